Background: an optimization exercise with open tools, aiming at small area and a short achievable clock period. Do not read the settings as production practice. At most, simulation tests tie the RTL to the original design; equivalence was not proved. Runs are listed by start time; runs that overlapped did not see each other's results, and the first one shown may already differ from the original design. The series may have gaps, and a smaller design here may also do less where the tests do not look. Function not checked in runs 5 to 8, 10 to 12, 16 to 22, 25, 26 and 35 to 37: the RTL went through the layout flow alone. Power figures rest on the tool's default switching activity, not on a simulated workload.

**flow/run.sh**
```bash
#!/bin/bash
# synth_recipe.tcl (not shown) runs the flow's synth.tcl, then flattens the netlist and writes it again
# the make line also repeats each setting of config.mk as NAME=value (left out here)
make -C /OpenROAD-flow-scripts/flow DESIGN_CONFIG=/design/flow/config.mk WORK_HOME=/design/flow/orfs CLKGATE_MAP_FILE= SYNTH_SCRIPT=/design/flow/synth_recipe.tcl finish
```
**flow/config.mk**
```make
export PLATFORM = sky130hd
export DESIGN_NAME = cpu_top_level
export DESIGN_NICKNAME = cpu_top_level
export VERILOG_FILES = /design/flow/design.v
export SDC_FILE = /design/flow/constraint.sdc
export NUM_CORES = 4
export LEC_CHECK = 0
export CAP_MARGIN = 20
export CORE_MARGIN = 2
export CORE_UTILIZATION = 40
export PLACE_DENSITY = 0.6
export SLEW_MARGIN = 20
```
**flow/constraint.sdc**
```tcl
create_clock -name core_clock -period 7.0 [get_ports {clk}]
set_input_delay 1.4000 -clock core_clock [delete_from_list [all_inputs] [get_ports {clk}]]
set_output_delay 1.4000 -clock core_clock [all_outputs]
set_load 0.01 [all_outputs]
```
**flow/design.v**
```verilog
module adder (A, B, out);
  input [15:0] A, B;
  output [15:0] out;
  assign out = A + B;
endmodule  
module sign_extend (IR_in,extended_out);
  input [15:0] IR_in;
  output [15:0] extended_out;
  wire [3:0] opcode;
  assign opcode = IR_in[15:12];
  reg [15:0] extend;
  assign extended_out = extend;
  always @(*) begin
       if((opcode == 4'b0000) || (opcode == 4'b0100) || (opcode == 4'b0101) || (opcode == 4'b1000) || (opcode == 4'b1001) || (opcode == 4'b1010))
            extend <= (IR_in[5] == 1) ? {10'b1111111111, IR_in[5:0]} : {10'b0000000000, IR_in[5:0]};
       else if((opcode == 4'b1100) || (opcode == 4'b1111))
            extend <= (IR_in[8] == 1) ? {7'b1111111, IR_in[8:0]} : {7'b0000000, IR_in[8:0]};
		 else
				extend <= 0;
  end
endmodule  
module alu(A,B,alu_out,carryin,alu_ctrl,carryout,zeroout);
    input [15:0] A,B;
    input carryin;
    input [2:0] alu_ctrl;
    output [15:0] alu_out;
    output zeroout,carryout;
    reg [16:0] result;
    always @(*) begin
        case(alu_ctrl)
            3'b000: result <= A + B;
            3'b001: result <= A + ~B;
            3'b010: result <= A + B + carryin;
            3'b011: result <= A + ~B + carryin;
            3'b100: result <= ~(A & B);
            3'b101: result <= ~(A & ~B);          
            3'b110: result <= A - B;
            default: result <= 17'b0;  
        endcase
    end
    assign alu_out = result[15:0];
    assign carryout = result[16];
    assign zeroout =  ~(alu_out[0] | alu_out[1] | alu_out[2] | alu_out[3] | alu_out[4] | alu_out[5] | alu_out[6] | alu_out[7] | 
                   alu_out[8] | alu_out[9] | alu_out[10] | alu_out[11] | alu_out[12] | alu_out[13] | alu_out[14] | alu_out[15]);
endmodule    
module flag_register(
    input clk,rst,
    input carry_in,
    input zero_in,
    input carry_wr,
    input zero_wr,
    output carry_flag_status,
    output zero_flag_status
);
    reg carry;
    reg zero;
    assign carry_flag_status = carry;
    assign zero_flag_status = zero;
    always @(posedge clk) begin
        if(rst) begin
            carry <= 0;
            zero <= 0;
        end
        else begin
            if(carry_wr) begin
                carry <= carry_in;
            end
            if(zero_wr) begin
                zero <= zero_in;
            end
        end
    end
endmodule
module reg_file(
    input clk, rst,wr_en, pc_write,
    input [2:0] A1, A2, A3,
    input [15:0] Data_in, pc_in,
    output [15:0] D1, D2, pc_out,
	 output [15:0] r0,r1,r2,r3,r4,r5,r6,r7
);
    reg [15:0] regfile [7:0];  
    assign D1 = regfile[A1];   
    assign D2 = regfile[A2];   
    assign pc_out = regfile[0];   
	 assign r0 = regfile[0];
	 assign r1 = regfile[1];
	 assign r2 = regfile[2];
	 assign r3 = regfile[3];
	 assign r4 = regfile[4];
	 assign r5 = regfile[5];
	 assign r6 = regfile[6];
	 assign r7 = regfile[7];
    always @(posedge clk) begin
		if (rst) begin
        regfile[0] <= 16'b0000000000000000;
        regfile[1] <= 16'b0000000000000000;
        regfile[2] <= 16'b0000000000000000;
        regfile[3] <= 16'b0000000000000000;
        regfile[4] <= 16'b0000000000000000;
        regfile[5] <= 16'b0000000000000000;
        regfile[6] <= 16'b0000000000000000;
        regfile[7] <= 16'b0000000000000000;
		end 
		else begin
			if (wr_en) begin
				regfile[A3] <= Data_in;
			end 
			if (pc_write) begin
				regfile[0] <= pc_in;
			end
		end 	
end
endmodule
module IF_stage(clk,rst,br_taken,pc_update_mux_signal,pc_plus_imm,regb
                ,rega_plus_imm,pc_in,IR,pc_2,pc_updated,pc_write,freeze,imem_addr,imem_data);
    input clk,rst;
    input br_taken,freeze;
    input [1:0] pc_update_mux_signal;
    input [15:0] pc_in,pc_plus_imm,regb,rega_plus_imm;
    output reg [15:0] pc_updated;
	output [15:0] IR,pc_2;	 
    output pc_write;
    output [15:0] imem_addr;
    input [15:0] imem_data;
    assign imem_addr = pc_in;
    assign IR = imem_data;
    adder add_2(.A(pc_in), .B(16'b0000000000000010), .out(pc_2));
    assign pc_write = (freeze) ? 1'b0 : 1'b1;
    always @(*) begin
        case(pc_update_mux_signal)
            2'b00: pc_updated <= pc_2;
            2'b01: pc_updated <= pc_plus_imm;
            2'b10: pc_updated <= regb;
            2'b11: pc_updated <= rega_plus_imm;
        endcase
    end
endmodule    
module IF_ID (clk, rst, br_taken, pc_in, pc2_in, IR_in, pc_out,pc2_out,IR_out,freeze);
  input clk, rst, br_taken;
  input [15:0] pc_in, pc2_in, IR_in;
  input freeze;
  output reg [15:0] pc_out, pc2_out, IR_out;
  always @ (posedge clk) begin    
        if(rst) begin         
          {pc_out,IR_out,pc2_out,IR_out} <= 0;
        end
		else begin
			if(freeze==0) begin
			  if (br_taken) begin
				 IR_out <= 0;
				 pc2_out <= pc2_in;
				 pc_out <= pc_in;           
			  end
			  else begin
				 IR_out <= IR_in;
				 pc2_out <= pc2_in;
				 pc_out <= pc_in; 
			  end
			end
			else begin
				IR_out <= IR_out;
				pc2_out <= pc2_out;
				pc_out <= pc_out; 
			end
		  end  
  end
endmodule  
module ID_stage(clk,pc_in,pc2_in,IR_in,alu_ctrl,reg_wr_en,mem_wr_en);
    input clk;
    input [15:0] pc_in,pc2_in,IR_in;
    output reg [2:0] alu_ctrl ;
    output reg reg_wr_en,mem_wr_en;
    wire [3:0] opcode;   
    assign opcode = IR_in[15:12]; 
    always @(*) begin
        alu_ctrl <= 3'b000;
        reg_wr_en <= 1'b0;
        mem_wr_en <= 1'b0;
        if(IR_in != 16'b0000000000000000) begin
            if(opcode == 4'b0000) begin
                alu_ctrl <= 3'b000;
                reg_wr_en <= 1'b1;
                mem_wr_en <=  1'b0;
            end
            else if(opcode == 4'b0001) begin
                reg_wr_en <= 1'b1;
                mem_wr_en <= 1'b0;
                if((IR_in[2:0] == 3'b000) || (IR_in[2:0] == 3'b010) || (IR_in[2:0] == 3'b001)) 
                    alu_ctrl <= 3'b000;
                else if((IR_in[2:0] == 3'b011))
                    alu_ctrl <= 3'b010;
                else if((IR_in[2:0] == 3'b100) || (IR_in[2:0] == 3'b110) || (IR_in[2:0] == 3'b101)) 
                    alu_ctrl <= 3'b001;
                else if((IR_in[2:0] == 3'b111))
                    alu_ctrl <= 3'b011;        
            end
            else if(opcode == 4'b0100) begin
                alu_ctrl <= 3'b000;
                reg_wr_en <= 1'b1;
                mem_wr_en <=  1'b0;
            end
            else if(opcode == 4'b0011) begin  
                alu_ctrl <= 3'b000;
                reg_wr_en <= 1'b1;
                mem_wr_en <=  1'b0;
            end
            else if(opcode == 4'b0101) begin
                alu_ctrl <= 3'b000;
                reg_wr_en <= 1'b0;
                mem_wr_en <=  1'b1;
            end
            else if((opcode == 4'b1000) || (opcode == 4'b1001) || (opcode == 4'b1010) ) begin
                alu_ctrl <= 3'b110;
                reg_wr_en <= 1'b0;
                mem_wr_en <=  1'b0;
            end
            else if((opcode == 4'b1100) || (opcode == 4'b1101)) begin
                alu_ctrl <= 3'b000;  
                reg_wr_en <= 1'b1;
                mem_wr_en <=  1'b0;
            end
            else if(opcode == 4'b1111) begin
                alu_ctrl <= 3'b000;  
                reg_wr_en <= 1'b0;
                mem_wr_en <=  1'b0;
            end
            else if(opcode == 4'b0010) begin
                reg_wr_en <= 1'b1;
                mem_wr_en <= 1'b0;
                if((IR_in[2:0] == 3'b000) || (IR_in[2:0] == 3'b010) || (IR_in[2:0] == 3'b001)) 
                    alu_ctrl <= 3'b000;
                else if((IR_in[2:0] == 3'b100) || (IR_in[2:0] == 3'b110) || (IR_in[2:0] == 3'b101)) 
                    alu_ctrl <= 3'b101;
            else begin
                alu_ctrl <= 3'b000;  
                reg_wr_en <= 1'b0;
                mem_wr_en <=  1'b0;
            end        
            end
        end    
        else begin
            alu_ctrl <= 3'b000;  
            reg_wr_en <= 1'b0;
            mem_wr_en <=  1'b0;
        end
    end
endmodule
module ID_RR (clk, rst, br_taken, pc_in, pc2_in, IR_in, pc_out,
              pc2_out,IR_out,alu_ctrl_in,reg_wr_en_in,mem_wr_en_in,
              alu_ctrl_out,reg_wr_en_out,mem_wr_en_out,freeze);
  input clk, rst, br_taken,mem_wr_en_in,reg_wr_en_in;
  input [15:0] pc_in, pc2_in, IR_in;
  input [2:0] alu_ctrl_in;
  input freeze;
  output reg [2:0] alu_ctrl_out;
  output reg mem_wr_en_out,reg_wr_en_out;
  output reg [15:0] pc_out, pc2_out, IR_out;
  always @ (posedge clk) begin 
        if(rst) begin
          IR_out <= 0; 
          pc2_out <= 0;
          pc_out <= 0; 
          alu_ctrl_out <= 0;
          mem_wr_en_out <= 0; 
          reg_wr_en_out <= 0;  
        end
        else begin
          if(freeze==0) begin  
            if (br_taken) begin
              mem_wr_en_out <= 1'b0;  
              reg_wr_en_out <= 1'b0;     
            end
            else begin
              mem_wr_en_out <= mem_wr_en_in; 
              reg_wr_en_out <= reg_wr_en_in;          
            end
              IR_out <= IR_in; 
              pc2_out <= pc2_in;
              pc_out <= pc_in; 
              alu_ctrl_out <= alu_ctrl_in;
          end
          else begin
            IR_out <= IR_out; 
            pc2_out <= pc2_out;
            pc_out <= pc_out; 
            alu_ctrl_out <= alu_ctrl_out;
            mem_wr_en_out <= mem_wr_en_out; 
            reg_wr_en_out <= reg_wr_en_out; 
          end
        end
  end
endmodule  
module RR_stage(clk,rst,IR_in,dest_add,data_in,write_signal,
D1_out,D2_out,pc,pc_update,pc_write,r0,r1,r2,r3,r4,r5,r6,r7);
    input clk, rst,write_signal, pc_write;
    input [2:0] dest_add;
    input [15:0] IR_in,data_in,pc_update;
    output [15:0] D1_out,D2_out,pc;
	output [15:0] r0,r1,r2,r3,r4,r5,r6,r7;
    wire [2:0] Ra,Rb;
    assign Ra = IR_in[11:9];
    assign Rb = IR_in[8:6];
    reg_file regfile(.clk(clk),.rst(rst),.A1(Ra),.A2(Rb),.A3(dest_add),.D1(D1_out)
                    ,.D2(D2_out),.Data_in(data_in),.wr_en(write_signal),.pc_out(pc),.pc_in(pc_update),.pc_write(pc_write),
						  .r0(r0),.r1(r1),.r2(r2),.r3(r3),.r4(r4),.r5(r5),.r6(r6),.r7(r7));
endmodule
module RR_EX (clk, rst, br_taken, pc_in, pc2_in, IR_in, pc_out,pc2_out,
              IR_out,alu_ctrl_in,reg_wr_en_in,mem_wr_en_in,alu_ctrl_out,
              reg_wr_en_out,mem_wr_en_out,D1_in,D2_in,D1_out,D2_out,D1_forward,
              D1_forward_en,D2_forward,D2_forward_en,freeze);
  input clk, rst, br_taken,mem_wr_en_in,reg_wr_en_in;
  input [15:0] pc_in, pc2_in, IR_in,D1_in,D2_in;
  input [2:0] alu_ctrl_in;
  input [15:0] D1_forward,D2_forward;
  input D1_forward_en,D2_forward_en;
  input freeze;
  output reg [2:0] alu_ctrl_out;
  output reg mem_wr_en_out,reg_wr_en_out;
  output reg [15:0] pc_out, pc2_out, IR_out,D1_out,D2_out;
  always @ (posedge clk) begin 
        if (rst) begin
          IR_out <= 0; 
          pc2_out <= 0;
          pc_out <= 0; 
          alu_ctrl_out <= 0;
          D1_out <= 0;
          D2_out <= 0;
          mem_wr_en_out <= 1'b0; 
          reg_wr_en_out <= 1'b0;
        end
        else begin
          if(freeze==0) begin 
            if (br_taken) begin
              mem_wr_en_out <= 1'b0;  
              reg_wr_en_out <= 1'b0;     
            end
            else begin
              mem_wr_en_out <= mem_wr_en_in; 
              reg_wr_en_out <= reg_wr_en_in;          
            end          
            IR_out <= IR_in; 
            pc2_out <= pc2_in;
            pc_out <= pc_in; 
            alu_ctrl_out <= alu_ctrl_in;
            if(D1_forward_en)
                D1_out <= D1_forward;
            else 
                D1_out <= D1_in;
            if(D2_forward_en) 
                D2_out <= D2_forward;   
            else       
                D2_out <= D2_in;
          end
          else begin
                IR_out <= 0; 
                pc2_out <= 0;
                pc_out <= 0; 
                alu_ctrl_out <= 0;
                D1_out <= 0;
                D2_out <= 0;
                mem_wr_en_out <= 0; 
                reg_wr_en_out <= 0;
          end
        end
  end
endmodule  
module EX_stage(clk,IR_in,D1_in,D2_in,alu_ctrl_in,
                carryin,alu_out,carryout,zeroout);
    input clk,carryin;
    input [2:0] alu_ctrl_in;
    input [15:0] IR_in,D1_in,D2_in;
    output [15:0] alu_out;
    output carryout,zeroout;
    reg [15:0] Ain,Bin;
    wire [3:0] opcode;
    assign opcode = IR_in[15:12];
    wire [15:0] extended_out;
    alu alu(.A(Ain),.B(Bin),.alu_out(alu_out),.carryin(carryin),.alu_ctrl(alu_ctrl_in),
                .carryout(carryout),.zeroout(zeroout));
    sign_extend sign_extend (.IR_in(IR_in),.extended_out(extended_out));     
    always @(*) begin
        if((opcode == 4'b0001) || (opcode == 4'b0010) || (opcode == 4'b1000) || (opcode == 4'b1001) || (opcode == 4'b1010)) begin
            Ain <= D1_in;
            Bin <= D2_in;
        end
        else if(opcode == 4'b0000)begin
            Ain <= D1_in;
            Bin <= extended_out;
        end
        else if((opcode == 4'b0100) || (opcode == 4'b0101))begin
            Ain <= extended_out;
            Bin <= D2_in;
        end
        else if(opcode == 4'b1111)begin
            Ain <= D1_in;
            Bin <= extended_out<<1;
        end
        else begin
            Ain <= D1_in;
            Bin <= D2_in;
        end
    end      
endmodule
module EX_MEM (clk, rst, pc_in, pc2_in, IR_in, pc_out,pc2_out,IR_out,reg_wr_en_in,mem_wr_en_in,reg_wr_en_out,mem_wr_en_out,D1_in,D1_out,alu_out_in,alu_out_out,carryin,carryout,zeroin,zeroout);
  input clk, rst, mem_wr_en_in,reg_wr_en_in,carryin,zeroin;
  input [15:0] pc_in, pc2_in, IR_in,D1_in,alu_out_in;  
  output reg carryout,zeroout;
  output reg mem_wr_en_out,reg_wr_en_out;
  output reg [15:0] pc_out, pc2_out, IR_out,D1_out,alu_out_out;
  always @ (posedge clk) begin    
        if(rst) begin
          mem_wr_en_out <= 0; 
          reg_wr_en_out <= 0;         
          IR_out <= 0; 
          pc2_out <= 0;
          pc_out <= 0;        
          D1_out <= 0;
          carryout <= 0;
          zeroout <= 0;
          alu_out_out <= 0;
        end
        else begin
          mem_wr_en_out <= mem_wr_en_in; 
          reg_wr_en_out <= reg_wr_en_in;         
          IR_out <= IR_in; 
          pc2_out <= pc2_in;
          pc_out <= pc_in;        
          D1_out <= D1_in;
          carryout <= carryin;
          zeroout <= zeroin;
          alu_out_out <= alu_out_in;
        end    
  end
endmodule  
module MEM_stage(clk,rst,data_in,mem_wr_en_in,alu_out_in,mem_read_val,
                 dmem_addr,dmem_wdata,dmem_we,dmem_rdata);
    input clk,mem_wr_en_in,rst;
    input [15:0] data_in,alu_out_in;
    output [15:0] mem_read_val;
    output [15:0] dmem_addr,dmem_wdata;
    output dmem_we;
    input [15:0] dmem_rdata;
    assign dmem_addr = alu_out_in;
    assign dmem_wdata = data_in;
    assign dmem_we = mem_wr_en_in;
    assign mem_read_val = dmem_rdata;         
endmodule
module MEM_WB (clk, rst, pc_in, pc2_in, IR_in, pc_out,pc2_out,IR_out,reg_wr_en_in,reg_wr_en_out,alu_out_in,alu_out_out,carryin,carryout,zeroin,zeroout,mem_read_val_in,mem_read_val_out);
  input clk, rst, reg_wr_en_in, carryin, zeroin;
  input [15:0] pc_in, pc2_in, IR_in, alu_out_in, mem_read_val_in;  
  output reg carryout, zeroout;
  output reg reg_wr_en_out;
  output reg [15:0] pc_out, pc2_out, IR_out, alu_out_out, mem_read_val_out;
  always @ (posedge clk) begin    
        if(rst) begin
            reg_wr_en_out <= 0;         
            IR_out <= 0; 
            pc2_out <= 0;
            pc_out <= 0;        
            mem_read_val_out <= 0;
            alu_out_out <= 0;
            carryout <= 0;
            zeroout <= 0;
        end
        else begin
          reg_wr_en_out <= reg_wr_en_in;         
          IR_out <= IR_in; 
          pc2_out <= pc2_in;
          pc_out <= pc_in;        
          mem_read_val_out <= mem_read_val_in;
          alu_out_out <= alu_out_in;
          carryout <= carryin;
          zeroout <= zeroin;
        end
  end
endmodule  
module WB_stage(clk,IR_in,alu_out,mem_read_val, pc_in,pc2_in, carryin,zeroin,carryout,zeroout,data_to_reg,dest_add,carry_wr,zero_wr,reg_wr_en_in,reg_wr_en_out,carry_flag_status,zero_flag_status);
    input clk,carryin,zeroin,carry_flag_status,zero_flag_status,reg_wr_en_in;
    input [15:0] IR_in,alu_out,mem_read_val,pc_in,pc2_in;
    output reg [15:0] data_to_reg;
    output reg reg_wr_en_out;
    output reg [2:0] dest_add;
    output reg carryout,zeroout;
    output reg carry_wr,zero_wr;
    wire [3:0] opcode;
    wire [2:0] last_3bits;
    assign opcode = IR_in[15:12];
    assign last_3bits = IR_in[2:0];
    wire [15:0] extended_out;
    sign_extend signExtend (.IR_in(IR_in),.extended_out(extended_out));         
    always @(*) begin
        if((opcode == 4'b0001) || (opcode == 4'b0010)) begin
            data_to_reg <= alu_out;
            dest_add <= IR_in[5:3];
        end
        else if(opcode == 4'b0000)begin
            data_to_reg <= alu_out;
            dest_add <= IR_in[8:6];
        end
        else if((opcode == 4'b0100) )begin
            data_to_reg <= mem_read_val;
            dest_add <= IR_in[11:9];
        end
        else if((opcode == 4'b0011) )begin
            data_to_reg <= {7'b0000000,IR_in[8:0]};
            dest_add <= IR_in[11:9];
        end
        else if((opcode == 4'b1100) || (opcode == 4'b1101) )begin
            data_to_reg <= pc2_in;
            dest_add <= IR_in[11:9];
        end
        else begin  
            data_to_reg <= 0;
            dest_add <= 0;
        end
	 end
    always @(*) begin
        if((opcode == 4'b0001)) begin
            carry_wr <= 1'b1;
            zero_wr <= 1'b1;
            carryout <= carryin;
            zeroout <= zeroin;
        end
        else if(opcode == 4'b0000)begin
            carry_wr <= 1'b1;
            zero_wr <= 1'b1;
            carryout <= carryin;
            zeroout <= zeroin;
        end
        else if(opcode == 4'b0010)begin
            carry_wr <= 1'b0;
            zero_wr <= 1'b1;
            carryout <= carryin;
            zeroout <= zeroin;
        end
        else if((opcode == 4'b0100) )begin
            carry_wr <= 1'b0;
            zero_wr <= 1'b1;
            carryout <= carryin;
            zeroout <=  ~(mem_read_val[0] | mem_read_val[1] | mem_read_val[2] | mem_read_val[3] | mem_read_val[4] | mem_read_val[5] | mem_read_val[6] | mem_read_val[7] | 
                   mem_read_val[8] | mem_read_val[9] | mem_read_val[10] | mem_read_val[11] | mem_read_val[12] | mem_read_val[13] | mem_read_val[14] | mem_read_val[15]);
        end
        else begin
            carry_wr <= 1'b0;
            zero_wr <= 1'b0;
            carryout <= carryin;
            zeroout <= zeroin;
        end
    end      
    always @(*) begin
        reg_wr_en_out <= reg_wr_en_in;  
        if((opcode == 4'b0001) ) begin
            if((last_3bits == 3'b000) || (last_3bits == 3'b011) || (last_3bits == 3'b100) || (last_3bits == 3'b111))
                reg_wr_en_out <= reg_wr_en_in;
            else if((last_3bits == 3'b010) || (last_3bits == 3'b110))
                reg_wr_en_out <= (carry_flag_status) ? reg_wr_en_in : 1'b0 ;
            else if((last_3bits == 3'b001) || (last_3bits == 3'b101))
                reg_wr_en_out <= (zero_flag_status) ? reg_wr_en_in : 1'b0 ;
        end
        else if ((opcode == 4'b0010)) begin
            if((last_3bits == 3'b000) ||  (last_3bits == 3'b100))
                reg_wr_en_out <= reg_wr_en_in;
            else if((last_3bits == 3'b010) || (last_3bits == 3'b110))
                reg_wr_en_out <= (carry_flag_status) ? reg_wr_en_in : 1'b0 ;
            else if((last_3bits == 3'b001) || (last_3bits == 3'b101))
                reg_wr_en_out <= (zero_flag_status) ? reg_wr_en_in : 1'b0 ;
        end 
        else begin  
            reg_wr_en_out <= reg_wr_en_in;
        end
    end  
endmodule
module branch_handler(IR_in_from_EX_stage,pc_update_mux_signal,flush);
    input [15:0] IR_in_from_EX_stage;    
    output reg flush;
    output reg [1:0] pc_update_mux_signal;
    wire [3:0] opcode;
    assign opcode = IR_in_from_EX_stage[15:12];
    always @(*) begin
        if((opcode == 4'b1000) || (opcode == 4'b1001) || (opcode == 4'b1010)) begin
            flush <= 1'b1;
            pc_update_mux_signal <= 2'b01;
        end
        else if(opcode == 4'b1100) begin
            flush <= 1'b1;
            pc_update_mux_signal <= 2'b01;
        end
        else if(opcode == 4'b1101) begin
            flush <= 1'b1;
            pc_update_mux_signal <= 2'b10;
        end
        else if(opcode == 4'b1111) begin
            flush <= 1'b1;
            pc_update_mux_signal <= 2'b11;
        end
        else begin
            flush <= 1'b0;
            pc_update_mux_signal <= 2'b00;
        end
    end
endmodule
module forwarding_unit(IR_RR,IR_EX,IR_MEM,IR_WB,alu_out_EX,alu_out_MEM,alu_out_WB,pc2_EX,
                        pc2_MEM,pc2_WB,mem_read_val_MEM,mem_read_val_WB,D1_forward,D1_forward_en,
                        D2_forward,D2_forward_en,
                        freeze,
                        reg_wr_en_EX,reg_wr_en_MEM,reg_wr_en_WB);
    input [15:0] IR_RR,IR_EX,IR_MEM,IR_WB,alu_out_EX,alu_out_MEM,alu_out_WB,pc2_EX,pc2_MEM,pc2_WB;
    input [15:0] mem_read_val_MEM,mem_read_val_WB;
    input reg_wr_en_EX,reg_wr_en_MEM,reg_wr_en_WB;
    output reg [15:0] D1_forward,D2_forward;
    output reg D1_forward_en,D2_forward_en;
    output freeze;
    wire [3:0] opcode_RR = IR_RR[15:12];
    wire [3:0] opcode_EX = IR_EX[15:12];
    wire [3:0] opcode_MEM = IR_MEM[15:12];
    wire [3:0] opcode_WB = IR_WB[15:12];
    reg freeze1,freeze2;
    assign freeze = freeze1 || freeze2;
    always @(*) begin
        if(((opcode_EX == 4'b0001) || (opcode_EX == 4'b0010)) && (IR_EX[5:3] == IR_RR[11:9]) && (reg_wr_en_EX == 1'b1)) begin             
                D1_forward <= alu_out_EX;
                D1_forward_en <= 1'b1; 
                freeze1 <= 1'b0;
        end
        else if((opcode_EX == 4'b0000) && (IR_EX[8:6] == IR_RR[11:9]) && (reg_wr_en_EX == 1'b1)) begin
                D1_forward <= alu_out_EX;
                D1_forward_en <= 1'b1; 
                freeze1 <= 1'b0;
        end
        else if(((opcode_EX == 4'b1100) || (opcode_EX == 4'b1101)) && (IR_EX[11:9] == IR_RR[11:9])  && (reg_wr_en_EX == 1'b1)) begin
                D1_forward <= pc2_EX;
                D1_forward_en <= 1'b1;
                freeze1 <= 1'b0;       
        end
        else if((opcode_EX == 4'b0100) && (IR_EX[11:9] == IR_RR[11:9]) && (reg_wr_en_EX == 1'b1) ) begin
                D1_forward <= 0;
                D1_forward_en <= 1'b0; 
                freeze1 <= 1'b1;
        end
        else if(((opcode_MEM == 4'b0001) || (opcode_MEM == 4'b0010)) && (IR_MEM[5:3] == IR_RR[11:9]) && (reg_wr_en_MEM == 1'b1)) begin    
                D1_forward <= alu_out_MEM;
                D1_forward_en <= 1'b1; 
                freeze1 <= 1'b0; 
        end
        else if((opcode_MEM == 4'b0000) && (IR_MEM[8:6] == IR_RR[11:9])&& (reg_wr_en_MEM == 1'b1)) begin
                D1_forward <= alu_out_MEM;
                D1_forward_en <= 1'b1; 
                freeze1 <= 1'b0; 
        end
        else if(((opcode_MEM == 4'b1100) || (opcode_MEM == 4'b1101)) && (IR_MEM[11:9] == IR_RR[11:9]) && (reg_wr_en_MEM == 1'b1)) begin
                D1_forward <= pc2_MEM;
                D1_forward_en <= 1'b1; 
                freeze1 <= 1'b0; 
        end
        else if((opcode_MEM == 4'b0100) && (IR_MEM[11:9] == IR_RR[11:9]) && (reg_wr_en_MEM == 1'b1) ) begin
                D1_forward <= mem_read_val_MEM;
                D1_forward_en <= 1'b1;
                freeze1 <= 1'b0; 
        end
        else if(((opcode_WB == 4'b0001) || (opcode_WB == 4'b0010)) && (IR_WB[5:3] == IR_RR[11:9]) && (reg_wr_en_WB == 1'b1)) begin    
                D1_forward <= alu_out_WB;
                D1_forward_en <= 1'b1;
                freeze1 <= 1'b0; 
        end
        else if((opcode_WB == 4'b0000) && (IR_WB[8:6] == IR_RR[11:9]) && (reg_wr_en_WB == 1'b1)) begin
                D1_forward <= alu_out_WB;
                D1_forward_en <= 1'b1; 
                freeze1 <= 1'b0;
        end
        else if((opcode_WB == 4'b0100) && (IR_WB[11:9] == IR_RR[11:9])&& (reg_wr_en_WB == 1'b1)) begin
                D1_forward <= mem_read_val_WB;
                D1_forward_en <= 1'b1; 
                freeze1 <= 1'b0;
        end
        else if(((opcode_WB == 4'b1100) || (opcode_WB == 4'b1101)) && (IR_WB[11:9] == IR_RR[11:9]) && (reg_wr_en_WB == 1'b1)) begin
                D1_forward <= pc2_WB;
                D1_forward_en <= 1'b1; 
                freeze1 <= 1'b0;
        end
        else begin
               D1_forward <= 0;
               D1_forward_en <= 1'b0; 
               freeze1 <= 1'b0;
        end
    end
    always @(*) begin  
        if(((opcode_EX == 4'b0001) || (opcode_EX == 4'b0010)) && (IR_EX[5:3] == IR_RR[8:6])&& (reg_wr_en_EX == 1'b1)) begin    
                D2_forward <= alu_out_EX;
                D2_forward_en <= 1'b1; 
                freeze2 <= 1'b0;
        end
        else if((opcode_EX == 4'b0000) && (IR_EX[8:6] == IR_RR[8:6]) && (reg_wr_en_EX == 1'b1)) begin
                D2_forward <= alu_out_EX;
                D2_forward_en <= 1'b1; 
                freeze2 <= 1'b0;
        end
        else if((opcode_EX == 4'b0100) && (IR_EX[11:9] == IR_RR[8:6]) && (reg_wr_en_EX == 1'b1) ) begin
                D2_forward <= 0;
                D2_forward_en <= 0; 
                freeze2 <= 1'b1;
        end
        else if(((opcode_EX == 4'b1100) || (opcode_EX == 4'b1101)) && (IR_EX[11:9] == IR_RR[8:6]) && (reg_wr_en_EX == 1'b1)) begin
                D2_forward <= pc2_EX;
                D2_forward_en <= 1'b1; 
                freeze2 <= 1'b0;
        end
        else if(((opcode_MEM == 4'b0001) || (opcode_MEM == 4'b0010)) && (IR_MEM[5:3] == IR_RR[8:6]) && (reg_wr_en_MEM == 1'b1)) begin    
                D2_forward <= alu_out_MEM;
                D2_forward_en <= 1'b1; 
                freeze2 <= 1'b0; 
        end
        else if((opcode_MEM == 4'b0000) && (IR_MEM[8:6] == IR_RR[8:6]) && (reg_wr_en_MEM == 1'b1)) begin
                D2_forward <= alu_out_MEM;
                D2_forward_en <= 1'b1; 
                freeze2 <= 1'b0; 
        end
        else if((opcode_MEM == 4'b0100) && (IR_MEM[11:9] == IR_RR[8:6]) && (reg_wr_en_MEM == 1'b1)) begin
                D2_forward <= mem_read_val_MEM;
                D2_forward_en <= 1'b1;
                freeze2 <= 1'b0; 
        end
        else if(((opcode_MEM == 4'b1100) || (opcode_MEM == 4'b1101)) && (IR_MEM[11:9] == IR_RR[8:6]) && (reg_wr_en_MEM == 1'b1)) begin
                D2_forward <= pc2_MEM;
                D2_forward_en <= 1'b1; 
                freeze2 <= 1'b0;
        end
        else if(((opcode_WB == 4'b0001) || (opcode_WB == 4'b0010)) && (IR_WB[5:3] == IR_RR[8:6]) && (reg_wr_en_WB == 1'b1) ) begin    
                D2_forward <= alu_out_WB;
                D2_forward_en <= 1'b1; 
                freeze2 <= 1'b0;
        end
        else if((opcode_WB == 4'b0000) && (IR_WB[8:6] == IR_RR[8:6]) && (reg_wr_en_WB == 1'b1)  ) begin
                D2_forward <= alu_out_WB;
                D2_forward_en <= 1'b1; 
                freeze2 <= 1'b0;
        end
        else if((opcode_WB == 4'b0100) && (IR_WB[11:9] == IR_RR[8:6]) && (reg_wr_en_WB == 1'b1) ) begin
                D2_forward <= mem_read_val_WB;
                D2_forward_en <= 1'b1; 
                freeze2 <= 1'b0;
        end
        else if(((opcode_WB == 4'b1100) || (opcode_WB == 4'b1101)) && (IR_WB[11:9] == IR_RR[8:6]) && (reg_wr_en_WB == 1'b1) ) begin
                D2_forward <= pc2_WB;
                D2_forward_en <= 1'b1; 
                freeze2 <= 1'b0;
        end
        else begin
                D2_forward <= 0;
                D2_forward_en <= 1'b0;
                freeze2 <= 1'b0;
        end
   end
endmodule
module cpu_top_level(clk,rst,r0,r1,r2,r3,r4,r5,r6,r7,
                     imem_addr,imem_data,dmem_addr,dmem_wdata,dmem_we,dmem_rdata);
    input clk,rst;
	output [15:0] r0,r1,r2,r3,r4,r5,r6,r7;
    output [15:0] imem_addr;
    input [15:0] imem_data;
    output [15:0] dmem_addr,dmem_wdata;
    output dmem_we;
    input [15:0] dmem_rdata;
    wire [15:0] pc_IF,pc_ID,pc_RR,pc_EX,pc_MEM,pc_WB;
    wire [15:0] pc2_IF,pc2_ID,pc2_RR,pc2_EX,pc2_MEM,pc2_WB;
    wire [15:0] IR_IF,IR_ID,IR_RR,IR_EX,IR_MEM,IR_WB;
    wire [15:0] pc_updated;
    wire [1:0] pc_mux_signal;
    wire [15:0] pc_plus_imm;
    wire reg_wr_en_ID,mem_wr_en_ID,reg_wr_en_RR,mem_wr_en_RR,reg_wr_en_EX,mem_wr_en_EX;
    wire reg_wr_en_MEM,mem_wr_en_MEM,reg_wr_en_WB;
    wire [2:0] alu_ctrl_ID,alu_ctrl_RR,alu_ctrl_EX;
    wire pc_write;
    wire write_signal_to_reg;
    wire [15:0] data_in_to_reg;
    wire [15:0] D1_val,D2_val,D1_EX,D2_EX,D1_MEM;
    wire [15:0] alu_out_EX,alu_out_MEM,alu_out_WB;
    wire [15:0] mem_read_val_MEM,mem_read_val_WB;
    wire carry_EX,zero_EX,carry_MEM,zero_MEM,carry_WB,zero_WB;
    wire carry_wr,zero_wr;
    reg carry_flag_status,zero_flag_status;
    wire [2:0] dest_add_to_reg;
    wire flush;
	wire carryout_WB,zeroout_WB;
    wire [15:0] Imm_16 ;
	wire [15:0] Imm_16_left_shifted;
    wire [15:0] D1_forward,D2_forward ;
    wire D1_forward_en,D2_forward_en;
    wire freeze;
    IF_stage IF_stage(.clk(clk),.rst(rst),.br_taken(flush),
                        .pc_update_mux_signal(pc_mux_signal),
                        .pc_plus_imm(pc_plus_imm),
                        .regb(D2_EX),
                        .rega_plus_imm(alu_out_EX),
                        .pc_in(pc_IF),
                        .IR(IR_IF),
                        .pc_2(pc2_IF),
                        .pc_updated(pc_updated),
                        .pc_write(pc_write),
                        .freeze(freeze),
                        .imem_addr(imem_addr),
                        .imem_data(imem_data));
    IF_ID IF_ID(.clk(clk), .rst(rst), .br_taken(flush), .pc_in(pc_IF),
                     .pc2_in(pc2_IF), .IR_in(IR_IF), .pc_out(pc_ID)
                     ,.pc2_out(pc2_ID),.IR_out(IR_ID),.freeze(freeze));
    ID_stage ID_stage(.clk(clk),.pc_in(pc_ID),.pc2_in(pc2_ID),.IR_in(IR_ID),
                        .alu_ctrl(alu_ctrl_ID),.reg_wr_en(reg_wr_en_ID),.mem_wr_en(mem_wr_en_ID));
    ID_RR ID_RR(.clk(clk), .rst(rst), .br_taken(flush), .pc_in(pc_ID), .pc2_in(pc2_ID),
                     .IR_in(IR_ID), .pc_out(pc_RR),.pc2_out(pc2_RR),.IR_out(IR_RR),
                     .alu_ctrl_in(alu_ctrl_ID),
                     .reg_wr_en_in(reg_wr_en_ID),.mem_wr_en_in(mem_wr_en_ID),.alu_ctrl_out(alu_ctrl_RR),
                     .reg_wr_en_out(reg_wr_en_RR),.mem_wr_en_out(mem_wr_en_RR),.freeze(freeze));
    RR_stage  RR_stage(.clk(clk),.rst(rst),.IR_in(IR_RR),.dest_add(dest_add_to_reg),.data_in(data_in_to_reg),
                        .write_signal(write_signal_to_reg),
                        .D1_out(D1_val),
                        .D2_out(D2_val),
                        .pc(pc_IF),
                        .pc_update(pc_updated),
                        .pc_write(pc_write),
								.r0(r0),.r1(r1),.r2(r2),.r3(r3),.r4(r4),.r5(r5),.r6(r6),.r7(r7)
								);
    RR_EX RR_EX(.clk(clk), .rst(rst), .br_taken(flush),
                     .pc_in(pc_RR), .pc2_in(pc2_RR), 
                    .IR_in(IR_RR), .pc_out(pc_EX),.pc2_out(pc2_EX),.IR_out(IR_EX),
                    .alu_ctrl_in(alu_ctrl_RR),
                    .reg_wr_en_in(reg_wr_en_RR),
                    .mem_wr_en_in(mem_wr_en_RR),
                    .alu_ctrl_out(alu_ctrl_EX),
                    .reg_wr_en_out(reg_wr_en_EX),
                    .mem_wr_en_out(mem_wr_en_EX),
                    .D1_in(D1_val),
                    .D2_in(D2_val),
                    .D1_out(D1_EX),
                    .D2_out(D2_EX),
                    .D1_forward(D1_forward),
                    .D1_forward_en(D1_forward_en),
                    .D2_forward(D2_forward),
                    .D2_forward_en(D2_forward_en),
                    .freeze(freeze));
    EX_stage EX_stage(.clk(clk),.IR_in(IR_EX),.D1_in(D1_EX),.D2_in(D2_EX),
                      .alu_ctrl_in(alu_ctrl_EX),
                      .carryin(carry_MEM),.alu_out(alu_out_EX),.carryout(carry_EX),.zeroout(zero_EX));
    EX_MEM EX_MEM(.clk(clk), .rst(rst), .pc_in(pc_EX), .pc2_in(pc2_EX), .IR_in(IR_EX),
                         .pc_out(pc_MEM),.pc2_out(pc2_MEM),
                         .IR_out(IR_MEM),
                         .reg_wr_en_in(reg_wr_en_EX),
                         . mem_wr_en_in(mem_wr_en_EX),
                         .reg_wr_en_out(reg_wr_en_MEM),.mem_wr_en_out(mem_wr_en_MEM),
                        .D1_in(D1_EX),.D1_out(D1_MEM),.alu_out_in(alu_out_EX),
                        .alu_out_out(alu_out_MEM),.carryin(carry_EX)
                        ,.carryout(carry_MEM),
                        .zeroin(zero_EX),
                        .zeroout(zero_MEM));
    MEM_stage MEM_stage(.clk(clk),.rst(rst),.data_in(D1_MEM),.mem_wr_en_in(mem_wr_en_MEM),
                        .alu_out_in(alu_out_MEM),.mem_read_val(mem_read_val_MEM),
                        .dmem_addr(dmem_addr),.dmem_wdata(dmem_wdata),
                        .dmem_we(dmem_we),.dmem_rdata(dmem_rdata)
                           );
    MEM_WB MEM_WB(.clk(clk), .rst(rst), .pc_in(pc_MEM), .pc2_in(pc2_MEM),
                       .IR_in(IR_MEM),  
                       .pc_out(pc_WB),.pc2_out(pc2_WB),.IR_out(IR_WB),
                       .reg_wr_en_in(reg_wr_en_MEM),
                       .reg_wr_en_out(reg_wr_en_WB),
                       .alu_out_in(alu_out_MEM),
                       .alu_out_out(alu_out_WB),
                       .carryin(carry_MEM),
                       .carryout(carry_WB),
                       .zeroin(zero_MEM),
                       .zeroout(zero_WB),
                       .mem_read_val_in(mem_read_val_MEM),
                       .mem_read_val_out(mem_read_val_WB));
    WB_stage WB_stage(.clk(clk),.IR_in(IR_WB),
                      .alu_out(alu_out_WB),
                      .mem_read_val(mem_read_val_WB),
                      .pc_in(pc_WB),
                      .pc2_in(pc2_WB),
                      .carryin(carry_WB),
                      .zeroin(zero_WB),
                      .carryout(carryout_WB),
                      .zeroout(zeroout_WB),
                      .data_to_reg(data_in_to_reg),
                      .dest_add(dest_add_to_reg),
                      .carry_wr(carry_wr),
                      .zero_wr(zero_wr),
                      .reg_wr_en_in(reg_wr_en_WB),
                      .reg_wr_en_out(write_signal_to_reg),
                      .carry_flag_status(carry_flag_status),
                      .zero_flag_status(zero_flag_status));    
    flag_register flag_reg(
                             .clk(clk),.rst(rst),
                             .carry_in(carryout_WB),
                             .zero_in(zeroout_WB),
                             .carry_wr(carry_wr),
                             .zero_wr(zero_wr),
                             .carry_flag_status(carry_flag_status),
                             .zero_flag_status(zero_flag_status));
    branch_handler branch_handler(.IR_in_from_EX_stage(IR_EX),
                                  .pc_update_mux_signal(pc_mux_signal),
                                  .flush(flush));    
    adder pc_branching(.A(pc_EX), .B(Imm_16_left_shifted), .out(pc_plus_imm));
	forwarding_unit forwarding_unit(.IR_RR(IR_RR),.IR_EX(IR_EX),.IR_MEM(IR_MEM),.IR_WB(IR_WB),
									.alu_out_EX(alu_out_EX),.alu_out_MEM(alu_out_MEM),
                                    .alu_out_WB(alu_out_WB),
									.pc2_EX(pc2_EX),
									.pc2_MEM(pc2_MEM),
									.pc2_WB(pc2_WB),
                                    .mem_read_val_MEM(mem_read_val_MEM),
                                    .mem_read_val_WB(mem_read_val_WB),
									.D1_forward(D1_forward),
									.D1_forward_en(D1_forward_en),
									.D2_forward(D2_forward),
									.D2_forward_en(D2_forward_en),
                           .freeze(freeze),
                           .reg_wr_en_EX(reg_wr_en_EX),.reg_wr_en_MEM(reg_wr_en_MEM)
                           ,.reg_wr_en_WB(reg_wr_en_WB)
                                    );
	 assign Imm_16_left_shifted = Imm_16<<1;
    sign_extend nine_to_sixteen(.IR_in(IR_EX),.extended_out(Imm_16));  
endmodule
```
==> results of run 1 <==
## per-stage QoR
stage | area, um^2 | instances | power (W)
detailed placement | 27500 | 3509 | 0.00429
global placement | 27500 | 3509 | 0.00429
global route | 29200 | 3604 | 0.00713
floorplan | 24800 | 2655 | 0.00373
CTS | 29200 | 3603 | 0.00691
finish | 29200 | 3604 | 0.00693
## worst max path at each step
stage	to	start	cells past startpoint
6_report	RR_stage.regfile.regfile[0][15]	RR_EX.IR_out[13]	17
5_1_grt	RR_EX.D2_out[14]	RR_EX.IR_out[13]	17
4_1_cts	RR_stage.regfile.regfile[0][15]	RR_EX.IR_out[13]	17
3_5_place_dp	RR_stage.regfile.regfile[0][15]	RR_EX.IR_out[13]	17
3_3_place_gp	RR_stage.regfile.regfile[0][15]	RR_EX.IR_out[13]	17
2_1_floorplan	RR_stage.regfile.regfile[0][15]	RR_EX.IR_out[13]	17
## worst reg2reg max path: stages, from the launching register on
cell and delay, ps:
dfxtp_1 620, and3b_1 260, o21ai_0 210, and3_1 310, nand2_1 130, nor2_1 850, a21o_1 180, ha_1 450
nor4_1 910, and3_1 310, a21boi_0 380, o31ai_1 160, a21oi_1 250, o2111ai_2 190, o31a_1 350, nor3_2 370
nor2_1 90, o22a_1 230
## state kept, by name, summed over array words and instances (netlist names), 15 cells and up, named ones only
register	cells
RR_EX.D1_out	16
RR_EX.pc2_out	16
EX_MEM.pc2_out	16
MEM_WB.IR_out	16
ID_RR.IR_out	16
MEM_WB.pc2_out	16
IF_ID.pc_out	15
IF_ID.pc2_out	16
EX_MEM.D1_out	16
RR_EX.pc_out	15
EX_MEM.alu_out_out	16
MEM_WB.mem_read_val_out	16
MEM_WB.alu_out_out	16
RR_EX.IR_out	16
RR_stage.regfile.regfile	128
ID_RR.pc2_out	16
EX_MEM.IR_out	16
IF_ID.IR_out	16
ID_RR.pc_out	15
RR_EX.D2_out	16
## synthesized netlist by cell type (38+ instances only)
master	instances
a211oi_1	65
mux4_2	64
a221oi_1	42
nand2_1	242
o21ai_0	68
clkbuf_1	156
dfxtp_1	326
and2_1	66
xnor2_1	77
inv_1	42
mux2i_1	47
edfxtp_1	128
a21oi_1	194
xor2_1	38
ha_1	50
nor2_1	292
nor2b_1	138
## metal layers
| layer | GRT usage [%] | up-vias |
|---|---|---|
| li1 | - | 9956 |
| met1 | 43.3 | 11235 |
| met2 | 48.1 | 1331 |
| met3 | 6.60 | 221 |
| met4 | 11.9 | 0 |
| met5 | 0 | - |
## cell families after synthesis
group / after synthesis / share of synthesized area [%]
compound gates: 689 / 19.5
buf+inv: 252 / 4.17
simple gates: 953 / 18.7
xor+xnor: 115 / 4.06
flops: 454 / 41.8
fa+ha+maj: 53 / 2.77
mux: 139 / 8.98
## power by group
part | internal, W | total [W] | switching, W
registers | 0.00281 | 0.00295 | 0.000139
logic | 0.000500 | 0.00133 | 0.000835
clock network | 0.00147 | 0.00264 | 0.00117
## final cells by class
cell class,count,share of cell area (%)
Clock buffer,69,4.86
Clock inverter,25,0.721
Inverter,45,0.579
Multi-Input combinational cell,1949,46.1
Sequential cell,454,35.6
Tap cell,790,3.39
Timing Repair Buffer,272,8.80
==> flow_metrics.env, run 1 <==
export IMPL_finalHoldViolations=0
export IMPL_syn_area_per_cell_um2=9.34
export IMPL_syn_area_um2=24800
export IMPL_tns_ps=0
export IMPL_finalClockSkew_ps=50.4
export IMPL_layout_common_cells="dfxtp_1 (324), nor2_1 (286), nand2_1 (242)"
export IMPL_placementRows=91
export IMPL_hpwl_mm=75.3
export IMPL_seq_area_um2=10400
export IMPL_wire_per_inst_um=28.4
export IMPL_vdd_ir_drop_max_uv=184
export IMPL_ys_flop_type="dfxtp_1"
export IMPL_timing_rr_end="RR_stage.regfile.regfile[0][15]"
export IMPL_top_layer="met4"
export IMPL_wl_met2_mm=45.0
export IMPL_die_h_um=253
export IMPL_num_vias=22743
export IMPL_grt_max_degree=73
export IMPL_timing_final_crit_share_pct=92.2
export IMPL_cts_resized=0
export IMPL_end_kind="flop"
export IMPL_place_ws_ps=729
export IMPL_start_util_pct=40.3
export IMPL_remaining_drc_errors=0
export IMPL_die_x_um=253
export IMPL_finish_utilization_pct=47.4
export IMPL_clkLatencyLatePin_ps=630
export IMPL_htreeDepth=2
export IMPL_first_iter_violations=2992
export IMPL_max_freq_mhz=155
export IMPL_cp_slowest_cell="nor4_1"
export IMPL_min_from="IF_ID.pc2_out[6]"
export IMPL_nets=2859
export IMPL_num_fill_cells=5845
export IMPL_grt_antenna_before_repair=3
export IMPL_clockBufferDepth=3
export IMPL_grt_ovfl_total=0
export IMPL_critPathTopFamily="simple AND/OR/NAND/NOR gates"
export IMPL_cts_tree="built"
export IMPL_r2r_slack_ps=540
export IMPL_drv_cap=0
export IMPL_hp_class="flop to flop"
export IMPL_p_per_area_nw_per_um2=237
export IMPL_globalplace_congestion=1.01
export IMPL_io_buffers=210
export IMPL_post_cts_buffers=0
export IMPL_cts_made_buffers=50
export IMPL_antenna_cells=0
export IMPL_grt_pass1_vias=21610
export IMPL_critPathKind="flop to flop"
export IMPL_cp_required_ps=7390
export IMPL_synth_edff_count=128
export IMPL_yosysTopAreaCellShare_pct=26.3
export IMPL_dr_pass1_iters=7
export IMPL_start_kind="flop"
export IMPL_grtUsageTotal_pct=31.3
export IMPL_tightest_slew_ps=1210
export IMPL_p_leak_nw=10.7
export IMPL_drive_gt1_share_pct=10.2
export IMPL_timing_slew_headroom_pct=19.0
export IMPL_yosys_area_top_type="dfxtp_1"
export IMPL_slew_violations=0
export IMPL_worstPathCellList="and3b_1 -> o21ai_0 -> and3_1 -> nand2_1 -> nor2_1 -> a21o_1 -> ha_1 -> nor4_1 -> and3_1 -> a21boi_0 -> o31ai_1 -> a21oi_1 -> o2111ai_2 -> o31a_1 -> nor3_2 -> nor2_1 -> o22a_1"
export IMPL_synth_area_leaders="dfxtp_1 (26%), edfxtp_1 (16%), mux4_2 (5.8%)"
export IMPL_area_delta_synth_final_pct=17.6
export IMPL_cts_sinks=454
export IMPL_status="complete, no violations"
export IMPL_worst_path_max_fanout=18
export IMPL_clk_pin_slew_worst_paths_ps=60
export IMPL_cts_root_buf="clkbuf_16"
export IMPL_met1Wirelength_mm=42.9
export IMPL_synthesis_nets=2742
export IMPL_ys_ff_latch=454
export IMPL_via_per_inst=6.31
export IMPL_setup_viol=0
export IMPL_rsz0062_at_grt="false"
export IMPL_core_area_um2=61500
export IMPL_mostFrequentLayoutCell="dfxtp_1"
export IMPL_r2r_cells=17
export IMPL_die_area_um2=64000
export IMPL_rr_startpoint="RR_EX.IR_out[13]"
export IMPL_ys_async_sr_fraction_pct=0
export IMPL_ios=211
export IMPL_ctsHoldBuffers=0
export IMPL_route_final_wire_length_mm=102
export IMPL_ys_types=92
export IMPL_period_needed_ps=6460
export IMPL_antenna_left=0
export IMPL_slowest_delay_ps=900
export IMPL_setup_ws_ps=543
export IMPL_hold_end="ID_RR.pc2_out[6]"
export IMPL_wl_met3_mm=9.92
export IMPL_yosysWarningCount=15
export IMPL_worstPathArrival_ps=6840
export IMPL_ys_seq_area_share_pct=41.8
export IMPL_grt_pass1_wl_mm=148
export IMPL_path_buf_inv=0
export IMPL_holdWs_ps=444
export IMPL_synthCells=2655
export IMPL_multi_input_area_um2=13400
export IMPL_hold_depth=2
==> run 2: changes to the inputs <==
==> flow/design.v (replaced) <==
module cpu_top_level(clk,rst,r0,r1,r2,r3,r4,r5,r6,r7,
                     imem_addr,imem_data,dmem_addr,dmem_wdata,dmem_we,dmem_rdata);
    input clk,rst;
    output [15:0] r0,r1,r2,r3,r4,r5,r6,r7;
    output [15:0] imem_addr;
    input [15:0] imem_data;
    output [15:0] dmem_addr,dmem_wdata;
    output dmem_we;
    input [15:0] dmem_rdata;
    reg [15:0] pc;                        
    reg [15:0] rf1,rf2,rf3,rf4,rf5,rf6,rf7;
    reg        cflag, zflag;
    reg [15:0] ir_id, pc2_id;
    reg [15:0] ir_rr, pc2_rr;
    reg        cancel_rr;
    reg [3:0]  op_ex;
    reg [2:0]  dest_ex;
    reg [8:0]  imm_ex;
    reg [15:0] pc2_ex, a_ex, b_ex;
    reg        wr_ex, we_ex, memop_ex, invb_ex, usec_ex, cin1_ex, nand_ex;
    reg [15:0] res_mem, sd_mem;
    reg        carry_mem;
    reg [2:0]  dest_mem;
    reg        wr_mem, fwd_mem, we_mem, lw_mem, cwr_mem, zwr_mem, cc_mem, zc_mem;
    reg [15:0] res_wb;
    reg        carry_wb;
    reg [2:0]  dest_wb;
    reg        wr_wb, fwd_wb, cwr_wb, zwr_wb, cc_wb, zc_wb;
    assign r0 = pc; assign r1 = rf1; assign r2 = rf2; assign r3 = rf3;
    assign r4 = rf4; assign r5 = rf5; assign r6 = rf6; assign r7 = rf7;
    assign imem_addr = pc;
    wire ex_br   = (op_ex == 4'b1000) | (op_ex == 4'b1001) | (op_ex == 4'b1010);
    wire ex_jal  = (op_ex == 4'b1100);
    wire ex_jlr  = (op_ex == 4'b1101);
    wire ex_jri  = (op_ex == 4'b1111);
    wire ex_lli  = (op_ex == 4'b0011);
    wire ex_lw   = (op_ex == 4'b0100);
    wire flush   = ex_br | ex_jal | ex_jlr | ex_jri;
    wire [15:0] ain = memop_ex ? {{10{imm_ex[5]}}, imm_ex[5:0]} : a_ex;
    wire [15:0] bx  = b_ex ^ {16{invb_ex}};
    wire        cin = usec_ex ? carry_mem : cin1_ex;
    wire [16:0] sum = {1'b0, ain} + {1'b0, bx} + {16'b0, cin};
    wire [15:0] alu = nand_ex ? ~(ain & ~b_ex) : sum[15:0];
    wire        carry_ex = nand_ex | (sum[16] ^ invb_ex);
    wire [15:0] res_ex = (ex_jal | ex_jlr) ? pc2_ex :
                         ex_lli ? {7'b0, imm_ex} : alu;
    wire [14:0] off = ex_jal ? {{6{imm_ex[8]}}, imm_ex} : {{9{imm_ex[5]}}, imm_ex[5:0]};
    wire [14:0] tgt_hi = pc2_ex[15:1] + off - 15'd1;
    wire [15:0] target = (ex_br | ex_jal) ? {tgt_hi, pc2_ex[0]} :
                         ex_jlr ? b_ex : alu;
    wire [3:0] op_rr = ir_rr[15:12];
    wire [2:0] fn_rr = ir_rr[2:0];
    wire [2:0] ra = ir_rr[11:9];
    wire [2:0] rb = ir_rr[8:6];
    wire rr_nz   = |ir_rr;
    wire rr_add  = (op_rr == 4'b0001);
    wire rr_nand = (op_rr == 4'b0010);
    wire rr_br   = (op_rr == 4'b1000) | (op_rr == 4'b1001) | (op_rr == 4'b1010);
    wire rr_dwr  = ((op_rr == 4'b0000) & rr_nz) | rr_add | (op_rr == 4'b0100) |
                   (op_rr == 4'b0011) | (op_rr == 4'b1100) | (op_rr == 4'b1101) |
                   (rr_nand & (fn_rr[1:0] != 2'b11));
    wire rr_dwe  = (op_rr == 4'b0101);
    wire [2:0] dest_rr = (rr_add | rr_nand) ? ir_rr[5:3] :
                         (op_rr == 4'b0000) ? ir_rr[8:6] : ir_rr[11:9];
    wire ex_fwd  = wr_ex & ~ex_lli;
    wire freeze  = wr_ex & ex_lw & ((dest_ex == ra) | (dest_ex == rb));
    wire [15:0] mem_val = lw_mem ? dmem_rdata : res_mem;
    reg [15:0] rf_a, rf_b;
    always @(*) begin
        case (ra)
            3'd0: rf_a = pc;  3'd1: rf_a = rf1; 3'd2: rf_a = rf2; 3'd3: rf_a = rf3;
            3'd4: rf_a = rf4; 3'd5: rf_a = rf5; 3'd6: rf_a = rf6; default: rf_a = rf7;
        endcase
        case (rb)
            3'd0: rf_b = pc;  3'd1: rf_b = rf1; 3'd2: rf_b = rf2; 3'd3: rf_b = rf3;
            3'd4: rf_b = rf4; 3'd5: rf_b = rf5; 3'd6: rf_b = rf6; default: rf_b = rf7;
        endcase
    end
    wire [15:0] a_old = (fwd_mem & (dest_mem == ra)) ? mem_val :
                        (fwd_wb  & (dest_wb  == ra)) ? res_wb : rf_a;
    wire [15:0] b_old = (fwd_mem & (dest_mem == rb)) ? mem_val :
                        (fwd_wb  & (dest_wb  == rb)) ? res_wb : rf_b;
    wire hit_a = ex_fwd & (dest_ex == ra);
    wire hit_b = ex_fwd & (dest_ex == rb);
    wire b_imm6 = (op_rr == 4'b0000);
    wire b_imm9 = (op_rr == 4'b1111);
    wire [15:0] a_next = hit_a ? res_ex : a_old;
    wire [15:0] b_next = b_imm6 ? {{10{ir_rr[5]}}, ir_rr[5:0]} :
                         b_imm9 ? {{6{ir_rr[8]}}, ir_rr[8:0], 1'b0} :
                         hit_b ? res_ex : b_old;
    wire wb_wr = wr_wb & (~cc_wb | cflag) & (~zc_wb | zflag);
    wire [15:0] pc2_if = {pc[15:1] + 15'd1, pc[0]};
    wire clr_ex = rst | freeze;
    always @(posedge clk) begin
        if (rst) pc <= 16'd0;
        else if (!freeze) pc <= flush ? target : pc2_if;
        else if (wb_wr && dest_wb == 3'd0) pc <= res_wb;
        if (rst) rf1 <= 16'd0; else if (wb_wr && dest_wb == 3'd1) rf1 <= res_wb;
        if (rst) rf2 <= 16'd0; else if (wb_wr && dest_wb == 3'd2) rf2 <= res_wb;
        if (rst) rf3 <= 16'd0; else if (wb_wr && dest_wb == 3'd3) rf3 <= res_wb;
        if (rst) rf4 <= 16'd0; else if (wb_wr && dest_wb == 3'd4) rf4 <= res_wb;
        if (rst) rf5 <= 16'd0; else if (wb_wr && dest_wb == 3'd5) rf5 <= res_wb;
        if (rst) rf6 <= 16'd0; else if (wb_wr && dest_wb == 3'd6) rf6 <= res_wb;
        if (rst) rf7 <= 16'd0; else if (wb_wr && dest_wb == 3'd7) rf7 <= res_wb;
        if (cwr_wb) cflag <= carry_wb;
        if (zwr_wb) zflag <= ~|res_wb;
        if (rst) ir_id <= 16'd0;
        else if (!freeze) ir_id <= flush ? 16'd0 : imem_data;
        if (!freeze) pc2_id <= pc2_if;
        if (rst) ir_rr <= 16'd0;
        else if (!freeze) ir_rr <= ir_id;
        if (!freeze) begin
            pc2_rr <= pc2_id;
            cancel_rr <= flush;
        end
        if (clr_ex) begin
            op_ex <= 4'd0; wr_ex <= 1'b0; we_ex <= 1'b0; memop_ex <= 1'b0;
            invb_ex <= 1'b0; usec_ex <= 1'b0; cin1_ex <= 1'b0; nand_ex <= 1'b0;
            a_ex <= 16'd0; b_ex <= 16'd0;
        end else begin
            op_ex <= op_rr;
            wr_ex <= rr_dwr & ~cancel_rr & ~flush;
            we_ex <= rr_dwe & ~cancel_rr & ~flush;
            memop_ex <= (op_rr == 4'b0100) | (op_rr == 4'b0101);
            invb_ex <= (rr_add & fn_rr[2]) | rr_br;
            usec_ex <= rr_add & (fn_rr[1:0] == 2'b11);
            cin1_ex <= rr_br;
            nand_ex <= rr_nand & fn_rr[2] & (fn_rr[1:0] != 2'b11);
            a_ex <= a_next;
            b_ex <= b_next;
        end
        dest_ex <= dest_rr;
        imm_ex <= ir_rr[8:0];
        pc2_ex <= pc2_rr;
        res_mem <= res_ex;
        sd_mem <= a_ex;
        carry_mem <= carry_ex;
        dest_mem <= dest_ex;
        lw_mem <= ex_lw;
        cwr_mem <= (op_ex == 4'b0000) | (op_ex == 4'b0001);
        zwr_mem <= (op_ex == 4'b0000) | (op_ex == 4'b0001) | (op_ex == 4'b0010) | ex_lw;
        cc_mem <= ((op_ex == 4'b0001) | (op_ex == 4'b0010)) & (imm_ex[1:0] == 2'b10);
        zc_mem <= ((op_ex == 4'b0001) | (op_ex == 4'b0010)) & (imm_ex[1:0] == 2'b01);
        if (rst) begin
            wr_mem <= 1'b0; fwd_mem <= 1'b0; we_mem <= 1'b0;
        end else begin
            wr_mem <= wr_ex; fwd_mem <= ex_fwd; we_mem <= we_ex;
        end
        res_wb <= mem_val;
        carry_wb <= carry_mem;
        dest_wb <= dest_mem;
        cwr_wb <= cwr_mem; zwr_wb <= zwr_mem; cc_wb <= cc_mem; zc_wb <= zc_mem;
        if (rst) begin
            wr_wb <= 1'b0; fwd_wb <= 1'b0;
        end else begin
            wr_wb <= wr_mem; fwd_wb <= fwd_mem;
        end
    end
    assign dmem_addr = res_mem;
    assign dmem_wdata = sd_mem;
    assign dmem_we = we_mem;
endmodule
==> run 2 against run 1 <==
  * Synthesized area fell by 29%
  * Sequential power down 21%
  * Power down 25%
  * Still clean
  * Critical endpoint is now pc[13]
  * Clock skew shrank 24 ps
  * Largest power group unchanged
==> flow_metrics.env, run 2 <==
export IMPL_cts_root_buf="clkbuf_16"
export IMPL_synth_most_common_cell="dfxtp_1"
export IMPL_cp_required_ps=7460
export IMPL_start_kind="flop"
export IMPL_wire_per_inst_um=26.6
export IMPL_synth_area_leaders="dfxtp_1 (34%), mux2i_1 (9.4%), edfxtp_1 (6.0%)"
export IMPL_tns_ps=0
export IMPL_layout_common_cells="dfxtp_1 (297), clkdlybuf4s50_1 (209), nor2_1 (197)"
export IMPL_rsz0062_at_grt="false"
export IMPL_antenna_left=0
export IMPL_start_util_pct=40.6
export IMPL_clkLatencyLatePin_ps=570
export IMPL_setup_viol=0
export IMPL_holdWs_ps=309
export IMPL_place_ws_ps=3010
export IMPL_mostFrequentLayoutCell="dfxtp_1"
export IMPL_ys_seq_area_share_pct=40.4
export IMPL_io_buffers=210
export IMPL_ios=211
export IMPL_first_iter_violations=1752
export IMPL_final_design_area_no_fill_um2=20900
export IMPL_cts_tree="built"
export IMPL_finalClockSkew_ps=26.3
export IMPL_area_delta_synth_final_pct=19.4
export IMPL_clk_pin_slew_worst_paths_ps=70
export IMPL_cts_resized=0
export IMPL_grt_antenna_before_repair=4
export IMPL_yosys_area_top_type="dfxtp_1"
export IMPL_grt_pass1_wl_mm=102
export IMPL_period_needed_ps=4080
export IMPL_hp_class="flop to flop"
export IMPL_synthesis_nets=2005
export IMPL_ys_async_sr_fraction_pct=0
export IMPL_p_leak_nw=7.96
export IMPL_use_met1_pct=43.4
export IMPL_timing_final_crit_share_pct=58.3
export IMPL_via_per_inst=5.98
export IMPL_remaining_drc_errors=0
export IMPL_ys_flop_type="dfxtp_1"
export IMPL_max_freq_mhz=245
export IMPL_nets=2105
export IMPL_die_h_um=213
export IMPL_cp_slowest_cell="a311oi_1"
export IMPL_hpwl_mm=50.9
export IMPL_dpl_cell_area_um2=19800
export IMPL_globalplace_congestion=0.924
export IMPL_die_x_um=213
export IMPL_timing_slew_headroom_pct=24.4
export IMPL_ys_ff_latch=336
export IMPL_die_area_um2=45500
export IMPL_met2_usage_pct=45.7
export IMPL_post_cts_buffers=0
export IMPL_synthCells=1925
export IMPL_busiest_layer="met2"
export IMPL_num_vias=15764
export IMPL_grt_ovfl_total=0
export IMPL_finalHoldViolations=0
export IMPL_critPathKind="flop to flop"
export IMPL_end_kind="flop"
export IMPL_status="complete, no violations"
export IMPL_yosysWarningCount=1
export IMPL_dpl_cell_count=2571
export IMPL_slew_violations=0
export IMPL_ctsHoldBuffers=0
export IMPL_htreeDepth=2
export IMPL_clockBufferDepth=3
export IMPL_grt_max_degree=112
export IMPL_p_per_area_nw_per_um2=248
export IMPL_syn_area_um2=17500
export IMPL_tightest_slew_ps=1130
export IMPL_yosysTopAreaCellShare_pct=34.4
export IMPL_core_area_um2=43200
export IMPL_setup_ws_ps=2920
export IMPL_dr_pass1_iters=6
export IMPL_syn_area_per_cell_um2=9.10
export IMPL_cts_sinks=336
export IMPL_worst_path_max_fanout=17
export IMPL_worstPathCellList="nand2_1 -> o21ai_0 -> ha_1 -> o211ai_1 -> nand2b_1 -> a31oi_2 -> nor4_1 -> a311oi_1 -> a221oi_1 -> a211oi_1"
export IMPL_synth_common_cells="dfxtp_1 (301), nor2_1 (200), mux2i_1 (164)"
export IMPL_worstPathArrival_ps=4540
export IMPL_fin_cells=2637
export IMPL_ys_types=85
export IMPL_grtUsageTotal_pct=30.6
export IMPL_synth_edff_count=35
export IMPL_vdd_ir_drop_max_uv=163
export IMPL_drv_cap=0
export IMPL_grt_pass1_vias=14804
export IMPL_cts_made_buffers=37
export IMPL_met3_usage_pct=5.71
export IMPL_drive_gt1_share_pct=8.00
export IMPL_slowest_delay_ps=920
export IMPL_route_final_wire_length_mm=70.2
export IMPL_placementRows=76
## run 2: cell types whose count changed in the layout (fill, tap and decap cells not counted), moves of 26 or more
cell	before	now
nor2_1	286	197
inv_1	42	82
nor2b_1	138	17
xnor2_1	77	39
and2_1	66	8
buf_4	61	23
a211oi_1	65	32
mux2i_1	47	164
nand2_1	242	141
o21ai_0	68	94
edfxtp_1	128	35
a21oi_1	193	137
dfxtp_1	324	297
mux4_2	64	29
## run 2: final timing paths
| path | cells past startpoint | from | endpoint | slack (ps) |
|---|---|---|---|---|
| hold / removal | 0 | zc_mem | zc_wb | 310 |
| hold reg to reg | 0 | zc_mem | zc_wb | 310 |
| setup reg to reg | 10 | memop_ex | pc[13] | 2920 |
| setup / recovery | 10 | memop_ex | pc[13] | 2920 |
## run 2: through the flow
stage	utilization, %	total power [W]
global route	48.4	0.00536
floorplan	-	0.00285
global placement	45.7	0.00328
finish	48.4	0.00518
CTS	48.4	0.00518
detailed placement	45.8	0.00328
## run 2: power breakdown
part	switching [W]	total, W	internal [W]	leakage (nW)
Clock	0.000824	0.00191	0.00108	0.559
Combinational	0.000553	0.000952	0.000398	4.53
Sequential	0.000239	0.00232	0.00208	2.87
## run 2: per-layer routing
metal | part of all wire (%) | vias up | routed length (um)
met5 | 0.037 | - | 26
met4 | 4.0 | 4 | 2800
met3 | 9.2 | 142 | 6430
met2 | 44 | 850 | 30700
met1 | 43 | 7665 | 30300
li1 | - | 7103 | -
## run 2: area by class of cell
cell class | count | area, um^2
Timing Repair Buffer | 234 | 2290
Clock inverter | 11 | 136
Multi-Input combinational cell | 1333 | 9350
Tap cell | 585 | 732
Inverter | 83 | 312
Fill cell | 4160 | 22300
Sequential cell | 336 | 7080
Clock buffer | 54 | 1010
Antenna cell | 1 | 2.50
## run 2: cell families (layout without fill, tap and decap cells)
group	after synthesis	after routing	share of synthesized area [%]
flops	336	336	40.4
simple gates	536	536	14.2
compound gates	456	456	16.8
other cells	0	1	0
xor+xnor	65	65	3.29
fa+ha+maj	47	47	3.47
mux	229	229	15.4
buf+inv	256	382	6.41
## run 2: critical path: cells and delay by family, from the launching register on
kind                       cells  cell delay (ps)
AOI/OAI and AO/OA              6             2320
adders and majority gates      1              340
DFF                            1              730
and+or+nand+nor                3              580
==> run 3: changes to the inputs <==
==> flow/flow/run.sh (new file) <==
#!/bin/bash
# Standard ORFS layout, with the smallest buffer cell on the ports.
set -euo pipefail
bash standard.sh "BUFFER_PORTS_ARGS=-buffer_cell sky130_fd_sc_hd__buf_1" finish > standard.log 2>&1
==> flow/standard.sh (new file) <==
#!/bin/bash
# synth_recipe.tcl (not shown) runs the flow's synth.tcl, then flattens the netlist and writes it again
# the make line also repeats each setting of config.mk as NAME=value (left out here)
make -C /OpenROAD-flow-scripts/flow DESIGN_CONFIG=/design/flow/config.mk WORK_HOME=/design/flow/orfs CLKGATE_MAP_FILE= SYNTH_SCRIPT=/design/flow/synth_recipe.tcl "${@:-finish}"
removed: flow/run.sh
==> run 3 against run 2 <==
  * Core utilization fell by 2.7 points
  * First-iteration DRC count rose by 2.4%
  * Critical path depth increased by 1
  * Sequential cell count stayed put
  * Clock skew down 8.7 ps
  * Worst hold slack better by 17 ps
  * Maximum frequency is 3.3% higher
  * Non-clock buffer count fell by 1
  * Wire length shrank 2.2%
  * Global-route usage fell by 0.74 points
  * Count of clock-buffer cells in the layout is 2 higher
  * Clock power grew 9%
==> flow_metrics.env, run 3 <==
export IMPL_status="complete, no violations"
export IMPL_seq_area_um2=7080
export IMPL_max_freq_mhz=253
export IMPL_antenna_left=0
export IMPL_wl_met3_mm=6.35
export IMPL_synthesis_nets=2005
export IMPL_fin_cells=2643
export IMPL_critPathKind="flop to flop"
export IMPL_cp_required_ps=7450
export IMPL_cts_made_buffers=39
export IMPL_wl_met2_mm=30.3
export IMPL_p_total_w=0.00530
export IMPL_grt_pass1_wl_mm=99.4
export IMPL_grt_ovfl_total=0
export IMPL_top_layer="met5"
export IMPL_grt_pass1_vias=14765
export IMPL_globalplace_congestion=0.965
export IMPL_clkLatencyLatePin_ps=560
export IMPL_dr_pass1_iters=8
export IMPL_ios=211
export IMPL_ys_seq_area_share_pct=40.4
export IMPL_htreeDepth=2
export IMPL_multi_input_area_um2=9360
export IMPL_worstPathCellList="mux2_2 -> fa_1 -> inv_1 -> fa_1 -> nor2b_1 -> o31ai_1 -> a21boi_1 -> nor2_1 -> xnor2_1 -> o21ai_0 -> a221oi_1"
export IMPL_critPathTopFamily="compound AO/OA/AOI/OAI gates"
export IMPL_core_area_um2=43200
export IMPL_clockBufferDepth=3
export IMPL_synth_common_cells="dfxtp_1 (301), nor2_1 (200), mux2i_1 (164)"
export IMPL_area_delta_synth_final_pct=12.8
export IMPL_rr_startpoint="memop_ex"
export IMPL_mostFrequentLayoutCell="dfxtp_1"
export IMPL_p_leak_nw=7.55
export IMPL_grtUsageTotal_pct=29.8
export IMPL_finalClockSkew_ps=17.7
export IMPL_grt_max_degree=90
export IMPL_yosys_area_top_type="dfxtp_1"
export IMPL_vdd_ir_drop_max_uv=142
export IMPL_layout_common_cells="dfxtp_1 (297), buf_1 (209), nor2_1 (198)"
export IMPL_ys_async_sr_fraction_pct=0
export IMPL_end_kind="flop"
export IMPL_clk_pin_slew_worst_paths_ps=70
export IMPL_hp_class="flop to flop"
export IMPL_cts_resized=0
export IMPL_hpwl_mm=49.5
export IMPL_cts_root_buf="clkbuf_16"
export IMPL_ctsHoldBuffers=0
export IMPL_num_vias=15829
export IMPL_dpl_cell_count=2570
export IMPL_start_util_pct=40.6
export IMPL_drive_gt1_share_pct=8.56
export IMPL_route_final_wire_length_mm=68.7
export IMPL_tns_ps=0
export IMPL_path_buf_inv=1
export IMPL_slew_violations=0
export IMPL_timing_rr_end="pc[10]"
export IMPL_synth_area_leaders="dfxtp_1 (34%), mux2i_1 (9.4%), edfxtp_1 (6.0%)"
export IMPL_yosysTopAreaCellShare_pct=34.4
export IMPL_ys_ff_latch=336
export IMPL_cts_sinks=336
export IMPL_placementRows=76
export IMPL_synth_edff_count=35
export IMPL_p_per_area_nw_per_um2=268
export IMPL_min_from="cc_mem"
export IMPL_ys_types=85
export IMPL_slowest_delay_ps=770
export IMPL_nets=2106
export IMPL_syn_area_per_cell_um2=9.10
export IMPL_die_x_um=213
export IMPL_tightest_slew_ps=1100
export IMPL_met1Wirelength_mm=29.1
export IMPL_synth_most_common_cell="dfxtp_1"
export IMPL_cts_tree="built"
export IMPL_timing_final_crit_share_pct=56.5
export IMPL_hold_depth=0
export IMPL_timing_slew_headroom_pct=26.0
export IMPL_first_iter_violations=1794
export IMPL_die_area_um2=45500
export IMPL_die_h_um=213
export IMPL_via_per_inst=5.99
export IMPL_drv_cap=0
export IMPL_post_cts_buffers=0
export IMPL_yosysWarningCount=1
export IMPL_rsz0062_at_grt="false"
export IMPL_remaining_drc_errors=0
export IMPL_hold_end="cc_wb"
export IMPL_num_fill_cells=4340
export IMPL_synthCells=1925
export IMPL_start_kind="flop"
export IMPL_holdWs_ps=326
export IMPL_grt_antenna_before_repair=4
export IMPL_cp_slowest_cell="dfxtp_1"
export IMPL_io_buffers=210
export IMPL_wire_per_inst_um=26.0
export IMPL_ys_flop_type="dfxtp_1"
export IMPL_cpMostUsedCell="fa_1"
export IMPL_period_needed_ps=3950
export IMPL_finish_utilization_pct=45.8
export IMPL_finalHoldViolations=0
export IMPL_r2r_slack_ps=3050
export IMPL_setup_viol=0
export IMPL_syn_area_um2=17500
export IMPL_worst_path_max_fanout=17
export IMPL_worstPathArrival_ps=4410
export IMPL_path_depth=11
export IMPL_r2r_cells=11
run 3: cell count changes in the layout (fill, tap and decap cells not counted), sizes merged:
cell,delta
clkinv,+2
buf,+207
inv,-1
clkbuf,+3
diode,+2
clkinvlp,+2
clkdlybuf4s50,-209
run 3: metrics by stage:
step / instance area [um^2] / setup slack [ps]
4_1_cts: 19700 / 2910
5_1_grt: 19800 / 2870
2_1_floorplan: 17500 / 3670
3_3_place_gp: 18400 / 2950
3_5_place_dp: 18400 / 2970
6_report: 19800 / 3050
run 3: worst reg2reg max path, delay by kind of cell (launching register included):
| family | cells | cell delay, ps |
|---|---|---|
| AO/OA/AOI/OAI | 4 | 1120 |
| AND/OR/NAND/NOR | 2 | 310 |
| flip-flops | 1 | 770 |
| buffers and inverters | 1 | 80 |
| multiplexers | 1 | 320 |
| XOR/XNOR | 1 | 530 |
| adder cells (fa/ha/maj) | 2 | 710 |
run 3: area by class of cell:
cell class              count  area share, %
clock buffers              56           5.94
flip-flops and latches    336           35.8
multi-input cells        1333           47.3
inverters                  83           1.58
well taps                 585           3.70
repair buffers            233           4.88
diodes                      3         0.0380
clock inverters            14          0.677
run 3: worst max-delay path by stage:
stage	from	endpoint	slack, ps
floorplan	invb_ex	b_ex[14]	3670
global placement	memop_ex	pc[13]	2950
detailed placement	memop_ex	pc[13]	2970
CTS	memop_ex	pc[13]	2910
global route	op_ex[3]	pc[14]	2870
finish	memop_ex	pc[10]	3050
run 3: kinds of logic after synthesis:
kind of cell               synth area share [%]
xor gates and xnor gates                   3.29
adders and majority gates                  3.47
buffers and inverters                      6.41
and+or+nand+nor                            14.2
AOI/OAI and AO/OA                          16.8
DFF                                        40.4
muxes                                      15.4
run 3: report_power, final:
group / internal [W] / leakage [nW] / total, W / switching [W]
combinational: 0.000332 / 4.04 / 0.000899 / 0.000567
sequential: 0.00208 / 2.87 / 0.00231 / 0.000232
clock: 0.00124 / 0.644 / 0.00209 / 0.000848
total: 0.00366 / 7.55 / 0.00530 / 0.00165
run 3: layer usage:
layer  track usage [%]  vias to the layer above
met5                 0                        -
met4              12.5                        2
met3              6.02                      146
met2              45.0                      868
met1              41.4                     7709
li1                  -                     7104
==> run 4: changes to the inputs <==
--- a/flow/config.mk
+++ b/flow/config.mk
@@ -10,3 +10,4 @@
 export CORE_UTILIZATION = 40
 export PLACE_DENSITY = 0.6
+export SETUP_SLACK_MARGIN = 4
 export SLEW_MARGIN = 20
==> run 4 against run 3 <==
  * Synthesized cell count unchanged
  * Worst hold slack improved by 2.8 ps
  * Via count increased by 2.2%
  * Critical endpoint is now b_ex[14]
==> flow_metrics.env, run 4 <==
export IMPL_status="complete, no violations"
export IMPL_timing_final_crit_share_pct=43.7
export IMPL_synthesis_nets=2005
export IMPL_setup_viol=0
export IMPL_rr_startpoint="op_ex[1]"
export IMPL_grt_max_degree=72
export IMPL_synth_most_common_cell="dfxtp_1"
export IMPL_grt_antenna_before_repair=2
export IMPL_r2r_slack_ps=3940
export IMPL_start_util_pct=40.6
export IMPL_p_per_area_nw_per_um2=257
export IMPL_first_iter_violations=1951
export IMPL_worstPathArrival_ps=3480
export IMPL_timing_slew_headroom_pct=28.0
export IMPL_yosysWarningCount=1
export IMPL_synth_common_cells="dfxtp_1 (301), nor2_1 (200), mux2i_1 (164)"
export IMPL_dr_pass1_iters=6
export IMPL_globalplace_congestion=0.966
export IMPL_holdWs_ps=329
export IMPL_die_area_um2=45500
export IMPL_grtUsageTotal_pct=29.8
export IMPL_placementRows=76
export IMPL_cts_tree="built"
export IMPL_grt_ovfl_total=0
export IMPL_tns_ps=0
export IMPL_synth_area_leaders="dfxtp_1 (34%), mux2i_1 (9.4%), edfxtp_1 (6.0%)"
export IMPL_min_from="zc_mem"
export IMPL_hpwl_mm=49.0
export IMPL_start_kind="flop"
export IMPL_clkLatencyLatePin_ps=560
export IMPL_hold_end="zc_wb"
export IMPL_ys_async_sr_fraction_pct=0
export IMPL_max_freq_mhz=327
export IMPL_yosys_area_top_type="dfxtp_1"
export IMPL_mostFrequentLayoutCell="dfxtp_1"
export IMPL_ys_types=85
export IMPL_cts_root_buf="clkbuf_16"
export IMPL_clockBufferDepth=3
export IMPL_ys_flop_type="dfxtp_1"
export IMPL_worst_path_max_fanout=26
export IMPL_layout_common_cells="dfxtp_1 (287), buf_1 (209), nor2_1 (197)"
export IMPL_r2r_cells=8
export IMPL_syn_area_per_cell_um2=9.10
export IMPL_period_needed_ps=3060
export IMPL_cts_sinks=336
export IMPL_area_delta_synth_final_pct=18.5
export IMPL_finalClockSkew_ps=18.3
export IMPL_remaining_drc_errors=0
export IMPL_ios=211
export IMPL_io_buffers=210
export IMPL_slew_violations=0
export IMPL_synthCells=1925
export IMPL_ys_ff_latch=336
export IMPL_antenna_left=0
export IMPL_die_h_um=213
export IMPL_critPathKind="flop to flop"
export IMPL_rsz0062_at_grt="true"
export IMPL_syn_area_um2=17500
export IMPL_drv_cap=0
export IMPL_vdd_ir_drop_max_uv=152
export IMPL_grt_pass1_wl_mm=100
export IMPL_p_total_w=0.00534
export IMPL_nets=2152
export IMPL_drive_gt1_share_pct=14.6
export IMPL_route_final_wire_length_mm=69.7
export IMPL_cp_required_ps=7420
export IMPL_ys_seq_area_share_pct=40.4
export IMPL_htreeDepth=2
export IMPL_synth_edff_count=35
export IMPL_tightest_slew_ps=1080
export IMPL_yosysTopAreaCellShare_pct=34.4
export IMPL_timing_rr_end="b_ex[14]"
export IMPL_clk_pin_slew_worst_paths_ps=60
export IMPL_end_kind="flop"
export IMPL_wire_per_inst_um=26.0
export IMPL_cts_made_buffers=38
export IMPL_finish_utilization_pct=48.1
export IMPL_num_vias=16184
export IMPL_finalHoldViolations=0
export IMPL_antenna_cells=0
export IMPL_die_x_um=213
export IMPL_grt_pass1_vias=15235
export IMPL_hp_class="flop to flop"
export IMPL_p_leak_nw=7.84
export IMPL_hold_depth=0
export IMPL_core_area_um2=43200
export IMPL_via_per_inst=6.03
## run 4: worst max path at each step
stage	slack, ps	depth (start not counted)	endpoint	from
global placement	2990	9	pc[13]	invb_ex
finish	3940	8	b_ex[14]	op_ex[1]
CTS	3850	12	b_ex[14]	memop_ex
global route	3860	12	b_ex[13]	memop_ex
floorplan	4000	12	b_ex[14]	memop_ex
detailed placement	2860	9	pc[13]	invb_ex
## run 4: per-layer routing
metal	wire length, um	vias up	global-route usage (%)
met2	30200	930	44.5
met1	29200	7886	40.6
li1	-	7192	-
met5	12	-	0
met4	3390	2	13.5
met3	6890	174	7.22
## run 4: cells by family after synthesis
group	Yosys count	share of synthesized area [%]
AOI/OAI and AO/OA	456	16.8
muxes	229	15.4
buffers and inverters	256	6.41
adders and majority gates	47	3.47
xor gates and xnor gates	65	3.29
DFF	336	40.4
and+or+nand+nor	536	14.2
## run 4: power breakdown
group	internal, W	switching, W	leakage [nW]	total, W
registers	0.00208	0.000242	2.88	0.00232
clock network	0.00116	0.000832	0.607	0.00199
logic	0.000416	0.000610	4.36	0.00103
total	0.00366	0.00168	7.84	0.00534
## run 4: metrics by stage
stage                     instances  setup slack [ps]  instance area, um^2
final                          2684              3940                20800
after global routing           2684              3860                20800
after CTS                      2666              3850                20200
after detailed placement       2570              2860                18500
after global placement         2570              2990                18500
after floorplan                1925              4000                17500
## run 4: cell type report
cell class,instances,area [um^2]
clock buffers,59,1180
clock inverters,8,52.6
fillers,4140,22400
inverters,83,312
multi-input cells,1336,9960
flip-flops and latches,336,7110
well taps,585,732
repair buffers,277,1400
## run 4: what timing repair did
| action | in CTS | in global routing |
|---|---|---|
| pin swaps | 24 | 33 |
| setup endpoints to repair | 84 | 97 |
| gates resized for setup | 73 | 81 |
| hold endpoints to repair | 0 | 0 |
| hold buffers | 0 | 0 |
| gates cloned | 2 | 1 |
| setup buffers | 27 | 17 |
## run 4: critical path: stages, from the launching register on
cell,delay (ps)
dfxtp_4,350
buf_4,200
nor4b_4,580
o211a_4,410
inv_2,100
nand2b_4,290
or3_1,340
nor3_1,90
or4_1,530
==> run 5: changes to the inputs <==
--- a/flow/design.v
+++ b/flow/design.v
@@ -18,5 +18,5 @@
     reg [8:0]  imm_ex;
     reg [15:0] pc2_ex, a_ex, b_ex;
-    reg        wr_ex, we_ex, memop_ex, invb_ex, usec_ex, cin1_ex, nand_ex;
+    reg        wr_ex, we_ex, memop_ex, invb_ex, usec_ex, cin1_ex, nand_ex, kill_ex;
     reg [15:0] res_mem, sd_mem;
     reg        carry_mem;
@@ -42,6 +42,6 @@
     wire [16:0] sum = {1'b0, ain} + {1'b0, bx} + {16'b0, cin};
     wire [15:0] alu = nand_ex ? ~(ain & ~b_ex) : sum[15:0];
-    wire        carry_ex = nand_ex | (sum[16] ^ invb_ex);
-    wire [15:0] res_ex = (ex_jal | ex_jlr) ? pc2_ex :
+    wire        carry_ex = ~kill_ex & (nand_ex | (sum[16] ^ invb_ex));
+    wire [15:0] res_ex = kill_ex ? 16'd0 : (ex_jal | ex_jlr) ? pc2_ex :
                          ex_lli ? {7'b0, imm_ex} : alu;
     wire [14:0] off = ex_jal ? {{6{imm_ex[8]}}, imm_ex} : {{9{imm_ex[5]}}, imm_ex[5:0]};
@@ -90,4 +90,6 @@
                          hit_b ? res_ex : b_old;
     wire wb_wr = wr_wb & (~cc_wb | cflag) & (~zc_wb | zflag);
+    wire [15:0] rf_wd = res_wb & {16{~rst}};
+    wire [7:0]  rf_we = {8{rst}} | ({8{wb_wr}} & (8'd1 << dest_wb));
     wire [15:0] pc2_if = {pc[15:1] + 15'd1, pc[0]};
     wire clr_ex = rst | freeze;
@@ -96,11 +98,11 @@
         else if (!freeze) pc <= flush ? target : pc2_if;
         else if (wb_wr && dest_wb == 3'd0) pc <= res_wb;
-        if (rst) rf1 <= 16'd0; else if (wb_wr && dest_wb == 3'd1) rf1 <= res_wb;
-        if (rst) rf2 <= 16'd0; else if (wb_wr && dest_wb == 3'd2) rf2 <= res_wb;
-        if (rst) rf3 <= 16'd0; else if (wb_wr && dest_wb == 3'd3) rf3 <= res_wb;
-        if (rst) rf4 <= 16'd0; else if (wb_wr && dest_wb == 3'd4) rf4 <= res_wb;
-        if (rst) rf5 <= 16'd0; else if (wb_wr && dest_wb == 3'd5) rf5 <= res_wb;
-        if (rst) rf6 <= 16'd0; else if (wb_wr && dest_wb == 3'd6) rf6 <= res_wb;
-        if (rst) rf7 <= 16'd0; else if (wb_wr && dest_wb == 3'd7) rf7 <= res_wb;
+        if (rf_we[1]) rf1 <= rf_wd;
+        if (rf_we[2]) rf2 <= rf_wd;
+        if (rf_we[3]) rf3 <= rf_wd;
+        if (rf_we[4]) rf4 <= rf_wd;
+        if (rf_we[5]) rf5 <= rf_wd;
+        if (rf_we[6]) rf6 <= rf_wd;
+        if (rf_we[7]) rf7 <= rf_wd;
         if (cwr_wb) cflag <= carry_wb;
         if (zwr_wb) zflag <= ~|res_wb;
@@ -114,12 +116,13 @@
             cancel_rr <= flush;
         end
+        kill_ex <= clr_ex;
         if (clr_ex) begin
-            op_ex <= 4'd0; wr_ex <= 1'b0; we_ex <= 1'b0; memop_ex <= 1'b0;
-            invb_ex <= 1'b0; usec_ex <= 1'b0; cin1_ex <= 1'b0; nand_ex <= 1'b0;
-            a_ex <= 16'd0; b_ex <= 16'd0;
+            op_ex <= 4'd0; wr_ex <= 1'b0; we_ex <= 1'b0;
         end else begin
             op_ex <= op_rr;
             wr_ex <= rr_dwr & ~cancel_rr & ~flush;
             we_ex <= rr_dwe & ~cancel_rr & ~flush;
+        end
+        begin
             memop_ex <= (op_rr == 4'b0100) | (op_rr == 4'b0101);
             invb_ex <= (rr_add & fn_rr[2]) | rr_br;
==> run 5 against run 4 <==
  * Core utilization decreased by 0.57 points
  * Clock power decreased by 5%
  * Die area decreased by 1.7%
  * Critical endpoint is now pc[12]
  * Largest power group unchanged
  * Combinational power increased by 82%
  * Worst hold slack got worse by 2.1 ps
==> flow_metrics.env, run 5 <==
export IMPL_status="complete, no violations"
export IMPL_hold_depth=0
export IMPL_ys_ff_latch=337
export IMPL_start_util_pct=40.8
export IMPL_synth_common_cells="dfxtp_1 (190), edfxtp_1 (147), nand2_1 (141)"
export IMPL_hold_end="cwr_wb"
export IMPL_grt_ovfl_total=0
export IMPL_drv_cap=0
export IMPL_p_per_area_nw_per_um2=325
export IMPL_ios=211
export IMPL_ys_async_sr_fraction_pct=0
export IMPL_timing_slew_headroom_pct=32.6
export IMPL_tightest_slew_ps=1000
export IMPL_route_final_wire_length_mm=65.8
export IMPL_nets=1960
export IMPL_htreeDepth=2
export IMPL_first_iter_violations=1611
export IMPL_syn_area_per_cell_um2=9.99
export IMPL_setup_viol=0
export IMPL_clk_pin_slew_worst_paths_ps=70
export IMPL_yosysTopAreaCellShare_pct=25.6
export IMPL_timing_final_crit_share_pct=43.6
export IMPL_remaining_drc_errors=0
export IMPL_period_needed_ps=3050
export IMPL_worstPathArrival_ps=3490
export IMPL_syn_area_um2=17200
export IMPL_synth_area_leaders="edfxtp_1 (26%), dfxtp_1 (22%), a21oi_1 (3.6%)"
export IMPL_ys_seq_area_share_pct=47.7
export IMPL_hp_class="flop to flop"
export IMPL_cts_sinks=337
export IMPL_finish_utilization_pct=47.5
export IMPL_p_leak_nw=7.39
export IMPL_drive_gt1_share_pct=13.5
export IMPL_mostFrequentLayoutCell="buf_1"
export IMPL_synthCells=1723
export IMPL_r2r_slack_ps=3950
export IMPL_min_from="cwr_mem"
export IMPL_area_delta_synth_final_pct=16.5
export IMPL_finalClockSkew_ps=18.6
export IMPL_timing_rr_end="pc[12]"
export IMPL_io_buffers=210
export IMPL_wire_per_inst_um=26.9
export IMPL_ys_flop_type="dfxtp_1"
export IMPL_cp_required_ps=7440
export IMPL_tns_ps=0
export IMPL_rr_startpoint="op_ex[1]"
export IMPL_ctsHoldBuffers=0
export IMPL_antenna_left=0
export IMPL_max_freq_mhz=328
export IMPL_cts_tree="built"
export IMPL_layout_common_cells="buf_1 (209), dfxtp_1 (171), edfxtp_1 (147)"
export IMPL_num_vias=15063
export IMPL_clockBufferDepth=3
export IMPL_dr_pass1_iters=6
export IMPL_r2r_cells=13
export IMPL_synthesis_nets=1803
export IMPL_finalHoldViolations=0
export IMPL_globalplace_congestion=0.950
export IMPL_clkLatencyLatePin_ps=550
export IMPL_ys_types=95
export IMPL_cts_made_buffers=37
export IMPL_grtUsageTotal_pct=28.8
export IMPL_yosys_area_top_type="edfxtp_1"
export IMPL_end_kind="flop"
export IMPL_via_per_inst=6.16
export IMPL_rsz0062_at_grt="true"
export IMPL_synth_edff_count=147
export IMPL_die_x_um=211
export IMPL_core_area_um2=42200
export IMPL_hpwl_mm=48.0
export IMPL_grt_pass1_wl_mm=95.3
export IMPL_placementRows=75
export IMPL_num_fill_cells=4017
export IMPL_cts_root_buf="clkbuf_16"
export IMPL_grt_antenna_before_repair=3
export IMPL_start_kind="flop"
export IMPL_grt_max_degree=78
export IMPL_die_area_um2=44700
export IMPL_grt_pass1_vias=14200
export IMPL_die_h_um=211
export IMPL_critPathKind="flop to flop"
export IMPL_synth_most_common_cell="dfxtp_1"
export IMPL_slew_violations=0
export IMPL_yosysWarningCount=1
export IMPL_vdd_ir_drop_max_uv=215
export IMPL_worst_path_max_fanout=5
==> run 5: changes by cell type after synthesis, sizes merged, moves of 14 or more <==
| cell | previous run | this run |
|---|---|---|
| dfxtp | 301 | 190 |
| clkbuf | 101 | 46 |
| buf | 72 | 86 |
| mux2i | 164 | 48 |
| nor2b | 18 | 35 |
| mux4 | 29 | 13 |
| nor2 | 200 | 115 |
| edfxtp | 35 | 147 |
==> run 5: area by class of cell <==
cell class / instances / area (um^2) / area share [%]
clock buffer: 49 / 1020 / 5.10
clock inverter: 15 / 130 / 0.649
sequential: 337 / 8260 / 41.2
antenna: 2 / 5.00 / 0.0250
inverter: 93 / 350 / 1.75
timing repair buffer: 250 / 1200 / 5.97
multi-input combinational: 1161 / 8420 / 42.0
tap: 539 / 674 / 3.36
==> run 5: worst max path at each step <==
stage	from	end	slack, ps	cells after the start
floorplan	op_ex[1]	pc[12]	4020	13
global placement	invb_ex	a_ex[8]	2870	11
detailed placement	invb_ex	a_ex[8]	2860	11
CTS	memop_ex	b_ex[15]	4000	11
global route	op_ex[1]	pc[12]	3850	13
finish	op_ex[1]	pc[12]	3950	13
==> run 5: worst max-delay path, cell delays in order (launching register included) <==
cell,delay (ps)
dfxtp_4,360
nor2_4,160
buf_12,130
a41oi_4,170
ha_1,320
inv_1,40
ha_1,230
or4_1,560
o21ai_2,100
a31oi_4,70
a22o_1,250
a211oi_1,200
o21ai_1,110
o31a_1,240
==> run 5: cell families (layout without fill, tap and decap cells) <==
group / after synthesis / in the layout / synth area share [%]
compound gates: 497 / 497 / 19.6
simple gates: 453 / 453 / 12.9
flops: 337 / 337 / 47.7
buf+inv: 225 / 407 / 6.01
mux: 94 / 94 / 6.70
xor+xnor: 70 / 70 / 3.56
fa+ha+maj: 47 / 47 / 3.54
other cells: 0 / 2 / 0
==> run 5: what timing repair did <==
action                     in CTS  in global routing
resized for setup              66                 65
setup endpoints to repair     125                 48
pin swaps                      11                 31
buffers inserted               16                  4
==> run 5: through the flow <==
| stage | setup WS (ps) | instance area (um^2) | power [W] | hold slack, ps | cells |
|---|---|---|---|---|---|
| CTS | 4000 | 19700 | 0.00639 | 329 | 2440 |
| global route | 3850 | 20100 | 0.00676 | 338 | 2444 |
| detailed placement | 2860 | 18200 | 0.00444 | 314 | 2360 |
| global placement | 2870 | 18200 | 0.00444 | 312 | 2358 |
| finish | 3950 | 20100 | 0.00653 | 327 | 2446 |
| floorplan | 4020 | 17200 | 0.00372 | 310 | 1723 |
==> run 5: report_power, final <==
group          internal (W)  total [W]  switching (W)
Clock               0.00110    0.00190       0.000802
Combinational      0.000701    0.00187        0.00117
Sequential          0.00239    0.00275       0.000361
==> run 5: layer usage <==
metal	part of all wire, %	global-route usage [%]	wire length, um	vias up
met2	45	44.6	29600	906
met5	0.049	0	32	-
met1	42	40.0	27300	7347
met4	3.6	10.3	2350	4
li1	-	-	-	6649
met3	9.8	5.59	6420	157
==> run 6: changes to the inputs <==
--- a/flow/design.v
+++ b/flow/design.v
@@ -19,4 +19,5 @@
     reg [15:0] pc2_ex, a_ex, b_ex;
     reg        wr_ex, we_ex, memop_ex, invb_ex, usec_ex, cin1_ex, nand_ex, kill_ex;
+    reg        lwr_ex, fwd_ex, flush_ex, link_ex;
     reg [15:0] res_mem, sd_mem;
     reg        carry_mem;
@@ -36,10 +37,11 @@
     wire ex_lli  = (op_ex == 4'b0011);
     wire ex_lw   = (op_ex == 4'b0100);
-    wire flush   = ex_br | ex_jal | ex_jlr | ex_jri;
+    wire flush   = flush_ex;
     wire [15:0] ain = memop_ex ? {{10{imm_ex[5]}}, imm_ex[5:0]} : a_ex;
     wire [15:0] bx  = b_ex ^ {16{invb_ex}};
     wire        cin = usec_ex ? carry_mem : cin1_ex;
     wire [16:0] sum = {1'b0, ain} + {1'b0, bx} + {16'b0, cin};
-    wire [15:0] alu = nand_ex ? ~(ain & ~b_ex) : sum[15:0];
+    wire [15:0] nres = ~(ain & ~b_ex);
+    wire [15:0] alu = nand_ex ? nres : sum[15:0];
     wire        carry_ex = ~kill_ex & (nand_ex | (sum[16] ^ invb_ex));
     wire [15:0] res_ex = kill_ex ? 16'd0 : (ex_jal | ex_jlr) ? pc2_ex :
@@ -63,6 +65,6 @@
     wire [2:0] dest_rr = (rr_add | rr_nand) ? ir_rr[5:3] :
                          (op_rr == 4'b0000) ? ir_rr[8:6] : ir_rr[11:9];
-    wire ex_fwd  = wr_ex & ~ex_lli;
-    wire freeze  = wr_ex & ex_lw & ((dest_ex == ra) | (dest_ex == rb));
+    wire ex_fwd  = fwd_ex;
+    wire freeze  = lwr_ex & ((dest_ex == ra) | (dest_ex == rb));
     wire [15:0] mem_val = lw_mem ? dmem_rdata : res_mem;
     reg [15:0] rf_a, rf_b;
@@ -85,8 +87,12 @@
     wire b_imm6 = (op_rr == 4'b0000);
     wire b_imm9 = (op_rr == 4'b1111);
-    wire [15:0] a_next = hit_a ? res_ex : a_old;
-    wire [15:0] b_next = b_imm6 ? {{10{ir_rr[5]}}, ir_rr[5:0]} :
-                         b_imm9 ? {{6{ir_rr[8]}}, ir_rr[8:0], 1'b0} :
-                         hit_b ? res_ex : b_old;
+    wire take_sum_a = hit_a & ~nand_ex & ~link_ex;
+    wire take_sum_b = hit_b & ~nand_ex & ~link_ex & ~b_imm6 & ~b_imm9;
+    wire [15:0] a_other = hit_a ? (link_ex ? pc2_ex : nres) : a_old;
+    wire [15:0] b_other = b_imm6 ? {{10{ir_rr[5]}}, ir_rr[5:0]} :
+                          b_imm9 ? {{6{ir_rr[8]}}, ir_rr[8:0], 1'b0} :
+                          hit_b ? (link_ex ? pc2_ex : nres) : b_old;
+    wire [15:0] a_next = take_sum_a ? sum[15:0] : a_other;
+    wire [15:0] b_next = take_sum_b ? sum[15:0] : b_other;
     wire wb_wr = wr_wb & (~cc_wb | cflag) & (~zc_wb | zflag);
     wire [15:0] rf_wd = res_wb & {16{~rst}};
@@ -96,5 +102,6 @@
     always @(posedge clk) begin
         if (rst) pc <= 16'd0;
-        else if (!freeze) pc <= flush ? target : pc2_if;
+        else if (flush) pc <= target;
+        else if (!freeze) pc <= pc2_if;
         else if (wb_wr && dest_wb == 3'd0) pc <= res_wb;
         if (rf_we[1]) rf1 <= rf_wd;
@@ -119,5 +126,10 @@
         if (clr_ex) begin
             op_ex <= 4'd0; wr_ex <= 1'b0; we_ex <= 1'b0;
+            lwr_ex <= 1'b0; fwd_ex <= 1'b0; flush_ex <= 1'b0; link_ex <= 1'b0;
         end else begin
+            lwr_ex <= (op_rr == 4'b0100) & ~cancel_rr & ~flush;
+            fwd_ex <= rr_dwr & (op_rr != 4'b0011) & ~cancel_rr & ~flush;
+            flush_ex <= op_rr[3] & (op_rr != 4'b1011) & (op_rr != 4'b1110);
+            link_ex <= (op_rr == 4'b1100) | (op_rr == 4'b1101);
             op_ex <= op_rr;
             wr_ex <= rr_dwr & ~cancel_rr & ~flush;
@@ -148,5 +160,5 @@
             wr_mem <= 1'b0; fwd_mem <= 1'b0; we_mem <= 1'b0;
         end else begin
-            wr_mem <= wr_ex; fwd_mem <= ex_fwd; we_mem <= we_ex;
+            wr_mem <= wr_ex; fwd_mem <= fwd_ex; we_mem <= we_ex;
         end
         res_wb <= mem_val;
==> run 6 against run 5 <==
  * Register-to-register slack better by 20 ps
  * Final cell count up 2.4%
  * Synthesized area up 2.0%
  * Wire length down 7.3%
  * Non-clock buffer count down 3
  * Critical path depth down 2
  * Design area up 1.6%
  * Global-route usage down 2.4 points
  * First-iteration DRC count down 6.3%
  * Via count down 1.2%
  * Synthesized cell count up 0.41%
  * Sequential share of layout area down 0.35 points
  * Critical endpoint is now pc[11]
==> flow_metrics.env, run 6 <==
export IMPL_combPwrFrac_pct=29.3
export IMPL_clk_pin_slew_worst_paths_ps=60
export IMPL_num_fill_cells=4147
export IMPL_ios=211
export IMPL_hp_class="flop to flop"
export IMPL_die_x_um=213
export IMPL_worstPathCellList="buf_8 -> o21a_1 -> inv_1 -> ha_2 -> and3_1 -> nand3_2 -> a211oi_2 -> nor2_1 -> xnor2_2 -> o221ai_1 -> a31oi_1"
export IMPL_grt_pass1_wl_mm=89.6
export IMPL_die_h_um=213
export IMPL_synth_common_cells="dfxtp_1 (194), edfxtp_1 (147), nand2_1 (143)"
export IMPL_cts_tree="built"
export IMPL_grtUsageTotal_pct=26.4
export IMPL_ys_ff_latch=341
export IMPL_yosys_area_top_type="edfxtp_1"
export IMPL_yosysTopAreaCellShare_pct=25.2
export IMPL_mostFrequentLayoutCell="buf_1"
export IMPL_timing_final_crit_share_pct=43.3
export IMPL_p_sw_w=0.00240
export IMPL_layout_common_cells="buf_1 (209), dfxtp_1 (180), edfxtp_1 (147)"
export IMPL_grt_ovfl_total=0
export IMPL_vdd_ir_drop_max_uv=171
export IMPL_top_layer="met5"
export IMPL_max_freq_mhz=330
export IMPL_route_final_wire_length_mm=61.0
export IMPL_multi_input_area_um2=8710
export IMPL_cp_slowest_cell="dfxtp_4"
export IMPL_p_clk_share_pct=29.7
export IMPL_grt_antenna_before_repair=2
export IMPL_ys_flop_type="dfxtp_1"
export IMPL_die_area_um2=45600
export IMPL_p_leak_nw=7.49
export IMPL_cts_root_buf="clkbuf_16"
export IMPL_htreeDepth=2
export IMPL_via_per_inst=5.94
export IMPL_io_buffers=210
export IMPL_cts_sinks=341
export IMPL_setup_viol=0
export IMPL_seq_power_share_pct=41.0
export IMPL_sw_frac_of_total_pct=35.5
export IMPL_antenna_left=0
export IMPL_synthesis_nets=1804
export IMPL_grt_pass1_vias=13820
export IMPL_timing_slew_headroom_pct=22.0
export IMPL_start_util_pct=40.7
export IMPL_hpwl_mm=42.5
export IMPL_setup_ws_ps=3970
export IMPL_slowest_delay_ps=410
export IMPL_synth_area_leaders="edfxtp_1 (25%), dfxtp_1 (22%), mux4_2 (4.6%)"
export IMPL_antenna_cells=0
export IMPL_core_area_um2=43200
export IMPL_period_needed_ps=3030
export IMPL_ys_types=88
export IMPL_yosysWarningCount=1
export IMPL_finalHoldViolations=0
export IMPL_seq_area_um2=8320
export IMPL_start_kind="flop"
export IMPL_worstPathArrival_ps=3530
export IMPL_finish_utilization_pct=47.2
export IMPL_critPathKind="flop to flop"
export IMPL_clkLatencyLatePin_ps=570
export IMPL_nets=1963
export IMPL_syn_area_um2=17600
export IMPL_met1Wirelength_mm=26.7
export IMPL_p_int_w=0.00435
export IMPL_num_vias=14878
export IMPL_p_per_area_nw_per_um2=331
export IMPL_first_iter_violations=1510
export IMPL_ys_seq_area_share_pct=47.3
export IMPL_rsz0062_at_grt="true"
export IMPL_place_ws_ps=2860
export IMPL_wire_per_inst_um=24.3
export IMPL_synthCells=1730
export IMPL_remaining_drc_errors=0
export IMPL_worst_path_max_fanout=11
export IMPL_drv_cap=0
export IMPL_finalClockSkew_ps=28.4
export IMPL_wl_met2_mm=26.0
export IMPL_synth_edff_count=147
export IMPL_status="complete, no violations"
export IMPL_wl_met3_mm=6.36
export IMPL_end_kind="flop"
export IMPL_clockBufferDepth=3
export IMPL_slew_violations=0
export IMPL_placementRows=76
export IMPL_cp_required_ps=7500
export IMPL_syn_area_per_cell_um2=10.1
export IMPL_synth_most_common_cell="dfxtp_1"
export IMPL_tightest_slew_ps=1170
export IMPL_ys_async_sr_fraction_pct=0
export IMPL_tns_ps=0
export IMPL_area_delta_synth_final_pct=16.1
export IMPL_drive_gt1_share_pct=13.8
export IMPL_cts_made_buffers=41
export IMPL_globalplace_congestion=0.944
export IMPL_ctsHoldBuffers=0
export IMPL_grt_max_degree=70
export IMPL_dr_pass1_iters=5
-- run 6: metrics by stage --
stage	hold slack (ps)	total power (W)	area [um^2]	instances
detailed placement	312	0.00460	18600	2412
global route	335	0.00704	20400	2505
global placement	313	0.00459	18600	2412
finish	329	0.00675	20400	2505
floorplan	310	0.00392	17600	1730
CTS	326	0.00666	20100	2502
-- run 6: area by class of cell --
class | count | area share [%]
clock inverter | 17 | 0.602
inverter | 68 | 1.30
clock buffer | 57 | 5.43
timing repair buffer | 247 | 5.53
multi-input combinational | 1190 | 42.7
tap | 585 | 3.59
sequential | 341 | 40.8
-- run 6: logic make-up (layout without fill, tap and decap cells) --
family	after synthesis	after routing	share of synthesized area, %
AOI/OAI and AO/OA	447	449	16.8
muxes	111	111	9.13
DFF	341	341	47.3
adders and majority gates	40	40	2.98
and+or+nand+nor	512	512	14.5
xor gates and xnor gates	78	78	3.98
buffers and inverters	201	389	5.33
-- run 6: final timing paths --
check | cells after the start | start | to | slack [ps]
worst min-delay path | 0 | cc_mem | cc_wb | 330
worst max-delay path | 11 | memop_ex | pc[11] | 3970
worst min register to register | 0 | cc_mem | cc_wb | 330
worst max register to register | 11 | memop_ex | pc[11] | 3970
-- run 6: power by group through the flow --
| stage | combinational, W | clock, W | sequential (W) |
|---|---|---|---|
| 5_1_grt | 0.00213 | 0.00211 | 0.00280 |
| 6_report | 0.00198 | 0.00201 | 0.00277 |
| 2_1_floorplan | 0.00119 | 0 | 0.00273 |
| 3_5_place_dp | 0.00180 | 0 | 0.00279 |
| 3_3_place_gp | 0.00179 | 0 | 0.00279 |
| 4_1_cts | 0.00187 | 0.00203 | 0.00275 |
-- run 6: layer usage --
layer,GRT usage [%],up-vias
met5,0,-
met4,8.86,2
met1,38.5,7260
met3,6.02,126
li1,-,6652
met2,38.4,838
-- run 6: worst max-delay path: cells and delay by family (launching register included) --
| kind | cells | cell delay (ps) |
|---|---|---|
| buf+inv | 2 | 270 |
| flops | 1 | 410 |
| simple gates | 3 | 620 |
| compound gates | 4 | 960 |
| fa+ha+maj | 1 | 390 |
| xor+xnor | 1 | 300 |
-- run 6: timing repair --
| action | 4_1_cts | 5_1_grt |
|---|---|---|
| hold endpoints to repair | 0 | 0 |
| gates resized for setup | 34 | 56 |
| gates cloned | 2 | 0 |
| setup buffers | 14 | 3 |
| setup endpoints to repair | 196 | 40 |
| pin swaps | 7 | 15 |
==> run 7: changes to the inputs <==
==> flow/design.v: back to that of run 5 <==
--- a/flow/config.mk
+++ b/flow/config.mk
@@ -10,4 +10,4 @@
 export CORE_UTILIZATION = 40
 export PLACE_DENSITY = 0.6
-export SETUP_SLACK_MARGIN = 4
+export SETUP_SLACK_MARGIN = 4.3
 export SLEW_MARGIN = 20
==> run 7 against run 6 <==
  * Power grew 6.3%
  * Sequential share of layout area shrank 2.4 points
  * Worst hold slack lost 2.4 ps
  * Final cell count fell by 0.12%
==> flow_metrics.env, run 7 <==
export IMPL_multi_input_area_um2=9200
export IMPL_end_kind="flop"
export IMPL_cp_slowest_cell="or4_4"
export IMPL_io_buffers=210
export IMPL_synth_edff_count=147
export IMPL_nets=2012
export IMPL_synth_area_leaders="edfxtp_1 (26%), dfxtp_1 (22%), a21oi_1 (3.6%)"
export IMPL_worstPathCellList="nor2_4 -> a31oi_4 -> a41oi_4 -> ha_4 -> inv_2 -> ha_4 -> or4_4 -> o21ai_4 -> a31oi_4 -> buf_6 -> buf_6 -> xor2_2 -> a221oi_2 -> a221oi_1"
export IMPL_grt_ovfl_total=0
export IMPL_period_needed_ps=3100
export IMPL_p_leak_nw=7.94
export IMPL_ios=211
export IMPL_antenna_left=0
export IMPL_mostFrequentLayoutCell="buf_1"
export IMPL_tns_ps=0
export IMPL_p_total_w=0.00718
export IMPL_grtUsageTotal_pct=29.2
export IMPL_num_fill_cells=3761
export IMPL_finish_utilization_pct=51.2
export IMPL_finalHoldViolations=0
export IMPL_vdd_ir_drop_max_uv=193
export IMPL_status="complete, no violations"
export IMPL_synthCells=1723
export IMPL_fin_cells=2502
export IMPL_ctsHoldBuffers=0
export IMPL_globalplace_congestion=1.00
export IMPL_syn_area_um2=17200
export IMPL_layout_common_cells="buf_1 (209), dfxtp_1 (158), edfxtp_1 (147)"
export IMPL_cp_required_ps=7410
export IMPL_p_per_area_nw_per_um2=332
export IMPL_area_delta_synth_final_pct=25.6
export IMPL_die_area_um2=44700
export IMPL_critPathLaunch="op_ex[0]"
export IMPL_ys_async_sr_fraction_pct=0
export IMPL_slew_violations=0
export IMPL_yosysTopAreaCellShare_pct=25.6
export IMPL_hold_depth=0
export IMPL_htreeDepth=2
export IMPL_worstPathArrival_ps=3510
export IMPL_first_iter_violations=1761
export IMPL_via_per_inst=6.22
export IMPL_grt_pass1_vias=14742
export IMPL_seq_area_um2=8300
export IMPL_synth_most_common_cell="dfxtp_1"
export IMPL_die_x_um=211
export IMPL_synthSimpleGateAreaFrac_pct=12.9
export IMPL_clk_pin_slew_worst_paths_ps=60
export IMPL_synthAdderAreaFrac_pct=3.54
export IMPL_synth_top_family_by_area="compound AO/OA/AOI/OAI gates"
export IMPL_synth_xor_xnor_area_share_pct=3.56
export IMPL_ys_flop_type="dfxtp_1"
export IMPL_ys_types=95
export IMPL_finalClockSkew_ps=41.9
export IMPL_synthesis_nets=1803
export IMPL_setup_viol=0
export IMPL_cts_root_buf="clkbuf_16"
export IMPL_drv_cap=0
export IMPL_dpl_cell_count=2360
export IMPL_core_area_um2=42200
export IMPL_cts_sinks=337
export IMPL_clkLatencyLatePin_ps=580
export IMPL_ys_ff_latch=337
export IMPL_max_freq_mhz=323
export IMPL_dr_pass1_iters=5
export IMPL_r2r_cells=14
export IMPL_placementRows=75
export IMPL_slowest_delay_ps=490
export IMPL_min_from="cc_mem"
export IMPL_clockBufferDepth=3
export IMPL_grt_max_degree=67
export IMPL_rsz0062_at_grt="true"
export IMPL_synthMuxAreaShare_pct=6.70
export IMPL_rr_startpoint="op_ex[0]"
export IMPL_yosys_area_top_type="edfxtp_1"
export IMPL_ys_seq_area_share_pct=47.7
export IMPL_wire_per_inst_um=26.8
export IMPL_syn_area_per_cell_um2=9.99
export IMPL_synth_compound_area_share_pct=19.6
export IMPL_num_vias=15569
export IMPL_cts_made_buffers=39
export IMPL_die_h_um=211
export IMPL_grt_pass1_wl_mm=97.8
export IMPL_hpwl_mm=47.7
export IMPL_remaining_drc_errors=0
export IMPL_start_kind="flop"
export IMPL_critPathKind="flop to flop"
export IMPL_start_util_pct=40.8
export IMPL_tightest_slew_ps=1020
export IMPL_hp_class="flop to flop"
export IMPL_drive_gt1_share_pct=21.6
export IMPL_cts_tree="built"
export IMPL_synth_common_cells="dfxtp_1 (190), edfxtp_1 (147), nand2_1 (141)"
export IMPL_route_final_wire_length_mm=67.2
export IMPL_timing_slew_headroom_pct=32.1
export IMPL_yosysWarningCount=1
export IMPL_worst_path_max_fanout=3
export IMPL_timing_final_crit_share_pct=44.3
export IMPL_grt_antenna_before_repair=1
run 7: cell count changes after synthesis, moves of 10 or more:
cell      previous run  this run
a221oi_1             8        27
a22oi_1              4        17
o221ai_1             8        19
o211ai_1            34        24
a21oi_1            135       123
clkbuf_1            58        46
nand3b_1            23         5
nand2b_1            28        12
inv_1               66        91
xor2_1              37        27
nor2_1             125       111
mux4_2              36        13
nor3_1              41        23
o21ai_0             89       101
run 7: timing repair:
item	4_1_cts	5_1_grt
pin swaps	47	80
setup buffers	32	37
resized for setup	139	155
gates cloned	0	1
setup endpoints to repair	216	86
run 7: path summary, 6_finish.rpt:
check	slack, ps	endpoint
setup / recovery	3900	pc[10]
hold / removal	330	cc_wb
setup reg to reg	3900	pc[10]
hold reg to reg	330	cc_wb
run 7: power by group:
part	internal [W]	leakage (nW)	total (W)	switching, W
Sequential	0.00239	3.15	0.00275	0.000355
Combinational	0.000943	4.08	0.00225	0.00130
Clock	0.00131	0.698	0.00218	0.000870
run 7: logic make-up (layout without fill, tap and decap cells):
| group | Yosys count | in the layout |
|---|---|---|
| other cells | 0 | 1 |
| flops | 337 | 337 |
| fa+ha+maj | 47 | 47 |
| xor+xnor | 70 | 70 |
| buf+inv | 225 | 463 |
| mux | 94 | 94 |
| simple gates | 453 | 454 |
| compound gates | 497 | 497 |
run 7: critical path: cells and delay by family (launching register included):
kind                       cells  cell delay [ps]
and+or+nand+nor                2              660
buffers and inverters          3              330
xor gates and xnor gates       1              150
DFF                            1              360
adders and majority gates      2              440
AOI/OAI and AO/OA              6             1030
run 7: layout make-up:
class	count	share of cell area (%)
Multi-Input combinational cell	1162	42.6
Sequential cell	337	38.4
Timing Repair Buffer	299	7.74
Clock buffer	59	5.93
Tap cell	539	3.12
Inverter	93	1.65
Clock inverter	12	0.591
Antenna cell	1	0.0116
run 7: metrics by stage:
| stage | worst slack [ps] | instance area (um^2) | hold WS [ps] |
|---|---|---|---|
| after floorplan | 4110 | 17300 | 310 |
| after global placement | 3270 | 18300 | 312 |
| after detailed placement | 3220 | 18300 | 313 |
| after CTS | 3890 | 20500 | 328 |
| after global routing | 3840 | 21600 | 337 |
| final | 3900 | 21600 | 327 |
run 7: per-layer routing:
layer	GRT usage (%)	vias to the layer above	share of wire, %
met3	6.14	172	10
met4	11.0	0	4.0
met2	44.8	985	44
met5	0	-	0
li1	-	6745	-
met1	40.6	7667	41
==> run 8: changes to the inputs <==
--- a/flow/config.mk
+++ b/flow/config.mk
@@ -10,4 +10,4 @@
 export CORE_UTILIZATION = 40
 export PLACE_DENSITY = 0.6
-export SETUP_SLACK_MARGIN = 4.3
+export SETUP_SLACK_MARGIN = 4.6
 export SLEW_MARGIN = 20
==> run 8 against run 7 <==
  * Synthesized area stayed put
  * Worst hold slack hardly changed
  * Maximum frequency is 2.9% higher
  * Count of clock-buffer cells in the layout is 6 lower
  * Still clean on timing, DRC and antenna
  * Clock power is 9.2% lower
  * First-iteration DRC count is 0.68% lower
==> flow_metrics.env, run 8 <==
export IMPL_slowest_delay_ps=450
export IMPL_grt_pass1_vias=15403
export IMPL_slew_violations=0
export IMPL_hpwl_mm=46.8
export IMPL_tns_ps=0
export IMPL_timing_final_crit_share_pct=43.0
export IMPL_max_freq_mhz=332
export IMPL_p_int_w=0.00473
export IMPL_finalHoldViolations=0
export IMPL_num_fill_cells=3644
export IMPL_combPwrFrac_pct=35.7
export IMPL_area_delta_synth_final_pct=34.3
export IMPL_end_kind="flop"
export IMPL_ys_seq_area_share_pct=47.7
export IMPL_critPathLaunch="memop_ex"
export IMPL_first_iter_violations=1749
export IMPL_clockBufferDepth=3
export IMPL_yosysWarningCount=1
export IMPL_core_area_um2=42200
export IMPL_setup_viol=0
export IMPL_layout_common_cells="buf_4 (217), edfxtp_1 (147), dfxtp_1 (138)"
export IMPL_p_sw_w=0.00256
export IMPL_seq_power_share_pct=37.2
export IMPL_grtUsageTotal_pct=29.6
export IMPL_ys_types=95
export IMPL_clkLatencyLatePin_ps=570
export IMPL_status="complete, no violations"
export IMPL_drv_cap=0
export IMPL_hold_depth=0
export IMPL_p_per_area_nw_per_um2=315
export IMPL_htreeDepth=2
export IMPL_grt_pass1_wl_mm=99.0
export IMPL_ys_ff_latch=337
export IMPL_grt_ovfl_total=0
export IMPL_die_x_um=211
export IMPL_antenna_left=0
export IMPL_synthesis_nets=1803
export IMPL_hp_class="flop to flop"
export IMPL_r2r_slack_ps=3990
export IMPL_p_leak_nw=9.22
export IMPL_ys_async_sr_fraction_pct=0
export IMPL_cp_slowest_cell="dfxtp_4"
export IMPL_r2r_cells=11
export IMPL_syn_area_per_cell_um2=9.99
export IMPL_met3_usage_pct=5.95
export IMPL_start_util_pct=40.8
export IMPL_globalplace_congestion=0.929
export IMPL_clk_pin_slew_worst_paths_ps=70
export IMPL_vdd_ir_drop_max_uv=219
export IMPL_syn_area_um2=17200
export IMPL_busiest_layer="met2"
export IMPL_timing_slew_headroom_pct=27.3
export IMPL_yosysTopAreaCellShare_pct=25.6
export IMPL_cts_made_buffers=37
export IMPL_p_clk_share_pct=27.1
export IMPL_cts_sinks=337
export IMPL_synth_area_leaders="edfxtp_1 (26%), dfxtp_1 (22%), a21oi_1 (3.6%)"
export IMPL_die_area_um2=44700
export IMPL_io_buffers=210
export IMPL_route_final_wire_length_mm=69.2
export IMPL_worstPathArrival_ps=3500
export IMPL_via_per_inst=6.10
export IMPL_synth_common_cells="dfxtp_1 (190), edfxtp_1 (147), nand2_1 (141)"
export IMPL_yosys_area_top_type="edfxtp_1"
export IMPL_timing_rr_end="b_ex[15]"
export IMPL_nets=2164
export IMPL_p_total_w=0.00729
export IMPL_ios=211
export IMPL_met2_usage_pct=46.1
export IMPL_synthCells=1723
export IMPL_placementRows=75
export IMPL_die_h_um=211
export IMPL_use_met1_pct=39.9
export IMPL_critPathKind="flop to flop"
export IMPL_worst_path_max_fanout=7
export IMPL_drive_gt1_share_pct=35.2
export IMPL_mostFrequentLayoutCell="buf_4"
export IMPL_synth_most_common_cell="dfxtp_1"
export IMPL_synth_edff_count=147
export IMPL_cts_root_buf="clkbuf_16"
export IMPL_finalClockSkew_ps=35.0
export IMPL_period_needed_ps=3010
export IMPL_ys_flop_type="dfxtp_1"
export IMPL_sw_frac_of_total_pct=35.2
export IMPL_start_kind="flop"
export IMPL_num_vias=16162
export IMPL_worstPathCellList="buf_4 -> mux2_2 -> ha_4 -> o21ai_2 -> o21ai_2 -> a41oi_2 -> buf_4 -> mux2_4 -> o41ai_4 -> nor2_1 -> o21ai_1"
export IMPL_cts_tree="built"
export IMPL_finish_utilization_pct=54.7
export IMPL_min_from="cwr_mem"
export IMPL_dr_pass1_iters=5
export IMPL_wire_per_inst_um=26.1
export IMPL_tightest_slew_ps=1090
export IMPL_rr_startpoint="memop_ex"
export IMPL_cp_required_ps=7490
export IMPL_grt_max_degree=66
export IMPL_hold_end="cwr_wb"
export IMPL_rsz0062_at_grt="true"
export IMPL_grt_antenna_before_repair=2
export IMPL_remaining_drc_errors=0
-- run 8: cell counts after synthesis --
Identical to the previous run, type by type.
-- run 8: worst max path at each step --
| stage | endpoint | depth (start not counted) |
|---|---|---|
| after floorplan | pc[12] | 14 |
| after global placement | pc[14] | 11 |
| after detailed placement | b_ex[8] | 11 |
| after CTS | b_ex[12] | 11 |
| after global routing | b_ex[8] | 12 |
| final | b_ex[15] | 11 |
-- run 8: layout make-up --
type	count	area [um^2]	area share (%)
timing repair buffer	454	3460	15.0
sequential	337	8360	36.2
clock buffer	53	1130	4.89
inverter	93	357	1.54
antenna	1	2.50	0.0108
tap	539	674	2.92
multi-input combinational	1161	9050	39.2
clock inverter	13	80.1	0.346
-- run 8: routing by layer --
layer	share of wire (%)	up-vias
met5	0	-
met2	45	1032
met4	4.8	0
li1	-	7072
met3	10	210
met1	40	7848
-- run 8: timing repair --
item	CTS	global route
buffers inserted	165	56
hold buffers	0	0
pin swaps	52	42
gates cloned	0	3
endpoints found under the setup margin	458	346
gates resized for setup	350	167
hold endpoints to repair	0	0
-- run 8: per-stage QoR --
stage	hold slack (ps)	area, um^2	setup slack (ps)	std cells
finish	327	23100	3990	2651
global route	337	23100	3900	2650
CTS	326	22100	4040	2589
detailed placement	312	18300	3140	2358
global placement	310	18300	3210	2357
floorplan	310	17500	4120	1723
-- run 8: cells by family after synthesis --
| group | count (synthesis) | synth area share [%] |
|---|---|---|
| AND/OR/NAND/NOR | 453 | 12.9 |
| adder cells (fa/ha/maj) | 47 | 3.54 |
| multiplexers | 94 | 6.70 |
| buffers and inverters | 225 | 6.01 |
| flip-flops | 337 | 47.7 |
| XOR/XNOR | 70 | 3.56 |
| AO/OA/AOI/OAI | 497 | 19.6 |
-- run 8: worst max-delay path: cells and delay by family, from the launching register on --
kind	cells	cell delay (ps)
AOI/OAI and AO/OA	5	1110
muxes	2	690
adders and majority gates	1	270
buffers and inverters	2	340
and+or+nand+nor	1	80
DFF	1	450
-- run 8: power by group through the flow --
| stage | clock (W) | sequential, W | combinational (W) |
|---|---|---|---|
| floorplan | 0 | 0.00266 | 0.00110 |
| global placement | 0 | 0.00276 | 0.00166 |
| detailed placement | 0 | 0.00276 | 0.00168 |
| CTS | 0.00198 | 0.00270 | 0.00227 |
| global route | 0.00206 | 0.00273 | 0.00274 |
| finish | 0.00198 | 0.00272 | 0.00260 |
==> run 9: changes to the inputs <==
--- a/flow/design.v
+++ b/flow/design.v
@@ -17,5 +17,5 @@
     reg [2:0]  dest_ex;
     reg [8:0]  imm_ex;
-    reg [15:0] pc2_ex, a_ex, b_ex;
+    reg [15:0] pc2_ex, a_ex, b_ex, tgt_ex;
     reg        wr_ex, we_ex, memop_ex, invb_ex, usec_ex, cin1_ex, nand_ex, kill_ex;
     reg [15:0] res_mem, sd_mem;
@@ -45,7 +45,5 @@
     wire [15:0] res_ex = kill_ex ? 16'd0 : (ex_jal | ex_jlr) ? pc2_ex :
                          ex_lli ? {7'b0, imm_ex} : alu;
-    wire [14:0] off = ex_jal ? {{6{imm_ex[8]}}, imm_ex} : {{9{imm_ex[5]}}, imm_ex[5:0]};
-    wire [14:0] tgt_hi = pc2_ex[15:1] + off - 15'd1;
-    wire [15:0] target = (ex_br | ex_jal) ? {tgt_hi, pc2_ex[0]} :
+    wire [15:0] target = (ex_br | ex_jal) ? tgt_ex :
                          ex_jlr ? b_ex : alu;
     wire [3:0] op_rr = ir_rr[15:12];
@@ -83,4 +81,6 @@
     wire hit_a = ex_fwd & (dest_ex == ra);
     wire hit_b = ex_fwd & (dest_ex == rb);
+    wire [14:0] off_rr = (op_rr == 4'b1100) ? {{6{ir_rr[8]}}, ir_rr[8:0]} : {{9{ir_rr[5]}}, ir_rr[5:0]};
+    wire [14:0] tgt_hi = pc2_rr[15:1] + off_rr - 15'd1;
     wire b_imm6 = (op_rr == 4'b0000);
     wire b_imm9 = (op_rr == 4'b1111);
@@ -136,4 +136,5 @@
         imm_ex <= ir_rr[8:0];
         pc2_ex <= pc2_rr;
+        tgt_ex <= {tgt_hi, pc2_rr[0]};
         res_mem <= res_ex;
         sd_mem <= a_ex;
--- a/flow/config.mk
+++ b/flow/config.mk
@@ -10,4 +10,4 @@
 export CORE_UTILIZATION = 40
 export PLACE_DENSITY = 0.6
-export SETUP_SLACK_MARGIN = 4.6
+export SETUP_SLACK_MARGIN = 4
 export SLEW_MARGIN = 20
==> run 9 against run 8 <==
  * Clock skew fell by 9.5 ps
  * Sequential cell count is 15 higher
  * Clock power grew 5%
  * Register-to-register slack improved by 60 ps
  * Via count down 9.5%
  * Sequential share of layout area grew 6.7 points
  * Still clean on timing, DRC and antenna
  * Combinational power is 45% lower
  * Non-clock buffer count decreased by 207
  * Design area shrank 14%
  * Core utilization is 7.2 points lower
==> flow_metrics.env, run 9 <==
export IMPL_grt_pass1_vias=13669
export IMPL_end_kind="primary output"
export IMPL_ys_flop_type="dfxtp_1"
export IMPL_timing_final_crit_share_pct=43.0
export IMPL_ys_types=79
export IMPL_hold_depth=0
export IMPL_cts_root_buf="clkbuf_16"
export IMPL_slowest_delay_ps=820
export IMPL_drive_gt1_share_pct=13.1
export IMPL_remaining_drc_errors=0
export IMPL_path_buf_inv=1
export IMPL_yosysTopAreaCellShare_pct=25.9
export IMPL_worst_path_max_fanout=9
export IMPL_critPathKind="flop to primary output"
export IMPL_clockBufferDepth=3
export IMPL_cp_required_ps=5600
export IMPL_start_kind="flop"
export IMPL_die_area_um2=44200
export IMPL_cts_tree="built"
export IMPL_grt_antenna_before_repair=0
export IMPL_htreeDepth=2
export IMPL_cts_sinks=352
export IMPL_die_x_um=210
export IMPL_antenna_left=0
export IMPL_die_h_um=210
export IMPL_dr_pass1_iters=6
export IMPL_hpwl_mm=47.0
export IMPL_synth_edff_count=147
export IMPL_rr_startpoint="usec_ex"
export IMPL_place_ws_ps=3170
export IMPL_hp_class="flop to flop"
export IMPL_period_needed_ps=3010
export IMPL_busiest_layer="met2"
export IMPL_rsz0062_at_grt="true"
export IMPL_ys_seq_area_share_pct=50.0
export IMPL_use_met1_pct=39.5
export IMPL_max_freq_mhz=332
export IMPL_globalplace_congestion=0.988
export IMPL_grt_pass1_wl_mm=92.1
export IMPL_timing_slew_headroom_pct=22.3
export IMPL_met2_usage_pct=42.5
export IMPL_synthCells=1691
export IMPL_critPathTopFamily="flip-flops"
export IMPL_ios=211
export IMPL_mostFrequentLayoutCell="buf_1"
export IMPL_clk_pin_slew_worst_paths_ps=60
export IMPL_route_final_wire_length_mm=64.0
export IMPL_tns_ps=0
export IMPL_vdd_ir_drop_max_uv=224
export IMPL_synthesis_nets=1771
export IMPL_finalClockSkew_ps=25.5
export IMPL_timing_rr_end="b_ex[14]"
export IMPL_slew_violations=0
export IMPL_first_iter_violations=1874
export IMPL_syn_area_um2=17000
export IMPL_synth_area_leaders="edfxtp_1 (26%), dfxtp_1 (24%), a21oi_1 (4.0%)"
export IMPL_tightest_slew_ps=1160
export IMPL_worstPathCellList="buf_1"
export IMPL_syn_area_per_cell_um2=10.1
export IMPL_r2r_slack_ps=4050
export IMPL_grtUsageTotal_pct=28.3
export IMPL_hold_end="cwr_wb"
export IMPL_min_from="cwr_mem"
export IMPL_core_area_um2=41900
export IMPL_r2r_cells=11
export IMPL_status="complete, no violations"
export IMPL_worstPathArrival_ps=1610
export IMPL_finalHoldViolations=0
export IMPL_start_util_pct=40.6
export IMPL_met3_usage_pct=5.75
export IMPL_placementRows=75
export IMPL_io_buffers=210
export IMPL_p_per_area_nw_per_um2=316
export IMPL_yosysWarningCount=1
export IMPL_layout_common_cells="buf_1 (209), dfxtp_1 (188), nand2_1 (153)"
export IMPL_clkLatencyLatePin_ps=570
export IMPL_p_leak_nw=7.52
export IMPL_ys_async_sr_fraction_pct=0
export IMPL_setup_viol=0
export IMPL_grt_ovfl_total=0
export IMPL_area_delta_synth_final_pct=17.1
export IMPL_synth_common_cells="dfxtp_1 (205), nand2_1 (155), edfxtp_1 (147)"
export IMPL_synth_most_common_cell="dfxtp_1"
export IMPL_cp_slowest_cell="dfxtp_1"
export IMPL_setup_ws_ps=3990
export IMPL_cts_made_buffers=39
export IMPL_yosys_area_top_type="edfxtp_1"
export IMPL_via_per_inst=6.04
export IMPL_drv_cap=0
export IMPL_nets=1933
export IMPL_grt_max_degree=71
export IMPL_ys_ff_latch=352
export IMPL_num_vias=14632
export IMPL_wire_per_inst_um=26.4
-- run 9: changes by cell type after synthesis, moves of 13 or more --
| cell | delta |
|---|---|
| o21ai_0 | -30 |
| dfxtp_1 | +15 |
| a21oi_1 | +13 |
| buf_2 | -19 |
| clkbuf_1 | +20 |
| nand2_1 | +14 |
| nor2_1 | -17 |
-- run 9: stage by stage --
step                area, um^2  hold slack (ps)  total power [W]  util, %  std cells
finish                   19900              326          0.00630     47.5       2424
CTS                      19600              323          0.00623     46.8       2419
global route             19900              333          0.00655     47.5       2423
global placement         18100              312          0.00414     43.2       2332
detailed placement       18200              312          0.00414     43.3       2334
floorplan                17000              310          0.00356        -       1691
-- run 9: cell type report --
| cell class | count | area (um^2) |
|---|---|---|
| clock inverters | 18 | 164 |
| well taps | 539 | 674 |
| clock buffers | 54 | 1120 |
| flip-flops and latches | 352 | 8550 |
| multi-input cells | 1113 | 7930 |
| inverters | 100 | 375 |
| fillers | 3954 | 22000 |
| repair buffers | 247 | 1130 |
| diodes | 1 | 2.50 |
-- run 9: cell families after synthesis --
group,after synthesis,synth area share (%)
fa+ha+maj,46,3.51
buf+inv,227,5.63
compound gates,481,18.7
flops,352,50.0
simple gates,425,12.0
mux,90,6.54
xor+xnor,70,3.60
-- run 9: timing repair --
action | CTS | global route
buffers inserted | 13 | 3
hold buffers | 0 | 0
gates cloned | 0 | 1
pin swaps | 4 | 9
endpoints found under the setup margin | 120 | 40
gates resized for setup | 33 | 67
-- run 9: per-layer routing --
metal / vias to the layer above / share of wire, %
met5: - / 0
met1: 7044 / 41
met2: 919 / 44
li1: 6510 / -
met3: 159 / 10
met4: 0 / 4.8
-- run 9: worst max-delay path by stage --
| stage | start | end | slack (ps) | cells after the start |
|---|---|---|---|---|
| 6_report | pc[2] | r0[2] | 3990 | 1 |
| 4_1_cts | memop_ex | b_ex[14] | 3990 | 11 |
| 3_5_place_dp | invb_ex | b_ex[4] | 3170 | 11 |
| 5_1_grt | memop_ex | a_ex[15] | 3890 | 12 |
| 3_3_place_gp | invb_ex | b_ex[4] | 3190 | 11 |
| 2_1_floorplan | memop_ex | b_ex[14] | 3970 | 12 |
-- run 9: power by group --
| group | leakage, nW | internal, W | switching, W |
|---|---|---|---|
| clock network | 0.645 | 0.00120 | 0.000865 |
| registers | 3.27 | 0.00248 | 0.000342 |
| logic | 3.61 | 0.000541 | 0.000875 |
==> run 10: changes to the inputs <==
--- a/flow/design.v
+++ b/flow/design.v
@@ -17,5 +17,5 @@
     reg [2:0]  dest_ex;
     reg [8:0]  imm_ex;
-    reg [15:0] pc2_ex, a_ex, b_ex, tgt_ex;
+    reg [15:0] pc2_ex, a_ex, b_ex;
     reg        wr_ex, we_ex, memop_ex, invb_ex, usec_ex, cin1_ex, nand_ex, kill_ex;
     reg [15:0] res_mem, sd_mem;
@@ -45,5 +45,7 @@
     wire [15:0] res_ex = kill_ex ? 16'd0 : (ex_jal | ex_jlr) ? pc2_ex :
                          ex_lli ? {7'b0, imm_ex} : alu;
-    wire [15:0] target = (ex_br | ex_jal) ? tgt_ex :
+    wire [14:0] off = ex_jal ? {{6{imm_ex[8]}}, imm_ex} : {{9{imm_ex[5]}}, imm_ex[5:0]};
+    wire [14:0] tgt_hi = pc2_ex[15:1] + off - 15'd1;
+    wire [15:0] target = (ex_br | ex_jal) ? {tgt_hi, pc2_ex[0]} :
                          ex_jlr ? b_ex : alu;
     wire [3:0] op_rr = ir_rr[15:12];
@@ -81,6 +83,4 @@
     wire hit_a = ex_fwd & (dest_ex == ra);
     wire hit_b = ex_fwd & (dest_ex == rb);
-    wire [14:0] off_rr = (op_rr == 4'b1100) ? {{6{ir_rr[8]}}, ir_rr[8:0]} : {{9{ir_rr[5]}}, ir_rr[5:0]};
-    wire [14:0] tgt_hi = pc2_rr[15:1] + off_rr - 15'd1;
     wire b_imm6 = (op_rr == 4'b0000);
     wire b_imm9 = (op_rr == 4'b1111);
@@ -136,5 +136,4 @@
         imm_ex <= ir_rr[8:0];
         pc2_ex <= pc2_rr;
-        tgt_ex <= {tgt_hi, pc2_rr[0]};
         res_mem <= res_ex;
         sd_mem <= a_ex;
--- a/flow/config.mk
+++ b/flow/config.mk
@@ -9,4 +9,5 @@
 export CORE_MARGIN = 2
 export CORE_UTILIZATION = 40
+export CTS_BUF_LIST = sky130_fd_sc_hd__clkbuf_8
 export PLACE_DENSITY = 0.6
 export SETUP_SLACK_MARGIN = 4
==> run 10 against run 9 <==
  * Still clean
  * Synthesized cell count grew 1.9%
  * Worst hold slack better by 0.98 ps
  * Non-clock buffer count up 7
  * Register-to-register slack lost 60 ps
==> flow_metrics.env, run 10 <==
export IMPL_status="complete, no violations"
export IMPL_num_vias=15186
export IMPL_ctsHoldBuffers=0
export IMPL_rsz0062_at_grt="true"
export IMPL_setup_ws_ps=3990
export IMPL_syn_area_per_cell_um2=9.99
export IMPL_synthCells=1723
export IMPL_synthAdderAreaFrac_pct=3.54
export IMPL_route_final_wire_length_mm=65.8
export IMPL_ys_seq_area_share_pct=47.7
export IMPL_clkLatencyLatePin_ps=640
export IMPL_cp_slowest_cell="or4_1"
export IMPL_grt_pass1_vias=14402
export IMPL_yosysWarningCount=1
export IMPL_period_needed_ps=3010
export IMPL_wire_per_inst_um=26.5
export IMPL_ys_async_sr_fraction_pct=0
export IMPL_drv_cap=0
export IMPL_antenna_left=0
export IMPL_yosys_area_top_type="edfxtp_1"
export IMPL_die_h_um=211
export IMPL_start_kind="flop"
export IMPL_synth_edff_count=147
export IMPL_first_iter_violations=1762
export IMPL_p_per_area_nw_per_um2=318
export IMPL_layout_common_cells="buf_1 (209), dfxtp_1 (167), edfxtp_1 (147)"
export IMPL_via_per_inst=6.11
export IMPL_finish_utilization_pct=47.3
export IMPL_critPathTopFamily="compound AO/OA/AOI/OAI gates"
export IMPL_holdWs_ps=327
export IMPL_worstPathCellList="nor2_4 -> buf_4 -> a41oi_4 -> ha_1 -> inv_1 -> ha_2 -> or4_1 -> o21ai_2 -> a31oi_4 -> a22o_1 -> a211oi_1 -> o21ai_1 -> o31a_1"
export IMPL_synth_top_family_by_area="compound AO/OA/AOI/OAI gates"
export IMPL_grt_ovfl_total=0
export IMPL_grtUsageTotal_pct=28.9
export IMPL_drive_gt1_share_pct=14.9
export IMPL_critPathKind="flop to flop"
export IMPL_area_delta_synth_final_pct=16.1
export IMPL_path_buf_inv=2
export IMPL_tns_ps=0
export IMPL_worst_path_max_fanout=5
export IMPL_cp_required_ps=7510
export IMPL_p_total_w=0.00636
export IMPL_grt_antenna_before_repair=1
export IMPL_synth_compound_area_share_pct=19.6
export IMPL_die_area_um2=44700
export IMPL_grt_pass1_wl_mm=95.9
export IMPL_cts_sinks=337
export IMPL_worstPathArrival_ps=3530
export IMPL_p_leak_nw=7.46
export IMPL_syn_area_um2=17200
export IMPL_ys_types=95
export IMPL_timing_final_crit_share_pct=43.1
export IMPL_end_kind="flop"
export IMPL_synth_common_cells="dfxtp_1 (190), edfxtp_1 (147), nand2_1 (141)"
export IMPL_slew_violations=0
export IMPL_core_area_um2=42200
export IMPL_yosysTopAreaCellShare_pct=25.6
export IMPL_dr_pass1_iters=5
export IMPL_globalplace_congestion=0.950
export IMPL_setup_viol=0
export IMPL_ys_flop_type="dfxtp_1"
export IMPL_io_buffers=210
export IMPL_ys_ff_latch=337
export IMPL_nets=1982
export IMPL_synthesis_nets=1803
export IMPL_tightest_slew_ps=986
export IMPL_hpwl_mm=48.0
export IMPL_placementRows=75
export IMPL_slowest_delay_ps=550
export IMPL_cts_tree="built"
export IMPL_clk_pin_slew_worst_paths_ps=70
export IMPL_clockBufferDepth=3
export IMPL_mostFrequentLayoutCell="buf_1"
export IMPL_synthSimpleGateAreaFrac_pct=12.9
export IMPL_die_x_um=211
export IMPL_vdd_ir_drop_max_uv=182
export IMPL_grt_max_degree=78
export IMPL_htreeDepth=2
export IMPL_remaining_drc_errors=0
export IMPL_synth_most_common_cell="dfxtp_1"
export IMPL_cts_made_buffers=55
export IMPL_finalClockSkew_ps=35.9
export IMPL_cts_root_buf="clkbuf_8"
export IMPL_finalHoldViolations=0
export IMPL_synth_area_leaders="edfxtp_1 (26%), dfxtp_1 (22%), a21oi_1 (3.6%)"
export IMPL_hp_class="flop to flop"
export IMPL_start_util_pct=40.8
export IMPL_synth_xor_xnor_area_share_pct=3.56
export IMPL_max_freq_mhz=332
export IMPL_synthMuxAreaShare_pct=6.70
export IMPL_place_ws_ps=2860
export IMPL_ios=211
export IMPL_timing_slew_headroom_pct=34.2
run 10: stage by stage:
stage | instances | cell area, um^2
2_1_floorplan | 1723 | 17200
3_3_place_gp | 2358 | 18200
3_5_place_dp | 2360 | 18200
4_1_cts | 2478 | 19700
5_1_grt | 2485 | 20000
6_report | 2486 | 20000
run 10: area by class of cell:
type | count | area (um^2)
Multi-Input combinational cell | 1161 | 8380
Fill cell | 4090 | 22200
Inverter | 93 | 353
Clock buffer | 67 | 922
Timing Repair Buffer | 254 | 1190
Clock inverter | 34 | 198
Sequential cell | 337 | 8260
Antenna cell | 1 | 2.50
Tap cell | 539 | 674
run 10: final timing paths:
path	startpoint	to	slack, ps	cells after the start
setup / recovery	op_ex[1]	pc[12]	3990	13
hold / removal	cwr_mem	cwr_wb	330	0
setup reg to reg	op_ex[1]	pc[12]	3990	13
hold reg to reg	cwr_mem	cwr_wb	330	0
run 10: repair_timing:
item,in CTS,in global routing
endpoints found under the setup margin,92,52
gates resized for setup,66,58
pin swaps,16,21
setup buffers,17,7
run 10: worst reg2reg max path: cells and delay by family, from the launching register on:
family	cells	cell delay, ps
AO/OA/AOI/OAI	7	1140
adder cells (fa/ha/maj)	2	510
buffers and inverters	2	200
flip-flops	1	370
AND/OR/NAND/NOR	2	670
run 10: where the power goes:
part,switching (W),internal (W)
clock network,0.000813,0.000937
registers,0.000361,0.00239
logic,0.00116,0.000697
run 10: cells by family after synthesis:
group	Yosys count
AO/OA/AOI/OAI	497
XOR/XNOR	70
adder cells (fa/ha/maj)	47
buffers and inverters	225
flip-flops	337
multiplexers	94
AND/OR/NAND/NOR	453
run 10: per-layer routing:
| metal | vias up | track usage [%] | wire [um] |
|---|---|---|---|
| met1 | 7418 | 39.7 | 27300 |
| met2 | 911 | 44.7 | 29500 |
| met5 | - | 0 | 12 |
| met3 | 152 | 6.10 | 6510 |
| li1 | 6703 | - | - |
| met4 | 2 | 11.1 | 2450 |
==> run 11: changes to the inputs <==
--- a/flow/design.v
+++ b/flow/design.v
@@ -17,6 +17,7 @@
     reg [2:0]  dest_ex;
     reg [8:0]  imm_ex;
-    reg [15:0] pc2_ex, a_ex, b_ex;
+    reg [15:0] pc2_ex, a_ex, b_ex, tgt_ex;
     reg        wr_ex, we_ex, memop_ex, invb_ex, usec_ex, cin1_ex, nand_ex, kill_ex;
+    reg        fa_ex, fb_ex;              
     reg [15:0] res_mem, sd_mem;
     reg        carry_mem;
@@ -37,16 +38,16 @@
     wire ex_lw   = (op_ex == 4'b0100);
     wire flush   = ex_br | ex_jal | ex_jlr | ex_jri;
-    wire [15:0] ain = memop_ex ? {{10{imm_ex[5]}}, imm_ex[5:0]} : a_ex;
-    wire [15:0] bx  = b_ex ^ {16{invb_ex}};
+    wire [15:0] a_eff = fa_ex ? res_mem : a_ex;
+    wire [15:0] b_eff = fb_ex ? res_mem : b_ex;
+    wire [15:0] ain = memop_ex ? {{10{imm_ex[5]}}, imm_ex[5:0]} : a_eff;
+    wire [15:0] bx  = b_eff ^ {16{invb_ex}};
     wire        cin = usec_ex ? carry_mem : cin1_ex;
     wire [16:0] sum = {1'b0, ain} + {1'b0, bx} + {16'b0, cin};
-    wire [15:0] alu = nand_ex ? ~(ain & ~b_ex) : sum[15:0];
+    wire [15:0] alu = nand_ex ? ~(ain & ~b_eff) : sum[15:0];
     wire        carry_ex = ~kill_ex & (nand_ex | (sum[16] ^ invb_ex));
     wire [15:0] res_ex = kill_ex ? 16'd0 : (ex_jal | ex_jlr) ? pc2_ex :
                          ex_lli ? {7'b0, imm_ex} : alu;
-    wire [14:0] off = ex_jal ? {{6{imm_ex[8]}}, imm_ex} : {{9{imm_ex[5]}}, imm_ex[5:0]};
-    wire [14:0] tgt_hi = pc2_ex[15:1] + off - 15'd1;
-    wire [15:0] target = (ex_br | ex_jal) ? {tgt_hi, pc2_ex[0]} :
-                         ex_jlr ? b_ex : alu;
+    wire [15:0] target = (ex_br | ex_jal) ? tgt_ex :
+                         ex_jlr ? b_eff : alu;
     wire [3:0] op_rr = ir_rr[15:12];
     wire [2:0] fn_rr = ir_rr[2:0];
@@ -83,10 +84,11 @@
     wire hit_a = ex_fwd & (dest_ex == ra);
     wire hit_b = ex_fwd & (dest_ex == rb);
+    wire [14:0] off_rr = (op_rr == 4'b1100) ? {{6{ir_rr[8]}}, ir_rr[8:0]} : {{9{ir_rr[5]}}, ir_rr[5:0]};
+    wire [14:0] tgt_hi = pc2_rr[15:1] + off_rr - 15'd1;
     wire b_imm6 = (op_rr == 4'b0000);
     wire b_imm9 = (op_rr == 4'b1111);
-    wire [15:0] a_next = hit_a ? res_ex : a_old;
+    wire [15:0] a_next = a_old;
     wire [15:0] b_next = b_imm6 ? {{10{ir_rr[5]}}, ir_rr[5:0]} :
-                         b_imm9 ? {{6{ir_rr[8]}}, ir_rr[8:0], 1'b0} :
-                         hit_b ? res_ex : b_old;
+                         b_imm9 ? {{6{ir_rr[8]}}, ir_rr[8:0], 1'b0} : b_old;
     wire wb_wr = wr_wb & (~cc_wb | cflag) & (~zc_wb | zflag);
     wire [15:0] rf_wd = res_wb & {16{~rst}};
@@ -132,10 +134,13 @@
             a_ex <= a_next;
             b_ex <= b_next;
+            fa_ex <= hit_a;
+            fb_ex <= hit_b & ~b_imm6 & ~b_imm9;
         end
         dest_ex <= dest_rr;
         imm_ex <= ir_rr[8:0];
         pc2_ex <= pc2_rr;
+        tgt_ex <= {tgt_hi, pc2_rr[0]};
         res_mem <= res_ex;
-        sd_mem <= a_ex;
+        sd_mem <= a_eff;
         carry_mem <= carry_ex;
         dest_mem <= dest_ex;
==> flow/flow/run.sh (replaced) <==
#!/bin/bash
# Standard ORFS layout, with the smallest buffer cell on the ports and a clock tree
# of fewer, larger leaf clusters.
set -euo pipefail
bash standard.sh "BUFFER_PORTS_ARGS=-buffer_cell sky130_fd_sc_hd__buf_1" \
  "CTS_ARGS=-sink_clustering_enable -repair_clock_nets -buf_list sky130_fd_sc_hd__clkbuf_16 -sink_clustering_size 30 -sink_clustering_max_diameter 100 -dont_use_dummy_load" \
  finish > standard.log 2>&1
--- a/flow/config.mk
+++ b/flow/config.mk
@@ -9,5 +9,4 @@
 export CORE_MARGIN = 2
 export CORE_UTILIZATION = 40
-export CTS_BUF_LIST = sky130_fd_sc_hd__clkbuf_8
 export PLACE_DENSITY = 0.6
 export SETUP_SLACK_MARGIN = 4
==> run 11 against run 10 <==
  * Wire length decreased by 3.7%
  * Synthesized area rose by 0.17%
  * First-iteration DRC count is 20% lower
  * Count of clock-buffer cells in the layout fell by 51
  * Final cell count is 3.1% lower
  * Synthesized cell count fell by 0.46%
  * Critical path depth unchanged
  * Die area rose by 0.17%
  * Power down 12%
  * Critical path type unchanged
  * Critical endpoint is now pc[10]
  * Largest cell class is now flip-flops and latches
==> flow_metrics.env, run 11 <==
export IMPL_rsz0062_at_grt="true"
export IMPL_timing_rr_end="pc[10]"
export IMPL_cts_root_buf="clkbuf_16"
export IMPL_place_ws_ps=2960
export IMPL_nets=1945
export IMPL_timing_slew_headroom_pct=33.0
export IMPL_met3_usage_pct=3.53
export IMPL_grt_ovfl_total=0
export IMPL_ctsHoldBuffers=0
export IMPL_synth_edff_count=147
export IMPL_grt_pass1_wl_mm=91.4
export IMPL_r2r_slack_ps=3790
export IMPL_hold_end="zc_wb"
export IMPL_ys_async_sr_fraction_pct=0
export IMPL_die_x_um=212
export IMPL_period_needed_ps=3210
export IMPL_setup_ws_ps=3790
export IMPL_yosysWarningCount=1
export IMPL_clk_pin_slew_worst_paths_ps=120
export IMPL_htreeDepth=1
export IMPL_met2_usage_pct=44.3
export IMPL_grt_pass1_vias=13661
export IMPL_grt_max_degree=66
export IMPL_p_per_area_nw_per_um2=287
export IMPL_drive_gt1_share_pct=12.8
export IMPL_min_from="zc_mem"
export IMPL_cts_tree="built"
export IMPL_p_leak_nw=7.25
export IMPL_start_util_pct=40.3
export IMPL_antenna_cells=0
export IMPL_io_buffers=210
export IMPL_synth_xor_xnor_area_share_pct=3.56
export IMPL_synthSimpleGateAreaFrac_pct=12.8
export IMPL_dr_pass1_iters=7
export IMPL_synth_common_cells="dfxtp_1 (207), nand2_1 (165), edfxtp_1 (147)"
export IMPL_clkLatencyLatePin_ps=530
export IMPL_synth_most_common_cell="dfxtp_1"
export IMPL_die_h_um=212
export IMPL_num_fill_cells=4154
export IMPL_start_kind="flop"
export IMPL_slew_violations=0
export IMPL_globalplace_congestion=0.994
export IMPL_rr_startpoint="fb_ex"
export IMPL_busiest_layer="met2"
export IMPL_synth_area_leaders="edfxtp_1 (26%), dfxtp_1 (24%), a21oi_1 (3.7%)"
export IMPL_area_delta_synth_final_pct=12.7
export IMPL_setup_viol=0
export IMPL_ios=211
export IMPL_p_total_w=0.00557
export IMPL_vdd_ir_drop_max_uv=169
export IMPL_first_iter_violations=1412
export IMPL_ys_seq_area_share_pct=49.6
export IMPL_ys_ff_latch=354
export IMPL_cts_sinks=354
export IMPL_num_vias=14379
export IMPL_placementRows=76
export IMPL_route_final_wire_length_mm=63.4
export IMPL_antenna_left=0
export IMPL_max_freq_mhz=312
export IMPL_synthCells=1715
export IMPL_yosysTopAreaCellShare_pct=25.6
export IMPL_core_area_um2=42800
export IMPL_tightest_slew_ps=994
export IMPL_mostFrequentLayoutCell="buf_1"
export IMPL_finish_utilization_pct=45.4
export IMPL_grtUsageTotal_pct=27.5
export IMPL_synthAdderAreaFrac_pct=3.53
export IMPL_layout_common_cells="buf_1 (209), dfxtp_1 (190), nand2_1 (164)"
export IMPL_synthMuxAreaShare_pct=8.75
export IMPL_die_area_um2=44800
export IMPL_via_per_inst=5.97
export IMPL_finalClockSkew_ps=35.3
export IMPL_grt_antenna_before_repair=0
export IMPL_hpwl_mm=46.1
export IMPL_synthesis_nets=1795
export IMPL_timing_final_crit_share_pct=45.8
export IMPL_hold_depth=0
export IMPL_r2r_cells=13
export IMPL_ys_types=80
export IMPL_tns_ps=0
export IMPL_yosys_area_top_type="edfxtp_1"
export IMPL_synth_compound_area_share_pct=16.1
export IMPL_end_kind="flop"
export IMPL_synth_top_family_by_area="compound AO/OA/AOI/OAI gates"
export IMPL_cts_made_buffers=16
export IMPL_fin_cells=2409
export IMPL_status="complete, no violations"
export IMPL_cp_required_ps=7420
export IMPL_remaining_drc_errors=0
export IMPL_use_met1_pct=39.0
export IMPL_hp_class="flop to flop"
export IMPL_drv_cap=0
export IMPL_dpl_cell_count=2362
export IMPL_worstPathArrival_ps=3620
export IMPL_worst_path_max_fanout=5
export IMPL_finalHoldViolations=0
export IMPL_ys_flop_type="dfxtp_1"
export IMPL_wire_per_inst_um=26.3
export IMPL_critPathKind="flop to flop"
export IMPL_clockBufferDepth=3
export IMPL_syn_area_per_cell_um2=10.1
export IMPL_syn_area_um2=17200
-- run 11: worst max-delay path, stage by stage (launching register included) --
cell and delay (ps):
dfxtp_2 360, buf_12 120, mux2i_4 260, xnor2_2 150
fa_2 260, inv_2 50, fa_2 360, nand2b_4 170
a21oi_4 230, o2111ai_4 170, mux2_4 350, a2111oi_4 260
o21ai_2 110, a221oi_2 240
-- run 11: logic make-up (layout without fill, tap and decap cells) --
kind of cell,after synthesis,count (layout)
XOR/XNOR,70,70
AO/OA/AOI/OAI,423,423
multiplexers,125,125
adder cells (fa/ha/maj),47,47
AND/OR/NAND/NOR,483,483
flip-flops,354,354
buffers and inverters,213,361
-- run 11: final cells by class --
cell class / count / area, um^2 / area share [%]
Multi-Input combinational cell: 1148 / 8150 / 42.0
Clock buffer: 16 / 400 / 2.06
Inverter: 78 / 298 / 1.53
Tap cell: 546 / 683 / 3.52
Sequential cell: 354 / 8590 / 44.2
Timing Repair Buffer: 267 / 1300 / 6.70
-- run 11: power breakdown --
group          switching [W]  internal (W)  total, W
sequential          0.000366       0.00251   0.00287
combinational       0.000963      0.000666   0.00163
clock               0.000655      0.000416   0.00107
-- run 11: metal layers --
layer / wire (um) / vias to the layer above / part of all wire (%)
met5: 0 / - / 0
met4: 1990 / 0 / 3.1
met3: 4760 / 100 / 7.5
met2: 29000 / 672 / 46
met1: 27600 / 7153 / 44
li1: - / 6454 / -
-- run 11: timing repair --
action / in CTS / in global routing
endpoints found under the setup margin: 80 / 38
pin swaps: 13 / 22
resized for setup: 53 / 60
setup buffers: 19 / 12
-- run 11: worst max-delay path by stage --
stage / from / end / slack, ps / cells past startpoint
global route: fb_ex / pc[10] / 3680 / 13
floorplan: fb_ex / pc[10] / 3990 / 14
detailed placement: fa_ex / pc[12] / 2960 / 12
finish: fb_ex / pc[10] / 3790 / 13
CTS: fb_ex / pc[10] / 3780 / 13
global placement: fa_ex / pc[12] / 3040 / 12
-- run 11: per-stage QoR --
stage               hold slack, ps  instance area, um^2
detailed placement             315                18300
global placement               313                18300
floorplan                      310                17300
global route                   343                19400
CTS                            341                19100
finish                         339                19400
==> run 12: changes to the inputs <==
==> flow/flow/run.sh (replaced) <==
#!/bin/bash
# Standard ORFS layout, with the smallest buffer cell on the ports and a clock tree
# of fewer, larger leaf clusters.
set -euo pipefail
bash standard.sh "BUFFER_PORTS_ARGS=-buffer_cell sky130_fd_sc_hd__buf_1" \
  "CTS_ARGS=-sink_clustering_enable -repair_clock_nets -buf_list sky130_fd_sc_hd__clkbuf_8 -sink_clustering_size 14 -sink_clustering_max_diameter 100 -dont_use_dummy_load" \
  finish > standard.log 2>&1
==> run 12 against run 11 <==
  * Clock skew rose by 33 ps
  * Still clean on timing, DRC and antenna
  * Core utilization up 0.16 points
  * Synthesized cell count stayed put
  * Worst setup slack improved by 27 ps
  * Count of clock-buffer cells in the layout increased by 13
  * Largest power group unchanged
==> flow_metrics.env, run 12 <==
export IMPL_grt_pass1_vias=13696
export IMPL_critPathKind="flop to flop"
export IMPL_setup_viol=0
export IMPL_clockBufferDepth=3
export IMPL_timing_final_crit_share_pct=45.4
export IMPL_die_x_um=212
export IMPL_start_util_pct=40.3
export IMPL_synth_most_common_cell="dfxtp_1"
export IMPL_wl_met3_mm=4.64
export IMPL_num_fill_cells=4146
export IMPL_worst_path_max_fanout=5
export IMPL_critPathTopFamily="compound AO/OA/AOI/OAI gates"
export IMPL_globalplace_congestion=0.994
export IMPL_die_h_um=212
export IMPL_p_total_w=0.00556
export IMPL_ys_types=80
export IMPL_io_buffers=210
export IMPL_tns_ps=0
export IMPL_ys_flop_type="dfxtp_1"
export IMPL_max_freq_mhz=315
export IMPL_start_kind="flop"
export IMPL_finalClockSkew_ps=68.8
export IMPL_area_delta_synth_final_pct=13.1
export IMPL_num_vias=14437
export IMPL_wl_met2_mm=29.3
export IMPL_setup_ws_ps=3820
export IMPL_grtUsageTotal_pct=27.7
export IMPL_synthesis_nets=1795
export IMPL_antenna_left=0
export IMPL_p_leak_nw=7.29
export IMPL_cp_required_ps=7530
export IMPL_antenna_cells=0
export IMPL_period_needed_ps=3180
export IMPL_grt_pass1_wl_mm=91.9
export IMPL_hold_end="zc_wb"
export IMPL_hold_depth=0
export IMPL_p_sw_w=0.00201
export IMPL_mostFrequentLayoutCell="buf_1"
export IMPL_synth_area_leaders="edfxtp_1 (26%), dfxtp_1 (24%), a21oi_1 (3.7%)"
export IMPL_p_clk_share_pct=18.9
export IMPL_placementRows=76
export IMPL_yosys_area_top_type="edfxtp_1"
export IMPL_path_buf_inv=2
export IMPL_slew_violations=0
export IMPL_grt_max_degree=66
export IMPL_cts_made_buffers=29
export IMPL_place_ws_ps=2960
export IMPL_seq_power_share_pct=51.7
export IMPL_remaining_drc_errors=0
export IMPL_synthCells=1715
export IMPL_synth_common_cells="dfxtp_1 (207), nand2_1 (165), edfxtp_1 (147)"
export IMPL_grt_antenna_before_repair=1
export IMPL_wire_per_inst_um=26.1
export IMPL_met1Wirelength_mm=27.6
export IMPL_vdd_ir_drop_max_uv=146
export IMPL_p_int_w=0.00355
export IMPL_p_per_area_nw_per_um2=285
export IMPL_fin_cells=2428
export IMPL_hp_class="flop to flop"
export IMPL_cts_root_buf="clkbuf_8"
export IMPL_end_kind="flop"
export IMPL_r2r_slack_ps=3820
export IMPL_status="complete, no violations"
export IMPL_worstPathCellList="buf_12 -> mux2i_4 -> xnor2_2 -> fa_2 -> inv_2 -> fa_2 -> nand2b_4 -> a21oi_4 -> o2111ai_4 -> mux2_4 -> a2111oi_4 -> o21ai_2 -> a221oi_2"
export IMPL_syn_area_um2=17200
export IMPL_cp_slowest_cell="dfxtp_2"
export IMPL_ys_seq_area_share_pct=49.6
export IMPL_clkLatencyLatePin_ps=650
export IMPL_top_layer="met4"
export IMPL_syn_area_per_cell_um2=10.1
export IMPL_layout_common_cells="buf_1 (209), dfxtp_1 (184), nand2_1 (163)"
export IMPL_min_from="zc_mem"
export IMPL_clk_pin_slew_worst_paths_ps=120
export IMPL_yosysTopAreaCellShare_pct=25.6
export IMPL_die_area_um2=44800
export IMPL_grt_ovfl_total=0
export IMPL_ys_ff_latch=354
export IMPL_synth_edff_count=147
export IMPL_ys_async_sr_fraction_pct=0
export IMPL_slowest_delay_ps=360
export IMPL_via_per_inst=5.95
export IMPL_timing_rr_end="pc[10]"
export IMPL_cts_sinks=354
export IMPL_rr_startpoint="fb_ex"
export IMPL_r2r_cells=13
export IMPL_ios=211
export IMPL_cts_tree="built"
export IMPL_sw_frac_of_total_pct=36.1
export IMPL_combPwrFrac_pct=29.4
export IMPL_tightest_slew_ps=973
export IMPL_yosysWarningCount=1
export IMPL_dpl_cell_count=2362
export IMPL_nets=1964
export IMPL_route_final_wire_length_mm=63.5
export IMPL_finalHoldViolations=0
export IMPL_worstPathArrival_ps=3710
export IMPL_cpMostUsedCell="fa_2"
export IMPL_core_area_um2=42800
export IMPL_first_iter_violations=1382
export IMPL_hpwl_mm=46.1
export IMPL_drive_gt1_share_pct=14.1
export IMPL_dr_pass1_iters=5
export IMPL_htreeDepth=1
export IMPL_ctsHoldBuffers=0
export IMPL_rsz0062_at_grt="true"
export IMPL_timing_slew_headroom_pct=34.7
export IMPL_drv_cap=0
==> run 12: worst max-delay path by stage <==
| stage | endpoint | slack (ps) | cells after the start | start |
|---|---|---|---|---|
| floorplan | pc[10] | 3990 | 14 | fb_ex |
| global placement | pc[12] | 3040 | 12 | fa_ex |
| detailed placement | pc[12] | 2960 | 12 | fa_ex |
| CTS | pc[10] | 3790 | 13 | fb_ex |
| global route | pc[12] | 3720 | 14 | fa_ex |
| finish | pc[10] | 3820 | 13 | fb_ex |
==> run 12: repair_timing <==
action                                  4_1_cts  5_1_grt
gates resized for setup                      53       70
endpoints found under the setup margin       90       37
pin swaps                                     7       21
hold endpoints to repair                      0        0
cloned                                        0        0
setup buffers                                17       20
==> run 12: logic make-up (layout without fill, tap and decap cells) <==
family	count (synthesis)	count (layout)	synth area share (%)
fa+ha+maj	47	47	3.53
compound gates	423	423	16.1
flops	354	354	49.6
mux	125	125	8.75
buf+inv	213	380	5.61
xor+xnor	70	70	3.56
simple gates	483	483	12.8
==> run 12: power groups by stage <==
stage	clock network (W)	logic, W	registers [W]
finish	0.00105	0.00163	0.00287
global placement	0	0.00142	0.00291
global route	0.00113	0.00177	0.00290
CTS	0.00107	0.00149	0.00286
floorplan	0	0.000948	0.00278
detailed placement	0	0.00143	0.00291
==> run 12: final cells by class <==
type,count,area [um^2],area share [%]
flip-flops and latches,354,8600,44.1
multi-input cells,1148,8160,41.9
inverters,78,298,1.53
repair buffers,273,1350,6.92
clock buffers,29,399,2.05
well taps,546,683,3.50
==> run 12: through the flow <==
step	util, %	hold WS (ps)	cell area, um^2
floorplan	-	310	17300
global placement	42.8	313	18300
detailed placement	42.8	315	18300
CTS	44.5	335	19100
global route	45.6	338	19500
finish	45.6	334	19500
==> run 12: layer usage <==
metal,vias up,GRT usage [%]
met5,-,0
met4,0,7.58
met3,109,3.81
met2,701,44.6
met1,7134,39.2
li1,6493,-
==> run 13: changes to the inputs <==
--- a/flow/design.v
+++ b/flow/design.v
@@ -19,5 +19,4 @@
     reg [15:0] pc2_ex, a_ex, b_ex, tgt_ex;
     reg        wr_ex, we_ex, memop_ex, invb_ex, usec_ex, cin1_ex, nand_ex, kill_ex;
-    reg        fa_ex, fb_ex;              
     reg [15:0] res_mem, sd_mem;
     reg        carry_mem;
@@ -38,16 +37,14 @@
     wire ex_lw   = (op_ex == 4'b0100);
     wire flush   = ex_br | ex_jal | ex_jlr | ex_jri;
-    wire [15:0] a_eff = fa_ex ? res_mem : a_ex;
-    wire [15:0] b_eff = fb_ex ? res_mem : b_ex;
-    wire [15:0] ain = memop_ex ? {{10{imm_ex[5]}}, imm_ex[5:0]} : a_eff;
-    wire [15:0] bx  = b_eff ^ {16{invb_ex}};
+    wire [15:0] ain = memop_ex ? {{10{imm_ex[5]}}, imm_ex[5:0]} : a_ex;
+    wire [15:0] bx  = b_ex ^ {16{invb_ex}};
     wire        cin = usec_ex ? carry_mem : cin1_ex;
     wire [16:0] sum = {1'b0, ain} + {1'b0, bx} + {16'b0, cin};
-    wire [15:0] alu = nand_ex ? ~(ain & ~b_eff) : sum[15:0];
+    wire [15:0] alu = nand_ex ? ~(ain & ~b_ex) : sum[15:0];
     wire        carry_ex = ~kill_ex & (nand_ex | (sum[16] ^ invb_ex));
     wire [15:0] res_ex = kill_ex ? 16'd0 : (ex_jal | ex_jlr) ? pc2_ex :
                          ex_lli ? {7'b0, imm_ex} : alu;
     wire [15:0] target = (ex_br | ex_jal) ? tgt_ex :
-                         ex_jlr ? b_eff : alu;
+                         ex_jlr ? b_ex : alu;
     wire [3:0] op_rr = ir_rr[15:12];
     wire [2:0] fn_rr = ir_rr[2:0];
@@ -88,7 +85,8 @@
     wire b_imm6 = (op_rr == 4'b0000);
     wire b_imm9 = (op_rr == 4'b1111);
-    wire [15:0] a_next = a_old;
+    wire [15:0] a_next = hit_a ? res_ex : a_old;
     wire [15:0] b_next = b_imm6 ? {{10{ir_rr[5]}}, ir_rr[5:0]} :
-                         b_imm9 ? {{6{ir_rr[8]}}, ir_rr[8:0], 1'b0} : b_old;
+                         b_imm9 ? {{6{ir_rr[8]}}, ir_rr[8:0], 1'b0} :
+                         hit_b ? res_ex : b_old;
     wire wb_wr = wr_wb & (~cc_wb | cflag) & (~zc_wb | zflag);
     wire [15:0] rf_wd = res_wb & {16{~rst}};
@@ -134,6 +132,4 @@
             a_ex <= a_next;
             b_ex <= b_next;
-            fa_ex <= hit_a;
-            fb_ex <= hit_b & ~b_imm6 & ~b_imm9;
         end
         dest_ex <= dest_rr;
@@ -142,5 +138,5 @@
         tgt_ex <= {tgt_hi, pc2_rr[0]};
         res_mem <= res_ex;
-        sd_mem <= a_eff;
+        sd_mem <= a_ex;
         carry_mem <= carry_ex;
         dest_mem <= dest_ex;
==> flow/flow/run.sh (replaced) <==
#!/bin/bash
# Standard ORFS layout, with the smallest buffer cell on the ports and a clock tree
# of fewer, larger leaf clusters.
set -euo pipefail
bash standard.sh "BUFFER_PORTS_ARGS=-buffer_cell sky130_fd_sc_hd__buf_1" \
  "CTS_ARGS=-sink_clustering_enable -repair_clock_nets -buf_list sky130_fd_sc_hd__clkbuf_16 -sink_clustering_size 30 -sink_clustering_max_diameter 100 -dont_use_dummy_load" \
  finish > standard.log 2>&1
==> run 13 against run 12 <==
  * Still clean on timing, DRC and antenna
  * Sequential share of layout area increased by 0.80 points
  * Synthesized cell count decreased by 1.4%
  * Register-to-register slack improved by 200 ps
  * Clock skew increased by 2.8 ps
  * Combinational power decreased by 13%
  * Die area decreased by 1.2%
  * Sequential cell count decreased by 2
  * Non-clock buffer count decreased by 25
  * Critical endpoint is now pc[15]
  * Highest routed layer unchanged
==> flow_metrics.env, run 13 <==
export IMPL_placementRows=75
export IMPL_htreeDepth=1
export IMPL_first_iter_violations=1909
export IMPL_ctsHoldBuffers=0
export IMPL_synth_common_cells="dfxtp_1 (205), nand2_1 (155), edfxtp_1 (147)"
export IMPL_timing_slew_headroom_pct=21.0
export IMPL_num_vias=14564
export IMPL_cp_required_ps=7400
export IMPL_drv_cap=0
export IMPL_antenna_left=0
export IMPL_die_x_um=210
export IMPL_worstPathCellList="buf_4 -> buf_4 -> xor2_1 -> ha_1 -> a21oi_1 -> o21ai_0 -> a221oi_1 -> o31ai_2 -> xor2_1 -> o221ai_1 -> o311ai_1"
export IMPL_synth_edff_count=147
export IMPL_synth_most_common_cell="dfxtp_1"
export IMPL_grt_antenna_before_repair=1
export IMPL_yosys_area_top_type="edfxtp_1"
export IMPL_critPathKind="flop to flop"
export IMPL_setup_viol=0
export IMPL_yosysWarningCount=1
export IMPL_dr_pass1_iters=5
export IMPL_p_per_area_nw_per_um2=279
export IMPL_tightest_slew_ps=1180
export IMPL_cts_made_buffers=17
export IMPL_die_area_um2=44200
export IMPL_yosysTopAreaCellShare_pct=25.9
export IMPL_finalClockSkew_ps=71.6
export IMPL_grt_pass1_wl_mm=91.3
export IMPL_io_buffers=210
export IMPL_finalHoldViolations=0
export IMPL_cts_tree="built"
export IMPL_area_delta_synth_final_pct=11.9
export IMPL_start_util_pct=40.6
export IMPL_clockBufferDepth=3
export IMPL_remaining_drc_errors=0
export IMPL_core_area_um2=41900
export IMPL_drive_gt1_share_pct=10.9
export IMPL_end_kind="flop"
export IMPL_start_kind="flop"
export IMPL_cts_sinks=352
export IMPL_grt_max_degree=71
export IMPL_p_total_w=0.00531
export IMPL_slowest_delay_ps=390
export IMPL_layout_common_cells="buf_1 (209), dfxtp_1 (183), nand2_1 (153)"
export IMPL_r2r_slack_ps=4020
export IMPL_cp_slowest_cell="ha_1"
export IMPL_critPathTopFamily="compound AO/OA/AOI/OAI gates"
export IMPL_cts_root_buf="clkbuf_16"
export IMPL_rsz0062_at_grt="true"
export IMPL_mostFrequentLayoutCell="buf_1"
export IMPL_synth_area_leaders="edfxtp_1 (26%), dfxtp_1 (24%), a21oi_1 (4.0%)"
export IMPL_ys_async_sr_fraction_pct=0
export IMPL_synthesis_nets=1771
export IMPL_clkLatencyLatePin_ps=550
export IMPL_tns_ps=0
export IMPL_die_h_um=210
export IMPL_ys_types=79
export IMPL_vdd_ir_drop_max_uv=171
export IMPL_hp_class="flop to flop"
export IMPL_grt_ovfl_total=0
export IMPL_max_freq_mhz=336
export IMPL_ys_ff_latch=352
export IMPL_wire_per_inst_um=26.8
export IMPL_period_needed_ps=2980
export IMPL_grtUsageTotal_pct=27.8
export IMPL_slew_violations=0
export IMPL_globalplace_congestion=0.988
export IMPL_p_leak_nw=7.07
export IMPL_worst_path_max_fanout=10
export IMPL_path_buf_inv=2
export IMPL_num_fill_cells=4037
export IMPL_route_final_wire_length_mm=63.7
export IMPL_hpwl_mm=47.0
export IMPL_place_ws_ps=3170
export IMPL_clk_pin_slew_worst_paths_ps=120
export IMPL_syn_area_um2=17000
export IMPL_ys_seq_area_share_pct=50.0
export IMPL_status="complete, no violations"
export IMPL_timing_final_crit_share_pct=42.6
export IMPL_grt_pass1_vias=13499
export IMPL_ys_flop_type="dfxtp_1"
export IMPL_nets=1912
export IMPL_syn_area_per_cell_um2=10.1
export IMPL_setup_ws_ps=4020
export IMPL_synthCells=1691
export IMPL_via_per_inst=6.14
export IMPL_ios=211
export IMPL_worstPathArrival_ps=3380
==> run 13: report_power, final <==
part	leakage, nW	internal (W)	switching [W]
sequential	3.27	0.00247	0.000341
combinational	3.59	0.000536	0.000877
clock	0.209	0.000439	0.000641
==> run 13: worst paths after layout <==
check,from,endpoint,cells after the start
hold reg to reg,cwr_mem,cwr_wb,0
setup reg to reg,invb_ex,pc[15],11
hold / removal,cwr_mem,cwr_wb,0
setup / recovery,invb_ex,pc[15],11
==> run 13: timing repair <==
item,4_1_cts,5_1_grt
pin swaps,5,10
setup buffers,13,4
cloned,0,1
resized for setup,38,60
endpoints found under the setup margin,121,43
==> run 13: kinds of logic (layout without fill, tap and decap cells) <==
kind of cell             count (synthesis)  in the layout  share of synthesized area (%)
flip-flops                             352            352                           50.0
multiplexers                            90             90                           6.54
adder cells (fa/ha/maj)                 46             46                           3.51
buffers and inverters                  227            365                           5.63
other                                    0              2                              0
XOR/XNOR                                70             70                           3.60
AND/OR/NAND/NOR                        425            425                           12.0
AO/OA/AOI/OAI                          481            482                           18.7
==> run 13: worst reg2reg max path, cell delays in order (launching register included) <==
cell and delay [ps]:
dfxtp_4 370, buf_4 190, buf_4 170, xor2_1 160, ha_1 390, a21oi_1 260, o21ai_0 170, a221oi_1 370
o31ai_2 130, xor2_1 350, o221ai_1 230, o311ai_1 110
==> run 13: routing by layer <==
metal  GRT usage, %  part of all wire [%]  wire, um  vias up
met5              0                     0         0        -
li1               -                     -         -     6439
met3           4.65                   9.8      6210      142
met1           39.2                    42     26500     7079
met2           42.4                    44     27900      904
met4           11.5                   4.8      3020        0
==> run 13: final cells by class <==
class	instances	area, um^2	share of cell area [%]
flip-flops and latches	352	8560	44.9
multi-input cells	1113	7880	41.4
repair buffers	248	1130	5.94
well taps	539	674	3.54
clock buffers	17	425	2.23
inverters	100	375	1.97
diodes	2	5.00	0.0263
==> run 13: metrics by stage <==
step	hold slack, ps	utilization (%)	cell area [um^2]	cells
after floorplan	310	-	17000	1691
after detailed placement	312	43.3	18200	2334
after global routing	347	45.4	19000	2369
after global placement	312	43.2	18100	2332
final	337	45.4	19100	2371
after CTS	337	44.8	18800	2364
==> run 14: changes to the inputs <==
--- a/flow/config.mk
+++ b/flow/config.mk
@@ -10,4 +10,4 @@
 export CORE_UTILIZATION = 40
 export PLACE_DENSITY = 0.6
-export SETUP_SLACK_MARGIN = 4
+export SETUP_SLACK_MARGIN = 4.3
 export SLEW_MARGIN = 20
==> run 14 against run 13 <==
  * Synthesized area did not move
  * Sequential share of layout area fell by 1.9 points
  * Core utilization rose by 2.3 points
  * Worst setup slack lost 84 ps
  * Wire length grew 3.1%
  * Sequential cell count unchanged
  * Clock power about the same
  * Non-clock buffer count is 37 higher
  * Critical endpoint is now b_ex[14]
  * Largest power group unchanged
==> flow_metrics.env, run 14 <==
export IMPL_grt_ovfl_total=0
export IMPL_setup_ws_ps=3940
export IMPL_die_x_um=210
export IMPL_ys_ff_latch=352
export IMPL_yosysWarningCount=1
export IMPL_met2_usage_pct=43.7
export IMPL_ys_seq_area_share_pct=50.0
export IMPL_sw_frac_of_total_pct=35.5
export IMPL_hp_class="flop to flop"
export IMPL_worst_path_max_fanout=6
export IMPL_final_design_area_no_fill_um2=20000
export IMPL_multi_input_area_um2=8420
export IMPL_worstPathArrival_ps=3440
export IMPL_synthesis_nets=1771
export IMPL_io_buffers=210
export IMPL_clk_pin_slew_worst_paths_ps=120
export IMPL_syn_area_per_cell_um2=10.1
export IMPL_ios=211
export IMPL_seq_area_um2=8620
export IMPL_grt_antenna_before_repair=0
export IMPL_hold_depth=0
export IMPL_finalClockSkew_ps=46.6
export IMPL_timing_final_crit_share_pct=43.8
export IMPL_die_h_um=210
export IMPL_finalHoldViolations=0
export IMPL_cp_required_ps=7380
export IMPL_use_met1_pct=39.6
export IMPL_core_area_um2=41900
export IMPL_tightest_slew_ps=1190
export IMPL_p_leak_nw=7.36
export IMPL_p_per_area_nw_per_um2=275
export IMPL_vdd_ir_drop_max_uv=131
export IMPL_grt_max_degree=72
export IMPL_synthCells=1691
export IMPL_grt_pass1_vias=13752
export IMPL_route_final_wire_length_mm=65.6
export IMPL_critPathLaunch="memop_ex"
export IMPL_die_area_um2=44200
export IMPL_p_sw_w=0.00195
export IMPL_drive_gt1_share_pct=17.4
export IMPL_ys_flop_type="dfxtp_1"
export IMPL_cts_root_buf="clkbuf_16"
export IMPL_cts_made_buffers=16
export IMPL_p_clk_share_pct=19.0
export IMPL_start_util_pct=40.6
export IMPL_start_kind="flop"
export IMPL_p_int_w=0.00355
export IMPL_dr_pass1_iters=8
export IMPL_layout_common_cells="buf_1 (209), dfxtp_1 (166), nand2_1 (149)"
export IMPL_wire_per_inst_um=27.3
export IMPL_place_ws_ps=3230
export IMPL_grtUsageTotal_pct=28.5
export IMPL_num_vias=14916
export IMPL_remaining_drc_errors=0
export IMPL_num_fill_cells=3892
export IMPL_min_from="cwr_mem"
export IMPL_syn_area_um2=17000
export IMPL_htreeDepth=1
export IMPL_rr_startpoint="memop_ex"
export IMPL_yosys_area_top_type="edfxtp_1"
export IMPL_drv_cap=0
export IMPL_synth_common_cells="dfxtp_1 (205), nand2_1 (155), edfxtp_1 (147)"
export IMPL_slew_violations=0
export IMPL_setup_viol=0
export IMPL_dpl_cell_area_um2=18200
export IMPL_grt_pass1_wl_mm=93.4
export IMPL_first_iter_violations=1965
export IMPL_synth_area_leaders="edfxtp_1 (26%), dfxtp_1 (24%), a21oi_1 (4.0%)"
export IMPL_ys_async_sr_fraction_pct=0
export IMPL_timing_slew_headroom_pct=20.8
export IMPL_status="complete, no violations"
export IMPL_antenna_cells=0
export IMPL_mostFrequentLayoutCell="buf_1"
export IMPL_clockBufferDepth=3
export IMPL_busiest_layer="met2"
export IMPL_critPathKind="flop to flop"
export IMPL_globalplace_congestion=0.997
export IMPL_nets=1947
export IMPL_combPwrFrac_pct=29.6
export IMPL_period_needed_ps=3060
export IMPL_holdWs_ps=338
export IMPL_rsz0062_at_grt="true"
export IMPL_via_per_inst=6.20
export IMPL_cts_tree="built"
export IMPL_area_delta_synth_final_pct=17.6
export IMPL_synth_edff_count=147
export IMPL_cts_sinks=352
export IMPL_end_kind="flop"
export IMPL_synth_most_common_cell="dfxtp_1"
export IMPL_tns_ps=0
export IMPL_hpwl_mm=47.3
export IMPL_r2r_cells=11
export IMPL_ys_types=79
export IMPL_antenna_left=0
export IMPL_clkLatencyLatePin_ps=540
export IMPL_met3_usage_pct=5.14
export IMPL_yosysTopAreaCellShare_pct=25.9
export IMPL_max_freq_mhz=326
export IMPL_p_total_w=0.00550
export IMPL_seq_power_share_pct=51.4
export IMPL_placementRows=75
## run 14: final timing paths
check	end	slack, ps
setup / recovery	b_ex[14]	3940
hold / removal	cwr_wb	340
setup reg to reg	b_ex[14]	3940
hold reg to reg	cwr_wb	340
## run 14: kinds of logic (layout without fill, tap and decap cells)
kind of cell | Yosys count | after routing | share of synthesized area, %
multiplexers | 90 | 90 | 6.54
adder cells (fa/ha/maj) | 46 | 46 | 3.51
buffers and inverters | 227 | 401 | 5.63
AO/OA/AOI/OAI | 481 | 481 | 18.7
AND/OR/NAND/NOR | 425 | 425 | 12.0
flip-flops | 352 | 352 | 50.0
XOR/XNOR | 70 | 70 | 3.60
## run 14: area by class of cell
| class | instances | share of cell area, % |
|---|---|---|
| Sequential cell | 352 | 43.0 |
| Timing Repair Buffer | 285 | 7.62 |
| Inverter | 100 | 1.94 |
| Multi-Input combinational cell | 1112 | 42.0 |
| Tap cell | 539 | 3.37 |
| Clock buffer | 16 | 2.00 |
## run 14: repair_timing
item	4_1_cts	5_1_grt
hold buffers	0	0
gates resized for setup	100	141
pin swaps	24	57
setup endpoints to repair	260	184
cloned	2	0
setup buffers	25	30
## run 14: power groups by stage
stage / combinational, W / clock (W) / sequential, W
after detailed placement: 0.00129 / 0 / 0.00286
after global routing: 0.00175 / 0.00113 / 0.00284
after CTS: 0.00139 / 0.00106 / 0.00282
after floorplan: 0.000842 / 0 / 0.00273
final: 0.00163 / 0.00105 / 0.00283
after global placement: 0.00129 / 0 / 0.00286
## run 14: stage by stage
step / cells / utilization [%]
floorplan: 1691 / -
global placement: 2331 / 43.3
detailed placement: 2331 / 43.3
CTS: 2374 / 45.7
global route: 2404 / 47.7
finish: 2404 / 47.7
## run 14: routing by layer
layer | vias up | wire length [um]
met5 | - | 0
met4 | 0 | 3570
met3 | 172 | 6920
met2 | 990 | 28700
met1 | 7247 | 26500
li1 | 6507 | -
## run 14: worst max-delay path, cell delays in order, from the launching register on
cell and delay [ps]:
dfxtp_4 430, mux2_4 330, fa_2 360, inv_2 70, fa_2 220, nor2b_2 60, o21ai_2 160, a31o_4 210
a221oi_4 80, or4b_1 480, and3_4 200, a221o_1 310
==> run 15: changes to the inputs <==
--- a/flow/config.mk
+++ b/flow/config.mk
@@ -10,4 +10,4 @@
 export CORE_UTILIZATION = 40
 export PLACE_DENSITY = 0.6
-export SETUP_SLACK_MARGIN = 4.3
+export SETUP_SLACK_MARGIN = 3.6
 export SLEW_MARGIN = 20
==> run 15 against run 14 <==
  * Worst setup slack got worse by 320 ps
  * Global-route usage fell by 0.69 points
  * Core utilization fell by 3.1 points
  * Wire length fell by 4.1%
  * Combinational power fell by 17%
  * Power fell by 5.3%
  * First-iteration DRC count fell by 16%
  * Final cell count fell by 1.7%
  * Sequential share of layout area rose by 2.5 points
  * Largest power group unchanged
==> flow_metrics.env, run 15 <==
export IMPL_timing_rr_end="b_ex[5]"
export IMPL_slew_violations=0
export IMPL_syn_area_um2=17000
export IMPL_syn_area_per_cell_um2=10.1
export IMPL_grt_pass1_wl_mm=91.2
export IMPL_setup_ws_ps=3610
export IMPL_cts_made_buffers=16
export IMPL_r2r_cells=6
export IMPL_globalplace_congestion=0.953
export IMPL_antenna_left=0
export IMPL_fin_cells=2362
export IMPL_max_freq_mhz=295
export IMPL_synth_common_cells="dfxtp_1 (205), nand2_1 (155), edfxtp_1 (147)"
export IMPL_ys_async_sr_fraction_pct=0
export IMPL_clockBufferDepth=3
export IMPL_ys_seq_area_share_pct=50.0
export IMPL_wire_per_inst_um=26.6
export IMPL_grtUsageTotal_pct=27.8
export IMPL_via_per_inst=6.14
export IMPL_rsz0062_at_grt="true"
export IMPL_synthCells=1691
export IMPL_p_clk_share_pct=20.2
export IMPL_drive_gt1_share_pct=7.68
export IMPL_worst_path_max_fanout=19
export IMPL_grt_pass1_vias=13167
export IMPL_timing_final_crit_share_pct=48.4
export IMPL_period_needed_ps=3390
export IMPL_grt_max_degree=67
export IMPL_ys_ff_latch=352
export IMPL_grt_ovfl_total=0
export IMPL_ys_types=79
export IMPL_end_kind="flop"
export IMPL_vdd_ir_drop_max_uv=159
export IMPL_dpl_cell_count=2336
export IMPL_synthesis_nets=1771
export IMPL_die_x_um=210
export IMPL_cp_required_ps=7450
export IMPL_start_util_pct=40.6
export IMPL_ctsHoldBuffers=0
export IMPL_placementRows=75
export IMPL_wl_met2_mm=27.9
export IMPL_critPathLaunch="op_ex[1]"
export IMPL_p_sw_w=0.00182
export IMPL_ys_flop_type="dfxtp_1"
export IMPL_first_iter_violations=1660
export IMPL_p_leak_nw=6.97
export IMPL_antenna_cells=0
export IMPL_combPwrFrac_pct=25.9
export IMPL_status="complete, no violations"
export IMPL_mostFrequentLayoutCell="buf_1"
export IMPL_worstPathArrival_ps=3840
export IMPL_num_vias=14504
export IMPL_synth_most_common_cell="dfxtp_1"
export IMPL_p_per_area_nw_per_um2=278
export IMPL_die_area_um2=44200
export IMPL_rr_startpoint="op_ex[1]"
export IMPL_tns_ps=0
export IMPL_setup_viol=0
export IMPL_finalClockSkew_ps=45.5
export IMPL_remaining_drc_errors=0
export IMPL_layout_common_cells="buf_1 (209), dfxtp_1 (198), nand2_1 (155)"
export IMPL_sw_frac_of_total_pct=34.8
export IMPL_die_h_um=210
export IMPL_seq_power_share_pct=53.8
export IMPL_clk_pin_slew_worst_paths_ps=120
export IMPL_critPathKind="flop to flop"
export IMPL_core_area_um2=41900
export IMPL_yosysWarningCount=1
export IMPL_dr_pass1_iters=5
export IMPL_num_fill_cells=4005
export IMPL_nets=1905
export IMPL_place_ws_ps=3240
export IMPL_start_kind="flop"
export IMPL_finalHoldViolations=0
export IMPL_io_buffers=210
export IMPL_p_int_w=0.00340
export IMPL_synth_edff_count=147
export IMPL_top_layer="met4"
export IMPL_yosys_area_top_type="edfxtp_1"
export IMPL_synth_area_leaders="edfxtp_1 (26%), dfxtp_1 (24%), a21oi_1 (4.0%)"
export IMPL_r2r_slack_ps=3610
export IMPL_area_delta_synth_final_pct=9.94
export IMPL_ios=211
export IMPL_p_total_w=0.00521
export IMPL_hpwl_mm=46.7
export IMPL_drv_cap=0
export IMPL_htreeDepth=1
export IMPL_route_final_wire_length_mm=62.9
export IMPL_timing_slew_headroom_pct=24.2
export IMPL_cts_tree="built"
export IMPL_clkLatencyLatePin_ps=540
export IMPL_cts_sinks=352
export IMPL_met1Wirelength_mm=26.1
export IMPL_wl_met3_mm=6.40
export IMPL_tightest_slew_ps=1140
export IMPL_endpoint="b_ex[5]"
export IMPL_hp_class="flop to flop"
export IMPL_yosysTopAreaCellShare_pct=25.9
export IMPL_grt_antenna_before_repair=1
export IMPL_cts_root_buf="clkbuf_16"
## run 15: changes by cell type in the layout (fill, tap and decap cells not counted), sizes merged
cell	delta
buf	-39
bufbuf	-2
clkinvlp	-2
inv	+2
clkbuf	-1
## run 15: area by class of cell
class,instances,area [um^2],area share [%]
inverter,100,375,2.00
tap,539,674,3.60
clock buffer,16,400,2.14
multi-input combinational,1112,7680,41.0
sequential,352,8530,45.6
timing repair buffer,243,1060,5.66
## run 15: metal layers
metal	up-vias	GRT usage, %
met5	-	0
met1	7025	40.0
li1	6433	-
met3	114	3.74
met4	0	9.81
met2	932	42.9
## run 15: power groups by stage
stage	sequential (W)	combinational, W	clock, W
2_1_floorplan	0.00273	0.000833	0
3_3_place_gp	0.00284	0.00130	0
3_5_place_dp	0.00284	0.00130	0
4_1_cts	0.00280	0.00131	0.00107
5_1_grt	0.00283	0.00146	0.00113
6_report	0.00280	0.00135	0.00105
## run 15: logic make-up after synthesis
logic type                 share of synthesized area [%]
DFF                                                 50.0
buffers and inverters                               5.63
adders and majority gates                           3.51
AOI/OAI and AO/OA                                   18.7
muxes                                               6.54
xor gates and xnor gates                            3.60
and+or+nand+nor                                     12.0
## run 15: what timing repair did
action	CTS	global route
buffers inserted	0	7
resized for setup	8	6
setup endpoints to repair	38	27
pin swaps	0	1
## run 15: worst min-delay path by stage
stage	depth (start not counted)	endpoint	startpoint
2_1_floorplan	0	cc_wb	cc_mem
3_3_place_gp	0	cc_wb	cc_mem
3_5_place_dp	0	cwr_wb	cwr_mem
4_1_cts	0	cc_wb	cc_mem
5_1_grt	0	cc_wb	cc_mem
6_report	0	cc_wb	cc_mem
## run 15: stage by stage
| stage | util (%) | instance area [um^2] | hold WS [ps] |
|---|---|---|---|
| after CTS | 44.3 | 18600 | 346 |
| final | 44.6 | 18700 | 342 |
| after floorplan | - | 17000 | 310 |
| after global routing | 44.6 | 18700 | 347 |
| after detailed placement | 43.3 | 18200 | 313 |
| after global placement | 43.3 | 18200 | 312 |
## run 15: worst max-delay path: stages (launching register included)
cell and delay, ps:
dfxtp_1 970, nand4bb_1 610, nand3_1 560, inv_1 190, nor2_1 560, o211ai_1 260, o211ai_1 160
==> run 16: changes to the inputs <==
--- a/flow/design.v
+++ b/flow/design.v
@@ -19,4 +19,5 @@
     reg [15:0] pc2_ex, a_ex, b_ex, tgt_ex;
     reg        wr_ex, we_ex, memop_ex, invb_ex, usec_ex, cin1_ex, nand_ex, kill_ex;
+    reg        fa_ex, fa_alu_ex, fb_ex;   
     reg [15:0] res_mem, sd_mem;
     reg        carry_mem;
@@ -37,14 +38,16 @@
     wire ex_lw   = (op_ex == 4'b0100);
     wire flush   = ex_br | ex_jal | ex_jlr | ex_jri;
-    wire [15:0] ain = memop_ex ? {{10{imm_ex[5]}}, imm_ex[5:0]} : a_ex;
-    wire [15:0] bx  = b_ex ^ {16{invb_ex}};
+    wire [15:0] a_eff = fa_ex ? res_mem : a_ex;
+    wire [15:0] ain = memop_ex ? {{10{imm_ex[5]}}, imm_ex[5:0]} :
+                      fa_alu_ex ? res_mem : a_ex;
+    wire [15:0] bx  = fb_ex ? (res_mem ^ {16{invb_ex}}) : b_ex;
     wire        cin = usec_ex ? carry_mem : cin1_ex;
     wire [16:0] sum = {1'b0, ain} + {1'b0, bx} + {16'b0, cin};
-    wire [15:0] alu = nand_ex ? ~(ain & ~b_ex) : sum[15:0];
+    wire [15:0] alu = nand_ex ? ~(ain & ~bx) : sum[15:0];
     wire        carry_ex = ~kill_ex & (nand_ex | (sum[16] ^ invb_ex));
     wire [15:0] res_ex = kill_ex ? 16'd0 : (ex_jal | ex_jlr) ? pc2_ex :
                          ex_lli ? {7'b0, imm_ex} : alu;
     wire [15:0] target = (ex_br | ex_jal) ? tgt_ex :
-                         ex_jlr ? b_ex : alu;
+                         ex_jlr ? bx : alu;
     wire [3:0] op_rr = ir_rr[15:12];
     wire [2:0] fn_rr = ir_rr[2:0];
@@ -85,8 +88,10 @@
     wire b_imm6 = (op_rr == 4'b0000);
     wire b_imm9 = (op_rr == 4'b1111);
-    wire [15:0] a_next = hit_a ? res_ex : a_old;
+    wire rr_memop = (op_rr == 4'b0100) | (op_rr == 4'b0101);
+    wire rr_invb  = (rr_add & fn_rr[2]) | rr_br;
+    wire [15:0] a_next = a_old;
     wire [15:0] b_next = b_imm6 ? {{10{ir_rr[5]}}, ir_rr[5:0]} :
                          b_imm9 ? {{6{ir_rr[8]}}, ir_rr[8:0], 1'b0} :
-                         hit_b ? res_ex : b_old;
+                         b_old ^ {16{rr_invb}};
     wire wb_wr = wr_wb & (~cc_wb | cflag) & (~zc_wb | zflag);
     wire [15:0] rf_wd = res_wb & {16{~rst}};
@@ -125,6 +130,6 @@
         end
         begin
-            memop_ex <= (op_rr == 4'b0100) | (op_rr == 4'b0101);
-            invb_ex <= (rr_add & fn_rr[2]) | rr_br;
+            memop_ex <= rr_memop;
+            invb_ex <= rr_invb;
             usec_ex <= rr_add & (fn_rr[1:0] == 2'b11);
             cin1_ex <= rr_br;
@@ -132,4 +137,7 @@
             a_ex <= a_next;
             b_ex <= b_next;
+            fa_ex <= hit_a;
+            fa_alu_ex <= hit_a & ~rr_memop;
+            fb_ex <= hit_b & ~b_imm6 & ~b_imm9;
         end
         dest_ex <= dest_rr;
@@ -138,5 +146,5 @@
         tgt_ex <= {tgt_hi, pc2_rr[0]};
         res_mem <= res_ex;
-        sd_mem <= a_ex;
+        sd_mem <= a_eff;
         carry_mem <= carry_ex;
         dest_mem <= dest_ex;
--- a/flow/config.mk
+++ b/flow/config.mk
@@ -10,4 +10,4 @@
 export CORE_UTILIZATION = 40
 export PLACE_DENSITY = 0.6
-export SETUP_SLACK_MARGIN = 3.6
+export SETUP_SLACK_MARGIN = 4
 export SLEW_MARGIN = 20
==> run 16 against run 15 <==
  * Clock skew up 25 ps
  * Combinational power up 19%
  * Worst hold slack worse by 4.6 ps
  * Critical path depth up 10
  * Highest routed layer unchanged
  * Critical path type unchanged
  * Sequential cell count up 3
  * Final cell count up 6.7%
  * Count of clock-buffer cells in the layout up 1
  * Global-route usage about the same
  * Clock power up 5%
  * Register-to-register slack better by 340 ps
==> flow_metrics.env, run 16 <==
export IMPL_ios=211
export IMPL_wire_per_inst_um=26.1
export IMPL_hold_depth=0
export IMPL_die_x_um=214
export IMPL_rsz0062_at_grt="true"
export IMPL_synthCells=1754
export IMPL_grtUsageTotal_pct=27.8
export IMPL_yosys_area_top_type="edfxtp_1"
export IMPL_synthesis_nets=1848
export IMPL_synth_common_cells="dfxtp_1 (208), nand2_1 (191), edfxtp_1 (147)"
export IMPL_rr_startpoint="fa_alu_ex"
export IMPL_fin_cells=2520
export IMPL_top_layer="met4"
export IMPL_drive_gt1_share_pct=16.0
export IMPL_ys_flop_type="dfxtp_1"
export IMPL_seq_power_share_pct=51.4
export IMPL_status="complete, no violations"
export IMPL_yosysWarningCount=1
export IMPL_die_h_um=214
export IMPL_met1Wirelength_mm=27.9
export IMPL_nets=2029
export IMPL_grt_antenna_before_repair=2
export IMPL_clk_pin_slew_worst_paths_ps=120
export IMPL_remaining_drc_errors=0
export IMPL_critPathKind="flop to flop"
export IMPL_hold_end="cwr_wb"
export IMPL_clockBufferDepth=3
export IMPL_dpl_cell_count=2445
export IMPL_cts_sinks=355
export IMPL_worstPathArrival_ps=3500
export IMPL_synth_area_leaders="edfxtp_1 (25%), dfxtp_1 (24%), ha_1 (4.1%)"
export IMPL_hp_class="flop to flop"
export IMPL_wl_met3_mm=5.73
export IMPL_worst_path_max_fanout=5
export IMPL_drv_cap=0
export IMPL_finalClockSkew_ps=70.0
export IMPL_via_per_inst=5.83
export IMPL_r2r_cells=16
export IMPL_grt_ovfl_total=0
export IMPL_mostFrequentLayoutCell="buf_1"
export IMPL_syn_area_um2=17600
export IMPL_cts_tree="built"
export IMPL_route_final_wire_length_mm=65.9
export IMPL_dr_pass1_iters=6
export IMPL_num_vias=14680
export IMPL_die_area_um2=45800
export IMPL_finalHoldViolations=0
export IMPL_globalplace_congestion=0.972
export IMPL_start_kind="flop"
export IMPL_p_per_area_nw_per_um2=272
export IMPL_tightest_slew_ps=1090
export IMPL_cts_made_buffers=17
export IMPL_synth_edff_count=147
export IMPL_max_freq_mhz=328
export IMPL_antenna_left=0
export IMPL_setup_viol=0
export IMPL_io_buffers=210
export IMPL_grt_pass1_wl_mm=95.8
export IMPL_layout_common_cells="buf_1 (209), nand2_1 (189), dfxtp_1 (177)"
export IMPL_first_iter_violations=1530
export IMPL_p_clk_share_pct=19.7
export IMPL_syn_area_per_cell_um2=10.1
export IMPL_sw_frac_of_total_pct=35.1
export IMPL_p_int_w=0.00360
export IMPL_start_util_pct=40.8
export IMPL_ys_seq_area_share_pct=48.6
export IMPL_cp_required_ps=7450
export IMPL_ys_async_sr_fraction_pct=0
export IMPL_timing_rr_end="pc[13]"
export IMPL_yosysTopAreaCellShare_pct=25.0
export IMPL_hpwl_mm=47.1
export IMPL_timing_final_crit_share_pct=43.5
export IMPL_ys_ff_latch=355
export IMPL_tns_ps=0
export IMPL_clkLatencyLatePin_ps=560
export IMPL_min_from="cwr_mem"
export IMPL_p_sw_w=0.00195
export IMPL_core_area_um2=43300
export IMPL_grt_pass1_vias=13861
export IMPL_area_delta_synth_final_pct=15.5
export IMPL_ys_types=82
export IMPL_slew_violations=0
export IMPL_period_needed_ps=3050
export IMPL_synth_most_common_cell="dfxtp_1"
export IMPL_cts_root_buf="clkbuf_16"
export IMPL_placementRows=76
export IMPL_vdd_ir_drop_max_uv=171
export IMPL_combPwrFrac_pct=28.9
export IMPL_r2r_slack_ps=3950
export IMPL_timing_slew_headroom_pct=27.4
export IMPL_htreeDepth=1
export IMPL_end_kind="flop"
export IMPL_wl_met2_mm=29.1
export IMPL_grt_max_degree=61
export IMPL_p_leak_nw=7.66
==> run 16: stage by stage <==
| step | total power, W | hold WS, ps | util [%] | setup WS [ps] | cell area (um^2) |
|---|---|---|---|---|---|
| finish | 0.00555 | 337 | 47.1 | 3950 | 20400 |
| global route | 0.00579 | 353 | 47.1 | 3830 | 20400 |
| CTS | 0.00541 | 341 | 45.8 | 3930 | 19800 |
| detailed placement | 0.00424 | 314 | 43.6 | 2920 | 18900 |
| global placement | 0.00423 | 311 | 43.6 | 3100 | 18900 |
| floorplan | 0.00364 | 310 | - | 3930 | 17700 |
==> run 16: routing by layer <==
metal	GRT usage, %	vias up
li1	-	6634
met1	38.8	7177
met2	42.5	718
met3	5.47	151
met4	11.0	0
met5	0	-
==> run 16: power by group through the flow <==
stage | Combinational [W] | Sequential (W) | Clock (W)
after floorplan | 0.000904 | 0.00274 | 0
after detailed placement | 0.00135 | 0.00289 | 0
after global placement | 0.00134 | 0.00289 | 0
final | 0.00160 | 0.00285 | 0.00110
after global routing | 0.00174 | 0.00287 | 0.00118
after CTS | 0.00145 | 0.00284 | 0.00112
==> run 16: worst max-delay path, stage by stage, from the launching register on <==
cell and delay [ps]:
dfxtp_4 370, buf_6 130, buf_6 110, mux2i_2 140, o21ai_2 200, ha_4 260, nor2b_4 140, buf_4 130
o21bai_4 70, a31oi_4 190, o32ai_4 130, buf_6 150, o211ai_4 200, nand2_2 100, xnor2_2 200, o2111ai_2 160
a221oi_2 260
==> run 16: cell type report <==
class                   count  area (um^2)
fillers                  4104        22900
multi-input cells        1175         8730
flip-flops and latches    355         8640
repair buffers            292         1480
well taps                 585          732
clock buffers              17          425
inverters                  94          357
diodes                      2         5.00
==> run 16: cell families (layout without fill, tap and decap cells) <==
logic type               after synthesis  in the layout  share of synthesized area, %
AO/OA/AOI/OAI                        419            419                          15.6
multiplexers                         128            128                          9.17
XOR/XNOR                              82             82                          4.11
adder cells (fa/ha/maj)               61             61                          4.40
other                                  0              2                             0
flip-flops                           355            355                          48.6
AND/OR/NAND/NOR                      485            485                          12.7
buffers and inverters                224            403                          5.41
==> run 16: how the worst max path moves through the flow <==
stage / startpoint / endpoint / slack [ps] / depth (start not counted)
finish: fa_alu_ex / pc[13] / 3950 / 16
floorplan: ir_rr[13] / tgt_ex[15] / 3930 / 14
detailed placement: memop_ex / pc[15] / 2920 / 12
global placement: invb_ex / pc[9] / 3100 / 13
CTS: ir_rr[13] / tgt_ex[15] / 3930 / 14
global route: ir_rr[13] / tgt_ex[15] / 3830 / 14
==> run 16: repair_timing <==
action	in CTS	in global routing
pin swaps	26	41
hold buffers	0	0
buffers inserted	36	20
gates resized for setup	87	78
endpoints found under the setup margin	65	32
==> run 17: changes to the inputs <==
==> flow/flow/run.sh (replaced) <==
#!/bin/bash
# Standard ORFS layout, with the smallest buffer cell on the ports and a clock tree
# of fewer, larger leaf clusters.
set -euo pipefail
bash standard.sh "BUFFER_PORTS_ARGS=-buffer_cell sky130_fd_sc_hd__buf_1" \
  "CTS_ARGS=-sink_clustering_enable -repair_clock_nets -buf_list sky130_fd_sc_hd__clkbuf_16 -sink_clustering_size 24 -sink_clustering_max_diameter 100 -dont_use_dummy_load" \
  finish > standard.log 2>&1
==> run 17 against run 16 <==
  * Core utilization about the same
  * Synthesized area unchanged
  * Clock power up 5%
  * Global-route usage down 0.076 points
  * Non-clock buffer count down 10
  * Maximum frequency up 1.4%
==> flow_metrics.env, run 17 <==
export IMPL_status="complete, no violations"
export IMPL_synthesis_nets=1848
export IMPL_route_final_wire_length_mm=65.9
export IMPL_p_total_w=0.00558
export IMPL_grt_pass1_vias=13874
export IMPL_core_area_um2=43300
export IMPL_drive_gt1_share_pct=16.3
export IMPL_end_kind="flop"
export IMPL_ios=211
export IMPL_worst_path_max_fanout=7
export IMPL_placementRows=76
export IMPL_cp_slowest_cell="or4_1"
export IMPL_die_h_um=214
export IMPL_grt_antenna_before_repair=2
export IMPL_drv_cap=0
export IMPL_remaining_drc_errors=0
export IMPL_die_x_um=214
export IMPL_grt_pass1_wl_mm=95.5
export IMPL_vdd_ir_drop_max_uv=175
export IMPL_wire_per_inst_um=26.2
export IMPL_ys_seq_area_share_pct=48.6
export IMPL_synth_common_cells="dfxtp_1 (208), nand2_1 (191), edfxtp_1 (147)"
export IMPL_cts_made_buffers=19
export IMPL_cts_tree="built"
export IMPL_critPathKind="flop to flop"
export IMPL_yosysTopAreaCellShare_pct=25.0
export IMPL_period_needed_ps=3000
export IMPL_globalplace_congestion=0.972
export IMPL_finalClockSkew_ps=40.1
export IMPL_num_vias=14648
export IMPL_antenna_left=0
export IMPL_ctsHoldBuffers=0
export IMPL_first_iter_violations=1379
export IMPL_cp_required_ps=7480
export IMPL_max_freq_mhz=333
export IMPL_slew_violations=0
export IMPL_grtUsageTotal_pct=27.7
export IMPL_nets=2021
export IMPL_finalHoldViolations=0
export IMPL_via_per_inst=5.83
export IMPL_dr_pass1_iters=5
export IMPL_ys_ff_latch=355
export IMPL_start_util_pct=40.8
export IMPL_clkLatencyLatePin_ps=550
export IMPL_tns_ps=0
export IMPL_layout_common_cells="buf_1 (209), nand2_1 (189), dfxtp_1 (177)"
export IMPL_tightest_slew_ps=1060
export IMPL_htreeDepth=1
export IMPL_ys_flop_type="dfxtp_1"
export IMPL_r2r_slack_ps=4000
export IMPL_p_clk_share_pct=20.8
export IMPL_area_delta_synth_final_pct=15.4
export IMPL_synth_most_common_cell="dfxtp_1"
export IMPL_syn_area_um2=17600
export IMPL_setup_viol=0
export IMPL_clockBufferDepth=3
export IMPL_syn_area_per_cell_um2=10.1
export IMPL_yosysWarningCount=1
export IMPL_rsz0062_at_grt="true"
export IMPL_slowest_delay_ps=440
export IMPL_grt_max_degree=61
export IMPL_start_kind="flop"
export IMPL_grt_ovfl_total=0
export IMPL_timing_slew_headroom_pct=29.2
export IMPL_p_int_w=0.00363
export IMPL_die_area_um2=45800
export IMPL_fin_cells=2513
export IMPL_io_buffers=210
export IMPL_dpl_cell_count=2445
export IMPL_clk_pin_slew_worst_paths_ps=100
export IMPL_p_sw_w=0.00196
export IMPL_synthCells=1754
export IMPL_seq_power_share_pct=51.1
export IMPL_yosys_area_top_type="edfxtp_1"
export IMPL_sw_frac_of_total_pct=35.1
export IMPL_p_leak_nw=7.65
export IMPL_finish_utilization_pct=47.1
export IMPL_critPathTopFamily="simple AND/OR/NAND/NOR gates"
export IMPL_timing_final_crit_share_pct=42.9
export IMPL_synth_area_leaders="edfxtp_1 (25%), dfxtp_1 (24%), ha_1 (4.1%)"
export IMPL_worstPathArrival_ps=3480
export IMPL_synth_edff_count=147
export IMPL_hp_class="flop to flop"
export IMPL_ys_async_sr_fraction_pct=0
export IMPL_worstPathCellList="nand2b_4 -> nor3b_4 -> buf_6 -> mux2i_4 -> ha_4 -> inv_2 -> ha_4 -> and2_4 -> o21ai_2 -> o31ai_2 -> or4_1 -> a41o_1 -> a21oi_2 -> xnor2_1"
export IMPL_mostFrequentLayoutCell="buf_1"
export IMPL_path_buf_inv=2
export IMPL_hpwl_mm=47.1
export IMPL_combPwrFrac_pct=28.1
export IMPL_p_per_area_nw_per_um2=274
export IMPL_cts_root_buf="clkbuf_16"
export IMPL_cpMostUsedCell="ha_4"
export IMPL_ys_types=82
export IMPL_cts_sinks=355
run 17: kinds of logic (layout without fill, tap and decap cells):
group	count (synthesis)	in the layout	share of synthesized area [%]
other	0	3	0
buffers and inverters	224	395	5.41
AO/OA/AOI/OAI	419	419	15.6
multiplexers	128	128	9.17
XOR/XNOR	82	82	4.11
adder cells (fa/ha/maj)	61	61	4.40
flip-flops	355	355	48.6
AND/OR/NAND/NOR	485	485	12.7
run 17: metrics by stage:
| step | worst slack (ps) | instance area [um^2] | hold WS (ps) |
|---|---|---|---|
| final | 4000 | 20400 | 340 |
| after floorplan | 3930 | 17700 | 310 |
| after CTS | 3940 | 19800 | 336 |
| after global placement | 3100 | 18900 | 311 |
| after global routing | 3850 | 20400 | 350 |
| after detailed placement | 2920 | 18900 | 314 |
run 17: power by group through the flow:
stage          combinational (W)  clock [W]  sequential (W)
6_report                 0.00157    0.00116         0.00285
4_1_cts                  0.00144    0.00117         0.00284
3_3_place_gp             0.00134          0         0.00289
2_1_floorplan           0.000904          0         0.00274
3_5_place_dp             0.00135          0         0.00289
5_1_grt                  0.00170    0.00124         0.00288
run 17: what timing repair did:
action | 4_1_cts | 5_1_grt
resized for setup | 82 | 90
endpoints found under the setup margin | 61 | 38
pin swaps | 13 | 42
buffers inserted | 26 | 20
run 17: worst paths after layout:
kind,startpoint,end,depth (start not counted)
max,ir_rr[13],tgt_ex[15],14
min,cwr_mem,cwr_wb,0
max reg2reg,ir_rr[13],tgt_ex[15],14
min reg2reg,cwr_mem,cwr_wb,0
run 17: layout make-up:
class | instances | area (um^2)
antenna | 3 | 7.51
clock buffer | 19 | 475
fill | 4137 | 22900
inverter | 94 | 357
multi-input combinational | 1175 | 8750
sequential | 355 | 8640
tap | 585 | 732
timing repair buffer | 282 | 1400
run 17: metal layers:
metal / global-route usage [%] / wire, um / vias to the layer above
met5: 0 / 0 / -
met4: 11.6 / 3240 / 0
met3: 5.47 / 5900 / 143
met2: 42.3 / 29300 / 673
met1: 38.5 / 27400 / 7210
li1: - / - / 6622
run 17: worst reg2reg max path, cell delays in order (launching register included):
cell	delay [ps]
dfxtp_4	380
nand2b_4	160
nor3b_4	180
buf_6	150
mux2i_4	320
ha_4	250
inv_2	50
ha_4	200
and2_4	130
o21ai_2	110
o31ai_2	90
or4_1	440
a41o_1	220
a21oi_2	140
xnor2_1	120
==> run 18: changes to the inputs <==
--- a/flow/config.mk
+++ b/flow/config.mk
@@ -10,4 +10,4 @@
 export CORE_UTILIZATION = 40
 export PLACE_DENSITY = 0.6
-export SETUP_SLACK_MARGIN = 4
+export SETUP_SLACK_MARGIN = 4.8
 export SLEW_MARGIN = 20
==> run 18 against run 17 <==
  * First-iteration DRC count is 33% higher
  * Clock skew is 13 ps higher
  * Clock power hardly changed
  * Critical endpoint unchanged
  * Via count is 10% higher
  * Non-clock buffer count is 242 higher
  * Wire length is 11% higher
  * Highest routed layer unchanged
  * Global-route usage is 2.8 points higher
  * Final cell count is 9.6% higher
  * Maximum frequency is 1.5% higher
  * Synthesized area stayed put
  * Sequential cell count stayed put
  * Die area stayed put
==> flow_metrics.env, run 18 <==
export IMPL_status="complete, no violations"
export IMPL_sw_frac_of_total_pct=34.6
export IMPL_cpMostUsedCell="buf_6"
export IMPL_ys_types=82
export IMPL_yosysWarningCount=1
export IMPL_path_buf_inv=3
export IMPL_use_met1_pct=40.4
export IMPL_first_iter_violations=1834
export IMPL_dr_pass1_iters=5
export IMPL_syn_area_um2=17600
export IMPL_htreeDepth=1
export IMPL_nets=2264
export IMPL_clkLatencyLatePin_ps=560
export IMPL_cp_slowest_cell="or4_4"
export IMPL_ys_seq_area_share_pct=48.6
export IMPL_combPwrFrac_pct=35.5
export IMPL_antenna_left=0
export IMPL_synth_edff_count=147
export IMPL_p_clk_share_pct=19.0
export IMPL_cts_tree="built"
export IMPL_p_int_w=0.00406
export IMPL_path_depth=14
export IMPL_clockBufferDepth=3
export IMPL_vdd_ir_drop_max_uv=233
export IMPL_globalplace_congestion=0.943
export IMPL_hp_class="flop to flop"
export IMPL_busiest_layer="met2"
export IMPL_synthesis_nets=1848
export IMPL_max_freq_mhz=338
export IMPL_synth_area_leaders="edfxtp_1 (25%), dfxtp_1 (24%), ha_1 (4.1%)"
export IMPL_cts_root_buf="clkbuf_16"
export IMPL_holdWs_ps=332
export IMPL_drive_gt1_share_pct=39.0
export IMPL_timing_slew_headroom_pct=22.4
export IMPL_synthCells=1754
export IMPL_ys_async_sr_fraction_pct=0
export IMPL_layout_common_cells="buf_4 (237), nand2_1 (186), dfxtp_1 (149)"
export IMPL_endpoint="tgt_ex[15]"
export IMPL_rr_startpoint="ir_rr[13]"
export IMPL_ios=211
export IMPL_cp_required_ps=7460
export IMPL_worstPathCellList="nand2b_4 -> nor3b_4 -> buf_6 -> mux2i_4 -> buf_6 -> ha_1 -> inv_1 -> ha_4 -> nand3_1 -> o31ai_2 -> or4_4 -> a41o_1 -> a21oi_2 -> xnor2_1"
export IMPL_die_x_um=214
export IMPL_timing_rr_end="tgt_ex[15]"
export IMPL_r2r_slack_ps=4040
export IMPL_tns_ps=0
export IMPL_drv_cap=0
export IMPL_placementRows=76
export IMPL_critPathKind="flop to flop"
export IMPL_route_final_wire_length_mm=72.9
export IMPL_yosys_area_top_type="edfxtp_1"
export IMPL_timing_final_crit_share_pct=42.3
export IMPL_finalHoldViolations=0
export IMPL_die_area_um2=45800
export IMPL_yosysTopAreaCellShare_pct=25.0
export IMPL_synth_most_common_cell="dfxtp_1"
export IMPL_period_needed_ps=2960
export IMPL_cts_made_buffers=19
export IMPL_antenna_cells=0
export IMPL_synth_common_cells="dfxtp_1 (208), nand2_1 (191), edfxtp_1 (147)"
export IMPL_met3_usage_pct=6.79
export IMPL_hpwl_mm=46.1
export IMPL_worstPathArrival_ps=3420
export IMPL_rsz0062_at_grt="true"
export IMPL_finalClockSkew_ps=53.5
export IMPL_p_leak_nw=9.92
export IMPL_end_kind="flop"
export IMPL_met2_usage_pct=48.1
export IMPL_io_buffers=210
export IMPL_tightest_slew_ps=1150
export IMPL_grt_pass1_wl_mm=105
export IMPL_grt_pass1_vias=15577
export IMPL_critPathTopFamily="simple AND/OR/NAND/NOR gates"
export IMPL_die_h_um=214
export IMPL_wire_per_inst_um=26.5
export IMPL_critPathLaunch="ir_rr[13]"
export IMPL_cts_sinks=355
export IMPL_area_delta_synth_final_pct=38.3
export IMPL_p_sw_w=0.00214
export IMPL_ys_flop_type="dfxtp_1"
export IMPL_core_area_um2=43300
export IMPL_slew_violations=0
export IMPL_worst_path_max_fanout=5
export IMPL_remaining_drc_errors=0
export IMPL_ys_ff_latch=355
export IMPL_setup_viol=0
export IMPL_start_util_pct=40.8
export IMPL_grt_ovfl_total=0
export IMPL_seq_power_share_pct=45.5
export IMPL_syn_area_per_cell_um2=10.1
export IMPL_start_kind="flop"
export IMPL_grtUsageTotal_pct=30.5
export IMPL_mostFrequentLayoutCell="buf_4"
export IMPL_clk_pin_slew_worst_paths_ps=100
export IMPL_p_per_area_nw_per_um2=254
export IMPL_r2r_cells=14
export IMPL_via_per_inst=5.88
export IMPL_grt_max_degree=61
export IMPL_slowest_delay_ps=430
export IMPL_grt_antenna_before_repair=2
export IMPL_num_vias=16186
[run 18: changes by cell type in the layout (fill, tap and decap cells not counted), sizes merged]
cell / before / now
buf: 281 / 452
bufbuf: 0 / 7
clkbuf: 20 / 84
clkinv: 1 / 2
clkinvlp: 0 / 1
diode: 3 / 0
inv: 93 / 92
[run 18: through the flow]
step	cell area [um^2]	instances	power, W	setup slack (ps)	util, %
after floorplan	18000	1754	0.00370	3970	-
after global placement	19100	2446	0.00426	3160	44.1
after detailed placement	19100	2447	0.00427	3190	44.2
after CTS	23100	2688	0.00592	4060	53.5
after global routing	24400	2753	0.00643	3910	56.4
final	24400	2753	0.00621	4040	56.4
[run 18: worst min-delay path by stage]
stage                     startpoint  slack, ps  cells past startpoint  endpoint
final                         cc_mem        330                      0     cc_wb
after global routing          cc_mem        330                      0     cc_wb
after CTS                     cc_mem        330                      0     cc_wb
after detailed placement     zwr_mem        310                      0    zwr_wb
after global placement        zc_mem        310                      0     zc_wb
after floorplan               cc_mem        310                      0     cc_wb
[run 18: worst register-to-register path: cells and delay by family (launching register included)]
kind	cells	cell delay, ps
AOI/OAI and AO/OA	3	420
xor gates and xnor gates	1	120
adders and majority gates	2	430
buffers and inverters	3	380
DFF	1	350
muxes	1	310
and+or+nand+nor	4	860
[run 18: layout make-up]
class / count / area [um^2]
multi-input cells: 1175 / 9460
flip-flops and latches: 355 / 8750
clock buffers: 19 / 475
repair buffers: 524 / 4590
fillers: 3687 / 18900
well taps: 585 / 732
repair inverters: 1 / 8.76
inverters: 94 / 378
[run 18: cells by family (layout without fill, tap and decap cells)]
kind of cell | count (synthesis) | count (layout) | synth area share, %
AO/OA/AOI/OAI | 419 | 419 | 15.6
XOR/XNOR | 82 | 82 | 4.11
adder cells (fa/ha/maj) | 61 | 61 | 4.40
buffers and inverters | 224 | 638 | 5.41
flip-flops | 355 | 355 | 48.6
multiplexers | 128 | 128 | 9.17
AND/OR/NAND/NOR | 485 | 485 | 12.7
[run 18: power groups by stage]
stage | Sequential, W | Clock [W] | Combinational, W
3_5_place_dp | 0.00287 | 0 | 0.00140
2_1_floorplan | 0.00274 | 0 | 0.000956
5_1_grt | 0.00284 | 0.00125 | 0.00234
6_report | 0.00282 | 0.00118 | 0.00221
4_1_cts | 0.00280 | 0.00118 | 0.00194
3_3_place_gp | 0.00287 | 0 | 0.00139
[run 18: repair_timing]
action	CTS	global route
hold buffers	0	0
hold endpoints to repair	0	0
setup endpoints to repair	524	291
setup buffers	209	62
resized for setup	450	211
pin swaps	80	70
cloned	13	3
[run 18: layer usage]
metal / vias up / share of wire [%]
met5: - / 0
met1: 7863 / 39
met4: 0 / 5.7
met2: 984 / 45
met3: 222 / 10
li1: 7117 / -
==> run 19: changes to the inputs <==
--- a/flow/config.mk
+++ b/flow/config.mk
@@ -10,4 +10,4 @@
 export CORE_UTILIZATION = 40
 export PLACE_DENSITY = 0.6
-export SETUP_SLACK_MARGIN = 4.8
+export SETUP_SLACK_MARGIN = 4.4
 export SLEW_MARGIN = 20
==> run 19 against run 18 <==
  * Sequential share of layout area is 4.2 points higher
  * Global-route usage is 1.9 points lower
  * Still clean
  * Synthesized cell count did not move
  * Count of clock-buffer cells in the layout unchanged
  * Power is 5.6% lower
  * Synthesized area unchanged
  * Wire length fell by 5.9%
  * Die area unchanged
  * Critical path type unchanged
  * Core utilization fell by 6.0 points
==> flow_metrics.env, run 19 <==
export IMPL_tns_ps=0
export IMPL_route_final_wire_length_mm=68.5
export IMPL_die_h_um=214
export IMPL_clockBufferDepth=3
export IMPL_finalClockSkew_ps=75.5
export IMPL_via_per_inst=5.85
export IMPL_num_fill_cells=4005
export IMPL_ios=211
export IMPL_timing_slew_headroom_pct=36.3
export IMPL_antenna_left=0
export IMPL_start_kind="flop"
export IMPL_cts_sinks=355
export IMPL_core_area_um2=43300
export IMPL_drive_gt1_share_pct=25.3
export IMPL_setup_viol=0
export IMPL_synth_most_common_cell="dfxtp_1"
export IMPL_max_freq_mhz=326
export IMPL_clkLatencyLatePin_ps=570
export IMPL_area_delta_synth_final_pct=23.6
export IMPL_syn_area_um2=17600
export IMPL_worst_path_max_fanout=3
export IMPL_hp_class="flop to flop"
export IMPL_finish_utilization_pct=50.4
export IMPL_holdWs_ps=331
export IMPL_drv_cap=0
export IMPL_grt_pass1_wl_mm=98.6
export IMPL_io_buffers=210
export IMPL_synth_common_cells="dfxtp_1 (208), nand2_1 (191), edfxtp_1 (147)"
export IMPL_synth_compound_area_share_pct=15.6
export IMPL_finalHoldViolations=0
export IMPL_dpl_cell_count=2446
export IMPL_clk_pin_slew_worst_paths_ps=100
export IMPL_p_per_area_nw_per_um2=269
export IMPL_synth_area_leaders="edfxtp_1 (25%), dfxtp_1 (24%), ha_1 (4.1%)"
export IMPL_rsz0062_at_grt="true"
export IMPL_htreeDepth=1
export IMPL_num_vias=15205
export IMPL_synthSimpleGateAreaFrac_pct=12.7
export IMPL_p_leak_nw=8.33
export IMPL_remaining_drc_errors=0
export IMPL_yosysTopAreaCellShare_pct=25.0
export IMPL_yosys_area_top_type="edfxtp_1"
export IMPL_synth_xor_xnor_area_share_pct=4.11
export IMPL_cts_tree="built"
export IMPL_cts_made_buffers=19
export IMPL_vdd_ir_drop_max_uv=173
export IMPL_syn_area_per_cell_um2=10.1
export IMPL_end_kind="flop"
export IMPL_period_needed_ps=3060
export IMPL_wire_per_inst_um=26.4
export IMPL_synth_edff_count=147
export IMPL_start_util_pct=40.8
export IMPL_dr_pass1_iters=6
export IMPL_grt_pass1_vias=14595
export IMPL_hpwl_mm=46.5
export IMPL_worstPathArrival_ps=3500
export IMPL_grtUsageTotal_pct=28.7
export IMPL_layout_common_cells="nand2_1 (187), buf_1 (171), dfxtp_1 (157)"
export IMPL_nets=2110
export IMPL_critPathKind="flop to flop"
export IMPL_status="complete, no violations"
export IMPL_ys_seq_area_share_pct=48.6
export IMPL_fin_cells=2601
export IMPL_synthCells=1754
export IMPL_grt_max_degree=61
export IMPL_grt_ovfl_total=0
export IMPL_ys_async_sr_fraction_pct=0
export IMPL_first_iter_violations=1530
export IMPL_ctsHoldBuffers=0
export IMPL_cts_root_buf="clkbuf_16"
export IMPL_placementRows=76
export IMPL_cp_required_ps=7430
export IMPL_synthMuxAreaShare_pct=9.17
export IMPL_yosysWarningCount=1
export IMPL_ys_ff_latch=355
export IMPL_slew_violations=0
export IMPL_grt_antenna_before_repair=4
export IMPL_dpl_cell_area_um2=19000
export IMPL_timing_final_crit_share_pct=43.8
export IMPL_tightest_slew_ps=945
export IMPL_synthAdderAreaFrac_pct=4.40
export IMPL_mostFrequentLayoutCell="nand2_1"
export IMPL_globalplace_congestion=0.931
export IMPL_ys_types=82
export IMPL_final_design_area_no_fill_um2=21800
export IMPL_ys_flop_type="dfxtp_1"
export IMPL_synth_top_family_by_area="compound AO/OA/AOI/OAI gates"
export IMPL_synthesis_nets=1848
export IMPL_die_area_um2=45800
export IMPL_die_x_um=214
==> run 19: cell counts after synthesis <==
No cell type changed its count.
==> run 19: critical path: stages, from the launching register on <==
cell and delay, ps:
dfxtp_4 350, nand2b_4 150, nor3b_4 310, mux2i_4 360, ha_4 240, inv_2 60
ha_4 190, and2_4 130, o21ai_2 110, o31ai_2 90, or4_4 430, a41o_1 210
a21oi_2 150, xnor2_1 120
==> run 19: per-layer routing <==
metal	GRT usage, %	up-vias	part of all wire (%)
met5	2.29	-	0.019
met4	11.1	2	4.2
li1	-	6791	-
met3	5.62	146	9.7
met2	44.7	838	45
met1	39.1	7428	41
==> run 19: repair_timing <==
action | CTS | global route
endpoints found under the setup margin | 143 | 218
setup buffers | 86 | 44
pin swaps | 51 | 65
gates resized for setup | 223 | 122
cloned | 3 | 1
endpoints found under the hold margin | 0 | 0
==> run 19: where the power goes <==
group / switching [W] / internal, W
Sequential: 0.000353 / 0.00249
Clock: 0.000689 / 0.000488
Combinational: 0.00102 / 0.000824
==> run 19: cell families after synthesis <==
| group | count (synthesis) |
|---|---|
| DFF | 355 |
| and+or+nand+nor | 485 |
| buffers and inverters | 224 |
| AOI/OAI and AO/OA | 419 |
| muxes | 128 |
| xor gates and xnor gates | 82 |
| adders and majority gates | 61 |
==> run 19: area by class of cell <==
cell class / count / area [um^2] / area share [%]
inverter: 94 / 369 / 1.69
clock buffer: 19 / 475 / 2.18
tap: 585 / 732 / 3.36
timing repair buffer: 371 / 2350 / 10.8
antenna: 2 / 5.00 / 0.0230
multi-input combinational: 1175 / 9130 / 41.9
sequential: 355 / 8730 / 40.1
==> run 19: worst paths after layout <==
check,start,endpoint,slack [ps],cells after the start
worst max-delay path,ir_rr[13],tgt_ex[15],3940,13
worst max register to register,ir_rr[13],tgt_ex[15],3940,13
worst min-delay path,pc2_rr[12],pc2_ex[12],330,0
worst min register to register,pc2_rr[12],pc2_ex[12],330,0
==> run 19: stage by stage <==
| stage | setup WS (ps) | total power, W |
|---|---|---|
| 2_1_floorplan | 3970 | 0.00367 |
| 5_1_grt | 3810 | 0.00609 |
| 3_5_place_dp | 3340 | 0.00425 |
| 3_3_place_gp | 3380 | 0.00424 |
| 6_report | 3940 | 0.00586 |
| 4_1_cts | 3940 | 0.00566 |
==> run 20: changes to the inputs <==
--- a/flow/design.v
+++ b/flow/design.v
@@ -11,6 +11,6 @@
     reg [15:0] rf1,rf2,rf3,rf4,rf5,rf6,rf7;
     reg        cflag, zflag;
-    reg [15:0] ir_id, pc2_id;
-    reg [15:0] ir_rr, pc2_rr;
+    reg [15:0] ir_id, pc_id;
+    reg [15:0] ir_rr, pc_rr;
     reg        cancel_rr;
     reg [3:0]  op_ex;
@@ -19,5 +19,6 @@
     reg [15:0] pc2_ex, a_ex, b_ex, tgt_ex;
     reg        wr_ex, we_ex, memop_ex, invb_ex, usec_ex, cin1_ex, nand_ex, kill_ex;
-    reg        fa_ex, fa_alu_ex, fb_ex;   
+    reg        fa_ex, fa_alu_ex;          
+    reg        fbp_ex, fbn_ex, nfb_ex;    
     reg [15:0] res_mem, sd_mem;
     reg        carry_mem;
@@ -41,5 +42,5 @@
     wire [15:0] ain = memop_ex ? {{10{imm_ex[5]}}, imm_ex[5:0]} :
                       fa_alu_ex ? res_mem : a_ex;
-    wire [15:0] bx  = fb_ex ? (res_mem ^ {16{invb_ex}}) : b_ex;
+    wire [15:0] bx  = ({16{fbp_ex}} & res_mem) | ({16{fbn_ex}} & ~res_mem) | ({16{nfb_ex}} & b_ex);
     wire        cin = usec_ex ? carry_mem : cin1_ex;
     wire [16:0] sum = {1'b0, ain} + {1'b0, bx} + {16'b0, cin};
@@ -85,5 +86,6 @@
     wire hit_b = ex_fwd & (dest_ex == rb);
     wire [14:0] off_rr = (op_rr == 4'b1100) ? {{6{ir_rr[8]}}, ir_rr[8:0]} : {{9{ir_rr[5]}}, ir_rr[5:0]};
-    wire [14:0] tgt_hi = pc2_rr[15:1] + off_rr - 15'd1;
+    wire [14:0] tgt_hi = pc_rr[15:1] + off_rr;
+    wire [14:0] pc2_hi = pc_rr[15:1] + 15'd1;
     wire b_imm6 = (op_rr == 4'b0000);
     wire b_imm9 = (op_rr == 4'b1111);
@@ -114,9 +116,9 @@
         if (rst) ir_id <= 16'd0;
         else if (!freeze) ir_id <= flush ? 16'd0 : imem_data;
-        if (!freeze) pc2_id <= pc2_if;
+        if (!freeze) pc_id <= pc;
         if (rst) ir_rr <= 16'd0;
         else if (!freeze) ir_rr <= ir_id;
         if (!freeze) begin
-            pc2_rr <= pc2_id;
+            pc_rr <= pc_id;
             cancel_rr <= flush;
         end
@@ -139,10 +141,12 @@
             fa_ex <= hit_a;
             fa_alu_ex <= hit_a & ~rr_memop;
-            fb_ex <= hit_b & ~b_imm6 & ~b_imm9;
+            fbp_ex <= hit_b & ~b_imm6 & ~b_imm9 & ~rr_invb;
+            fbn_ex <= hit_b & ~b_imm6 & ~b_imm9 & rr_invb;
+            nfb_ex <= ~(hit_b & ~b_imm6 & ~b_imm9);
         end
         dest_ex <= dest_rr;
         imm_ex <= ir_rr[8:0];
-        pc2_ex <= pc2_rr;
-        tgt_ex <= {tgt_hi, pc2_rr[0]};
+        pc2_ex <= {pc2_hi, pc_rr[0]};
+        tgt_ex <= {tgt_hi, pc_rr[0]};
         res_mem <= res_ex;
         sd_mem <= a_eff;
--- a/flow/config.mk
+++ b/flow/config.mk
@@ -10,4 +10,4 @@
 export CORE_UTILIZATION = 40
 export PLACE_DENSITY = 0.6
-export SETUP_SLACK_MARGIN = 4.4
+export SETUP_SLACK_MARGIN = 4
 export SLEW_MARGIN = 20
==> run 20 against run 19 <==
  * Via count decreased by 4.9%
  * Core utilization decreased by 4.5 points
  * Sequential power decreased by 4%
  * Synthesized cell count decreased by 2.5%
  * Wire length decreased by 6.3%
  * Non-clock buffer count decreased by 108
  * Clock skew decreased by 14 ps
  * Maximum frequency increased by 2.2%
  * Design area decreased by 9.3%
  * Register-to-register slack improved by 70 ps
  * Critical path type unchanged
  * Largest power group unchanged
==> flow_metrics.env, run 20 <==
export IMPL_status="complete, no violations"
export IMPL_synthCells=1710
export IMPL_synth_edff_count=147
export IMPL_finalClockSkew_ps=61.6
export IMPL_setup_viol=0
export IMPL_finalHoldViolations=0
export IMPL_cp_required_ps=7410
export IMPL_cts_made_buffers=19
export IMPL_htreeDepth=1
export IMPL_ys_async_sr_fraction_pct=0
export IMPL_die_area_um2=45300
export IMPL_drive_gt1_share_pct=14.0
export IMPL_num_vias=14465
export IMPL_core_area_um2=43100
export IMPL_endpoint="carry_mem"
export IMPL_holdWs_ps=335
export IMPL_wire_per_inst_um=26.3
export IMPL_tightest_slew_ps=1090
export IMPL_ys_flop_type="dfxtp_1"
export IMPL_cts_tree="built"
export IMPL_r2r_cells=13
export IMPL_antenna_left=0
export IMPL_area_delta_synth_final_pct=13.3
export IMPL_yosysWarningCount=1
export IMPL_grtUsageTotal_pct=28.0
export IMPL_max_freq_mhz=333
export IMPL_worstPathArrival_ps=3410
export IMPL_globalplace_congestion=0.947
export IMPL_grt_ovfl_total=0
export IMPL_hp_class="flop to flop"
export IMPL_ys_types=72
export IMPL_synth_common_cells="dfxtp_1 (210), nand2_1 (158), edfxtp_1 (147)"
export IMPL_num_fill_cells=4084
export IMPL_grt_antenna_before_repair=2
export IMPL_yosysTopAreaCellShare_pct=25.3
export IMPL_io_buffers=210
export IMPL_critPathKind="flop to flop"
export IMPL_cpMostUsedCell="nor2b_1"
export IMPL_mostFrequentLayoutCell="buf_1"
export IMPL_worst_path_max_fanout=9
export IMPL_ios=211
export IMPL_placementRows=76
export IMPL_slowest_delay_ps=390
export IMPL_worstPathCellList="nor2b_1 -> a221o_2 -> inv_1 -> ha_4 -> nor2b_1 -> o21ai_0 -> o211ai_1 -> nor2b_4 -> or3_4 -> o41ai_4 -> o311a_1 -> xor2_1 -> a21oi_1"
export IMPL_critPathLaunch="fbn_ex"
export IMPL_end_kind="flop"
export IMPL_timing_slew_headroom_pct=27.1
export IMPL_die_x_um=213
export IMPL_start_util_pct=40.5
export IMPL_start_kind="flop"
export IMPL_first_iter_violations=1558
export IMPL_ys_seq_area_share_pct=49.4
export IMPL_remaining_drc_errors=0
export IMPL_tns_ps=0
export IMPL_p_per_area_nw_per_um2=257
export IMPL_yosys_area_top_type="edfxtp_1"
export IMPL_cp_slowest_cell="dfxtp_4"
export IMPL_clockBufferDepth=3
export IMPL_grt_pass1_vias=13857
export IMPL_hpwl_mm=46.0
export IMPL_grt_max_degree=79
export IMPL_syn_area_um2=17400
export IMPL_seq_area_um2=8670
export IMPL_synth_most_common_cell="dfxtp_1"
export IMPL_drv_cap=0
export IMPL_timing_rr_end="carry_mem"
export IMPL_nets=1942
export IMPL_cts_sinks=357
export IMPL_multi_input_area_um2=8460
export IMPL_syn_area_per_cell_um2=10.2
export IMPL_min_from="cwr_mem"
export IMPL_slew_violations=0
export IMPL_clk_pin_slew_worst_paths_ps=110
export IMPL_ys_ff_latch=357
export IMPL_period_needed_ps=3000
export IMPL_vdd_ir_drop_max_uv=168
export IMPL_p_leak_nw=7.26
export IMPL_die_h_um=213
export IMPL_rsz0062_at_grt="true"
export IMPL_grt_pass1_wl_mm=92.9
export IMPL_synthesis_nets=1791
export IMPL_timing_final_crit_share_pct=42.8
export IMPL_dr_pass1_iters=6
export IMPL_rr_startpoint="fbn_ex"
export IMPL_synth_area_leaders="edfxtp_1 (25%), dfxtp_1 (24%), mux2i_1 (3.5%)"
export IMPL_r2r_slack_ps=4000
export IMPL_route_final_wire_length_mm=64.2
export IMPL_clkLatencyLatePin_ps=560
export IMPL_layout_common_cells="buf_1 (209), dfxtp_1 (180), nand2_1 (158)"
export IMPL_cts_root_buf="clkbuf_16"
export IMPL_via_per_inst=5.91
run 20: cell types whose count changed in the layout (fill, tap and decap cells not counted), sizes merged, moves of 14 or more:
cell / change
nand2: -33
xnor2: -14
inv: -45
buf: -86
clkbuf: -21
o21ai: -19
run 20: power breakdown:
group          total (W)  internal [W]  switching (W)
registers        0.00274       0.00243       0.000311
clock network    0.00116      0.000488       0.000673
logic            0.00117      0.000482       0.000691
total            0.00507       0.00340        0.00168
run 20: what timing repair did:
item | in CTS | in global routing
buffers inserted | 17 | 13
setup endpoints to repair | 53 | 35
hold buffers | 0 | 0
pin swaps | 12 | 34
resized for setup | 71 | 70
run 20: cell families (layout without fill, tap and decap cells):
| kind of cell | count (synthesis) | in the layout | synth area share (%) |
|---|---|---|---|
| and+or+nand+nor | 487 | 487 | 13.4 |
| AOI/OAI and AO/OA | 428 | 428 | 16.3 |
| DFF | 357 | 357 | 49.4 |
| buffers and inverters | 182 | 331 | 4.38 |
| muxes | 132 | 132 | 9.14 |
| xor gates and xnor gates | 76 | 76 | 3.89 |
| adders and majority gates | 48 | 48 | 3.51 |
| other | 0 | 2 | 0 |
run 20: routing by layer:
metal	vias up	part of all wire, %	global-route usage, %	wire [um]
met5	-	0	0	0
met4	0	4.0	10.3	2550
met3	117	8.7	6.37	5580
met2	675	45	44.2	29200
met1	7143	42	37.5	26900
li1	6530	-	-	-
run 20: worst min-delay path by stage:
| stage | to | slack (ps) | cells past startpoint |
|---|---|---|---|
| 3_5_place_dp | cwr_wb | 310 | 0 |
| 5_1_grt | cwr_wb | 340 | 0 |
| 3_3_place_gp | zc_wb | 310 | 0 |
| 6_report | cwr_wb | 340 | 0 |
| 2_1_floorplan | cc_wb | 310 | 0 |
| 4_1_cts | cwr_wb | 330 | 0 |
run 20: through the flow:
step | utilization [%] | worst slack, ps | instances | cell area (um^2) | power [W]
floorplan | - | 4000 | 1710 | 17400 | 0.00332
global route | 45.9 | 3850 | 2444 | 19800 | 0.00527
detailed placement | 43.1 | 3020 | 2394 | 18600 | 0.00381
CTS | 45.1 | 3980 | 2430 | 19400 | 0.00500
global placement | 43.1 | 3080 | 2394 | 18600 | 0.00380
finish | 45.9 | 4000 | 2446 | 19800 | 0.00507
run 20: area by class of cell:
class	instances	share of cell area [%]
diodes	2	0.0253
repair buffers	263	6.23
flip-flops and latches	357	43.9
clock buffers	19	2.41
well taps	585	3.70
multi-input cells	1171	42.8
inverters	49	0.962
run 20: critical path, delay by kind of cell, from the launching register on:
family | cells | cell delay (ps)
buf+inv | 1 | 120
xor+xnor | 1 | 150
flops | 1 | 390
compound gates | 6 | 1250
fa+ha+maj | 1 | 190
simple gates | 4 | 770
==> run 21: changes to the inputs <==
--- a/flow/config.mk
+++ b/flow/config.mk
@@ -10,4 +10,4 @@
 export CORE_UTILIZATION = 40
 export PLACE_DENSITY = 0.6
-export SETUP_SLACK_MARGIN = 4
+export SETUP_SLACK_MARGIN = 4.4
 export SLEW_MARGIN = 20
==> run 21 against run 20 <==
  * Highest routed layer unchanged
  * Still clean on timing, DRC and antenna
  * Largest power group unchanged
  * Synthesized area unchanged
  * Wire length increased by 2.7%
  * Synthesized cell count unchanged
  * Critical path type unchanged
  * Critical endpoint is now pc[7]
  * Worst setup slack improved by 14 ps
  * Sequential share of layout area decreased by 2.7 points
==> flow_metrics.env, run 21 <==
export IMPL_status="complete, no violations"
export IMPL_htreeDepth=1
export IMPL_ys_ff_latch=357
export IMPL_cts_tree="built"
export IMPL_min_from="cwr_mem"
export IMPL_synth_area_leaders="edfxtp_1 (25%), dfxtp_1 (24%), mux2i_1 (3.5%)"
export IMPL_grt_pass1_vias=13879
export IMPL_route_final_wire_length_mm=66.0
export IMPL_p_per_area_nw_per_um2=249
export IMPL_io_buffers=210
export IMPL_nets=2030
export IMPL_finalClockSkew_ps=49.1
export IMPL_synthesis_nets=1791
export IMPL_hold_end="cwr_wb"
export IMPL_num_fill_cells=4014
export IMPL_num_vias=14920
export IMPL_ios=211
export IMPL_rr_startpoint="fbn_ex"
export IMPL_timing_rr_end="pc[7]"
export IMPL_critPathKind="flop to flop"
export IMPL_grt_ovfl_total=0
export IMPL_tightest_slew_ps=963
export IMPL_end_kind="flop"
export IMPL_cp_required_ps=7440
export IMPL_grt_antenna_before_repair=2
export IMPL_worstPathArrival_ps=3420
export IMPL_yosys_area_top_type="edfxtp_1"
export IMPL_syn_area_um2=17400
export IMPL_yosysTopAreaCellShare_pct=25.3
export IMPL_synth_edff_count=147
export IMPL_first_iter_violations=1496
export IMPL_ys_flop_type="dfxtp_1"
export IMPL_wire_per_inst_um=26.0
export IMPL_rsz0062_at_grt="true"
export IMPL_synth_most_common_cell="dfxtp_1"
export IMPL_start_util_pct=40.5
export IMPL_hpwl_mm=46.4
export IMPL_area_delta_synth_final_pct=21.9
export IMPL_vdd_ir_drop_max_uv=196
export IMPL_r2r_cells=13
export IMPL_placementRows=76
export IMPL_clk_pin_slew_worst_paths_ps=100
export IMPL_layout_common_cells="buf_1 (185), dfxtp_1 (160), nand2_1 (155)"
export IMPL_dr_pass1_iters=5
export IMPL_ys_async_sr_fraction_pct=0
export IMPL_max_freq_mhz=335
export IMPL_cts_made_buffers=19
export IMPL_drv_cap=0
export IMPL_clkLatencyLatePin_ps=560
export IMPL_antenna_left=0
export IMPL_r2r_slack_ps=4020
export IMPL_globalplace_congestion=0.946
export IMPL_start_kind="flop"
export IMPL_hold_depth=0
export IMPL_slew_violations=0
export IMPL_mostFrequentLayoutCell="buf_1"
export IMPL_core_area_um2=43100
export IMPL_grt_max_degree=61
export IMPL_drive_gt1_share_pct=23.8
export IMPL_remaining_drc_errors=0
export IMPL_clockBufferDepth=3
export IMPL_synthCells=1710
export IMPL_ctsHoldBuffers=0
export IMPL_setup_viol=0
export IMPL_synth_common_cells="dfxtp_1 (210), nand2_1 (158), edfxtp_1 (147)"
export IMPL_grtUsageTotal_pct=28.3
export IMPL_period_needed_ps=2980
export IMPL_worst_path_max_fanout=8
export IMPL_timing_slew_headroom_pct=35.7
export IMPL_syn_area_per_cell_um2=10.2
export IMPL_ys_types=72
export IMPL_p_leak_nw=7.91
export IMPL_sw_frac_of_total_pct=33.4
export IMPL_p_int_w=0.00353
export IMPL_hp_class="flop to flop"
export IMPL_yosysWarningCount=1
export IMPL_die_h_um=213
export IMPL_timing_final_crit_share_pct=42.6
export IMPL_p_sw_w=0.00177
export IMPL_combPwrFrac_pct=26.3
export IMPL_via_per_inst=5.89
export IMPL_p_total_w=0.00530
export IMPL_cts_sinks=357
export IMPL_die_x_um=213
export IMPL_grt_pass1_wl_mm=94.1
export IMPL_die_area_um2=45300
export IMPL_finalHoldViolations=0
export IMPL_tns_ps=0
export IMPL_seq_power_share_pct=51.8
export IMPL_ys_seq_area_share_pct=49.4
export IMPL_cts_root_buf="clkbuf_16"
export IMPL_p_clk_share_pct=21.9
-- run 21: cell counts after synthesis --
Identical to the previous run, type by type.
-- run 21: what timing repair did --
action                                  4_1_cts  5_1_grt
endpoints found under the hold margin         0        0
pin swaps                                    57       43
buffers inserted                             81       36
endpoints found under the setup margin      255      165
gates resized for setup                     226       97
gates cloned                                  0        2
-- run 21: layout make-up --
cell class                      count  area (um^2)  share of cell area, %
Antenna cell                        1         2.50                 0.0118
Clock buffer                       19          475                   2.24
Timing Repair Buffer              351         2080                   9.77
Sequential cell                   357         8770                   41.2
Multi-Input combinational cell   1171         9020                   42.4
Inverter                           49          190                  0.894
Tap cell                          585          732                   3.44
-- run 21: per-stage QoR --
step	cell area (um^2)	setup slack, ps	util [%]	std cells	hold slack [ps]
2_1_floorplan	17700	4170	-	1710	310
3_3_place_gp	18700	3450	43.4	2393	315
3_5_place_dp	18700	3430	43.4	2394	315
4_1_cts	20500	4010	47.7	2494	339
5_1_grt	21300	3920	49.4	2532	351
6_report	21300	4020	49.4	2533	340
-- run 21: power groups by stage --
stage | clock network (W) | logic, W | registers, W
5_1_grt | 0.00124 | 0.00149 | 0.00276
6_report | 0.00116 | 0.00139 | 0.00274
4_1_cts | 0.00117 | 0.00127 | 0.00273
3_3_place_gp | 0 | 0.00106 | 0.00278
3_5_place_dp | 0 | 0.00106 | 0.00278
2_1_floorplan | 0 | 0.000682 | 0.00266
-- run 21: kinds of logic (layout without fill, tap and decap cells) --
group / Yosys count / after routing / share of synthesized area (%)
buf+inv: 182 / 419 / 4.38
compound gates: 428 / 428 / 16.3
flops: 357 / 357 / 49.4
fa+ha+maj: 48 / 48 / 3.51
mux: 132 / 132 / 9.14
xor+xnor: 76 / 76 / 3.89
other cells: 0 / 1 / 0
simple gates: 487 / 487 / 13.4
-- run 21: critical path, cell delays in order, from the launching register on --
cell and delay [ps]:
dfxtp_4 410, buf_6 140, nor2b_4 150, a221oi_2 40, buf_4 170, ha_4 320
nor3_4 50, a311o_2 370, a21oi_2 180, o211ai_1 120, and3_1 190, or3_4 390
a311oi_2 270, a211oi_1 70
-- run 21: how the worst max path moves through the flow --
stage | startpoint | to | slack [ps] | cells past startpoint
3_5_place_dp | memop_ex | carry_mem | 3430 | 12
5_1_grt | fbn_ex | res_mem[10] | 3920 | 15
4_1_cts | fa_alu_ex | carry_mem | 4010 | 13
3_3_place_gp | nfb_ex | carry_mem | 3450 | 14
2_1_floorplan | fbn_ex | carry_mem | 4170 | 15
6_report | fbn_ex | pc[7] | 4020 | 13
-- run 21: per-layer routing --
metal | track usage (%) | vias to the layer above | share of wire, %
met4 | 11.3 | 0 | 4.6
met2 | 44.2 | 756 | 45
met1 | 38.8 | 7316 | 42
met5 | 0 | - | 0
met3 | 5.12 | 141 | 8.4
li1 | - | 6707 | -
==> run 22: changes to the inputs <==
--- a/flow/design.v
+++ b/flow/design.v
@@ -20,4 +20,5 @@
     reg        wr_ex, we_ex, memop_ex, invb_ex, usec_ex, cin1_ex, nand_ex, kill_ex;
     reg        fa_ex, fa_alu_ex;          
+    reg        sum_ex;                    
     reg        fbp_ex, fbn_ex, nfb_ex;    
     reg [15:0] res_mem, sd_mem;
@@ -47,8 +48,7 @@
     wire [15:0] alu = nand_ex ? ~(ain & ~bx) : sum[15:0];
     wire        carry_ex = ~kill_ex & (nand_ex | (sum[16] ^ invb_ex));
-    wire [15:0] res_ex = kill_ex ? 16'd0 : (ex_jal | ex_jlr) ? pc2_ex :
-                         ex_lli ? {7'b0, imm_ex} : alu;
-    wire [15:0] target = (ex_br | ex_jal) ? tgt_ex :
-                         ex_jlr ? bx : alu;
+    wire [15:0] res_other = kill_ex ? 16'd0 : (ex_jal | ex_jlr) ? pc2_ex :
+                            ex_lli ? {7'b0, imm_ex} : ~(ain & ~bx);
+    wire [15:0] res_ex = sum_ex ? sum[15:0] : res_other;
     wire [3:0] op_rr = ir_rr[15:12];
     wire [2:0] fn_rr = ir_rr[2:0];
@@ -102,6 +102,8 @@
     wire clr_ex = rst | freeze;
     always @(posedge clk) begin
-        if (rst) pc <= 16'd0;
-        else if (!freeze) pc <= flush ? target : pc2_if;
+        if (ex_jri && !rst) pc <= sum[15:0];
+        else if (rst) pc <= 16'd0;
+        else if (flush) pc <= (ex_br | ex_jal) ? tgt_ex : bx;
+        else if (!freeze) pc <= pc2_if;
         else if (wb_wr && dest_wb == 3'd0) pc <= res_wb;
         if (rf_we[1]) rf1 <= rf_wd;
@@ -124,4 +126,6 @@
         end
         kill_ex <= clr_ex;
+        sum_ex <= ~clr_ex & ~(op_rr == 4'b1100) & ~(op_rr == 4'b1101) & ~(op_rr == 4'b0011) &
+                  ~(rr_nand & fn_rr[2] & (fn_rr[1:0] != 2'b11));
         if (clr_ex) begin
             op_ex <= 4'd0; wr_ex <= 1'b0; we_ex <= 1'b0;
--- a/flow/config.mk
+++ b/flow/config.mk
@@ -10,4 +10,4 @@
 export CORE_UTILIZATION = 40
 export PLACE_DENSITY = 0.6
-export SETUP_SLACK_MARGIN = 4.4
+export SETUP_SLACK_MARGIN = 4
 export SLEW_MARGIN = 20
==> run 22 against run 21 <==
  * Largest power group unchanged
  * Still clean on timing, DRC and antenna
  * Wire length up 3.3%
  * Worst hold slack got worse by 4.6 ps
  * Sequential cell count grew 1
  * Maximum frequency shrank 0.55%
==> flow_metrics.env, run 22 <==
export IMPL_start_util_pct=40.4
export IMPL_io_buffers=210
export IMPL_die_h_um=215
export IMPL_grt_ovfl_total=0
export IMPL_finalHoldViolations=0
export IMPL_num_fill_cells=4268
export IMPL_start_kind="flop"
export IMPL_rr_startpoint="fa_alu_ex"
export IMPL_ys_async_sr_fraction_pct=0
export IMPL_slowest_delay_ps=430
export IMPL_synth_top_family_by_area="compound AO/OA/AOI/OAI gates"
export IMPL_ys_flop_type="dfxtp_1"
export IMPL_grt_antenna_before_repair=3
export IMPL_die_area_um2=46300
export IMPL_layout_common_cells="buf_1 (209), dfxtp_1 (177), edfxtp_1 (163)"
export IMPL_rsz0062_at_grt="true"
export IMPL_placementRows=77
export IMPL_grtUsageTotal_pct=28.6
export IMPL_antenna_left=0
export IMPL_cp_required_ps=7300
export IMPL_end_kind="flop"
export IMPL_slew_violations=0
export IMPL_ys_ff_latch=358
export IMPL_p_total_w=0.00550
export IMPL_setup_ws_ps=4000
export IMPL_wire_per_inst_um=27.5
export IMPL_synth_compound_area_share_pct=17.5
export IMPL_hpwl_mm=49.2
export IMPL_remaining_drc_errors=0
export IMPL_critPathKind="flop to flop"
export IMPL_status="complete, no violations"
export IMPL_num_vias=14941
export IMPL_r2r_cells=12
export IMPL_place_ws_ps=3290
export IMPL_p_leak_nw=7.46
export IMPL_critPathTopFamily="compound AO/OA/AOI/OAI gates"
export IMPL_yosysTopAreaCellShare_pct=27.4
export IMPL_wl_met2_mm=30.0
export IMPL_yosys_area_top_type="edfxtp_1"
export IMPL_cts_sinks=358
export IMPL_synth_edff_count=163
export IMPL_dr_pass1_iters=5
export IMPL_nets=1972
export IMPL_clk_pin_slew_worst_paths_ps=110
export IMPL_yosysWarningCount=1
export IMPL_hp_class="flop to flop"
export IMPL_die_x_um=215
export IMPL_timing_rr_end="pc[15]"
export IMPL_worstPathCellList="buf_4 -> buf_12 -> nor2b_1 -> a211oi_1 -> nor2_1 -> ha_1 -> nor2b_1 -> o21a_1 -> or2_2 -> o311ai_1 -> nand3_1 -> a31o_1"
export IMPL_cp_slowest_cell="dfxtp_4"
export IMPL_synth_area_leaders="edfxtp_1 (27%), dfxtp_1 (22%), mux2i_1 (3.3%)"
export IMPL_ys_seq_area_share_pct=49.3
export IMPL_worst_path_max_fanout=6
export IMPL_cts_root_buf="clkbuf_16"
export IMPL_path_buf_inv=2
export IMPL_synthSimpleGateAreaFrac_pct=12.5
export IMPL_synthAdderAreaFrac_pct=3.69
export IMPL_via_per_inst=6.03
export IMPL_synthCells=1710
export IMPL_tightest_slew_ps=987
export IMPL_core_area_um2=44100
export IMPL_hold_end="cwr_wb"
export IMPL_min_from="cwr_mem"
export IMPL_clockBufferDepth=3
export IMPL_wl_met3_mm=5.90
export IMPL_hold_depth=0
export IMPL_grt_pass1_vias=14204
export IMPL_top_layer="met4"
export IMPL_ys_types=87
export IMPL_cts_made_buffers=19
export IMPL_area_delta_synth_final_pct=13.5
export IMPL_timing_slew_headroom_pct=34.1
export IMPL_period_needed_ps=3000
export IMPL_syn_area_um2=17800
export IMPL_p_per_area_nw_per_um2=271
export IMPL_route_final_wire_length_mm=68.1
export IMPL_clkLatencyLatePin_ps=560
export IMPL_htreeDepth=1
export IMPL_synthMuxAreaShare_pct=7.79
export IMPL_globalplace_congestion=0.949
export IMPL_finalClockSkew_ps=43.1
export IMPL_synthesis_nets=1794
export IMPL_max_freq_mhz=333
export IMPL_worstPathArrival_ps=3300
export IMPL_mostFrequentLayoutCell="buf_1"
export IMPL_met1Wirelength_mm=29.5
export IMPL_grt_pass1_wl_mm=98.1
export IMPL_r2r_slack_ps=4000
export IMPL_grt_max_degree=66
export IMPL_antenna_cells=0
export IMPL_synth_xor_xnor_area_share_pct=3.90
export IMPL_tns_ps=0
export IMPL_timing_final_crit_share_pct=42.9
export IMPL_syn_area_per_cell_um2=10.4
export IMPL_synth_common_cells="dfxtp_1 (195), edfxtp_1 (163), nand2_1 (126)"
export IMPL_vdd_ir_drop_max_uv=212
export IMPL_first_iter_violations=1845
export IMPL_setup_viol=0
export IMPL_drv_cap=0
export IMPL_drive_gt1_share_pct=13.6
export IMPL_cts_tree="built"
export IMPL_ios=211
export IMPL_cpMostUsedCell="nor2b_1"
export IMPL_synth_most_common_cell="dfxtp_1"
-- run 22: worst reg2reg max path, cell delays in order (launching register included) --
cell and delay, ps:
dfxtp_4 430, buf_4 140, buf_12 100, nor2b_1 40, a211oi_1 230, nor2_1 140
ha_1 230, nor2b_1 130, o21a_1 200, or2_2 330, o311ai_1 390, nand3_1 150
a31o_1 230
-- run 22: cells by family after synthesis --
family	Yosys count
simple gates	451
buf+inv	189
flops	358
fa+ha+maj	51
xor+xnor	77
compound gates	462
mux	122
-- run 22: area by class of cell --
type	instances	area [um^2]	area share, %
Inverter	61	236	1.17
Sequential cell	358	8840	43.6
Multi-Input combinational cell	1163	8500	42.0
Tap cell	592	741	3.66
Timing Repair inverter	1	5.00	0.0247
Timing Repair Buffer	284	1460	7.23
Clock buffer	19	475	2.35
-- run 22: power breakdown --
group          internal, W  switching, W  leakage, nW
registers          0.00252      0.000423         3.38
clock network     0.000488      0.000682        0.234
logic             0.000549      0.000837         3.85
total              0.00355       0.00194         7.46
-- run 22: how the worst max path moves through the flow --
stage | startpoint | cells past startpoint | to | slack, ps
6_report | fa_alu_ex | 12 | pc[15] | 4000
3_5_place_dp | rst | 7 | pc[6] | 3290
4_1_cts | fa_alu_ex | 11 | pc[14] | 3890
3_3_place_gp | rst | 7 | pc[6] | 3300
5_1_grt | fa_alu_ex | 12 | pc[14] | 3860
2_1_floorplan | fbp_ex | 12 | pc[14] | 4040
-- run 22: routing by layer --
layer / GRT usage, % / vias up
met5: 0 / -
met4: 9.40 / 0
met3: 4.26 / 145
met2: 44.2 / 833
met1: 41.1 / 7320
li1: - / 6643
-- run 22: what timing repair did --
item,4_1_cts,5_1_grt
pin swaps,5,18
resized for setup,32,64
gates cloned,0,1
buffers inserted,24,29
setup endpoints to repair,61,70
hold buffers,0,0
-- run 22: per-stage QoR --
step	hold WS [ps]	util, %	instance area (um^2)	std cells
after global placement	314	42.8	18900	2403
after global routing	348	45.9	20300	2478
final	336	45.9	20300	2478
after detailed placement	316	42.9	18900	2405
after floorplan	310	-	17900	1710
after CTS	338	44.7	19700	2448
==> run 23: changes to the inputs <==
==> flow/design.v: back to that of run 9 <==
--- a/flow/config.mk
+++ b/flow/config.mk
@@ -9,5 +9,7 @@
 export CORE_MARGIN = 2
 export CORE_UTILIZATION = 40
+export GPL_TIMING_DRIVEN = 0
 export PLACE_DENSITY = 0.6
 export SETUP_SLACK_MARGIN = 4
 export SLEW_MARGIN = 20
+export TNS_END_PERCENT = 20
==> run 23 against run 22 <==
  * Clock skew rose by 16 ps
  * Register-to-register slack worse by 130 ps
  * Sequential cell count is 6 lower
  * Power increased by 1.7%
  * Critical path type is now flop to primary output
  * Critical endpoint is now r0[5]
  * Still clean
==> flow_metrics.env, run 23 <==
export IMPL_fin_cells=2502
export IMPL_p_int_w=0.00361
export IMPL_holdWs_ps=336
export IMPL_grt_max_degree=31
export IMPL_dr_pass1_iters=6
export IMPL_die_h_um=210
export IMPL_syn_area_per_cell_um2=10.1
export IMPL_remaining_drc_errors=0
export IMPL_timing_final_crit_share_pct=44.8
export IMPL_slowest_delay_ps=830
export IMPL_cts_root_buf="clkbuf_16"
export IMPL_grtUsageTotal_pct=31.3
export IMPL_antenna_left=0
export IMPL_p_sw_w=0.00198
export IMPL_nets=2044
export IMPL_seq_power_share_pct=50.3
export IMPL_num_vias=15407
export IMPL_ys_seq_area_share_pct=50.0
export IMPL_dpl_cell_area_um2=18700
export IMPL_via_per_inst=6.16
export IMPL_clockBufferDepth=3
export IMPL_start_kind="flop"
export IMPL_htreeDepth=1
export IMPL_setup_ws_ps=3860
export IMPL_synth_xor_xnor_area_share_pct=3.60
export IMPL_ctsHoldBuffers=0
export IMPL_hp_class="flop to flop"
export IMPL_timing_rr_end="b_ex[14]"
export IMPL_r2r_cells=12
export IMPL_synthesis_nets=1771
export IMPL_period_needed_ps=3140
export IMPL_synthSimpleGateAreaFrac_pct=12.0
export IMPL_yosysTopAreaCellShare_pct=25.9
export IMPL_area_delta_synth_final_pct=18.3
export IMPL_synth_compound_area_share_pct=18.7
export IMPL_globalplace_congestion=1.02
export IMPL_cp_slowest_cell="dfxtp_1"
export IMPL_tns_ps=0
export IMPL_num_fill_cells=3992
export IMPL_setup_viol=0
export IMPL_drv_cap=0
export IMPL_synth_most_common_cell="dfxtp_1"
export IMPL_yosys_area_top_type="edfxtp_1"
export IMPL_rsz0062_at_grt="true"
export IMPL_min_from="cc_mem"
export IMPL_ys_ff_latch=352
export IMPL_sw_frac_of_total_pct=35.5
export IMPL_max_freq_mhz=319
export IMPL_first_iter_violations=2223
export IMPL_hpwl_mm=54.6
export IMPL_worstPathArrival_ps=1740
export IMPL_critPathLaunch="pc[5]"
export IMPL_multi_input_area_um2=8190
export IMPL_ys_async_sr_fraction_pct=0
export IMPL_slew_violations=0
export IMPL_start_util_pct=40.6
export IMPL_ys_flop_type="dfxtp_1"
export IMPL_cp_required_ps=5600
export IMPL_final_design_area_no_fill_um2=20100
export IMPL_clk_pin_slew_worst_paths_ps=110
export IMPL_finalHoldViolations=0
export IMPL_endpoint="r0[5]"
export IMPL_mostFrequentLayoutCell="buf_1"
export IMPL_p_per_area_nw_per_um2=277
export IMPL_cts_sinks=352
export IMPL_ys_types=79
export IMPL_clkLatencyLatePin_ps=570
export IMPL_grt_pass1_vias=14438
export IMPL_grt_ovfl_total=0
export IMPL_end_kind="primary output"
export IMPL_synthAdderAreaFrac_pct=3.51
export IMPL_synth_top_family_by_area="compound AO/OA/AOI/OAI gates"
export IMPL_synthMuxAreaShare_pct=6.54
export IMPL_core_area_um2=41900
export IMPL_p_clk_share_pct=20.5
export IMPL_synth_common_cells="dfxtp_1 (205), nand2_1 (155), edfxtp_1 (147)"
export IMPL_yosysWarningCount=1
export IMPL_r2r_slack_ps=3870
export IMPL_synth_edff_count=147
export IMPL_vdd_ir_drop_max_uv=182
export IMPL_tightest_slew_ps=1190
export IMPL_synth_area_leaders="edfxtp_1 (26%), dfxtp_1 (24%), a21oi_1 (4.0%)"
export IMPL_ios=211
export IMPL_grt_antenna_before_repair=2
export IMPL_layout_common_cells="buf_1 (216), dfxtp_1 (197), nand2_1 (153)"
export IMPL_combPwrFrac_pct=29.1
export IMPL_cts_made_buffers=19
export IMPL_p_leak_nw=7.60
export IMPL_dpl_cell_count=2449
export IMPL_wire_per_inst_um=28.5
export IMPL_die_area_um2=44200
export IMPL_placementRows=75
export IMPL_syn_area_um2=17000
export IMPL_grt_pass1_wl_mm=100
export IMPL_timing_slew_headroom_pct=20.3
export IMPL_drive_gt1_share_pct=14.3
export IMPL_critPathKind="flop to primary output"
export IMPL_die_x_um=210
export IMPL_worst_path_max_fanout=7
export IMPL_cts_tree="built"
export IMPL_place_ws_ps=2930
export IMPL_rr_startpoint="memop_ex"
export IMPL_route_final_wire_length_mm=71.3
export IMPL_finalClockSkew_ps=59.4
export IMPL_seq_area_um2=8540
export IMPL_synthCells=1691
export IMPL_io_buffers=209
export IMPL_status="complete, no violations"
export IMPL_worstPathCellList="buf_4 -> buf_1"
## run 23: changes by cell type after synthesis, sizes merged, moves of 18 or more
cell	before	now
nand2	126	155
mux2i	59	37
nor2b	57	33
o211ai	11	32
o22ai	43	25
nor2	120	94
a22oi	7	26
a21oi	113	136
inv	59	100
xnor2	54	31
## run 23: layout make-up
class | count | share of cell area, %
clock buffers | 19 | 2.36
plain buffers | 127 | 3.52
diodes | 1 | 0.0124
flip-flops and latches | 352 | 42.4
well taps | 539 | 3.35
repair buffers | 252 | 5.89
multi-input cells | 1112 | 40.6
inverters | 100 | 1.86
## run 23: worst min-delay path by stage
stage	endpoint	slack (ps)	cells after the start
after floorplan	cc_wb	310	0
after global placement	cc_wb	310	0
after detailed placement	cc_wb	310	0
after CTS	cc_wb	340	0
after global routing	zwr_wb	340	0
final	cc_wb	340	0
## run 23: power groups by stage
stage	clock network (W)	logic, W	registers [W]
after global placement	0	0.00134	0.00284
after floorplan	0	0.000834	0.00273
after global routing	0.00121	0.00174	0.00283
after detailed placement	0	0.00136	0.00284
final	0.00115	0.00163	0.00281
after CTS	0.00116	0.00147	0.00280
## run 23: critical path, delay by kind of cell, from the launching register on
kind	cells	cell delay [ps]
flops	1	830
buf+inv	2	370
## run 23: per-layer routing
layer | vias to the layer above | wire length, um | track usage (%)
met2 | 1084 | 31000 | 48.4
met5 | - | 33 | 0
li1 | 6702 | - | -
met1 | 7403 | 29000 | 42.9
met4 | 4 | 3840 | 13.3
met3 | 214 | 7400 | 6.00
## run 23: logic make-up (layout without fill, tap and decap cells)
| kind of cell | count (synthesis) | after routing |
|---|---|---|
| AOI/OAI and AO/OA | 481 | 481 |
| adders and majority gates | 46 | 46 |
| and+or+nand+nor | 425 | 425 |
| other | 0 | 1 |
| muxes | 90 | 90 |
| buffers and inverters | 227 | 498 |
| DFF | 352 | 352 |
| xor gates and xnor gates | 70 | 70 |
## run 23: metrics by stage
step / utilization [%] / total power (W)
final: 48.0 / 0.00559
after global routing: 48.0 / 0.00578
after global placement: 44.1 / 0.00418
after detailed placement: 44.6 / 0.00420
after floorplan: - / 0.00356
after CTS: 46.8 / 0.00542
## run 23: timing repair
item / in CTS / in global routing
gates resized for setup: 80 / 100
hold endpoints to repair: 0 / 0
pin swaps: 15 / 27
setup buffers: 14 / 19
setup endpoints to repair: 157 / 166
==> run 24: changes to the inputs <==
--- a/flow/config.mk
+++ b/flow/config.mk
@@ -9,5 +9,4 @@
 export CORE_MARGIN = 2
 export CORE_UTILIZATION = 40
-export GPL_TIMING_DRIVEN = 0
 export PLACE_DENSITY = 0.6
 export SETUP_SLACK_MARGIN = 4
==> run 24 against run 23 <==
  * Still clean
  * Clock skew increased by 8.5 ps
  * Sequential cell count is the same
  * Register-to-register slack gained 70 ps
  * Clock power is essentially flat
  * Synthesized area did not move
  * Power down 4.1%
  * Core utilization shrank 2.7 points
  * Non-clock buffer count down 136
  * Synthesized cell count unchanged
  * Final cell count down 5.4%
  * Worst hold slack worse by 3.1 ps
  * Highest routed layer is now met4
==> flow_metrics.env, run 24 <==
export IMPL_wl_met2_mm=27.5
export IMPL_cts_sinks=352
export IMPL_drv_cap=0
export IMPL_grt_max_degree=71
export IMPL_grtUsageTotal_pct=27.8
export IMPL_placementRows=75
export IMPL_mostFrequentLayoutCell="buf_1"
export IMPL_clockBufferDepth=3
export IMPL_drive_gt1_share_pct=9.91
export IMPL_place_ws_ps=3170
export IMPL_cp_required_ps=7410
export IMPL_grt_antenna_before_repair=0
export IMPL_clkLatencyLatePin_ps=550
export IMPL_p_leak_nw=7.06
export IMPL_max_freq_mhz=327
export IMPL_tightest_slew_ps=1210
export IMPL_num_vias=14455
export IMPL_htreeDepth=1
export IMPL_worstPathArrival_ps=3470
export IMPL_syn_area_um2=17000
export IMPL_cp_slowest_cell="or4b_1"
export IMPL_num_fill_cells=4035
export IMPL_path_buf_inv=2
export IMPL_slowest_delay_ps=480
export IMPL_cts_made_buffers=19
export IMPL_start_util_pct=40.6
export IMPL_wire_per_inst_um=26.8
export IMPL_synth_most_common_cell="dfxtp_1"
export IMPL_layout_common_cells="buf_1 (209), dfxtp_1 (191), nand2_1 (153)"
export IMPL_io_buffers=210
export IMPL_via_per_inst=6.10
export IMPL_synth_area_leaders="edfxtp_1 (26%), dfxtp_1 (24%), a21oi_1 (4.0%)"
export IMPL_critPathTopFamily="compound AO/OA/AOI/OAI gates"
export IMPL_yosys_area_top_type="edfxtp_1"
export IMPL_ys_seq_area_share_pct=50.0
export IMPL_globalplace_congestion=0.988
export IMPL_ios=211
export IMPL_timing_slew_headroom_pct=18.9
export IMPL_tns_ps=0
export IMPL_worst_path_max_fanout=11
export IMPL_ys_flop_type="dfxtp_1"
export IMPL_worstPathCellList="buf_4 -> buf_4 -> o21ai_1 -> ha_1 -> a21oi_1 -> a31o_4 -> a221oi_2 -> or4b_1 -> and3_4 -> a221o_1"
export IMPL_start_kind="flop"
export IMPL_yosysTopAreaCellShare_pct=25.9
export IMPL_slew_violations=0
export IMPL_synthesis_nets=1771
export IMPL_p_per_area_nw_per_um2=282
export IMPL_wl_met3_mm=5.82
export IMPL_status="complete, no violations"
export IMPL_ys_types=79
export IMPL_critPathKind="flop to flop"
export IMPL_cts_root_buf="clkbuf_16"
export IMPL_cpMostUsedCell="buf_4"
export IMPL_end_kind="flop"
export IMPL_setup_viol=0
export IMPL_antenna_left=0
export IMPL_cts_tree="built"
export IMPL_grt_ovfl_total=0
export IMPL_timing_final_crit_share_pct=43.7
export IMPL_met1Wirelength_mm=26.8
export IMPL_remaining_drc_errors=0
export IMPL_ys_async_sr_fraction_pct=0
export IMPL_route_final_wire_length_mm=63.4
export IMPL_setup_ws_ps=3940
export IMPL_die_x_um=210
export IMPL_die_area_um2=44200
export IMPL_area_delta_synth_final_pct=11.7
export IMPL_synth_common_cells="dfxtp_1 (205), nand2_1 (155), edfxtp_1 (147)"
export IMPL_ys_ff_latch=352
export IMPL_grt_pass1_vias=13487
export IMPL_hp_class="flop to flop"
export IMPL_syn_area_per_cell_um2=10.1
export IMPL_dpl_cell_count=2334
export IMPL_fin_cells=2368
export IMPL_grt_pass1_wl_mm=91.2
export IMPL_synthCells=1691
export IMPL_die_h_um=210
export IMPL_core_area_um2=41900
export IMPL_first_iter_violations=2003
export IMPL_yosysWarningCount=1
export IMPL_finalHoldViolations=0
export IMPL_period_needed_ps=3060
export IMPL_rsz0062_at_grt="true"
export IMPL_clk_pin_slew_worst_paths_ps=110
export IMPL_top_layer="met4"
export IMPL_vdd_ir_drop_max_uv=169
export IMPL_dr_pass1_iters=6
export IMPL_nets=1909
export IMPL_synth_edff_count=147
export IMPL_finalClockSkew_ps=67.9
export IMPL_hpwl_mm=47.0
==> run 24: final timing paths <==
kind | from | end | slack (ps) | cells past startpoint
worst min-delay path | cwr_mem | cwr_wb | 330 | 0
worst min register to register | cwr_mem | cwr_wb | 330 | 0
worst max-delay path | memop_ex | b_ex[14] | 3940 | 10
worst max register to register | memop_ex | b_ex[14] | 3940 | 10
==> run 24: routing by layer <==
layer | up-vias | GRT usage, %
met3 | 150 | 4.62
met4 | 0 | 12.0
met1 | 7029 | 39.2
met2 | 853 | 42.2
li1 | 6423 | -
met5 | - | 0
==> run 24: stage by stage <==
step | total power, W | hold WS [ps] | instance area [um^2] | util (%)
2_1_floorplan | 0.00356 | 310 | 17000 | -
3_3_place_gp | 0.00414 | 312 | 18100 | 43.2
3_5_place_dp | 0.00414 | 312 | 18200 | 43.3
4_1_cts | 0.00530 | 333 | 18800 | 44.9
5_1_grt | 0.00557 | 342 | 19000 | 45.3
6_report | 0.00536 | 333 | 19000 | 45.3
==> run 24: where the power goes <==
group / internal [W] / switching, W
sequential: 0.00247 / 0.000341
clock: 0.000487 / 0.000659
combinational: 0.000528 / 0.000873
==> run 24: cell families after synthesis <==
family,Yosys count,synth area share (%)
AOI/OAI and AO/OA,481,18.7
and+or+nand+nor,425,12.0
DFF,352,50.0
buffers and inverters,227,5.63
muxes,90,6.54
xor gates and xnor gates,70,3.60
adders and majority gates,46,3.51
==> run 24: cell type report <==
cell class | count | area [um^2] | share of cell area, %
Inverter | 100 | 375 | 1.97
Antenna cell | 2 | 5.00 | 0.0263
Timing Repair Buffer | 243 | 1100 | 5.78
Multi-Input combinational cell | 1113 | 7850 | 41.3
Tap cell | 539 | 674 | 3.55
Sequential cell | 352 | 8540 | 44.9
Clock buffer | 19 | 475 | 2.50
==> run 24: repair_timing <==
action                                  CTS  global route
gates cloned                              0             1
hold buffers                              0             0
pin swaps                                 4             5
resized for setup                        32            46
endpoints found under the setup margin  120            44
setup buffers                            12             0
==> run 24: worst reg2reg max path, delay by kind of cell, from the launching register on <==
| family | cells | cell delay (ps) |
|---|---|---|
| AOI/OAI and AO/OA | 5 | 1220 |
| and+or+nand+nor | 2 | 700 |
| DFF | 1 | 370 |
| adders and majority gates | 1 | 340 |
| buffers and inverters | 2 | 310 |
==> run 25: changes to the inputs <==
--- a/flow/design.v
+++ b/flow/design.v
@@ -17,6 +17,6 @@
     reg [2:0]  dest_ex;
     reg [8:0]  imm_ex;
-    reg [15:0] pc2_ex, a_ex, b_ex, tgt_ex;
-    reg        wr_ex, we_ex, memop_ex, invb_ex, usec_ex, cin1_ex, nand_ex, kill_ex;
+    reg [15:0] pc2_ex, a_ex, b_ex, tgt_ex, sd_ex;
+    reg        wr_ex, we_ex, invb_ex, usec_ex, cin1_ex, nand_ex, kill_ex;
     reg [15:0] res_mem, sd_mem;
     reg        carry_mem;
@@ -37,9 +37,9 @@
     wire ex_lw   = (op_ex == 4'b0100);
     wire flush   = ex_br | ex_jal | ex_jlr | ex_jri;
-    wire [15:0] ain = memop_ex ? {{10{imm_ex[5]}}, imm_ex[5:0]} : a_ex;
-    wire [15:0] bx  = b_ex ^ {16{invb_ex}};
+    wire [15:0] ain = a_ex;
+    wire [15:0] bx  = b_ex;
     wire        cin = usec_ex ? carry_mem : cin1_ex;
     wire [16:0] sum = {1'b0, ain} + {1'b0, bx} + {16'b0, cin};
-    wire [15:0] alu = nand_ex ? ~(ain & ~b_ex) : sum[15:0];
+    wire [15:0] alu = nand_ex ? ~(ain & ~bx) : sum[15:0];
     wire        carry_ex = ~kill_ex & (nand_ex | (sum[16] ^ invb_ex));
     wire [15:0] res_ex = kill_ex ? 16'd0 : (ex_jal | ex_jlr) ? pc2_ex :
@@ -85,8 +85,11 @@
     wire b_imm6 = (op_rr == 4'b0000);
     wire b_imm9 = (op_rr == 4'b1111);
-    wire [15:0] a_next = hit_a ? res_ex : a_old;
-    wire [15:0] b_next = b_imm6 ? {{10{ir_rr[5]}}, ir_rr[5:0]} :
-                         b_imm9 ? {{6{ir_rr[8]}}, ir_rr[8:0], 1'b0} :
-                         hit_b ? res_ex : b_old;
+    wire rr_memop = (op_rr == 4'b0100) | (op_rr == 4'b0101);
+    wire rr_invb  = (rr_add & fn_rr[2]) | rr_br;
+    wire [15:0] a_val  = hit_a ? res_ex : a_old;
+    wire [15:0] a_next = rr_memop ? {{10{ir_rr[5]}}, ir_rr[5:0]} : a_val;
+    wire [15:0] b_next = (b_imm6 ? {{10{ir_rr[5]}}, ir_rr[5:0]} :
+                          b_imm9 ? {{6{ir_rr[8]}}, ir_rr[8:0], 1'b0} :
+                          hit_b ? res_ex : b_old) ^ {16{rr_invb}};
     wire wb_wr = wr_wb & (~cc_wb | cflag) & (~zc_wb | zflag);
     wire [15:0] rf_wd = res_wb & {16{~rst}};
@@ -125,6 +128,5 @@
         end
         begin
-            memop_ex <= (op_rr == 4'b0100) | (op_rr == 4'b0101);
-            invb_ex <= (rr_add & fn_rr[2]) | rr_br;
+            invb_ex <= rr_invb;
             usec_ex <= rr_add & (fn_rr[1:0] == 2'b11);
             cin1_ex <= rr_br;
@@ -132,4 +134,5 @@
             a_ex <= a_next;
             b_ex <= b_next;
+            sd_ex <= a_val;
         end
         dest_ex <= dest_rr;
@@ -138,5 +141,5 @@
         tgt_ex <= {tgt_hi, pc2_rr[0]};
         res_mem <= res_ex;
-        sd_mem <= a_ex;
+        sd_mem <= sd_ex;
         carry_mem <= carry_ex;
         dest_mem <= dest_ex;
--- a/flow/config.mk
+++ b/flow/config.mk
@@ -12,3 +12,2 @@
 export SETUP_SLACK_MARGIN = 4
 export SLEW_MARGIN = 20
-export TNS_END_PERCENT = 20
==> run 25 against run 24 <==
  * Design area grew 5.1%
  * Die area grew 3.7%
  * Count of clock-buffer cells in the layout is the same
  * Wire length shrank 1.2%
  * Via count grew 0.37%
==> flow_metrics.env, run 25 <==
export IMPL_via_per_inst=5.96
export IMPL_setup_ws_ps=3910
export IMPL_slowest_delay_ps=580
export IMPL_area_delta_synth_final_pct=13.1
export IMPL_grt_ovfl_total=0
export IMPL_r2r_cells=11
export IMPL_drive_gt1_share_pct=13.0
export IMPL_cp_slowest_cell="o221ai_1"
export IMPL_end_kind="flop"
export IMPL_synth_area_leaders="edfxtp_1 (25%), dfxtp_1 (25%), ha_1 (4.2%)"
export IMPL_worstPathCellList="inv_1 -> ha_1 -> or2_1 -> a211oi_4 -> buf_4 -> mux2i_1 -> a21oi_1 -> o221ai_1 -> o211ai_1 -> o221ai_1 -> xnor2_1"
export IMPL_slew_violations=0
export IMPL_holdWs_ps=330
export IMPL_die_h_um=214
export IMPL_critPathKind="flop to flop"
export IMPL_finalClockSkew_ps=59.5
export IMPL_start_kind="flop"
export IMPL_period_needed_ps=3090
export IMPL_drv_cap=0
export IMPL_rr_startpoint="b_ex[4]"
export IMPL_place_ws_ps=3380
export IMPL_ys_async_sr_fraction_pct=0
export IMPL_yosys_area_top_type="edfxtp_1"
export IMPL_remaining_drc_errors=0
export IMPL_dr_pass1_iters=6
export IMPL_finish_utilization_pct=45.5
export IMPL_synthesis_nets=1787
export IMPL_timing_rr_end="b_ex[5]"
export IMPL_setup_viol=0
export IMPL_rsz0062_at_grt="true"
export IMPL_start_util_pct=40.2
export IMPL_ys_flop_type="dfxtp_1"
export IMPL_hpwl_mm=46.0
export IMPL_grt_max_degree=74
export IMPL_die_x_um=214
export IMPL_globalplace_congestion=0.966
export IMPL_grt_pass1_wl_mm=89.9
export IMPL_timing_final_crit_share_pct=44.2
export IMPL_wire_per_inst_um=25.7
export IMPL_min_from="sd_ex[0]"
export IMPL_ys_ff_latch=367
export IMPL_cpMostUsedCell="o221ai_1"
export IMPL_cts_made_buffers=19
export IMPL_cts_root_buf="clkbuf_16"
export IMPL_grt_antenna_before_repair=0
export IMPL_hp_class="flop to flop"
export IMPL_finalHoldViolations=0
export IMPL_grtUsageTotal_pct=26.2
export IMPL_layout_common_cells="buf_1 (209), dfxtp_1 (203), edfxtp_1 (147)"
export IMPL_synth_edff_count=147
export IMPL_ctsHoldBuffers=0
export IMPL_max_freq_mhz=323
export IMPL_syn_area_um2=17700
export IMPL_num_fill_cells=4248
export IMPL_hold_depth=0
export IMPL_ys_seq_area_share_pct=49.9
export IMPL_vdd_ir_drop_max_uv=171
export IMPL_yosysWarningCount=1
export IMPL_synthCells=1691
export IMPL_syn_area_per_cell_um2=10.4
export IMPL_yosysTopAreaCellShare_pct=25.0
export IMPL_mostFrequentLayoutCell="buf_1"
export IMPL_status="complete, no violations"
export IMPL_num_vias=14509
export IMPL_tns_ps=0
export IMPL_cts_tree="built"
export IMPL_hold_end="sd_mem[0]"
export IMPL_tightest_slew_ps=1140
export IMPL_placementRows=77
export IMPL_r2r_slack_ps=3910
export IMPL_grt_pass1_vias=13462
export IMPL_p_leak_nw=7.44
export IMPL_nets=1939
export IMPL_synth_common_cells="dfxtp_1 (220), edfxtp_1 (147), nand2_1 (136)"
export IMPL_io_buffers=210
export IMPL_cts_sinks=367
export IMPL_route_final_wire_length_mm=62.6
export IMPL_cp_required_ps=7400
export IMPL_antenna_left=0
export IMPL_ios=211
export IMPL_worstPathArrival_ps=3500
export IMPL_p_per_area_nw_per_um2=290
export IMPL_clkLatencyLatePin_ps=560
export IMPL_timing_slew_headroom_pct=23.7
export IMPL_first_iter_violations=1594
export IMPL_htreeDepth=1
export IMPL_clk_pin_slew_worst_paths_ps=110
export IMPL_core_area_um2=43900
export IMPL_clockBufferDepth=3
export IMPL_die_area_um2=45900
export IMPL_worst_path_max_fanout=4
export IMPL_ys_types=88
export IMPL_synth_most_common_cell="dfxtp_1"
export IMPL_antenna_cells=0
[run 25: cell count changes after synthesis, sizes merged, moves of 14 or more]
cell	before	now
dfxtp	205	220
ha	43	59
mux2i	37	64
mux4	13	28
nand2	155	136
o211ai	32	17
xnor2	31	45
xor2	39	11
[run 25: worst max-delay path: cells and delay by family (launching register included)]
family	cells	cell delay [ps]
compound gates	5	1270
xor+xnor	1	200
fa+ha+maj	1	330
buf+inv	2	240
flops	1	350
mux	1	230
simple gates	1	340
[run 25: kinds of logic (layout without fill, tap and decap cells)]
| family | after synthesis | in the layout | synth area share (%) |
|---|---|---|---|
| DFF | 367 | 367 | 49.9 |
| muxes | 133 | 133 | 9.85 |
| AOI/OAI and AO/OA | 398 | 398 | 14.9 |
| and+or+nand+nor | 450 | 451 | 12.7 |
| xor gates and xnor gates | 56 | 56 | 2.78 |
| buffers and inverters | 224 | 373 | 5.38 |
| adders and majority gates | 63 | 63 | 4.57 |
[run 25: repair_timing]
action	in CTS	in global routing
cloned	1	0
resized for setup	53	55
setup endpoints to repair	75	51
buffers inserted	9	13
pin swaps	17	19
[run 25: worst max-delay path by stage]
stage / startpoint / to / depth (start not counted)
after floorplan: ir_rr[13] / tgt_ex[14] / 14
after global placement: rst / rf6[1] / 4
after detailed placement: rst / rf6[1] / 4
after CTS: carry_mem / b_ex[12] / 12
after global routing: carry_mem / b_ex[12] / 12
final: b_ex[4] / b_ex[5] / 11
[run 25: where the power goes]
group          switching (W)  internal [W]
logic               0.000996      0.000669
registers           0.000359       0.00261
clock network       0.000676      0.000488
total                0.00203       0.00376
[run 25: metrics by stage]
step,instances,total power [W],instance area [um^2]
global route,2433,0.00602,20000
global placement,2388,0.00447,18900
finish,2433,0.00580,20000
floorplan,1691,0.00384,17700
CTS,2418,0.00569,19600
detailed placement,2389,0.00449,18900
[run 25: final cells by class]
| type | count | area, um^2 | share of cell area, % |
|---|---|---|---|
| clock buffer | 19 | 475 | 2.38 |
| inverter | 99 | 377 | 1.89 |
| multi-input combinational | 1101 | 8300 | 41.6 |
| sequential | 367 | 8860 | 44.3 |
| tap | 592 | 741 | 3.71 |
| timing repair buffer | 255 | 1220 | 6.13 |
[run 25: routing by layer]
layer,vias to the layer above,share of wire (%),track usage (%)
li1,6421,-,-
met1,7055,42,37.3
met2,885,43,38.9
met3,148,9.8,4.81
met4,0,5.3,11.5
met5,-,0,0
==> run 26: changes to the inputs <==
--- a/flow/config.mk
+++ b/flow/config.mk
@@ -10,4 +10,4 @@
 export CORE_UTILIZATION = 40
 export PLACE_DENSITY = 0.6
-export SETUP_SLACK_MARGIN = 4
+export SETUP_SLACK_MARGIN = 4.4
 export SLEW_MARGIN = 20
==> run 26 against run 25 <==
  * First-iteration DRC count rose by 11%
  * Via count rose by 5.2%
  * Design area rose by 9.8%
  * Critical endpoint is now a_ex[10]
==> flow_metrics.env, run 26 <==
export IMPL_vdd_ir_drop_max_uv=168
export IMPL_timing_slew_headroom_pct=22.4
export IMPL_cts_sinks=367
export IMPL_finish_utilization_pct=49.9
export IMPL_synth_edff_count=147
export IMPL_period_needed_ps=3190
export IMPL_hp_class="flop to flop"
export IMPL_ys_seq_area_share_pct=49.9
export IMPL_worstPathArrival_ps=3610
export IMPL_synth_area_leaders="edfxtp_1 (25%), dfxtp_1 (25%), ha_1 (4.2%)"
export IMPL_grt_pass1_vias=14213
export IMPL_cts_tree="built"
export IMPL_timing_final_crit_share_pct=45.6
export IMPL_rr_startpoint="usec_ex"
export IMPL_clk_pin_slew_worst_paths_ps=100
export IMPL_core_area_um2=43900
export IMPL_yosysTopAreaCellShare_pct=25.0
export IMPL_mostFrequentLayoutCell="buf_1"
export IMPL_num_fill_cells=4008
export IMPL_ctsHoldBuffers=0
export IMPL_synth_most_common_cell="dfxtp_1"
export IMPL_wire_per_inst_um=26.4
export IMPL_dr_pass1_iters=5
export IMPL_r2r_cells=12
export IMPL_clkLatencyLatePin_ps=560
export IMPL_finalHoldViolations=0
export IMPL_antenna_cells=0
export IMPL_ys_flop_type="dfxtp_1"
export IMPL_syn_area_per_cell_um2=10.4
export IMPL_die_h_um=214
export IMPL_worst_path_max_fanout=4
export IMPL_synthesis_nets=1787
export IMPL_route_final_wire_length_mm=67.1
export IMPL_area_delta_synth_final_pct=24.1
export IMPL_ys_types=88
export IMPL_critPathKind="flop to flop"
export IMPL_ys_ff_latch=367
export IMPL_antenna_left=0
export IMPL_layout_common_cells="buf_1 (198), dfxtp_1 (180), edfxtp_1 (147)"
export IMPL_grtUsageTotal_pct=27.9
export IMPL_ys_async_sr_fraction_pct=0
export IMPL_placementRows=77
export IMPL_finalClockSkew_ps=44.1
export IMPL_start_kind="flop"
export IMPL_via_per_inst=6.00
export IMPL_yosys_area_top_type="edfxtp_1"
export IMPL_r2r_slack_ps=3810
export IMPL_nets=2052
export IMPL_setup_viol=0
export IMPL_die_area_um2=45900
export IMPL_die_x_um=214
export IMPL_drv_cap=0
export IMPL_fin_cells=2546
export IMPL_max_freq_mhz=313
export IMPL_syn_area_um2=17700
export IMPL_cts_root_buf="clkbuf_16"
export IMPL_cts_made_buffers=19
export IMPL_end_kind="flop"
export IMPL_timing_rr_end="a_ex[10]"
export IMPL_grt_max_degree=71
export IMPL_grt_ovfl_total=0
export IMPL_slew_violations=0
export IMPL_first_iter_violations=1765
export IMPL_remaining_drc_errors=0
export IMPL_clockBufferDepth=3
export IMPL_synth_common_cells="dfxtp_1 (220), edfxtp_1 (147), nand2_1 (136)"
export IMPL_synthCells=1691
export IMPL_critPathLaunch="usec_ex"
export IMPL_grt_antenna_before_repair=3
export IMPL_dpl_cell_count=2391
export IMPL_globalplace_congestion=0.964
export IMPL_cp_required_ps=7420
export IMPL_num_vias=15268
export IMPL_tightest_slew_ps=1160
export IMPL_htreeDepth=1
export IMPL_p_leak_nw=8.29
export IMPL_tns_ps=0
export IMPL_hpwl_mm=47.6
export IMPL_status="complete, no violations"
export IMPL_drive_gt1_share_pct=25.6
export IMPL_io_buffers=210
export IMPL_rsz0062_at_grt="true"
export IMPL_grt_pass1_wl_mm=96.2
export IMPL_holdWs_ps=328
export IMPL_endpoint="a_ex[10]"
export IMPL_start_util_pct=40.2
export IMPL_yosysWarningCount=1
export IMPL_ios=211
export IMPL_p_per_area_nw_per_um2=287
==> run 26: critical path: stages, from the launching register on <==
cell       delay (ps)
dfxtp_2           340
mux2_4            310
fa_2              380
inv_2              80
fa_2              220
o21ba_4           170
o2111ai_4         160
nor3b_2           200
o2111ai_1         200
mux2i_1           170
a22o_2            320
mux2_4            300
a21bo_2           190
==> run 26: routing by layer <==
| metal | GRT usage (%) | wire length (um) | part of all wire, % |
|---|---|---|---|
| met1 | 39.8 | 27300 | 41 |
| met2 | 41.6 | 28800 | 43 |
| met3 | 5.33 | 7650 | 11 |
| met4 | 11.3 | 3350 | 5.0 |
| met5 | 0 | 54 | 0.080 |
==> run 26: where the power goes <==
group	switching [W]	leakage, nW	internal (W)	total (W)
combinational	0.00120	4.64	0.000964	0.00217
sequential	0.000367	3.41	0.00261	0.00297
clock	0.000671	0.234	0.000488	0.00116
==> run 26: area by class of cell <==
class                   count  area, um^2  share of cell area (%)
multi-input cells        1103        9160                    41.7
flip-flops and latches    367        8940                    40.7
repair buffers            366        2240                    10.2
inverters                  99         385                    1.76
well taps                 592         741                    3.38
clock buffers              19         475                    2.17
==> run 26: how the worst min path moves through the flow <==
stage	start	end	cells past startpoint
after floorplan	cc_mem	cc_wb	0
after global placement	sd_ex[5]	sd_mem[5]	0
after detailed placement	sd_ex[2]	sd_mem[2]	0
after CTS	sd_ex[2]	sd_mem[2]	0
after global routing	sd_ex[2]	sd_mem[2]	0
final	sd_ex[12]	sd_mem[12]	0
==> run 26: through the flow <==
step,total power [W],setup WS [ps],area (um^2)
final,0.00630,3810,21900
after detailed placement,0.00456,3340,19000
after CTS,0.00605,3850,21100
after floorplan,0.00387,4120,17800
after global placement,0.00454,3380,19000
after global routing,0.00653,3740,21900
==> run 26: cells by family (layout without fill, tap and decap cells) <==
| logic type | after synthesis | count (layout) | synth area share [%] |
|---|---|---|---|
| simple gates | 450 | 453 | 12.7 |
| buf+inv | 224 | 484 | 5.38 |
| fa+ha+maj | 63 | 63 | 4.57 |
| compound gates | 398 | 398 | 14.9 |
| flops | 367 | 367 | 49.9 |
| mux | 133 | 133 | 9.85 |
| xor+xnor | 56 | 56 | 2.78 |
==> run 26: what timing repair did <==
item                       4_1_cts  5_1_grt
cloned                           3        2
pin swaps                       68       56
setup endpoints to repair      325      195
gates resized for setup        237      103
buffers inserted                86       44
==> run 27: changes to the inputs <==
==> flow/design.v: back to that of run 9 <==
--- a/flow/config.mk
+++ b/flow/config.mk
@@ -10,4 +10,4 @@
 export CORE_UTILIZATION = 40
 export PLACE_DENSITY = 0.6
-export SETUP_SLACK_MARGIN = 4.4
+export SETUP_SLACK_MARGIN = 4.15
 export SLEW_MARGIN = 20
==> run 27 against run 26 <==
  * Critical path depth is 1 lower
  * Synthesized area is 3.6% lower
  * Register-to-register slack better by 150 ps
  * Power is 13% lower
  * Design area is 11% lower
  * Clock power hardly changed
  * Wire length is 2.8% lower
  * Combinational power is 31% lower
  * Still clean on timing, DRC and antenna
  * Largest power group unchanged
  * Die area is 3.5% lower
  * Global-route usage is 0.50 points higher
  * Maximum frequency is 4.9% higher
  * First-iteration DRC count is 8.4% higher
==> flow_metrics.env, run 27 <==
export IMPL_max_freq_mhz=329
export IMPL_rsz0062_at_grt="true"
export IMPL_seq_power_share_pct=51.4
export IMPL_ys_types=79
export IMPL_remaining_drc_errors=0
export IMPL_globalplace_congestion=0.952
export IMPL_synth_area_leaders="edfxtp_1 (26%), dfxtp_1 (24%), a21oi_1 (4.0%)"
export IMPL_mostFrequentLayoutCell="buf_1"
export IMPL_critPathKind="flop to flop"
export IMPL_grt_max_degree=67
export IMPL_hold_depth=0
export IMPL_area_delta_synth_final_pct=15.2
export IMPL_start_util_pct=40.6
export IMPL_sw_frac_of_total_pct=35.0
export IMPL_ys_flop_type="dfxtp_1"
export IMPL_via_per_inst=6.13
export IMPL_min_from="zc_mem"
export IMPL_grt_pass1_wl_mm=92.9
export IMPL_tns_ps=0
export IMPL_nets=1934
export IMPL_finalHoldViolations=0
export IMPL_p_total_w=0.00548
export IMPL_p_sw_w=0.00191
export IMPL_grt_ovfl_total=0
export IMPL_period_needed_ps=3040
export IMPL_ios=211
export IMPL_cpMostUsedCell="fa_2"
export IMPL_finalClockSkew_ps=67.4
export IMPL_wire_per_inst_um=27.3
export IMPL_hold_end="zc_wb"
export IMPL_p_leak_nw=7.25
export IMPL_status="complete, no violations"
export IMPL_htreeDepth=1
export IMPL_die_h_um=210
export IMPL_combPwrFrac_pct=27.4
export IMPL_synth_most_common_cell="dfxtp_1"
export IMPL_io_buffers=210
export IMPL_synth_common_cells="dfxtp_1 (205), nand2_1 (155), edfxtp_1 (147)"
export IMPL_synth_edff_count=147
export IMPL_antenna_left=0
export IMPL_start_kind="flop"
export IMPL_vdd_ir_drop_max_uv=221
export IMPL_ys_async_sr_fraction_pct=0
export IMPL_slew_violations=0
export IMPL_hp_class="flop to flop"
export IMPL_layout_common_cells="buf_1 (209), dfxtp_1 (170), nand2_1 (152)"
export IMPL_cp_required_ps=7420
export IMPL_p_per_area_nw_per_um2=279
export IMPL_num_fill_cells=3944
export IMPL_die_x_um=210
export IMPL_r2r_slack_ps=3960
export IMPL_route_final_wire_length_mm=65.2
export IMPL_cts_root_buf="clkbuf_16"
export IMPL_dpl_cell_count=2336
export IMPL_clockBufferDepth=3
export IMPL_num_vias=14671
export IMPL_ys_seq_area_share_pct=50.0
export IMPL_p_clk_share_pct=21.1
export IMPL_drv_cap=0
export IMPL_cts_tree="built"
export IMPL_clkLatencyLatePin_ps=570
export IMPL_hpwl_mm=47.3
export IMPL_grt_antenna_before_repair=0
export IMPL_setup_viol=0
export IMPL_yosysWarningCount=1
export IMPL_worstPathArrival_ps=3470
export IMPL_timing_slew_headroom_pct=22.3
export IMPL_rr_startpoint="memop_ex"
export IMPL_cts_made_buffers=19
export IMPL_synthCells=1691
export IMPL_clk_pin_slew_worst_paths_ps=110
export IMPL_syn_area_per_cell_um2=10.1
export IMPL_end_kind="flop"
export IMPL_slowest_delay_ps=480
export IMPL_dr_pass1_iters=6
export IMPL_die_area_um2=44200
export IMPL_grt_pass1_vias=13612
export IMPL_first_iter_violations=1914
export IMPL_cts_sinks=352
export IMPL_yosys_area_top_type="edfxtp_1"
export IMPL_synthesis_nets=1771
export IMPL_worstPathCellList="mux2_4 -> fa_2 -> inv_2 -> fa_2 -> nor2b_2 -> o21ai_4 -> a31o_4 -> a221oi_4 -> or4b_1 -> and3_4 -> a221o_1"
export IMPL_fin_cells=2392
export IMPL_timing_final_crit_share_pct=43.5
export IMPL_placementRows=75
export IMPL_p_int_w=0.00356
export IMPL_ys_ff_latch=352
export IMPL_r2r_cells=11
export IMPL_ctsHoldBuffers=0
export IMPL_drive_gt1_share_pct=14.5
export IMPL_cp_slowest_cell="or4b_1"
export IMPL_worst_path_max_fanout=6
export IMPL_grtUsageTotal_pct=28.4
export IMPL_syn_area_um2=17000
export IMPL_timing_rr_end="b_ex[14]"
export IMPL_tightest_slew_ps=1160
export IMPL_finish_utilization_pct=46.8
export IMPL_yosysTopAreaCellShare_pct=25.9
export IMPL_core_area_um2=41900
==> run 27: layer usage <==
layer | share of wire, % | wire [um] | track usage, %
met5 | 0 | 0 | 0
met4 | 4.6 | 3010 | 10.5
met3 | 10 | 6670 | 5.01
met2 | 44 | 29000 | 44.5
met1 | 41 | 26500 | 39.4
==> run 27: timing repair <==
item | 4_1_cts | 5_1_grt
resized for setup | 79 | 83
endpoints found under the setup margin | 154 | 47
pin swaps | 10 | 34
buffers inserted | 17 | 19
==> run 27: worst max-delay path by stage <==
stage             start        to  slack (ps)  cells after the start
2_1_floorplan  memop_ex  b_ex[14]        4040                     12
3_3_place_gp    invb_ex  b_ex[14]        3280                     11
3_5_place_dp    invb_ex  b_ex[14]        3220                     11
4_1_cts        memop_ex  b_ex[14]        3990                     11
5_1_grt        memop_ex  b_ex[14]        3900                     11
6_report       memop_ex  b_ex[14]        3960                     11
==> run 27: cell type report <==
type                       count  area (um^2)  share of cell area (%)
sequential                   352         8580                    43.8
tap                          539          674                    3.44
antenna                        1         2.50                  0.0128
clock buffer                  19          475                    2.42
inverter                     100          375                    1.91
timing repair buffer         269         1350                    6.87
multi-input combinational   1112         8150                    41.6
==> run 27: cell families after synthesis <==
family                     synth area share [%]
xor gates and xnor gates                   3.60
AOI/OAI and AO/OA                          18.7
buffers and inverters                      5.63
DFF                                        50.0
and+or+nand+nor                            12.0
muxes                                      6.54
adders and majority gates                  3.51
==> run 27: worst max-delay path: cells and delay by family, from the launching register on <==
kind | cells | cell delay (ps)
muxes | 1 | 330
buffers and inverters | 1 | 70
adders and majority gates | 2 | 580
DFF | 1 | 420
and+or+nand+nor | 3 | 760
AOI/OAI and AO/OA | 4 | 770
==> run 27: power groups by stage <==
stage | Sequential (W) | Clock (W) | Combinational [W]
floorplan | 0.00273 | 0 | 0.000837
global placement | 0.00285 | 0 | 0.00128
detailed placement | 0.00285 | 0 | 0.00128
global route | 0.00283 | 0.00123 | 0.00162
CTS | 0.00280 | 0.00117 | 0.00135
finish | 0.00282 | 0.00116 | 0.00150
==> run 27: metrics by stage <==
step                cell area (um^2)  hold WS, ps  worst slack (ps)
detailed placement             18200          318              3220
global placement               18200          311              3280
finish                         19600          335              3960
global route                   19600          339              3900
floorplan                      17100          310              4040
CTS                            19100          336              3990
==> run 28: changes to the inputs <==
--- a/flow/flow/run.sh
+++ b/flow/flow/run.sh
@@ -5,3 +5,3 @@
 bash standard.sh "BUFFER_PORTS_ARGS=-buffer_cell sky130_fd_sc_hd__buf_1" \
   "CTS_ARGS=-sink_clustering_enable -repair_clock_nets -buf_list sky130_fd_sc_hd__clkbuf_16 -sink_clustering_size 24 -sink_clustering_max_diameter 100 -dont_use_dummy_load" \
-  finish > standard.log 2>&1
+  "RECOVER_POWER=100" finish > standard.log 2>&1
--- a/flow/config.mk
+++ b/flow/config.mk
@@ -10,4 +10,4 @@
 export CORE_UTILIZATION = 40
 export PLACE_DENSITY = 0.6
-export SETUP_SLACK_MARGIN = 4.15
+export SETUP_SLACK_MARGIN = 4
 export SLEW_MARGIN = 20
==> run 28 against run 27 <==
  * Now fails the layout checks on capacitance limit, slew limit
  * Sequential power is essentially flat
  * Sequential share of layout area grew 1.5 points
  * Synthesized cell count is the same
  * First-iteration DRC count shrank 8.9%
  * Synthesized area is the same
  * Clock power is essentially flat
  * Critical path depth shrank 3
  * Register-to-register slack lost 1600 ps
  * Sequential cell count is the same
  * Non-clock buffer count shrank 18
  * Clock skew grew 4.3 ps
  * Count of clock-buffer cells in the layout is the same
  * Largest cell class unchanged
  * Largest power group unchanged
==> flow_metrics.env, run 28 <==
export IMPL_start_kind="flop"
export IMPL_synth_edff_count=147
export IMPL_status="complete, but fails checks"
export IMPL_cts_tree="built"
export IMPL_yosys_area_top_type="edfxtp_1"
export IMPL_start_util_pct=40.6
export IMPL_drv_cap=8
export IMPL_finalClockSkew_ps=71.6
export IMPL_ctsHoldBuffers=0
export IMPL_synth_common_cells="dfxtp_1 (205), nand2_1 (155), edfxtp_1 (147)"
export IMPL_die_x_um=210
export IMPL_io_buffers=210
export IMPL_htreeDepth=1
export IMPL_die_area_um2=44200
export IMPL_ys_ff_latch=352
export IMPL_placementRows=75
export IMPL_antenna_cells=0
export IMPL_synth_area_leaders="edfxtp_1 (26%), dfxtp_1 (24%), a21oi_1 (4.0%)"
export IMPL_critPathKind="flop to flop"
export IMPL_synth_most_common_cell="dfxtp_1"
export IMPL_hpwl_mm=47.0
export IMPL_antenna_left=0
export IMPL_cts_sinks=352
export IMPL_setup_viol=0
export IMPL_ios=211
export IMPL_yosysWarningCount=1
export IMPL_timing_slew_headroom_pct=-126
export IMPL_ys_flop_type="dfxtp_1"
export IMPL_grtUsageTotal_pct=27.8
export IMPL_period_needed_ps=4680
export IMPL_synthesis_nets=1771
export IMPL_syn_area_per_cell_um2=10.1
export IMPL_syn_area_um2=17000
export IMPL_rr_startpoint="ir_rr[8]"
export IMPL_layout_common_cells="buf_1 (209), dfxtp_1 (198), nand2_1 (154)"
export IMPL_cp_slowest_cell="clkbuf_1"
export IMPL_grt_max_degree=71
export IMPL_timing_final_crit_share_pct=66.9
export IMPL_p_leak_nw=7.03
export IMPL_cp_required_ps=7430
export IMPL_clk_pin_slew_worst_paths_ps=100
export IMPL_setup_ws_ps=2320
export IMPL_cts_made_buffers=19
export IMPL_place_ws_ps=3170
export IMPL_worst_path_max_fanout=38
export IMPL_nets=1917
export IMPL_vdd_ir_drop_max_uv=170
export IMPL_hp_class="flop to flop"
export IMPL_critPathLaunch="ir_rr[8]"
export IMPL_grt_antenna_before_repair=0
export IMPL_grt_pass1_vias=13487
export IMPL_synthCells=1691
export IMPL_worstPathArrival_ps=5110
export IMPL_clockBufferDepth=3
export IMPL_num_fill_cells=4061
export IMPL_ys_seq_area_share_pct=50.0
export IMPL_min_from="cwr_mem"
export IMPL_num_vias=14536
export IMPL_failed_checks="capacitance limit, slew limit"
export IMPL_route_final_wire_length_mm=63.8
export IMPL_slowest_delay_ps=1620
export IMPL_rsz0062_at_grt="true"
export IMPL_tns_ps=0
export IMPL_multi_input_area_um2=7710
export IMPL_holdWs_ps=333
export IMPL_drive_gt1_share_pct=7.57
export IMPL_tightest_slew_ps=3350
export IMPL_finalHoldViolations=0
export IMPL_remaining_drc_errors=0
export IMPL_first_iter_violations=1744
export IMPL_seq_area_um2=8530
export IMPL_finish_utilization_pct=45.0
export IMPL_die_h_um=210
export IMPL_mostFrequentLayoutCell="buf_1"
export IMPL_p_per_area_nw_per_um2=284
export IMPL_worstPathCellList="clkbuf_1 -> nor2b_1 -> a221o_1 -> a221oi_1 -> o21ai_0 -> o211a_1 -> a211oi_1 -> o22ai_1"
export IMPL_wire_per_inst_um=26.9
export IMPL_area_delta_synth_final_pct=10.8
export IMPL_grt_pass1_wl_mm=91.2
export IMPL_ys_async_sr_fraction_pct=0
export IMPL_grt_ovfl_total=0
export IMPL_end_kind="flop"
export IMPL_globalplace_congestion=0.988
export IMPL_slew_violations=160
export IMPL_cts_root_buf="clkbuf_16"
export IMPL_core_area_um2=41900
export IMPL_max_freq_mhz=214
export IMPL_ys_types=79
export IMPL_clkLatencyLatePin_ps=560
export IMPL_dr_pass1_iters=5
export IMPL_yosysTopAreaCellShare_pct=25.9
export IMPL_via_per_inst=6.12
## run 28: cell counts after synthesis
No cell type changed its count.
## run 28: cells by family (layout without fill, tap and decap cells)
| kind of cell | count (synthesis) | count (layout) | share of synthesized area (%) |
|---|---|---|---|
| compound gates | 481 | 482 | 18.7 |
| xor+xnor | 70 | 70 | 3.60 |
| fa+ha+maj | 46 | 46 | 3.51 |
| buf+inv | 227 | 370 | 5.63 |
| flops | 352 | 352 | 50.0 |
| mux | 90 | 90 | 6.54 |
| simple gates | 425 | 425 | 12.0 |
## run 28: final timing paths
check	end	slack, ps	depth (start not counted)
worst max-delay path	b_ex[1]	2320	8
worst min-delay path	cwr_wb	330	0
worst max register to register	b_ex[1]	2320	8
worst min register to register	cwr_wb	330	0
## run 28: final cells by class
cell class | instances | area share [%]
flip-flops and latches | 352 | 45.2
multi-input cells | 1113 | 40.9
repair buffers | 251 | 5.82
well taps | 539 | 3.57
clock buffers | 19 | 2.52
inverters | 100 | 1.99
## run 28: power breakdown
group          switching [W]  internal, W
logic               0.000866     0.000522
clock network       0.000663     0.000487
registers           0.000336      0.00248
total                0.00187      0.00349
## run 28: what timing repair did
item	in CTS	in global routing
resized for setup	33	78
endpoints found under the setup margin	120	44
pin swaps	4	12
setup buffers	12	8
cloned	0	1
## run 28: critical path, delay by kind of cell (launching register included)
family                 cells  cell delay [ps]
AO/OA/AOI/OAI              6             1660
buffers and inverters      1             1620
flip-flops                 1             1060
AND/OR/NAND/NOR            1              210
## run 28: routing by layer
layer / GRT usage [%] / wire, um / part of all wire, %
met1: 39.2 / 26700 / 42
met2: 42.2 / 27800 / 44
met3: 4.62 / 6110 / 9.6
met4: 12.0 / 3180 / 5.0
met5: 0 / 0 / 0
## run 28: through the flow
step                      instance area (um^2)  std cells  total power [W]
after detailed placement                 18200       2334          0.00414
after CTS                                18800       2365          0.00530
after floorplan                          17000       1691          0.00356
final                                    18900       2374          0.00535
after global placement                   18100       2332          0.00414
after global routing                     18900       2374          0.00555
==> run 29: changes to the inputs <==
--- a/flow/flow/run.sh
+++ b/flow/flow/run.sh
@@ -5,3 +5,3 @@
 bash standard.sh "BUFFER_PORTS_ARGS=-buffer_cell sky130_fd_sc_hd__buf_1" \
   "CTS_ARGS=-sink_clustering_enable -repair_clock_nets -buf_list sky130_fd_sc_hd__clkbuf_16 -sink_clustering_size 24 -sink_clustering_max_diameter 100 -dont_use_dummy_load" \
-  "RECOVER_POWER=100" finish > standard.log 2>&1
+  finish > standard.log 2>&1
==> run 29 against run 28 <==
  * The run now finishes clean
  * Wire length is 0.41% lower
  * Worst hold slack better by 0.82 ps
  * Design area is 1.7% higher
  * Clock power hardly changed
  * Synthesized cell count stayed put
  * Non-clock buffer count stayed put
  * Maximum frequency is 55% higher
  * Global-route usage stayed put
  * Final cell count hardly changed
  * Register-to-register slack better by 1700 ps
  * Power is 1.0% higher
  * Synthesized area stayed put
  * Largest cell class unchanged
==> flow_metrics.env, run 29 <==
export IMPL_status="complete, no violations"
export IMPL_clkLatencyLatePin_ps=560
export IMPL_dpl_cell_count=2334
export IMPL_drv_cap=0
export IMPL_tns_ps=0
export IMPL_core_area_um2=41900
export IMPL_worstPathArrival_ps=1630
export IMPL_timing_slew_headroom_pct=21.1
export IMPL_grt_antenna_before_repair=0
export IMPL_yosys_area_top_type="edfxtp_1"
export IMPL_grtUsageTotal_pct=27.8
export IMPL_grt_pass1_vias=13487
export IMPL_dr_pass1_iters=6
export IMPL_cp_slowest_cell="dfxtp_1"
export IMPL_synth_common_cells="dfxtp_1 (205), nand2_1 (155), edfxtp_1 (147)"
export IMPL_cts_made_buffers=19
export IMPL_ys_seq_area_share_pct=50.0
export IMPL_yosysTopAreaCellShare_pct=25.9
export IMPL_die_area_um2=44200
export IMPL_syn_area_per_cell_um2=10.1
export IMPL_start_kind="flop"
export IMPL_num_vias=14460
export IMPL_cts_tree="built"
export IMPL_antenna_left=0
export IMPL_start_util_pct=40.6
export IMPL_max_freq_mhz=330
export IMPL_ys_ff_latch=352
export IMPL_p_leak_nw=7.13
export IMPL_remaining_drc_errors=0
export IMPL_ys_types=79
export IMPL_syn_area_um2=17000
export IMPL_htreeDepth=1
export IMPL_worst_path_max_fanout=9
export IMPL_path_buf_inv=1
export IMPL_p_per_area_nw_per_um2=282
export IMPL_period_needed_ps=3030
export IMPL_die_x_um=210
export IMPL_ys_async_sr_fraction_pct=0
export IMPL_hpwl_mm=47.0
export IMPL_ios=211
export IMPL_critPathTopFamily="flip-flops"
export IMPL_synth_area_leaders="edfxtp_1 (26%), dfxtp_1 (24%), a21oi_1 (4.0%)"
export IMPL_io_buffers=210
export IMPL_area_delta_synth_final_pct=12.6
export IMPL_yosysWarningCount=1
export IMPL_cp_required_ps=5600
export IMPL_cts_root_buf="clkbuf_16"
export IMPL_slowest_delay_ps=850
export IMPL_clockBufferDepth=3
export IMPL_synth_most_common_cell="dfxtp_1"
export IMPL_placementRows=75
export IMPL_ctsHoldBuffers=0
export IMPL_seq_area_um2=8550
export IMPL_grt_max_degree=71
export IMPL_first_iter_violations=1930
export IMPL_wire_per_inst_um=26.7
export IMPL_layout_common_cells="buf_1 (209), dfxtp_1 (187), nand2_1 (153)"
export IMPL_globalplace_congestion=0.988
export IMPL_setup_viol=0
export IMPL_fin_cells=2375
export IMPL_rsz0062_at_grt="true"
export IMPL_cts_sinks=352
export IMPL_drive_gt1_share_pct=11.5
export IMPL_clk_pin_slew_worst_paths_ps=100
export IMPL_end_kind="primary output"
export IMPL_ys_flop_type="dfxtp_1"
export IMPL_multi_input_area_um2=7940
export IMPL_grt_pass1_wl_mm=91.2
export IMPL_worstPathCellList="buf_1"
export IMPL_route_final_wire_length_mm=63.5
export IMPL_finalHoldViolations=0
export IMPL_grt_ovfl_total=0
export IMPL_hp_class="flop to flop"
export IMPL_mostFrequentLayoutCell="buf_1"
export IMPL_nets=1917
export IMPL_die_h_um=210
export IMPL_vdd_ir_drop_max_uv=169
export IMPL_synth_edff_count=147
export IMPL_num_fill_cells=4017
export IMPL_tightest_slew_ps=1180
export IMPL_r2r_slack_ps=4010
export IMPL_via_per_inst=6.09
export IMPL_finalClockSkew_ps=71.0
export IMPL_timing_final_crit_share_pct=43.2
export IMPL_slew_violations=0
export IMPL_synthCells=1691
export IMPL_synthesis_nets=1771
export IMPL_critPathKind="flop to primary output"
==> run 29: cells by family after synthesis <==
group / synth area share, %
multiplexers: 6.54
buffers and inverters: 5.63
AO/OA/AOI/OAI: 18.7
XOR/XNOR: 3.60
adder cells (fa/ha/maj): 3.51
AND/OR/NAND/NOR: 12.0
flip-flops: 50.0
==> run 29: area by class of cell <==
class	instances	share of cell area, %
Timing Repair Buffer	251	6.07
Inverter	100	1.96
Antenna cell	1	0.0130
Sequential cell	352	44.6
Multi-Input combinational cell	1113	41.4
Tap cell	539	3.52
Clock buffer	19	2.48
==> run 29: what timing repair did <==
| action | in CTS | in global routing |
|---|---|---|
| cloned | 0 | 1 |
| buffers inserted | 12 | 8 |
| pin swaps | 4 | 12 |
| resized for setup | 33 | 78 |
| endpoints found under the setup margin | 120 | 44 |
==> run 29: power by group <==
group | switching, W | leakage (nW) | total (W) | internal [W]
Combinational | 0.000885 | 3.63 | 0.00144 | 0.000550
Clock | 0.000666 | 0.234 | 0.00115 | 0.000487
Sequential | 0.000342 | 3.27 | 0.00282 | 0.00247
Total | 0.00189 | 7.13 | 0.00541 | 0.00351
==> run 29: stage by stage <==
step	power, W	cell area [um^2]	utilization [%]	worst slack [ps]	hold slack [ps]
finish	0.00541	19200	45.7	3970	334
global route	0.00560	19200	45.7	3920	342
CTS	0.00530	18800	44.9	3940	333
detailed placement	0.00414	18200	43.3	3170	312
global placement	0.00414	18100	43.2	3190	312
floorplan	0.00356	17000	-	3970	310
==> run 29: final timing paths <==
kind | from | endpoint | cells past startpoint
max | pc[2] | r0[2] | 1
min | cwr_mem | cwr_wb | 0
max reg2reg | memop_ex | b_ex[14] | 11
min reg2reg | cwr_mem | cwr_wb | 0
==> run 29: layer usage <==
| layer | GRT usage [%] | vias up | part of all wire, % |
|---|---|---|---|
| met4 | 12.0 | 0 | 5.0 |
| met5 | 0 | - | 0 |
| met1 | 39.2 | 7006 | 42 |
| li1 | - | 6448 | - |
| met2 | 42.2 | 871 | 44 |
| met3 | 4.62 | 135 | 9.7 |
==> run 30: changes to the inputs <==
--- a/flow/config.mk
+++ b/flow/config.mk
@@ -8,6 +8,6 @@
 export CAP_MARGIN = 20
 export CORE_MARGIN = 2
-export CORE_UTILIZATION = 40
-export PLACE_DENSITY = 0.6
+export CORE_UTILIZATION = 55
+export PLACE_DENSITY = 0.7
 export SETUP_SLACK_MARGIN = 4
 export SLEW_MARGIN = 20
==> run 30 against run 29 <==
  * Clock power shrank 4%
  * First-iteration DRC count shrank 11%
  * Critical endpoint is now b_ex[14]
  * Via count grew 0.55%
  * Sequential cell count is the same
==> flow_metrics.env, run 30 <==
export IMPL_layout_common_cells="buf_1 (209), dfxtp_1 (187), nand2_1 (151)"
export IMPL_grt_pass1_vias=13645
export IMPL_die_x_um=180
export IMPL_worst_path_max_fanout=4
export IMPL_hpwl_mm=42.8
export IMPL_synth_common_cells="dfxtp_1 (205), nand2_1 (155), edfxtp_1 (147)"
export IMPL_dpl_cell_count=2192
export IMPL_critPathKind="flop to flop"
export IMPL_status="complete, no violations"
export IMPL_vdd_ir_drop_max_uv=220
export IMPL_endpoint="b_ex[14]"
export IMPL_yosysTopAreaCellShare_pct=25.9
export IMPL_globalplace_congestion=1.00
export IMPL_io_buffers=210
export IMPL_p_int_w=0.00347
export IMPL_num_fill_cells=2553
export IMPL_multi_input_area_um2=7800
export IMPL_rr_startpoint="a_ex[0]"
export IMPL_finalHoldViolations=0
export IMPL_clkLatencyLatePin_ps=540
export IMPL_grt_antenna_before_repair=1
export IMPL_ys_seq_area_share_pct=50.0
export IMPL_finalClockSkew_ps=31.6
export IMPL_period_needed_ps=3040
export IMPL_cts_root_buf="clkbuf_16"
export IMPL_htreeDepth=1
export IMPL_placementRows=64
export IMPL_fin_cells=2229
export IMPL_rsz0062_at_grt="true"
export IMPL_tns_ps=0
export IMPL_wire_per_inst_um=26.3
export IMPL_seq_area_um2=8560
export IMPL_cts_tree="built"
export IMPL_timing_rr_end="b_ex[14]"
export IMPL_drive_gt1_share_pct=10.5
export IMPL_clockBufferDepth=3
export IMPL_critPathLaunch="a_ex[0]"
export IMPL_area_delta_synth_final_pct=10.4
export IMPL_clk_pin_slew_worst_paths_ps=100
export IMPL_antenna_cells=0
export IMPL_p_clk_share_pct=20.9
export IMPL_grtUsageTotal_pct=35.2
export IMPL_tightest_slew_ps=972
export IMPL_ios=211
export IMPL_seq_power_share_pct=53.0
export IMPL_ctsHoldBuffers=0
export IMPL_p_leak_nw=7.08
export IMPL_ys_ff_latch=352
export IMPL_p_sw_w=0.00181
export IMPL_yosysWarningCount=1
export IMPL_yosys_area_top_type="edfxtp_1"
export IMPL_grt_max_degree=70
export IMPL_mostFrequentLayoutCell="buf_1"
export IMPL_synthCells=1691
export IMPL_core_area_um2=30500
export IMPL_hp_class="flop to flop"
export IMPL_combPwrFrac_pct=26.1
export IMPL_die_h_um=180
export IMPL_drv_cap=0
export IMPL_via_per_inst=6.52
export IMPL_start_kind="flop"
export IMPL_synth_most_common_cell="dfxtp_1"
export IMPL_setup_viol=0
export IMPL_r2r_slack_ps=3960
export IMPL_remaining_drc_errors=0
export IMPL_synthesis_nets=1771
export IMPL_die_area_um2=32400
export IMPL_grt_pass1_wl_mm=87.6
export IMPL_met3_usage_pct=5.88
export IMPL_r2r_cells=11
export IMPL_num_vias=14540
export IMPL_synth_edff_count=147
export IMPL_ys_types=79
export IMPL_ys_flop_type="dfxtp_1"
export IMPL_worstPathArrival_ps=3450
export IMPL_slew_violations=0
export IMPL_first_iter_violations=1721
export IMPL_cp_required_ps=7410
export IMPL_sw_frac_of_total_pct=34.3
export IMPL_timing_final_crit_share_pct=43.4
export IMPL_end_kind="flop"
export IMPL_cts_made_buffers=18
export IMPL_route_final_wire_length_mm=58.6
export IMPL_ys_async_sr_fraction_pct=0
export IMPL_max_freq_mhz=329
export IMPL_busiest_layer="met2"
export IMPL_syn_area_um2=17000
export IMPL_met2_usage_pct=55.9
export IMPL_syn_area_per_cell_um2=10.1
export IMPL_dr_pass1_iters=6
export IMPL_p_per_area_nw_per_um2=280
export IMPL_synth_area_leaders="edfxtp_1 (26%), dfxtp_1 (24%), a21oi_1 (4.0%)"
export IMPL_nets=1915
export IMPL_timing_slew_headroom_pct=35.1
export IMPL_grt_ovfl_total=0
export IMPL_antenna_left=0
export IMPL_use_met1_pct=48.5
export IMPL_start_util_pct=55.8
export IMPL_cts_sinks=352
run 30: what timing repair did:
action | CTS | global route
buffers inserted | 10 | 8
gates cloned | 0 | 0
pin swaps | 4 | 12
gates resized for setup | 24 | 61
setup endpoints to repair | 65 | 45
run 30: critical path: stages (launching register included):
cell and delay, ps:
dfxtp_1 370, mux2_4 310, fa_2 400, inv_2 70, fa_2 200, nor2b_2 50
o21ai_2 190, a31o_4 230, a221oi_4 90, or4b_1 500, and3_4 220, a221o_1 280
run 30: area by class of cell:
| cell class | instances | area share (%) |
|---|---|---|
| Clock buffer | 18 | 2.39 |
| Tap cell | 396 | 2.63 |
| Inverter | 100 | 2.01 |
| Multi-Input combinational cell | 1112 | 41.5 |
| Timing Repair Buffer | 251 | 6.01 |
| Sequential cell | 352 | 45.5 |
run 30: cell families (layout without fill, tap and decap cells):
group / count (synthesis) / count (layout) / share of synthesized area, %
fa+ha+maj: 46 / 46 / 3.51
compound gates: 481 / 481 / 18.7
simple gates: 425 / 425 / 12.0
buf+inv: 227 / 369 / 5.63
flops: 352 / 352 / 50.0
mux: 90 / 90 / 6.54
xor+xnor: 70 / 70 / 3.60
run 30: through the flow:
| stage | worst slack, ps | util [%] | total power (W) | instance area, um^2 | hold WS, ps |
|---|---|---|---|---|---|
| after floorplan | 3970 | - | 0.00356 | 17000 | 310 |
| after global placement | 3370 | 58.8 | 0.00408 | 17900 | 313 |
| after detailed placement | 3360 | 58.8 | 0.00409 | 18000 | 312 |
| after CTS | 3850 | 60.8 | 0.00518 | 18500 | 331 |
| after global routing | 3850 | 61.7 | 0.00548 | 18800 | 340 |
| final | 3960 | 61.7 | 0.00527 | 18800 | 329 |
run 30: power by group through the flow:
stage               Clock (W)  Combinational (W)  Sequential [W]
floorplan                   0           0.000834         0.00273
global placement            0            0.00126         0.00282
detailed placement          0            0.00127         0.00282
CTS                   0.00111            0.00129         0.00278
global route          0.00117            0.00148         0.00282
finish                0.00110            0.00137         0.00279
run 30: worst min-delay path by stage:
stage / slack, ps / end / startpoint / cells past startpoint
2_1_floorplan: 310 / cc_wb / cc_mem / 0
6_report: 330 / cwr_wb / cwr_mem / 0
3_3_place_gp: 310 / cc_wb / cc_mem / 0
4_1_cts: 330 / cwr_wb / cwr_mem / 0
3_5_place_dp: 310 / cwr_wb / cwr_mem / 0
5_1_grt: 340 / zwr_wb / zwr_mem / 0
run 30: layer usage:
metal	share of wire, %	up-vias
met5	0.027	-
met4	4.4	2
met3	11	146
met2	45	986
met1	40	6955
li1	-	6451
==> run 31: changes to the inputs <==
--- a/flow/flow/run.sh
+++ b/flow/flow/run.sh
@@ -5,3 +5,3 @@
 bash standard.sh "BUFFER_PORTS_ARGS=-buffer_cell sky130_fd_sc_hd__buf_1" \
   "CTS_ARGS=-sink_clustering_enable -repair_clock_nets -buf_list sky130_fd_sc_hd__clkbuf_16 -sink_clustering_size 24 -sink_clustering_max_diameter 100 -dont_use_dummy_load" \
-  finish > standard.log 2>&1
+  "MATCH_CELL_FOOTPRINT=0" finish > standard.log 2>&1
--- a/flow/config.mk
+++ b/flow/config.mk
@@ -8,6 +8,6 @@
 export CAP_MARGIN = 20
 export CORE_MARGIN = 2
-export CORE_UTILIZATION = 55
-export PLACE_DENSITY = 0.7
+export CORE_UTILIZATION = 40
+export PLACE_DENSITY = 0.6
 export SETUP_SLACK_MARGIN = 4
 export SLEW_MARGIN = 20
==> run 31 against run 30 <==
  * Wire length grew 9.6%
  * First-iteration DRC count increased by 11%
  * Count of clock-buffer cells in the layout up 1
  * Final cell count is 6.5% higher
  * Worst setup slack got worse by 5.0 ps
  * Core utilization down 16 points
  * Sequential power about the same
  * Synthesized area did not move
  * Sequential share of layout area shrank 0.84 points
  * Synthesized cell count unchanged
  * Largest power group unchanged
==> flow_metrics.env, run 31 <==
export IMPL_tightest_slew_ps=1130
export IMPL_p_per_area_nw_per_um2=280
export IMPL_finalClockSkew_ps=37.6
export IMPL_seq_area_um2=8560
export IMPL_synthSimpleGateAreaFrac_pct=12.0
export IMPL_antenna_cells=0
export IMPL_yosysTopAreaCellShare_pct=25.9
export IMPL_synth_edff_count=147
export IMPL_start_kind="flop"
export IMPL_cts_made_buffers=19
export IMPL_status="complete, no violations"
export IMPL_synth_xor_xnor_area_share_pct=3.60
export IMPL_antenna_left=0
export IMPL_num_vias=14525
export IMPL_grt_antenna_before_repair=2
export IMPL_die_x_um=210
export IMPL_slew_violations=0
export IMPL_r2r_cells=8
export IMPL_hpwl_mm=47.7
export IMPL_period_needed_ps=3040
export IMPL_ios=211
export IMPL_p_leak_nw=7.11
export IMPL_ys_types=79
export IMPL_synthAdderAreaFrac_pct=3.51
export IMPL_ctsHoldBuffers=0
export IMPL_finalHoldViolations=0
export IMPL_tns_ps=0
export IMPL_synth_common_cells="dfxtp_1 (205), nand2_1 (155), edfxtp_1 (147)"
export IMPL_grt_pass1_vias=13577
export IMPL_endpoint="b_ex[0]"
export IMPL_synth_area_leaders="edfxtp_1 (26%), dfxtp_1 (24%), a21oi_1 (4.0%)"
export IMPL_rr_startpoint="memop_ex"
export IMPL_core_area_um2=41900
export IMPL_syn_area_um2=17000
export IMPL_first_iter_violations=1903
export IMPL_grtUsageTotal_pct=28.3
export IMPL_end_kind="flop"
export IMPL_vdd_ir_drop_max_uv=139
export IMPL_start_util_pct=40.6
export IMPL_ys_flop_type="dfxtp_1"
export IMPL_ys_seq_area_share_pct=50.0
export IMPL_timing_rr_end="b_ex[0]"
export IMPL_placementRows=75
export IMPL_worst_path_max_fanout=4
export IMPL_syn_area_per_cell_um2=10.1
export IMPL_synthMuxAreaShare_pct=6.54
export IMPL_io_buffers=210
export IMPL_grt_ovfl_total=0
export IMPL_multi_input_area_um2=7910
export IMPL_nets=1917
export IMPL_final_design_area_no_fill_um2=19200
export IMPL_synthCells=1691
export IMPL_layout_common_cells="buf_1 (209), dfxtp_1 (184), nand2_1 (153)"
export IMPL_mostFrequentLayoutCell="buf_1"
export IMPL_via_per_inst=6.12
export IMPL_finish_utilization_pct=45.7
export IMPL_ys_async_sr_fraction_pct=0
export IMPL_htreeDepth=1
export IMPL_max_freq_mhz=329
export IMPL_num_fill_cells=3995
export IMPL_yosysWarningCount=1
export IMPL_worstPathArrival_ps=3500
export IMPL_synthesis_nets=1771
export IMPL_r2r_slack_ps=3960
export IMPL_clk_pin_slew_worst_paths_ps=90
export IMPL_synth_compound_area_share_pct=18.7
export IMPL_grt_max_degree=60
export IMPL_cts_root_buf="clkbuf_16"
export IMPL_clkLatencyLatePin_ps=550
export IMPL_drive_gt1_share_pct=11.0
export IMPL_ys_ff_latch=352
export IMPL_clockBufferDepth=3
export IMPL_remaining_drc_errors=0
export IMPL_hp_class="flop to flop"
export IMPL_timing_final_crit_share_pct=43.5
export IMPL_cts_sinks=352
export IMPL_setup_viol=0
export IMPL_globalplace_congestion=0.958
export IMPL_dpl_cell_area_um2=18200
export IMPL_cts_tree="built"
export IMPL_die_area_um2=44200
export IMPL_wire_per_inst_um=27.1
export IMPL_rsz0062_at_grt="true"
export IMPL_grt_pass1_wl_mm=92.9
export IMPL_area_delta_synth_final_pct=12.6
export IMPL_critPathKind="flop to flop"
export IMPL_route_final_wire_length_mm=64.3
export IMPL_die_h_um=210
export IMPL_dr_pass1_iters=6
export IMPL_drv_cap=0
export IMPL_yosys_area_top_type="edfxtp_1"
export IMPL_synth_top_family_by_area="compound AO/OA/AOI/OAI gates"
export IMPL_cp_required_ps=7460
export IMPL_critPathLaunch="memop_ex"
export IMPL_timing_slew_headroom_pct=25.0
export IMPL_synth_most_common_cell="dfxtp_1"
-- run 31: cell type report --
cell class / count / area share (%)
flip-flops and latches: 352 / 44.6
multi-input cells: 1113 / 41.2
well taps: 539 / 3.52
inverters: 100 / 1.96
repair buffers: 251 / 6.18
clock buffers: 19 / 2.48
-- run 31: worst min-delay path by stage --
stage | start | to | slack (ps) | cells past startpoint
after floorplan | cc_mem | cc_wb | 310 | 0
after global placement | cwr_mem | cwr_wb | 310 | 0
after detailed placement | zwr_mem | zwr_wb | 310 | 0
after CTS | cc_mem | cc_wb | 340 | 0
after global routing | cwr_mem | cwr_wb | 350 | 0
final | cc_mem | cc_wb | 330 | 0
-- run 31: power by group --
group	internal (W)	switching (W)
Sequential	0.00247	0.000346
Clock	0.000487	0.000668
Combinational	0.000537	0.000861
-- run 31: what timing repair did --
item	in CTS	in global routing
cloned	0	1
gates resized for setup	35	60
pin swaps	4	13
setup buffers	12	4
setup endpoints to repair	124	39
-- run 31: cell families after synthesis --
kind of cell / after synthesis
simple gates: 425
xor+xnor: 70
fa+ha+maj: 46
mux: 90
compound gates: 481
buf+inv: 227
flops: 352
-- run 31: metal layers --
| metal | up-vias | share of wire (%) | global-route usage (%) |
|---|---|---|---|
| met4 | 4 | 5.3 | 12.3 |
| met5 | - | 0.036 | 0 |
| li1 | 6441 | - | - |
| met3 | 158 | 10 | 5.15 |
| met1 | 7041 | 41 | 39.6 |
| met2 | 881 | 43 | 43.1 |
-- run 31: critical path, cell delays in order (launching register included) --
cell	delay, ps
dfxtp_4	400
mux2_4	320
fa_2	520
nor2_1	40
a31oi_1	340
nand2_1	110
a311oi_1	890
a22oi_1	150
nand2_1	190
-- run 31: stage by stage --
step	total power (W)	hold slack, ps	std cells	setup slack (ps)
after floorplan	0.00356	310	1691	4000
after global placement	0.00414	310	2335	3340
after detailed placement	0.00414	314	2337	3290
after CTS	0.00530	336	2368	3930
after global routing	0.00559	348	2374	3920
final	0.00537	334	2374	3960
==> run 32: changes to the inputs <==
--- a/flow/config.mk
+++ b/flow/config.mk
@@ -10,4 +10,4 @@
 export CORE_UTILIZATION = 40
 export PLACE_DENSITY = 0.6
-export SETUP_SLACK_MARGIN = 4
+export SETUP_SLACK_MARGIN = 4.4
 export SLEW_MARGIN = 20
==> run 32 against run 31 <==
  * Sequential share of layout area down 3.0 points
  * Combinational power up 25%
  * Synthesized area unchanged
  * Register-to-register slack better by 20 ps
  * Critical path type unchanged
  * Critical endpoint is now b_ex[14]
  * Largest cell class unchanged
  * Largest power group unchanged
  * Highest routed layer unchanged
==> flow_metrics.env, run 32 <==
export IMPL_nets=2007
export IMPL_syn_area_per_cell_um2=10.1
export IMPL_ios=211
export IMPL_grt_ovfl_total=0
export IMPL_synthesis_nets=1771
export IMPL_slowest_delay_ps=480
export IMPL_cp_slowest_cell="or4b_1"
export IMPL_path_buf_inv=1
export IMPL_grt_antenna_before_repair=1
export IMPL_ys_async_sr_fraction_pct=0
export IMPL_seq_power_share_pct=49.1
export IMPL_finalHoldViolations=0
export IMPL_p_leak_nw=7.80
export IMPL_status="complete, no violations"
export IMPL_drive_gt1_share_pct=21.8
export IMPL_remaining_drc_errors=0
export IMPL_worstPathCellList="mux2_4 -> fa_2 -> inv_2 -> fa_2 -> nor2b_4 -> o21ai_4 -> a31o_4 -> a221oi_4 -> or4b_1 -> and3_4 -> a221o_1"
export IMPL_ys_seq_area_share_pct=50.0
export IMPL_multi_input_area_um2=8590
export IMPL_finish_utilization_pct=49.4
export IMPL_max_freq_mhz=330
export IMPL_placementRows=75
export IMPL_critPathTopFamily="simple AND/OR/NAND/NOR gates"
export IMPL_slew_violations=0
export IMPL_syn_area_um2=17000
export IMPL_antenna_cells=0
export IMPL_met1Wirelength_mm=27.0
export IMPL_hp_class="flop to flop"
export IMPL_worstPathArrival_ps=3450
export IMPL_tns_ps=0
export IMPL_period_needed_ps=3030
export IMPL_io_buffers=210
export IMPL_combPwrFrac_pct=30.7
export IMPL_first_iter_violations=2168
export IMPL_mostFrequentLayoutCell="buf_1"
export IMPL_synth_edff_count=147
export IMPL_yosysTopAreaCellShare_pct=25.9
export IMPL_start_kind="flop"
export IMPL_tightest_slew_ps=1290
export IMPL_p_per_area_nw_per_um2=275
export IMPL_cts_made_buffers=19
export IMPL_setup_viol=0
export IMPL_num_vias=15193
export IMPL_holdWs_ps=337
export IMPL_via_per_inst=6.17
export IMPL_rsz0062_at_grt="true"
export IMPL_grtUsageTotal_pct=28.8
export IMPL_dr_pass1_iters=6
export IMPL_start_util_pct=40.6
export IMPL_cp_required_ps=7420
export IMPL_finalClockSkew_ps=55.0
export IMPL_clockBufferDepth=3
export IMPL_htreeDepth=1
export IMPL_synth_common_cells="dfxtp_1 (205), nand2_1 (155), edfxtp_1 (147)"
export IMPL_hpwl_mm=46.9
export IMPL_ys_flop_type="dfxtp_1"
export IMPL_globalplace_congestion=0.977
export IMPL_synthCells=1691
export IMPL_num_fill_cells=3857
export IMPL_yosys_area_top_type="edfxtp_1"
export IMPL_ys_types=79
export IMPL_grt_pass1_vias=13968
export IMPL_vdd_ir_drop_max_uv=187
export IMPL_end_kind="flop"
export IMPL_worst_path_max_fanout=5
export IMPL_p_clk_share_pct=20.1
export IMPL_layout_common_cells="buf_1 (194), dfxtp_1 (166), nand2_1 (148)"
export IMPL_die_area_um2=44200
export IMPL_synth_most_common_cell="dfxtp_1"
export IMPL_cts_sinks=352
export IMPL_wire_per_inst_um=27.0
export IMPL_area_delta_synth_final_pct=21.8
export IMPL_core_area_um2=41900
export IMPL_wl_met2_mm=29.2
export IMPL_ys_ff_latch=352
export IMPL_seq_area_um2=8640
export IMPL_route_final_wire_length_mm=66.6
export IMPL_die_x_um=210
export IMPL_timing_slew_headroom_pct=13.3
export IMPL_yosysWarningCount=1
export IMPL_p_sw_w=0.00200
export IMPL_synth_area_leaders="edfxtp_1 (26%), dfxtp_1 (24%), a21oi_1 (4.0%)"
export IMPL_wl_met3_mm=6.67
export IMPL_grt_pass1_wl_mm=94.2
export IMPL_clkLatencyLatePin_ps=560
export IMPL_ctsHoldBuffers=0
export IMPL_grt_max_degree=62
export IMPL_antenna_left=0
export IMPL_cts_tree="built"
export IMPL_top_layer="met5"
export IMPL_die_h_um=210
export IMPL_sw_frac_of_total_pct=35.0
export IMPL_cts_root_buf="clkbuf_16"
export IMPL_cpMostUsedCell="fa_2"
export IMPL_critPathKind="flop to flop"
export IMPL_p_total_w=0.00570
export IMPL_drv_cap=0
export IMPL_timing_final_crit_share_pct=43.3
export IMPL_p_int_w=0.00370
export IMPL_clk_pin_slew_worst_paths_ps=100
## run 32: layout make-up
class                   count  area share, %
clock buffers              19           2.29
inverters                 100           1.84
multi-input cells        1112           41.4
flip-flops and latches    352           41.7
well taps                 539           3.25
repair buffers            342           9.55
## run 32: worst register-to-register path: stages (launching register included)
cell,delay (ps)
dfxtp_4,410
mux2_4,330
fa_2,410
inv_2,70
fa_2,230
nor2b_4,60
o21ai_4,160
a31o_4,220
a221oi_4,80
or4b_1,480
and3_4,200
a221o_1,280
## run 32: cells by family after synthesis
family          Yosys count  share of synthesized area, %
buf+inv                 227                          5.63
fa+ha+maj                46                          3.51
flops                   352                          50.0
xor+xnor                 70                          3.60
compound gates          481                          18.7
simple gates            425                          12.0
mux                      90                          6.54
## run 32: worst paths after layout
path | start | endpoint | slack [ps] | cells past startpoint
worst max-delay path | memop_ex | b_ex[14] | 3970 | 11
worst min-delay path | cc_mem | cc_wb | 340 | 0
worst max register to register | memop_ex | b_ex[14] | 3970 | 11
worst min register to register | cc_mem | cc_wb | 340 | 0
## run 32: timing repair
item / 4_1_cts / 5_1_grt
resized for setup: 152 / 130
buffers inserted: 57 / 55
pin swaps: 50 / 87
endpoints found under the setup margin: 291 / 131
cloned: 1 / 1
## run 32: metrics by stage
stage | cells | setup slack (ps) | instance area, um^2
2_1_floorplan | 1691 | 4060 | 17200
3_3_place_gp | 2329 | 3380 | 18200
3_5_place_dp | 2329 | 3330 | 18200
4_1_cts | 2406 | 3990 | 19700
5_1_grt | 2464 | 3920 | 20700
6_report | 2464 | 3970 | 20700
## run 32: power groups by stage
stage          combinational [W]  clock [W]  sequential (W)
2_1_floorplan           0.000857          0         0.00273
3_3_place_gp             0.00129          0         0.00286
3_5_place_dp             0.00129          0         0.00285
4_1_cts                  0.00149    0.00115         0.00279
5_1_grt                  0.00187    0.00123         0.00282
6_report                 0.00175    0.00115         0.00280
## run 32: layer usage
layer  GRT usage [%]  vias to the layer above
met2            43.8                      978
li1                -                     6637
met5               0                        -
met3            5.96                      183
met1            39.5                     7393
met4            13.2                        2
==> run 33: changes to the inputs <==
--- a/flow/design.v
+++ b/flow/design.v
@@ -19,4 +19,5 @@
     reg [15:0] pc2_ex, a_ex, b_ex, tgt_ex;
     reg        wr_ex, we_ex, memop_ex, invb_ex, usec_ex, cin1_ex, nand_ex, kill_ex;
+    reg        link_ex, sum_ex;           
     reg [15:0] res_mem, sd_mem;
     reg        carry_mem;
@@ -41,10 +42,10 @@
     wire        cin = usec_ex ? carry_mem : cin1_ex;
     wire [16:0] sum = {1'b0, ain} + {1'b0, bx} + {16'b0, cin};
-    wire [15:0] alu = nand_ex ? ~(ain & ~b_ex) : sum[15:0];
+    wire [15:0] nres = ~(ain & ~b_ex);
+    wire [15:0] alu = nand_ex ? nres : sum[15:0];
     wire        carry_ex = ~kill_ex & (nand_ex | (sum[16] ^ invb_ex));
-    wire [15:0] res_ex = kill_ex ? 16'd0 : (ex_jal | ex_jlr) ? pc2_ex :
-                         ex_lli ? {7'b0, imm_ex} : alu;
-    wire [15:0] target = (ex_br | ex_jal) ? tgt_ex :
-                         ex_jlr ? b_ex : alu;
+    wire [15:0] res_other = kill_ex ? 16'd0 : link_ex ? pc2_ex :
+                            ex_lli ? {7'b0, imm_ex} : nres;
+    wire [15:0] res_ex = sum_ex ? sum[15:0] : res_other;
     wire [3:0] op_rr = ir_rr[15:12];
     wire [2:0] fn_rr = ir_rr[2:0];
@@ -85,8 +86,12 @@
     wire b_imm6 = (op_rr == 4'b0000);
     wire b_imm9 = (op_rr == 4'b1111);
-    wire [15:0] a_next = hit_a ? res_ex : a_old;
-    wire [15:0] b_next = b_imm6 ? {{10{ir_rr[5]}}, ir_rr[5:0]} :
-                         b_imm9 ? {{6{ir_rr[8]}}, ir_rr[8:0], 1'b0} :
-                         hit_b ? res_ex : b_old;
+    wire take_a = hit_a & sum_ex;
+    wire take_b = hit_b & sum_ex & ~b_imm6 & ~b_imm9;
+    wire [15:0] a_other = hit_a ? (link_ex ? pc2_ex : nres) : a_old;
+    wire [15:0] b_other = b_imm6 ? {{10{ir_rr[5]}}, ir_rr[5:0]} :
+                          b_imm9 ? {{6{ir_rr[8]}}, ir_rr[8:0], 1'b0} :
+                          hit_b ? (link_ex ? pc2_ex : nres) : b_old;
+    wire [15:0] a_next = take_a ? sum[15:0] : a_other;
+    wire [15:0] b_next = take_b ? sum[15:0] : b_other;
     wire wb_wr = wr_wb & (~cc_wb | cflag) & (~zc_wb | zflag);
     wire [15:0] rf_wd = res_wb & {16{~rst}};
@@ -95,6 +100,8 @@
     wire clr_ex = rst | freeze;
     always @(posedge clk) begin
-        if (rst) pc <= 16'd0;
-        else if (!freeze) pc <= flush ? target : pc2_if;
+        if (ex_jri && !rst) pc <= sum[15:0];
+        else if (rst) pc <= 16'd0;
+        else if (flush) pc <= (ex_br | ex_jal) ? tgt_ex : b_ex;
+        else if (!freeze) pc <= pc2_if;
         else if (wb_wr && dest_wb == 3'd0) pc <= res_wb;
         if (rf_we[1]) rf1 <= rf_wd;
@@ -117,4 +124,7 @@
         end
         kill_ex <= clr_ex;
+        link_ex <= ~clr_ex & ((op_rr == 4'b1100) | (op_rr == 4'b1101));
+        sum_ex <= ~clr_ex & (op_rr != 4'b1100) & (op_rr != 4'b1101) & (op_rr != 4'b0011) &
+                  ~(rr_nand & fn_rr[2] & (fn_rr[1:0] != 2'b11));
         if (clr_ex) begin
             op_ex <= 4'd0; wr_ex <= 1'b0; we_ex <= 1'b0;
--- a/flow/flow/run.sh
+++ b/flow/flow/run.sh
@@ -5,3 +5,3 @@
 bash standard.sh "BUFFER_PORTS_ARGS=-buffer_cell sky130_fd_sc_hd__buf_1" \
   "CTS_ARGS=-sink_clustering_enable -repair_clock_nets -buf_list sky130_fd_sc_hd__clkbuf_16 -sink_clustering_size 24 -sink_clustering_max_diameter 100 -dont_use_dummy_load" \
-  "MATCH_CELL_FOOTPRINT=0" finish > standard.log 2>&1
+  finish > standard.log 2>&1
--- a/flow/config.mk
+++ b/flow/config.mk
@@ -10,4 +10,4 @@
 export CORE_UTILIZATION = 40
 export PLACE_DENSITY = 0.6
-export SETUP_SLACK_MARGIN = 4.4
+export SETUP_SLACK_MARGIN = 4.3
 export SLEW_MARGIN = 20
==> run 33 against run 32 <==
  * Critical path depth stayed put
  * Final cell count is 2.5% higher
  * Combinational power is 21% higher
  * Power is 8.7% higher
  * Core utilization is 0.96 points lower
  * Global-route usage is 0.53 points lower
  * Largest power group unchanged
  * Synthesized area is 2.0% higher
==> flow_metrics.env, run 33 <==
export IMPL_globalplace_congestion=0.960
export IMPL_via_per_inst=6.03
export IMPL_antenna_left=0
export IMPL_synth_xor_xnor_area_share_pct=3.73
export IMPL_rsz0062_at_grt="true"
export IMPL_ios=211
export IMPL_period_needed_ps=2910
export IMPL_p_leak_nw=7.80
export IMPL_nets=2022
export IMPL_cp_required_ps=7430
export IMPL_first_iter_violations=1653
export IMPL_die_h_um=212
export IMPL_drive_gt1_share_pct=17.3
export IMPL_cts_root_buf="clkbuf_16"
export IMPL_yosysTopAreaCellShare_pct=28.2
export IMPL_die_area_um2=45100
export IMPL_vdd_ir_drop_max_uv=198
export IMPL_layout_common_cells="buf_1 (202), dfxtp_1 (171), edfxtp_1 (163)"
export IMPL_num_vias=15230
export IMPL_route_final_wire_length_mm=67.0
export IMPL_syn_area_per_cell_um2=10.1
export IMPL_ys_flop_type="dfxtp_1"
export IMPL_worstPathArrival_ps=3340
export IMPL_cts_sinks=354
export IMPL_ys_types=70
export IMPL_status="complete, no violations"
export IMPL_critPathKind="flop to flop"
export IMPL_grtUsageTotal_pct=28.3
export IMPL_tns_ps=0
export IMPL_drv_cap=0
export IMPL_mostFrequentLayoutCell="buf_1"
export IMPL_p_per_area_nw_per_um2=298
export IMPL_start_kind="flop"
export IMPL_htreeDepth=1
export IMPL_grt_pass1_wl_mm=93.4
export IMPL_die_x_um=212
export IMPL_placementRows=76
export IMPL_syn_area_um2=17400
export IMPL_synth_area_leaders="edfxtp_1 (28%), dfxtp_1 (22%), a21oi_1 (4.1%)"
export IMPL_ys_async_sr_fraction_pct=0
export IMPL_hpwl_mm=45.7
export IMPL_synth_compound_area_share_pct=16.9
export IMPL_setup_viol=0
export IMPL_start_util_pct=40.4
export IMPL_synthAdderAreaFrac_pct=3.50
export IMPL_synthCells=1723
export IMPL_worst_path_max_fanout=8
export IMPL_cts_tree="built"
export IMPL_core_area_um2=43000
export IMPL_synthMuxAreaShare_pct=7.57
export IMPL_yosysWarningCount=1
export IMPL_remaining_drc_errors=0
export IMPL_area_delta_synth_final_pct=20.0
export IMPL_grt_ovfl_total=0
export IMPL_num_fill_cells=4060
export IMPL_synth_top_family_by_area="compound AO/OA/AOI/OAI gates"
export IMPL_timing_final_crit_share_pct=41.6
export IMPL_clockBufferDepth=3
export IMPL_dr_pass1_iters=6
export IMPL_slew_violations=0
export IMPL_ys_ff_latch=354
export IMPL_io_buffers=210
export IMPL_clkLatencyLatePin_ps=550
export IMPL_grt_max_degree=61
export IMPL_hp_class="flop to flop"
export IMPL_finalClockSkew_ps=47.9
export IMPL_max_freq_mhz=344
export IMPL_finalHoldViolations=0
export IMPL_grt_pass1_vias=13859
export IMPL_tightest_slew_ps=823
export IMPL_clk_pin_slew_worst_paths_ps=100
export IMPL_synthesis_nets=1803
export IMPL_synth_most_common_cell="dfxtp_1"
export IMPL_cts_made_buffers=19
export IMPL_end_kind="flop"
export IMPL_ys_seq_area_share_pct=50.2
export IMPL_synthSimpleGateAreaFrac_pct=12.7
export IMPL_grt_antenna_before_repair=1
export IMPL_synth_edff_count=163
export IMPL_synth_common_cells="dfxtp_1 (191), edfxtp_1 (163), a21oi_1 (143), nand2_1 (143), nor2_1 (107)"
export IMPL_p_total_w=0.00620
export IMPL_timing_slew_headroom_pct=45.1
export IMPL_yosys_area_top_type="edfxtp_1"
export IMPL_wire_per_inst_um=26.5
run 33: changes by cell type in the layout (fill, tap and decap cells not counted), moves of 17 or more:
cell | before | now
nor3_1 | 12 | 30
o21ai_0 | 53 | 88
a21oi_1 | 117 | 134
nand3_1 | 33 | 55
buf_4 | 109 | 86
run 33: where the power goes:
part | total (W) | switching [W] | leakage (nW) | internal [W]
logic | 0.00211 | 0.00127 | 4.22 | 0.000847
registers | 0.00292 | 0.000346 | 3.35 | 0.00257
clock network | 0.00117 | 0.000679 | 0.234 | 0.000488
run 33: cell families (layout without fill, tap and decap cells):
group | Yosys count | count (layout)
xor gates and xnor gates | 74 | 74
DFF | 354 | 354
AOI/OAI and AO/OA | 464 | 464
and+or+nand+nor | 464 | 465
muxes | 99 | 99
adders and majority gates | 47 | 47
buffers and inverters | 221 | 437
other | 0 | 1
run 33: through the flow:
step,std cells,util [%],hold slack [ps],instance area (um^2),setup slack (ps)
2_1_floorplan,1723,-,310,17500,4100
3_3_place_gp,2416,43.3,312,18600,3070
3_5_place_dp,2416,43.3,316,18600,3030
4_1_cts,2491,46.5,335,20000,4100
5_1_grt,2525,48.5,347,20800,4040
6_report,2526,48.5,335,20800,4090
run 33: worst max-delay path, stage by stage, from the launching register on:
cell,delay (ps)
dfxtp_4,420
mux2i_4,210
fa_2,390
fa_2,380
nor2b_4,150
o31ai_4,80
a211oi_2,320
buf_4,190
o21ai_1,70
a21oi_1,140
nor3_1,60
or3_1,370
run 33: metal layers:
layer	vias up	global-route usage (%)	part of all wire (%)
li1	6693	-	-
met4	0	10.1	4.3
met1	7447	40.5	41
met3	133	5.38	11
met5	-	0	0
met2	957	42.7	43
run 33: timing repair:
item	CTS	global route
pin swaps	27	56
gates cloned	1	5
buffers inserted	55	29
hold buffers	0	0
setup endpoints to repair	253	79
resized for setup	108	121
hold endpoints to repair	0	0
run 33: final cells by class:
| type | instances | area, um^2 | share of cell area (%) |
|---|---|---|---|
| sequential | 354 | 8780 | 42.1 |
| multi-input combinational | 1149 | 8510 | 40.8 |
| timing repair buffer | 325 | 1960 | 9.39 |
| tap | 585 | 732 | 3.51 |
| clock buffer | 19 | 475 | 2.28 |
| inverter | 93 | 385 | 1.85 |
| antenna | 1 | 2.50 | 0.0120 |
run 33: final timing paths:
check	startpoint	end	depth (start not counted)	slack [ps]
worst max-delay path	memop_ex	a_ex[14]	11	4090
worst max register to register	memop_ex	a_ex[14]	11	4090
worst min register to register	cwr_mem	cwr_wb	0	330
worst min-delay path	cwr_mem	cwr_wb	0	330
==> run 34: changes to the inputs <==
--- a/flow/config.mk
+++ b/flow/config.mk
@@ -10,4 +10,4 @@
 export CORE_UTILIZATION = 40
 export PLACE_DENSITY = 0.6
-export SETUP_SLACK_MARGIN = 4.3
+export SETUP_SLACK_MARGIN = 4
 export SLEW_MARGIN = 20
==> run 34 against run 33 <==
  * Highest routed layer unchanged
  * Final cell count decreased by 2.8%
  * Sequential power hardly changed
  * Largest power group unchanged
  * Still clean
  * Critical path type is now flop to primary output
  * Worst hold slack hardly changed
  * Synthesized cell count unchanged
  * Maximum frequency shrank 1.5%
==> flow_metrics.env, run 34 <==
export IMPL_status="complete, no violations"
export IMPL_end_kind="primary output"
export IMPL_area_delta_synth_final_pct=12.8
export IMPL_grt_ovfl_total=0
export IMPL_die_area_um2=45100
export IMPL_p_per_area_nw_per_um2=299
export IMPL_slowest_delay_ps=780
export IMPL_synthSimpleGateAreaFrac_pct=12.7
export IMPL_ys_types=70
export IMPL_synth_most_common_cell="dfxtp_1"
export IMPL_finalHoldViolations=0
export IMPL_yosysWarningCount=1
export IMPL_wire_per_inst_um=25.4
export IMPL_clk_pin_slew_worst_paths_ps=100
export IMPL_die_x_um=212
export IMPL_syn_area_per_cell_um2=10.1
export IMPL_place_ws_ps=2800
export IMPL_finalClockSkew_ps=38.5
export IMPL_synth_top_family_by_area="compound AO/OA/AOI/OAI gates"
export IMPL_yosysTopAreaCellShare_pct=28.2
export IMPL_syn_area_um2=17400
export IMPL_seq_power_share_pct=50.1
export IMPL_timing_slew_headroom_pct=40.6
export IMPL_timing_rr_end="pc[14]"
export IMPL_grtUsageTotal_pct=27.2
export IMPL_path_buf_inv=1
export IMPL_min_from="cc_mem"
export IMPL_critPathLaunch="pc[2]"
export IMPL_hp_class="flop to flop"
export IMPL_clockBufferDepth=3
export IMPL_grt_pass1_wl_mm=90.8
export IMPL_slew_violations=0
export IMPL_timing_final_crit_share_pct=42.2
export IMPL_period_needed_ps=2950
export IMPL_synth_edff_count=163
export IMPL_ys_seq_area_share_pct=50.2
export IMPL_r2r_cells=11
export IMPL_p_sw_w=0.00216
export IMPL_tightest_slew_ps=892
export IMPL_synthCells=1723
export IMPL_layout_common_cells="buf_1 (209), dfxtp_1 (174), edfxtp_1 (163)"
export IMPL_rr_startpoint="memop_ex"
export IMPL_sw_frac_of_total_pct=36.8
export IMPL_grt_max_degree=57
export IMPL_max_freq_mhz=339
export IMPL_cp_required_ps=5600
export IMPL_num_fill_cells=4153
export IMPL_hpwl_mm=45.0
export IMPL_cts_tree="built"
export IMPL_endpoint="r0[2]"
export IMPL_holdWs_ps=335
export IMPL_combPwrFrac_pct=30.6
export IMPL_tns_ps=0
export IMPL_critPathTopFamily="flip-flops"
export IMPL_path_depth=1
export IMPL_cts_sinks=354
export IMPL_antenna_left=0
export IMPL_via_per_inst=5.92
export IMPL_core_area_um2=43000
export IMPL_yosys_area_top_type="edfxtp_1"
export IMPL_worst_path_max_fanout=8
export IMPL_htreeDepth=1
export IMPL_ys_flop_type="dfxtp_1"
export IMPL_clkLatencyLatePin_ps=550
export IMPL_critPathKind="flop to primary output"
export IMPL_first_iter_violations=1593
export IMPL_drive_gt1_share_pct=10.1
export IMPL_nets=1952
export IMPL_mostFrequentLayoutCell="buf_1"
export IMPL_rsz0062_at_grt="true"
export IMPL_grt_antenna_before_repair=1
export IMPL_r2r_slack_ps=4070
export IMPL_num_vias=14542
export IMPL_synth_area_leaders="edfxtp_1 (28%), dfxtp_1 (22%), a21oi_1 (4.1%)"
export IMPL_ctsHoldBuffers=0
export IMPL_worstPathArrival_ps=1550
export IMPL_setup_ws_ps=4050
export IMPL_vdd_ir_drop_max_uv=164
export IMPL_synth_compound_area_share_pct=16.9
export IMPL_setup_viol=0
export IMPL_cts_root_buf="clkbuf_16"
export IMPL_cts_made_buffers=18
export IMPL_dr_pass1_iters=7
export IMPL_worstPathCellList="buf_1"
export IMPL_synthAdderAreaFrac_pct=3.50
export IMPL_remaining_drc_errors=0
export IMPL_placementRows=76
export IMPL_synthesis_nets=1803
export IMPL_ys_async_sr_fraction_pct=0
export IMPL_p_leak_nw=7.30
export IMPL_synth_common_cells="dfxtp_1 (191), edfxtp_1 (163), a21oi_1 (143), nand2_1 (143), nor2_1 (107)"
export IMPL_p_int_w=0.00370
export IMPL_ios=211
export IMPL_globalplace_congestion=0.941
export IMPL_route_final_wire_length_mm=62.5
export IMPL_die_h_um=212
export IMPL_p_clk_share_pct=19.4
export IMPL_ys_ff_latch=354
export IMPL_drv_cap=0
export IMPL_start_util_pct=40.4
export IMPL_synth_xor_xnor_area_share_pct=3.73
export IMPL_start_kind="flop"
export IMPL_synthMuxAreaShare_pct=7.57
export IMPL_cp_slowest_cell="edfxtp_1"
export IMPL_io_buffers=210
export IMPL_grt_pass1_vias=13730
run 34: cell counts after synthesis:
No cell type changed its count.
run 34: repair_timing:
action                     CTS  global route
resized for setup           42            49
gates cloned                 1             0
pin swaps                    7             5
setup endpoints to repair  139            71
buffers inserted            15             3
run 34: kinds of logic after synthesis:
logic type	Yosys count
AND/OR/NAND/NOR	464
adder cells (fa/ha/maj)	47
XOR/XNOR	74
flip-flops	354
AO/OA/AOI/OAI	464
buffers and inverters	221
multiplexers	99
run 34: area by class of cell:
type                    instances  area (um^2)  share of cell area, %
flip-flops and latches        354         8750                   44.7
clock buffers                  18          450                   2.30
repair buffers                256         1230                   6.26
inverters                      93          355                   1.81
well taps                     585          732                   3.74
multi-input cells            1149         8060                   41.2
diodes                          1         2.50                 0.0128
run 34: worst min path at each step:
| stage | to | slack, ps | cells after the start |
|---|---|---|---|
| floorplan | cc_wb | 310 | 0 |
| global placement | cc_wb | 310 | 0 |
| detailed placement | cc_wb | 310 | 0 |
| CTS | cc_wb | 330 | 0 |
| global route | cc_wb | 340 | 0 |
| finish | cc_wb | 330 | 0 |
run 34: power by group through the flow:
| stage | Clock (W) | Combinational, W | Sequential, W |
|---|---|---|---|
| finish | 0.00113 | 0.00179 | 0.00293 |
| global route | 0.00122 | 0.00192 | 0.00296 |
| CTS | 0.00115 | 0.00171 | 0.00292 |
| detailed placement | 0 | 0.00164 | 0.00297 |
| global placement | 0 | 0.00163 | 0.00296 |
| floorplan | 0 | 0.00101 | 0.00288 |
run 34: through the flow:
| stage | utilization (%) | instances | area (um^2) | total power, W |
|---|---|---|---|---|
| final | 45.6 | 2456 | 19600 | 0.00586 |
| after global routing | 45.6 | 2455 | 19600 | 0.00611 |
| after CTS | 45.0 | 2452 | 19400 | 0.00577 |
| after detailed placement | 43.3 | 2418 | 18600 | 0.00461 |
| after global placement | 43.2 | 2417 | 18600 | 0.00459 |
| after floorplan | - | 1723 | 17400 | 0.00389 |
run 34: per-layer routing:
metal	track usage (%)	share of wire, %	routed length [um]
met1	38.7	42	26400
met2	41.6	44	27200
met3	5.94	11	7020
met4	7.50	3.0	1880
met5	0	0	0
==> run 35: changes to the inputs <==
--- a/flow/design.v
+++ b/flow/design.v
@@ -17,6 +17,6 @@
     reg [2:0]  dest_ex;
     reg [8:0]  imm_ex;
-    reg [15:0] pc2_ex, a_ex, b_ex, tgt_ex;
-    reg        wr_ex, we_ex, memop_ex, invb_ex, usec_ex, cin1_ex, nand_ex, kill_ex;
+    reg [15:0] pc2_ex, a_ex, b_ex, tgt_ex, sd_ex;
+    reg        wr_ex, we_ex, invb_ex, usec_ex, cin1_ex, nand_ex, kill_ex;
     reg        link_ex, sum_ex;           
     reg [15:0] res_mem, sd_mem;
@@ -38,6 +38,6 @@
     wire ex_lw   = (op_ex == 4'b0100);
     wire flush   = ex_br | ex_jal | ex_jlr | ex_jri;
-    wire [15:0] ain = memop_ex ? {{10{imm_ex[5]}}, imm_ex[5:0]} : a_ex;
-    wire [15:0] bx  = b_ex ^ {16{invb_ex}};
+    wire [15:0] ain = a_ex;
+    wire [15:0] bx  = b_ex;
     wire        cin = usec_ex ? carry_mem : cin1_ex;
     wire [16:0] sum = {1'b0, ain} + {1'b0, bx} + {16'b0, cin};
@@ -92,6 +92,14 @@
                           b_imm9 ? {{6{ir_rr[8]}}, ir_rr[8:0], 1'b0} :
                           hit_b ? (link_ex ? pc2_ex : nres) : b_old;
-    wire [15:0] a_next = take_a ? sum[15:0] : a_other;
-    wire [15:0] b_next = take_b ? sum[15:0] : b_other;
+    wire rr_memop = (op_rr == 4'b0100) | (op_rr == 4'b0101);
+    wire rr_invb  = (rr_add & fn_rr[2]) | rr_br;
+    wire take_a_alu = take_a & ~rr_memop;
+    wire take_bp = take_b & ~rr_invb;
+    wire take_bn = take_b & rr_invb;
+    wire [15:0] sd_next = take_a ? sum[15:0] : a_other;
+    wire [15:0] a_next = take_a_alu ? sum[15:0] :
+                         rr_memop ? {{10{ir_rr[5]}}, ir_rr[5:0]} : a_other;
+    wire [15:0] b_next = take_bp ? sum[15:0] : take_bn ? ~sum[15:0] :
+                         b_other ^ {16{rr_invb}};
     wire wb_wr = wr_wb & (~cc_wb | cflag) & (~zc_wb | zflag);
     wire [15:0] rf_wd = res_wb & {16{~rst}};
@@ -135,6 +143,5 @@
         end
         begin
-            memop_ex <= (op_rr == 4'b0100) | (op_rr == 4'b0101);
-            invb_ex <= (rr_add & fn_rr[2]) | rr_br;
+            invb_ex <= rr_invb;
             usec_ex <= rr_add & (fn_rr[1:0] == 2'b11);
             cin1_ex <= rr_br;
@@ -142,4 +149,5 @@
             a_ex <= a_next;
             b_ex <= b_next;
+            sd_ex <= sd_next;
         end
         dest_ex <= dest_rr;
@@ -148,5 +156,5 @@
         tgt_ex <= {tgt_hi, pc2_rr[0]};
         res_mem <= res_ex;
-        sd_mem <= a_ex;
+        sd_mem <= sd_ex;
         carry_mem <= carry_ex;
         dest_mem <= dest_ex;
--- a/flow/config.mk
+++ b/flow/config.mk
@@ -10,4 +10,4 @@
 export CORE_UTILIZATION = 40
 export PLACE_DENSITY = 0.6
-export SETUP_SLACK_MARGIN = 4
+export SETUP_SLACK_MARGIN = 4.3
 export SLEW_MARGIN = 20
==> run 35 against run 34 <==
  * Maximum frequency fell by 0.13%
  * Clock skew is 17 ps higher
  * Critical path depth increased by 10
  * Worst hold slack got worse by 2.6 ps
  * Design area increased by 11%
  * Core utilization increased by 2.6 points
  * Sequential power is 5% higher
  * Power up 14%
  * Register-to-register slack worse by 30 ps
  * Non-clock buffer count is 66 higher
  * Still clean on timing, DRC and antenna
==> flow_metrics.env, run 35 <==
export IMPL_status="complete, no violations"
export IMPL_timing_rr_end="carry_mem"
export IMPL_slowest_delay_ps=360
export IMPL_cp_required_ps=7430
export IMPL_num_fill_cells=4234
export IMPL_area_delta_synth_final_pct=19.1
export IMPL_critPathKind="flop to flop"
export IMPL_p_per_area_nw_per_um2=308
export IMPL_end_kind="flop"
export IMPL_die_x_um=218
export IMPL_cts_tree="built"
export IMPL_synth_edff_count=163
export IMPL_period_needed_ps=2960
export IMPL_place_ws_ps=3210
export IMPL_htreeDepth=1
export IMPL_cpMostUsedCell="fa_2"
export IMPL_clk_pin_slew_worst_paths_ps=110
export IMPL_dpl_cell_area_um2=19400
export IMPL_worst_path_max_fanout=3
export IMPL_tns_ps=0
export IMPL_drive_gt1_share_pct=18.1
export IMPL_synth_area_leaders="edfxtp_1 (27%), dfxtp_1 (23%), ha_1 (4.0%)"
export IMPL_die_area_um2=47500
export IMPL_worstPathArrival_ps=3390
export IMPL_cts_made_buffers=20
export IMPL_hp_class="flop to flop"
export IMPL_setup_viol=0
export IMPL_remaining_drc_errors=0
export IMPL_tightest_slew_ps=1200
export IMPL_core_area_um2=45300
export IMPL_r2r_cells=11
export IMPL_grt_ovfl_total=0
export IMPL_setup_ws_ps=4040
export IMPL_slew_violations=0
export IMPL_syn_area_um2=18300
export IMPL_route_final_wire_length_mm=73.0
export IMPL_ys_flop_type="dfxtp_1"
export IMPL_mostFrequentLayoutCell="buf_1"
export IMPL_layout_common_cells="buf_1 (200), dfxtp_1 (183), edfxtp_1 (163)"
export IMPL_max_freq_mhz=338
export IMPL_die_h_um=218
export IMPL_grt_antenna_before_repair=3
export IMPL_num_vias=16021
export IMPL_grt_pass1_vias=14457
export IMPL_drv_cap=0
export IMPL_ctsHoldBuffers=0
export IMPL_grtUsageTotal_pct=29.3
export IMPL_synth_common_cells="dfxtp_1 (206), edfxtp_1 (163), nand2_1 (142)"
export IMPL_first_iter_violations=2438
export IMPL_r2r_slack_ps=4040
export IMPL_synthesis_nets=1891
export IMPL_globalplace_congestion=0.987
export IMPL_timing_final_crit_share_pct=42.2
export IMPL_wire_per_inst_um=28.0
export IMPL_synth_most_common_cell="dfxtp_1"
export IMPL_ios=211
export IMPL_ys_async_sr_fraction_pct=0
export IMPL_placementRows=78
export IMPL_clockBufferDepth=3
export IMPL_timing_slew_headroom_pct=20.3
export IMPL_yosysTopAreaCellShare_pct=26.8
export IMPL_ys_types=86
export IMPL_syn_area_per_cell_um2=10.2
export IMPL_rsz0062_at_grt="true"
export IMPL_finalClockSkew_ps=55.1
export IMPL_finalHoldViolations=0
export IMPL_ys_seq_area_share_pct=49.3
export IMPL_cts_sinks=369
export IMPL_hpwl_mm=51.2
export IMPL_start_kind="flop"
export IMPL_critPathLaunch="usec_ex"
export IMPL_io_buffers=210
export IMPL_clkLatencyLatePin_ps=570
export IMPL_start_util_pct=40.4
export IMPL_yosys_area_top_type="edfxtp_1"
export IMPL_yosysWarningCount=1
export IMPL_endpoint="carry_mem"
export IMPL_dr_pass1_iters=6
export IMPL_via_per_inst=6.14
export IMPL_cts_root_buf="clkbuf_16"
export IMPL_antenna_left=0
export IMPL_grt_max_degree=63
export IMPL_grt_pass1_wl_mm=101
export IMPL_ys_ff_latch=369
export IMPL_p_leak_nw=8.08
export IMPL_cp_slowest_cell="fa_2"
export IMPL_worstPathCellList="mux2_4 -> fa_2 -> inv_2 -> fa_2 -> nor2_4 -> o311a_4 -> o211ai_1 -> nand3b_1 -> a221oi_4 -> nor4b_2 -> a2111oi_2"
export IMPL_final_design_area_no_fill_um2=21800
export IMPL_vdd_ir_drop_max_uv=181
export IMPL_synthCells=1795
export IMPL_nets=2104
export IMPL_rr_startpoint="usec_ex"
export IMPL_p_total_w=0.00671
-- run 35: changes by cell type in the layout (fill, tap and decap cells not counted), sizes merged, moves of 18 or more --
cell,delta
a21oi,-34
o21ai,-18
xor2,-20
buf,+60
nor2,+32
-- run 35: through the flow --
step           cells  util [%]  hold WS, ps
2_1_floorplan   1795         -          310
3_3_place_gp    2496      42.9          312
3_5_place_dp    2496      42.9          312
4_1_cts         2575      46.3          333
5_1_grt         2606      48.1          342
6_report        2608      48.1          332
-- run 35: power breakdown --
group	switching, W	leakage, nW	total [W]	internal [W]
clock network	0.000711	0.246	0.00122	0.000513
registers	0.000407	3.48	0.00309	0.00268
logic	0.00146	4.36	0.00240	0.000936
-- run 35: area by class of cell --
cell class	count	area, um^2	area share, %
Sequential cell	369	9070	41.6
Timing Repair Buffer	322	2000	9.20
Antenna cell	2	5.00	0.0230
Inverter	102	418	1.92
Multi-Input combinational cell	1193	9040	41.5
Tap cell	600	751	3.44
Clock buffer	20	500	2.30
-- run 35: metal layers --
layer,wire length (um),vias up,GRT usage (%)
met4,2990,4,10.1
met1,29600,7789,42.4
met5,23,-,0
met2,31800,1117,43.6
met3,8550,165,5.61
li1,-,6946,-
-- run 35: worst min-delay path by stage --
| stage | from | endpoint | slack, ps | cells after the start |
|---|---|---|---|---|
| 3_3_place_gp | cc_mem | cc_wb | 310 | 0 |
| 6_report | sd_ex[12] | sd_mem[12] | 330 | 0 |
| 5_1_grt | sd_ex[5] | sd_mem[5] | 340 | 0 |
| 4_1_cts | sd_ex[12] | sd_mem[12] | 330 | 0 |
| 3_5_place_dp | sd_ex[5] | sd_mem[5] | 310 | 0 |
| 2_1_floorplan | cc_mem | cc_wb | 310 | 0 |
-- run 35: logic make-up after synthesis --
kind of cell / after synthesis / synth area share (%)
buffers and inverters: 233 / 5.78
AND/OR/NAND/NOR: 505 / 13.6
XOR/XNOR: 71 / 3.40
AO/OA/AOI/OAI: 452 / 16.5
multiplexers: 102 / 7.08
flip-flops: 369 / 49.3
adder cells (fa/ha/maj): 63 / 4.42
-- run 35: critical path: cells and delay by family, from the launching register on --
family	cells	cell delay [ps]
flops	1	340
compound gates	4	1250
simple gates	3	300
buf+inv	1	70
mux	1	290
fa+ha+maj	2	580
-- run 35: repair_timing --
action,4_1_cts,5_1_grt
endpoints found under the setup margin,311,105
gates cloned,0,5
setup buffers,59,25
pin swaps,42,54
resized for setup,121,124
==> run 36: changes to the inputs <==
--- a/flow/design.v
+++ b/flow/design.v
@@ -17,7 +17,8 @@
     reg [2:0]  dest_ex;
     reg [8:0]  imm_ex;
-    reg [15:0] pc2_ex, a_ex, b_ex, tgt_ex, sd_ex;
-    reg        wr_ex, we_ex, invb_ex, usec_ex, cin1_ex, nand_ex, kill_ex;
+    reg [15:0] pc2_ex, a_ex, b_ex, tgt_ex;
+    reg        wr_ex, we_ex, memop_ex, invb_ex, usec_ex, cin1_ex, nand_ex, kill_ex;
     reg        link_ex, sum_ex;           
+    reg        c1_ex, cp_ex, cn_ex;       
     reg [15:0] res_mem, sd_mem;
     reg        carry_mem;
@@ -38,11 +39,11 @@
     wire ex_lw   = (op_ex == 4'b0100);
     wire flush   = ex_br | ex_jal | ex_jlr | ex_jri;
-    wire [15:0] ain = a_ex;
-    wire [15:0] bx  = b_ex;
-    wire        cin = usec_ex ? carry_mem : cin1_ex;
+    wire [15:0] ain = memop_ex ? {{10{imm_ex[5]}}, imm_ex[5:0]} : a_ex;
+    wire [15:0] bx  = b_ex ^ {16{invb_ex}};
+    wire        cin = (usec_ex & carry_mem) | cin1_ex;
     wire [16:0] sum = {1'b0, ain} + {1'b0, bx} + {16'b0, cin};
     wire [15:0] nres = ~(ain & ~b_ex);
     wire [15:0] alu = nand_ex ? nres : sum[15:0];
-    wire        carry_ex = ~kill_ex & (nand_ex | (sum[16] ^ invb_ex));
+    wire        carry_ex = c1_ex | (cp_ex & sum[16]) | (cn_ex & ~sum[16]);
     wire [15:0] res_other = kill_ex ? 16'd0 : link_ex ? pc2_ex :
                             ex_lli ? {7'b0, imm_ex} : nres;
@@ -92,14 +93,6 @@
                           b_imm9 ? {{6{ir_rr[8]}}, ir_rr[8:0], 1'b0} :
                           hit_b ? (link_ex ? pc2_ex : nres) : b_old;
-    wire rr_memop = (op_rr == 4'b0100) | (op_rr == 4'b0101);
-    wire rr_invb  = (rr_add & fn_rr[2]) | rr_br;
-    wire take_a_alu = take_a & ~rr_memop;
-    wire take_bp = take_b & ~rr_invb;
-    wire take_bn = take_b & rr_invb;
-    wire [15:0] sd_next = take_a ? sum[15:0] : a_other;
-    wire [15:0] a_next = take_a_alu ? sum[15:0] :
-                         rr_memop ? {{10{ir_rr[5]}}, ir_rr[5:0]} : a_other;
-    wire [15:0] b_next = take_bp ? sum[15:0] : take_bn ? ~sum[15:0] :
-                         b_other ^ {16{rr_invb}};
+    wire [15:0] a_next = take_a ? sum[15:0] : a_other;
+    wire [15:0] b_next = take_b ? sum[15:0] : b_other;
     wire wb_wr = wr_wb & (~cc_wb | cflag) & (~zc_wb | zflag);
     wire [15:0] rf_wd = res_wb & {16{~rst}};
@@ -132,4 +125,7 @@
         end
         kill_ex <= clr_ex;
+        c1_ex <= ~clr_ex & rr_nand & fn_rr[2] & (fn_rr[1:0] != 2'b11);
+        cp_ex <= ~clr_ex & ~(rr_nand & fn_rr[2] & (fn_rr[1:0] != 2'b11)) & ~((rr_add & fn_rr[2]) | rr_br);
+        cn_ex <= ~clr_ex & ~(rr_nand & fn_rr[2] & (fn_rr[1:0] != 2'b11)) & ((rr_add & fn_rr[2]) | rr_br);
         link_ex <= ~clr_ex & ((op_rr == 4'b1100) | (op_rr == 4'b1101));
         sum_ex <= ~clr_ex & (op_rr != 4'b1100) & (op_rr != 4'b1101) & (op_rr != 4'b0011) &
@@ -143,5 +139,6 @@
         end
         begin
-            invb_ex <= rr_invb;
+            memop_ex <= (op_rr == 4'b0100) | (op_rr == 4'b0101);
+            invb_ex <= (rr_add & fn_rr[2]) | rr_br;
             usec_ex <= rr_add & (fn_rr[1:0] == 2'b11);
             cin1_ex <= rr_br;
@@ -149,5 +146,4 @@
             a_ex <= a_next;
             b_ex <= b_next;
-            sd_ex <= sd_next;
         end
         dest_ex <= dest_rr;
@@ -156,5 +152,5 @@
         tgt_ex <= {tgt_hi, pc2_rr[0]};
         res_mem <= res_ex;
-        sd_mem <= sd_ex;
+        sd_mem <= a_ex;
         carry_mem <= carry_ex;
         dest_mem <= dest_ex;
--- a/flow/config.mk
+++ b/flow/config.mk
@@ -10,4 +10,4 @@
 export CORE_UTILIZATION = 40
 export PLACE_DENSITY = 0.6
-export SETUP_SLACK_MARGIN = 4.3
+export SETUP_SLACK_MARGIN = 4
 export SLEW_MARGIN = 20
==> run 36 against run 35 <==
  * Register-to-register slack got worse by 90 ps
  * Design area is 10% lower
  * First-iteration DRC count down 29%
==> flow_metrics.env, run 36 <==
export IMPL_cts_tree="built"
export IMPL_drv_cap=0
export IMPL_antenna_cells=0
export IMPL_timing_slew_headroom_pct=22.8
export IMPL_fin_cells=2437
export IMPL_setup_viol=0
export IMPL_die_area_um2=45100
export IMPL_cts_made_buffers=18
export IMPL_synth_most_common_cell="dfxtp_1"
export IMPL_grt_pass1_vias=13910
export IMPL_nets=1934
export IMPL_slew_violations=0
export IMPL_ys_async_sr_fraction_pct=0
export IMPL_ys_types=84
export IMPL_cp_required_ps=7400
export IMPL_grt_ovfl_total=0
export IMPL_critPathKind="flop to flop"
export IMPL_hpwl_mm=46.2
export IMPL_area_delta_synth_final_pct=12.5
export IMPL_tightest_slew_ps=1160
export IMPL_grt_max_degree=58
export IMPL_placementRows=76
export IMPL_end_kind="flop"
export IMPL_ys_ff_latch=356
export IMPL_ios=211
export IMPL_p_int_w=0.00377
export IMPL_dr_pass1_iters=6
export IMPL_sw_frac_of_total_pct=37.3
export IMPL_r2r_slack_ps=3950
export IMPL_synthesis_nets=1786
export IMPL_num_vias=14690
export IMPL_vdd_ir_drop_max_uv=188
export IMPL_timing_final_crit_share_pct=43.6
export IMPL_finalClockSkew_ps=19.8
export IMPL_tns_ps=0
export IMPL_core_area_um2=43000
export IMPL_rsz0062_at_grt="true"
export IMPL_cts_root_buf="clkbuf_16"
export IMPL_remaining_drc_errors=0
export IMPL_synth_area_leaders="edfxtp_1 (28%), dfxtp_1 (22%), o21ai_0 (3.6%)"
export IMPL_seq_power_share_pct=50.3
export IMPL_htreeDepth=1
export IMPL_first_iter_violations=1719
export IMPL_start_kind="flop"
export IMPL_globalplace_congestion=0.932
export IMPL_die_x_um=212
export IMPL_clockBufferDepth=3
export IMPL_route_final_wire_length_mm=63.9
export IMPL_finalHoldViolations=0
export IMPL_combPwrFrac_pct=30.8
export IMPL_start_util_pct=40.4
export IMPL_syn_area_um2=17400
export IMPL_synthCells=1706
export IMPL_antenna_left=0
export IMPL_r2r_cells=11
export IMPL_hold_depth=0
export IMPL_p_per_area_nw_per_um2=307
export IMPL_synth_common_cells="dfxtp_1 (193), edfxtp_1 (163), o21ai_0 (126)"
export IMPL_grtUsageTotal_pct=27.8
export IMPL_worstPathArrival_ps=3450
export IMPL_grt_antenna_before_repair=1
export IMPL_cts_sinks=356
export IMPL_clk_pin_slew_worst_paths_ps=100
export IMPL_yosys_area_top_type="edfxtp_1"
export IMPL_wire_per_inst_um=26.2
export IMPL_dpl_cell_count=2403
export IMPL_p_leak_nw=7.25
export IMPL_ctsHoldBuffers=0
export IMPL_ys_seq_area_share_pct=50.4
export IMPL_ys_flop_type="dfxtp_1"
export IMPL_p_sw_w=0.00224
export IMPL_synth_edff_count=163
export IMPL_via_per_inst=6.03
export IMPL_syn_area_per_cell_um2=10.2
export IMPL_yosysTopAreaCellShare_pct=28.2
export IMPL_die_h_um=212
export IMPL_mostFrequentLayoutCell="buf_1"
export IMPL_max_freq_mhz=328
export IMPL_layout_common_cells="buf_1 (210), dfxtp_1 (176), edfxtp_1 (163)"
export IMPL_hp_class="flop to flop"
export IMPL_worst_path_max_fanout=8
export IMPL_io_buffers=210
export IMPL_period_needed_ps=3050
export IMPL_yosysWarningCount=1
export IMPL_status="complete, no violations"
export IMPL_p_clk_share_pct=18.9
export IMPL_clkLatencyLatePin_ps=540
export IMPL_grt_pass1_wl_mm=93.1
export IMPL_drive_gt1_share_pct=10.0
## run 36: cell types whose count changed after synthesis, moves of 19 or more
cell / before / now
a22oi_1: 4 / 27
nor2_1: 139 / 111
nand2_1: 142 / 101
nand3_1: 50 / 18
o21ai_0: 93 / 126
o211ai_1: 39 / 20
a22o_1: 0 / 46
## run 36: stage by stage
step / hold slack, ps / cell area [um^2] / power [W] / worst slack (ps) / util (%)
finish: 333 / 19600 / 0.00601 / 3950 / 45.5
global route: 339 / 19600 / 0.00626 / 3890 / 45.5
CTS: 336 / 19300 / 0.00587 / 3980 / 44.9
detailed placement: 316 / 18600 / 0.00471 / 3290 / 43.3
global placement: 312 / 18600 / 0.00470 / 3470 / 43.3
floorplan: 310 / 17400 / 0.00397 / 3970 / -
## run 36: routing by layer
layer  routed length, um  GRT usage (%)  vias to the layer above
li1                    -              -                     6534
met1               26400           38.5                     7139
met2               28600           43.5                      894
met3                6760           5.70                      121
met4                2170           8.99                        2
met5                  11              0                        -
## run 36: worst paths after layout
check	startpoint	endpoint
max	memop_ex	res_mem[14]
min	cc_mem	cc_wb
max reg2reg	memop_ex	res_mem[14]
min reg2reg	cc_mem	cc_wb
## run 36: repair_timing
action / in CTS / in global routing
setup endpoints to repair: 78 / 32
resized for setup: 33 / 44
buffers inserted: 9 / 7
pin swaps: 4 / 4
## run 36: logic make-up after synthesis
family	synth area share [%]
multiplexers	5.84
XOR/XNOR	3.67
flip-flops	50.4
buffers and inverters	5.40
AO/OA/AOI/OAI	19.5
AND/OR/NAND/NOR	11.7
adder cells (fa/ha/maj)	3.50
## run 36: critical path, cell delays in order, from the launching register on
cell,delay [ps]
dfxtp_4,470
mux2i_4,280
fa_2,250
fa_2,240
nor2b_4,50
o31a_1,300
or4_4,490
a311oi_4,260
o21bai_2,130
xnor2_2,210
buf_4,170
o32ai_2,70
## run 36: area by class of cell
cell class	instances	area, um^2
multi-input combinational	1133	8080
inverter	90	338
clock buffer	18	450
tap	585	732
fill	4138	23400
timing repair buffer	255	1160
sequential	356	8800
## run 36: power by group through the flow
stage	Clock, W	Combinational (W)	Sequential [W]
detailed placement	0	0.00167	0.00304
global route	0.00121	0.00199	0.00306
CTS	0.00115	0.00172	0.00300
global placement	0	0.00165	0.00305
floorplan	0	0.00104	0.00293
finish	0.00114	0.00185	0.00302
==> run 37: changes to the inputs <==
--- a/flow/config.mk
+++ b/flow/config.mk
@@ -10,4 +10,4 @@
 export CORE_UTILIZATION = 40
 export PLACE_DENSITY = 0.6
-export SETUP_SLACK_MARGIN = 4
+export SETUP_SLACK_MARGIN = 4.2
 export SLEW_MARGIN = 20
==> run 37 against run 36 <==
  * First-iteration DRC count fell by 6.5%
  * Via count rose by 0.75%
  * Sequential power barely moved
  * Die area did not move
  * Clock skew rose by 32 ps
  * Worst hold slack improved by 3.0 ps
  * Non-clock buffer count rose by 46
  * Count of clock-buffer cells in the layout rose by 1
  * Wire length rose by 2.1%
  * Clock power barely moved
  * Power rose by 2.6%
  * Sequential cell count did not move
==> flow_metrics.env, run 37 <==
export IMPL_r2r_slack_ps=4050
export IMPL_place_ws_ps=3380
export IMPL_synth_compound_area_share_pct=19.5
export IMPL_remaining_drc_errors=0
export IMPL_grt_antenna_before_repair=0
export IMPL_drive_gt1_share_pct=14.2
export IMPL_status="complete, no violations"
export IMPL_max_freq_mhz=339
export IMPL_synthSimpleGateAreaFrac_pct=11.7
export IMPL_cts_made_buffers=19
export IMPL_r2r_cells=10
export IMPL_die_h_um=212
export IMPL_syn_area_um2=17400
export IMPL_hp_class="flop to flop"
export IMPL_cp_required_ps=7300
export IMPL_yosysWarningCount=1
export IMPL_setup_viol=0
export IMPL_num_fill_cells=4150
export IMPL_grt_max_degree=58
export IMPL_finalClockSkew_ps=51.4
export IMPL_synth_area_leaders="edfxtp_1 (28%), dfxtp_1 (22%), o21ai_0 (3.6%)"
export IMPL_cts_sinks=356
export IMPL_clk_pin_slew_worst_paths_ps=110
export IMPL_fin_cells=2485
export IMPL_endpoint="pc[14]"
export IMPL_clockBufferDepth=3
export IMPL_first_iter_violations=1608
export IMPL_start_kind="flop"
export IMPL_synth_xor_xnor_area_share_pct=3.67
export IMPL_seq_area_um2=8810
export IMPL_grt_pass1_vias=14126
export IMPL_dr_pass1_iters=5
export IMPL_route_final_wire_length_mm=65.3
export IMPL_timing_slew_headroom_pct=37.3
export IMPL_wire_per_inst_um=26.3
export IMPL_synth_common_cells="dfxtp_1 (193), edfxtp_1 (163), o21ai_0 (126)"
export IMPL_yosys_area_top_type="edfxtp_1"
export IMPL_dpl_cell_count=2405
export IMPL_multi_input_area_um2=8270
export IMPL_finish_utilization_pct=47.0
export IMPL_rsz0062_at_grt="true"
export IMPL_synth_edff_count=163
export IMPL_synthCells=1706
export IMPL_via_per_inst=5.96
export IMPL_ys_async_sr_fraction_pct=0
export IMPL_grt_ovfl_total=0
export IMPL_grt_pass1_wl_mm=94.7
export IMPL_ys_seq_area_share_pct=50.4
export IMPL_vdd_ir_drop_max_uv=204
export IMPL_start_util_pct=40.4
export IMPL_critPathLaunch="memop_ex"
export IMPL_p_per_area_nw_per_um2=305
export IMPL_core_area_um2=43000
export IMPL_grtUsageTotal_pct=28.4
export IMPL_yosysTopAreaCellShare_pct=28.2
export IMPL_end_kind="flop"
export IMPL_synthMuxAreaShare_pct=5.84
export IMPL_globalplace_congestion=0.956
export IMPL_area_delta_synth_final_pct=16.3
export IMPL_slew_violations=0
export IMPL_synth_top_family_by_area="compound AO/OA/AOI/OAI gates"
export IMPL_antenna_left=0
export IMPL_period_needed_ps=2950
export IMPL_drv_cap=0
export IMPL_nets=1981
export IMPL_synth_most_common_cell="dfxtp_1"
export IMPL_ios=211
export IMPL_rr_startpoint="memop_ex"
export IMPL_p_leak_nw=7.59
export IMPL_timing_rr_end="pc[14]"
export IMPL_die_x_um=212
export IMPL_placementRows=76
export IMPL_critPathKind="flop to flop"
export IMPL_finalHoldViolations=0
export IMPL_ys_ff_latch=356
export IMPL_layout_common_cells="buf_1 (210), dfxtp_1 (173), edfxtp_1 (163)"
export IMPL_clkLatencyLatePin_ps=560
export IMPL_timing_final_crit_share_pct=42.1
export IMPL_worstPathArrival_ps=3250
export IMPL_syn_area_per_cell_um2=10.2
export IMPL_tightest_slew_ps=937
export IMPL_htreeDepth=1
export IMPL_cts_tree="built"
export IMPL_die_area_um2=45100
export IMPL_cts_root_buf="clkbuf_16"
export IMPL_num_vias=14800
export IMPL_mostFrequentLayoutCell="buf_1"
export IMPL_worst_path_max_fanout=5
export IMPL_ys_flop_type="dfxtp_1"
export IMPL_hpwl_mm=47.0
export IMPL_synthAdderAreaFrac_pct=3.50
export IMPL_holdWs_ps=336
export IMPL_synthesis_nets=1786
export IMPL_ys_types=84
export IMPL_tns_ps=0
export IMPL_setup_ws_ps=4050
export IMPL_io_buffers=210
run 37: cell counts after synthesis:
Identical to the previous run, type by type.
run 37: final cells by class:
type                            instances  share of cell area [%]
Sequential cell                       356                    43.6
Multi-Input combinational cell       1133                    40.9
Timing Repair Buffer                  301                    7.79
Tap cell                              585                    3.62
Clock buffer                           19                    2.35
Inverter                               90                    1.69
Antenna cell                            1                  0.0124
run 37: cells by family (layout without fill, tap and decap cells):
group | after synthesis | in the layout
buffers and inverters | 217 | 410
and+or+nand+nor | 407 | 407
adders and majority gates | 47 | 47
other | 0 | 1
DFF | 356 | 356
xor gates and xnor gates | 72 | 72
muxes | 88 | 88
AOI/OAI and AO/OA | 519 | 519
run 37: metal layers:
layer	GRT usage (%)	part of all wire, %	vias up
met2	43.4	44	778
li1	-	-	6626
met4	11.7	4.5	0
met3	4.95	9.3	137
met5	0	0	-
met1	39.7	42	7259
run 37: how the worst min path moves through the flow:
stage	from	end	slack, ps	depth (start not counted)
after global placement	cc_mem	cc_wb	310	0
after floorplan	cc_mem	cc_wb	310	0
final	cc_mem	cc_wb	340	0
after CTS	cc_mem	cc_wb	330	0
after detailed placement	cc_mem	cc_wb	310	0
after global routing	cwr_mem	cwr_wb	350	0
run 37: critical path, cell delays in order, from the launching register on:
cell       delay, ps
dfxtp_4          420
mux2i_4          270
fa_2             260
fa_2             240
nor2b_4           50
o31a_1           270
or4_4            450
a311oi_2         220
o21bai_1         130
xnor2_2          280
o2bb2ai_1        100
run 37: stage by stage:
step	instance area, um^2	total power (W)
floorplan	17500	0.00398
global placement	18700	0.00472
detailed placement	18700	0.00472
CTS	19700	0.00600
global route	20200	0.00643
finish	20200	0.00617
run 37: timing repair:
action                     CTS  global route
pin swaps                   13            28
hold buffers                 0             0
resized for setup           70            63
buffers inserted            29            30
setup endpoints to repair   89            58
hold endpoints to repair     0             0
cloned                       0             1
run 37: report_power, final:
group | leakage (nW) | switching [W] | internal [W]
clock network | 0.234 | 0.000682 | 0.000488
registers | 3.37 | 0.000399 | 0.00260
logic | 3.99 | 0.00121 | 0.000786
total | 7.59 | 0.00229 | 0.00388
==> run 38: changes to the inputs <==
--- a/flow/design.v
+++ b/flow/design.v
@@ -20,5 +20,4 @@
     reg        wr_ex, we_ex, memop_ex, invb_ex, usec_ex, cin1_ex, nand_ex, kill_ex;
     reg        link_ex, sum_ex;           
-    reg        c1_ex, cp_ex, cn_ex;       
     reg [15:0] res_mem, sd_mem;
     reg        carry_mem;
@@ -41,9 +40,9 @@
     wire [15:0] ain = memop_ex ? {{10{imm_ex[5]}}, imm_ex[5:0]} : a_ex;
     wire [15:0] bx  = b_ex ^ {16{invb_ex}};
-    wire        cin = (usec_ex & carry_mem) | cin1_ex;
+    wire        cin = usec_ex ? carry_mem : cin1_ex;
     wire [16:0] sum = {1'b0, ain} + {1'b0, bx} + {16'b0, cin};
     wire [15:0] nres = ~(ain & ~b_ex);
     wire [15:0] alu = nand_ex ? nres : sum[15:0];
-    wire        carry_ex = c1_ex | (cp_ex & sum[16]) | (cn_ex & ~sum[16]);
+    wire        carry_ex = ~kill_ex & (nand_ex | (sum[16] ^ invb_ex));
     wire [15:0] res_other = kill_ex ? 16'd0 : link_ex ? pc2_ex :
                             ex_lli ? {7'b0, imm_ex} : nres;
@@ -125,7 +124,4 @@
         end
         kill_ex <= clr_ex;
-        c1_ex <= ~clr_ex & rr_nand & fn_rr[2] & (fn_rr[1:0] != 2'b11);
-        cp_ex <= ~clr_ex & ~(rr_nand & fn_rr[2] & (fn_rr[1:0] != 2'b11)) & ~((rr_add & fn_rr[2]) | rr_br);
-        cn_ex <= ~clr_ex & ~(rr_nand & fn_rr[2] & (fn_rr[1:0] != 2'b11)) & ((rr_add & fn_rr[2]) | rr_br);
         link_ex <= ~clr_ex & ((op_rr == 4'b1100) | (op_rr == 4'b1101));
         sum_ex <= ~clr_ex & (op_rr != 4'b1100) & (op_rr != 4'b1101) & (op_rr != 4'b0011) &
--- a/flow/config.mk
+++ b/flow/config.mk
@@ -10,4 +10,4 @@
 export CORE_UTILIZATION = 40
 export PLACE_DENSITY = 0.6
-export SETUP_SLACK_MARGIN = 4.2
+export SETUP_SLACK_MARGIN = 3.9
 export SLEW_MARGIN = 20
==> run 38 against run 37 <==
  * Final cell count down 1.0%
  * Die area hardly changed
  * Sequential cell count is 2 lower
  * First-iteration DRC count increased by 16%
  * Maximum frequency shrank 2.7%
  * Worst setup slack lost 82 ps
  * Core utilization down 1.7 points
  * Highest routed layer is now met5
==> flow_metrics.env, run 38 <==
export IMPL_synth_compound_area_share_pct=16.9
export IMPL_rsz0062_at_grt="true"
export IMPL_mostFrequentLayoutCell="buf_1"
export IMPL_timing_rr_end="pc[14]"
export IMPL_core_area_um2=43000
export IMPL_ys_ff_latch=354
export IMPL_finalHoldViolations=0
export IMPL_grt_antenna_before_repair=3
export IMPL_drive_gt1_share_pct=9.56
export IMPL_layout_common_cells="buf_1 (209), dfxtp_1 (175), edfxtp_1 (163)"
export IMPL_grt_ovfl_total=0
export IMPL_grt_pass1_vias=13387
export IMPL_grt_max_degree=57
export IMPL_antenna_left=0
export IMPL_syn_area_um2=17400
export IMPL_synthMuxAreaShare_pct=7.57
export IMPL_finalClockSkew_ps=65.6
export IMPL_max_freq_mhz=330
export IMPL_cts_made_buffers=19
export IMPL_synth_top_family_by_area="compound AO/OA/AOI/OAI gates"
export IMPL_synth_most_common_cell="dfxtp_1"
export IMPL_remaining_drc_errors=0
export IMPL_tns_ps=0
export IMPL_placementRows=76
export IMPL_tightest_slew_ps=1010
export IMPL_end_kind="flop"
export IMPL_clk_pin_slew_worst_paths_ps=100
export IMPL_ios=211
export IMPL_dpl_cell_count=2415
export IMPL_p_total_w=0.00587
export IMPL_cp_slowest_cell="fa_1"
export IMPL_die_area_um2=45100
export IMPL_p_leak_nw=7.28
export IMPL_synth_area_leaders="edfxtp_1 (28%), dfxtp_1 (22%), a21oi_1 (4.1%)"
export IMPL_synth_edff_count=163
export IMPL_slowest_delay_ps=480
export IMPL_hp_class="flop to flop"
export IMPL_rr_startpoint="memop_ex"
export IMPL_min_from="cc_mem"
export IMPL_syn_area_per_cell_um2=10.1
export IMPL_r2r_cells=11
export IMPL_die_h_um=212
export IMPL_grtUsageTotal_pct=27.3
export IMPL_synthAdderAreaFrac_pct=3.50
export IMPL_ys_async_sr_fraction_pct=0
export IMPL_num_vias=14700
export IMPL_clkLatencyLatePin_ps=570
export IMPL_multi_input_area_um2=7970
export IMPL_nets=1955
export IMPL_hold_end="cc_wb"
export IMPL_fin_cells=2459
export IMPL_yosysWarningCount=1
export IMPL_hpwl_mm=45.3
export IMPL_ys_flop_type="dfxtp_1"
export IMPL_synth_xor_xnor_area_share_pct=3.73
export IMPL_ys_types=70
export IMPL_synth_common_cells="dfxtp_1 (191), edfxtp_1 (163), a21oi_1 (143), nand2_1 (143), nor2_1 (107)"
export IMPL_yosysTopAreaCellShare_pct=28.2
export IMPL_cp_required_ps=7270
export IMPL_die_x_um=212
export IMPL_area_delta_synth_final_pct=12.2
export IMPL_synthCells=1723
export IMPL_cts_sinks=354
export IMPL_htreeDepth=1
export IMPL_cpMostUsedCell="a211oi_2"
export IMPL_worstPathArrival_ps=3300
export IMPL_cts_root_buf="clkbuf_16"
export IMPL_worstPathCellList="mux2i_1 -> fa_2 -> fa_1 -> nor2b_2 -> o31ai_2 -> a211oi_2 -> o21a_4 -> nor4b_2 -> a211oi_2 -> buf_4 -> o22ai_1"
export IMPL_period_needed_ps=3030
export IMPL_num_fill_cells=4156
export IMPL_dr_pass1_iters=5
export IMPL_io_buffers=210
export IMPL_setup_viol=0
export IMPL_critPathKind="flop to flop"
export IMPL_start_util_pct=40.4
export IMPL_seq_area_um2=8750
export IMPL_dpl_cell_area_um2=18600
export IMPL_final_design_area_no_fill_um2=19500
export IMPL_hold_depth=0
export IMPL_worst_path_max_fanout=7
export IMPL_globalplace_congestion=0.963
export IMPL_p_per_area_nw_per_um2=301
export IMPL_status="complete, no violations"
export IMPL_vdd_ir_drop_max_uv=146
export IMPL_start_kind="flop"
export IMPL_ys_seq_area_share_pct=50.2
export IMPL_via_per_inst=5.98
export IMPL_route_final_wire_length_mm=62.8
export IMPL_synthSimpleGateAreaFrac_pct=12.7
export IMPL_wire_per_inst_um=25.5
export IMPL_clockBufferDepth=3
export IMPL_grt_pass1_wl_mm=90.1
export IMPL_timing_slew_headroom_pct=32.6
export IMPL_synthesis_nets=1803
export IMPL_timing_final_crit_share_pct=43.3
export IMPL_r2r_slack_ps=3970
export IMPL_drv_cap=0
export IMPL_first_iter_violations=1860
export IMPL_cts_tree="built"
export IMPL_yosys_area_top_type="edfxtp_1"
export IMPL_slew_violations=0
-- run 38: logic make-up after synthesis --
kind of cell             count (synthesis)
buffers and inverters                  221
AND/OR/NAND/NOR                        464
adder cells (fa/ha/maj)                 47
multiplexers                            99
flip-flops                             354
AO/OA/AOI/OAI                          464
XOR/XNOR                                74
-- run 38: final cells by class --
class                      instances  share of cell area (%)
antenna                            1                  0.0128
clock buffer                      19                    2.44
inverter                          93                    1.84
multi-input combinational       1149                    40.9
sequential                       354                    44.9
tap                              585                    3.76
timing repair buffer             258                    6.12
-- run 38: worst max-delay path, delay by kind of cell (launching register included) --
kind | cells | cell delay, ps
flip-flops | 1 | 400
adder cells (fa/ha/maj) | 2 | 860
AND/OR/NAND/NOR | 2 | 220
AO/OA/AOI/OAI | 5 | 940
multiplexers | 1 | 170
buffers and inverters | 1 | 170
-- run 38: through the flow --
stage               utilization, %  hold WS, ps  worst slack [ps]
detailed placement            43.2          313              2790
CTS                           44.9          334              3860
floorplan                        -          310              3880
global placement              43.2          311              2800
global route                  45.3          351              3840
finish                        45.3          332              3970
-- run 38: worst max path at each step --
stage,depth (start not counted),endpoint,slack (ps),start
floorplan,12,pc[14],3880,invb_ex
global placement,6,pc[13],2800,rst
detailed placement,6,pc[11],2790,rst
CTS,11,pc[14],3860,b_ex[0]
global route,11,pc[14],3840,memop_ex
finish,11,pc[14],3970,memop_ex
-- run 38: layer usage --
metal	up-vias	part of all wire, %	GRT usage (%)
met1	7190	43	39.2
met4	2	3.1	7.19
li1	6542	-	-
met3	110	11	6.19
met2	856	43	41.4
met5	-	0.029	0
-- run 38: report_power, final --
group          internal, W  switching [W]
Sequential         0.00258       0.000361
Combinational     0.000645        0.00113
Clock             0.000487       0.000670
Total              0.00371        0.00216
-- run 38: repair_timing --
item / in CTS / in global routing
cloned: 1 / 0
setup endpoints to repair: 131 / 39
hold buffers: 0 / 0
pin swaps: 2 / 2
buffers inserted: 18 / 4
gates resized for setup: 31 / 29
hold endpoints to repair: 0 / 0

[re-timing with driven ports]
Ports are ideal in the flow. The routed layouts listed here were re-timed in OpenROAD.
Step 1 (the two cells are an assumption about what drives the block):
set clk [get_ports {clk}]
set_driving_cell -lib_cell sky130_fd_sc_hd__clkbuf_16 $clk
set_driving_cell -lib_cell sky130_fd_sc_hd__buf_2 [delete_from_list [all_inputs] $clk]
Step 2 also shifts input and output timing later by t, the mid clock arrival at the registers, as if the neighbouring blocks saw the same clock.
a / b / c = ideal / step 1 / step 2; a / b = the first two.
| run | t (ns) | setup slack, ns | cell pins on the clock port's net |
|---|---|---|---|
| run 1 | 0.662 | 0.543 / 0.543 / 0.543 | 1 |
| run 2 | 0.616 | 2.918 / 2.918 / 2.918 | 1 |
| run 3 | 0.613 | 3.048 / 3.048 / 3.048 | 1 |
| run 4 | 0.611 | 3.938 / 3.938 / 3.375 | 1 |
| run 5 | 0.599 | 3.947 / 3.947 / 3.482 | 1 |
| run 6 | 0.615 | 3.970 / 3.970 / 3.592 | 1 |
| run 7 | 0.614 | 3.899 / 3.899 / 3.819 | 1 |
| run 8 | 0.613 | 3.987 / 3.987 / 3.961 | 1 |
| run 9 | 0.619 | 3.991 / 3.932 / 3.878 | 1 |
| run 10 | 0.672 | 3.986 / 3.967 / 3.521 | 1 |
| run 11 | 0.572 | 3.793 / 3.793 / 3.480 | 1 |
| run 12 | 0.670 | 3.820 / 3.820 / 3.467 | 1 |
| run 13 | 0.573 | 4.020 / 3.997 / 3.914 | 1 |
| run 14 | 0.572 | 3.936 / 3.936 / 3.807 | 1 |
| run 15 | 0.573 | 3.613 / 3.613 / 3.611 | 1 |
| run 16 | 0.582 | 3.954 / 3.954 / 3.871 | 1 |
| run 17 | 0.590 | 3.997 / 3.971 / 3.863 | 1 |
| run 18 | 0.597 | 4.042 / 4.042 / 4.042 | 1 |
| run 19 | 0.598 | 3.936 / 3.936 / 3.936 | 1 |
| run 20 | 0.586 | 4.001 / 3.959 / 3.470 | 1 |
| run 21 | 0.596 | 4.016 / 4.016 / 3.875 | 1 |
| run 22 | 0.598 | 3.999 / 3.947 / 3.584 | 1 |
| run 23 | 0.596 | 3.863 / 3.809 / 3.741 | 1 |
| run 24 | 0.574 | 3.938 / 3.938 / 3.922 | 1 |
| run 25 | 0.582 | 3.905 / 3.905 / 3.591 | 1 |
| run 26 | 0.595 | 3.808 / 3.808 / 3.808 | 1 |
| run 27 | 0.595 | 3.958 / 3.958 / 3.590 | 1 |
| run 28 | 0.578 | 2.318 / 2.318 / 2.318 | 1 |
| run 29 | 0.576 | 3.974 / 3.919 / 3.917 | 1 |
| run 30 | 0.575 | 3.962 / 3.949 / 3.936 | 1 |
| run 31 | 0.592 | 3.957 / 3.957 / 3.507 | 1 |
| run 32 | 0.589 | 3.972 / 3.972 / 3.892 | 1 |
| run 33 | 0.584 | 4.090 / 4.090 / 3.778 | 1 |
| run 34 | 0.587 | 4.047 / 3.989 / 3.555 | 1 |
| run 35 | 0.604 | 4.043 / 4.043 / 3.842 | 1 |
| run 36 | 0.589 | 3.948 / 3.948 / 3.462 | 1 |
| run 37 | 0.587 | 4.054 / 4.054 / 3.714 | 1 |
| run 38 | 0.590 | 3.972 / 3.925 / 3.427 | 1 |
The setup slack of run 4, which loses most, moves by 0.000 ns with the drivers and by -0.563 ns with both steps.
